What follows belongs to an exercise in optimizing a design on an open flow for small area; a production flow would make more cautious choices. At most, simulation tests tie the RTL to the original design; equivalence was not proved. Runs are listed by start time; runs that overlapped did not see each other's results, and the first one shown may already differ from the original design. Not every run is shown, and edits may drop behaviour that the tests do not exercise. For runs 2 to 4, 11, 14 and 22, only the layout was checked, not whether the RTL still works. The clock port is modelled as an ideal driver; clocking choices that lean on that would not hold on a real chip. Power and IR drop assume default switching activity.

### design/flow/config.mk
export PLATFORM = sky130hd
export DESIGN_NAME = gain
export DESIGN_NICKNAME = gain
export VERILOG_FILES = /design/flow/design.v
export SDC_FILE = /design/flow/constraint.sdc
export NUM_CORES = 4
export LEC_CHECK = 0
export CAP_MARGIN = 20
export CORE_MARGIN = 2
export CORE_UTILIZATION = 40
export SETUP_SLACK_MARGIN = 0.15
export SLEW_MARGIN = 20
### design/flow/constraint.sdc
create_clock -name core_clock -period 6.4 [get_ports {clk}]
set_input_delay 1.2800 -clock core_clock [delete_from_list [all_inputs] [get_ports {clk}]]
set_output_delay 1.2800 -clock core_clock [all_outputs]
set_load 0.01 [all_outputs]
### design/flow/design.v
module gainAvs   
  #( parameter int COEF_WDT = 16 )   
   ( input  logic                      clk,
     input  logic                      reset,     
     input  logic                      avsWr,
     input  logic           [ 31 : 0 ] avsWrData,
     output logic           [ 31 : 0 ] avsRdData,
     output logic [ COEF_WDT - 1 : 0 ] coef );    
   always_ff @( posedge clk, posedge reset )
   if ( reset ) begin
      avsRdData <= '0;
      coef      <= ( COEF_WDT )'( 2 ** ( COEF_WDT / 2 ) );  
   end else begin
      if ( avsWr ) begin
         if ( COEF_WDT == 32 ) begin
            coef <= avsWrData;
         end else begin  
            if ( |avsWrData[ 31 : COEF_WDT ] )  
               coef <= '1;
            else
               coef <= avsWrData[ COEF_WDT - 1 : 0 ];
         end
      end
      avsRdData <= { { 32 - COEF_WDT { 1'b0 } }, coef };
   end
endmodule
module gainMult  
  #( parameter int A_WDT    = 16,
                   COEF_WDT = 16 )   
   ( input  logic                          clk,
     input  logic                          reset,  
     input  logic                          st,     
     input  logic signed [ A_WDT - 1 : 0 ] a,      
     input  logic     [ COEF_WDT - 1 : 0 ] coef,   
     output logic                          rdy,   
     output logic signed [ A_WDT - 1 : 0 ] y );    
   logic                    [ 1 : 0 ] rdyReg;
   logic signed      [ COEF_WDT : 0 ] coefCnv;  
   localparam MULT_WDT = A_WDT + COEF_WDT + 1;
   logic signed  [ MULT_WDT - 1 : 0 ] mult;     
   always @( posedge clk, posedge reset )
   if ( reset ) begin
      y      <= '0;
      rdyReg <= '0;
      mult   <= '0;
   end else begin
      rdyReg <= { rdyReg[ 0 ], st };
      mult <= a * coefCnv;
      if ( ~mult[ MULT_WDT - 1 ] & |mult[ MULT_WDT - 2 : MULT_WDT - COEF_WDT / 2 - 2 ] )       
         y <= { 1'b0, { A_WDT - 1 { 1'b1 } } };     
      else if ( mult[ MULT_WDT - 1 ] & ~&mult[ MULT_WDT - 2 : MULT_WDT - COEF_WDT / 2 - 2 ] )  
         y <= { 1'b1, { A_WDT - 1 { 1'b0 } } };     
      else
         y <= { mult[ MULT_WDT - 1 ], mult[ MULT_WDT - 3 - COEF_WDT / 2 : COEF_WDT / 2 ] };
   end   
   assign coefCnv = { 1'b0, coef };  
   assign rdy = rdyReg[ 1 ];
endmodule
module gain  
  #( parameter int A_WDT    = 16,
                   COEF_WDT = 16 )   
   ( input  logic                          clk,
     input  logic                          reset,  
     input  logic                          avsWr,
     input  logic               [ 31 : 0 ] avsWrData,
     output logic               [ 31 : 0 ] avsRdData,
     input  logic                          st,     
     input  logic signed [ A_WDT - 1 : 0 ] a,     
     output logic                          rdy,
     output logic signed [ A_WDT - 1 : 0 ] y );   
   logic                    [ 1 : 0 ] rdyReg;
   logic signed      [ COEF_WDT : 0 ] coefCnv;  
   localparam MULT_WDT = A_WDT + COEF_WDT + 1;
   logic signed  [ MULT_WDT - 1 : 0 ] mult;     
   initial begin
      if ( ( COEF_WDT > 32 ) || ( COEF_WDT % 2 ) != 0 ) begin  
         $error( "Not correct parameter, COEF_WDT" );
         $stop;
      end
   end
   logic [ COEF_WDT - 1 : 0 ] coef;  
   gainAvs
     #( .COEF_WDT ( COEF_WDT ) )
   gainAvsInst
      ( .clk       ( clk       ),
        .reset     ( reset     ),
        .avsWr     ( avsWr     ),
        .avsWrData ( avsWrData ),
        .avsRdData ( avsRdData ),    
        .coef      ( coef      ) );
   gainMult
     #( .A_WDT    ( A_WDT    ),
        .COEF_WDT ( COEF_WDT ) )
   gainMultInst
      ( .clk   ( clk   ),
        .reset ( reset ),
        .st    ( st    ),
        .a     ( a     ),
        .coef  ( coef  ),      
        .rdy   ( rdy   ),
        .y     ( y     ) );
endmodule
### design/flow/run.sh
#!/bin/bash
# synth_recipe.tcl (not shown) runs the flow's synth.tcl, then flattens the netlist and writes it again
# the make line also repeats each setting of config.mk as NAME=value (left out here)
make -C /OpenROAD-flow-scripts/flow DESIGN_CONFIG=/design/flow/config.mk WORK_HOME=/design/flow/orfs CLKGATE_MAP_FILE= SYNTH_SCRIPT=/design/flow/synth_recipe.tcl finish
==> results.txt, run 1 <==
- Status: timing/DRC/antenna clean
- Die area: 0.0297 mm2
- Fin crit period: 6.25 ns
- Area grow syn2layout: 28.7%
- Syn_area_per_cell: 9.30 um2
- Top-area cell type share of the netlist area: 34.1%
- GRT Overall Usage: 22.1%
- Largest net degree at the start of global routing: 73
- DR WL/cell: 16.8 um
- CTS root buf: clkbuf_16
- Max Clk Rate: 0.160 GHz
- RePlAce Congestion: 0.857
- Final antenna diode count: 0
- Unrepaired setup endpoints after global routing: true
- Clk latency of the worst-skew pair: 0.36 ns
- Post-Route Skew: 0.0167 ns
- Slew Viols, Final: 0
- Overflow left after global routing: 0
- FFs w/ async S/R, synth: 100%
- Final number of setup-violating endpoints: 0
- First-pass GRT wire length: 50000 um
- Final worst path period share: 97.6%
- Post-synthesis cell area: 0.0113 mm2
- Die span in y: 172 um
- Critical Path AT: 6.47 ns
- Final Hold Fails: 0
- Hold Buf Count CTS: 0
- Worst slew pin tran: 0.975 ns
- Area contributors post-synth: fa_1, dfrtp_1, ha_1, inv_1, and2_1
- DP HPWL: 24300 um
- Routed wire length: 30700 um
- Clock Tree Buf Depth: 2
- Vias in the first global route: 9684
- Final Net Count: 1810
- I/O Pins: 101
- Sequential share of the synthesized area: 16.6%
- Hold/Removal Path Class: reg -> reg
- Largest area contributor in the netlist: fa_1
- Antenna viol nets, final: 0
- Floorplan Core Area: 0.0279 mm2
- Drc violations: 0
- TNS Setup: 0 ns
- Die span in x: 172 um
- Initial Util: 40.7%
- Max transition margin: 35.0%
- Drt pass-1 iters: 5
- Antenna violations before repair: 0
- CTS buffer count: 9
- Synthesized instance count: 1219
- Worst-path clk slew: 0.07 ns
- Yosys reg bits: 75
- Row cnt: 61
- IO buf count: 84
- Detailed Route Iter0 Violations: 375
- Startpoint Class: primary input
- Clock tree sinks: 75
- Synth cell types: 50
- Req. time, crit path: 6.62 ns
- Via/cell ratio: 4.90
- Worst-path fanout max: 7
- CTS tree: yes
- Synth warn: 3
- Post-synth top flop: dfrtp_1
- Post-synth EDFFs: 0
- Setup Crit Path Kind: in -> reg
- Ratio of cells with drive above 1 in the final layout: 21.7%
- CTS H-tree lvls: 3
- Max cap viols: 0
- Type of destination of the critical path: flop
- Via Count: 8954
placed cells by master, fill, tap and decap left out, types with 4 or more instances in the layout:
master             n
dfrtp_1           74
and2_4             8
a21oi_1           21
xor2_1             9
nor2_1            24
a21oi_2           11
ha_4              11
o22a_1            16
nand4_1            9
fa_1             181
nor4_1             5
nand2_2            4
nor2_4             5
conb_1            16
nand2b_1           9
buf_4            162
buf_6             17
a31oi_1            4
nand2_1          150
clkbuf_16          9
nor2_2             4
inv_1            248
fa_2              12
a21o_1             4
nor3_1             6
ha_1             105
o21bai_1           4
and2_1           106
xnor2_1           16
clkdlybuf4s50_1   69
o21ai_1            7
o21ai_0           13
o21a_1            16
o21ai_2            7
inv_2             13
nand3_1            4
buf_2              8
timing repair:
item                       CTS  global route
pin swaps                   52            52
buffers inserted            20             4
cloned                       6             0
setup endpoints to repair   20            16
gates resized for setup    130            72
layout make-up:
cell class,instances,area [um2]
fill,2581,13300
multi-input combinational,834,8690
timing repair buffer,263,2230
sequential,75,1880
inverter,263,990
tap,378,473
clock buffer,9,225
clock inverter,7,100
metrics by stage:
step / area (um2) / cells / hold WS (ns) / util (%) / setup slack, ns
2_1_floorplan: 11500 / 1234 / 0.331 / - / 0.0659
6_report: 14600 / 1829 / 0.352 / 52.4 / 0.154
3_3_place_gp: 13600 / 1783 / 0.333 / 48.8 / -0.634
3_5_place_dp: 13600 / 1783 / 0.343 / 48.8 / -0.669
5_1_grt: 14600 / 1829 / 0.375 / 52.4 / -0.0237
4_1_cts: 14300 / 1825 / 0.356 / 51.4 / 0.128
per-layer routing:
| layer | part of all wire (%) | GRT usage, % |
|---|---|---|
| met1 | 42 | 27.5 |
| met2 | 51 | 39.2 |
| met3 | 4.6 | 3.85 |
| met4 | 2.5 | 6.54 |
| met5 | 0 | 0 |
final timing paths:
check	from	endpoint	slack (ns)	depth (start not counted)
worst max register to register	gainAvsInst.coef[7]$_DFFE_PP0P_	gainMultInst.mult[32]$_DFF_PP0_	0.41	19
worst min register to register	gainMultInst.rdyReg[0]$_DFF_PP0_	gainMultInst.rdyReg[1]$_DFF_PP0_	0.35	0
min in group asynchronous	reset	gainMultInst.y[15]$_DFF_PP0_	1.11	2
worst max-delay path	a[6]	gainMultInst.mult[32]$_DFF_PP0_	0.15	18
max in group asynchronous	reset	gainAvsInst.avsRdData[7]$_DFF_PP0_	4.17	3
worst min-delay path	gainMultInst.rdyReg[0]$_DFF_PP0_	gainMultInst.rdyReg[1]$_DFF_PP0_	0.35	0
worst max-delay path: stages:
cell	delay [ns]
clkbuf_4	0.16
buf_4	0.16
and2_1	0.16
fa_1	0.47
inv_1	0.06
fa_2	0.54
fa_2	0.44
fa_1	0.55
inv_1	0.05
fa_1	0.50
fa_1	0.43
ha_1	0.31
nand4_1	0.18
nor2_4	0.18
a41oi_2	0.17
a31oi_2	0.28
nor2_1	0.06
or4_1	0.49
synth_stat cells (2+ instances only):
cell	n
nand3_1	6
inv_1	261
fa_1	193
a31oi_1	5
ha_1	119
buf_4	16
buf_2	4
o21a_1	16
nor4_1	6
a211oi_1	6
and3_1	4
a21o_1	4
a21oi_2	2
o21ai_0	26
o22a_1	16
dfrtp_1	74
nand2b_1	9
o31ai_1	2
nand2_1	155
nand4_1	9
nor3_1	9
nor2_1	33
xnor2_1	18
and2_1	114
xor2_1	9
a21oi_1	32
o21bai_1	4
clkbuf_1	42
o211ai_1	3
a41oi_1	2
sequential cells by signal, summed over array words and instances, names as in the netlist:
register	cells
gainMultInst.mult	25
gainMultInst.y	16
gainMultInst.rdyReg	2
gainAvsInst.avsRdData	16
gainAvsInst.coef	16
logic make-up after synthesis:
logic type	synth area share, %
AOI/OAI and AO/OA	7.67
xor gates and xnor gates	2.09
adders and majority gates	47.2
buffers and inverters	11.3
DFF	16.6
other	0.0331
and+or+nand+nor	15.1
Power of run 1 is not shown: default switching activity piles up to over one toggle a cycle in this logic, so the estimate is an artifact.
==> inputs of run 2 (changes only) <==
==> design/flow/design.v (replaced) <==
module gainAvs   
  #( parameter int COEF_WDT = 16 )   
   ( input  logic                      clk,
     input  logic                      reset,     
     input  logic                      avsWr,
     input  logic           [ 31 : 0 ] avsWrData,
     output logic           [ 31 : 0 ] avsRdData,
     output logic [ COEF_WDT - 1 : 0 ] coef );    
   always_ff @( posedge clk, posedge reset )
   if ( reset ) begin
      avsRdData <= '0;
      coef      <= ( COEF_WDT )'( 2 ** ( COEF_WDT / 2 ) );  
   end else begin
      if ( avsWr ) begin
         if ( COEF_WDT == 32 ) begin
            coef <= avsWrData;
         end else begin  
            if ( |avsWrData[ 31 : COEF_WDT ] )  
               coef <= '1;
            else
               coef <= avsWrData[ COEF_WDT - 1 : 0 ];
         end
      end
      avsRdData <= { { 32 - COEF_WDT { 1'b0 } }, coef };
   end
endmodule
module gainMult
   ( input  logic                   clk,
     input  logic                   reset,
     input  logic                   st,
     input  logic signed [ 15 : 0 ] a,
     input  logic        [ 15 : 0 ] coef,
     output logic                   rdy,
     output logic signed [ 15 : 0 ] y );
   logic          [ 1 : 0 ] rdyReg;
   logic         [ 15 : 0 ] aReg;
   logic         [ 23 : 0 ] nP;       
   logic         [ 23 : 0 ] P;
   logic         [ 14 : 0 ] aMag;     
   logic         [ 15 : 0 ] cSuf;     
   logic                    big, neg, ovf;
   logic pp1, pp2, pp3, pp4, pp5, pp6, pp7, pp8, pp9, pp10, pp11, pp12, pp13, pp14, pp15, pp16;
   logic pp17, pp18, pp19, pp20, pp21, pp22, pp23, pp24, pp25, pp26, pp27, pp28, pp29, pp30, pp31, pp32;
   logic pp33, pp34, pp35, pp36, pp37, pp38, pp39, pp40, pp41, pp42, pp43, pp44, pp45, pp46, pp47, pp48;
   logic pp49, pp50, pp51, pp52, pp53, pp54, pp55, pp56, pp57, pp58, pp59, pp60, pp61, pp62, pp63, pp64;
   logic pp65, pp66, pp67, pp68, pp69, pp70, pp71, pp72, pp73, pp74, pp75, pp76, pp77, pp78, pp79, pp80;
   logic pp81, pp82, pp83, pp84, pp85, pp86, pp87, pp88, pp89, pp90, pp91, pp92, pp93, pp94, pp95, pp96;
   logic pp97, pp98, pp99, pp100, pp101, pp102, pp103, pp104, pp105, pp106, pp107, pp108, pp109, pp110, pp111, pp112;
   logic pp113, pp114, pp115, pp116, pp117, pp118, pp119, pp120, pp121, pp122, pp123, pp124, pp125, pp126, pp127, pp128;
   logic pp129, pp130, pp131, pp132, pp133, pp134, pp135, pp136, pp137, pp138, pp139, pp140, pp141, pp142, pp143, pp144;
   logic pp145, pp146, pp147, pp148, pp149, pp150, pp151, pp152, pp153, pp154, pp155, pp156, pp157, pp158, pp159, pp160;
   logic pp161, pp162, pp163, pp164, pp165, pp166, pp167, pp168, pp169, pp170, pp171, pp172, pp173, pp174, pp175, pp176;
   logic pp177, pp178, pp179, pp180, pp181, pp182, pp183, pp184, pp185, pp186, pp187, pp188, pp189, pp190, pp191, pp192;
   logic pp193, pp194, pp195, pp196, pp197, pp198, pp199, pp200, pp201, pp202, pp203, pp204, pp205, pp206, pp207, pp208;
   logic pp209, pp210, pp211, pp212, pp213, pp214, pp215, pp216, pp217, pp218, pp219, pp220, pp221, pp222, pp223, pp224;
   logic pp225, pp226, pp227, pp228, s229, c230, s231, c232, s233, c234, s235, c236, s237, c238, s239, c240;
   logic s241, c242, s243, c244, s245, c246, s247, c248, s249, c250, s251, c252, s253, c254, s255, c256;
   logic s257, c258, s259, c260, s261, c262, s263, c264, s265, c266, s267, c268, s269, c270, s271, c272;
   logic s273, c274, s275, c276, s277, c278, s279, c280, s281, c282, s283, c284, s285, c286, s287, c288;
   logic s289, c290, s291, c292, s293, c294, s295, c296, s297, c298, s299, c300, s301, c302, s303, c304;
   logic s305, c306, s307, c308, s309, c310, s311, c312, s313, c314, s315, c316, s317, c318, s319, c320;
   logic s321, c322, s323, c324, s325, c326, s327, c328, s329, c330, s331, c332, s333, c334, s335, c336;
   logic s337, c338, s339, c340, s341, c342, s343, c344, s345, c346, s347, c348, s349, c350, s351, c352;
   logic s353, c354, s355, c356, s357, c358, s359, c360, s361, c362, s363, c364, s365, c366, s367, c368;
   logic s369, c370, s371, c372, s373, c374, s375, c376, s377, c378, s379, c380, s381, c382, s383, c384;
   logic s385, c386, s387, c388, s389, c390, s391, c392, s393, c394, s395, c396, s397, c398, s399, c400;
   logic s401, c402, s403, c404, s405, c406, s407, c408, s409, c410, s411, c412, s413, c414, s415, c416;
   logic s417, c418, s419, c420, s421, c422, s423, c424, s425, c426, s427, c428, s429, c430, s431, c432;
   logic s433, c434, s435, c436, s437, c438, s439, c440, s441, c442, s443, c444, s445, c446, s447, c448;
   logic s449, c450, s451, c452, s453, c454, s455, c456, s457, c458, s459, c460, s461, c462, s463, c464;
   logic s465, c466, s467, c468, s469, c470, s471, c472, s473, c474, s475, c476, s477, c478, s479, c480;
   logic s481, c482, s483, c484, s485, c486, s487, c488, s489, c490, s491, c492, s493, c494, s495, c496;
   logic s497, c498, s499, c500, s501, c502, s503, c504, s505, c506, s507, c508, s509, c510, s511, c512;
   logic s513, c514, s515, c516, s517, c518, s519, c520, s521, c522, s523, c524, s525, c526, s527, c528;
   logic s529, c530, s531, c532, s533, c534, s535, c536, s537, c538, s539, c540, s541, c542, s543, c544;
   logic s545, c546, s547, c548, s549, c550, s551, c552, s553, c554, s555, c556, s557, c558, s559, c560;
   logic s561, c562, s563, c564, s565, c566, s567, c568, s569, c570, s571, c572, s573, c574, s575, c576;
   logic s577, c578, s579, c580, s581, c582, s583, c584, s585, c586, s587, c588, s589, c590, s591, c592;
   logic s593, c594, s595, c596, s597, c598, s599, c600, s601, c602, s603, c604, s605, c606, s607, c608;
   logic s609, c610, s611, c612, s613, c614, s615, c616, s617, c618, s619, c620, s621, c622, s623, c624;
   logic s625, c626, s627, c628, s629, c630, s631, c632, s633, c634, s635, c636, s637, c638, s639, c640;
   logic s641, c642, s643, c644, s645, c646, s647, c648, s649, c650, s651, c652;
   always_ff @( posedge clk )
      aReg <= a;
   assign pp1 = ~( aReg[ 0 ] & coef[ 0 ] );
   assign pp2 = ~( aReg[ 0 ] & coef[ 1 ] );
   assign pp3 = ~( aReg[ 0 ] & coef[ 2 ] );
   assign pp4 = ~( aReg[ 0 ] & coef[ 3 ] );
   assign pp5 = ~( aReg[ 0 ] & coef[ 4 ] );
   assign pp6 = ~( aReg[ 0 ] & coef[ 5 ] );
   assign pp7 = ~( aReg[ 0 ] & coef[ 6 ] );
   assign pp8 = ~( aReg[ 0 ] & coef[ 7 ] );
   assign pp9 = ~( aReg[ 0 ] & coef[ 8 ] );
   assign pp10 = ~( aReg[ 0 ] & coef[ 9 ] );
   assign pp11 = ~( aReg[ 0 ] & coef[ 10 ] );
   assign pp12 = ~( aReg[ 0 ] & coef[ 11 ] );
   assign pp13 = ~( aReg[ 0 ] & coef[ 12 ] );
   assign pp14 = ~( aReg[ 0 ] & coef[ 13 ] );
   assign pp15 = ~( aReg[ 0 ] & coef[ 14 ] );
   assign pp16 = ~( aReg[ 0 ] & coef[ 15 ] );
   assign pp17 = ~( aReg[ 1 ] & coef[ 0 ] );
   assign pp18 = ~( aReg[ 1 ] & coef[ 1 ] );
   assign pp19 = ~( aReg[ 1 ] & coef[ 2 ] );
   assign pp20 = ~( aReg[ 1 ] & coef[ 3 ] );
   assign pp21 = ~( aReg[ 1 ] & coef[ 4 ] );
   assign pp22 = ~( aReg[ 1 ] & coef[ 5 ] );
   assign pp23 = ~( aReg[ 1 ] & coef[ 6 ] );
   assign pp24 = ~( aReg[ 1 ] & coef[ 7 ] );
   assign pp25 = ~( aReg[ 1 ] & coef[ 8 ] );
   assign pp26 = ~( aReg[ 1 ] & coef[ 9 ] );
   assign pp27 = ~( aReg[ 1 ] & coef[ 10 ] );
   assign pp28 = ~( aReg[ 1 ] & coef[ 11 ] );
   assign pp29 = ~( aReg[ 1 ] & coef[ 12 ] );
   assign pp30 = ~( aReg[ 1 ] & coef[ 13 ] );
   assign pp31 = ~( aReg[ 1 ] & coef[ 14 ] );
   assign pp32 = ~( aReg[ 1 ] & coef[ 15 ] );
   assign pp33 = ~( aReg[ 2 ] & coef[ 0 ] );
   assign pp34 = ~( aReg[ 2 ] & coef[ 1 ] );
   assign pp35 = ~( aReg[ 2 ] & coef[ 2 ] );
   assign pp36 = ~( aReg[ 2 ] & coef[ 3 ] );
   assign pp37 = ~( aReg[ 2 ] & coef[ 4 ] );
   assign pp38 = ~( aReg[ 2 ] & coef[ 5 ] );
   assign pp39 = ~( aReg[ 2 ] & coef[ 6 ] );
   assign pp40 = ~( aReg[ 2 ] & coef[ 7 ] );
   assign pp41 = ~( aReg[ 2 ] & coef[ 8 ] );
   assign pp42 = ~( aReg[ 2 ] & coef[ 9 ] );
   assign pp43 = ~( aReg[ 2 ] & coef[ 10 ] );
   assign pp44 = ~( aReg[ 2 ] & coef[ 11 ] );
   assign pp45 = ~( aReg[ 2 ] & coef[ 12 ] );
   assign pp46 = ~( aReg[ 2 ] & coef[ 13 ] );
   assign pp47 = ~( aReg[ 2 ] & coef[ 14 ] );
   assign pp48 = ~( aReg[ 2 ] & coef[ 15 ] );
   assign pp49 = ~( aReg[ 3 ] & coef[ 0 ] );
   assign pp50 = ~( aReg[ 3 ] & coef[ 1 ] );
   assign pp51 = ~( aReg[ 3 ] & coef[ 2 ] );
   assign pp52 = ~( aReg[ 3 ] & coef[ 3 ] );
   assign pp53 = ~( aReg[ 3 ] & coef[ 4 ] );
   assign pp54 = ~( aReg[ 3 ] & coef[ 5 ] );
   assign pp55 = ~( aReg[ 3 ] & coef[ 6 ] );
   assign pp56 = ~( aReg[ 3 ] & coef[ 7 ] );
   assign pp57 = ~( aReg[ 3 ] & coef[ 8 ] );
   assign pp58 = ~( aReg[ 3 ] & coef[ 9 ] );
   assign pp59 = ~( aReg[ 3 ] & coef[ 10 ] );
   assign pp60 = ~( aReg[ 3 ] & coef[ 11 ] );
   assign pp61 = ~( aReg[ 3 ] & coef[ 12 ] );
   assign pp62 = ~( aReg[ 3 ] & coef[ 13 ] );
   assign pp63 = ~( aReg[ 3 ] & coef[ 14 ] );
   assign pp64 = ~( aReg[ 3 ] & coef[ 15 ] );
   assign pp65 = ~( aReg[ 4 ] & coef[ 0 ] );
   assign pp66 = ~( aReg[ 4 ] & coef[ 1 ] );
   assign pp67 = ~( aReg[ 4 ] & coef[ 2 ] );
   assign pp68 = ~( aReg[ 4 ] & coef[ 3 ] );
   assign pp69 = ~( aReg[ 4 ] & coef[ 4 ] );
   assign pp70 = ~( aReg[ 4 ] & coef[ 5 ] );
   assign pp71 = ~( aReg[ 4 ] & coef[ 6 ] );
   assign pp72 = ~( aReg[ 4 ] & coef[ 7 ] );
   assign pp73 = ~( aReg[ 4 ] & coef[ 8 ] );
   assign pp74 = ~( aReg[ 4 ] & coef[ 9 ] );
   assign pp75 = ~( aReg[ 4 ] & coef[ 10 ] );
   assign pp76 = ~( aReg[ 4 ] & coef[ 11 ] );
   assign pp77 = ~( aReg[ 4 ] & coef[ 12 ] );
   assign pp78 = ~( aReg[ 4 ] & coef[ 13 ] );
   assign pp79 = ~( aReg[ 4 ] & coef[ 14 ] );
   assign pp80 = ~( aReg[ 4 ] & coef[ 15 ] );
   assign pp81 = ~( aReg[ 5 ] & coef[ 0 ] );
   assign pp82 = ~( aReg[ 5 ] & coef[ 1 ] );
   assign pp83 = ~( aReg[ 5 ] & coef[ 2 ] );
   assign pp84 = ~( aReg[ 5 ] & coef[ 3 ] );
   assign pp85 = ~( aReg[ 5 ] & coef[ 4 ] );
   assign pp86 = ~( aReg[ 5 ] & coef[ 5 ] );
   assign pp87 = ~( aReg[ 5 ] & coef[ 6 ] );
   assign pp88 = ~( aReg[ 5 ] & coef[ 7 ] );
   assign pp89 = ~( aReg[ 5 ] & coef[ 8 ] );
   assign pp90 = ~( aReg[ 5 ] & coef[ 9 ] );
   assign pp91 = ~( aReg[ 5 ] & coef[ 10 ] );
   assign pp92 = ~( aReg[ 5 ] & coef[ 11 ] );
   assign pp93 = ~( aReg[ 5 ] & coef[ 12 ] );
   assign pp94 = ~( aReg[ 5 ] & coef[ 13 ] );
   assign pp95 = ~( aReg[ 5 ] & coef[ 14 ] );
   assign pp96 = ~( aReg[ 5 ] & coef[ 15 ] );
   assign pp97 = ~( aReg[ 6 ] & coef[ 0 ] );
   assign pp98 = ~( aReg[ 6 ] & coef[ 1 ] );
   assign pp99 = ~( aReg[ 6 ] & coef[ 2 ] );
   assign pp100 = ~( aReg[ 6 ] & coef[ 3 ] );
   assign pp101 = ~( aReg[ 6 ] & coef[ 4 ] );
   assign pp102 = ~( aReg[ 6 ] & coef[ 5 ] );
   assign pp103 = ~( aReg[ 6 ] & coef[ 6 ] );
   assign pp104 = ~( aReg[ 6 ] & coef[ 7 ] );
   assign pp105 = ~( aReg[ 6 ] & coef[ 8 ] );
   assign pp106 = ~( aReg[ 6 ] & coef[ 9 ] );
   assign pp107 = ~( aReg[ 6 ] & coef[ 10 ] );
   assign pp108 = ~( aReg[ 6 ] & coef[ 11 ] );
   assign pp109 = ~( aReg[ 6 ] & coef[ 12 ] );
   assign pp110 = ~( aReg[ 6 ] & coef[ 13 ] );
   assign pp111 = ~( aReg[ 6 ] & coef[ 14 ] );
   assign pp112 = ~( aReg[ 6 ] & coef[ 15 ] );
   assign pp113 = ~( aReg[ 7 ] & coef[ 0 ] );
   assign pp114 = ~( aReg[ 7 ] & coef[ 1 ] );
   assign pp115 = ~( aReg[ 7 ] & coef[ 2 ] );
   assign pp116 = ~( aReg[ 7 ] & coef[ 3 ] );
   assign pp117 = ~( aReg[ 7 ] & coef[ 4 ] );
   assign pp118 = ~( aReg[ 7 ] & coef[ 5 ] );
   assign pp119 = ~( aReg[ 7 ] & coef[ 6 ] );
   assign pp120 = ~( aReg[ 7 ] & coef[ 7 ] );
   assign pp121 = ~( aReg[ 7 ] & coef[ 8 ] );
   assign pp122 = ~( aReg[ 7 ] & coef[ 9 ] );
   assign pp123 = ~( aReg[ 7 ] & coef[ 10 ] );
   assign pp124 = ~( aReg[ 7 ] & coef[ 11 ] );
   assign pp125 = ~( aReg[ 7 ] & coef[ 12 ] );
   assign pp126 = ~( aReg[ 7 ] & coef[ 13 ] );
   assign pp127 = ~( aReg[ 7 ] & coef[ 14 ] );
   assign pp128 = ~( aReg[ 7 ] & coef[ 15 ] );
   assign pp129 = ~( aReg[ 8 ] & coef[ 0 ] );
   assign pp130 = ~( aReg[ 8 ] & coef[ 1 ] );
   assign pp131 = ~( aReg[ 8 ] & coef[ 2 ] );
   assign pp132 = ~( aReg[ 8 ] & coef[ 3 ] );
   assign pp133 = ~( aReg[ 8 ] & coef[ 4 ] );
   assign pp134 = ~( aReg[ 8 ] & coef[ 5 ] );
   assign pp135 = ~( aReg[ 8 ] & coef[ 6 ] );
   assign pp136 = ~( aReg[ 8 ] & coef[ 7 ] );
   assign pp137 = ~( aReg[ 8 ] & coef[ 8 ] );
   assign pp138 = ~( aReg[ 8 ] & coef[ 9 ] );
   assign pp139 = ~( aReg[ 8 ] & coef[ 10 ] );
   assign pp140 = ~( aReg[ 8 ] & coef[ 11 ] );
   assign pp141 = ~( aReg[ 8 ] & coef[ 12 ] );
   assign pp142 = ~( aReg[ 8 ] & coef[ 13 ] );
   assign pp143 = ~( aReg[ 8 ] & coef[ 14 ] );
   assign pp144 = ~( aReg[ 8 ] & coef[ 15 ] );
   assign pp145 = ~( aReg[ 9 ] & coef[ 0 ] );
   assign pp146 = ~( aReg[ 9 ] & coef[ 1 ] );
   assign pp147 = ~( aReg[ 9 ] & coef[ 2 ] );
   assign pp148 = ~( aReg[ 9 ] & coef[ 3 ] );
   assign pp149 = ~( aReg[ 9 ] & coef[ 4 ] );
   assign pp150 = ~( aReg[ 9 ] & coef[ 5 ] );
   assign pp151 = ~( aReg[ 9 ] & coef[ 6 ] );
   assign pp152 = ~( aReg[ 9 ] & coef[ 7 ] );
   assign pp153 = ~( aReg[ 9 ] & coef[ 8 ] );
   assign pp154 = ~( aReg[ 9 ] & coef[ 9 ] );
   assign pp155 = ~( aReg[ 9 ] & coef[ 10 ] );
   assign pp156 = ~( aReg[ 9 ] & coef[ 11 ] );
   assign pp157 = ~( aReg[ 9 ] & coef[ 12 ] );
   assign pp158 = ~( aReg[ 9 ] & coef[ 13 ] );
   assign pp159 = ~( aReg[ 9 ] & coef[ 14 ] );
   assign pp160 = ~( aReg[ 10 ] & coef[ 0 ] );
   assign pp161 = ~( aReg[ 10 ] & coef[ 1 ] );
   assign pp162 = ~( aReg[ 10 ] & coef[ 2 ] );
   assign pp163 = ~( aReg[ 10 ] & coef[ 3 ] );
   assign pp164 = ~( aReg[ 10 ] & coef[ 4 ] );
   assign pp165 = ~( aReg[ 10 ] & coef[ 5 ] );
   assign pp166 = ~( aReg[ 10 ] & coef[ 6 ] );
   assign pp167 = ~( aReg[ 10 ] & coef[ 7 ] );
   assign pp168 = ~( aReg[ 10 ] & coef[ 8 ] );
   assign pp169 = ~( aReg[ 10 ] & coef[ 9 ] );
   assign pp170 = ~( aReg[ 10 ] & coef[ 10 ] );
   assign pp171 = ~( aReg[ 10 ] & coef[ 11 ] );
   assign pp172 = ~( aReg[ 10 ] & coef[ 12 ] );
   assign pp173 = ~( aReg[ 10 ] & coef[ 13 ] );
   assign pp174 = ~( aReg[ 11 ] & coef[ 0 ] );
   assign pp175 = ~( aReg[ 11 ] & coef[ 1 ] );
   assign pp176 = ~( aReg[ 11 ] & coef[ 2 ] );
   assign pp177 = ~( aReg[ 11 ] & coef[ 3 ] );
   assign pp178 = ~( aReg[ 11 ] & coef[ 4 ] );
   assign pp179 = ~( aReg[ 11 ] & coef[ 5 ] );
   assign pp180 = ~( aReg[ 11 ] & coef[ 6 ] );
   assign pp181 = ~( aReg[ 11 ] & coef[ 7 ] );
   assign pp182 = ~( aReg[ 11 ] & coef[ 8 ] );
   assign pp183 = ~( aReg[ 11 ] & coef[ 9 ] );
   assign pp184 = ~( aReg[ 11 ] & coef[ 10 ] );
   assign pp185 = ~( aReg[ 11 ] & coef[ 11 ] );
   assign pp186 = ~( aReg[ 11 ] & coef[ 12 ] );
   assign pp187 = ~( aReg[ 12 ] & coef[ 0 ] );
   assign pp188 = ~( aReg[ 12 ] & coef[ 1 ] );
   assign pp189 = ~( aReg[ 12 ] & coef[ 2 ] );
   assign pp190 = ~( aReg[ 12 ] & coef[ 3 ] );
   assign pp191 = ~( aReg[ 12 ] & coef[ 4 ] );
   assign pp192 = ~( aReg[ 12 ] & coef[ 5 ] );
   assign pp193 = ~( aReg[ 12 ] & coef[ 6 ] );
   assign pp194 = ~( aReg[ 12 ] & coef[ 7 ] );
   assign pp195 = ~( aReg[ 12 ] & coef[ 8 ] );
   assign pp196 = ~( aReg[ 12 ] & coef[ 9 ] );
   assign pp197 = ~( aReg[ 12 ] & coef[ 10 ] );
   assign pp198 = ~( aReg[ 12 ] & coef[ 11 ] );
   assign pp199 = ~( aReg[ 13 ] & coef[ 0 ] );
   assign pp200 = ~( aReg[ 13 ] & coef[ 1 ] );
   assign pp201 = ~( aReg[ 13 ] & coef[ 2 ] );
   assign pp202 = ~( aReg[ 13 ] & coef[ 3 ] );
   assign pp203 = ~( aReg[ 13 ] & coef[ 4 ] );
   assign pp204 = ~( aReg[ 13 ] & coef[ 5 ] );
   assign pp205 = ~( aReg[ 13 ] & coef[ 6 ] );
   assign pp206 = ~( aReg[ 13 ] & coef[ 7 ] );
   assign pp207 = ~( aReg[ 13 ] & coef[ 8 ] );
   assign pp208 = ~( aReg[ 13 ] & coef[ 9 ] );
   assign pp209 = ~( aReg[ 13 ] & coef[ 10 ] );
   assign pp210 = ~( aReg[ 14 ] & coef[ 0 ] );
   assign pp211 = ~( aReg[ 14 ] & coef[ 1 ] );
   assign pp212 = ~( aReg[ 14 ] & coef[ 2 ] );
   assign pp213 = ~( aReg[ 14 ] & coef[ 3 ] );
   assign pp214 = ~( aReg[ 14 ] & coef[ 4 ] );
   assign pp215 = ~( aReg[ 14 ] & coef[ 5 ] );
   assign pp216 = ~( aReg[ 14 ] & coef[ 6 ] );
   assign pp217 = ~( aReg[ 14 ] & coef[ 7 ] );
   assign pp218 = ~( aReg[ 14 ] & coef[ 8 ] );
   assign pp219 = ~( aReg[ 14 ] & coef[ 9 ] );
   assign pp220 = aReg[ 15 ] & coef[ 0 ];
   assign pp221 = aReg[ 15 ] & coef[ 1 ];
   assign pp222 = aReg[ 15 ] & coef[ 2 ];
   assign pp223 = aReg[ 15 ] & coef[ 3 ];
   assign pp224 = aReg[ 15 ] & coef[ 4 ];
   assign pp225 = aReg[ 15 ] & coef[ 5 ];
   assign pp226 = aReg[ 15 ] & coef[ 6 ];
   assign pp227 = aReg[ 15 ] & coef[ 7 ];
   assign pp228 = aReg[ 15 ] & coef[ 8 ];
   assign s229 = 1'b1 ^ pp2 ^ pp17;
   assign c230 = ( 1'b1 & pp2 ) | ( 1'b1 & pp17 ) | ( pp2 & pp17 );
   assign s231 = 1'b1 ^ pp3 ^ pp18;
   assign c232 = ( 1'b1 & pp3 ) | ( 1'b1 & pp18 ) | ( pp3 & pp18 );
   assign s233 = pp33 ^ c230 ^ s231;
   assign c234 = ( pp33 & c230 ) | ( pp33 & s231 ) | ( c230 & s231 );
   assign s235 = 1'b1 ^ pp4 ^ pp19;
   assign c236 = ( 1'b1 & pp4 ) | ( 1'b1 & pp19 ) | ( pp4 & pp19 );
   assign s237 = pp34 ^ pp49 ^ c232;
   assign c238 = ( pp34 & pp49 ) | ( pp34 & c232 ) | ( pp49 & c232 );
   assign s239 = s235 ^ s237 ^ c234;
   assign c240 = ( s235 & s237 ) | ( s235 & c234 ) | ( s237 & c234 );
   assign s241 = 1'b1 ^ pp5 ^ pp20;
   assign c242 = ( 1'b1 & pp5 ) | ( 1'b1 & pp20 ) | ( pp5 & pp20 );
   assign s243 = pp35 ^ pp50 ^ pp65;
   assign c244 = ( pp35 & pp50 ) | ( pp35 & pp65 ) | ( pp50 & pp65 );
   assign s245 = c236 ^ s241 ^ s243;
   assign c246 = ( c236 & s241 ) | ( c236 & s243 ) | ( s241 & s243 );
   assign s247 = c238 ^ s245 ^ c240;
   assign c248 = ( c238 & s245 ) | ( c238 & c240 ) | ( s245 & c240 );
   assign s249 = 1'b1 ^ pp6 ^ pp21;
   assign c250 = ( 1'b1 & pp6 ) | ( 1'b1 & pp21 ) | ( pp6 & pp21 );
   assign s251 = pp36 ^ pp51 ^ pp66;
   assign c252 = ( pp36 & pp51 ) | ( pp36 & pp66 ) | ( pp51 & pp66 );
   assign s253 = pp81 ^ c242 ^ c244;
   assign c254 = ( pp81 & c242 ) | ( pp81 & c244 ) | ( c242 & c244 );
   assign s255 = s249 ^ s251 ^ s253;
   assign c256 = ( s249 & s251 ) | ( s249 & s253 ) | ( s251 & s253 );
   assign s257 = c246 ^ s255 ^ c248;
   assign c258 = ( c246 & s255 ) | ( c246 & c248 ) | ( s255 & c248 );
   assign s259 = 1'b1 ^ pp7 ^ pp22;
   assign c260 = ( 1'b1 & pp7 ) | ( 1'b1 & pp22 ) | ( pp7 & pp22 );
   assign s261 = pp37 ^ pp52 ^ pp67;
   assign c262 = ( pp37 & pp52 ) | ( pp37 & pp67 ) | ( pp52 & pp67 );
   assign s263 = pp82 ^ pp97 ^ c250;
   assign c264 = ( pp82 & pp97 ) | ( pp82 & c250 ) | ( pp97 & c250 );
   assign s265 = c252 ^ s259 ^ s261;
   assign c266 = ( c252 & s259 ) | ( c252 & s261 ) | ( s259 & s261 );
   assign s267 = c254 ^ s263 ^ s265;
   assign c268 = ( c254 & s263 ) | ( c254 & s265 ) | ( s263 & s265 );
   assign s269 = c256 ^ s267 ^ c258;
   assign c270 = ( c256 & s267 ) | ( c256 & c258 ) | ( s267 & c258 );
   assign s271 = 1'b1 ^ pp8 ^ pp23;
   assign c272 = ( 1'b1 & pp8 ) | ( 1'b1 & pp23 ) | ( pp8 & pp23 );
   assign s273 = pp38 ^ pp53 ^ pp68;
   assign c274 = ( pp38 & pp53 ) | ( pp38 & pp68 ) | ( pp53 & pp68 );
   assign s275 = pp83 ^ pp98 ^ pp113;
   assign c276 = ( pp83 & pp98 ) | ( pp83 & pp113 ) | ( pp98 & pp113 );
   assign s277 = c260 ^ c262 ^ s271;
   assign c278 = ( c260 & c262 ) | ( c260 & s271 ) | ( c262 & s271 );
   assign s279 = s273 ^ s275 ^ c264;
   assign c280 = ( s273 & s275 ) | ( s273 & c264 ) | ( s275 & c264 );
   assign s281 = c266 ^ s277 ^ s279;
   assign c282 = ( c266 & s277 ) | ( c266 & s279 ) | ( s277 & s279 );
   assign s283 = c268 ^ s281 ^ c270;
   assign c284 = ( c268 & s281 ) | ( c268 & c270 ) | ( s281 & c270 );
   assign s285 = 1'b1 ^ pp9 ^ pp24;
   assign c286 = ( 1'b1 & pp9 ) | ( 1'b1 & pp24 ) | ( pp9 & pp24 );
   assign s287 = pp39 ^ pp54 ^ pp69;
   assign c288 = ( pp39 & pp54 ) | ( pp39 & pp69 ) | ( pp54 & pp69 );
   assign s289 = pp84 ^ pp99 ^ pp114;
   assign c290 = ( pp84 & pp99 ) | ( pp84 & pp114 ) | ( pp99 & pp114 );
   assign s291 = pp129 ^ c272 ^ c274;
   assign c292 = ( pp129 & c272 ) | ( pp129 & c274 ) | ( c272 & c274 );
   assign s293 = c276 ^ s285 ^ s287;
   assign c294 = ( c276 & s285 ) | ( c276 & s287 ) | ( s285 & s287 );
   assign s295 = s289 ^ s291 ^ c278;
   assign c296 = ( s289 & s291 ) | ( s289 & c278 ) | ( s291 & c278 );
   assign s297 = s293 ^ c280 ^ s295;
   assign c298 = ( s293 & c280 ) | ( s293 & s295 ) | ( c280 & s295 );
   assign s299 = c282 ^ s297 ^ c284;
   assign c300 = ( c282 & s297 ) | ( c282 & c284 ) | ( s297 & c284 );
   assign s301 = 1'b1 ^ pp10 ^ pp25;
   assign c302 = ( 1'b1 & pp10 ) | ( 1'b1 & pp25 ) | ( pp10 & pp25 );
   assign s303 = pp40 ^ pp55 ^ pp70;
   assign c304 = ( pp40 & pp55 ) | ( pp40 & pp70 ) | ( pp55 & pp70 );
   assign s305 = pp85 ^ pp100 ^ pp115;
   assign c306 = ( pp85 & pp100 ) | ( pp85 & pp115 ) | ( pp100 & pp115 );
   assign s307 = pp130 ^ pp145 ^ c286;
   assign c308 = ( pp130 & pp145 ) | ( pp130 & c286 ) | ( pp145 & c286 );
   assign s309 = c288 ^ c290 ^ s301;
   assign c310 = ( c288 & c290 ) | ( c288 & s301 ) | ( c290 & s301 );
   assign s311 = s303 ^ s305 ^ c292;
   assign c312 = ( s303 & s305 ) | ( s303 & c292 ) | ( s305 & c292 );
   assign s313 = s307 ^ c294 ^ s309;
   assign c314 = ( s307 & c294 ) | ( s307 & s309 ) | ( c294 & s309 );
   assign s315 = c296 ^ s311 ^ s313;
   assign c316 = ( c296 & s311 ) | ( c296 & s313 ) | ( s311 & s313 );
   assign s317 = c298 ^ s315 ^ c300;
   assign c318 = ( c298 & s315 ) | ( c298 & c300 ) | ( s315 & c300 );
   assign s319 = 1'b1 ^ pp11 ^ pp26;
   assign c320 = ( 1'b1 & pp11 ) | ( 1'b1 & pp26 ) | ( pp11 & pp26 );
   assign s321 = pp41 ^ pp56 ^ pp71;
   assign c322 = ( pp41 & pp56 ) | ( pp41 & pp71 ) | ( pp56 & pp71 );
   assign s323 = pp86 ^ pp101 ^ pp116;
   assign c324 = ( pp86 & pp101 ) | ( pp86 & pp116 ) | ( pp101 & pp116 );
   assign s325 = pp131 ^ pp146 ^ pp160;
   assign c326 = ( pp131 & pp146 ) | ( pp131 & pp160 ) | ( pp146 & pp160 );
   assign s327 = c302 ^ c304 ^ c306;
   assign c328 = ( c302 & c304 ) | ( c302 & c306 ) | ( c304 & c306 );
   assign s329 = s319 ^ s321 ^ s323;
   assign c330 = ( s319 & s321 ) | ( s319 & s323 ) | ( s321 & s323 );
   assign s331 = s325 ^ c308 ^ s327;
   assign c332 = ( s325 & c308 ) | ( s325 & s327 ) | ( c308 & s327 );
   assign s333 = c310 ^ s329 ^ c312;
   assign c334 = ( c310 & s329 ) | ( c310 & c312 ) | ( s329 & c312 );
   assign s335 = c314 ^ s331 ^ s333;
   assign c336 = ( c314 & s331 ) | ( c314 & s333 ) | ( s331 & s333 );
   assign s337 = c316 ^ s335 ^ c318;
   assign c338 = ( c316 & s335 ) | ( c316 & c318 ) | ( s335 & c318 );
   assign s339 = 1'b1 ^ pp12 ^ pp27;
   assign c340 = ( 1'b1 & pp12 ) | ( 1'b1 & pp27 ) | ( pp12 & pp27 );
   assign s341 = pp42 ^ pp57 ^ pp72;
   assign c342 = ( pp42 & pp57 ) | ( pp42 & pp72 ) | ( pp57 & pp72 );
   assign s343 = pp87 ^ pp102 ^ pp117;
   assign c344 = ( pp87 & pp102 ) | ( pp87 & pp117 ) | ( pp102 & pp117 );
   assign s345 = pp132 ^ pp147 ^ pp161;
   assign c346 = ( pp132 & pp147 ) | ( pp132 & pp161 ) | ( pp147 & pp161 );
   assign s347 = pp174 ^ c320 ^ c322;
   assign c348 = ( pp174 & c320 ) | ( pp174 & c322 ) | ( c320 & c322 );
   assign s349 = c324 ^ c326 ^ s339;
   assign c350 = ( c324 & c326 ) | ( c324 & s339 ) | ( c326 & s339 );
   assign s351 = s341 ^ s343 ^ s345;
   assign c352 = ( s341 & s343 ) | ( s341 & s345 ) | ( s343 & s345 );
   assign s353 = c328 ^ s347 ^ c330;
   assign c354 = ( c328 & s347 ) | ( c328 & c330 ) | ( s347 & c330 );
   assign s355 = s349 ^ s351 ^ c332;
   assign c356 = ( s349 & s351 ) | ( s349 & c332 ) | ( s351 & c332 );
   assign s357 = s353 ^ c334 ^ s355;
   assign c358 = ( s353 & c334 ) | ( s353 & s355 ) | ( c334 & s355 );
   assign s359 = c336 ^ s357 ^ c338;
   assign c360 = ( c336 & s357 ) | ( c336 & c338 ) | ( s357 & c338 );
   assign s361 = 1'b1 ^ pp13 ^ pp28;
   assign c362 = ( 1'b1 & pp13 ) | ( 1'b1 & pp28 ) | ( pp13 & pp28 );
   assign s363 = pp43 ^ pp58 ^ pp73;
   assign c364 = ( pp43 & pp58 ) | ( pp43 & pp73 ) | ( pp58 & pp73 );
   assign s365 = pp88 ^ pp103 ^ pp118;
   assign c366 = ( pp88 & pp103 ) | ( pp88 & pp118 ) | ( pp103 & pp118 );
   assign s367 = pp133 ^ pp148 ^ pp162;
   assign c368 = ( pp133 & pp148 ) | ( pp133 & pp162 ) | ( pp148 & pp162 );
   assign s369 = pp175 ^ pp187 ^ c340;
   assign c370 = ( pp175 & pp187 ) | ( pp175 & c340 ) | ( pp187 & c340 );
   assign s371 = c342 ^ c344 ^ c346;
   assign c372 = ( c342 & c344 ) | ( c342 & c346 ) | ( c344 & c346 );
   assign s373 = s361 ^ s363 ^ s365;
   assign c374 = ( s361 & s363 ) | ( s361 & s365 ) | ( s363 & s365 );
   assign s375 = s367 ^ c348 ^ s369;
   assign c376 = ( s367 & c348 ) | ( s367 & s369 ) | ( c348 & s369 );
   assign s377 = s371 ^ c350 ^ c352;
   assign c378 = ( s371 & c350 ) | ( s371 & c352 ) | ( c350 & c352 );
   assign s379 = s373 ^ c354 ^ s375;
   assign c380 = ( s373 & c354 ) | ( s373 & s375 ) | ( c354 & s375 );
   assign s381 = s377 ^ c356 ^ s379;
   assign c382 = ( s377 & c356 ) | ( s377 & s379 ) | ( c356 & s379 );
   assign s383 = c358 ^ s381 ^ c360;
   assign c384 = ( c358 & s381 ) | ( c358 & c360 ) | ( s381 & c360 );
   assign s385 = 1'b1 ^ pp14 ^ pp29;
   assign c386 = ( 1'b1 & pp14 ) | ( 1'b1 & pp29 ) | ( pp14 & pp29 );
   assign s387 = pp44 ^ pp59 ^ pp74;
   assign c388 = ( pp44 & pp59 ) | ( pp44 & pp74 ) | ( pp59 & pp74 );
   assign s389 = pp89 ^ pp104 ^ pp119;
   assign c390 = ( pp89 & pp104 ) | ( pp89 & pp119 ) | ( pp104 & pp119 );
   assign s391 = pp134 ^ pp149 ^ pp163;
   assign c392 = ( pp134 & pp149 ) | ( pp134 & pp163 ) | ( pp149 & pp163 );
   assign s393 = pp176 ^ pp188 ^ pp199;
   assign c394 = ( pp176 & pp188 ) | ( pp176 & pp199 ) | ( pp188 & pp199 );
   assign s395 = c362 ^ c364 ^ c366;
   assign c396 = ( c362 & c364 ) | ( c362 & c366 ) | ( c364 & c366 );
   assign s397 = c368 ^ s385 ^ s387;
   assign c398 = ( c368 & s385 ) | ( c368 & s387 ) | ( s385 & s387 );
   assign s399 = s389 ^ s391 ^ s393;
   assign c400 = ( s389 & s391 ) | ( s389 & s393 ) | ( s391 & s393 );
   assign s401 = c370 ^ c372 ^ s395;
   assign c402 = ( c370 & c372 ) | ( c370 & s395 ) | ( c372 & s395 );
   assign s403 = c374 ^ s397 ^ s399;
   assign c404 = ( c374 & s397 ) | ( c374 & s399 ) | ( s397 & s399 );
   assign s405 = c376 ^ c378 ^ s401;
   assign c406 = ( c376 & c378 ) | ( c376 & s401 ) | ( c378 & s401 );
   assign s407 = s403 ^ c380 ^ s405;
   assign c408 = ( s403 & c380 ) | ( s403 & s405 ) | ( c380 & s405 );
   assign s409 = c382 ^ s407 ^ c384;
   assign c410 = ( c382 & s407 ) | ( c382 & c384 ) | ( s407 & c384 );
   assign s411 = 1'b1 ^ pp15 ^ pp30;
   assign c412 = ( 1'b1 & pp15 ) | ( 1'b1 & pp30 ) | ( pp15 & pp30 );
   assign s413 = pp45 ^ pp60 ^ pp75;
   assign c414 = ( pp45 & pp60 ) | ( pp45 & pp75 ) | ( pp60 & pp75 );
   assign s415 = pp90 ^ pp105 ^ pp120;
   assign c416 = ( pp90 & pp105 ) | ( pp90 & pp120 ) | ( pp105 & pp120 );
   assign s417 = pp135 ^ pp150 ^ pp164;
   assign c418 = ( pp135 & pp150 ) | ( pp135 & pp164 ) | ( pp150 & pp164 );
   assign s419 = pp177 ^ pp189 ^ pp200;
   assign c420 = ( pp177 & pp189 ) | ( pp177 & pp200 ) | ( pp189 & pp200 );
   assign s421 = pp210 ^ c386 ^ c388;
   assign c422 = ( pp210 & c386 ) | ( pp210 & c388 ) | ( c386 & c388 );
   assign s423 = c390 ^ c392 ^ c394;
   assign c424 = ( c390 & c392 ) | ( c390 & c394 ) | ( c392 & c394 );
   assign s425 = s411 ^ s413 ^ s415;
   assign c426 = ( s411 & s413 ) | ( s411 & s415 ) | ( s413 & s415 );
   assign s427 = s417 ^ s419 ^ c396;
   assign c428 = ( s417 & s419 ) | ( s417 & c396 ) | ( s419 & c396 );
   assign s429 = s421 ^ s423 ^ c398;
   assign c430 = ( s421 & s423 ) | ( s421 & c398 ) | ( s423 & c398 );
   assign s431 = c400 ^ s425 ^ c402;
   assign c432 = ( c400 & s425 ) | ( c400 & c402 ) | ( s425 & c402 );
   assign s433 = s427 ^ c404 ^ s429;
   assign c434 = ( s427 & c404 ) | ( s427 & s429 ) | ( c404 & s429 );
   assign s435 = c406 ^ s431 ^ s433;
   assign c436 = ( c406 & s431 ) | ( c406 & s433 ) | ( s431 & s433 );
   assign s437 = c408 ^ s435 ^ c410;
   assign c438 = ( c408 & s435 ) | ( c408 & c410 ) | ( s435 & c410 );
   assign s439 = pp16 ^ pp31 ^ pp46;
   assign c440 = ( pp16 & pp31 ) | ( pp16 & pp46 ) | ( pp31 & pp46 );
   assign s441 = pp61 ^ pp76 ^ pp91;
   assign c442 = ( pp61 & pp76 ) | ( pp61 & pp91 ) | ( pp76 & pp91 );
   assign s443 = pp106 ^ pp121 ^ pp136;
   assign c444 = ( pp106 & pp121 ) | ( pp106 & pp136 ) | ( pp121 & pp136 );
   assign s445 = pp151 ^ pp165 ^ pp178;
   assign c446 = ( pp151 & pp165 ) | ( pp151 & pp178 ) | ( pp165 & pp178 );
   assign s447 = pp190 ^ pp201 ^ pp211;
   assign c448 = ( pp190 & pp201 ) | ( pp190 & pp211 ) | ( pp201 & pp211 );
   assign s449 = pp220 ^ c412 ^ c414;
   assign c450 = ( pp220 & c412 ) | ( pp220 & c414 ) | ( c412 & c414 );
   assign s451 = c416 ^ c418 ^ c420;
   assign c452 = ( c416 & c418 ) | ( c416 & c420 ) | ( c418 & c420 );
   assign s453 = s439 ^ s441 ^ s443;
   assign c454 = ( s439 & s441 ) | ( s439 & s443 ) | ( s441 & s443 );
   assign s455 = s445 ^ s447 ^ c422;
   assign c456 = ( s445 & s447 ) | ( s445 & c422 ) | ( s447 & c422 );
   assign s457 = c424 ^ s449 ^ s451;
   assign c458 = ( c424 & s449 ) | ( c424 & s451 ) | ( s449 & s451 );
   assign s459 = c426 ^ s453 ^ c428;
   assign c460 = ( c426 & s453 ) | ( c426 & c428 ) | ( s453 & c428 );
   assign s461 = c430 ^ s455 ^ s457;
   assign c462 = ( c430 & s455 ) | ( c430 & s457 ) | ( s455 & s457 );
   assign s463 = c432 ^ s459 ^ c434;
   assign c464 = ( c432 & s459 ) | ( c432 & c434 ) | ( s459 & c434 );
   assign s465 = s461 ^ c436 ^ s463;
   assign c466 = ( s461 & c436 ) | ( s461 & s463 ) | ( c436 & s463 );
   assign s467 = s465 ^ c438;
   assign c468 = s465 & c438;
   assign s469 = 1'b1 ^ pp32 ^ pp47;
   assign c470 = ( 1'b1 & pp32 ) | ( 1'b1 & pp47 ) | ( pp32 & pp47 );
   assign s471 = pp62 ^ pp77 ^ pp92;
   assign c472 = ( pp62 & pp77 ) | ( pp62 & pp92 ) | ( pp77 & pp92 );
   assign s473 = pp107 ^ pp122 ^ pp137;
   assign c474 = ( pp107 & pp122 ) | ( pp107 & pp137 ) | ( pp122 & pp137 );
   assign s475 = pp152 ^ pp166 ^ pp179;
   assign c476 = ( pp152 & pp166 ) | ( pp152 & pp179 ) | ( pp166 & pp179 );
   assign s477 = pp191 ^ pp202 ^ pp212;
   assign c478 = ( pp191 & pp202 ) | ( pp191 & pp212 ) | ( pp202 & pp212 );
   assign s479 = pp221 ^ c440 ^ c442;
   assign c480 = ( pp221 & c440 ) | ( pp221 & c442 ) | ( c440 & c442 );
   assign s481 = c444 ^ c446 ^ c448;
   assign c482 = ( c444 & c446 ) | ( c444 & c448 ) | ( c446 & c448 );
   assign s483 = s469 ^ s471 ^ s473;
   assign c484 = ( s469 & s471 ) | ( s469 & s473 ) | ( s471 & s473 );
   assign s485 = s475 ^ s477 ^ c450;
   assign c486 = ( s475 & s477 ) | ( s475 & c450 ) | ( s477 & c450 );
   assign s487 = c452 ^ s479 ^ s481;
   assign c488 = ( c452 & s479 ) | ( c452 & s481 ) | ( s479 & s481 );
   assign s489 = c454 ^ s483 ^ c456;
   assign c490 = ( c454 & s483 ) | ( c454 & c456 ) | ( s483 & c456 );
   assign s491 = c458 ^ s485 ^ s487;
   assign c492 = ( c458 & s485 ) | ( c458 & s487 ) | ( s485 & s487 );
   assign s493 = c460 ^ s489 ^ c462;
   assign c494 = ( c460 & s489 ) | ( c460 & c462 ) | ( s489 & c462 );
   assign s495 = s491 ^ c464 ^ s493;
   assign c496 = ( s491 & c464 ) | ( s491 & s493 ) | ( c464 & s493 );
   assign s497 = c466 ^ s495 ^ c468;
   assign c498 = ( c466 & s495 ) | ( c466 & c468 ) | ( s495 & c468 );
   assign s499 = pp48 ^ pp63 ^ pp78;
   assign c500 = ( pp48 & pp63 ) | ( pp48 & pp78 ) | ( pp63 & pp78 );
   assign s501 = pp93 ^ pp108 ^ pp123;
   assign c502 = ( pp93 & pp108 ) | ( pp93 & pp123 ) | ( pp108 & pp123 );
   assign s503 = pp138 ^ pp153 ^ pp167;
   assign c504 = ( pp138 & pp153 ) | ( pp138 & pp167 ) | ( pp153 & pp167 );
   assign s505 = pp180 ^ pp192 ^ pp203;
   assign c506 = ( pp180 & pp192 ) | ( pp180 & pp203 ) | ( pp192 & pp203 );
   assign s507 = pp213 ^ pp222 ^ c470;
   assign c508 = ( pp213 & pp222 ) | ( pp213 & c470 ) | ( pp222 & c470 );
   assign s509 = c472 ^ c474 ^ c476;
   assign c510 = ( c472 & c474 ) | ( c472 & c476 ) | ( c474 & c476 );
   assign s511 = c478 ^ s499 ^ s501;
   assign c512 = ( c478 & s499 ) | ( c478 & s501 ) | ( s499 & s501 );
   assign s513 = s503 ^ s505 ^ c480;
   assign c514 = ( s503 & s505 ) | ( s503 & c480 ) | ( s505 & c480 );
   assign s515 = c482 ^ s507 ^ s509;
   assign c516 = ( c482 & s507 ) | ( c482 & s509 ) | ( s507 & s509 );
   assign s517 = c484 ^ s511 ^ c486;
   assign c518 = ( c484 & s511 ) | ( c484 & c486 ) | ( s511 & c486 );
   assign s519 = c488 ^ s513 ^ s515;
   assign c520 = ( c488 & s513 ) | ( c488 & s515 ) | ( s513 & s515 );
   assign s521 = c490 ^ s517 ^ c492;
   assign c522 = ( c490 & s517 ) | ( c490 & c492 ) | ( s517 & c492 );
   assign s523 = s519 ^ c494 ^ s521;
   assign c524 = ( s519 & c494 ) | ( s519 & s521 ) | ( c494 & s521 );
   assign s525 = c496 ^ s523 ^ c498;
   assign c526 = ( c496 & s523 ) | ( c496 & c498 ) | ( s523 & c498 );
   assign s527 = pp64 ^ pp79 ^ pp94;
   assign c528 = ( pp64 & pp79 ) | ( pp64 & pp94 ) | ( pp79 & pp94 );
   assign s529 = pp109 ^ pp124 ^ pp139;
   assign c530 = ( pp109 & pp124 ) | ( pp109 & pp139 ) | ( pp124 & pp139 );
   assign s531 = pp154 ^ pp168 ^ pp181;
   assign c532 = ( pp154 & pp168 ) | ( pp154 & pp181 ) | ( pp168 & pp181 );
   assign s533 = pp193 ^ pp204 ^ pp214;
   assign c534 = ( pp193 & pp204 ) | ( pp193 & pp214 ) | ( pp204 & pp214 );
   assign s535 = pp223 ^ c500 ^ c502;
   assign c536 = ( pp223 & c500 ) | ( pp223 & c502 ) | ( c500 & c502 );
   assign s537 = c504 ^ c506 ^ s527;
   assign c538 = ( c504 & c506 ) | ( c504 & s527 ) | ( c506 & s527 );
   assign s539 = s529 ^ s531 ^ s533;
   assign c540 = ( s529 & s531 ) | ( s529 & s533 ) | ( s531 & s533 );
   assign s541 = c508 ^ c510 ^ s535;
   assign c542 = ( c508 & c510 ) | ( c508 & s535 ) | ( c510 & s535 );
   assign s543 = c512 ^ s537 ^ s539;
   assign c544 = ( c512 & s537 ) | ( c512 & s539 ) | ( s537 & s539 );
   assign s545 = c514 ^ c516 ^ s541;
   assign c546 = ( c514 & c516 ) | ( c514 & s541 ) | ( c516 & s541 );
   assign s547 = s543 ^ c518 ^ c520;
   assign c548 = ( s543 & c518 ) | ( s543 & c520 ) | ( c518 & c520 );
   assign s549 = s545 ^ c522 ^ s547;
   assign c550 = ( s545 & c522 ) | ( s545 & s547 ) | ( c522 & s547 );
   assign s551 = c524 ^ s549 ^ c526;
   assign c552 = ( c524 & s549 ) | ( c524 & c526 ) | ( s549 & c526 );
   assign s553 = pp80 ^ pp95 ^ pp110;
   assign c554 = ( pp80 & pp95 ) | ( pp80 & pp110 ) | ( pp95 & pp110 );
   assign s555 = pp125 ^ pp140 ^ pp155;
   assign c556 = ( pp125 & pp140 ) | ( pp125 & pp155 ) | ( pp140 & pp155 );
   assign s557 = pp169 ^ pp182 ^ pp194;
   assign c558 = ( pp169 & pp182 ) | ( pp169 & pp194 ) | ( pp182 & pp194 );
   assign s559 = pp205 ^ pp215 ^ pp224;
   assign c560 = ( pp205 & pp215 ) | ( pp205 & pp224 ) | ( pp215 & pp224 );
   assign s561 = c528 ^ c530 ^ c532;
   assign c562 = ( c528 & c530 ) | ( c528 & c532 ) | ( c530 & c532 );
   assign s563 = c534 ^ s553 ^ s555;
   assign c564 = ( c534 & s553 ) | ( c534 & s555 ) | ( s553 & s555 );
   assign s565 = s557 ^ s559 ^ c536;
   assign c566 = ( s557 & s559 ) | ( s557 & c536 ) | ( s559 & c536 );
   assign s567 = s561 ^ c538 ^ c540;
   assign c568 = ( s561 & c538 ) | ( s561 & c540 ) | ( c538 & c540 );
   assign s569 = s563 ^ c542 ^ s565;
   assign c570 = ( s563 & c542 ) | ( s563 & s565 ) | ( c542 & s565 );
   assign s571 = c544 ^ s567 ^ c546;
   assign c572 = ( c544 & s567 ) | ( c544 & c546 ) | ( s567 & c546 );
   assign s573 = s569 ^ c548 ^ s571;
   assign c574 = ( s569 & c548 ) | ( s569 & s571 ) | ( c548 & s571 );
   assign s575 = c550 ^ s573 ^ c552;
   assign c576 = ( c550 & s573 ) | ( c550 & c552 ) | ( s573 & c552 );
   assign s577 = pp96 ^ pp111 ^ pp126;
   assign c578 = ( pp96 & pp111 ) | ( pp96 & pp126 ) | ( pp111 & pp126 );
   assign s579 = pp141 ^ pp156 ^ pp170;
   assign c580 = ( pp141 & pp156 ) | ( pp141 & pp170 ) | ( pp156 & pp170 );
   assign s581 = pp183 ^ pp195 ^ pp206;
   assign c582 = ( pp183 & pp195 ) | ( pp183 & pp206 ) | ( pp195 & pp206 );
   assign s583 = pp216 ^ pp225 ^ c554;
   assign c584 = ( pp216 & pp225 ) | ( pp216 & c554 ) | ( pp225 & c554 );
   assign s585 = c556 ^ c558 ^ c560;
   assign c586 = ( c556 & c558 ) | ( c556 & c560 ) | ( c558 & c560 );
   assign s587 = s577 ^ s579 ^ s581;
   assign c588 = ( s577 & s579 ) | ( s577 & s581 ) | ( s579 & s581 );
   assign s589 = c562 ^ s583 ^ s585;
   assign c590 = ( c562 & s583 ) | ( c562 & s585 ) | ( s583 & s585 );
   assign s591 = c564 ^ s587 ^ c566;
   assign c592 = ( c564 & s587 ) | ( c564 & c566 ) | ( s587 & c566 );
   assign s593 = c568 ^ s589 ^ c570;
   assign c594 = ( c568 & s589 ) | ( c568 & c570 ) | ( s589 & c570 );
   assign s595 = s591 ^ c572 ^ s593;
   assign c596 = ( s591 & c572 ) | ( s591 & s593 ) | ( c572 & s593 );
   assign s597 = c574 ^ s595 ^ c576;
   assign c598 = ( c574 & s595 ) | ( c574 & c576 ) | ( s595 & c576 );
   assign s599 = pp112 ^ pp127 ^ pp142;
   assign c600 = ( pp112 & pp127 ) | ( pp112 & pp142 ) | ( pp127 & pp142 );
   assign s601 = pp157 ^ pp171 ^ pp184;
   assign c602 = ( pp157 & pp171 ) | ( pp157 & pp184 ) | ( pp171 & pp184 );
   assign s603 = pp196 ^ pp207 ^ pp217;
   assign c604 = ( pp196 & pp207 ) | ( pp196 & pp217 ) | ( pp207 & pp217 );
   assign s605 = pp226 ^ c578 ^ c580;
   assign c606 = ( pp226 & c578 ) | ( pp226 & c580 ) | ( c578 & c580 );
   assign s607 = c582 ^ s599 ^ s601;
   assign c608 = ( c582 & s599 ) | ( c582 & s601 ) | ( s599 & s601 );
   assign s609 = s603 ^ c584 ^ c586;
   assign c610 = ( s603 & c584 ) | ( s603 & c586 ) | ( c584 & c586 );
   assign s611 = s605 ^ c588 ^ s607;
   assign c612 = ( s605 & c588 ) | ( s605 & s607 ) | ( c588 & s607 );
   assign s613 = c590 ^ s609 ^ s611;
   assign c614 = ( c590 & s609 ) | ( c590 & s611 ) | ( s609 & s611 );
   assign s615 = c592 ^ s613 ^ c594;
   assign c616 = ( c592 & s613 ) | ( c592 & c594 ) | ( s613 & c594 );
   assign s617 = c596 ^ s615 ^ c598;
   assign c618 = ( c596 & s615 ) | ( c596 & c598 ) | ( s615 & c598 );
   assign s619 = pp128 ^ pp143 ^ pp158;
   assign c620 = ( pp128 & pp143 ) | ( pp128 & pp158 ) | ( pp143 & pp158 );
   assign s621 = pp172 ^ pp185 ^ pp197;
   assign c622 = ( pp172 & pp185 ) | ( pp172 & pp197 ) | ( pp185 & pp197 );
   assign s623 = pp208 ^ pp218 ^ pp227;
   assign c624 = ( pp208 & pp218 ) | ( pp208 & pp227 ) | ( pp218 & pp227 );
   assign s625 = c600 ^ c602 ^ c604;
   assign c626 = ( c600 & c602 ) | ( c600 & c604 ) | ( c602 & c604 );
   assign s627 = s619 ^ s621 ^ s623;
   assign c628 = ( s619 & s621 ) | ( s619 & s623 ) | ( s621 & s623 );
   assign s629 = c606 ^ s625 ^ c608;
   assign c630 = ( c606 & s625 ) | ( c606 & c608 ) | ( s625 & c608 );
   assign s631 = s627 ^ c610 ^ c612;
   assign c632 = ( s627 & c610 ) | ( s627 & c612 ) | ( c610 & c612 );
   assign s633 = s629 ^ s631 ^ c614;
   assign c634 = ( s629 & s631 ) | ( s629 & c614 ) | ( s631 & c614 );
   assign s635 = s633 ^ c616 ^ c618;
   assign c636 = ( s633 & c616 ) | ( s633 & c618 ) | ( c616 & c618 );
   assign s637 = pp144 ^ pp159 ^ pp173;
   assign c638 = ( pp144 & pp159 ) | ( pp144 & pp173 ) | ( pp159 & pp173 );
   assign s639 = pp186 ^ pp198 ^ pp209;
   assign c640 = ( pp186 & pp198 ) | ( pp186 & pp209 ) | ( pp198 & pp209 );
   assign s641 = pp219 ^ pp228 ^ c620;
   assign c642 = ( pp219 & pp228 ) | ( pp219 & c620 ) | ( pp228 & c620 );
   assign s643 = c622 ^ c624 ^ s637;
   assign c644 = ( c622 & c624 ) | ( c622 & s637 ) | ( c624 & s637 );
   assign s645 = s639 ^ c626 ^ s641;
   assign c646 = ( s639 & c626 ) | ( s639 & s641 ) | ( c626 & s641 );
   assign s647 = c628 ^ s643 ^ c630;
   assign c648 = ( c628 & s643 ) | ( c628 & c630 ) | ( s643 & c630 );
   assign s649 = s645 ^ c632 ^ s647;
   assign c650 = ( s645 & c632 ) | ( s645 & s647 ) | ( c632 & s647 );
   assign s651 = c634 ^ s649 ^ c636;
   assign c652 = ( c634 & s649 ) | ( c634 & c636 ) | ( s649 & c636 );
   assign nP = { s651, s635, s617, s597, s575, s551, s525, s497, s467, s437, s409, s383, s359, s337, s317, s299, s283, s269, s257, s247, s239, s233, s229, pp1 };
   assign P = ~nP;
   assign aMag = aReg[ 14 : 0 ] ^ { 15{ aReg[ 15 ] } };
   always_comb begin
      cSuf[ 15 ] = coef[ 15 ];
      for ( int k = 14; k >= 0; k-- )
         cSuf[ k ] = cSuf[ k + 1 ] | coef[ k ];
   end
   always_comb begin
      big = 1'b0;
      for ( int i = 8; i <= 14; i++ )
         big = big | ( aMag[ i ] & cSuf[ 23 - i ] );
   end
   assign neg = aReg[ 15 ] & cSuf[ 0 ];
   assign ovf = big | ( P[ 23 ] ^ neg );
   always_ff @( posedge clk, posedge reset )
   if ( reset ) begin
      y      <= '0;
      rdyReg <= '0;
   end else begin
      rdyReg <= { rdyReg[ 0 ], st };
      if ( ovf )
         y <= { neg, { 15{ ~neg } } };
      else
         y <= P[ 23 : 8 ];
   end
   assign rdy = rdyReg[ 1 ];
endmodule
module gain
   ( input  logic                 clk,
     input  logic                 reset,
     input  logic                 avsWr,
     input  logic        [ 31 : 0 ] avsWrData,
     output logic        [ 31 : 0 ] avsRdData,
     input  logic                 st,
     input  logic signed [ 15 : 0 ] a,
     output logic                 rdy,
     output logic signed [ 15 : 0 ] y );
   logic [ 15 : 0 ] coef;
   gainAvs #( .COEF_WDT ( 16 ) ) gainAvsInst
      ( .clk       ( clk       ),
        .reset     ( reset     ),
        .avsWr     ( avsWr     ),
        .avsWrData ( avsWrData ),
        .avsRdData ( avsRdData ),
        .coef      ( coef      ) );
   gainMult gainMultInst
      ( .clk   ( clk                ),
        .reset ( reset              ),
        .st    ( st                 ),
        .a     ( a                  ),
        .coef  ( avsRdData[ 15 : 0 ] ),
        .rdy   ( rdy                ),
        .y     ( y                  ) );
endmodule
==> results.txt, run 2 <==
- Clock tree sinks: 66 (-12%)
- Fin crit period: 8.66 ns (+2.42 ns)
- Min Hold Slack: 0.351 ns (-0.000316 ns)
- Commonest cells after routing, fill and taps aside: and2_1, fa_1, inv_1
- Final antenna diode count: 0 (unchanged)
- Slew Viols, Final: 0 (unchanged)
- Commonest non-fill, non-tap cell in the layout: and2_1
- Hold Buf Count CTS: 0 (unchanged)
- First-pass GRT wire length: 34100 um (-32%)
- CTS H-tree lvls: 3 (unchanged)
- Req. time, crit path: 6.62 ns (about the same)
- Synthesized instance count: 797 (-35%)
- Hold/Removal Path Class: reg -> reg
- Most frequent cell on the critical path: fa_2
- Drt pass-1 iters: 4 (-1)
- Startpoint Class: flop
- CP max-delay cell: fa_1
- I/O Pins: 101 (unchanged)
- Final Hold Fails: 0 (unchanged)
- CP max stage delay: 0.54 ns (about the same)
- Post-synth EDFFs: 0 (unchanged)
- Post-synth top cells: and2_1, fa_1, inv_1, dfrtp_1, nand2_1
- Sequential share of the synthesized area: 18.9% (+2.3 points)
- Setup Crit Path Kind: reg -> reg
- CTS root buf: clkbuf_16
- Via Count: 5536 (-38%)
- Final worst path period share: 135% (+38 points)
- Overflow left after global routing: 0 (unchanged)
- Adder-cell area share of the yosys netlist: 46.1% (-1.2 points)
- Antenna viol nets, final: 0 (unchanged)
- Final worst slack: -2.26 ns (-2.42 ns)
- Unrepaired setup endpoints after global routing: true
- Via/cell ratio: 4.64 (-5.2%)
- Die area: 0.0220 mm2 (-26%)
- Simple-gate share of the synthesized area: 17.2% (+2.1 points)
- Leak: 4.58 nW
- Top-area cell type share of the netlist area: 43.8% (+9.7 points)
- CTS tree: yes
- Routed wire length: 20800 um (-32%)
- Post-synth top flop: dfrtp_1
- Clk latency of the worst-skew pair: 0.34 ns (-0.02 ns)
- Dpl ws: -2.31 ns (-1.65 ns)
- Final number of setup-violating endpoints: 15 (+15)
- Main combinational cell family by area after synthesis: adder cells
- Post-Route Skew: 0.0118 ns (-0.00496 ns)
- CTS buffer count: 9 (unchanged)
- Mux cell area share after synthesis: 0% (unchanged)
- Die span in x: 148 um (-14%)
- Most common cell in the netlist: and2_1
- Max transition margin: 39.4% (+4.4 points)
- Max cap viols: 0 (unchanged)
- Yosys reg bits: 66 (-12%)
- Synth cell types: 45 (-10%)
- Syn_area_per_cell: 10.4 um2 (+12%)
- Clock Tree Buf Depth: 2 (unchanged)
- Status: failed layout checks
- DR WL/cell: 17.4 um (+3.9%)
- Worst slew pin tran: 0.905 ns (-0.0691 ns)
- Worst-path fanout max: 15 (+8)
- Largest area contributor in the netlist: fa_1
- Vias in the first global route: 6168 (-36%)
- GRT Overall Usage: 20.4% (-1.6 points)
- Drc violations: 0 (unchanged)
- Area grow syn2layout: 22.6%
- Cell Pwr Density: 397 mW/mm2
- Area contributors post-synth: fa_1, dfrtp_1, and2_1, inv_1, dfxtp_1
- Critical Path AT: 8.88 ns (+2.41 ns)
- Synth Area in XOR/XNOR: 1.86% (-0.22 points)
- Synth warn: 2 (-1)
- IO buf count: 84 (unchanged)
- Final Power: 4.05 mW
- Die span in y: 148 um (-14%)
- Type of destination of the critical path: flop
- FFs w/ async S/R, synth: 75.8% (-24 points)
- Detailed Route Iter0 Violations: 364 (-2.9%)
- TNS Setup: -33.86 ns (-33.86 ns)
- Initial Util: 41.0% (+0.30 points)
- Floorplan Core Area: 0.0203 mm2 (-27%)
- Ratio of cells with drive above 1 in the final layout: 12.9% (-8.8 points)
- Worst-path clk slew: 0.06 ns (about the same)
- DP HPWL: 17000 um (-30%)
- Post-synthesis cell area: 0.00832 mm2 (-27%)
- Final Net Count: 1167 (-36%)
- Row cnt: 52 (-15%)
- Maximum vdd drop: 0.308 mV
- Largest net degree at the start of global routing: 51 (-30%)
- RePlAce Congestion: 0.868 (+1.4%)
- Layout Check Failures: negative setup slack
- Antenna violations before repair: 0 (unchanged)
- Max Clk Rate: 0.115 GHz (-28%)
- Compound-Gate Fraction of Synth Area: 4.96% (-2.7 points)
-- run 2: cell types whose count changed in the layout (fill, tap and decap cells not counted), sizes merged, moves of 16 or more --
cell | previous run | this run
nand2 | 155 | 41
nor2 | 33 | 4
ha | 119 | 15
dfxtp | 0 | 16
inv | 262 | 172
dfrtp | 74 | 49
and2 | 114 | 184
buf | 191 | 65
o21ai | 27 | 2
-- run 2: worst max-delay path, delay by kind of cell, from the launching register on --
kind | cells | cell delay, ns
AOI/OAI and AO/OA | 2 | 0.23
xor gates and xnor gates | 4 | 0.78
adders and majority gates | 19 | 6.57
buffers and inverters | 5 | 0.37
DFF | 1 | 0.43
and+or+nand+nor | 1 | 0.17
-- run 2: repair_timing --
action	CTS	global route
endpoints found under the setup margin	15	15
pin swaps	1	1
setup buffers	1	0
gates resized for setup	2	5
-- run 2: report_power, final --
group	leakage [nW]	internal, mW	switching, mW
sequential	0.635	0.484	0.0215
combinational	3.78	1.43	1.55
clock	0.164	0.350	0.209
-- run 2: logic make-up after synthesis --
kind of cell,after synthesis
buffers and inverters,222
AO/OA/AOI/OAI,53
other,1
AND/OR/NAND/NOR,245
flip-flops,66
adder cells (fa/ha/maj),197
XOR/XNOR,13
-- run 2: final timing paths --
check	start	to	cells past startpoint	slack, ns
max	gainAvsInst.avsRdData[4]$_DFF_PP0_	gainMultInst.y[3]$_DFF_PP0_	31	-2.26
min	gainMultInst.rdyReg[0]$_DFF_PP0_	gainMultInst.rdyReg[1]$_DFF_PP0_	0	0.35
max reg2reg	gainAvsInst.avsRdData[4]$_DFF_PP0_	gainMultInst.y[3]$_DFF_PP0_	31	-2.26
min reg2reg	gainMultInst.rdyReg[0]$_DFF_PP0_	gainMultInst.rdyReg[1]$_DFF_PP0_	0	0.35
max in group asynchronous	reset	gainAvsInst.avsRdData[4]$_DFF_PP0_	3	4.50
min in group asynchronous	reset	gainAvsInst.coef[4]$_DFFE_PP0P_	3	1.43
-- run 2: per-layer routing --
metal	part of all wire (%)	GRT usage, %	wire length [um]
met4	1.1	4.10	236
met2	43	30.6	9000
met1	47	30.5	9840
met5	0	0	0
met3	8.2	4.97	1700
-- run 2: cell type report --
type                    count  area (um2)
fillers                  1912       10100
multi-input cells         524        5970
flip-flops and latches     66        1580
repair buffers            149        1350
inverters                 168         631
well taps                 270         338
clock buffers               9         225
clock inverters             7         109
-- run 2: through the flow --
stage	instance area [um2]	utilization, %	cells
6_report	10200	50.3	1193
5_1_grt	10200	50.3	1193
4_1_cts	10200	50.1	1193
3_5_place_dp	9830	48.4	1176
3_3_place_gp	9830	48.4	1176
2_1_floorplan	8460	-	812
==> inputs of run 3 (changes only) <==
==> design/flow/design.v (replaced) <==
module gainAvs   
  #( parameter int COEF_WDT = 16 )   
   ( input  logic                      clk,
     input  logic                      reset,     
     input  logic                      avsWr,
     input  logic           [ 31 : 0 ] avsWrData,
     output logic           [ 31 : 0 ] avsRdData,
     output logic [ COEF_WDT - 1 : 0 ] coef );    
   always_ff @( posedge clk, posedge reset )
   if ( reset ) begin
      avsRdData <= '0;
      coef      <= ( COEF_WDT )'( 2 ** ( COEF_WDT / 2 ) );  
   end else begin
      if ( avsWr ) begin
         if ( COEF_WDT == 32 ) begin
            coef <= avsWrData;
         end else begin  
            if ( |avsWrData[ 31 : COEF_WDT ] )  
               coef <= '1;
            else
               coef <= avsWrData[ COEF_WDT - 1 : 0 ];
         end
      end
      avsRdData <= { { 32 - COEF_WDT { 1'b0 } }, coef };
   end
endmodule
module gainMult
   ( input  logic                   clk,
     input  logic                   reset,
     input  logic                   st,
     input  logic signed [ 15 : 0 ] a,
     input  logic        [ 15 : 0 ] coef,
     output logic                   rdy,
     output logic signed [ 15 : 0 ] y );
   logic          [ 1 : 0 ] rdyReg;
   logic         [ 15 : 0 ] aReg;
   logic         [ 23 : 0 ] nP;       
   logic         [ 23 : 0 ] P;
   logic         [ 14 : 0 ] aMag;     
   logic         [ 15 : 0 ] cSuf;     
   logic                    big, neg, ovf;
   logic pp1, pp2, pp3, pp4, pp5, pp6, pp7, pp8, pp9, pp10, pp11, pp12, pp13, pp14, pp15, pp16;
   logic pp17, pp18, pp19, pp20, pp21, pp22, pp23, pp24, pp25, pp26, pp27, pp28, pp29, pp30, pp31, pp32;
   logic pp33, pp34, pp35, pp36, pp37, pp38, pp39, pp40, pp41, pp42, pp43, pp44, pp45, pp46, pp47, pp48;
   logic pp49, pp50, pp51, pp52, pp53, pp54, pp55, pp56, pp57, pp58, pp59, pp60, pp61, pp62, pp63, pp64;
   logic pp65, pp66, pp67, pp68, pp69, pp70, pp71, pp72, pp73, pp74, pp75, pp76, pp77, pp78, pp79, pp80;
   logic pp81, pp82, pp83, pp84, pp85, pp86, pp87, pp88, pp89, pp90, pp91, pp92, pp93, pp94, pp95, pp96;
   logic pp97, pp98, pp99, pp100, pp101, pp102, pp103, pp104, pp105, pp106, pp107, pp108, pp109, pp110, pp111, pp112;
   logic pp113, pp114, pp115, pp116, pp117, pp118, pp119, pp120, pp121, pp122, pp123, pp124, pp125, pp126, pp127, pp128;
   logic pp129, pp130, pp131, pp132, pp133, pp134, pp135, pp136, pp137, pp138, pp139, pp140, pp141, pp142, pp143, pp144;
   logic pp145, pp146, pp147, pp148, pp149, pp150, pp151, pp152, pp153, pp154, pp155, pp156, pp157, pp158, pp159, pp160;
   logic pp161, pp162, pp163, pp164, pp165, pp166, pp167, pp168, pp169, pp170, pp171, pp172, pp173, pp174, pp175, pp176;
   logic pp177, pp178, pp179, pp180, pp181, pp182, pp183, pp184, pp185, pp186, pp187, pp188, pp189, pp190, pp191, pp192;
   logic pp193, pp194, pp195, pp196, pp197, pp198, pp199, pp200, pp201, pp202, pp203, pp204, pp205, pp206, pp207, pp208;
   logic pp209, pp210, pp211, pp212, pp213, pp214, pp215, pp216, pp217, pp218, pp219, pp220, pp221, pp222, pp223, pp224;
   logic pp225, pp226, pp227, pp228, s229, c230, s231, c232, s233, c234, s235, c236, s237, c238, s239, c240;
   logic s241, c242, s243, c244, s245, c246, s247, c248, s249, c250, s251, c252, s253, c254, s255, c256;
   logic s257, c258, s259, c260, s261, c262, s263, c264, s265, c266, s267, c268, s269, c270, s271, c272;
   logic s273, c274, s275, c276, s277, c278, s279, c280, s281, c282, s283, c284, s285, c286, s287, c288;
   logic s289, c290, s291, c292, s293, c294, s295, c296, s297, c298, s299, c300, s301, c302, s303, c304;
   logic s305, c306, s307, c308, s309, c310, s311, c312, s313, c314, s315, c316, s317, c318, s319, c320;
   logic s321, c322, s323, c324, s325, c326, s327, c328, s329, c330, s331, c332, s333, c334, s335, c336;
   logic s337, c338, s339, c340, s341, c342, s343, c344, s345, c346, s347, c348, s349, c350, s351, c352;
   logic s353, c354, s355, c356, s357, c358, s359, c360, s361, c362, s363, c364, s365, c366, s367, c368;
   logic s369, c370, s371, c372, s373, c374, s375, c376, s377, c378, s379, c380, s381, c382, s383, c384;
   logic s385, c386, s387, c388, s389, c390, s391, c392, s393, c394, s395, c396, s397, c398, s399, c400;
   logic s401, c402, s403, c404, s405, c406, s407, c408, s409, c410, s411, c412, s413, c414, s415, c416;
   logic s417, c418, s419, c420, s421, c422, s423, c424, s425, c426, s427, c428, s429, c430, s431, c432;
   logic s433, c434, s435, c436, s437, c438, s439, c440, s441, c442, s443, c444, s445, c446, s447, c448;
   logic s449, c450, s451, c452, s453, c454, s455, c456, s457, c458, s459, c460, s461, c462, s463, c464;
   logic s465, c466, s467, c468, s469, c470, s471, c472, s473, c474, s475, c476, s477, c478, s479, c480;
   logic s481, c482, s483, c484, s485, c486, s487, c488, s489, c490, s491, c492, s493, c494, s495, c496;
   logic s497, c498, s499, c500, s501, c502, s503, c504, s505, c506, s507, c508, s509, c510, s511, c512;
   logic s513, c514, s515, c516, s517, c518, s519, c520, s521, c522, s523, c524, s525, c526, s527, c528;
   logic s529, c530, s531, c532, s533, c534, s535, c536, s537, c538, s539, c540, s541, c542, s543, c544;
   logic s545, c546, s547, c548, s549, c550, s551, c552, s553, c554, s555, c556, s557, c558, s559, c560;
   logic s561, c562, s563, c564, s565, c566, s567, c568, s569, c570, s571, c572, s573, c574, s575, c576;
   logic s577, c578, s579, c580, s581, c582, s583, c584, s585, c586, s587, c588, s589, c590, s591, c592;
   logic s593, c594, s595, c596, s597, c598, s599, c600, s601, c602, s603, c604, s605, c606, s607, c608;
   logic s609, c610, s611, c612, s613, c614, s615, c616, s617, c618, s619, c620, s621, c622, s623, c624;
   logic s625, c626, s627, c628, s629, c630, s631, c632, s633, c634, s635, c636, s637, c638, s639, c640;
   logic s641, c642, s643, c644, s645, c646, s647, c648, s649, c650, s651, c652;
   always_ff @( posedge clk )
      aReg <= a;
   assign pp1 = ~( aReg[ 0 ] & coef[ 0 ] );
   assign pp2 = ~( aReg[ 0 ] & coef[ 1 ] );
   assign pp3 = ~( aReg[ 0 ] & coef[ 2 ] );
   assign pp4 = ~( aReg[ 0 ] & coef[ 3 ] );
   assign pp5 = ~( aReg[ 0 ] & coef[ 4 ] );
   assign pp6 = ~( aReg[ 0 ] & coef[ 5 ] );
   assign pp7 = ~( aReg[ 0 ] & coef[ 6 ] );
   assign pp8 = ~( aReg[ 0 ] & coef[ 7 ] );
   assign pp9 = ~( aReg[ 0 ] & coef[ 8 ] );
   assign pp10 = ~( aReg[ 0 ] & coef[ 9 ] );
   assign pp11 = ~( aReg[ 0 ] & coef[ 10 ] );
   assign pp12 = ~( aReg[ 0 ] & coef[ 11 ] );
   assign pp13 = ~( aReg[ 0 ] & coef[ 12 ] );
   assign pp14 = ~( aReg[ 0 ] & coef[ 13 ] );
   assign pp15 = ~( aReg[ 0 ] & coef[ 14 ] );
   assign pp16 = ~( aReg[ 0 ] & coef[ 15 ] );
   assign pp17 = ~( aReg[ 1 ] & coef[ 0 ] );
   assign pp18 = ~( aReg[ 1 ] & coef[ 1 ] );
   assign pp19 = ~( aReg[ 1 ] & coef[ 2 ] );
   assign pp20 = ~( aReg[ 1 ] & coef[ 3 ] );
   assign pp21 = ~( aReg[ 1 ] & coef[ 4 ] );
   assign pp22 = ~( aReg[ 1 ] & coef[ 5 ] );
   assign pp23 = ~( aReg[ 1 ] & coef[ 6 ] );
   assign pp24 = ~( aReg[ 1 ] & coef[ 7 ] );
   assign pp25 = ~( aReg[ 1 ] & coef[ 8 ] );
   assign pp26 = ~( aReg[ 1 ] & coef[ 9 ] );
   assign pp27 = ~( aReg[ 1 ] & coef[ 10 ] );
   assign pp28 = ~( aReg[ 1 ] & coef[ 11 ] );
   assign pp29 = ~( aReg[ 1 ] & coef[ 12 ] );
   assign pp30 = ~( aReg[ 1 ] & coef[ 13 ] );
   assign pp31 = ~( aReg[ 1 ] & coef[ 14 ] );
   assign pp32 = ~( aReg[ 1 ] & coef[ 15 ] );
   assign pp33 = ~( aReg[ 2 ] & coef[ 0 ] );
   assign pp34 = ~( aReg[ 2 ] & coef[ 1 ] );
   assign pp35 = ~( aReg[ 2 ] & coef[ 2 ] );
   assign pp36 = ~( aReg[ 2 ] & coef[ 3 ] );
   assign pp37 = ~( aReg[ 2 ] & coef[ 4 ] );
   assign pp38 = ~( aReg[ 2 ] & coef[ 5 ] );
   assign pp39 = ~( aReg[ 2 ] & coef[ 6 ] );
   assign pp40 = ~( aReg[ 2 ] & coef[ 7 ] );
   assign pp41 = ~( aReg[ 2 ] & coef[ 8 ] );
   assign pp42 = ~( aReg[ 2 ] & coef[ 9 ] );
   assign pp43 = ~( aReg[ 2 ] & coef[ 10 ] );
   assign pp44 = ~( aReg[ 2 ] & coef[ 11 ] );
   assign pp45 = ~( aReg[ 2 ] & coef[ 12 ] );
   assign pp46 = ~( aReg[ 2 ] & coef[ 13 ] );
   assign pp47 = ~( aReg[ 2 ] & coef[ 14 ] );
   assign pp48 = ~( aReg[ 2 ] & coef[ 15 ] );
   assign pp49 = ~( aReg[ 3 ] & coef[ 0 ] );
   assign pp50 = ~( aReg[ 3 ] & coef[ 1 ] );
   assign pp51 = ~( aReg[ 3 ] & coef[ 2 ] );
   assign pp52 = ~( aReg[ 3 ] & coef[ 3 ] );
   assign pp53 = ~( aReg[ 3 ] & coef[ 4 ] );
   assign pp54 = ~( aReg[ 3 ] & coef[ 5 ] );
   assign pp55 = ~( aReg[ 3 ] & coef[ 6 ] );
   assign pp56 = ~( aReg[ 3 ] & coef[ 7 ] );
   assign pp57 = ~( aReg[ 3 ] & coef[ 8 ] );
   assign pp58 = ~( aReg[ 3 ] & coef[ 9 ] );
   assign pp59 = ~( aReg[ 3 ] & coef[ 10 ] );
   assign pp60 = ~( aReg[ 3 ] & coef[ 11 ] );
   assign pp61 = ~( aReg[ 3 ] & coef[ 12 ] );
   assign pp62 = ~( aReg[ 3 ] & coef[ 13 ] );
   assign pp63 = ~( aReg[ 3 ] & coef[ 14 ] );
   assign pp64 = ~( aReg[ 3 ] & coef[ 15 ] );
   assign pp65 = ~( aReg[ 4 ] & coef[ 0 ] );
   assign pp66 = ~( aReg[ 4 ] & coef[ 1 ] );
   assign pp67 = ~( aReg[ 4 ] & coef[ 2 ] );
   assign pp68 = ~( aReg[ 4 ] & coef[ 3 ] );
   assign pp69 = ~( aReg[ 4 ] & coef[ 4 ] );
   assign pp70 = ~( aReg[ 4 ] & coef[ 5 ] );
   assign pp71 = ~( aReg[ 4 ] & coef[ 6 ] );
   assign pp72 = ~( aReg[ 4 ] & coef[ 7 ] );
   assign pp73 = ~( aReg[ 4 ] & coef[ 8 ] );
   assign pp74 = ~( aReg[ 4 ] & coef[ 9 ] );
   assign pp75 = ~( aReg[ 4 ] & coef[ 10 ] );
   assign pp76 = ~( aReg[ 4 ] & coef[ 11 ] );
   assign pp77 = ~( aReg[ 4 ] & coef[ 12 ] );
   assign pp78 = ~( aReg[ 4 ] & coef[ 13 ] );
   assign pp79 = ~( aReg[ 4 ] & coef[ 14 ] );
   assign pp80 = ~( aReg[ 4 ] & coef[ 15 ] );
   assign pp81 = ~( aReg[ 5 ] & coef[ 0 ] );
   assign pp82 = ~( aReg[ 5 ] & coef[ 1 ] );
   assign pp83 = ~( aReg[ 5 ] & coef[ 2 ] );
   assign pp84 = ~( aReg[ 5 ] & coef[ 3 ] );
   assign pp85 = ~( aReg[ 5 ] & coef[ 4 ] );
   assign pp86 = ~( aReg[ 5 ] & coef[ 5 ] );
   assign pp87 = ~( aReg[ 5 ] & coef[ 6 ] );
   assign pp88 = ~( aReg[ 5 ] & coef[ 7 ] );
   assign pp89 = ~( aReg[ 5 ] & coef[ 8 ] );
   assign pp90 = ~( aReg[ 5 ] & coef[ 9 ] );
   assign pp91 = ~( aReg[ 5 ] & coef[ 10 ] );
   assign pp92 = ~( aReg[ 5 ] & coef[ 11 ] );
   assign pp93 = ~( aReg[ 5 ] & coef[ 12 ] );
   assign pp94 = ~( aReg[ 5 ] & coef[ 13 ] );
   assign pp95 = ~( aReg[ 5 ] & coef[ 14 ] );
   assign pp96 = ~( aReg[ 5 ] & coef[ 15 ] );
   assign pp97 = ~( aReg[ 6 ] & coef[ 0 ] );
   assign pp98 = ~( aReg[ 6 ] & coef[ 1 ] );
   assign pp99 = ~( aReg[ 6 ] & coef[ 2 ] );
   assign pp100 = ~( aReg[ 6 ] & coef[ 3 ] );
   assign pp101 = ~( aReg[ 6 ] & coef[ 4 ] );
   assign pp102 = ~( aReg[ 6 ] & coef[ 5 ] );
   assign pp103 = ~( aReg[ 6 ] & coef[ 6 ] );
   assign pp104 = ~( aReg[ 6 ] & coef[ 7 ] );
   assign pp105 = ~( aReg[ 6 ] & coef[ 8 ] );
   assign pp106 = ~( aReg[ 6 ] & coef[ 9 ] );
   assign pp107 = ~( aReg[ 6 ] & coef[ 10 ] );
   assign pp108 = ~( aReg[ 6 ] & coef[ 11 ] );
   assign pp109 = ~( aReg[ 6 ] & coef[ 12 ] );
   assign pp110 = ~( aReg[ 6 ] & coef[ 13 ] );
   assign pp111 = ~( aReg[ 6 ] & coef[ 14 ] );
   assign pp112 = ~( aReg[ 6 ] & coef[ 15 ] );
   assign pp113 = ~( aReg[ 7 ] & coef[ 0 ] );
   assign pp114 = ~( aReg[ 7 ] & coef[ 1 ] );
   assign pp115 = ~( aReg[ 7 ] & coef[ 2 ] );
   assign pp116 = ~( aReg[ 7 ] & coef[ 3 ] );
   assign pp117 = ~( aReg[ 7 ] & coef[ 4 ] );
   assign pp118 = ~( aReg[ 7 ] & coef[ 5 ] );
   assign pp119 = ~( aReg[ 7 ] & coef[ 6 ] );
   assign pp120 = ~( aReg[ 7 ] & coef[ 7 ] );
   assign pp121 = ~( aReg[ 7 ] & coef[ 8 ] );
   assign pp122 = ~( aReg[ 7 ] & coef[ 9 ] );
   assign pp123 = ~( aReg[ 7 ] & coef[ 10 ] );
   assign pp124 = ~( aReg[ 7 ] & coef[ 11 ] );
   assign pp125 = ~( aReg[ 7 ] & coef[ 12 ] );
   assign pp126 = ~( aReg[ 7 ] & coef[ 13 ] );
   assign pp127 = ~( aReg[ 7 ] & coef[ 14 ] );
   assign pp128 = ~( aReg[ 7 ] & coef[ 15 ] );
   assign pp129 = ~( aReg[ 8 ] & coef[ 0 ] );
   assign pp130 = ~( aReg[ 8 ] & coef[ 1 ] );
   assign pp131 = ~( aReg[ 8 ] & coef[ 2 ] );
   assign pp132 = ~( aReg[ 8 ] & coef[ 3 ] );
   assign pp133 = ~( aReg[ 8 ] & coef[ 4 ] );
   assign pp134 = ~( aReg[ 8 ] & coef[ 5 ] );
   assign pp135 = ~( aReg[ 8 ] & coef[ 6 ] );
   assign pp136 = ~( aReg[ 8 ] & coef[ 7 ] );
   assign pp137 = ~( aReg[ 8 ] & coef[ 8 ] );
   assign pp138 = ~( aReg[ 8 ] & coef[ 9 ] );
   assign pp139 = ~( aReg[ 8 ] & coef[ 10 ] );
   assign pp140 = ~( aReg[ 8 ] & coef[ 11 ] );
   assign pp141 = ~( aReg[ 8 ] & coef[ 12 ] );
   assign pp142 = ~( aReg[ 8 ] & coef[ 13 ] );
   assign pp143 = ~( aReg[ 8 ] & coef[ 14 ] );
   assign pp144 = ~( aReg[ 8 ] & coef[ 15 ] );
   assign pp145 = ~( aReg[ 9 ] & coef[ 0 ] );
   assign pp146 = ~( aReg[ 9 ] & coef[ 1 ] );
   assign pp147 = ~( aReg[ 9 ] & coef[ 2 ] );
   assign pp148 = ~( aReg[ 9 ] & coef[ 3 ] );
   assign pp149 = ~( aReg[ 9 ] & coef[ 4 ] );
   assign pp150 = ~( aReg[ 9 ] & coef[ 5 ] );
   assign pp151 = ~( aReg[ 9 ] & coef[ 6 ] );
   assign pp152 = ~( aReg[ 9 ] & coef[ 7 ] );
   assign pp153 = ~( aReg[ 9 ] & coef[ 8 ] );
   assign pp154 = ~( aReg[ 9 ] & coef[ 9 ] );
   assign pp155 = ~( aReg[ 9 ] & coef[ 10 ] );
   assign pp156 = ~( aReg[ 9 ] & coef[ 11 ] );
   assign pp157 = ~( aReg[ 9 ] & coef[ 12 ] );
   assign pp158 = ~( aReg[ 9 ] & coef[ 13 ] );
   assign pp159 = ~( aReg[ 9 ] & coef[ 14 ] );
   assign pp160 = ~( aReg[ 10 ] & coef[ 0 ] );
   assign pp161 = ~( aReg[ 10 ] & coef[ 1 ] );
   assign pp162 = ~( aReg[ 10 ] & coef[ 2 ] );
   assign pp163 = ~( aReg[ 10 ] & coef[ 3 ] );
   assign pp164 = ~( aReg[ 10 ] & coef[ 4 ] );
   assign pp165 = ~( aReg[ 10 ] & coef[ 5 ] );
   assign pp166 = ~( aReg[ 10 ] & coef[ 6 ] );
   assign pp167 = ~( aReg[ 10 ] & coef[ 7 ] );
   assign pp168 = ~( aReg[ 10 ] & coef[ 8 ] );
   assign pp169 = ~( aReg[ 10 ] & coef[ 9 ] );
   assign pp170 = ~( aReg[ 10 ] & coef[ 10 ] );
   assign pp171 = ~( aReg[ 10 ] & coef[ 11 ] );
   assign pp172 = ~( aReg[ 10 ] & coef[ 12 ] );
   assign pp173 = ~( aReg[ 10 ] & coef[ 13 ] );
   assign pp174 = ~( aReg[ 11 ] & coef[ 0 ] );
   assign pp175 = ~( aReg[ 11 ] & coef[ 1 ] );
   assign pp176 = ~( aReg[ 11 ] & coef[ 2 ] );
   assign pp177 = ~( aReg[ 11 ] & coef[ 3 ] );
   assign pp178 = ~( aReg[ 11 ] & coef[ 4 ] );
   assign pp179 = ~( aReg[ 11 ] & coef[ 5 ] );
   assign pp180 = ~( aReg[ 11 ] & coef[ 6 ] );
   assign pp181 = ~( aReg[ 11 ] & coef[ 7 ] );
   assign pp182 = ~( aReg[ 11 ] & coef[ 8 ] );
   assign pp183 = ~( aReg[ 11 ] & coef[ 9 ] );
   assign pp184 = ~( aReg[ 11 ] & coef[ 10 ] );
   assign pp185 = ~( aReg[ 11 ] & coef[ 11 ] );
   assign pp186 = ~( aReg[ 11 ] & coef[ 12 ] );
   assign pp187 = ~( aReg[ 12 ] & coef[ 0 ] );
   assign pp188 = ~( aReg[ 12 ] & coef[ 1 ] );
   assign pp189 = ~( aReg[ 12 ] & coef[ 2 ] );
   assign pp190 = ~( aReg[ 12 ] & coef[ 3 ] );
   assign pp191 = ~( aReg[ 12 ] & coef[ 4 ] );
   assign pp192 = ~( aReg[ 12 ] & coef[ 5 ] );
   assign pp193 = ~( aReg[ 12 ] & coef[ 6 ] );
   assign pp194 = ~( aReg[ 12 ] & coef[ 7 ] );
   assign pp195 = ~( aReg[ 12 ] & coef[ 8 ] );
   assign pp196 = ~( aReg[ 12 ] & coef[ 9 ] );
   assign pp197 = ~( aReg[ 12 ] & coef[ 10 ] );
   assign pp198 = ~( aReg[ 12 ] & coef[ 11 ] );
   assign pp199 = ~( aReg[ 13 ] & coef[ 0 ] );
   assign pp200 = ~( aReg[ 13 ] & coef[ 1 ] );
   assign pp201 = ~( aReg[ 13 ] & coef[ 2 ] );
   assign pp202 = ~( aReg[ 13 ] & coef[ 3 ] );
   assign pp203 = ~( aReg[ 13 ] & coef[ 4 ] );
   assign pp204 = ~( aReg[ 13 ] & coef[ 5 ] );
   assign pp205 = ~( aReg[ 13 ] & coef[ 6 ] );
   assign pp206 = ~( aReg[ 13 ] & coef[ 7 ] );
   assign pp207 = ~( aReg[ 13 ] & coef[ 8 ] );
   assign pp208 = ~( aReg[ 13 ] & coef[ 9 ] );
   assign pp209 = ~( aReg[ 13 ] & coef[ 10 ] );
   assign pp210 = ~( aReg[ 14 ] & coef[ 0 ] );
   assign pp211 = ~( aReg[ 14 ] & coef[ 1 ] );
   assign pp212 = ~( aReg[ 14 ] & coef[ 2 ] );
   assign pp213 = ~( aReg[ 14 ] & coef[ 3 ] );
   assign pp214 = ~( aReg[ 14 ] & coef[ 4 ] );
   assign pp215 = ~( aReg[ 14 ] & coef[ 5 ] );
   assign pp216 = ~( aReg[ 14 ] & coef[ 6 ] );
   assign pp217 = ~( aReg[ 14 ] & coef[ 7 ] );
   assign pp218 = ~( aReg[ 14 ] & coef[ 8 ] );
   assign pp219 = ~( aReg[ 14 ] & coef[ 9 ] );
   assign pp220 = aReg[ 15 ] & coef[ 0 ];
   assign pp221 = aReg[ 15 ] & coef[ 1 ];
   assign pp222 = aReg[ 15 ] & coef[ 2 ];
   assign pp223 = aReg[ 15 ] & coef[ 3 ];
   assign pp224 = aReg[ 15 ] & coef[ 4 ];
   assign pp225 = aReg[ 15 ] & coef[ 5 ];
   assign pp226 = aReg[ 15 ] & coef[ 6 ];
   assign pp227 = aReg[ 15 ] & coef[ 7 ];
   assign pp228 = aReg[ 15 ] & coef[ 8 ];
   gainFa fa230 ( 1'b1, pp2, pp17, s229, c230 );
   gainFa fa232 ( 1'b1, pp3, pp18, s231, c232 );
   gainFa fa234 ( pp33, c230, s231, s233, c234 );
   gainFa fa236 ( 1'b1, pp4, pp19, s235, c236 );
   gainFa fa238 ( pp34, pp49, c232, s237, c238 );
   gainFa fa240 ( s235, s237, c234, s239, c240 );
   gainFa fa242 ( 1'b1, pp5, pp20, s241, c242 );
   gainFa fa244 ( pp35, pp50, pp65, s243, c244 );
   gainFa fa246 ( c236, s241, s243, s245, c246 );
   gainFa fa248 ( c238, s245, c240, s247, c248 );
   gainFa fa250 ( 1'b1, pp6, pp21, s249, c250 );
   gainFa fa252 ( pp36, pp51, pp66, s251, c252 );
   gainFa fa254 ( pp81, c242, c244, s253, c254 );
   gainFa fa256 ( s249, s251, s253, s255, c256 );
   gainFa fa258 ( c246, s255, c248, s257, c258 );
   gainFa fa260 ( 1'b1, pp7, pp22, s259, c260 );
   gainFa fa262 ( pp37, pp52, pp67, s261, c262 );
   gainFa fa264 ( pp82, pp97, c250, s263, c264 );
   gainFa fa266 ( c252, s259, s261, s265, c266 );
   gainFa fa268 ( c254, s263, s265, s267, c268 );
   gainFa fa270 ( c256, s267, c258, s269, c270 );
   gainFa fa272 ( 1'b1, pp8, pp23, s271, c272 );
   gainFa fa274 ( pp38, pp53, pp68, s273, c274 );
   gainFa fa276 ( pp83, pp98, pp113, s275, c276 );
   gainFa fa278 ( c260, c262, s271, s277, c278 );
   gainFa fa280 ( s273, s275, c264, s279, c280 );
   gainFa fa282 ( c266, s277, s279, s281, c282 );
   gainFa fa284 ( c268, s281, c270, s283, c284 );
   gainFa fa286 ( 1'b1, pp9, pp24, s285, c286 );
   gainFa fa288 ( pp39, pp54, pp69, s287, c288 );
   gainFa fa290 ( pp84, pp99, pp114, s289, c290 );
   gainFa fa292 ( pp129, c272, c274, s291, c292 );
   gainFa fa294 ( c276, s285, s287, s293, c294 );
   gainFa fa296 ( s289, s291, c278, s295, c296 );
   gainFa fa298 ( s293, c280, s295, s297, c298 );
   gainFa fa300 ( c282, s297, c284, s299, c300 );
   gainFa fa302 ( 1'b1, pp10, pp25, s301, c302 );
   gainFa fa304 ( pp40, pp55, pp70, s303, c304 );
   gainFa fa306 ( pp85, pp100, pp115, s305, c306 );
   gainFa fa308 ( pp130, pp145, c286, s307, c308 );
   gainFa fa310 ( c288, c290, s301, s309, c310 );
   gainFa fa312 ( s303, s305, c292, s311, c312 );
   gainFa fa314 ( s307, c294, s309, s313, c314 );
   gainFa fa316 ( c296, s311, s313, s315, c316 );
   gainFa fa318 ( c298, s315, c300, s317, c318 );
   gainFa fa320 ( 1'b1, pp11, pp26, s319, c320 );
   gainFa fa322 ( pp41, pp56, pp71, s321, c322 );
   gainFa fa324 ( pp86, pp101, pp116, s323, c324 );
   gainFa fa326 ( pp131, pp146, pp160, s325, c326 );
   gainFa fa328 ( c302, c304, c306, s327, c328 );
   gainFa fa330 ( s319, s321, s323, s329, c330 );
   gainFa fa332 ( s325, c308, s327, s331, c332 );
   gainFa fa334 ( c310, s329, c312, s333, c334 );
   gainFa fa336 ( c314, s331, s333, s335, c336 );
   gainFa fa338 ( c316, s335, c318, s337, c338 );
   gainFa fa340 ( 1'b1, pp12, pp27, s339, c340 );
   gainFa fa342 ( pp42, pp57, pp72, s341, c342 );
   gainFa fa344 ( pp87, pp102, pp117, s343, c344 );
   gainFa fa346 ( pp132, pp147, pp161, s345, c346 );
   gainFa fa348 ( pp174, c320, c322, s347, c348 );
   gainFa fa350 ( c324, c326, s339, s349, c350 );
   gainFa fa352 ( s341, s343, s345, s351, c352 );
   gainFa fa354 ( c328, s347, c330, s353, c354 );
   gainFa fa356 ( s349, s351, c332, s355, c356 );
   gainFa fa358 ( s353, c334, s355, s357, c358 );
   gainFa fa360 ( c336, s357, c338, s359, c360 );
   gainFa fa362 ( 1'b1, pp13, pp28, s361, c362 );
   gainFa fa364 ( pp43, pp58, pp73, s363, c364 );
   gainFa fa366 ( pp88, pp103, pp118, s365, c366 );
   gainFa fa368 ( pp133, pp148, pp162, s367, c368 );
   gainFa fa370 ( pp175, pp187, c340, s369, c370 );
   gainFa fa372 ( c342, c344, c346, s371, c372 );
   gainFa fa374 ( s361, s363, s365, s373, c374 );
   gainFa fa376 ( s367, c348, s369, s375, c376 );
   gainFa fa378 ( s371, c350, c352, s377, c378 );
   gainFa fa380 ( s373, c354, s375, s379, c380 );
   gainFa fa382 ( s377, c356, s379, s381, c382 );
   gainFa fa384 ( c358, s381, c360, s383, c384 );
   gainFa fa386 ( 1'b1, pp14, pp29, s385, c386 );
   gainFa fa388 ( pp44, pp59, pp74, s387, c388 );
   gainFa fa390 ( pp89, pp104, pp119, s389, c390 );
   gainFa fa392 ( pp134, pp149, pp163, s391, c392 );
   gainFa fa394 ( pp176, pp188, pp199, s393, c394 );
   gainFa fa396 ( c362, c364, c366, s395, c396 );
   gainFa fa398 ( c368, s385, s387, s397, c398 );
   gainFa fa400 ( s389, s391, s393, s399, c400 );
   gainFa fa402 ( c370, c372, s395, s401, c402 );
   gainFa fa404 ( c374, s397, s399, s403, c404 );
   gainFa fa406 ( c376, c378, s401, s405, c406 );
   gainFa fa408 ( s403, c380, s405, s407, c408 );
   gainFa fa410 ( c382, s407, c384, s409, c410 );
   gainFa fa412 ( 1'b1, pp15, pp30, s411, c412 );
   gainFa fa414 ( pp45, pp60, pp75, s413, c414 );
   gainFa fa416 ( pp90, pp105, pp120, s415, c416 );
   gainFa fa418 ( pp135, pp150, pp164, s417, c418 );
   gainFa fa420 ( pp177, pp189, pp200, s419, c420 );
   gainFa fa422 ( pp210, c386, c388, s421, c422 );
   gainFa fa424 ( c390, c392, c394, s423, c424 );
   gainFa fa426 ( s411, s413, s415, s425, c426 );
   gainFa fa428 ( s417, s419, c396, s427, c428 );
   gainFa fa430 ( s421, s423, c398, s429, c430 );
   gainFa fa432 ( c400, s425, c402, s431, c432 );
   gainFa fa434 ( s427, c404, s429, s433, c434 );
   gainFa fa436 ( c406, s431, s433, s435, c436 );
   gainFa fa438 ( c408, s435, c410, s437, c438 );
   gainFa fa440 ( pp16, pp31, pp46, s439, c440 );
   gainFa fa442 ( pp61, pp76, pp91, s441, c442 );
   gainFa fa444 ( pp106, pp121, pp136, s443, c444 );
   gainFa fa446 ( pp151, pp165, pp178, s445, c446 );
   gainFa fa448 ( pp190, pp201, pp211, s447, c448 );
   gainFa fa450 ( pp220, c412, c414, s449, c450 );
   gainFa fa452 ( c416, c418, c420, s451, c452 );
   gainFa fa454 ( s439, s441, s443, s453, c454 );
   gainFa fa456 ( s445, s447, c422, s455, c456 );
   gainFa fa458 ( c424, s449, s451, s457, c458 );
   gainFa fa460 ( c426, s453, c428, s459, c460 );
   gainFa fa462 ( c430, s455, s457, s461, c462 );
   gainFa fa464 ( c432, s459, c434, s463, c464 );
   gainFa fa466 ( s461, c436, s463, s465, c466 );
   gainHa ha468 ( s465, c438, s467, c468 );
   gainFa fa470 ( 1'b1, pp32, pp47, s469, c470 );
   gainFa fa472 ( pp62, pp77, pp92, s471, c472 );
   gainFa fa474 ( pp107, pp122, pp137, s473, c474 );
   gainFa fa476 ( pp152, pp166, pp179, s475, c476 );
   gainFa fa478 ( pp191, pp202, pp212, s477, c478 );
   gainFa fa480 ( pp221, c440, c442, s479, c480 );
   gainFa fa482 ( c444, c446, c448, s481, c482 );
   gainFa fa484 ( s469, s471, s473, s483, c484 );
   gainFa fa486 ( s475, s477, c450, s485, c486 );
   gainFa fa488 ( c452, s479, s481, s487, c488 );
   gainFa fa490 ( c454, s483, c456, s489, c490 );
   gainFa fa492 ( c458, s485, s487, s491, c492 );
   gainFa fa494 ( c460, s489, c462, s493, c494 );
   gainFa fa496 ( s491, c464, s493, s495, c496 );
   gainFa fa498 ( c466, s495, c468, s497, c498 );
   gainFa fa500 ( pp48, pp63, pp78, s499, c500 );
   gainFa fa502 ( pp93, pp108, pp123, s501, c502 );
   gainFa fa504 ( pp138, pp153, pp167, s503, c504 );
   gainFa fa506 ( pp180, pp192, pp203, s505, c506 );
   gainFa fa508 ( pp213, pp222, c470, s507, c508 );
   gainFa fa510 ( c472, c474, c476, s509, c510 );
   gainFa fa512 ( c478, s499, s501, s511, c512 );
   gainFa fa514 ( s503, s505, c480, s513, c514 );
   gainFa fa516 ( c482, s507, s509, s515, c516 );
   gainFa fa518 ( c484, s511, c486, s517, c518 );
   gainFa fa520 ( c488, s513, s515, s519, c520 );
   gainFa fa522 ( c490, s517, c492, s521, c522 );
   gainFa fa524 ( s519, c494, s521, s523, c524 );
   gainFa fa526 ( c496, s523, c498, s525, c526 );
   gainFa fa528 ( pp64, pp79, pp94, s527, c528 );
   gainFa fa530 ( pp109, pp124, pp139, s529, c530 );
   gainFa fa532 ( pp154, pp168, pp181, s531, c532 );
   gainFa fa534 ( pp193, pp204, pp214, s533, c534 );
   gainFa fa536 ( pp223, c500, c502, s535, c536 );
   gainFa fa538 ( c504, c506, s527, s537, c538 );
   gainFa fa540 ( s529, s531, s533, s539, c540 );
   gainFa fa542 ( c508, c510, s535, s541, c542 );
   gainFa fa544 ( c512, s537, s539, s543, c544 );
   gainFa fa546 ( c514, c516, s541, s545, c546 );
   gainFa fa548 ( s543, c518, c520, s547, c548 );
   gainFa fa550 ( s545, c522, s547, s549, c550 );
   gainFa fa552 ( c524, s549, c526, s551, c552 );
   gainFa fa554 ( pp80, pp95, pp110, s553, c554 );
   gainFa fa556 ( pp125, pp140, pp155, s555, c556 );
   gainFa fa558 ( pp169, pp182, pp194, s557, c558 );
   gainFa fa560 ( pp205, pp215, pp224, s559, c560 );
   gainFa fa562 ( c528, c530, c532, s561, c562 );
   gainFa fa564 ( c534, s553, s555, s563, c564 );
   gainFa fa566 ( s557, s559, c536, s565, c566 );
   gainFa fa568 ( s561, c538, c540, s567, c568 );
   gainFa fa570 ( s563, c542, s565, s569, c570 );
   gainFa fa572 ( c544, s567, c546, s571, c572 );
   gainFa fa574 ( s569, c548, s571, s573, c574 );
   gainFa fa576 ( c550, s573, c552, s575, c576 );
   gainFa fa578 ( pp96, pp111, pp126, s577, c578 );
   gainFa fa580 ( pp141, pp156, pp170, s579, c580 );
   gainFa fa582 ( pp183, pp195, pp206, s581, c582 );
   gainFa fa584 ( pp216, pp225, c554, s583, c584 );
   gainFa fa586 ( c556, c558, c560, s585, c586 );
   gainFa fa588 ( s577, s579, s581, s587, c588 );
   gainFa fa590 ( c562, s583, s585, s589, c590 );
   gainFa fa592 ( c564, s587, c566, s591, c592 );
   gainFa fa594 ( c568, s589, c570, s593, c594 );
   gainFa fa596 ( s591, c572, s593, s595, c596 );
   gainFa fa598 ( c574, s595, c576, s597, c598 );
   gainFa fa600 ( pp112, pp127, pp142, s599, c600 );
   gainFa fa602 ( pp157, pp171, pp184, s601, c602 );
   gainFa fa604 ( pp196, pp207, pp217, s603, c604 );
   gainFa fa606 ( pp226, c578, c580, s605, c606 );
   gainFa fa608 ( c582, s599, s601, s607, c608 );
   gainFa fa610 ( s603, c584, c586, s609, c610 );
   gainFa fa612 ( s605, c588, s607, s611, c612 );
   gainFa fa614 ( c590, s609, s611, s613, c614 );
   gainFa fa616 ( c592, s613, c594, s615, c616 );
   gainFa fa618 ( c596, s615, c598, s617, c618 );
   gainFa fa620 ( pp128, pp143, pp158, s619, c620 );
   gainFa fa622 ( pp172, pp185, pp197, s621, c622 );
   gainFa fa624 ( pp208, pp218, pp227, s623, c624 );
   gainFa fa626 ( c600, c602, c604, s625, c626 );
   gainFa fa628 ( s619, s621, s623, s627, c628 );
   gainFa fa630 ( c606, s625, c608, s629, c630 );
   gainFa fa632 ( s627, c610, c612, s631, c632 );
   gainFa fa634 ( s629, s631, c614, s633, c634 );
   gainFa fa636 ( s633, c616, c618, s635, c636 );
   gainFa fa638 ( pp144, pp159, pp173, s637, c638 );
   gainFa fa640 ( pp186, pp198, pp209, s639, c640 );
   gainFa fa642 ( pp219, pp228, c620, s641, c642 );
   gainFa fa644 ( c622, c624, s637, s643, c644 );
   gainFa fa646 ( s639, c626, s641, s645, c646 );
   gainFa fa648 ( c628, s643, c630, s647, c648 );
   gainFa fa650 ( s645, c632, s647, s649, c650 );
   gainFa fa652 ( c634, s649, c636, s651, c652 );
   assign nP = { s651, s635, s617, s597, s575, s551, s525, s497, s467, s437, s409, s383, s359, s337, s317, s299, s283, s269, s257, s247, s239, s233, s229, pp1 };
   assign P = ~nP;
   assign aMag = aReg[ 14 : 0 ] ^ { 15{ aReg[ 15 ] } };
   always_comb begin
      cSuf[ 15 ] = coef[ 15 ];
      for ( int k = 14; k >= 0; k-- )
         cSuf[ k ] = cSuf[ k + 1 ] | coef[ k ];
   end
   always_comb begin
      big = 1'b0;
      for ( int i = 8; i <= 14; i++ )
         big = big | ( aMag[ i ] & cSuf[ 23 - i ] );
   end
   assign neg = aReg[ 15 ] & cSuf[ 0 ];
   assign ovf = big | ( P[ 23 ] ^ neg );
   always_ff @( posedge clk, posedge reset )
   if ( reset ) begin
      y      <= '0;
      rdyReg <= '0;
   end else begin
      rdyReg <= { rdyReg[ 0 ], st };
      if ( ovf )
         y <= { neg, { 15{ ~neg } } };
      else
         y <= P[ 23 : 8 ];
   end
   assign rdy = rdyReg[ 1 ];
endmodule
module gainFa
   ( input  logic a, b, ci,
     output logic s, co );
   assign s  = a ^ b ^ ci;
   assign co = ( a & b ) | ( a & ci ) | ( b & ci );
endmodule
module gainHa
   ( input  logic a, b,
     output logic s, co );
   assign s  = a ^ b;
   assign co = a & b;
endmodule
module gain
   ( input  logic                 clk,
     input  logic                 reset,
     input  logic                 avsWr,
     input  logic        [ 31 : 0 ] avsWrData,
     output logic        [ 31 : 0 ] avsRdData,
     input  logic                 st,
     input  logic signed [ 15 : 0 ] a,
     output logic                 rdy,
     output logic signed [ 15 : 0 ] y );
   logic [ 15 : 0 ] coef;
   gainAvs #( .COEF_WDT ( 16 ) ) gainAvsInst
      ( .clk       ( clk       ),
        .reset     ( reset     ),
        .avsWr     ( avsWr     ),
        .avsWrData ( avsWrData ),
        .avsRdData ( avsRdData ),
        .coef      ( coef      ) );
   gainMult gainMultInst
      ( .clk   ( clk                ),
        .reset ( reset              ),
        .st    ( st                 ),
        .a     ( a                  ),
        .coef  ( avsRdData[ 15 : 0 ] ),
        .rdy   ( rdy                ),
        .y     ( y                  ) );
endmodule
--- a/design/flow/config.mk
+++ b/design/flow/config.mk
@@ -12 +12,3 @@
 export SLEW_MARGIN = 20
+export SYNTH_HIERARCHICAL = 1
+export SYNTH_MINIMUM_KEEP_SIZE = 0
==> results.txt, run 3 <==
- Status: failed layout checks
- Layout Check Failures: negative setup slack
- Worst slew pin tran: 0.959 ns (+0.0540 ns)
- Antenna viol nets, final: 0 (unchanged)
- Cell Pwr Density: 543 mW/mm2 (+37%)
- Floorplan Core Area: 0.0193 mm2 (-5.1%)
- CP startpoint: gainAvsInst.avsRdData[1]$_DFF_PP0_
- Drt pass-1 iters: 7 (+3)
- Worst-path clk slew: 0.05 ns (about the same)
- Synth warn: 8 (+6)
- CTS root buf: clkbuf_16
- I/O Pins: 101 (unchanged)
- Initial Util: 40.4% (-0.57 points)
- Leak: 4.25 nW (-7.2%)
- Util after Layout: 50.0% (-0.26 points)
- Area contributors post-synth: fa_1, dfrtp_1, nand2_1, dfxtp_1, clkbuf_1
- Sequential share of the synthesized area: 20.2% (+1.3 points)
- First-pass GRT wire length: 34700 um (+1.5%)
- Post-DP Area: 0.00933 mm2 (-5.1%)
- IO buf count: 84 (unchanged)
- Hold/Removal Path Class: reg -> reg
- Final Net Count: 1063 (-8.9%)
- Slew Viols, Final: 0 (unchanged)
- Maximum vdd drop: 0.728 mV (+140%)
- CTS H-tree lvls: 3 (unchanged)
- Final antenna diode count: 0 (unchanged)
- Worst-path fanout max: 30 (+15)
- Yosys reg bits: 66 (unchanged)
- Critical Path AT: 9.51 ns (+0.63 ns)
- Most common cell in the netlist: nand2_1
- Antenna violations before repair: 0 (unchanged)
- Synth cell types: 36 (-20%)
- Max Clk Rate: 0.108 GHz (-6.7%)
- Row cnt: 51 (-1.9%)
- Die span in x: 144 um (-3.2%)
- Unrepaired setup endpoints after global routing: true
- CTS buffer count: 9 (unchanged)
- Clock tree sinks: 66 (unchanged)
- Post-Route Skew: 0.0160 ns (+0.00424 ns)
- Largest area contributor in the netlist: fa_1
- Max transition margin: 35.6% (-3.8 points)
- Post-synth top cells: nand2_1, fa_1, clkbuf_1, dfrtp_1, buf_4
- Ratio of cells with drive above 1 in the final layout: 14.3% (+1.4 points)
- Die area: 0.0206 mm2 (-6.2%)
- Final worst slack: -2.88 ns (-0.620 ns)
- Area grow syn2layout: 23.7%
- Max cap viols: 0 (unchanged)
- Type of destination of the critical path: flop
- Post-synth EDFFs: 0 (unchanged)
- CTS tree: yes
- RePlAce Congestion: 0.968 (+11%)
- GRT Overall Usage: 22.9% (+2.5 points)
- Crit Reg-Reg Startpoint: gainAvsInst.avsRdData[1]$_DFF_PP0_
- Fin crit period: 9.28 ns (+0.620 ns)
- Clock Tree Buf Depth: 2 (unchanged)
- HP Start: gainMultInst.rdyReg[0]$_DFF_PP0_
- Via/cell ratio: 5.20 (+12%)
- Vias in the first global route: 6262 (+1.5%)
- Top-area cell type share of the netlist area: 54.2% (+10 points)
- Post-synthesis cell area: 0.00779 mm2 (-6.4%)
- TNS Setup: -42.87 ns (-9.01 ns)
- Clk latency of the worst-skew pair: 0.36 ns (+0.02 ns)
- Setup Crit Path Kind: reg -> reg
- Commonest cells after routing, fill and taps aside: nand2_1, fa_1, clkdlybuf4s50_1
- Via Count: 5562 (+0.47%)
- Detailed Route Iter0 Violations: 501 (+38%)
- Drc violations: 0 (unchanged)
- Startpoint Class: flop
- Fillers: 1747 (-8.6%)
- Final number of setup-violating endpoints: 15 (unchanged)
- Synthesized instance count: 685 (-14%)
- Req. time, crit path: 6.63 ns (about the same)
- Post-synth top flop: dfrtp_1
- Largest net degree at the start of global routing: 33 (-35%)
- DR WL/cell: 20.9 um (+20%)
- Min Hold Slack: 0.348 ns (-0.00356 ns)
- Post-route cell area: 0.00964 mm2 (-5.6%)
- Commonest non-fill, non-tap cell in the layout: nand2_1
- Overflow left after global routing: 0 (unchanged)
- Dpl ws: -2.93 ns (-0.615 ns)
- Routed wire length: 22300 um (+7.5%)
- DP HPWL: 17500 um (+2.7%)
- Die span in y: 144 um (-3.2%)
- Final Hold Fails: 0 (unchanged)
- Final worst path period share: 145% (+9.7 points)
- Syn_area_per_cell: 11.4 um2 (+8.9%)
- FFs w/ async S/R, synth: 75.8% (unchanged)
-- run 3: cell count changes in the layout (fill, tap and decap cells not counted), moves of 14 or more --
cell / before / now
nand2_1: 41 / 235
and2_1: 182 / 10
inv_1: 165 / 2
fa_1: 167 / 189
a21oi_1: 18 / 2
o22a_1: 16 / 0
o32a_1: 0 / 16
conb_1: 16 / 31
o211a_1: 0 / 15
ha_1: 14 / 0
-- run 3: path summary, 6_finish.rpt --
kind                                                     to  slack (ns)  depth (start not counted)
hold / removal             gainMultInst.rdyReg[1]$_DFF_PP0_        0.35                          0
min in group asynchronous       gainMultInst.y[7]$_DFF_PP0_        1.34                          2
setup / recovery                gainMultInst.y[0]$_DFF_PP0_       -2.88                         27
hold reg to reg            gainMultInst.rdyReg[1]$_DFF_PP0_        0.35                          0
max in group asynchronous      gainMultInst.y[14]$_DFF_PP0_        4.62                          2
setup reg to reg                gainMultInst.y[0]$_DFF_PP0_       -2.88                         27
-- run 3: repair_timing --
item | CTS | global route
setup buffers | 1 | 0
gates resized for setup | 2 | 3
pin swaps | 1 | 0
cloned | 0 | 0
hold endpoints to repair | 0 | 0
hold buffers | 0 | 0
endpoints found under the setup margin | 15 | 15
-- run 3: logic make-up (layout without fill, tap and decap cells) --
logic type | count (synthesis) | in the layout | share of synthesized area [%]
xor gates and xnor gates | 2 | 2 | 0.225
AOI/OAI and AO/OA | 56 | 56 | 5.82
DFF | 66 | 66 | 20.2
adders and majority gates | 212 | 212 | 54.4
buffers and inverters | 82 | 172 | 5.16
and+or+nand+nor | 265 | 265 | 14.1
other | 2 | 31 | 0.0964
-- run 3: cell type report --
type	count	area (um2)	area share, %
Clock buffer	12	246	2.56
Clock inverter	4	51.3	0.532
Inverter	2	7.51	0.0779
Multi-Input combinational cell	566	5980	62.1
Sequential cell	66	1570	16.3
Tap cell	265	332	3.44
Timing Repair Buffer	154	1440	15.0
-- run 3: through the flow --
stage,power (mW),cells
after floorplan,3.74,714
after global placement,4.59,1052
after detailed placement,4.72,1052
after CTS,5.24,1069
after global routing,5.85,1069
final,5.23,1069
-- run 3: per-module statistics from Yosys (local to each module, per instance), a selection --
| module | cells | cell area [um2] | copies in the design | flip-flops and latches |
|---|---|---|---|---|
| gainFa | 1 | 20.0 | 211 | 0 |
| gainHa | 1 | 12.5 | 1 | 0 |
| gainMult | 396 | 2350 | 1 | 34 |
-- run 3: layer usage --
metal	vias to the layer above	part of all wire, %	GRT usage, %
li1	2291	-	-
met1	2869	41	31.1
met2	350	45	34.6
met3	52	11	8.10
met4	0	3.1	7.43
met5	-	0	0
-- run 3: critical path, cell delays in order (launching register included) --
cell	delay, ns
dfrtp_1	0.41
nand2_2	0.08
fa_2	0.44
fa_2	0.38
fa_2	0.40
fa_2	0.35
fa_2	0.35
fa_2	0.35
fa_2	0.35
fa_2	0.34
fa_2	0.34
fa_2	0.35
fa_2	0.35
fa_2	0.35
fa_2	0.35
fa_2	0.34
ha_2	0.18
fa_2	0.33
fa_2	0.34
fa_2	0.34
fa_2	0.35
fa_2	0.35
fa_2	0.34
fa_2	0.35
fa_2	0.57
buf_12	0.16
o21ai_0	0.10
o211a_1	0.18
-- run 3: power by group --
group / switching (mW) / internal, mW
Combinational: 2.20 / 2.02
Sequential: 0.0176 / 0.481
Clock: 0.197 / 0.312
Total: 2.41 / 2.82
==> inputs of run 4 (changes only) <==
--- a/design/flow/design.v
+++ b/design/flow/design.v
@@ -41,2 +41,3 @@
    logic                    big, neg, ovf;
+   logic [ 20 : 0 ] ra, rb, rs;
    logic pp1, pp2, pp3, pp4, pp5, pp6, pp7, pp8, pp9, pp10, pp11, pp12, pp13, pp14, pp15, pp16;
@@ -80,4 +81,3 @@
    logic s609, c610, s611, c612, s613, c614, s615, c616, s617, c618, s619, c620, s621, c622, s623, c624;
-   logic s625, c626, s627, c628, s629, c630, s631, c632, s633, c634, s635, c636, s637, c638, s639, c640;
-   logic s641, c642, s643, c644, s645, c646, s647, c648, s649, c650, s651, c652;
+   logic s625, c626, s627, c628, s629, c630, s631, c632, s633, c634, c635, s636, c637, s638, c639;
    always_ff @( posedge clk )
@@ -312,8 +312,8 @@
    assign pp228 = aReg[ 15 ] & coef[ 8 ];
-   gainFa fa230 ( 1'b1, pp2, pp17, s229, c230 );
+   gainHa ha230 ( 1'b1, pp2, s229, c230 );
    gainFa fa232 ( 1'b1, pp3, pp18, s231, c232 );
-   gainFa fa234 ( pp33, c230, s231, s233, c234 );
+   gainHa ha234 ( pp33, c230, s233, c234 );
    gainFa fa236 ( 1'b1, pp4, pp19, s235, c236 );
    gainFa fa238 ( pp34, pp49, c232, s237, c238 );
-   gainFa fa240 ( s235, s237, c234, s239, c240 );
+   gainHa ha240 ( s235, c234, s239, c240 );
    gainFa fa242 ( 1'b1, pp5, pp20, s241, c242 );
@@ -321,3 +321,3 @@
    gainFa fa246 ( c236, s241, s243, s245, c246 );
-   gainFa fa248 ( c238, s245, c240, s247, c248 );
+   gainHa ha248 ( c240, c238, s247, c248 );
    gainFa fa250 ( 1'b1, pp6, pp21, s249, c250 );
@@ -326,3 +326,3 @@
    gainFa fa256 ( s249, s251, s253, s255, c256 );
-   gainFa fa258 ( c246, s255, c248, s257, c258 );
+   gainHa ha258 ( c246, c248, s257, c258 );
    gainFa fa260 ( 1'b1, pp7, pp22, s259, c260 );
@@ -332,3 +332,3 @@
    gainFa fa268 ( c254, s263, s265, s267, c268 );
-   gainFa fa270 ( c256, s267, c258, s269, c270 );
+   gainHa ha270 ( c256, c258, s269, c270 );
    gainFa fa272 ( 1'b1, pp8, pp23, s271, c272 );
@@ -339,3 +339,3 @@
    gainFa fa282 ( c266, s277, s279, s281, c282 );
-   gainFa fa284 ( c268, s281, c270, s283, c284 );
+   gainHa ha284 ( c268, c270, s283, c284 );
    gainFa fa286 ( 1'b1, pp9, pp24, s285, c286 );
@@ -347,3 +347,3 @@
    gainFa fa298 ( s293, c280, s295, s297, c298 );
-   gainFa fa300 ( c282, s297, c284, s299, c300 );
+   gainHa ha300 ( c282, s297, s299, c300 );
    gainFa fa302 ( 1'b1, pp10, pp25, s301, c302 );
@@ -356,3 +356,3 @@
    gainFa fa316 ( c296, s311, s313, s315, c316 );
-   gainFa fa318 ( c298, s315, c300, s317, c318 );
+   gainHa ha318 ( c298, s315, s317, c318 );
    gainFa fa320 ( 1'b1, pp11, pp26, s319, c320 );
@@ -366,3 +366,3 @@
    gainFa fa336 ( c314, s331, s333, s335, c336 );
-   gainFa fa338 ( c316, s335, c318, s337, c338 );
+   gainHa ha338 ( c316, c318, s337, c338 );
    gainFa fa340 ( 1'b1, pp12, pp27, s339, c340 );
@@ -377,3 +377,3 @@
    gainFa fa358 ( s353, c334, s355, s357, c358 );
-   gainFa fa360 ( c336, s357, c338, s359, c360 );
+   gainHa ha360 ( c336, s357, s359, c360 );
    gainFa fa362 ( 1'b1, pp13, pp28, s361, c362 );
@@ -389,3 +389,3 @@
    gainFa fa382 ( s377, c356, s379, s381, c382 );
-   gainFa fa384 ( c358, s381, c360, s383, c384 );
+   gainHa ha384 ( c358, s381, s383, c384 );
    gainFa fa386 ( 1'b1, pp14, pp29, s385, c386 );
@@ -402,3 +402,3 @@
    gainFa fa408 ( s403, c380, s405, s407, c408 );
-   gainFa fa410 ( c382, s407, c384, s409, c410 );
+   gainHa ha410 ( c382, s407, s409, c410 );
    gainFa fa412 ( 1'b1, pp15, pp30, s411, c412 );
@@ -416,3 +416,3 @@
    gainFa fa436 ( c406, s431, s433, s435, c436 );
-   gainFa fa438 ( c408, s435, c410, s437, c438 );
+   gainHa ha438 ( c408, s435, s437, c438 );
    gainFa fa440 ( pp16, pp31, pp46, s439, c440 );
@@ -431,108 +431,100 @@
    gainFa fa466 ( s461, c436, s463, s465, c466 );
-   gainHa ha468 ( s465, c438, s467, c468 );
-   gainFa fa470 ( 1'b1, pp32, pp47, s469, c470 );
-   gainFa fa472 ( pp62, pp77, pp92, s471, c472 );
-   gainFa fa474 ( pp107, pp122, pp137, s473, c474 );
-   gainFa fa476 ( pp152, pp166, pp179, s475, c476 );
-   gainFa fa478 ( pp191, pp202, pp212, s477, c478 );
-   gainFa fa480 ( pp221, c440, c442, s479, c480 );
-   gainFa fa482 ( c444, c446, c448, s481, c482 );
-   gainFa fa484 ( s469, s471, s473, s483, c484 );
-   gainFa fa486 ( s475, s477, c450, s485, c486 );
-   gainFa fa488 ( c452, s479, s481, s487, c488 );
-   gainFa fa490 ( c454, s483, c456, s489, c490 );
-   gainFa fa492 ( c458, s485, s487, s491, c492 );
-   gainFa fa494 ( c460, s489, c462, s493, c494 );
-   gainFa fa496 ( s491, c464, s493, s495, c496 );
-   gainFa fa498 ( c466, s495, c468, s497, c498 );
-   gainFa fa500 ( pp48, pp63, pp78, s499, c500 );
-   gainFa fa502 ( pp93, pp108, pp123, s501, c502 );
-   gainFa fa504 ( pp138, pp153, pp167, s503, c504 );
-   gainFa fa506 ( pp180, pp192, pp203, s505, c506 );
-   gainFa fa508 ( pp213, pp222, c470, s507, c508 );
-   gainFa fa510 ( c472, c474, c476, s509, c510 );
-   gainFa fa512 ( c478, s499, s501, s511, c512 );
-   gainFa fa514 ( s503, s505, c480, s513, c514 );
-   gainFa fa516 ( c482, s507, s509, s515, c516 );
-   gainFa fa518 ( c484, s511, c486, s517, c518 );
-   gainFa fa520 ( c488, s513, s515, s519, c520 );
-   gainFa fa522 ( c490, s517, c492, s521, c522 );
-   gainFa fa524 ( s519, c494, s521, s523, c524 );
-   gainFa fa526 ( c496, s523, c498, s525, c526 );
-   gainFa fa528 ( pp64, pp79, pp94, s527, c528 );
-   gainFa fa530 ( pp109, pp124, pp139, s529, c530 );
-   gainFa fa532 ( pp154, pp168, pp181, s531, c532 );
-   gainFa fa534 ( pp193, pp204, pp214, s533, c534 );
-   gainFa fa536 ( pp223, c500, c502, s535, c536 );
-   gainFa fa538 ( c504, c506, s527, s537, c538 );
-   gainFa fa540 ( s529, s531, s533, s539, c540 );
-   gainFa fa542 ( c508, c510, s535, s541, c542 );
-   gainFa fa544 ( c512, s537, s539, s543, c544 );
-   gainFa fa546 ( c514, c516, s541, s545, c546 );
-   gainFa fa548 ( s543, c518, c520, s547, c548 );
-   gainFa fa550 ( s545, c522, s547, s549, c550 );
-   gainFa fa552 ( c524, s549, c526, s551, c552 );
-   gainFa fa554 ( pp80, pp95, pp110, s553, c554 );
-   gainFa fa556 ( pp125, pp140, pp155, s555, c556 );
-   gainFa fa558 ( pp169, pp182, pp194, s557, c558 );
-   gainFa fa560 ( pp205, pp215, pp224, s559, c560 );
-   gainFa fa562 ( c528, c530, c532, s561, c562 );
-   gainFa fa564 ( c534, s553, s555, s563, c564 );
-   gainFa fa566 ( s557, s559, c536, s565, c566 );
-   gainFa fa568 ( s561, c538, c540, s567, c568 );
-   gainFa fa570 ( s563, c542, s565, s569, c570 );
-   gainFa fa572 ( c544, s567, c546, s571, c572 );
-   gainFa fa574 ( s569, c548, s571, s573, c574 );
-   gainFa fa576 ( c550, s573, c552, s575, c576 );
-   gainFa fa578 ( pp96, pp111, pp126, s577, c578 );
-   gainFa fa580 ( pp141, pp156, pp170, s579, c580 );
-   gainFa fa582 ( pp183, pp195, pp206, s581, c582 );
-   gainFa fa584 ( pp216, pp225, c554, s583, c584 );
-   gainFa fa586 ( c556, c558, c560, s585, c586 );
-   gainFa fa588 ( s577, s579, s581, s587, c588 );
-   gainFa fa590 ( c562, s583, s585, s589, c590 );
-   gainFa fa592 ( c564, s587, c566, s591, c592 );
-   gainFa fa594 ( c568, s589, c570, s593, c594 );
-   gainFa fa596 ( s591, c572, s593, s595, c596 );
-   gainFa fa598 ( c574, s595, c576, s597, c598 );
-   gainFa fa600 ( pp112, pp127, pp142, s599, c600 );
-   gainFa fa602 ( pp157, pp171, pp184, s601, c602 );
-   gainFa fa604 ( pp196, pp207, pp217, s603, c604 );
-   gainFa fa606 ( pp226, c578, c580, s605, c606 );
-   gainFa fa608 ( c582, s599, s601, s607, c608 );
-   gainFa fa610 ( s603, c584, c586, s609, c610 );
-   gainFa fa612 ( s605, c588, s607, s611, c612 );
-   gainFa fa614 ( c590, s609, s611, s613, c614 );
-   gainFa fa616 ( c592, s613, c594, s615, c616 );
-   gainFa fa618 ( c596, s615, c598, s617, c618 );
-   gainFa fa620 ( pp128, pp143, pp158, s619, c620 );
-   gainFa fa622 ( pp172, pp185, pp197, s621, c622 );
-   gainFa fa624 ( pp208, pp218, pp227, s623, c624 );
-   gainFa fa626 ( c600, c602, c604, s625, c626 );
-   gainFa fa628 ( s619, s621, s623, s627, c628 );
-   gainFa fa630 ( c606, s625, c608, s629, c630 );
-   gainFa fa632 ( s627, c610, c612, s631, c632 );
-   gainFa fa634 ( s629, s631, c614, s633, c634 );
-   gainFa fa636 ( s633, c616, c618, s635, c636 );
-   gainFa fa638 ( pp144, pp159, pp173, s637, c638 );
-   gainFa fa640 ( pp186, pp198, pp209, s639, c640 );
-   gainFa fa642 ( pp219, pp228, c620, s641, c642 );
-   gainFa fa644 ( c622, c624, s637, s643, c644 );
-   gainFa fa646 ( s639, c626, s641, s645, c646 );
-   gainFa fa648 ( c628, s643, c630, s647, c648 );
-   gainFa fa650 ( s645, c632, s647, s649, c650 );
-   gainFa fa652 ( c634, s649, c636, s651, c652 );
-   assign nP = { s651, s635, s617, s597, s575, s551, s525, s497, s467, s437, s409, s383, s359, s337, s317, s299, s283, s269, s257, s247, s239, s233, s229, pp1 };
+   gainFa fa468 ( 1'b1, pp32, pp47, s467, c468 );
+   gainFa fa470 ( pp62, pp77, pp92, s469, c470 );
+   gainFa fa472 ( pp107, pp122, pp137, s471, c472 );
+   gainFa fa474 ( pp152, pp166, pp179, s473, c474 );
+   gainFa fa476 ( pp191, pp202, pp212, s475, c476 );
+   gainFa fa478 ( pp221, c440, c442, s477, c478 );
+   gainFa fa480 ( c444, c446, c448, s479, c480 );
+   gainFa fa482 ( s467, s469, s471, s481, c482 );
+   gainFa fa484 ( s473, s475, c450, s483, c484 );
+   gainFa fa486 ( c452, s477, s479, s485, c486 );
+   gainFa fa488 ( c454, s481, c456, s487, c488 );
+   gainFa fa490 ( c458, s483, s485, s489, c490 );
+   gainFa fa492 ( c460, s487, c462, s491, c492 );
+   gainFa fa494 ( s489, c464, s491, s493, c494 );
+   gainFa fa496 ( pp48, pp63, pp78, s495, c496 );
+   gainFa fa498 ( pp93, pp108, pp123, s497, c498 );
+   gainFa fa500 ( pp138, pp153, pp167, s499, c500 );
+   gainFa fa502 ( pp180, pp192, pp203, s501, c502 );
+   gainFa fa504 ( pp213, pp222, c468, s503, c504 );
+   gainFa fa506 ( c470, c472, c474, s505, c506 );
+   gainFa fa508 ( c476, s495, s497, s507, c508 );
+   gainFa fa510 ( s499, s501, c478, s509, c510 );
+   gainFa fa512 ( c480, s503, s505, s511, c512 );
+   gainFa fa514 ( c482, s507, c484, s513, c514 );
+   gainFa fa516 ( c486, s509, s511, s515, c516 );
+   gainFa fa518 ( c488, s513, c490, s517, c518 );
+   gainFa fa520 ( s515, c492, s517, s519, c520 );
+   gainFa fa522 ( pp64, pp79, pp94, s521, c522 );
+   gainFa fa524 ( pp109, pp124, pp139, s523, c524 );
+   gainFa fa526 ( pp154, pp168, pp181, s525, c526 );
+   gainFa fa528 ( pp193, pp204, pp214, s527, c528 );
+   gainFa fa530 ( pp223, c496, c498, s529, c530 );
+   gainFa fa532 ( c500, c502, s521, s531, c532 );
+   gainFa fa534 ( s523, s525, s527, s533, c534 );
+   gainFa fa536 ( c504, c506, s529, s535, c536 );
+   gainFa fa538 ( c508, s531, s533, s537, c538 );
+   gainFa fa540 ( c510, c512, s535, s539, c540 );
+   gainFa fa542 ( s537, c514, c516, s541, c542 );
+   gainFa fa544 ( s539, c518, s541, s543, c544 );
+   gainFa fa546 ( pp80, pp95, pp110, s545, c546 );
+   gainFa fa548 ( pp125, pp140, pp155, s547, c548 );
+   gainFa fa550 ( pp169, pp182, pp194, s549, c550 );
+   gainFa fa552 ( pp205, pp215, pp224, s551, c552 );
+   gainFa fa554 ( c522, c524, c526, s553, c554 );
+   gainFa fa556 ( c528, s545, s547, s555, c556 );
+   gainFa fa558 ( s549, s551, c530, s557, c558 );
+   gainFa fa560 ( s553, c532, c534, s559, c560 );
+   gainFa fa562 ( s555, c536, s557, s561, c562 );
+   gainFa fa564 ( c538, s559, c540, s563, c564 );
+   gainFa fa566 ( s561, c542, s563, s565, c566 );
+   gainFa fa568 ( pp96, pp111, pp126, s567, c568 );
+   gainFa fa570 ( pp141, pp156, pp170, s569, c570 );
+   gainFa fa572 ( pp183, pp195, pp206, s571, c572 );
+   gainFa fa574 ( pp216, pp225, c546, s573, c574 );
+   gainFa fa576 ( c548, c550, c552, s575, c576 );
+   gainFa fa578 ( s567, s569, s571, s577, c578 );
+   gainFa fa580 ( c554, s573, s575, s579, c580 );
+   gainFa fa582 ( c556, s577, c558, s581, c582 );
+   gainFa fa584 ( c560, s579, c562, s583, c584 );
+   gainFa fa586 ( s581, c564, s583, s585, c586 );
+   gainFa fa588 ( pp112, pp127, pp142, s587, c588 );
+   gainFa fa590 ( pp157, pp171, pp184, s589, c590 );
+   gainFa fa592 ( pp196, pp207, pp217, s591, c592 );
+   gainFa fa594 ( pp226, c568, c570, s593, c594 );
+   gainFa fa596 ( c572, s587, s589, s595, c596 );
+   gainFa fa598 ( s591, c574, c576, s597, c598 );
+   gainFa fa600 ( s593, c578, s595, s599, c600 );
+   gainFa fa602 ( c580, s597, s599, s601, c602 );
+   gainFa fa604 ( c582, s601, c584, s603, c604 );
+   gainFa fa606 ( pp128, pp143, pp158, s605, c606 );
+   gainFa fa608 ( pp172, pp185, pp197, s607, c608 );
+   gainFa fa610 ( pp208, pp218, pp227, s609, c610 );
+   gainFa fa612 ( c588, c590, c592, s611, c612 );
+   gainFa fa614 ( s605, s607, s609, s613, c614 );
+   gainFa fa616 ( c594, s611, c596, s615, c616 );
+   gainFa fa618 ( s613, c598, c600, s617, c618 );
+   gainFa fa620 ( s615, s617, c602, s619, c620 );
+   gainFa fa622 ( pp144, pp159, pp173, s621, c622 );
+   gainFa fa624 ( pp186, pp198, pp209, s623, c624 );
+   gainFa fa626 ( pp219, pp228, c606, s625, c626 );
+   gainFa fa628 ( c608, c610, s621, s627, c628 );
+   gainFa fa630 ( s623, c612, s625, s629, c630 );
+   gainFa fa632 ( c614, s627, c616, s631, c632 );
+   gainFa fa634 ( s629, c618, s631, s633, c634 );
+   assign c635 = pp17 & s229;
+   gainFa fa637 ( s231, s233, c635, s636, c637 );
+   gainFa fa639 ( s237, s239, c637, s638, c639 );
+   assign ra = { c620, c604, c586, c566, c544, c520, c494, c466, c438, c410, c384, c360, c338, s335, c300, c284, s281, s267, s255, s245, 1'b1 };
+   assign rb = { s633, s619, s603, s585, s565, s543, s519, s493, s465, s437, s409, s383, s359, s337, s317, s299, s283, s269, s257, s247, c639 };
+   assign rs = ra + rb;
+   assign nP[ 23 : 4 ] = rs[ 20 : 1 ];
    assign P = ~nP;
    assign aMag = aReg[ 14 : 0 ] ^ { 15{ aReg[ 15 ] } };
-   always_comb begin
-      cSuf[ 15 ] = coef[ 15 ];
-      for ( int k = 14; k >= 0; k-- )
-         cSuf[ k ] = cSuf[ k + 1 ] | coef[ k ];
-   end
-   always_comb begin
-      big = 1'b0;
-      for ( int i = 8; i <= 14; i++ )
-         big = big | ( aMag[ i ] & cSuf[ 23 - i ] );
+   assign cSuf[ 15 ] = coef[ 15 ];
+   for ( genvar k = 14; k >= 0; k-- ) begin : gSuf
+      assign cSuf[ k ] = cSuf[ k + 1 ] | coef[ k ];
    end
+   assign big = |( aMag[ 14 : 8 ] & { cSuf[ 9 ], cSuf[ 10 ], cSuf[ 11 ], cSuf[ 12 ], cSuf[ 13 ], cSuf[ 14 ], cSuf[ 15 ] } );
    assign neg = aReg[ 15 ] & cSuf[ 0 ];
--- a/design/flow/config.mk
+++ b/design/flow/config.mk
@@ -10,3 +10,3 @@
 export CORE_UTILIZATION = 40
-export SETUP_SLACK_MARGIN = 0.15
+export SETUP_SLACK_MARGIN = 0.05
 export SLEW_MARGIN = 20
==> results.txt, run 4 <==
- Startpoint Class: flop
- Routed wire length: 20700 um (-7.5%)
- CP startpoint: gainAvsInst.avsRdData[8]$_DFF_PP0_
- Final number of setup-violating endpoints: 0 (-15)
- Critical Path AT: 6.11 ns (-3.40 ns)
- Post-route cell area: 0.00957 mm2 (-0.71%)
- R2r endpoint: gainMultInst.y[14]$_DFF_PP0_
- RePlAce Congestion: 0.881 (-9.0%)
- Detailed Route Iter0 Violations: 396 (-21%)
- CTS tree: yes
- Overflow left after global routing: 0 (unchanged)
- Antenna violations before repair: 0 (unchanged)
- Die area: 0.0215 mm2 (+4.3%)
- Drc violations: 0 (unchanged)
- Worst-path fanout max: 18 (-40%)
- Hold/Removal Path Class: reg -> reg
- Final antenna diode count: 0 (unchanged)
- I/O Pins: 101 (unchanged)
- Final worst path period share: 91.6% (-53 points)
- Top Family by Delay on Critical Path: adder cells
- Floorplan Core Area: 0.0201 mm2 (+4.3%)
- Post-CTS Setup Repair Bufs: 0 (-1)
- CP endpoint: gainMultInst.y[14]$_DFF_PP0_
- Flop-to-flop setup slack: 0.54 ns (+3.42 ns)
- CP max-delay cell: dfrtp_1
- Hold Buf Count CTS: 0 (unchanged)
- Clock Tree Buf Depth: 2 (unchanged)
- Type of destination of the critical path: flop
- Top-area cell type share of the netlist area: 47.0% (-7.2 points)
- Unrepaired setup endpoints after global routing: false
- CTS root buf: clkbuf_16
- Max transition margin: 50.2% (+15 points)
- TNS Setup: 0 ns (+42.87 ns)
- Post-synth top cells: nand2_1, fa_1, clkbuf_1, dfrtp_1, ha_1
- Antenna viol nets, final: 0 (unchanged)
- Area grow syn2layout: 17.7%
- DP HPWL: 16600 um (-5.2%)
- Min Hold Slack: 0.355 ns (+0.00755 ns)
- Via/cell ratio: 5.13 (-1.4%)
- Vias in the first global route: 6194 (-1.1%)
- Mux cell area share after synthesis: 1.85% (+1.8 points)
- Most common cell in the netlist: nand2_1
- Max Clk Rate: 0.171 GHz (+58%)
- IO buf count: 84 (unchanged)
- Req. time, crit path: 6.65 ns (+0.02 ns)
- Die span in y: 147 um (+2.1%)
- Synth Area in XOR/XNOR: 1.71% (+1.5 points)
- Drt pass-1 iters: 5 (-2)
- Commonest non-fill, non-tap cell in the layout: nand2_1
- Most frequent cell on the critical path: fa_1
- Crit Reg-Reg Startpoint: gainAvsInst.avsRdData[8]$_DFF_PP0_
- Post-synthesis cell area: 0.00813 mm2 (+4.4%)
- Worst path cell trace: nand2_1 > fa_1 > fa_1 > fa_1 > fa_1 > fa_1 > fa_1 > ha_1 > a21o_1 > a221o_1 > a31oi_1 > o2111ai_1 > a211oi_1 > o32ai_1 > mux2i_1
- Ratio of cells with drive above 1 in the final layout: 6.79% (-7.5 points)
- Final Net Count: 1096 (+3.1%)
- Worst-path clk slew: 0.06 ns (about the same)
- Fillers: 1877 (+7.4%)
- Placed cells: 1079 (+2.6%)
- Commonest cells after routing, fill and taps aside: nand2_1, fa_1, clkdlybuf4s50_1
- Max cap viols: 0 (unchanged)
- Synthesized instance count: 737 (+7.6%)
- Initial Util: 40.4% (about the same)
- Post-synth EDFFs: 0 (unchanged)
- Simple-gate share of the synthesized area: 14.6% (+0.47 points)
- Main combinational cell family by area after synthesis: adder cells
- Via Count: 5619 (+1.0%)
- Largest net degree at the start of global routing: 33 (unchanged)
- First-pass GRT wire length: 33600 um (-3.2%)
- Final Hold Fails: 0 (unchanged)
- DR WL/cell: 18.9 um (-9.7%)
- Synth warn: 16 (+8)
- Area contributors post-synth: fa_1, dfrtp_1, nand2_1, ha_1, dfxtp_1
- Synth cell types: 52 (+44%)
- Adder-cell area share of the yosys netlist: 52.1% (-2.3 points)
- Cell Count, Final, Fillers Out: 1095 (+2.4%)
- Compound-Gate Fraction of Synth Area: 5.45% (-0.37 points)
- CP max stage delay: 0.78 ns (+0.21 ns)
- Syn_area_per_cell: 11.0 um2 (-3.0%)
- Largest area contributor in the netlist: fa_1
- Reg2Reg Depth: 15 (-44%)
- Row cnt: 52 (+2.0%)
- Setup Crit Path Kind: reg -> reg
- Slew Viols, Final: 0 (unchanged)
- Clock tree sinks: 66 (unchanged)
- Total stage count of the critical path: 15 (-44%)
- Post-Route Skew: 0.0158 ns (-0.000161 ns)
- Buf+Inv Stages, Crit Path: 0 (-1)
- GRT Overall Usage: 20.3% (-2.6 points)
- Yosys reg bits: 66 (unchanged)
- Sequential share of the synthesized area: 19.3% (-0.85 points)
- FFs w/ async S/R, synth: 75.8% (unchanged)
- Status: timing/DRC/antenna clean
- Multi-input logic area: 0.00627 mm2 (+4.8%)
- FF+latch area: 0.00157 mm2 (about the same)
- CTS buffer count: 9 (unchanged)
- Post-synth top flop: dfrtp_1
- Die span in x: 147 um (+2.1%)
- CTS H-tree lvls: 3 (unchanged)
- Worst slew pin tran: 0.747 ns (-0.213 ns)
- Clk latency of the worst-skew pair: 0.35 ns (about the same)
- Post-CTS Resized: 0 (-2)
- Post-DP Area: 0.00929 mm2 (-0.40%)
- Fin crit period: 5.86 ns (-3.42 ns)
## run 4: kinds of logic after synthesis
group,count (synthesis)
compound gates,58
xor+xnor,15
fa+ha+maj,224
buf+inv,80
flops,66
mux,15
other cells,2
simple gates,277
## run 4: cell type report
type	count	share of cell area [%]
multi-input cells	620	65.5
flip-flops and latches	66	16.4
repair buffers	116	11.3
well taps	270	3.53
clock buffers	11	2.54
clock inverters	5	0.392
inverters	7	0.275
## run 4: worst min path at each step
stage / startpoint / to / slack [ns] / cells past startpoint
after CTS: gainMultInst.rdyReg[0]$_DFF_PP0_ / gainMultInst.rdyReg[1]$_DFF_PP0_ / 0.36 / 0
final: gainMultInst.rdyReg[0]$_DFF_PP0_ / gainMultInst.rdyReg[1]$_DFF_PP0_ / 0.36 / 0
after global placement: gainMultInst.rdyReg[0]$_DFF_PP0_ / gainMultInst.rdyReg[1]$_DFF_PP0_ / 0.34 / 0
after detailed placement: gainMultInst.rdyReg[0]$_DFF_PP0_ / gainMultInst.rdyReg[1]$_DFF_PP0_ / 0.34 / 0
after floorplan: gainMultInst.rdyReg[0]$_DFF_PP0_ / gainMultInst.rdyReg[1]$_DFF_PP0_ / 0.33 / 0
after global routing: gainMultInst.rdyReg[0]$_DFF_PP0_ / gainMultInst.rdyReg[1]$_DFF_PP0_ / 0.36 / 0
## run 4: routing by layer
| metal | track usage [%] | share of wire, % | routed length, um | vias to the layer above |
|---|---|---|---|---|
| met5 | 0 | 0 | 0 | - |
| met4 | 4.51 | 1.4 | 289 | 0 |
| met3 | 4.97 | 9.0 | 1850 | 29 |
| met2 | 32.5 | 48 | 9840 | 268 |
| met1 | 28.4 | 42 | 8700 | 2861 |
| li1 | - | - | - | 2461 |
## run 4: metrics by stage
stage | setup WS [ns] | util (%)
finish | 0.540 | 47.6
CTS | 0.579 | 47.6
floorplan | 0.798 | -
global placement | 0.669 | 46.2
global route | 0.257 | 47.6
detailed placement | 0.591 | 46.2
## run 4: per-module statistics from Yosys, one instance, submodules excluded, excerpt
| module | cell area [um2] | cells inside | copies in the design | flops+latches |
|---|---|---|---|---|
| gainMult | 2930 | 455 | 1 | 34 |
| gainFa | 20.0 | 1 | 191 | 0 |
| gainHa | 12.5 | 1 | 14 | 0 |
Power of run 4 is not shown: the default activity estimate is doubtful for this run.
==> inputs of run 5 (changes only) <==
--- a/design/flow/design.v
+++ b/design/flow/design.v
@@ -36,4 +36,4 @@
    logic         [ 15 : 0 ] aReg;
-   logic         [ 23 : 0 ] nP;       
-   logic         [ 23 : 0 ] P;
+   logic         [ 23 : 8 ] nP;       
+   logic         [ 23 : 8 ] P;
    logic         [ 14 : 0 ] aMag;     
@@ -521,3 +521,3 @@
    assign rs = ra + rb;
-   assign nP[ 23 : 4 ] = rs[ 20 : 1 ];
+   assign nP[ 23 : 8 ] = rs[ 20 : 5 ];
    assign P = ~nP;
==> results.txt, run 5 <==
- Fillers: 1877 (unchanged)
- Synthesized instance count: 737 (unchanged)
- Post-synth top flop: dfrtp_1
- Top-area cell type share of the netlist area: 47.0% (unchanged)
- Syn_area_per_cell: 11.0 um2 (unchanged)
- Post-CTS Resized: 0 (unchanged)
- DR WL/cell: 18.9 um (unchanged)
- CTS H-tree lvls: 3 (unchanged)
- Overflow left after global routing: 0 (unchanged)
- Critical Path AT: 6.11 ns (about the same)
- Post-synthesis cell area: 0.00813 mm2 (unchanged)
- Max Clk Rate: 0.171 GHz (unchanged)
- Synth cell types: 52 (unchanged)
- Post-CTS Setup Repair Bufs: 0 (unchanged)
- TNS Setup: 0 ns (unchanged)
- Status: timing/DRC/antenna clean
- Placed cells: 1079 (unchanged)
- Initial Util: 40.4% (unchanged)
- CP max-delay cell: dfrtp_1
- Most frequent cell on the critical path: fa_1
- Ratio of cells with drive above 1 in the final layout: 6.79% (unchanged)
- Final worst path period share: 91.6% (unchanged)
- Largest area contributor in the netlist: fa_1
- Max cap viols: 0 (unchanged)
- Startpoint Class: flop
- GRT Overall Usage: 20.3% (unchanged)
- Final antenna diode count: 0 (unchanged)
- Via Count: 5619 (unchanged)
- IO buf count: 84 (unchanged)
- Worst-path fanout max: 18 (unchanged)
- Via/cell ratio: 5.13 (unchanged)
- Final Hold Fails: 0 (unchanged)
- Unrepaired setup endpoints after global routing: false
- Setup Crit Path Kind: reg -> reg
- Post-Route Skew: 0.0158 ns (unchanged)
- Vias in the first global route: 6194 (unchanged)
- Final Net Count: 1096 (unchanged)
- I/O Pins: 101 (unchanged)
- Antenna violations before repair: 0 (unchanged)
- CP max stage delay: 0.78 ns (about the same)
- Max transition margin: 50.2% (unchanged)
- Worst path cell trace: nand2_1 > fa_1 > fa_1 > fa_1 > fa_1 > fa_1 > fa_1 > ha_1 > a21o_1 > a221o_1 > a31oi_1 > o2111ai_1 > a211oi_1 > o32ai_1 > mux2i_1
- RePlAce Congestion: 0.881 (unchanged)
- Clk latency of the worst-skew pair: 0.35 ns (about the same)
- Worst slew pin tran: 0.747 ns (unchanged)
- Commonest cells after routing, fill and taps aside: nand2_1, fa_1, clkdlybuf4s50_1
- Post-synth top cells: nand2_1, fa_1, clkbuf_1, dfrtp_1, ha_1
- Commonest non-fill, non-tap cell in the layout: nand2_1
- Req. time, crit path: 6.65 ns (about the same)
- Yosys reg bits: 66 (unchanged)
- Die span in x: 147 um (unchanged)
- FFs w/ async S/R, synth: 75.8% (unchanged)
- Drc violations: 0 (unchanged)
- Clock Tree Buf Depth: 2 (unchanged)
- Largest net degree at the start of global routing: 33 (unchanged)
- Post-synth EDFFs: 0 (unchanged)
- CTS buffer count: 9 (unchanged)
- First-pass GRT wire length: 33600 um (unchanged)
- Row cnt: 52 (unchanged)
- Fin crit period: 5.86 ns (unchanged)
- Dpl ws: 0.591 ns (unchanged)
- Most common cell in the netlist: nand2_1
- Floorplan Core Area: 0.0201 mm2 (unchanged)
- DP HPWL: 16600 um (unchanged)
- Detailed Route Iter0 Violations: 396 (unchanged)
- Die span in y: 147 um (unchanged)
- Clock tree sinks: 66 (unchanged)
- Type of destination of the critical path: flop
- Final number of setup-violating endpoints: 0 (unchanged)
- Die area: 0.0215 mm2 (unchanged)
- Final worst slack: 0.540 ns (unchanged)
- Post-route cell area: 0.00957 mm2 (unchanged)
- Drt pass-1 iters: 5 (unchanged)
- Worst-path clk slew: 0.06 ns (about the same)
- CTS tree: yes
- Area grow syn2layout: 17.7% (unchanged)
- Antenna viol nets, final: 0 (unchanged)
- Hold/Removal Path Class: reg -> reg
- Synth warn: 8 (-8)
- CTS root buf: clkbuf_16
- Slew Viols, Final: 0 (unchanged)
- Routed wire length: 20700 um (unchanged)
- Cell Count, Final, Fillers Out: 1095 (unchanged)
- Area contributors post-synth: fa_1, dfrtp_1, nand2_1, ha_1, dfxtp_1
- Hold Buf Count CTS: 0 (unchanged)
- Post-DP Area: 0.00929 mm2 (unchanged)
- Sequential share of the synthesized area: 19.3% (unchanged)
-- run 5: cell counts in the layout (fill, tap and decap cells not counted) --
Identical to the previous run, type by type.
-- run 5: kinds of logic (layout without fill, tap and decap cells) --
family | count (synthesis) | after routing | synth area share [%]
AOI/OAI and AO/OA | 58 | 58 | 5.45
xor gates and xnor gates | 15 | 15 | 1.71
adders and majority gates | 224 | 224 | 52.1
buffers and inverters | 80 | 139 | 4.88
DFF | 66 | 66 | 19.3
muxes | 15 | 15 | 1.85
other | 2 | 31 | 0.0924
and+or+nand+nor | 277 | 277 | 14.6
-- run 5: area by class of cell --
type	instances	area, um2	area share (%)
Clock buffer	11	243	2.54
Tap cell	270	338	3.53
Inverter	7	26.3	0.275
Clock inverter	5	37.5	0.392
Multi-Input combinational cell	620	6270	65.5
Timing Repair Buffer	116	1080	11.3
Sequential cell	66	1570	16.4
-- run 5: per-module statistics from Yosys, one instance, submodules excluded, excerpt --
module / times used / cells inside / flip-flops and latches
gainMult: 1 / 455 / 34
gainFa: 191 / 1 / 0
gainHa: 14 / 1 / 0
-- run 5: final timing paths --
| kind | to | slack, ns | from | cells past startpoint |
|---|---|---|---|---|
| setup / recovery | gainMultInst.y[14]$_DFF_PP0_ | 0.54 | gainAvsInst.avsRdData[8]$_DFF_PP0_ | 15 |
| hold / removal | gainMultInst.rdyReg[1]$_DFF_PP0_ | 0.36 | gainMultInst.rdyReg[0]$_DFF_PP0_ | 0 |
| setup reg to reg | gainMultInst.y[14]$_DFF_PP0_ | 0.54 | gainAvsInst.avsRdData[8]$_DFF_PP0_ | 15 |
| hold reg to reg | gainMultInst.rdyReg[1]$_DFF_PP0_ | 0.36 | gainMultInst.rdyReg[0]$_DFF_PP0_ | 0 |
| max in group asynchronous | gainMultInst.y[6]$_DFF_PP0_ | 4.46 | reset | 2 |
| min in group asynchronous | gainAvsInst.coef[1]$_DFFE_PP0P_ | 1.48 | reset | 3 |
-- run 5: worst max-delay path: cells and delay by family, from the launching register on --
family	cells	cell delay, ns
adders and majority gates	7	3.16
AOI/OAI and AO/OA	6	1.52
DFF	1	0.78
and+or+nand+nor	1	0.17
muxes	1	0.13
-- run 5: metrics by stage --
| stage | hold WS (ns) | utilization [%] |
|---|---|---|
| finish | 0.355 | 47.6 |
| global route | 0.359 | 47.6 |
| CTS | 0.359 | 47.6 |
| detailed placement | 0.341 | 46.2 |
| global placement | 0.340 | 46.2 |
| floorplan | 0.331 | - |
-- run 5: metal layers --
metal  part of all wire, %  vias up  global-route usage, %
met3                   9.0       29                   4.97
met1                    42     2861                   28.4
met5                     0        -                      0
met2                    48      268                   32.5
li1                      -     2461                      -
met4                   1.4        0                   4.51
Power of run 5 is not shown: the default activity estimate is doubtful for this run.
==> inputs of run 6 (changes only) <==
==> design/flow/design.v (replaced) <==
module gainAvs   
  #( parameter int COEF_WDT = 16 )   
   ( input  logic                      clk,
     input  logic                      reset,     
     input  logic                      avsWr,
     input  logic           [ 31 : 0 ] avsWrData,
     output logic           [ 31 : 0 ] avsRdData,
     output logic [ COEF_WDT - 1 : 0 ] coef );    
   always_ff @( posedge clk, posedge reset )
   if ( reset ) begin
      avsRdData <= '0;
      coef      <= ( COEF_WDT )'( 2 ** ( COEF_WDT / 2 ) );  
   end else begin
      if ( avsWr ) begin
         if ( COEF_WDT == 32 ) begin
            coef <= avsWrData;
         end else begin  
            if ( |avsWrData[ 31 : COEF_WDT ] )  
               coef <= '1;
            else
               coef <= avsWrData[ COEF_WDT - 1 : 0 ];
         end
      end
      avsRdData <= { { 32 - COEF_WDT { 1'b0 } }, coef };
   end
endmodule
module gainMult
   ( input  logic                   clk,
     input  logic                   reset,
     input  logic                   st,
     input  logic signed [ 15 : 0 ] a,
     input  logic        [ 15 : 0 ] coef,
     output logic                   rdy,
     output logic signed [ 15 : 0 ] y );
   logic          [ 1 : 0 ] rdyReg;
   logic         [ 15 : 0 ] aReg;
   logic         [ 23 : 8 ] nP;       
   logic         [ 23 : 8 ] P;
   logic         [ 14 : 0 ] aMag;     
   logic         [ 15 : 0 ] cSuf;     
   logic                    big, neg, ovf;
   logic          [ 7 : 0 ] bOne, bTwo, bNeg;   
   logic [ 16 : 0 ] ra, rb, rs;
   logic [ 16 : 0 ] pg, pp_;
   logic pp1, pp2, pp3, pp4, pp5, pp6, pp7, pp8, pp9, pp10, pp11, pp12, pp13, pp14, pp15, pp16;
   logic pp17, pp18, pp19, pp20, pp21, pp22, pp23, pp24, pp25, pp26, pp27, pp28, pp29, pp30, pp31, pp32;
   logic pp33, pp34, pp35, pp36, pp37, pp38, pp39, pp40, pp41, pp42, pp43, pp44, pp45, pp46, pp47, pp48;
   logic pp49, pp50, pp51, pp52, pp53, pp54, pp55, pp56, pp57, pp58, pp59, pp60, pp61, pp62, pp63, pp64;
   logic pp65, pp66, pp67, pp68, pp69, pp70, pp71, pp72, pp73, pp74, pp75, pp76, pp77, pp78, pp79, pp80;
   logic pp81, pp82, pp83, pp84, pp85, pp86, pp87, pp88, pp89, pp90, pp91, pp92, pp93, pp94, pp95, pp96;
   logic pp97, pp98, pp99, pp100, pp101, pp102, pp103, pp104, pp105, pp106, pp107, pp108, pp109, pp110, pp111, pp112;
   logic pp113, pp114, pp115, pp116, pp117, pp118, pp119, pp120, pp121, pp122, pp123, pp124, s125, c126, s127, c128;
   logic s129, c130, s131, c132, s133, c134, s135, c136, s137, c138, s139, c140, s141, c142, s143, c144;
   logic s145, c146, s147, c148, s149, c150, s151, c152, s153, c154, s155, c156, s157, c158, s159, c160;
   logic s161, c162, s163, c164, s165, c166, s167, c168, s169, c170, s171, c172, s173, c174, s175, c176;
   logic s177, c178, s179, c180, s181, c182, s183, c184, s185, c186, s187, c188, s189, c190, s191, c192;
   logic s193, c194, s195, c196, s197, c198, s199, c200, s201, c202, s203, c204, s205, c206, s207, c208;
   logic s209, c210, s211, c212, s213, c214, s215, c216, s217, c218, s219, c220, s221, c222, s223, c224;
   logic s225, c226, s227, c228, s229, c230, s231, c232, s233, c234, s235, c236, s237, c238, s239, c240;
   logic s241, c242, s243, c244, s245, c246, s247, c248, s249, c250, s251, c252, s253, c254, s255, c256;
   logic s257, c258, s259, c260, s261, c262, s263, c264, s265, c266, s267, c268, s269, c270, s271, c272;
   logic s273, c274, s275, c276, s277, c278, s279, c280, s281, c282, s283, c284, s285, c286, s287, c288;
   logic s289, c290, s291, c292, s293, c294, s295, c296, s297, c298, s299, c300, s301, c302, s303, c304;
   logic s305, c306, s307, c308, s309, c310, s311, c312, s313, c314, s315, c316, s317, c318, s319, c320;
   logic s321, c322, s323, c324, s325, c326, s327, c328, s329, c330, c331, c332, s333, c334, s335, c336;
   logic s337, c338, s339, c340, s341, c342, s343, c344, pG345, pP346, pG347, pP348, pG349, pP350, pG351, pP352;
   logic pG353, pP354, pG355, pP356, pG357, pP358, pG359, pP360, pG361, pP362, pG363, pP364, pG365, pP366, pG367, pP368;
   logic pG369, pP370, pG371, pP372, pG373, pP374, pG375, pP376, pG377, pP378, pG379, pP380, pG381, pP382, pG383, pP384;
   logic pG385, pP386, pG387, pP388, pG389, pP390, pG391, pP392, pG393, pP394, pG395, pP396, pG397, pP398;
   always_ff @( posedge clk )
      aReg <= a;
   assign bOne[ 0 ] = aReg[ 0 ] ^ 1'b0;
   assign bTwo[ 0 ] = ( aReg[ 1 ] & ~aReg[ 0 ] & ~1'b0 ) | ( ~aReg[ 1 ] & aReg[ 0 ] & 1'b0 );
   assign bNeg[ 0 ] = aReg[ 1 ];
   assign pp1 = ( ( bOne[ 0 ] & coef[ 0 ] ) ) ^ bNeg[ 0 ];
   assign pp2 = ( ( bOne[ 0 ] & coef[ 1 ] ) | ( bTwo[ 0 ] & coef[ 0 ] ) ) ^ bNeg[ 0 ];
   assign pp3 = ( ( bOne[ 0 ] & coef[ 2 ] ) | ( bTwo[ 0 ] & coef[ 1 ] ) ) ^ bNeg[ 0 ];
   assign pp4 = ( ( bOne[ 0 ] & coef[ 3 ] ) | ( bTwo[ 0 ] & coef[ 2 ] ) ) ^ bNeg[ 0 ];
   assign pp5 = ( ( bOne[ 0 ] & coef[ 4 ] ) | ( bTwo[ 0 ] & coef[ 3 ] ) ) ^ bNeg[ 0 ];
   assign pp6 = ( ( bOne[ 0 ] & coef[ 5 ] ) | ( bTwo[ 0 ] & coef[ 4 ] ) ) ^ bNeg[ 0 ];
   assign pp7 = ( ( bOne[ 0 ] & coef[ 6 ] ) | ( bTwo[ 0 ] & coef[ 5 ] ) ) ^ bNeg[ 0 ];
   assign pp8 = ( ( bOne[ 0 ] & coef[ 7 ] ) | ( bTwo[ 0 ] & coef[ 6 ] ) ) ^ bNeg[ 0 ];
   assign pp9 = ( ( bOne[ 0 ] & coef[ 8 ] ) | ( bTwo[ 0 ] & coef[ 7 ] ) ) ^ bNeg[ 0 ];
   assign pp10 = ( ( bOne[ 0 ] & coef[ 9 ] ) | ( bTwo[ 0 ] & coef[ 8 ] ) ) ^ bNeg[ 0 ];
   assign pp11 = ( ( bOne[ 0 ] & coef[ 10 ] ) | ( bTwo[ 0 ] & coef[ 9 ] ) ) ^ bNeg[ 0 ];
   assign pp12 = ( ( bOne[ 0 ] & coef[ 11 ] ) | ( bTwo[ 0 ] & coef[ 10 ] ) ) ^ bNeg[ 0 ];
   assign pp13 = ( ( bOne[ 0 ] & coef[ 12 ] ) | ( bTwo[ 0 ] & coef[ 11 ] ) ) ^ bNeg[ 0 ];
   assign pp14 = ( ( bOne[ 0 ] & coef[ 13 ] ) | ( bTwo[ 0 ] & coef[ 12 ] ) ) ^ bNeg[ 0 ];
   assign pp15 = ( ( bOne[ 0 ] & coef[ 14 ] ) | ( bTwo[ 0 ] & coef[ 13 ] ) ) ^ bNeg[ 0 ];
   assign pp16 = ( ( bOne[ 0 ] & coef[ 15 ] ) | ( bTwo[ 0 ] & coef[ 14 ] ) ) ^ bNeg[ 0 ];
   assign pp17 = ( ( bTwo[ 0 ] & coef[ 15 ] ) ) ^ bNeg[ 0 ];
   assign pp18 = ~bNeg[ 0 ];
   assign bOne[ 1 ] = aReg[ 2 ] ^ aReg[ 1 ];
   assign bTwo[ 1 ] = ( aReg[ 3 ] & ~aReg[ 2 ] & ~aReg[ 1 ] ) | ( ~aReg[ 3 ] & aReg[ 2 ] & aReg[ 1 ] );
   assign bNeg[ 1 ] = aReg[ 3 ];
   assign pp19 = ( ( bOne[ 1 ] & coef[ 0 ] ) ) ^ bNeg[ 1 ];
   assign pp20 = ( ( bOne[ 1 ] & coef[ 1 ] ) | ( bTwo[ 1 ] & coef[ 0 ] ) ) ^ bNeg[ 1 ];
   assign pp21 = ( ( bOne[ 1 ] & coef[ 2 ] ) | ( bTwo[ 1 ] & coef[ 1 ] ) ) ^ bNeg[ 1 ];
   assign pp22 = ( ( bOne[ 1 ] & coef[ 3 ] ) | ( bTwo[ 1 ] & coef[ 2 ] ) ) ^ bNeg[ 1 ];
   assign pp23 = ( ( bOne[ 1 ] & coef[ 4 ] ) | ( bTwo[ 1 ] & coef[ 3 ] ) ) ^ bNeg[ 1 ];
   assign pp24 = ( ( bOne[ 1 ] & coef[ 5 ] ) | ( bTwo[ 1 ] & coef[ 4 ] ) ) ^ bNeg[ 1 ];
   assign pp25 = ( ( bOne[ 1 ] & coef[ 6 ] ) | ( bTwo[ 1 ] & coef[ 5 ] ) ) ^ bNeg[ 1 ];
   assign pp26 = ( ( bOne[ 1 ] & coef[ 7 ] ) | ( bTwo[ 1 ] & coef[ 6 ] ) ) ^ bNeg[ 1 ];
   assign pp27 = ( ( bOne[ 1 ] & coef[ 8 ] ) | ( bTwo[ 1 ] & coef[ 7 ] ) ) ^ bNeg[ 1 ];
   assign pp28 = ( ( bOne[ 1 ] & coef[ 9 ] ) | ( bTwo[ 1 ] & coef[ 8 ] ) ) ^ bNeg[ 1 ];
   assign pp29 = ( ( bOne[ 1 ] & coef[ 10 ] ) | ( bTwo[ 1 ] & coef[ 9 ] ) ) ^ bNeg[ 1 ];
   assign pp30 = ( ( bOne[ 1 ] & coef[ 11 ] ) | ( bTwo[ 1 ] & coef[ 10 ] ) ) ^ bNeg[ 1 ];
   assign pp31 = ( ( bOne[ 1 ] & coef[ 12 ] ) | ( bTwo[ 1 ] & coef[ 11 ] ) ) ^ bNeg[ 1 ];
   assign pp32 = ( ( bOne[ 1 ] & coef[ 13 ] ) | ( bTwo[ 1 ] & coef[ 12 ] ) ) ^ bNeg[ 1 ];
   assign pp33 = ( ( bOne[ 1 ] & coef[ 14 ] ) | ( bTwo[ 1 ] & coef[ 13 ] ) ) ^ bNeg[ 1 ];
   assign pp34 = ( ( bOne[ 1 ] & coef[ 15 ] ) | ( bTwo[ 1 ] & coef[ 14 ] ) ) ^ bNeg[ 1 ];
   assign pp35 = ( ( bTwo[ 1 ] & coef[ 15 ] ) ) ^ bNeg[ 1 ];
   assign pp36 = ~bNeg[ 1 ];
   assign bOne[ 2 ] = aReg[ 4 ] ^ aReg[ 3 ];
   assign bTwo[ 2 ] = ( aReg[ 5 ] & ~aReg[ 4 ] & ~aReg[ 3 ] ) | ( ~aReg[ 5 ] & aReg[ 4 ] & aReg[ 3 ] );
   assign bNeg[ 2 ] = aReg[ 5 ];
   assign pp37 = ( ( bOne[ 2 ] & coef[ 0 ] ) ) ^ bNeg[ 2 ];
   assign pp38 = ( ( bOne[ 2 ] & coef[ 1 ] ) | ( bTwo[ 2 ] & coef[ 0 ] ) ) ^ bNeg[ 2 ];
   assign pp39 = ( ( bOne[ 2 ] & coef[ 2 ] ) | ( bTwo[ 2 ] & coef[ 1 ] ) ) ^ bNeg[ 2 ];
   assign pp40 = ( ( bOne[ 2 ] & coef[ 3 ] ) | ( bTwo[ 2 ] & coef[ 2 ] ) ) ^ bNeg[ 2 ];
   assign pp41 = ( ( bOne[ 2 ] & coef[ 4 ] ) | ( bTwo[ 2 ] & coef[ 3 ] ) ) ^ bNeg[ 2 ];
   assign pp42 = ( ( bOne[ 2 ] & coef[ 5 ] ) | ( bTwo[ 2 ] & coef[ 4 ] ) ) ^ bNeg[ 2 ];
   assign pp43 = ( ( bOne[ 2 ] & coef[ 6 ] ) | ( bTwo[ 2 ] & coef[ 5 ] ) ) ^ bNeg[ 2 ];
   assign pp44 = ( ( bOne[ 2 ] & coef[ 7 ] ) | ( bTwo[ 2 ] & coef[ 6 ] ) ) ^ bNeg[ 2 ];
   assign pp45 = ( ( bOne[ 2 ] & coef[ 8 ] ) | ( bTwo[ 2 ] & coef[ 7 ] ) ) ^ bNeg[ 2 ];
   assign pp46 = ( ( bOne[ 2 ] & coef[ 9 ] ) | ( bTwo[ 2 ] & coef[ 8 ] ) ) ^ bNeg[ 2 ];
   assign pp47 = ( ( bOne[ 2 ] & coef[ 10 ] ) | ( bTwo[ 2 ] & coef[ 9 ] ) ) ^ bNeg[ 2 ];
   assign pp48 = ( ( bOne[ 2 ] & coef[ 11 ] ) | ( bTwo[ 2 ] & coef[ 10 ] ) ) ^ bNeg[ 2 ];
   assign pp49 = ( ( bOne[ 2 ] & coef[ 12 ] ) | ( bTwo[ 2 ] & coef[ 11 ] ) ) ^ bNeg[ 2 ];
   assign pp50 = ( ( bOne[ 2 ] & coef[ 13 ] ) | ( bTwo[ 2 ] & coef[ 12 ] ) ) ^ bNeg[ 2 ];
   assign pp51 = ( ( bOne[ 2 ] & coef[ 14 ] ) | ( bTwo[ 2 ] & coef[ 13 ] ) ) ^ bNeg[ 2 ];
   assign pp52 = ( ( bOne[ 2 ] & coef[ 15 ] ) | ( bTwo[ 2 ] & coef[ 14 ] ) ) ^ bNeg[ 2 ];
   assign pp53 = ( ( bTwo[ 2 ] & coef[ 15 ] ) ) ^ bNeg[ 2 ];
   assign pp54 = ~bNeg[ 2 ];
   assign bOne[ 3 ] = aReg[ 6 ] ^ aReg[ 5 ];
   assign bTwo[ 3 ] = ( aReg[ 7 ] & ~aReg[ 6 ] & ~aReg[ 5 ] ) | ( ~aReg[ 7 ] & aReg[ 6 ] & aReg[ 5 ] );
   assign bNeg[ 3 ] = aReg[ 7 ];
   assign pp55 = ( ( bOne[ 3 ] & coef[ 0 ] ) ) ^ bNeg[ 3 ];
   assign pp56 = ( ( bOne[ 3 ] & coef[ 1 ] ) | ( bTwo[ 3 ] & coef[ 0 ] ) ) ^ bNeg[ 3 ];
   assign pp57 = ( ( bOne[ 3 ] & coef[ 2 ] ) | ( bTwo[ 3 ] & coef[ 1 ] ) ) ^ bNeg[ 3 ];
   assign pp58 = ( ( bOne[ 3 ] & coef[ 3 ] ) | ( bTwo[ 3 ] & coef[ 2 ] ) ) ^ bNeg[ 3 ];
   assign pp59 = ( ( bOne[ 3 ] & coef[ 4 ] ) | ( bTwo[ 3 ] & coef[ 3 ] ) ) ^ bNeg[ 3 ];
   assign pp60 = ( ( bOne[ 3 ] & coef[ 5 ] ) | ( bTwo[ 3 ] & coef[ 4 ] ) ) ^ bNeg[ 3 ];
   assign pp61 = ( ( bOne[ 3 ] & coef[ 6 ] ) | ( bTwo[ 3 ] & coef[ 5 ] ) ) ^ bNeg[ 3 ];
   assign pp62 = ( ( bOne[ 3 ] & coef[ 7 ] ) | ( bTwo[ 3 ] & coef[ 6 ] ) ) ^ bNeg[ 3 ];
   assign pp63 = ( ( bOne[ 3 ] & coef[ 8 ] ) | ( bTwo[ 3 ] & coef[ 7 ] ) ) ^ bNeg[ 3 ];
   assign pp64 = ( ( bOne[ 3 ] & coef[ 9 ] ) | ( bTwo[ 3 ] & coef[ 8 ] ) ) ^ bNeg[ 3 ];
   assign pp65 = ( ( bOne[ 3 ] & coef[ 10 ] ) | ( bTwo[ 3 ] & coef[ 9 ] ) ) ^ bNeg[ 3 ];
   assign pp66 = ( ( bOne[ 3 ] & coef[ 11 ] ) | ( bTwo[ 3 ] & coef[ 10 ] ) ) ^ bNeg[ 3 ];
   assign pp67 = ( ( bOne[ 3 ] & coef[ 12 ] ) | ( bTwo[ 3 ] & coef[ 11 ] ) ) ^ bNeg[ 3 ];
   assign pp68 = ( ( bOne[ 3 ] & coef[ 13 ] ) | ( bTwo[ 3 ] & coef[ 12 ] ) ) ^ bNeg[ 3 ];
   assign pp69 = ( ( bOne[ 3 ] & coef[ 14 ] ) | ( bTwo[ 3 ] & coef[ 13 ] ) ) ^ bNeg[ 3 ];
   assign pp70 = ( ( bOne[ 3 ] & coef[ 15 ] ) | ( bTwo[ 3 ] & coef[ 14 ] ) ) ^ bNeg[ 3 ];
   assign pp71 = ( ( bTwo[ 3 ] & coef[ 15 ] ) ) ^ bNeg[ 3 ];
   assign pp72 = ~bNeg[ 3 ];
   assign bOne[ 4 ] = aReg[ 8 ] ^ aReg[ 7 ];
   assign bTwo[ 4 ] = ( aReg[ 9 ] & ~aReg[ 8 ] & ~aReg[ 7 ] ) | ( ~aReg[ 9 ] & aReg[ 8 ] & aReg[ 7 ] );
   assign bNeg[ 4 ] = aReg[ 9 ];
   assign pp73 = ( ( bOne[ 4 ] & coef[ 0 ] ) ) ^ bNeg[ 4 ];
   assign pp74 = ( ( bOne[ 4 ] & coef[ 1 ] ) | ( bTwo[ 4 ] & coef[ 0 ] ) ) ^ bNeg[ 4 ];
   assign pp75 = ( ( bOne[ 4 ] & coef[ 2 ] ) | ( bTwo[ 4 ] & coef[ 1 ] ) ) ^ bNeg[ 4 ];
   assign pp76 = ( ( bOne[ 4 ] & coef[ 3 ] ) | ( bTwo[ 4 ] & coef[ 2 ] ) ) ^ bNeg[ 4 ];
   assign pp77 = ( ( bOne[ 4 ] & coef[ 4 ] ) | ( bTwo[ 4 ] & coef[ 3 ] ) ) ^ bNeg[ 4 ];
   assign pp78 = ( ( bOne[ 4 ] & coef[ 5 ] ) | ( bTwo[ 4 ] & coef[ 4 ] ) ) ^ bNeg[ 4 ];
   assign pp79 = ( ( bOne[ 4 ] & coef[ 6 ] ) | ( bTwo[ 4 ] & coef[ 5 ] ) ) ^ bNeg[ 4 ];
   assign pp80 = ( ( bOne[ 4 ] & coef[ 7 ] ) | ( bTwo[ 4 ] & coef[ 6 ] ) ) ^ bNeg[ 4 ];
   assign pp81 = ( ( bOne[ 4 ] & coef[ 8 ] ) | ( bTwo[ 4 ] & coef[ 7 ] ) ) ^ bNeg[ 4 ];
   assign pp82 = ( ( bOne[ 4 ] & coef[ 9 ] ) | ( bTwo[ 4 ] & coef[ 8 ] ) ) ^ bNeg[ 4 ];
   assign pp83 = ( ( bOne[ 4 ] & coef[ 10 ] ) | ( bTwo[ 4 ] & coef[ 9 ] ) ) ^ bNeg[ 4 ];
   assign pp84 = ( ( bOne[ 4 ] & coef[ 11 ] ) | ( bTwo[ 4 ] & coef[ 10 ] ) ) ^ bNeg[ 4 ];
   assign pp85 = ( ( bOne[ 4 ] & coef[ 12 ] ) | ( bTwo[ 4 ] & coef[ 11 ] ) ) ^ bNeg[ 4 ];
   assign pp86 = ( ( bOne[ 4 ] & coef[ 13 ] ) | ( bTwo[ 4 ] & coef[ 12 ] ) ) ^ bNeg[ 4 ];
   assign pp87 = ( ( bOne[ 4 ] & coef[ 14 ] ) | ( bTwo[ 4 ] & coef[ 13 ] ) ) ^ bNeg[ 4 ];
   assign pp88 = ( ( bOne[ 4 ] & coef[ 15 ] ) | ( bTwo[ 4 ] & coef[ 14 ] ) ) ^ bNeg[ 4 ];
   assign bOne[ 5 ] = aReg[ 10 ] ^ aReg[ 9 ];
   assign bTwo[ 5 ] = ( aReg[ 11 ] & ~aReg[ 10 ] & ~aReg[ 9 ] ) | ( ~aReg[ 11 ] & aReg[ 10 ] & aReg[ 9 ] );
   assign bNeg[ 5 ] = aReg[ 11 ];
   assign pp89 = ( ( bOne[ 5 ] & coef[ 0 ] ) ) ^ bNeg[ 5 ];
   assign pp90 = ( ( bOne[ 5 ] & coef[ 1 ] ) | ( bTwo[ 5 ] & coef[ 0 ] ) ) ^ bNeg[ 5 ];
   assign pp91 = ( ( bOne[ 5 ] & coef[ 2 ] ) | ( bTwo[ 5 ] & coef[ 1 ] ) ) ^ bNeg[ 5 ];
   assign pp92 = ( ( bOne[ 5 ] & coef[ 3 ] ) | ( bTwo[ 5 ] & coef[ 2 ] ) ) ^ bNeg[ 5 ];
   assign pp93 = ( ( bOne[ 5 ] & coef[ 4 ] ) | ( bTwo[ 5 ] & coef[ 3 ] ) ) ^ bNeg[ 5 ];
   assign pp94 = ( ( bOne[ 5 ] & coef[ 5 ] ) | ( bTwo[ 5 ] & coef[ 4 ] ) ) ^ bNeg[ 5 ];
   assign pp95 = ( ( bOne[ 5 ] & coef[ 6 ] ) | ( bTwo[ 5 ] & coef[ 5 ] ) ) ^ bNeg[ 5 ];
   assign pp96 = ( ( bOne[ 5 ] & coef[ 7 ] ) | ( bTwo[ 5 ] & coef[ 6 ] ) ) ^ bNeg[ 5 ];
   assign pp97 = ( ( bOne[ 5 ] & coef[ 8 ] ) | ( bTwo[ 5 ] & coef[ 7 ] ) ) ^ bNeg[ 5 ];
   assign pp98 = ( ( bOne[ 5 ] & coef[ 9 ] ) | ( bTwo[ 5 ] & coef[ 8 ] ) ) ^ bNeg[ 5 ];
   assign pp99 = ( ( bOne[ 5 ] & coef[ 10 ] ) | ( bTwo[ 5 ] & coef[ 9 ] ) ) ^ bNeg[ 5 ];
   assign pp100 = ( ( bOne[ 5 ] & coef[ 11 ] ) | ( bTwo[ 5 ] & coef[ 10 ] ) ) ^ bNeg[ 5 ];
   assign pp101 = ( ( bOne[ 5 ] & coef[ 12 ] ) | ( bTwo[ 5 ] & coef[ 11 ] ) ) ^ bNeg[ 5 ];
   assign pp102 = ( ( bOne[ 5 ] & coef[ 13 ] ) | ( bTwo[ 5 ] & coef[ 12 ] ) ) ^ bNeg[ 5 ];
   assign bOne[ 6 ] = aReg[ 12 ] ^ aReg[ 11 ];
   assign bTwo[ 6 ] = ( aReg[ 13 ] & ~aReg[ 12 ] & ~aReg[ 11 ] ) | ( ~aReg[ 13 ] & aReg[ 12 ] & aReg[ 11 ] );
   assign bNeg[ 6 ] = aReg[ 13 ];
   assign pp103 = ( ( bOne[ 6 ] & coef[ 0 ] ) ) ^ bNeg[ 6 ];
   assign pp104 = ( ( bOne[ 6 ] & coef[ 1 ] ) | ( bTwo[ 6 ] & coef[ 0 ] ) ) ^ bNeg[ 6 ];
   assign pp105 = ( ( bOne[ 6 ] & coef[ 2 ] ) | ( bTwo[ 6 ] & coef[ 1 ] ) ) ^ bNeg[ 6 ];
   assign pp106 = ( ( bOne[ 6 ] & coef[ 3 ] ) | ( bTwo[ 6 ] & coef[ 2 ] ) ) ^ bNeg[ 6 ];
   assign pp107 = ( ( bOne[ 6 ] & coef[ 4 ] ) | ( bTwo[ 6 ] & coef[ 3 ] ) ) ^ bNeg[ 6 ];
   assign pp108 = ( ( bOne[ 6 ] & coef[ 5 ] ) | ( bTwo[ 6 ] & coef[ 4 ] ) ) ^ bNeg[ 6 ];
   assign pp109 = ( ( bOne[ 6 ] & coef[ 6 ] ) | ( bTwo[ 6 ] & coef[ 5 ] ) ) ^ bNeg[ 6 ];
   assign pp110 = ( ( bOne[ 6 ] & coef[ 7 ] ) | ( bTwo[ 6 ] & coef[ 6 ] ) ) ^ bNeg[ 6 ];
   assign pp111 = ( ( bOne[ 6 ] & coef[ 8 ] ) | ( bTwo[ 6 ] & coef[ 7 ] ) ) ^ bNeg[ 6 ];
   assign pp112 = ( ( bOne[ 6 ] & coef[ 9 ] ) | ( bTwo[ 6 ] & coef[ 8 ] ) ) ^ bNeg[ 6 ];
   assign pp113 = ( ( bOne[ 6 ] & coef[ 10 ] ) | ( bTwo[ 6 ] & coef[ 9 ] ) ) ^ bNeg[ 6 ];
   assign pp114 = ( ( bOne[ 6 ] & coef[ 11 ] ) | ( bTwo[ 6 ] & coef[ 10 ] ) ) ^ bNeg[ 6 ];
   assign bOne[ 7 ] = aReg[ 14 ] ^ aReg[ 13 ];
   assign bTwo[ 7 ] = ( aReg[ 15 ] & ~aReg[ 14 ] & ~aReg[ 13 ] ) | ( ~aReg[ 15 ] & aReg[ 14 ] & aReg[ 13 ] );
   assign bNeg[ 7 ] = aReg[ 15 ];
   assign pp115 = ( ( bOne[ 7 ] & coef[ 0 ] ) ) ^ bNeg[ 7 ];
   assign pp116 = ( ( bOne[ 7 ] & coef[ 1 ] ) | ( bTwo[ 7 ] & coef[ 0 ] ) ) ^ bNeg[ 7 ];
   assign pp117 = ( ( bOne[ 7 ] & coef[ 2 ] ) | ( bTwo[ 7 ] & coef[ 1 ] ) ) ^ bNeg[ 7 ];
   assign pp118 = ( ( bOne[ 7 ] & coef[ 3 ] ) | ( bTwo[ 7 ] & coef[ 2 ] ) ) ^ bNeg[ 7 ];
   assign pp119 = ( ( bOne[ 7 ] & coef[ 4 ] ) | ( bTwo[ 7 ] & coef[ 3 ] ) ) ^ bNeg[ 7 ];
   assign pp120 = ( ( bOne[ 7 ] & coef[ 5 ] ) | ( bTwo[ 7 ] & coef[ 4 ] ) ) ^ bNeg[ 7 ];
   assign pp121 = ( ( bOne[ 7 ] & coef[ 6 ] ) | ( bTwo[ 7 ] & coef[ 5 ] ) ) ^ bNeg[ 7 ];
   assign pp122 = ( ( bOne[ 7 ] & coef[ 7 ] ) | ( bTwo[ 7 ] & coef[ 6 ] ) ) ^ bNeg[ 7 ];
   assign pp123 = ( ( bOne[ 7 ] & coef[ 8 ] ) | ( bTwo[ 7 ] & coef[ 7 ] ) ) ^ bNeg[ 7 ];
   assign pp124 = ( ( bOne[ 7 ] & coef[ 9 ] ) | ( bTwo[ 7 ] & coef[ 8 ] ) ) ^ bNeg[ 7 ];
   gainHa ha126 ( bNeg[ 5 ], pp11, s125, c126 );
   gainHa ha128 ( pp12, pp28, s127, c128 );
   gainFa fa130 ( bNeg[ 6 ], pp13, pp29, s129, c130 );
   gainHa ha132 ( pp45, pp61, s131, c132 );
   gainFa fa134 ( pp14, pp30, pp46, s133, c134 );
   gainHa ha136 ( pp62, pp78, s135, c136 );
   gainFa fa138 ( bNeg[ 7 ], pp15, pp31, s137, c138 );
   gainFa fa140 ( pp47, pp63, pp79, s139, c140 );
   gainHa ha142 ( pp93, pp105, s141, c142 );
   gainFa fa144 ( pp16, pp32, pp48, s143, c144 );
   gainFa fa146 ( pp64, pp80, pp94, s145, c146 );
   gainHa ha148 ( pp106, pp116, s147, c148 );
   gainFa fa150 ( pp17, pp33, pp49, s149, c150 );
   gainFa fa152 ( pp65, pp81, pp95, s151, c152 );
   gainHa ha154 ( pp107, pp117, s153, c154 );
   gainFa fa156 ( 1'b1, pp18, pp34, s155, c156 );
   gainFa fa158 ( pp50, pp66, pp82, s157, c158 );
   gainFa fa160 ( pp96, pp108, pp118, s159, c160 );
   gainFa fa162 ( 1'b1, pp35, pp51, s161, c162 );
   gainFa fa164 ( pp67, pp83, pp97, s163, c164 );
   gainHa ha166 ( pp109, pp119, s165, c166 );
   gainFa fa168 ( pp36, pp52, pp68, s167, c168 );
   gainFa fa170 ( pp84, pp98, pp110, s169, c170 );
   gainFa fa172 ( 1'b1, pp53, pp69, s171, c172 );
   gainHa ha174 ( pp85, pp99, s173, c174 );
   gainFa fa176 ( pp54, pp70, pp86, s175, c176 );
   gainHa ha178 ( 1'b1, pp71, s177, c178 );
   gainHa ha180 ( bNeg[ 3 ], pp7, s179, c180 );
   gainHa ha182 ( pp8, pp24, s181, c182 );
   gainFa fa184 ( bNeg[ 4 ], pp9, pp25, s183, c184 );
   gainHa ha186 ( pp41, pp57, s185, c186 );
   gainFa fa188 ( pp10, pp26, pp42, s187, c188 );
   gainHa ha190 ( pp58, pp74, s189, c190 );
   gainFa fa192 ( pp27, pp43, pp59, s191, c192 );
   gainFa fa194 ( pp75, pp89, s125, s193, c194 );
   gainFa fa196 ( pp44, pp60, pp76, s195, c196 );
   gainFa fa198 ( pp90, s127, c126, s197, c198 );
   gainFa fa200 ( pp77, pp91, pp103, s199, c200 );
   gainFa fa202 ( s131, c128, s129, s201, c202 );
   gainFa fa204 ( pp92, pp104, s135, s203, c204 );
   gainFa fa206 ( c132, c130, s133, s205, c206 );
   gainFa fa208 ( pp115, s141, c136, s207, c208 );
   gainFa fa210 ( c134, s137, s139, s209, c210 );
   gainFa fa212 ( s147, c142, c138, s211, c212 );
   gainFa fa214 ( c140, s143, s145, s213, c214 );
   gainFa fa216 ( s153, c148, c144, s215, c216 );
   gainFa fa218 ( c146, s149, s151, s217, c218 );
   gainFa fa220 ( c154, c150, c152, s219, c220 );
   gainFa fa222 ( s155, s157, s159, s221, c222 );
   gainFa fa224 ( s165, c156, c158, s223, c224 );
   gainFa fa226 ( c160, s161, s163, s225, c226 );
   gainFa fa228 ( pp120, c166, c162, s227, c228 );
   gainFa fa230 ( c164, s167, s169, s229, c230 );
   gainFa fa232 ( pp111, pp121, s173, s231, c232 );
   gainFa fa234 ( c168, c170, s171, s233, c234 );
   gainFa fa236 ( pp100, pp112, pp122, s235, c236 );
   gainFa fa238 ( c174, c172, s175, s237, c238 );
   gainFa fa240 ( pp87, pp101, pp113, s239, c240 );
   gainFa fa242 ( pp123, s177, c176, s241, c242 );
   gainFa fa244 ( pp72, pp88, pp102, s243, c244 );
   gainFa fa246 ( pp114, pp124, c178, s245, c246 );
   gainHa ha248 ( bNeg[ 2 ], pp5, s247, c248 );
   gainHa ha250 ( pp6, pp22, s249, c250 );
   gainFa fa252 ( pp23, pp39, pp55, s251, c252 );
   gainFa fa254 ( pp40, pp56, s181, s253, c254 );
   gainFa fa256 ( pp73, s185, c182, s255, c256 );
   gainFa fa258 ( s189, c186, c184, s257, c258 );
   gainFa fa260 ( c190, c188, s191, s259, c260 );
   gainFa fa262 ( c192, s195, c194, s261, c262 );
   gainFa fa264 ( c196, s199, c198, s263, c264 );
   gainFa fa266 ( c200, s203, c202, s265, c266 );
   gainFa fa268 ( c204, s207, c206, s267, c268 );
   gainFa fa270 ( c208, s211, c210, s269, c270 );
   gainFa fa272 ( c212, s215, c214, s271, c272 );
   gainFa fa274 ( c216, s219, c218, s273, c274 );
   gainFa fa276 ( c220, s223, c222, s275, c276 );
   gainFa fa278 ( c224, s227, c226, s277, c278 );
   gainFa fa280 ( s231, c228, c230, s279, c280 );
   gainFa fa282 ( s235, c232, c234, s281, c282 );
   gainFa fa284 ( c236, s239, s241, s283, c284 );
   gainFa fa286 ( c240, s243, s245, s285, c286 );
   gainHa ha288 ( bNeg[ 1 ], pp3, s287, c288 );
   gainHa ha290 ( pp4, pp20, s289, c290 );
   gainFa fa292 ( pp21, pp37, s247, s291, c292 );
   gainFa fa294 ( pp38, s249, c248, s293, c294 );
   gainFa fa296 ( s179, c250, s251, s295, c296 );
   gainFa fa298 ( c180, c252, s253, s297, c298 );
   gainFa fa300 ( s183, c254, s255, s299, c300 );
   gainFa fa302 ( s187, c256, s257, s301, c302 );
   gainFa fa304 ( s193, c258, s259, s303, c304 );
   gainFa fa306 ( s197, c260, s261, s305, c306 );
   gainFa fa308 ( s201, c262, s263, s307, c308 );
   gainFa fa310 ( s205, c264, s265, s309, c310 );
   gainFa fa312 ( s209, c266, s267, s311, c312 );
   gainFa fa314 ( s213, c268, s269, s313, c314 );
   gainFa fa316 ( s217, c270, s271, s315, c316 );
   gainFa fa318 ( s221, c272, s273, s317, c318 );
   gainFa fa320 ( s225, c274, s275, s319, c320 );
   gainFa fa322 ( s229, c276, s277, s321, c322 );
   gainFa fa324 ( s233, c278, s279, s323, c324 );
   gainFa fa326 ( s237, c280, s281, s325, c326 );
   gainFa fa328 ( c238, c282, s283, s327, c328 );
   gainFa fa330 ( c242, s285, c284, s329, c330 );
   assign c331 = bNeg[ 0 ] & pp1;
   assign c332 = pp2 & c331;
   gainFa fa334 ( pp19, s287, c332, s333, c334 );
   gainFa fa336 ( s289, c288, c334, s335, c336 );
   gainFa fa338 ( s291, c290, c336, s337, c338 );
   gainFa fa340 ( s293, c292, c338, s339, c340 );
   gainFa fa342 ( s295, c294, c340, s341, c342 );
   gainFa fa344 ( s297, c296, c342, s343, c344 );
   assign ra = { s329, s327, s325, s323, s321, s319, s317, s315, s313, s311, s309, s307, s305, s303, s301, s299, 1'b1 };
   assign rb = { c328, c326, c324, c322, c320, c318, c316, c314, c312, c310, c308, c306, c304, c302, c300, c298, c344 };
   assign pg[ 0 ] = ra[ 0 ] & rb[ 0 ];
   assign pp_[ 0 ] = ra[ 0 ] ^ rb[ 0 ];
   assign pg[ 1 ] = ra[ 1 ] & rb[ 1 ];
   assign pp_[ 1 ] = ra[ 1 ] ^ rb[ 1 ];
   assign pg[ 2 ] = ra[ 2 ] & rb[ 2 ];
   assign pp_[ 2 ] = ra[ 2 ] ^ rb[ 2 ];
   assign pg[ 3 ] = ra[ 3 ] & rb[ 3 ];
   assign pp_[ 3 ] = ra[ 3 ] ^ rb[ 3 ];
   assign pg[ 4 ] = ra[ 4 ] & rb[ 4 ];
   assign pp_[ 4 ] = ra[ 4 ] ^ rb[ 4 ];
   assign pg[ 5 ] = ra[ 5 ] & rb[ 5 ];
   assign pp_[ 5 ] = ra[ 5 ] ^ rb[ 5 ];
   assign pg[ 6 ] = ra[ 6 ] & rb[ 6 ];
   assign pp_[ 6 ] = ra[ 6 ] ^ rb[ 6 ];
   assign pg[ 7 ] = ra[ 7 ] & rb[ 7 ];
   assign pp_[ 7 ] = ra[ 7 ] ^ rb[ 7 ];
   assign pg[ 8 ] = ra[ 8 ] & rb[ 8 ];
   assign pp_[ 8 ] = ra[ 8 ] ^ rb[ 8 ];
   assign pg[ 9 ] = ra[ 9 ] & rb[ 9 ];
   assign pp_[ 9 ] = ra[ 9 ] ^ rb[ 9 ];
   assign pg[ 10 ] = ra[ 10 ] & rb[ 10 ];
   assign pp_[ 10 ] = ra[ 10 ] ^ rb[ 10 ];
   assign pg[ 11 ] = ra[ 11 ] & rb[ 11 ];
   assign pp_[ 11 ] = ra[ 11 ] ^ rb[ 11 ];
   assign pg[ 12 ] = ra[ 12 ] & rb[ 12 ];
   assign pp_[ 12 ] = ra[ 12 ] ^ rb[ 12 ];
   assign pg[ 13 ] = ra[ 13 ] & rb[ 13 ];
   assign pp_[ 13 ] = ra[ 13 ] ^ rb[ 13 ];
   assign pg[ 14 ] = ra[ 14 ] & rb[ 14 ];
   assign pp_[ 14 ] = ra[ 14 ] ^ rb[ 14 ];
   assign pg[ 15 ] = ra[ 15 ] & rb[ 15 ];
   assign pp_[ 15 ] = ra[ 15 ] ^ rb[ 15 ];
   assign pg[ 16 ] = ra[ 16 ] & rb[ 16 ];
   assign pp_[ 16 ] = ra[ 16 ] ^ rb[ 16 ];
   assign pG345 = pg[ 1 ] | ( pp_[ 1 ] & pg[ 0 ] );
   assign pP346 = pp_[ 1 ] & pp_[ 0 ];
   assign pG347 = pg[ 3 ] | ( pp_[ 3 ] & pg[ 2 ] );
   assign pP348 = pp_[ 3 ] & pp_[ 2 ];
   assign pG349 = pg[ 5 ] | ( pp_[ 5 ] & pg[ 4 ] );
   assign pP350 = pp_[ 5 ] & pp_[ 4 ];
   assign pG351 = pg[ 7 ] | ( pp_[ 7 ] & pg[ 6 ] );
   assign pP352 = pp_[ 7 ] & pp_[ 6 ];
   assign pG353 = pg[ 9 ] | ( pp_[ 9 ] & pg[ 8 ] );
   assign pP354 = pp_[ 9 ] & pp_[ 8 ];
   assign pG355 = pg[ 11 ] | ( pp_[ 11 ] & pg[ 10 ] );
   assign pP356 = pp_[ 11 ] & pp_[ 10 ];
   assign pG357 = pg[ 13 ] | ( pp_[ 13 ] & pg[ 12 ] );
   assign pP358 = pp_[ 13 ] & pp_[ 12 ];
   assign pG359 = pg[ 15 ] | ( pp_[ 15 ] & pg[ 14 ] );
   assign pP360 = pp_[ 15 ] & pp_[ 14 ];
   assign pG361 = pG347 | ( pP348 & pG345 );
   assign pP362 = pP348 & pP346;
   assign pG363 = pG351 | ( pP352 & pG349 );
   assign pP364 = pP352 & pP350;
   assign pG365 = pG355 | ( pP356 & pG353 );
   assign pP366 = pP356 & pP354;
   assign pG367 = pG359 | ( pP360 & pG357 );
   assign pP368 = pP360 & pP358;
   assign pG369 = pG363 | ( pP364 & pG361 );
   assign pP370 = pP364 & pP362;
   assign pG371 = pG367 | ( pP368 & pG365 );
   assign pP372 = pP368 & pP366;
   assign pG373 = pG371 | ( pP372 & pG369 );
   assign pP374 = pP372 & pP370;
   assign pG375 = pG365 | ( pP366 & pG369 );
   assign pP376 = pP366 & pP370;
   assign pG377 = pG349 | ( pP350 & pG361 );
   assign pP378 = pP350 & pP362;
   assign pG379 = pG353 | ( pP354 & pG369 );
   assign pP380 = pP354 & pP370;
   assign pG381 = pG357 | ( pP358 & pG375 );
   assign pP382 = pP358 & pP376;
   assign pG383 = pg[ 2 ] | ( pp_[ 2 ] & pG345 );
   assign pP384 = pp_[ 2 ] & pP346;
   assign pG385 = pg[ 4 ] | ( pp_[ 4 ] & pG361 );
   assign pP386 = pp_[ 4 ] & pP362;
   assign pG387 = pg[ 6 ] | ( pp_[ 6 ] & pG377 );
   assign pP388 = pp_[ 6 ] & pP378;
   assign pG389 = pg[ 8 ] | ( pp_[ 8 ] & pG369 );
   assign pP390 = pp_[ 8 ] & pP370;
   assign pG391 = pg[ 10 ] | ( pp_[ 10 ] & pG379 );
   assign pP392 = pp_[ 10 ] & pP380;
   assign pG393 = pg[ 12 ] | ( pp_[ 12 ] & pG375 );
   assign pP394 = pp_[ 12 ] & pP376;
   assign pG395 = pg[ 14 ] | ( pp_[ 14 ] & pG381 );
   assign pP396 = pp_[ 14 ] & pP382;
   assign pG397 = pg[ 16 ] | ( pp_[ 16 ] & pG373 );
   assign pP398 = pp_[ 16 ] & pP374;
   assign rs[ 0 ] = 1'b0;
   assign rs[ 1 ] = pp_[ 1 ] ^ pg[ 0 ];
   assign rs[ 2 ] = pp_[ 2 ] ^ pG345;
   assign rs[ 3 ] = pp_[ 3 ] ^ pG383;
   assign rs[ 4 ] = pp_[ 4 ] ^ pG361;
   assign rs[ 5 ] = pp_[ 5 ] ^ pG385;
   assign rs[ 6 ] = pp_[ 6 ] ^ pG377;
   assign rs[ 7 ] = pp_[ 7 ] ^ pG387;
   assign rs[ 8 ] = pp_[ 8 ] ^ pG369;
   assign rs[ 9 ] = pp_[ 9 ] ^ pG389;
   assign rs[ 10 ] = pp_[ 10 ] ^ pG379;
   assign rs[ 11 ] = pp_[ 11 ] ^ pG391;
   assign rs[ 12 ] = pp_[ 12 ] ^ pG375;
   assign rs[ 13 ] = pp_[ 13 ] ^ pG393;
   assign rs[ 14 ] = pp_[ 14 ] ^ pG381;
   assign rs[ 15 ] = pp_[ 15 ] ^ pG395;
   assign rs[ 16 ] = pp_[ 16 ] ^ pG373;
   assign nP[ 23 : 8 ] = rs[ 16 : 1 ];
   assign P = nP;
   assign aMag = aReg[ 14 : 0 ] ^ { 15{ aReg[ 15 ] } };
   assign cSuf[ 15 ] = coef[ 15 ];
   for ( genvar k = 14; k >= 0; k-- ) begin : gSuf
      assign cSuf[ k ] = cSuf[ k + 1 ] | coef[ k ];
   end
   assign big = |( aMag[ 14 : 8 ] & { cSuf[ 9 ], cSuf[ 10 ], cSuf[ 11 ], cSuf[ 12 ], cSuf[ 13 ], cSuf[ 14 ], cSuf[ 15 ] } );
   assign neg = aReg[ 15 ] & cSuf[ 0 ];
   assign ovf = big | ( P[ 23 ] ^ neg );
   always_ff @( posedge clk, posedge reset )
   if ( reset ) begin
      y      <= '0;
      rdyReg <= '0;
   end else begin
      rdyReg <= { rdyReg[ 0 ], st };
      if ( ovf )
         y <= { neg, { 15{ ~neg } } };
      else
         y <= P[ 23 : 8 ];
   end
   assign rdy = rdyReg[ 1 ];
endmodule
module gainFa
   ( input  logic a, b, ci,
     output logic s, co );
   assign s  = a ^ b ^ ci;
   assign co = ( a & b ) | ( a & ci ) | ( b & ci );
endmodule
module gainHa
   ( input  logic a, b,
     output logic s, co );
   assign s  = a ^ b;
   assign co = a & b;
endmodule
module gain
   ( input  logic                 clk,
     input  logic                 reset,
     input  logic                 avsWr,
     input  logic        [ 31 : 0 ] avsWrData,
     output logic        [ 31 : 0 ] avsRdData,
     input  logic                 st,
     input  logic signed [ 15 : 0 ] a,
     output logic                 rdy,
     output logic signed [ 15 : 0 ] y );
   logic [ 15 : 0 ] coef;
   gainAvs #( .COEF_WDT ( 16 ) ) gainAvsInst
      ( .clk       ( clk       ),
        .reset     ( reset     ),
        .avsWr     ( avsWr     ),
        .avsWrData ( avsWrData ),
        .avsRdData ( avsRdData ),
        .coef      ( coef      ) );
   gainMult gainMultInst
      ( .clk   ( clk                ),
        .reset ( reset              ),
        .st    ( st                 ),
        .a     ( a                  ),
        .coef  ( avsRdData[ 15 : 0 ] ),
        .rdy   ( rdy                ),
        .y     ( y                  ) );
endmodule
--- a/design/flow/config.mk
+++ b/design/flow/config.mk
@@ -7,5 +7,7 @@
 export LEC_CHECK = 0
+export ABC_AREA = 1
 export CAP_MARGIN = 20
 export CORE_MARGIN = 2
-export CORE_UTILIZATION = 40
+export CORE_UTILIZATION = 65
+export CTS_BUF_LIST = sky130_fd_sc_hd__clkbuf_4
 export SETUP_SLACK_MARGIN = 0.05
==> results.txt, run 6 <==
- Floorplan Core Area: 0.0114 mm2 (-43%)
- Sw frac: 51.5%
- Clk latency of the worst-skew pair: 0.46 ns (+0.11 ns)
- Syn_area_per_cell: 9.31 um2 (-16%)
- Via/cell ratio: 5.83 (+14%)
- Largest net degree at the start of global routing: 33 (unchanged)
- Most frequent cell on the critical path: fa_1
- Synthesized instance count: 807 (+9.5%)
- Maximum vdd drop: 0.596 mV
- NetSw: 2.01 mW
- Post-synthesis cell area: 0.00751 mm2 (-7.6%)
- Commonest cells after routing, fill and taps aside: xor2_1, o22ai_1, fa_1
- CP max stage delay: 0.41 ns (-0.37 ns)
- Initial Util: 66.1% (+26 points)
- CTS buffer count: 9 (unchanged)
- Util after Layout: 75.1% (+27 points)
- Most common cell in the netlist: xor2_1
- Final antenna diode count: 0 (unchanged)
- M2 GR Usage: 52.4% (+20 points)
- Post-synth EDFFs: 0 (unchanged)
- Pint: 1.90 mW
- GR Util met3: 5.77% (+0.80 points)
- Reg2Reg Depth: 24 (+9)
- Final worst path period share: 89.6% (-2.0 points)
- R2r endpoint: gainMultInst.y[14]$_DFF_PP0_
- Die span in y: 111 um (-24%)
- Critical Path AT: 6.09 ns (-0.02 ns)
- Reg power frac: 11.2%
- GRT Overall Usage: 30.6% (+10 points)
- Worst-path fanout max: 16 (-2)
- Min Hold Slack: 0.363 ns (+0.00743 ns)
- Final number of setup-violating endpoints: 0 (unchanged)
- Power share of the combinational group: 82.4%
- Cell Pwr Density: 459 mW/mm2
- Hold/Removal Path Class: reg -> reg
- Post-Route Skew: 0.0143 ns (-0.00156 ns)
- Adder-cell area share of the yosys netlist: 32.1% (-20 points)
- Worst path cell trace: buf_4 > nand2_1 > o22ai_1 > xor2_1 > ha_1 > fa_1 > fa_1 > fa_1 > fa_1 > fa_1 > fa_1 > inv_1 > fa_1 > inv_1 > nand3_1 > nand2_1 > nand2_1 > a21oi_1 > or2_2 > a31o_2 > fa_1 > xor2_1 > nand3_1 > nand2_1
- Drc violations: 0 (unchanged)
- First-pass GRT wire length: 30100 um (-10%)
- IO buf count: 84 (unchanged)
- Clock tree sinks: 66 (unchanged)
- Slew Viols, Final: 0 (unchanged)
- Antenna viol nets, final: 0 (unchanged)
- Total stage count of the critical path: 24 (+9)
- Hold Buf Count CTS: 0 (unchanged)
- Routed wire length: 17900 um (-13%)
- Area grow syn2layout: 13.7%
- Worst slew pin tran: 0.712 ns (-0.0343 ns)
- Antenna violations before repair: 0 (unchanged)
- Max Clk Rate: 0.174 GHz (+2.2%)
- TNS Setup: 0 ns (unchanged)
- DR WL/cell: 17.4 um (-7.7%)
- Compound-Gate Fraction of Synth Area: 11.0% (+5.6 points)
- Final Hold Fails: 0 (unchanged)
- CP max-delay cell: fa_1
- Drt pass-1 iters: 5 (unchanged)
- CP startpoint: gainMultInst.aReg[1]$_DFF_P_
- Type of destination of the critical path: flop
- Overflow left after global routing: 0 (unchanged)
- RePlAce Congestion: 0.899 (+2.0%)
- Post-synth top flop: dfrtp_1
- GRT Max-Usage Layer: met2
- Via Count: 5989 (+6.6%)
- Synth cell types: 36 (-31%)
- Die area: 0.0124 mm2 (-42%)
- Req. time, crit path: 6.75 ns (+0.10 ns)
- Final Net Count: 1064 (-2.9%)
- Ratio of cells with drive above 1 in the final layout: 7.92% (+1.1 points)
- Buf+Inv Stages, Crit Path: 3 (+3)
- Row cnt: 39 (-25%)
- Crit Reg-Reg Startpoint: gainMultInst.aReg[1]$_DFF_P_
- DP HPWL: 14000 um (-16%)
- Die span in x: 111 um (-24%)
- Detailed Route Iter0 Violations: 407 (+2.8%)
- CP endpoint: gainMultInst.y[14]$_DFF_PP0_
- Max transition margin: 52.5% (+2.2 points)
- FFs w/ async S/R, synth: 75.8% (unchanged)
- Top Family by Delay on Critical Path: adder cells
- Post-CTS Setup Repair Bufs: 0 (unchanged)
- Post-synth top cells: xor2_1, o22ai_1, fa_1, nand2_1, inv_1
- Simple-gate share of the synthesized area: 12.6% (-2.0 points)
- Leak: 3.71 nW
- Sequential share of the synthesized area: 20.9% (+1.6 points)
- Clock Power Share: 6.4%
- Yosys reg bits: 66 (unchanged)
- Clock Tree Buf Depth: 2 (unchanged)
- Top-area cell type share of the netlist area: 26.4% (-21 points)
- CTS root buf: clkbuf_4
- Grt met1 use: 37.5% (+9.2 points)
- CTS H-tree lvls: 3 (unchanged)
- Startpoint Class: flop
- Max cap viols: 0 (unchanged)
- Dpl ws: 0.723 ns (+0.132 ns)
- CTS tree: yes
- Post-CTS Resized: 0 (unchanged)
- Flop-to-flop setup slack: 0.67 ns (+0.13 ns)
- Final worst slack: 0.668 ns (+0.128 ns)
- Setup Crit Path Kind: reg -> reg
- Synth warn: 8 (unchanged)
- Mux cell area share after synthesis: 0.133% (-1.7 points)
- Fin crit period: 5.73 ns (-0.128 ns)
- Unrepaired setup endpoints after global routing: false
- Commonest non-fill, non-tap cell in the layout: xor2_1
- Synth Area in XOR/XNOR: 14.6% (+13 points)
- Vias in the first global route: 6239 (+0.73%)
- Largest area contributor in the netlist: fa_1
- I/O Pins: 101 (unchanged)
- Area contributors post-synth: fa_1, dfrtp_1, xor2_1, o22ai_1, ha_1
- Status: timing/DRC/antenna clean
- Main combinational cell family by area after synthesis: adder cells
- Worst-path clk slew: 0.12 ns (+0.06 ns)
## run 6: cell count changes in the layout (fill, tap and decap cells not counted), moves of 10 or more
cell,previous run,this run
nor2_1,12,51
nand3_1,5,43
xor2_1,6,123
nand2_1,227,87
o32a_1,16,0
clkbuf_4,0,10
fa_1,191,99
inv_1,7,63
and2_1,10,0
or2_1,0,10
o22ai_1,1,107
mux2i_1,15,1
conb_1,31,20
## run 6: cells by family after synthesis
logic type / count (synthesis)
flip-flops: 66
other: 2
AND/OR/NAND/NOR: 209
AO/OA/AOI/OAI: 133
multiplexers: 1
adder cells (fa/ha/maj): 133
buffers and inverters: 138
XOR/XNOR: 125
## run 6: cell type report
class | instances | area [um2]
clock buffer | 10 | 75.1
clock inverter | 6 | 43.8
fill | 858 | 2830
inverter | 71 | 267
multi-input combinational | 621 | 5360
sequential | 66 | 1570
tap | 143 | 179
timing repair buffer | 110 | 1040
## run 6: metrics by stage
stage | instance area (um2) | cells | power [mW]
finish | 8540 | 1027 | 3.92
global route | 8540 | 1027 | 4.43
CTS | 8540 | 1027 | 3.96
detailed placement | 8420 | 1011 | 3.69
global placement | 8420 | 1011 | 3.55
floorplan | 7580 | 825 | 3.01
## run 6: power by group through the flow
stage                     Clock [mW]  Sequential, mW  Combinational [mW]
after floorplan                    0           0.448                2.56
after global placement             0           0.446                3.10
after detailed placement           0           0.447                3.24
after CTS                      0.257           0.438                3.27
after global routing           0.273           0.440                3.72
final                          0.250           0.438                3.23
## run 6: worst min path at each step
stage	to	start	cells past startpoint
floorplan	gainMultInst.rdyReg[1]$_DFF_PP0_	gainMultInst.rdyReg[0]$_DFF_PP0_	0
global placement	gainMultInst.rdyReg[1]$_DFF_PP0_	gainMultInst.rdyReg[0]$_DFF_PP0_	0
detailed placement	gainMultInst.rdyReg[1]$_DFF_PP0_	gainMultInst.rdyReg[0]$_DFF_PP0_	0
CTS	gainMultInst.rdyReg[1]$_DFF_PP0_	gainMultInst.rdyReg[0]$_DFF_PP0_	0
global route	gainMultInst.rdyReg[1]$_DFF_PP0_	gainMultInst.rdyReg[0]$_DFF_PP0_	0
finish	gainMultInst.rdyReg[1]$_DFF_PP0_	gainMultInst.rdyReg[0]$_DFF_PP0_	0
## run 6: layer usage
| metal | wire, um | up-vias |
|---|---|---|
| li1 | - | 2750 |
| met1 | 7070 | 2950 |
| met2 | 9070 | 237 |
| met3 | 1040 | 52 |
| met4 | 708 | 0 |
| met5 | 0 | - |
## run 6: Yosys stat by module, one instance, submodules excluded, a selection
| module | cells inside | area (um2) | copies in the design |
|---|---|---|---|
| gainFa | 1 | 20.0 | 91 |
| gainHa | 1 | 12.5 | 18 |
| gainMult | 549 | 4070 | 1 |
==> inputs of run 7 (changes only) <==
--- a/design/flow/config.mk
+++ b/design/flow/config.mk
@@ -10,4 +10,3 @@
 export CORE_MARGIN = 2
-export CORE_UTILIZATION = 65
-export CTS_BUF_LIST = sky130_fd_sc_hd__clkbuf_4
+export CORE_UTILIZATION = 40
 export SETUP_SLACK_MARGIN = 0.05
==> results.txt, run 7 <==
- Overflow left after global routing: 0 (unchanged)
- Synthesized instance count: 807 (unchanged)
- Antenna violations before repair: 0 (unchanged)
- Final Net Count: 1067 (+0.28%)
- Top Family by Delay on Critical Path: adder cells
- Largest area contributor in the netlist: fa_1
- HP Start: gainMultInst.rdyReg[0]$_DFF_PP0_
- Post-Route Skew: 0.0106 ns (-0.00370 ns)
- Initial Util: 40.4% (-26 points)
- Clock tree sinks: 66 (unchanged)
- Floorplan Core Area: 0.0186 mm2 (+63%)
- Setup Crit Path Kind: reg -> reg
- Antenna viol nets, final: 0 (unchanged)
- R2r endpoint: gainMultInst.y[14]$_DFF_PP0_
- Post-CTS Resized: 0 (unchanged)
- CP max-delay cell: fa_1
- Yosys reg bits: 66 (unchanged)
- Largest net degree at the start of global routing: 33 (unchanged)
- Cell Pwr Density: 468 mW/mm2 (+2.0%)
- I/O Pins: 101 (unchanged)
- Area contributors post-synth: fa_1, dfrtp_1, xor2_1, o22ai_1, ha_1
- RePlAce Congestion: 0.898 (-0.13%)
- Die span in x: 141 um (+26%)
- Hold Buf Count CTS: 0 (unchanged)
- Worst path cell trace: inv_1 > nand2_1 > o22ai_1 > xor2_1 > ha_1 > fa_1 > fa_1 > fa_1 > fa_1 > fa_1 > fa_1 > inv_1 > fa_1 > inv_1 > nand3_1 > nand2_1 > nand2_1 > a21oi_1 > or2_2 > a31o_2 > fa_1 > xor2_1 > nand3_1 > nand2_1
- Leak: 3.81 nW (+2.7%)
- Fin crit period: 5.77 ns (+0.0367 ns)
- Startpoint Class: flop
- CP max stage delay: 0.42 ns (about the same)
- Area grow syn2layout: 17.9%
- Post-synthesis cell area: 0.00751 mm2 (unchanged)
- Worst-path clk slew: 0.06 ns (-0.06 ns)
- Post-CTS Setup Repair Bufs: 0 (unchanged)
- CTS buffer count: 9 (unchanged)
- FFs w/ async S/R, synth: 75.8% (unchanged)
- Max cap viols: 0 (unchanged)
- Routed wire length: 18700 um (+4.6%)
- Final Hold Fails: 0 (unchanged)
- Drc violations: 0 (unchanged)
- Final number of setup-violating endpoints: 0 (unchanged)
- Flop-to-flop setup slack: 0.63 ns (-0.04 ns)
- Post-synth top flop: dfrtp_1
- Clock Tree Buf Depth: 2 (unchanged)
- Die span in y: 141 um (+26%)
- Clk latency of the worst-skew pair: 0.34 ns (-0.12 ns)
- Via/cell ratio: 5.13 (-12%)
- Reg2Reg Depth: 24 (unchanged)
- Dpl ws: 0.716 ns (-0.00659 ns)
- Type of destination of the critical path: flop
- Fillers: 1764 (+110%)
- Slew Viols, Final: 0 (unchanged)
- Worst slew pin tran: 0.929 ns (+0.216 ns)
- Buf+Inv Stages, Crit Path: 3 (unchanged)
- Synth warn: 8 (unchanged)
- Commonest non-fill, non-tap cell in the layout: xor2_1
- Max transition margin: 38.1% (-14 points)
- CTS root buf: clkbuf_16
- Max Clk Rate: 0.173 GHz (-0.64%)
- Ratio of cells with drive above 1 in the final layout: 8.23% (+0.31 points)
- Most frequent cell on the critical path: fa_1
- Final antenna diode count: 0 (unchanged)
- IO buf count: 84 (unchanged)
- Status: timing/DRC/antenna clean
- Util after Layout: 47.7% (-27 points)
- Commonest cells after routing, fill and taps aside: xor2_1, o22ai_1, fa_1
- Worst-path fanout max: 16 (unchanged)
- Post-synth top cells: xor2_1, o22ai_1, fa_1, nand2_1, inv_1
- Row cnt: 50 (+28%)
- Die area: 0.0199 mm2 (+60%)
- TNS Setup: 0 ns (unchanged)
- Synth cell types: 36 (unchanged)
- Sequential share of the synthesized area: 20.9% (unchanged)
- GRT Overall Usage: 19.7% (-11 points)
- Final worst path period share: 90.1% (+0.57 points)
- Top-area cell type share of the netlist area: 26.4% (unchanged)
- WHS Path Cells: 0 (unchanged)
- Post-synth EDFFs: 0 (unchanged)
- Critical Path AT: 5.99 ns (-0.10 ns)
- Unrepaired setup endpoints after global routing: false
- Drt pass-1 iters: 5 (unchanged)
- Via Count: 5753 (-3.9%)
- Syn_area_per_cell: 9.31 um2 (unchanged)
- CTS H-tree lvls: 3 (unchanged)
- DR WL/cell: 16.7 um (-4.2%)
- Hold/Removal Path Class: reg -> reg
- Crit Reg-Reg Startpoint: gainMultInst.aReg[0]$_DFF_P_
- First-pass GRT wire length: 30500 um (+1.3%)
- WHS Endpoint: gainMultInst.rdyReg[1]$_DFF_PP0_
- Most common cell in the netlist: xor2_1
- Final worst slack: 0.631 ns (-0.0367 ns)
- Vias in the first global route: 5813 (-6.8%)
- Req. time, crit path: 6.62 ns (-0.13 ns)
- Detailed Route Iter0 Violations: 398 (-2.2%)
- CTS tree: yes
- DP HPWL: 14500 um (+3.5%)
- Maximum vdd drop: 0.323 mV (-46%)
==> run 7: how the worst max path moves through the flow <==
stage | end | cells past startpoint | slack (ns) | from
2_1_floorplan | gainMultInst.y[14]$_DFF_PP0_ | 24 | 0.90 | gainAvsInst.avsRdData[1]$_DFF_PP0_
3_3_place_gp | gainMultInst.y[14]$_DFF_PP0_ | 24 | 0.73 | gainMultInst.aReg[0]$_DFF_P_
3_5_place_dp | gainMultInst.y[14]$_DFF_PP0_ | 24 | 0.72 | gainMultInst.aReg[0]$_DFF_P_
4_1_cts | gainMultInst.y[14]$_DFF_PP0_ | 24 | 0.65 | gainMultInst.aReg[0]$_DFF_P_
5_1_grt | gainMultInst.y[14]$_DFF_PP0_ | 24 | 0.34 | gainMultInst.aReg[0]$_DFF_P_
6_report | gainMultInst.y[14]$_DFF_PP0_ | 24 | 0.63 | gainMultInst.aReg[0]$_DFF_P_
==> run 7: routing by layer <==
metal / share of wire (%) / track usage [%] / wire [um] / up-vias
li1: - / - / - / 2750
met1: 43 / 25.6 / 8060 / 2732
met2: 47 / 32.5 / 8750 / 235
met3: 7.1 / 4.08 / 1320 / 36
met4: 3.1 / 7.58 / 580 / 0
met5: 0 / 0 / 0 / -
==> run 7: metrics by stage <==
stage                     power [mW]  instances  area (um2)  hold WS, ns
after global routing            4.67       1121        8860        0.358
after floorplan                 3.01        825        7580        0.331
after detailed placement        3.66       1105        8550        0.339
after global placement          3.59       1105        8550        0.336
after CTS                       4.21       1121        8860        0.351
final                           4.14       1121        8860        0.349
==> run 7: power breakdown <==
part | switching (mW) | total, mW | internal (mW)
combinational | 1.81 | 3.19 | 1.39
clock | 0.198 | 0.510 | 0.313
sequential | 0.00999 | 0.440 | 0.430
total | 2.01 | 4.14 | 2.13
==> run 7: cell type report <==
| class | instances | area, um2 | share of cell area [%] |
|---|---|---|---|
| multi-input combinational | 621 | 5360 | 60.5 |
| clock buffer | 10 | 239 | 2.70 |
| timing repair buffer | 113 | 1060 | 12.0 |
| sequential | 66 | 1570 | 17.8 |
| tap | 234 | 293 | 3.31 |
| clock inverter | 6 | 65.1 | 0.735 |
| inverter | 71 | 267 | 3.01 |
==> run 7: Yosys stat by module, one instance, submodules excluded, a selection <==
module | area (um2) | cells | copies in the design
gainMult | 4070 | 549 | 1
gainFa | 20.0 | 1 | 91
gainHa | 12.5 | 1 | 18
==> run 7: cells by family after synthesis <==
group                    after synthesis  share of synthesized area (%)
AND/OR/NAND/NOR                      209                           12.6
buffers and inverters                138                           8.55
adder cells (fa/ha/maj)              133                           32.1
AO/OA/AOI/OAI                        133                           11.0
XOR/XNOR                             125                           14.6
flip-flops                            66                           20.9
other                                  2                          0.100
multiplexers                           1                          0.133
==> inputs of run 8 (changes only) <==
--- a/design/flow/config.mk
+++ b/design/flow/config.mk
@@ -10,3 +10,5 @@
 export CORE_MARGIN = 2
-export CORE_UTILIZATION = 40
+export CORE_UTILIZATION = 65
+export CTS_BUF_LIST = sky130_fd_sc_hd__clkbuf_4
+export CTS_CLUSTER_SIZE = 8
 export SETUP_SLACK_MARGIN = 0.05
==> results.txt, run 8 <==
- Status: timing/DRC/antenna clean
- Final Hold Fails: 0 (unchanged)
- WHS Path Cells: 0 (unchanged)
- Slew Viols, Final: 0 (unchanged)
- Die span in x: 111 um (-21%)
- Final Net Count: 1064 (-0.28%)
- Area grow syn2layout: 13.7%
- IO buf count: 84 (unchanged)
- Drt pass-1 iters: 5 (unchanged)
- Unrepaired setup endpoints after global routing: false
- Post-DP Area: 0.00842 mm2 (-1.6%)
- Detailed Route Iter0 Violations: 407 (+2.3%)
- Max cap viols: 0 (unchanged)
- Vias in the first global route: 6239 (+7.3%)
- Commonest cells after routing, fill and taps aside: xor2_1, o22ai_1, fa_1
- Final worst path period share: 89.6% (-0.57 points)
- Hold Buf Count CTS: 0 (unchanged)
- Post-route cell area: 0.00854 mm2 (-3.6%)
- Compound-Gate Fraction of Synth Area: 11.0% (unchanged)
- CTS tree: yes
- Antenna viol nets, final: 0 (unchanged)
- CP max-delay cell: fa_1
- Via Count: 5989 (+4.1%)
- GRT Overall Usage: 30.6% (+11 points)
- Setup Crit Path Kind: reg -> reg
- Post-synth top cells: xor2_1, o22ai_1, fa_1, nand2_1, inv_1
- Largest net degree at the start of global routing: 33 (unchanged)
- Post-Route Skew: 0.0143 ns (+0.00370 ns)
- Critical Path AT: 6.09 ns (+0.10 ns)
- CP max stage delay: 0.41 ns (about the same)
- Type of destination of the critical path: flop
- Die area: 0.0124 mm2 (-38%)
- Main combinational cell family by area after synthesis: adder cells
- Cell Count, Final, Fillers Out: 1027 (-8.4%)
- Final number of setup-violating endpoints: 0 (unchanged)
- Row cnt: 39 (-22%)
- Adder-cell area share of the yosys netlist: 32.1% (unchanged)
- Final worst slack: 0.668 ns (+0.0367 ns)
- Maximum vdd drop: 0.596 mV (+85%)
- Post-CTS Resized: 0 (unchanged)
- Worst-path clk slew: 0.12 ns (+0.06 ns)
- Final antenna diode count: 0 (unchanged)
- Clock Tree Buf Depth: 2 (unchanged)
- RePlAce Congestion: 0.899 (+0.13%)
- Leak: 3.71 nW (-2.6%)
- Via/cell ratio: 5.83 (+14%)
- Antenna violations before repair: 0 (unchanged)
- FFs w/ async S/R, synth: 75.8% (unchanged)
- Top-area cell type share of the netlist area: 26.4% (unchanged)
- Mux cell area share after synthesis: 0.133% (unchanged)
- Clk latency of the worst-skew pair: 0.46 ns (+0.12 ns)
- Pint: 1.90 mW (-11%)
- Ratio of cells with drive above 1 in the final layout: 7.92% (-0.31 points)
- Sequential share of the synthesized area: 20.9% (unchanged)
- Dpl ws: 0.723 ns (+0.00659 ns)
- Hold/Removal Path Class: reg -> reg
- Sw frac: 51.5% (+2.9 points)
- NetSw: 2.01 mW (about the same)
- Drc violations: 0 (unchanged)
- First-pass GRT wire length: 30100 um (-1.3%)
- Cell Pwr Density: 459 mW/mm2 (-1.9%)
- CTS H-tree lvls: 3 (unchanged)
- Reg power frac: 11.2% (+0.6 points)
- Max transition margin: 52.5% (+14 points)
- Power share of the combinational group: 82.4% (+5.3 points)
- Largest area contributor in the netlist: fa_1
- Synth cell types: 36 (unchanged)
- Most common cell in the netlist: xor2_1
- DP HPWL: 14000 um (-3.4%)
- Worst-path fanout max: 16 (unchanged)
- Clock Power Share: 6.4% (-5.9 points)
- Worst path cell trace: buf_4 > nand2_1 > o22ai_1 > xor2_1 > ha_1 > fa_1 > fa_1 > fa_1 > fa_1 > fa_1 > fa_1 > inv_1 > fa_1 > inv_1 > nand3_1 > nand2_1 > nand2_1 > a21oi_1 > or2_2 > a31o_2 > fa_1 > xor2_1 > nand3_1 > nand2_1
- Overflow left after global routing: 0 (unchanged)
- TNS Setup: 0 ns (unchanged)
- Reg2Reg Depth: 24 (unchanged)
- Syn_area_per_cell: 9.31 um2 (unchanged)
- CTS buffer count: 9 (unchanged)
- Yosys reg bits: 66 (unchanged)
- Initial Util: 66.1% (+26 points)
- Clock tree sinks: 66 (unchanged)
- Die span in y: 111 um (-21%)
- Simple-gate share of the synthesized area: 12.6% (unchanged)
- Post-synth top flop: dfrtp_1
- Synth warn: 8 (unchanged)
- Floorplan Core Area: 0.0114 mm2 (-39%)
- Req. time, crit path: 6.75 ns (+0.13 ns)
- Util after Layout: 75.1% (+27 points)
- Fin crit period: 5.73 ns (-0.0367 ns)
- CTS root buf: clkbuf_4
- Post-CTS Setup Repair Bufs: 0 (unchanged)
- Worst slew pin tran: 0.712 ns (-0.216 ns)
- Routed wire length: 17900 um (-4.4%)
- Max Clk Rate: 0.174 GHz (+0.64%)
- DR WL/cell: 17.4 um (+4.4%)
- Most frequent cell on the critical path: fa_1
- Final Power: 3.92 mW (-5.5%)
- Synth Area in XOR/XNOR: 14.6% (unchanged)
- Area contributors post-synth: fa_1, dfrtp_1, xor2_1, o22ai_1, ha_1
- Synthesized instance count: 807 (unchanged)
- Fillers: 858 (-51%)
- Commonest non-fill, non-tap cell in the layout: xor2_1
- Flop-to-flop setup slack: 0.67 ns (+0.04 ns)
- Placed cells: 1011 (-8.5%)
- I/O Pins: 101 (unchanged)
- Startpoint Class: flop
- Min Hold Slack: 0.363 ns (+0.0140 ns)
- Post-synth EDFFs: 0 (unchanged)
- Post-synthesis cell area: 0.00751 mm2 (unchanged)
==> run 8: Yosys stat by module, one instance, submodules excluded, a selection <==
module / flip-flops and latches / times used
gainHa: 0 / 18
gainFa: 0 / 91
gainMult: 34 / 1
==> run 8: cell families (layout without fill, tap and decap cells) <==
family / count (synthesis) / after routing
other cells: 2 / 20
compound gates: 133 / 133
mux: 1 / 1
simple gates: 209 / 209
fa+ha+maj: 133 / 133
flops: 66 / 66
xor+xnor: 125 / 125
buf+inv: 138 / 197
==> run 8: layout make-up <==
type,count,area [um2],share of cell area (%)
Multi-Input combinational cell,621,5360,62.8
Sequential cell,66,1570,18.4
Timing Repair Buffer,110,1040,12.1
Inverter,71,267,3.12
Tap cell,143,179,2.10
Clock buffer,10,75.1,0.880
Clock inverter,6,43.8,0.513
==> run 8: final timing paths <==
check                                                 start                          endpoint
max in group asynchronous                             reset      gainMultInst.y[10]$_DFF_PP0_
min in group asynchronous                             reset   gainAvsInst.coef[9]$_DFFE_PP0P_
min                        gainMultInst.rdyReg[0]$_DFF_PP0_  gainMultInst.rdyReg[1]$_DFF_PP0_
min reg2reg                gainMultInst.rdyReg[0]$_DFF_PP0_  gainMultInst.rdyReg[1]$_DFF_PP0_
max reg2reg                    gainMultInst.aReg[1]$_DFF_P_      gainMultInst.y[14]$_DFF_PP0_
max                            gainMultInst.aReg[1]$_DFF_P_      gainMultInst.y[14]$_DFF_PP0_
==> run 8: layer usage <==
metal | global-route usage (%) | wire length [um]
met5 | 0 | 0
met2 | 52.4 | 9070
met3 | 5.77 | 1040
met1 | 37.5 | 7070
met4 | 14.4 | 708
==> run 8: worst max-delay path, delay by kind of cell, from the launching register on <==
family / cells / cell delay [ns]
AO/OA/AOI/OAI: 3 / 0.45
XOR/XNOR: 2 / 0.33
adder cells (fa/ha/maj): 9 / 3.19
buffers and inverters: 3 / 0.40
flip-flops: 1 / 0.37
AND/OR/NAND/NOR: 7 / 0.86
==> run 8: power by group through the flow <==
stage / clock (mW) / sequential [mW] / combinational (mW)
2_1_floorplan: 0 / 0.448 / 2.56
3_3_place_gp: 0 / 0.446 / 3.10
3_5_place_dp: 0 / 0.447 / 3.24
4_1_cts: 0.257 / 0.438 / 3.27
5_1_grt: 0.273 / 0.440 / 3.72
6_report: 0.250 / 0.438 / 3.23
==> inputs of run 9 (changes only) <==
==> design/flow/flow/run.sh (new file) <==
#!/bin/bash
# Standard layout (standard.sh: standard synthesis and ORFS steps), with the
# input and output ports buffered by the smallest buffer cell instead of the one
# buffer_ports picks by default. Each ORFS step keeps its own log under orfs/logs/.
set -euo pipefail
bash standard.sh 'BUFFER_PORTS_ARGS=-buffer_cell sky130_fd_sc_hd__buf_1' finish > standard_flow.log 2>&1
==> design/flow/standard.sh (new file) <==
#!/bin/bash
# synth_recipe.tcl (not shown) runs the flow's synth.tcl, then flattens the netlist and writes it again
# the make line also repeats each setting of config.mk as NAME=value (left out here)
make -C /OpenROAD-flow-scripts/flow DESIGN_CONFIG=/design/flow/config.mk WORK_HOME=/design/flow/orfs CLKGATE_MAP_FILE= SYNTH_SCRIPT=/design/flow/synth_recipe.tcl "${@:-finish}"
--- a/design/flow/config.mk
+++ b/design/flow/config.mk
@@ -12,3 +12,2 @@
 export CTS_BUF_LIST = sky130_fd_sc_hd__clkbuf_4
-export CTS_CLUSTER_SIZE = 8
 export SETUP_SLACK_MARGIN = 0.05
removed: design/flow/run.sh
==> results.txt, run 9 <==
- Status: timing/DRC/antenna clean
- Startpoint Class: flop
- Critical Path AT: 6.21 ns (+0.12 ns)
- Multi-input logic area: 0.00536 mm2 (unchanged)
- Fillers: 934 (+8.9%)
- Worst slew pin tran: 0.704 ns (-0.00803 ns)
- Final Hold Fails: 0 (unchanged)
- Floorplan Core Area: 0.0114 mm2 (unchanged)
- Simple-gate share of the synthesized area: 12.6% (unchanged)
- Crit Reg-Reg Startpoint: gainMultInst.aReg[0]$_DFF_P_
- Synth warn: 8 (unchanged)
- Routed wire length: 18300 um (+2.4%)
- Clock tree sinks: 66 (unchanged)
- Max Clk Rate: 0.170 GHz (-2.3%)
- Clock Tree Buf Depth: 2 (unchanged)
- Worst-path fanout max: 16 (unchanged)
- Clk latency of the worst-skew pair: 0.45 ns (about the same)
- R2r endpoint: gainMultInst.y[14]$_DFF_PP0_
- Leak: 3.49 nW (-6.0%)
- Drc violations: 0 (unchanged)
- FFs w/ async S/R, synth: 75.8% (unchanged)
- Area grow syn2layout: 7.33%
- Max transition margin: 52.7% (+0.27 points)
- Yosys reg bits: 66 (unchanged)
- DR WL/cell: 17.8 um (+2.4%)
- Die area: 0.0124 mm2 (unchanged)
- Antenna viol nets, final: 0 (unchanged)
- Sequential share of the synthesized area: 20.9% (unchanged)
- Detailed Route Iter0 Violations: 466 (+14%)
- Largest net degree at the start of global routing: 33 (unchanged)
- Final number of setup-violating endpoints: 0 (unchanged)
- Largest area contributor in the netlist: fa_1
- Cell Pwr Density: 499 mW/mm2 (+8.7%)
- WHS Path Cells: 0 (unchanged)
- First-pass GRT wire length: 30600 um (+1.8%)
- Via/cell ratio: 5.83 (about the same)
- I/O Pins: 101 (unchanged)
- Row cnt: 39 (unchanged)
- Initial Util: 66.1% (unchanged)
- WHS Endpoint: gainMultInst.rdyReg[1]$_DFF_PP0_
- IO buf count: 84 (unchanged)
- Worst-path clk slew: 0.12 ns (about the same)
- CTS tree: yes
- Type of destination of the critical path: flop
- CTS root buf: clkbuf_4
- Via Count: 5990 (+0.017%)
- Slew Viols, Final: 0 (unchanged)
- Hold Buf Count CTS: 0 (unchanged)
- Fin crit period: 5.87 ns (+0.136 ns)
- Compound-Gate Fraction of Synth Area: 11.0% (unchanged)
- Synth Area in XOR/XNOR: 14.6% (unchanged)
- Post-synth EDFFs: 0 (unchanged)
- Post-synth top cells: xor2_1, o22ai_1, fa_1, nand2_1, inv_1
- Mux cell area share after synthesis: 0.133% (unchanged)
- Area contributors post-synth: fa_1, dfrtp_1, xor2_1, o22ai_1, ha_1
- Drt pass-1 iters: 5 (unchanged)
- Most common cell in the netlist: xor2_1
- Synth cell types: 36 (unchanged)
- Vias in the first global route: 6263 (+0.38%)
- Setup Crit Path Kind: reg -> reg
- Die span in x: 111 um (unchanged)
- Flop-to-flop setup slack: 0.53 ns (-0.14 ns)
- Post-Route Skew: 0.0142 ns (-0.0000591 ns)
- Final antenna diode count: 0 (unchanged)
- Commonest cells after routing, fill and taps aside: xor2_1, o22ai_1, fa_1
- TNS Setup: 0 ns (unchanged)
- Ratio of cells with drive above 1 in the final layout: 7.92% (unchanged)
- RePlAce Congestion: 0.940 (+4.6%)
- CTS buffer count: 9 (unchanged)
- Commonest non-fill, non-tap cell in the layout: xor2_1
- Req. time, crit path: 6.75 ns (about the same)
- GRT Overall Usage: 31.2% (+0.63 points)
- Synthesized instance count: 807 (unchanged)
- Die span in y: 111 um (unchanged)
- Top-area cell type share of the netlist area: 26.4% (unchanged)
- Dpl ws: 0.599 ns (-0.124 ns)
- Final Power: 4.02 mW (+2.7%)
- Overflow left after global routing: 0 (unchanged)
- Maximum vdd drop: 0.588 mV (-1.4%)
- HP Start: gainMultInst.rdyReg[0]$_DFF_PP0_
- Unrepaired setup endpoints after global routing: false
- Hold/Removal Path Class: reg -> reg
- Reg2Reg Depth: 24 (unchanged)
- CTS H-tree lvls: 3 (unchanged)
- Post-synthesis cell area: 0.00751 mm2 (unchanged)
- Final worst path period share: 91.7% (+2.1 points)
- Post-CTS Resized: 0 (unchanged)
- Final worst slack: 0.532 ns (-0.136 ns)
- Antenna violations before repair: 0 (unchanged)
- Max cap viols: 0 (unchanged)
- Main combinational cell family by area after synthesis: adder cells
- FF+latch area: 0.00157 mm2 (unchanged)
- Post-synth top flop: dfrtp_1
- Post-CTS Setup Repair Bufs: 0 (unchanged)
- Final Net Count: 1064 (unchanged)
- Min Hold Slack: 0.362 ns (-0.00122 ns)
- DP HPWL: 14200 um (+1.2%)
- Syn_area_per_cell: 9.31 um2 (unchanged)
- Adder-cell area share of the yosys netlist: 32.1% (unchanged)
## run 9: cell counts after synthesis
No cell type changed its count.
## run 9: per-module statistics from Yosys, one instance, submodules excluded, a selection
module	times used	area [um2]	cells	flip-flops and latches
gainMult	1	4070	549	34
gainFa	91	20.0	1	0
gainHa	18	12.5	1	0
## run 9: worst max path at each step
stage,to,from,cells after the start
4_1_cts,gainMultInst.y[14]$_DFF_PP0_,gainMultInst.aReg[0]$_DFF_P_,24
2_1_floorplan,gainMultInst.y[14]$_DFF_PP0_,gainAvsInst.avsRdData[1]$_DFF_PP0_,24
3_3_place_gp,gainMultInst.y[14]$_DFF_PP0_,gainMultInst.aReg[0]$_DFF_P_,24
3_5_place_dp,gainMultInst.y[14]$_DFF_PP0_,gainMultInst.aReg[0]$_DFF_P_,24
5_1_grt,gainMultInst.y[14]$_DFF_PP0_,gainMultInst.aReg[0]$_DFF_P_,24
6_report,gainMultInst.y[14]$_DFF_PP0_,gainMultInst.aReg[0]$_DFF_P_,24
## run 9: report_power, final
group | leakage, nW | switching [mW] | internal [mW] | total (mW)
registers | 0.627 | 0.00975 | 0.429 | 0.439
logic | 2.78 | 1.87 | 1.38 | 3.25
clock network | 0.0831 | 0.171 | 0.161 | 0.332
total | 3.49 | 2.05 | 1.97 | 4.02
## run 9: per-layer routing
layer | GRT usage (%) | vias to the layer above | share of wire, %
met4 | 12.6 | 0 | 3.8
met3 | 7.08 | 52 | 7.3
met1 | 39.0 | 2927 | 40
li1 | - | 2744 | -
met5 | 0 | - | 0
met2 | 52.9 | 267 | 49
## run 9: final cells by class
type / instances / share of cell area, %
multi-input combinational: 621 / 66.5
sequential: 66 / 19.5
timing repair buffer: 110 / 6.33
inverter: 71 / 3.31
tap: 143 / 2.22
clock inverter: 7 / 1.26
clock buffer: 9 / 0.838
## run 9: kinds of logic (layout without fill, tap and decap cells)
kind of cell / after synthesis / in the layout
buf+inv: 138 / 197
xor+xnor: 125 / 125
flops: 66 / 66
fa+ha+maj: 133 / 133
mux: 1 / 1
compound gates: 133 / 133
simple gates: 209 / 209
other cells: 2 / 20
## run 9: stage by stage
step | instances | utilization, % | area, um2
2_1_floorplan | 825 | - | 7580
3_3_place_gp | 1011 | 69.4 | 7890
3_5_place_dp | 1011 | 69.4 | 7890
4_1_cts | 1027 | 70.9 | 8060
5_1_grt | 1027 | 70.9 | 8060
6_report | 1027 | 70.9 | 8060
## run 9: worst max-delay path, stage by stage (launching register included)
cell and delay, ns:
dfxtp_1 0.33, inv_1 0.34, nand2_1 0.14, o22ai_1 0.19, xor2_1 0.19, ha_1 0.27, fa_1 0.42, fa_1 0.41
fa_1 0.43, fa_1 0.40, fa_1 0.39, fa_1 0.36, inv_1 0.08, fa_1 0.16, inv_1 0.06, nand3_1 0.07
nand2_1 0.14, nand2_1 0.12, a21oi_1 0.09, or2_2 0.31, a31o_2 0.21, fa_1 0.37, xor2_1 0.17, nand3_1 0.08
nand2_1 0.05
==> inputs of run 10 (changes only) <==
==> design/flow/run.sh (new file) <==
#!/bin/bash
# synth_recipe.tcl (not shown) runs the flow's synth.tcl, then flattens the netlist and writes it again
# the make line also repeats each setting of config.mk as NAME=value (left out here)
make -C /OpenROAD-flow-scripts/flow DESIGN_CONFIG=/design/flow/config.mk WORK_HOME=/design/flow/orfs CLKGATE_MAP_FILE= SYNTH_SCRIPT=/design/flow/synth_recipe.tcl finish
--- a/design/flow/config.mk
+++ b/design/flow/config.mk
@@ -11,3 +11,3 @@
 export CORE_UTILIZATION = 65
-export CTS_BUF_LIST = sky130_fd_sc_hd__clkbuf_4
+export CTS_BUF_LIST = sky130_fd_sc_hd__clkbuf_8
 export SETUP_SLACK_MARGIN = 0.05
removed: design/flow/flow/run.sh
removed: design/flow/standard.sh
==> results.txt, run 10 <==
- Initial Util: 66.1% (unchanged)
- Final Hold Fails: 0 (unchanged)
- IO buf count: 84 (unchanged)
- I/O Pins: 101 (unchanged)
- Post-route cell area: 0.00859 mm2 (+6.6%)
- Compound-Gate Fraction of Synth Area: 11.0% (unchanged)
- Hold/Removal Path Class: reg -> reg
- Routed wire length: 17900 um (-2.4%)
- CTS H-tree lvls: 3 (unchanged)
- Syn_area_per_cell: 9.31 um2 (unchanged)
- Synth warn: 8 (unchanged)
- Post-synthesis cell area: 0.00751 mm2 (unchanged)
- Worst-path clk slew: 0.08 ns (-0.04 ns)
- Drc violations: 0 (unchanged)
- Final number of setup-violating endpoints: 0 (unchanged)
- Row cnt: 39 (unchanged)
- Post-synth top cells: xor2_1, o22ai_1, fa_1, nand2_1, inv_1
- First-pass GRT wire length: 30100 um (-1.6%)
- Sw frac: 50.8% (-0.32 points)
- Top-area cell type share of the netlist area: 26.4% (unchanged)
- Drt pass-1 iters: 5 (unchanged)
- Req. time, crit path: 6.65 ns (-0.10 ns)
- Clock Power Share: 7.8% (-0.5 points)
- Synthesized instance count: 807 (unchanged)
- Synth cell types: 36 (unchanged)
- Detailed Route Iter0 Violations: 406 (-13%)
- CTS tree: yes
- Startpoint Class: flop
- Multi-input logic area: 0.00536 mm2 (unchanged)
- Fillers: 854 (-8.6%)
- Power share of the combinational group: 81.2% (+0.4 points)
- Die span in x: 111 um (unchanged)
- DP HPWL: 14000 um (-1.2%)
- Post-DP Area: 0.00842 mm2 (+6.7%)
- Type of destination of the critical path: flop
- CTS buffer count: 9 (unchanged)
- Critical Path AT: 5.98 ns (-0.23 ns)
- NetSw: 2.02 mW (-1.8%)
- Util after Layout: 75.5% (+4.6 points)
- FFs w/ async S/R, synth: 75.8% (unchanged)
- Most common cell in the netlist: xor2_1
- Synth Area in XOR/XNOR: 14.6% (unchanged)
- Mux cell area share after synthesis: 0.133% (unchanged)
- Adder-cell area share of the yosys netlist: 32.1% (unchanged)
- Max cap viols: 0 (unchanged)
- Post-synth top flop: dfrtp_1
- CTS root buf: clkbuf_8
- Via Count: 5956 (-0.57%)
- Simple-gate share of the synthesized area: 12.6% (unchanged)
- Final worst slack: 0.666 ns (+0.135 ns)
- Area contributors post-synth: fa_1, dfrtp_1, xor2_1, o22ai_1, ha_1
- Floorplan Core Area: 0.0114 mm2 (unchanged)
- Max Clk Rate: 0.174 GHz (+2.3%)
- Die area: 0.0124 mm2 (unchanged)
- Post-Route Skew: 0.00896 ns (-0.00526 ns)
- Final Net Count: 1064 (unchanged)
- Main combinational cell family by area after synthesis: adder cells
- Final Power: 3.97 mW (-1.1%)
- Sequential share of the synthesized area: 20.9% (unchanged)
- Ratio of cells with drive above 1 in the final layout: 7.81% (-0.11 points)
- GRT Overall Usage: 30.6% (-0.59 points)
- Via/cell ratio: 5.80 (-0.57%)
- Max transition margin: 53.4% (+0.62 points)
- Area grow syn2layout: 14.4%
- DR WL/cell: 17.4 um (-2.4%)
- Clock Tree Buf Depth: 2 (unchanged)
- Post-CTS Resized: 0 (unchanged)
- Setup Crit Path Kind: reg -> reg
- FF+latch area: 0.00157 mm2 (unchanged)
- Vias in the first global route: 6245 (-0.29%)
- Largest net degree at the start of global routing: 33 (unchanged)
- Commonest non-fill, non-tap cell in the layout: xor2_1
- Post-synth EDFFs: 0 (unchanged)
- Maximum vdd drop: 0.608 mV (+3.5%)
- Overflow left after global routing: 0 (unchanged)
- RePlAce Congestion: 0.899 (-4.4%)
- Pint: 1.96 mW (-0.50%)
- Largest area contributor in the netlist: fa_1
- Final worst path period share: 89.6% (-2.1 points)
- Dpl ws: 0.723 ns (+0.124 ns)
- Worst slew pin tran: 0.699 ns (-0.00539 ns)
- Die span in y: 111 um (unchanged)
- TNS Setup: 0 ns (unchanged)
- Hold Buf Count CTS: 0 (unchanged)
- Reg power frac: 11.0% (about the same)
- Post-CTS Setup Repair Bufs: 0 (unchanged)
- Yosys reg bits: 66 (unchanged)
- Clock tree sinks: 66 (unchanged)
- Unrepaired setup endpoints after global routing: false
- Status: timing/DRC/antenna clean
- Fin crit period: 5.73 ns (-0.135 ns)
- Leak: 3.73 nW (+7.0%)
- Flop-to-flop setup slack: 0.67 ns (+0.13 ns)
- Cell Pwr Density: 463 mW/mm2 (-7.2%)
- Antenna viol nets, final: 0 (unchanged)
- Clk latency of the worst-skew pair: 0.36 ns (-0.09 ns)
- Commonest cells after routing, fill and taps aside: xor2_1, o22ai_1, fa_1
- Worst-path fanout max: 16 (unchanged)
- Antenna violations before repair: 0 (unchanged)
- Slew Viols, Final: 0 (unchanged)
- Final antenna diode count: 0 (unchanged)
[run 10: cell counts after synthesis]
No cell type changed its count.
[run 10: critical path: stages (launching register included)]
cell and delay (ns):
dfxtp_1 0.35, buf_4 0.27, nand2_1 0.11, o22ai_1 0.15
xor2_1 0.16, ha_1 0.26, fa_1 0.41, fa_1 0.41
fa_1 0.41, fa_1 0.40, fa_1 0.39, fa_1 0.37
inv_1 0.07, fa_1 0.18, inv_1 0.06, nand3_1 0.06
nand2_1 0.13, nand2_1 0.12, a21oi_1 0.08, or2_2 0.31
a31o_2 0.22, fa_1 0.37, xor2_1 0.17, nand3_1 0.08
nand2_1 0.05
[run 10: per-stage QoR]
stage | cells | hold WS [ns]
floorplan | 825 | 0.331
global placement | 1011 | 0.333
detailed placement | 1011 | 0.336
CTS | 1027 | 0.352
global route | 1027 | 0.354
finish | 1027 | 0.353
[run 10: kinds of logic after synthesis]
logic type / Yosys count
compound gates: 133
xor+xnor: 125
fa+ha+maj: 133
buf+inv: 138
flops: 66
mux: 1
other cells: 2
simple gates: 209
[run 10: worst paths after layout]
kind	cells after the start	startpoint	end
max	24	gainMultInst.aReg[1]$_DFF_P_	gainMultInst.y[14]$_DFF_PP0_
min	0	gainMultInst.rdyReg[0]$_DFF_PP0_	gainMultInst.rdyReg[1]$_DFF_PP0_
max reg2reg	24	gainMultInst.aReg[1]$_DFF_P_	gainMultInst.y[14]$_DFF_PP0_
min reg2reg	0	gainMultInst.rdyReg[0]$_DFF_PP0_	gainMultInst.rdyReg[1]$_DFF_PP0_
max in group asynchronous	2	reset	gainMultInst.y[1]$_DFF_PP0_
min in group asynchronous	3	reset	gainAvsInst.coef[9]$_DFFE_PP0P_
[run 10: modules after synthesis, one instance, submodules excluded, excerpt]
module | area [um2] | flip-flops and latches
gainFa | 20.0 | 0
gainHa | 12.5 | 0
gainMult | 4070 | 34
[run 10: cell type report]
| class | instances | share of cell area [%] |
|---|---|---|
| Sequential cell | 66 | 18.3 |
| Timing Repair Buffer | 110 | 12.1 |
| Inverter | 71 | 3.10 |
| Tap cell | 143 | 2.08 |
| Clock buffer | 9 | 1.44 |
| Multi-Input combinational cell | 621 | 62.4 |
| Clock inverter | 7 | 0.554 |
[run 10: routing by layer]
layer	vias up	wire, um	GRT usage, %
met4	0	642	13.7
met1	2903	6960	37.4
met2	250	9150	53.4
li1	2748	-	-
met5	-	0	0
met3	55	1120	5.28
[run 10: power by group through the flow]
stage          registers [mW]  logic [mW]  clock network [mW]
5_1_grt                 0.440        3.71               0.336
2_1_floorplan           0.448        2.56                   0
4_1_cts                 0.438        3.26               0.317
6_report                0.438        3.23               0.310
3_3_place_gp            0.446        3.10                   0
3_5_place_dp            0.447        3.24                   0
==> inputs of run 11 (changes only) <==
==> design/flow/design.v (replaced) <==
module gainAvs
   ( input  logic              clk,
     input  logic              reset,     
     input  logic              avsWr,
     input  logic   [ 31 : 0 ] avsWrData,
     output logic   [ 31 : 0 ] avsRdData,
     output logic   [ 15 : 0 ] coef );    
   logic            wrSat, hold;
   logic [ 15 : 0 ] coefNext;
   assign wrSat = avsWr & ( |avsWrData[ 31 : 16 ] );
   assign hold  = ~avsWr;
   for ( genvar i = 0; i < 16; i++ ) begin : gBit
      gainCoefBit coefBitInst
         ( .wr   ( avsWr          ),
           .hold ( hold           ),
           .sat  ( wrSat          ),
           .d    ( avsWrData[ i ] ),
           .q    ( coef[ i ]      ),
           .n    ( coefNext[ i ]  ) );
   end
   always_ff @( posedge clk, posedge reset )
   if ( reset ) begin
      avsRdData <= '0;
      coef      <= 16'd256;    
   end else begin
      coef      <= coefNext;
      avsRdData <= { 16'b0, coef };
   end
endmodule
module gainCoefBit
   ( input  logic wr, hold, sat, d, q,
     output logic n );
   assign n = ( wr & d ) | ( hold & q ) | sat;
endmodule
module gainMult
   ( input  logic                   clk,
     input  logic                   reset,
     input  logic                   st,
     input  logic signed [ 15 : 0 ] a,
     input  logic        [ 15 : 0 ] coef,
     output logic                   rdy,
     output logic signed [ 15 : 0 ] y );
   logic          [ 1 : 0 ] rdyReg;
   logic         [ 15 : 0 ] aReg;
   logic         [ 15 : 0 ] nCoef;
   logic          [ 7 : 0 ] bNOne, bNTwo, bNeg;    
   logic         [ 23 : 8 ] nP;                    
   logic         [ 14 : 0 ] aMag;                  
   logic         [ 15 : 0 ] cSuf;                  
   logic                    big, neg, ovf, nSet0, nSet1;
   logic         [ 15 : 0 ] yNext;
   logic         [ 16 : 0 ] ag, ap;
   logic pp1, pp2, pp3, pp4, pp5, pp6, pp7, pp8, pp9, pp10, pp11, pp12;
   logic pp13, pp14, pp15, pp16, pp17, pp18, pp19, pp20, pp21, pp22, pp23, pp24;
   logic pp25, pp26, pp27, pp28, pp29, pp30, pp31, pp32, pp33, pp34, pp35, pp36;
   logic pp37, pp38, pp39, pp40, pp41, pp42, pp43, pp44, pp45, pp46, pp47, pp48;
   logic pp49, pp50, pp51, pp52, pp53, pp54, pp55, pp56, pp57, pp58, pp59, pp60;
   logic pp61, pp62, pp63, pp64, pp65, pp66, pp67, pp68, pp69, pp70, pp71, pp72;
   logic pp73, pp74, pp75, pp76, pp77, pp78, pp79, pp80, pp81, pp82, pp83, pp84;
   logic pp85, pp86, pp87, pp88, pp89, pp90, pp91, pp92, pp93, pp94, pp95, pp96;
   logic pp97, pp98, pp99, pp100, pp101, pp102, pp103, pp104, pp105, pp106, pp107, pp108;
   logic pp109, pp110, pp111, pp112, pp113, pp114, pp115, pp116, pp117, pp118, pp119, pp120;
   logic pp121, pp122, pp123, pp124, s125, c126, s127, c128, s129, c130, s131, c132;
   logic s133, c134, s135, c136, s137, c138, s139, c140, s141, c142, s143, c144;
   logic s145, c146, s147, c148, s149, c150, s151, c152, s153, c154, s155, c156;
   logic s157, c158, s159, c160, s161, c162, s163, c164, s165, c166, s167, c168;
   logic s169, c170, s171, c172, s173, c174, s175, c176, s177, c178, s179, c180;
   logic s181, c182, s183, c184, s185, c186, s187, c188, s189, c190, s191, c192;
   logic s193, c194, s195, c196, s197, c198, s199, c200, s201, c202, s203, c204;
   logic s205, c206, s207, c208, s209, c210, s211, c212, s213, c214, s215, c216;
   logic s217, c218, s219, c220, s221, c222, s223, c224, s225, c226, s227, c228;
   logic s229, c230, s231, c232, s233, c234, s235, c236, s237, c238, s239, c240;
   logic s241, c242, s243, c244, s245, c246, s247, c248, s249, c250, s251, c252;
   logic s253, c254, s255, c256, s257, c258, s259, c260, s261, c262, s263, c264;
   logic s265, c266, s267, c268, s269, c270, s271, c272, s273, c274, s275, c276;
   logic s277, c278, s279, c280, s281, c282, s283, c284, s285, c286, s287, c288;
   logic s289, c290, s291, c292, s293, c294, s295, c296, s297, c298, s299, c300;
   logic s301, c302, s303, c304, s305, c306, s307, c308, s309, c310, s311, c312;
   logic s313, c314, s315, c316, s317, c318, s319, c320, s321, c322, s323, c324;
   logic s325, c326, s327, c328, s329, c330, c331, c332, c333, c334, c335, c336;
   logic c337, c338, pG339, pP340, pG341, pP342, pG343, pP344, pG345, pP346, pG347, pP348;
   logic pG349, pP350, pG351, pP352, pG353, pP354, pG355, pP356, pG357, pP358, pG359, pP360;
   logic pG361, pP362, pG363, pP364, pG365, pP366, pG367, pP368, pG369, pP370, pG371, pP372;
   logic pG373, pP374, pG375, pP376, pG377, pP378, pG379, pP380, pG381, pP382, pG383, pP384;
   logic pG385, pP386, pG387, pP388, pG389, pP390, pG391, pP392;
   always_ff @( posedge clk )
      aReg <= a;
   assign nCoef = ~coef;
   for ( genvar k = 0; k < 8; k++ ) begin : gEnc
      logic b2, b1, b0;
      assign b2 = aReg[ 2 * k + 1 ];
      assign b1 = aReg[ 2 * k ];
      if ( k == 0 ) begin : gLow
         assign b0 = 1'b0;
      end else begin : gHigh
         assign b0 = aReg[ 2 * k - 1 ];
      end
      assign bNOne[ k ] = ~( b1 ^ b0 );
      assign bNTwo[ k ] = ~( ( b2 & ~b1 & ~b0 ) | ( ~b2 & b1 & b0 ) );
      assign bNeg[ k ]  = b2;
   end
   gainBsel bsel1 ( bNOne[ 0 ], bNTwo[ 0 ], bNeg[ 0 ], nCoef[ 0 ], 1'b1, pp1 );
   gainBsel bsel2 ( bNOne[ 0 ], bNTwo[ 0 ], bNeg[ 0 ], nCoef[ 1 ], nCoef[ 0 ], pp2 );
   gainBsel bsel3 ( bNOne[ 0 ], bNTwo[ 0 ], bNeg[ 0 ], nCoef[ 2 ], nCoef[ 1 ], pp3 );
   gainBsel bsel4 ( bNOne[ 0 ], bNTwo[ 0 ], bNeg[ 0 ], nCoef[ 3 ], nCoef[ 2 ], pp4 );
   gainBsel bsel5 ( bNOne[ 0 ], bNTwo[ 0 ], bNeg[ 0 ], nCoef[ 4 ], nCoef[ 3 ], pp5 );
   gainBsel bsel6 ( bNOne[ 0 ], bNTwo[ 0 ], bNeg[ 0 ], nCoef[ 5 ], nCoef[ 4 ], pp6 );
   gainBsel bsel7 ( bNOne[ 0 ], bNTwo[ 0 ], bNeg[ 0 ], nCoef[ 6 ], nCoef[ 5 ], pp7 );
   gainBsel bsel8 ( bNOne[ 0 ], bNTwo[ 0 ], bNeg[ 0 ], nCoef[ 7 ], nCoef[ 6 ], pp8 );
   gainBsel bsel9 ( bNOne[ 0 ], bNTwo[ 0 ], bNeg[ 0 ], nCoef[ 8 ], nCoef[ 7 ], pp9 );
   gainBsel bsel10 ( bNOne[ 0 ], bNTwo[ 0 ], bNeg[ 0 ], nCoef[ 9 ], nCoef[ 8 ], pp10 );
   gainBsel bsel11 ( bNOne[ 0 ], bNTwo[ 0 ], bNeg[ 0 ], nCoef[ 10 ], nCoef[ 9 ], pp11 );
   gainBsel bsel12 ( bNOne[ 0 ], bNTwo[ 0 ], bNeg[ 0 ], nCoef[ 11 ], nCoef[ 10 ], pp12 );
   gainBsel bsel13 ( bNOne[ 0 ], bNTwo[ 0 ], bNeg[ 0 ], nCoef[ 12 ], nCoef[ 11 ], pp13 );
   gainBsel bsel14 ( bNOne[ 0 ], bNTwo[ 0 ], bNeg[ 0 ], nCoef[ 13 ], nCoef[ 12 ], pp14 );
   gainBsel bsel15 ( bNOne[ 0 ], bNTwo[ 0 ], bNeg[ 0 ], nCoef[ 14 ], nCoef[ 13 ], pp15 );
   gainBsel bsel16 ( bNOne[ 0 ], bNTwo[ 0 ], bNeg[ 0 ], nCoef[ 15 ], nCoef[ 14 ], pp16 );
   gainBsel bsel17 ( bNOne[ 0 ], bNTwo[ 0 ], bNeg[ 0 ], 1'b1, nCoef[ 15 ], pp17 );
   assign pp18 = ~bNeg[ 0 ];
   gainBsel bsel19 ( bNOne[ 1 ], bNTwo[ 1 ], bNeg[ 1 ], nCoef[ 0 ], 1'b1, pp19 );
   gainBsel bsel20 ( bNOne[ 1 ], bNTwo[ 1 ], bNeg[ 1 ], nCoef[ 1 ], nCoef[ 0 ], pp20 );
   gainBsel bsel21 ( bNOne[ 1 ], bNTwo[ 1 ], bNeg[ 1 ], nCoef[ 2 ], nCoef[ 1 ], pp21 );
   gainBsel bsel22 ( bNOne[ 1 ], bNTwo[ 1 ], bNeg[ 1 ], nCoef[ 3 ], nCoef[ 2 ], pp22 );
   gainBsel bsel23 ( bNOne[ 1 ], bNTwo[ 1 ], bNeg[ 1 ], nCoef[ 4 ], nCoef[ 3 ], pp23 );
   gainBsel bsel24 ( bNOne[ 1 ], bNTwo[ 1 ], bNeg[ 1 ], nCoef[ 5 ], nCoef[ 4 ], pp24 );
   gainBsel bsel25 ( bNOne[ 1 ], bNTwo[ 1 ], bNeg[ 1 ], nCoef[ 6 ], nCoef[ 5 ], pp25 );
   gainBsel bsel26 ( bNOne[ 1 ], bNTwo[ 1 ], bNeg[ 1 ], nCoef[ 7 ], nCoef[ 6 ], pp26 );
   gainBsel bsel27 ( bNOne[ 1 ], bNTwo[ 1 ], bNeg[ 1 ], nCoef[ 8 ], nCoef[ 7 ], pp27 );
   gainBsel bsel28 ( bNOne[ 1 ], bNTwo[ 1 ], bNeg[ 1 ], nCoef[ 9 ], nCoef[ 8 ], pp28 );
   gainBsel bsel29 ( bNOne[ 1 ], bNTwo[ 1 ], bNeg[ 1 ], nCoef[ 10 ], nCoef[ 9 ], pp29 );
   gainBsel bsel30 ( bNOne[ 1 ], bNTwo[ 1 ], bNeg[ 1 ], nCoef[ 11 ], nCoef[ 10 ], pp30 );
   gainBsel bsel31 ( bNOne[ 1 ], bNTwo[ 1 ], bNeg[ 1 ], nCoef[ 12 ], nCoef[ 11 ], pp31 );
   gainBsel bsel32 ( bNOne[ 1 ], bNTwo[ 1 ], bNeg[ 1 ], nCoef[ 13 ], nCoef[ 12 ], pp32 );
   gainBsel bsel33 ( bNOne[ 1 ], bNTwo[ 1 ], bNeg[ 1 ], nCoef[ 14 ], nCoef[ 13 ], pp33 );
   gainBsel bsel34 ( bNOne[ 1 ], bNTwo[ 1 ], bNeg[ 1 ], nCoef[ 15 ], nCoef[ 14 ], pp34 );
   gainBsel bsel35 ( bNOne[ 1 ], bNTwo[ 1 ], bNeg[ 1 ], 1'b1, nCoef[ 15 ], pp35 );
   assign pp36 = ~bNeg[ 1 ];
   gainBsel bsel37 ( bNOne[ 2 ], bNTwo[ 2 ], bNeg[ 2 ], nCoef[ 0 ], 1'b1, pp37 );
   gainBsel bsel38 ( bNOne[ 2 ], bNTwo[ 2 ], bNeg[ 2 ], nCoef[ 1 ], nCoef[ 0 ], pp38 );
   gainBsel bsel39 ( bNOne[ 2 ], bNTwo[ 2 ], bNeg[ 2 ], nCoef[ 2 ], nCoef[ 1 ], pp39 );
   gainBsel bsel40 ( bNOne[ 2 ], bNTwo[ 2 ], bNeg[ 2 ], nCoef[ 3 ], nCoef[ 2 ], pp40 );
   gainBsel bsel41 ( bNOne[ 2 ], bNTwo[ 2 ], bNeg[ 2 ], nCoef[ 4 ], nCoef[ 3 ], pp41 );
   gainBsel bsel42 ( bNOne[ 2 ], bNTwo[ 2 ], bNeg[ 2 ], nCoef[ 5 ], nCoef[ 4 ], pp42 );
   gainBsel bsel43 ( bNOne[ 2 ], bNTwo[ 2 ], bNeg[ 2 ], nCoef[ 6 ], nCoef[ 5 ], pp43 );
   gainBsel bsel44 ( bNOne[ 2 ], bNTwo[ 2 ], bNeg[ 2 ], nCoef[ 7 ], nCoef[ 6 ], pp44 );
   gainBsel bsel45 ( bNOne[ 2 ], bNTwo[ 2 ], bNeg[ 2 ], nCoef[ 8 ], nCoef[ 7 ], pp45 );
   gainBsel bsel46 ( bNOne[ 2 ], bNTwo[ 2 ], bNeg[ 2 ], nCoef[ 9 ], nCoef[ 8 ], pp46 );
   gainBsel bsel47 ( bNOne[ 2 ], bNTwo[ 2 ], bNeg[ 2 ], nCoef[ 10 ], nCoef[ 9 ], pp47 );
   gainBsel bsel48 ( bNOne[ 2 ], bNTwo[ 2 ], bNeg[ 2 ], nCoef[ 11 ], nCoef[ 10 ], pp48 );
   gainBsel bsel49 ( bNOne[ 2 ], bNTwo[ 2 ], bNeg[ 2 ], nCoef[ 12 ], nCoef[ 11 ], pp49 );
   gainBsel bsel50 ( bNOne[ 2 ], bNTwo[ 2 ], bNeg[ 2 ], nCoef[ 13 ], nCoef[ 12 ], pp50 );
   gainBsel bsel51 ( bNOne[ 2 ], bNTwo[ 2 ], bNeg[ 2 ], nCoef[ 14 ], nCoef[ 13 ], pp51 );
   gainBsel bsel52 ( bNOne[ 2 ], bNTwo[ 2 ], bNeg[ 2 ], nCoef[ 15 ], nCoef[ 14 ], pp52 );
   gainBsel bsel53 ( bNOne[ 2 ], bNTwo[ 2 ], bNeg[ 2 ], 1'b1, nCoef[ 15 ], pp53 );
   assign pp54 = ~bNeg[ 2 ];
   gainBsel bsel55 ( bNOne[ 3 ], bNTwo[ 3 ], bNeg[ 3 ], nCoef[ 0 ], 1'b1, pp55 );
   gainBsel bsel56 ( bNOne[ 3 ], bNTwo[ 3 ], bNeg[ 3 ], nCoef[ 1 ], nCoef[ 0 ], pp56 );
   gainBsel bsel57 ( bNOne[ 3 ], bNTwo[ 3 ], bNeg[ 3 ], nCoef[ 2 ], nCoef[ 1 ], pp57 );
   gainBsel bsel58 ( bNOne[ 3 ], bNTwo[ 3 ], bNeg[ 3 ], nCoef[ 3 ], nCoef[ 2 ], pp58 );
   gainBsel bsel59 ( bNOne[ 3 ], bNTwo[ 3 ], bNeg[ 3 ], nCoef[ 4 ], nCoef[ 3 ], pp59 );
   gainBsel bsel60 ( bNOne[ 3 ], bNTwo[ 3 ], bNeg[ 3 ], nCoef[ 5 ], nCoef[ 4 ], pp60 );
   gainBsel bsel61 ( bNOne[ 3 ], bNTwo[ 3 ], bNeg[ 3 ], nCoef[ 6 ], nCoef[ 5 ], pp61 );
   gainBsel bsel62 ( bNOne[ 3 ], bNTwo[ 3 ], bNeg[ 3 ], nCoef[ 7 ], nCoef[ 6 ], pp62 );
   gainBsel bsel63 ( bNOne[ 3 ], bNTwo[ 3 ], bNeg[ 3 ], nCoef[ 8 ], nCoef[ 7 ], pp63 );
   gainBsel bsel64 ( bNOne[ 3 ], bNTwo[ 3 ], bNeg[ 3 ], nCoef[ 9 ], nCoef[ 8 ], pp64 );
   gainBsel bsel65 ( bNOne[ 3 ], bNTwo[ 3 ], bNeg[ 3 ], nCoef[ 10 ], nCoef[ 9 ], pp65 );
   gainBsel bsel66 ( bNOne[ 3 ], bNTwo[ 3 ], bNeg[ 3 ], nCoef[ 11 ], nCoef[ 10 ], pp66 );
   gainBsel bsel67 ( bNOne[ 3 ], bNTwo[ 3 ], bNeg[ 3 ], nCoef[ 12 ], nCoef[ 11 ], pp67 );
   gainBsel bsel68 ( bNOne[ 3 ], bNTwo[ 3 ], bNeg[ 3 ], nCoef[ 13 ], nCoef[ 12 ], pp68 );
   gainBsel bsel69 ( bNOne[ 3 ], bNTwo[ 3 ], bNeg[ 3 ], nCoef[ 14 ], nCoef[ 13 ], pp69 );
   gainBsel bsel70 ( bNOne[ 3 ], bNTwo[ 3 ], bNeg[ 3 ], nCoef[ 15 ], nCoef[ 14 ], pp70 );
   gainBsel bsel71 ( bNOne[ 3 ], bNTwo[ 3 ], bNeg[ 3 ], 1'b1, nCoef[ 15 ], pp71 );
   assign pp72 = ~bNeg[ 3 ];
   gainBsel bsel73 ( bNOne[ 4 ], bNTwo[ 4 ], bNeg[ 4 ], nCoef[ 0 ], 1'b1, pp73 );
   gainBsel bsel74 ( bNOne[ 4 ], bNTwo[ 4 ], bNeg[ 4 ], nCoef[ 1 ], nCoef[ 0 ], pp74 );
   gainBsel bsel75 ( bNOne[ 4 ], bNTwo[ 4 ], bNeg[ 4 ], nCoef[ 2 ], nCoef[ 1 ], pp75 );
   gainBsel bsel76 ( bNOne[ 4 ], bNTwo[ 4 ], bNeg[ 4 ], nCoef[ 3 ], nCoef[ 2 ], pp76 );
   gainBsel bsel77 ( bNOne[ 4 ], bNTwo[ 4 ], bNeg[ 4 ], nCoef[ 4 ], nCoef[ 3 ], pp77 );
   gainBsel bsel78 ( bNOne[ 4 ], bNTwo[ 4 ], bNeg[ 4 ], nCoef[ 5 ], nCoef[ 4 ], pp78 );
   gainBsel bsel79 ( bNOne[ 4 ], bNTwo[ 4 ], bNeg[ 4 ], nCoef[ 6 ], nCoef[ 5 ], pp79 );
   gainBsel bsel80 ( bNOne[ 4 ], bNTwo[ 4 ], bNeg[ 4 ], nCoef[ 7 ], nCoef[ 6 ], pp80 );
   gainBsel bsel81 ( bNOne[ 4 ], bNTwo[ 4 ], bNeg[ 4 ], nCoef[ 8 ], nCoef[ 7 ], pp81 );
   gainBsel bsel82 ( bNOne[ 4 ], bNTwo[ 4 ], bNeg[ 4 ], nCoef[ 9 ], nCoef[ 8 ], pp82 );
   gainBsel bsel83 ( bNOne[ 4 ], bNTwo[ 4 ], bNeg[ 4 ], nCoef[ 10 ], nCoef[ 9 ], pp83 );
   gainBsel bsel84 ( bNOne[ 4 ], bNTwo[ 4 ], bNeg[ 4 ], nCoef[ 11 ], nCoef[ 10 ], pp84 );
   gainBsel bsel85 ( bNOne[ 4 ], bNTwo[ 4 ], bNeg[ 4 ], nCoef[ 12 ], nCoef[ 11 ], pp85 );
   gainBsel bsel86 ( bNOne[ 4 ], bNTwo[ 4 ], bNeg[ 4 ], nCoef[ 13 ], nCoef[ 12 ], pp86 );
   gainBsel bsel87 ( bNOne[ 4 ], bNTwo[ 4 ], bNeg[ 4 ], nCoef[ 14 ], nCoef[ 13 ], pp87 );
   gainBsel bsel88 ( bNOne[ 4 ], bNTwo[ 4 ], bNeg[ 4 ], nCoef[ 15 ], nCoef[ 14 ], pp88 );
   gainBsel bsel89 ( bNOne[ 5 ], bNTwo[ 5 ], bNeg[ 5 ], nCoef[ 0 ], 1'b1, pp89 );
   gainBsel bsel90 ( bNOne[ 5 ], bNTwo[ 5 ], bNeg[ 5 ], nCoef[ 1 ], nCoef[ 0 ], pp90 );
   gainBsel bsel91 ( bNOne[ 5 ], bNTwo[ 5 ], bNeg[ 5 ], nCoef[ 2 ], nCoef[ 1 ], pp91 );
   gainBsel bsel92 ( bNOne[ 5 ], bNTwo[ 5 ], bNeg[ 5 ], nCoef[ 3 ], nCoef[ 2 ], pp92 );
   gainBsel bsel93 ( bNOne[ 5 ], bNTwo[ 5 ], bNeg[ 5 ], nCoef[ 4 ], nCoef[ 3 ], pp93 );
   gainBsel bsel94 ( bNOne[ 5 ], bNTwo[ 5 ], bNeg[ 5 ], nCoef[ 5 ], nCoef[ 4 ], pp94 );
   gainBsel bsel95 ( bNOne[ 5 ], bNTwo[ 5 ], bNeg[ 5 ], nCoef[ 6 ], nCoef[ 5 ], pp95 );
   gainBsel bsel96 ( bNOne[ 5 ], bNTwo[ 5 ], bNeg[ 5 ], nCoef[ 7 ], nCoef[ 6 ], pp96 );
   gainBsel bsel97 ( bNOne[ 5 ], bNTwo[ 5 ], bNeg[ 5 ], nCoef[ 8 ], nCoef[ 7 ], pp97 );
   gainBsel bsel98 ( bNOne[ 5 ], bNTwo[ 5 ], bNeg[ 5 ], nCoef[ 9 ], nCoef[ 8 ], pp98 );
   gainBsel bsel99 ( bNOne[ 5 ], bNTwo[ 5 ], bNeg[ 5 ], nCoef[ 10 ], nCoef[ 9 ], pp99 );
   gainBsel bsel100 ( bNOne[ 5 ], bNTwo[ 5 ], bNeg[ 5 ], nCoef[ 11 ], nCoef[ 10 ], pp100 );
   gainBsel bsel101 ( bNOne[ 5 ], bNTwo[ 5 ], bNeg[ 5 ], nCoef[ 12 ], nCoef[ 11 ], pp101 );
   gainBsel bsel102 ( bNOne[ 5 ], bNTwo[ 5 ], bNeg[ 5 ], nCoef[ 13 ], nCoef[ 12 ], pp102 );
   gainBsel bsel103 ( bNOne[ 6 ], bNTwo[ 6 ], bNeg[ 6 ], nCoef[ 0 ], 1'b1, pp103 );
   gainBsel bsel104 ( bNOne[ 6 ], bNTwo[ 6 ], bNeg[ 6 ], nCoef[ 1 ], nCoef[ 0 ], pp104 );
   gainBsel bsel105 ( bNOne[ 6 ], bNTwo[ 6 ], bNeg[ 6 ], nCoef[ 2 ], nCoef[ 1 ], pp105 );
   gainBsel bsel106 ( bNOne[ 6 ], bNTwo[ 6 ], bNeg[ 6 ], nCoef[ 3 ], nCoef[ 2 ], pp106 );
   gainBsel bsel107 ( bNOne[ 6 ], bNTwo[ 6 ], bNeg[ 6 ], nCoef[ 4 ], nCoef[ 3 ], pp107 );
   gainBsel bsel108 ( bNOne[ 6 ], bNTwo[ 6 ], bNeg[ 6 ], nCoef[ 5 ], nCoef[ 4 ], pp108 );
   gainBsel bsel109 ( bNOne[ 6 ], bNTwo[ 6 ], bNeg[ 6 ], nCoef[ 6 ], nCoef[ 5 ], pp109 );
   gainBsel bsel110 ( bNOne[ 6 ], bNTwo[ 6 ], bNeg[ 6 ], nCoef[ 7 ], nCoef[ 6 ], pp110 );
   gainBsel bsel111 ( bNOne[ 6 ], bNTwo[ 6 ], bNeg[ 6 ], nCoef[ 8 ], nCoef[ 7 ], pp111 );
   gainBsel bsel112 ( bNOne[ 6 ], bNTwo[ 6 ], bNeg[ 6 ], nCoef[ 9 ], nCoef[ 8 ], pp112 );
   gainBsel bsel113 ( bNOne[ 6 ], bNTwo[ 6 ], bNeg[ 6 ], nCoef[ 10 ], nCoef[ 9 ], pp113 );
   gainBsel bsel114 ( bNOne[ 6 ], bNTwo[ 6 ], bNeg[ 6 ], nCoef[ 11 ], nCoef[ 10 ], pp114 );
   gainBsel bsel115 ( bNOne[ 7 ], bNTwo[ 7 ], bNeg[ 7 ], nCoef[ 0 ], 1'b1, pp115 );
   gainBsel bsel116 ( bNOne[ 7 ], bNTwo[ 7 ], bNeg[ 7 ], nCoef[ 1 ], nCoef[ 0 ], pp116 );
   gainBsel bsel117 ( bNOne[ 7 ], bNTwo[ 7 ], bNeg[ 7 ], nCoef[ 2 ], nCoef[ 1 ], pp117 );
   gainBsel bsel118 ( bNOne[ 7 ], bNTwo[ 7 ], bNeg[ 7 ], nCoef[ 3 ], nCoef[ 2 ], pp118 );
   gainBsel bsel119 ( bNOne[ 7 ], bNTwo[ 7 ], bNeg[ 7 ], nCoef[ 4 ], nCoef[ 3 ], pp119 );
   gainBsel bsel120 ( bNOne[ 7 ], bNTwo[ 7 ], bNeg[ 7 ], nCoef[ 5 ], nCoef[ 4 ], pp120 );
   gainBsel bsel121 ( bNOne[ 7 ], bNTwo[ 7 ], bNeg[ 7 ], nCoef[ 6 ], nCoef[ 5 ], pp121 );
   gainBsel bsel122 ( bNOne[ 7 ], bNTwo[ 7 ], bNeg[ 7 ], nCoef[ 7 ], nCoef[ 6 ], pp122 );
   gainBsel bsel123 ( bNOne[ 7 ], bNTwo[ 7 ], bNeg[ 7 ], nCoef[ 8 ], nCoef[ 7 ], pp123 );
   gainBsel bsel124 ( bNOne[ 7 ], bNTwo[ 7 ], bNeg[ 7 ], nCoef[ 9 ], nCoef[ 8 ], pp124 );
   gainHa ha126 ( bNeg[ 5 ], pp11, s125, c126 );
   gainHa ha128 ( pp12, pp28, s127, c128 );
   gainFa fa130 ( bNeg[ 6 ], pp13, pp29, s129, c130 );
   gainHa ha132 ( pp45, pp61, s131, c132 );
   gainFa fa134 ( pp14, pp30, pp46, s133, c134 );
   gainHa ha136 ( pp62, pp78, s135, c136 );
   gainFa fa138 ( bNeg[ 7 ], pp15, pp31, s137, c138 );
   gainFa fa140 ( pp47, pp63, pp79, s139, c140 );
   gainHa ha142 ( pp93, pp105, s141, c142 );
   gainFa fa144 ( pp16, pp32, pp48, s143, c144 );
   gainFa fa146 ( pp64, pp80, pp94, s145, c146 );
   gainHa ha148 ( pp106, pp116, s147, c148 );
   gainFa fa150 ( pp17, pp33, pp49, s149, c150 );
   gainFa fa152 ( pp65, pp81, pp95, s151, c152 );
   gainHa ha154 ( pp107, pp117, s153, c154 );
   gainFa1 fa156 ( pp18, pp34, s155, c156 );
   gainFa fa158 ( pp50, pp66, pp82, s157, c158 );
   gainFa fa160 ( pp96, pp108, pp118, s159, c160 );
   gainFa1 fa162 ( pp35, pp51, s161, c162 );
   gainFa fa164 ( pp67, pp83, pp97, s163, c164 );
   gainHa ha166 ( pp109, pp119, s165, c166 );
   gainFa fa168 ( pp36, pp52, pp68, s167, c168 );
   gainFa fa170 ( pp84, pp98, pp110, s169, c170 );
   gainFa1 fa172 ( pp53, pp69, s171, c172 );
   gainHa ha174 ( pp85, pp99, s173, c174 );
   gainFa fa176 ( pp54, pp70, pp86, s175, c176 );
   assign s177 = ~pp71;
   assign c178 = pp71;
   gainHa ha180 ( bNeg[ 3 ], pp7, s179, c180 );
   gainHa ha182 ( pp8, pp24, s181, c182 );
   gainFa fa184 ( bNeg[ 4 ], pp9, pp25, s183, c184 );
   gainHa ha186 ( pp41, pp57, s185, c186 );
   gainFa fa188 ( pp10, pp26, pp42, s187, c188 );
   gainHa ha190 ( pp58, pp74, s189, c190 );
   gainFa fa192 ( pp27, pp43, pp59, s191, c192 );
   gainFa fa194 ( pp75, pp89, s125, s193, c194 );
   gainFa fa196 ( pp44, pp60, pp76, s195, c196 );
   gainFa fa198 ( pp90, s127, c126, s197, c198 );
   gainFa fa200 ( pp77, pp91, pp103, s199, c200 );
   gainFa fa202 ( s131, c128, s129, s201, c202 );
   gainFa fa204 ( pp92, pp104, s135, s203, c204 );
   gainFa fa206 ( c132, c130, s133, s205, c206 );
   gainFa fa208 ( pp115, s141, c136, s207, c208 );
   gainFa fa210 ( c134, s137, s139, s209, c210 );
   gainFa fa212 ( s147, c142, c138, s211, c212 );
   gainFa fa214 ( c140, s143, s145, s213, c214 );
   gainFa fa216 ( s153, c148, c144, s215, c216 );
   gainFa fa218 ( c146, s149, s151, s217, c218 );
   gainFa fa220 ( c154, c150, c152, s219, c220 );
   gainFa fa222 ( s155, s157, s159, s221, c222 );
   gainFa fa224 ( s165, c156, c158, s223, c224 );
   gainFa fa226 ( c160, s161, s163, s225, c226 );
   gainFa fa228 ( pp120, c166, c162, s227, c228 );
   gainFa fa230 ( c164, s167, s169, s229, c230 );
   gainFa fa232 ( pp111, pp121, s173, s231, c232 );
   gainFa fa234 ( c168, c170, s171, s233, c234 );
   gainFa fa236 ( pp100, pp112, pp122, s235, c236 );
   gainFa fa238 ( c174, c172, s175, s237, c238 );
   gainFa fa240 ( pp87, pp101, pp113, s239, c240 );
   gainFa fa242 ( pp123, s177, c176, s241, c242 );
   gainFa fa244 ( pp72, pp88, pp102, s243, c244 );
   gainFa fa246 ( pp114, pp124, c178, s245, c246 );
   gainHa ha248 ( bNeg[ 2 ], pp5, s247, c248 );
   gainHa ha250 ( pp6, pp22, s249, c250 );
   gainFa fa252 ( pp23, pp39, pp55, s251, c252 );
   gainFa fa254 ( pp40, pp56, s181, s253, c254 );
   gainFa fa256 ( pp73, s185, c182, s255, c256 );
   gainFa fa258 ( s189, c186, c184, s257, c258 );
   gainFa fa260 ( c190, c188, s191, s259, c260 );
   gainFa fa262 ( c192, s195, c194, s261, c262 );
   gainFa fa264 ( c196, s199, c198, s263, c264 );
   gainFa fa266 ( c200, s203, c202, s265, c266 );
   gainFa fa268 ( c204, s207, c206, s267, c268 );
   gainFa fa270 ( c208, s211, c210, s269, c270 );
   gainFa fa272 ( c212, s215, c214, s271, c272 );
   gainFa fa274 ( c216, s219, c218, s273, c274 );
   gainFa fa276 ( c220, s223, c222, s275, c276 );
   gainFa fa278 ( c224, s227, c226, s277, c278 );
   gainFa fa280 ( s231, c228, c230, s279, c280 );
   gainFa fa282 ( s235, c232, c234, s281, c282 );
   gainFa fa284 ( c236, s239, s241, s283, c284 );
   gainFa fa286 ( c240, s243, s245, s285, c286 );
   gainHa ha288 ( bNeg[ 1 ], pp3, s287, c288 );
   gainHa ha290 ( pp4, pp20, s289, c290 );
   gainFa fa292 ( pp21, pp37, s247, s291, c292 );
   gainFa fa294 ( pp38, s249, c248, s293, c294 );
   gainFa fa296 ( s179, c250, s251, s295, c296 );
   gainFa fa298 ( c180, c252, s253, s297, c298 );
   gainFa fa300 ( s183, c254, s255, s299, c300 );
   gainFa fa302 ( s187, c256, s257, s301, c302 );
   gainFa fa304 ( s193, c258, s259, s303, c304 );
   gainFa fa306 ( s197, c260, s261, s305, c306 );
   gainFa fa308 ( s201, c262, s263, s307, c308 );
   gainFa fa310 ( s205, c264, s265, s309, c310 );
   gainFa fa312 ( s209, c266, s267, s311, c312 );
   gainFa fa314 ( s213, c268, s269, s313, c314 );
   gainFa fa316 ( s217, c270, s271, s315, c316 );
   gainFa fa318 ( s221, c272, s273, s317, c318 );
   gainFa fa320 ( s225, c274, s275, s319, c320 );
   gainFa fa322 ( s229, c276, s277, s321, c322 );
   gainFa fa324 ( s233, c278, s279, s323, c324 );
   gainFa fa326 ( s237, c280, s281, s325, c326 );
   gainFa fa328 ( c238, c282, s283, s327, c328 );
   gainFa fa330 ( c242, s285, c284, s329, c330 );
   assign c331 = bNeg[ 0 ] & pp1;
   assign c332 = pp2 & c331;
   gainMaj maj333 ( pp19, s287, c332, c333 );
   gainMaj maj334 ( s289, c288, c333, c334 );
   gainMaj maj335 ( s291, c290, c334, c335 );
   gainMaj maj336 ( s293, c292, c335, c336 );
   gainMaj maj337 ( s295, c294, c336, c337 );
   gainMaj maj338 ( s297, c296, c337, c338 );
   assign ag[ 0 ] = 1'b1 & c338;
   assign ap[ 0 ] = 1'b1 ^ c338;
   assign ag[ 1 ] = s299 & c298;
   assign ap[ 1 ] = s299 ^ c298;
   assign ag[ 2 ] = s301 & c300;
   assign ap[ 2 ] = s301 ^ c300;
   assign ag[ 3 ] = s303 & c302;
   assign ap[ 3 ] = s303 ^ c302;
   assign ag[ 4 ] = s305 & c304;
   assign ap[ 4 ] = s305 ^ c304;
   assign ag[ 5 ] = s307 & c306;
   assign ap[ 5 ] = s307 ^ c306;
   assign ag[ 6 ] = s309 & c308;
   assign ap[ 6 ] = s309 ^ c308;
   assign ag[ 7 ] = s311 & c310;
   assign ap[ 7 ] = s311 ^ c310;
   assign ag[ 8 ] = s313 & c312;
   assign ap[ 8 ] = s313 ^ c312;
   assign ag[ 9 ] = s315 & c314;
   assign ap[ 9 ] = s315 ^ c314;
   assign ag[ 10 ] = s317 & c316;
   assign ap[ 10 ] = s317 ^ c316;
   assign ag[ 11 ] = s319 & c318;
   assign ap[ 11 ] = s319 ^ c318;
   assign ag[ 12 ] = s321 & c320;
   assign ap[ 12 ] = s321 ^ c320;
   assign ag[ 13 ] = s323 & c322;
   assign ap[ 13 ] = s323 ^ c322;
   assign ag[ 14 ] = s325 & c324;
   assign ap[ 14 ] = s325 ^ c324;
   assign ag[ 15 ] = s327 & c326;
   assign ap[ 15 ] = s327 ^ c326;
   assign ag[ 16 ] = s329 & c328;
   assign ap[ 16 ] = s329 ^ c328;
   assign pG339 = ag[ 1 ] | ( ap[ 1 ] & ag[ 0 ] );
   assign pP340 = ap[ 1 ] & ap[ 0 ];
   assign pG341 = ag[ 3 ] | ( ap[ 3 ] & ag[ 2 ] );
   assign pP342 = ap[ 3 ] & ap[ 2 ];
   assign pG343 = ag[ 5 ] | ( ap[ 5 ] & ag[ 4 ] );
   assign pP344 = ap[ 5 ] & ap[ 4 ];
   assign pG345 = ag[ 7 ] | ( ap[ 7 ] & ag[ 6 ] );
   assign pP346 = ap[ 7 ] & ap[ 6 ];
   assign pG347 = ag[ 9 ] | ( ap[ 9 ] & ag[ 8 ] );
   assign pP348 = ap[ 9 ] & ap[ 8 ];
   assign pG349 = ag[ 11 ] | ( ap[ 11 ] & ag[ 10 ] );
   assign pP350 = ap[ 11 ] & ap[ 10 ];
   assign pG351 = ag[ 13 ] | ( ap[ 13 ] & ag[ 12 ] );
   assign pP352 = ap[ 13 ] & ap[ 12 ];
   assign pG353 = ag[ 15 ] | ( ap[ 15 ] & ag[ 14 ] );
   assign pP354 = ap[ 15 ] & ap[ 14 ];
   assign pG355 = pG341 | ( pP342 & pG339 );
   assign pP356 = pP342 & pP340;
   assign pG357 = pG345 | ( pP346 & pG343 );
   assign pP358 = pP346 & pP344;
   assign pG359 = pG349 | ( pP350 & pG347 );
   assign pP360 = pP350 & pP348;
   assign pG361 = pG353 | ( pP354 & pG351 );
   assign pP362 = pP354 & pP352;
   assign pG363 = pG357 | ( pP358 & pG355 );
   assign pP364 = pP358 & pP356;
   assign pG365 = pG361 | ( pP362 & pG359 );
   assign pP366 = pP362 & pP360;
   assign pG367 = pG365 | ( pP366 & pG363 );
   assign pP368 = pP366 & pP364;
   assign pG369 = pG359 | ( pP360 & pG363 );
   assign pP370 = pP360 & pP364;
   assign pG371 = pG343 | ( pP344 & pG355 );
   assign pP372 = pP344 & pP356;
   assign pG373 = pG347 | ( pP348 & pG363 );
   assign pP374 = pP348 & pP364;
   assign pG375 = pG351 | ( pP352 & pG369 );
   assign pP376 = pP352 & pP370;
   assign pG377 = ag[ 2 ] | ( ap[ 2 ] & pG339 );
   assign pP378 = ap[ 2 ] & pP340;
   assign pG379 = ag[ 4 ] | ( ap[ 4 ] & pG355 );
   assign pP380 = ap[ 4 ] & pP356;
   assign pG381 = ag[ 6 ] | ( ap[ 6 ] & pG371 );
   assign pP382 = ap[ 6 ] & pP372;
   assign pG383 = ag[ 8 ] | ( ap[ 8 ] & pG363 );
   assign pP384 = ap[ 8 ] & pP364;
   assign pG385 = ag[ 10 ] | ( ap[ 10 ] & pG373 );
   assign pP386 = ap[ 10 ] & pP374;
   assign pG387 = ag[ 12 ] | ( ap[ 12 ] & pG369 );
   assign pP388 = ap[ 12 ] & pP370;
   assign pG389 = ag[ 14 ] | ( ap[ 14 ] & pG375 );
   assign pP390 = ap[ 14 ] & pP376;
   assign pG391 = ag[ 16 ] | ( ap[ 16 ] & pG367 );
   assign pP392 = ap[ 16 ] & pP368;
   assign nP[ 8 ] = ~( ap[ 1 ] ^ ag[ 0 ] );
   assign nP[ 9 ] = ~( ap[ 2 ] ^ pG339 );
   assign nP[ 10 ] = ~( ap[ 3 ] ^ pG377 );
   assign nP[ 11 ] = ~( ap[ 4 ] ^ pG355 );
   assign nP[ 12 ] = ~( ap[ 5 ] ^ pG379 );
   assign nP[ 13 ] = ~( ap[ 6 ] ^ pG371 );
   assign nP[ 14 ] = ~( ap[ 7 ] ^ pG381 );
   assign nP[ 15 ] = ~( ap[ 8 ] ^ pG363 );
   assign nP[ 16 ] = ~( ap[ 9 ] ^ pG383 );
   assign nP[ 17 ] = ~( ap[ 10 ] ^ pG373 );
   assign nP[ 18 ] = ~( ap[ 11 ] ^ pG385 );
   assign nP[ 19 ] = ~( ap[ 12 ] ^ pG369 );
   assign nP[ 20 ] = ~( ap[ 13 ] ^ pG387 );
   assign nP[ 21 ] = ~( ap[ 14 ] ^ pG375 );
   assign nP[ 22 ] = ~( ap[ 15 ] ^ pG389 );
   assign nP[ 23 ] = ~( ap[ 16 ] ^ pG367 );
   assign aMag = aReg[ 14 : 0 ] ^ { 15{ aReg[ 15 ] } };
   assign cSuf[ 15 ] = coef[ 15 ];
   for ( genvar k = 14; k >= 0; k-- ) begin : gSuf
      assign cSuf[ k ] = cSuf[ k + 1 ] | coef[ k ];
   end
   assign big = |( aMag[ 14 : 8 ] & { cSuf[ 9 ], cSuf[ 10 ], cSuf[ 11 ], cSuf[ 12 ], cSuf[ 13 ], cSuf[ 14 ], cSuf[ 15 ] } );
   assign neg = aReg[ 15 ] & cSuf[ 0 ];
   assign ovf = big | ~( nP[ 23 ] ^ neg );
   assign nSet0 = ~( ovf & ~neg );
   for ( genvar k = 0; k < 15; k++ ) begin : gSat
      gainSat satInst ( ovf, nP[ k + 8 ], nSet0, yNext[ k ] );
   end
   assign yNext[ 15 ] = neg;
   always_ff @( posedge clk, posedge reset )
   if ( reset ) begin
      y      <= '0;
      rdyReg <= '0;
   end else begin
      rdyReg <= { rdyReg[ 0 ], st };
      y      <= yNext;
   end
   assign rdy = rdyReg[ 1 ];
endmodule
module gainBsel
   ( input  logic nOne, nTwo, neg, nc0, nc1,
     output logic x );
   assign x = ~( ( nOne | nc0 ) & ( nTwo | nc1 ) ) ^ neg;
endmodule
module gainFa
   ( input  logic a, b, ci,
     output logic s, co );
   assign s  = a ^ b ^ ci;
   assign co = ( a & b ) | ( a & ci ) | ( b & ci );
endmodule
module gainFa1
   ( input  logic a, b,
     output logic s, co );
   assign s  = ~( a ^ b );
   assign co = a | b;
endmodule
module gainHa
   ( input  logic a, b,
     output logic s, co );
   assign s  = a ^ b;
   assign co = a & b;
endmodule
module gainMaj
   ( input  logic a, b, ci,
     output logic co );
   assign co = ( a & b ) | ( a & ci ) | ( b & ci );
endmodule
module gainSat
   ( input  logic ovf, nP, nSet,
     output logic y );
   assign y = ~( ( ovf | nP ) & nSet );
endmodule
module gain
   ( input  logic                 clk,
     input  logic                 reset,
     input  logic                 avsWr,
     input  logic        [ 31 : 0 ] avsWrData,
     output logic        [ 31 : 0 ] avsRdData,
     input  logic                 st,
     input  logic signed [ 15 : 0 ] a,
     output logic                 rdy,
     output logic signed [ 15 : 0 ] y );
   logic [ 15 : 0 ] coef;
   gainAvs gainAvsInst
      ( .clk       ( clk       ),
        .reset     ( reset     ),
        .avsWr     ( avsWr     ),
        .avsWrData ( avsWrData ),
        .avsRdData ( avsRdData ),
        .coef      ( coef      ) );
   gainMult gainMultInst
      ( .clk   ( clk                ),
        .reset ( reset              ),
        .st    ( st                 ),
        .a     ( a                  ),
        .coef  ( avsRdData[ 15 : 0 ] ),
        .rdy   ( rdy                ),
        .y     ( y                  ) );
endmodule
==> design/flow/flow/run.sh (new file) <==
#!/bin/bash
# Standard layout (standard.sh: standard synthesis and ORFS steps) with two
# changes: every combinational cell is set to its smallest drive strength after
# floorplan (flow/downsize.tcl; later repair steps size up what they need), and the
# ports are buffered with the smallest buffer cell. Each ORFS step keeps its own log
# under orfs/logs/; make's output goes to standard_flow.log.
set -euo pipefail
here=$(pwd)
bash standard.sh "POST_FLOORPLAN_TCL=$here/flow/downsize.tcl" \
  'BUFFER_PORTS_ARGS=-buffer_cell sky130_fd_sc_hd__buf_1' finish > standard_flow.log 2>&1
==> design/flow/flow/downsize.tcl (new file) <==
# Sourced after floorplan (POST_FLOORPLAN_TCL): give every combinational cell
# the smallest drive strength of its function; the later repair steps size up
# what timing, slew and capacitance need.
set skip {^(df|dl|sdf|edf|conb|tap|fill|decap|diode|clk|lpflow|probe|macro)}
set dont_use [split [string trim $::env(DONT_USE_CELLS)]]
set n_swapped 0
foreach inst [get_cells *] {
  set m [get_property $inst ref_name]
  if { ![regexp {^sky130_fd_sc_hd__(.+)_([0-9]+)$} $m -> base drv] } { continue }
  if { [regexp $skip $base] } { continue }
  set best ""
  set best_area 1e9
  foreach lc [get_lib_cells sky130_fd_sc_hd__${base}_*] {
    set name [get_property $lc name]
    if { ![regexp "^sky130_fd_sc_hd__${base}_\[0-9\]+\$" $name] } { continue }
    if { [lsearch -exact $dont_use $name] >= 0 } { continue }
    set a [get_property $lc area]
    if { $a < $best_area } {
      set best_area $a
      set best $name
    }
  }
  if { $best ne "" && $best ne $m } {
    set cur_area [get_property [lindex [get_lib_cells $m] 0] area]
    if { $best_area < $cur_area } {
      replace_cell [get_property $inst full_name] $best
      incr n_swapped
    }
  }
}
puts "downsize: $n_swapped cells downsized"
==> design/flow/standard.sh (new file) <==
#!/bin/bash
# synth_recipe.tcl (not shown) runs the flow's synth.tcl, then flattens the netlist and writes it again
# the make line also repeats each setting of config.mk as NAME=value (left out here)
make -C /OpenROAD-flow-scripts/flow DESIGN_CONFIG=/design/flow/config.mk WORK_HOME=/design/flow/orfs CLKGATE_MAP_FILE= SYNTH_SCRIPT=/design/flow/synth_recipe.tcl "${@:-finish}"
--- a/design/flow/config.mk
+++ b/design/flow/config.mk
@@ -7,3 +7,2 @@
 export LEC_CHECK = 0
-export ABC_AREA = 1
 export CAP_MARGIN = 20
removed: design/flow/run.sh
==> results.txt, run 11 <==
- Reg2Reg Depth: 18 (-25%)
- CP max-delay cell: fa_1
- Vias in the first global route: 5840 (-6.5%)
- CTS root buf: clkbuf_8
- Max Clk Rate: 0.170 GHz (-2.8%)
- CP max stage delay: 0.45 ns (+0.04 ns)
- Post-Route Skew: 0.0161 ns (+0.00714 ns)
- Drt pass-1 iters: 18 (+13)
- Post-CTS Setup Repair Bufs: 0 (unchanged)
- GRT Overall Usage: 31.2% (+0.61 points)
- Synth warn: 8 (unchanged)
- Max cap viols: 0 (unchanged)
- Slew Viols, Final: 0 (unchanged)
- CTS buffer count: 9 (unchanged)
- Synthesized instance count: 652 (-19%)
- Req. time, crit path: 6.63 ns (-0.02 ns)
- Hold/Removal Path Class: reg -> reg
- Area contributors post-synth: fa_1, o22ai_2, dfrtp_1, xor2_1, ha_1
- TNS Setup: 0 ns (unchanged)
- Post-synth top cells: xor2_1, o22ai_2, fa_1, inv_1, dfrtp_1
- Antenna viol nets, final: 0 (unchanged)
- Area grow syn2layout: 1.71%
- Drc violations: 0 (unchanged)
- Most frequent cell on the critical path: maj3_1
- Setup Crit Path Kind: reg -> reg
- Sequential share of the synthesized area: 20.3% (-0.63 points)
- Unrepaired setup endpoints after global routing: false
- CTS tree: yes
- Floorplan Core Area: 0.0115 mm2 (+1.3%)
- Final antenna diode count: 0 (unchanged)
- Buf+Inv Stages, Crit Path: 1 (-2)
- Commonest non-fill, non-tap cell in the layout: xor2_1
- Post-synth top flop: dfrtp_1
- FFs w/ async S/R, synth: 75.8% (unchanged)
- Max transition margin: 34.1% (-19 points)
- Final number of setup-violating endpoints: 0 (unchanged)
- Post-synth EDFFs: 0 (unchanged)
- Status: timing/DRC/antenna clean
- DP HPWL: 14400 um (+3.0%)
- RePlAce Congestion: 0.975 (+8.4%)
- WHS Endpoint: gainAvsInst.avsRdData[1]$_DFF_PP0_
- Top Family by Delay on Critical Path: adder cells
- Min Hold Slack: 0.371 ns (+0.0186 ns)
- Post-CTS Resized: 0 (unchanged)
- Die span in y: 113 um (+1.5%)
- Row cnt: 39 (unchanged)
- Worst slew pin tran: 0.982 ns (+0.283 ns)
- DR WL/cell: 20.3 um (+17%)
- Via Count: 5812 (-2.4%)
- I/O Pins: 101 (unchanged)
- Worst path cell trace: inv_1 > o22ai_1 > xor2_1 > ha_1 > maj3_1 > maj3_1 > maj3_1 > maj3_1 > maj3_1 > maj3_1 > fa_1 > a211o_1 > a21oi_1 > a2111oi_1 > a211o_1 > a21oi_1 > or2_1 > o21ai_1
- Synth cell types: 45 (+25%)
- Die area: 0.0128 mm2 (+3.0%)
- Type of destination of the critical path: flop
- Final Net Count: 964 (-9.4%)
- Largest area contributor in the netlist: fa_1
- Initial Util: 67.2% (+1.2 points)
- Dpl ws: 0.285 ns (-0.438 ns)
- Final worst slack: 0.504 ns (-0.162 ns)
- Syn_area_per_cell: 11.9 um2 (+28%)
- Critical Path AT: 6.13 ns (+0.15 ns)
- HP Start: gainAvsInst.coef[1]$_DFF_PP0_
- Fin crit period: 5.90 ns (+0.162 ns)
- Detailed Route Iter0 Violations: 489 (+20%)
- Commonest cells after routing, fill and taps aside: xor2_1, o22ai_1, fa_1
- Final worst path period share: 92.1% (+2.5 points)
- First-pass GRT wire length: 30800 um (+2.1%)
- Top-area cell type share of the netlist area: 23.3% (-3.1 points)
- Yosys reg bits: 66 (unchanged)
- Worst-path fanout max: 15 (-1)
- CTS H-tree lvls: 3 (unchanged)
- Most common cell in the netlist: xor2_1
- IO buf count: 84 (unchanged)
- Clock tree sinks: 66 (unchanged)
- Antenna violations before repair: 0 (unchanged)
- Clock Tree Buf Depth: 2 (unchanged)
- Final Hold Fails: 0 (unchanged)
- Post-DP Area: 0.00766 mm2 (-9.0%)
- Ratio of cells with drive above 1 in the final layout: 6.95% (-0.85 points)
- Hold Buf Count CTS: 0 (unchanged)
- Startpoint Class: flop
- Clk latency of the worst-skew pair: 0.37 ns (about the same)
- Largest net degree at the start of global routing: 33 (unchanged)
- Flop-to-flop setup slack: 0.50 ns (-0.16 ns)
- Crit Reg-Reg Startpoint: gainAvsInst.avsRdData[1]$_DFF_PP0_
- Post-synthesis cell area: 0.00774 mm2 (+3.1%)
- Die span in x: 113 um (+1.5%)
- R2r endpoint: gainMultInst.y[8]$_DFF_PP0_
- WHS Path Cells: 0 (unchanged)
- Via/cell ratio: 6.22 (+7.3%)
- Routed wire length: 19000 um (+6.0%)
- Overflow left after global routing: 0 (unchanged)
- Worst-path clk slew: 0.09 ns (about the same)
- Post-route cell area: 0.00788 mm2 (-8.3%)
-- run 11: cell type report --
class	count	area, um2
clock buffers	10	138
clock inverters	6	72.6
fillers	901	3640
inverters	55	206
multi-input cells	538	5150
flip-flops and latches	66	1570
well taps	143	179
repair buffers	116	556
-- run 11: per-layer routing --
metal / part of all wire (%) / global-route usage (%) / vias to the layer above
met3: 8.2 / 4.71 / 53
li1: - / - / 2577
met1: 41 / 41.6 / 2848
met5: 0 / 0 / -
met4: 3.0 / 10.7 / 0
met2: 48 / 52.5 / 334
-- run 11: how the worst max path moves through the flow --
stage,startpoint,end,slack (ns),depth (start not counted)
finish,gainAvsInst.avsRdData[1]$_DFF_PP0_,gainMultInst.y[8]$_DFF_PP0_,0.50,18
global route,gainMultInst.aReg[1]$_DFF_P_,gainMultInst.y[5]$_DFF_PP0_,0.20,17
CTS,gainMultInst.aReg[6]$_DFF_P_,gainMultInst.y[14]$_DFF_PP0_,0.26,15
detailed placement,gainMultInst.aReg[6]$_DFF_P_,gainMultInst.y[14]$_DFF_PP0_,0.28,15
global placement,gainMultInst.aReg[6]$_DFF_P_,gainMultInst.y[7]$_DFF_PP0_,0.53,16
floorplan,gainMultInst.aReg[3]$_DFF_P_,gainMultInst.y[0]$_DFF_PP0_,0.06,16
-- run 11: through the flow --
step,instances,utilization (%)
finish,934,68.4
global placement,918,66.4
floorplan,678,-
global route,934,68.4
CTS,934,68.3
detailed placement,918,66.5
-- run 11: Yosys stat by module, one instance, submodules excluded, excerpt --
module / copies in the design / flip-flops and latches / cells / area (um2)
gainAvs: 1 / 32 / 56 / 967
gainBsel: 120 / 0 / 2 / 21.3
gainCoefBit: 16 / 0 / 1 / 10.0
gainFa: 82 / 0 / 1 / 20.0
gainFa1: 3 / 0 / 5 / 27.5
gainHa: 17 / 0 / 1 / 12.5
gainMaj: 6 / 0 / 1 / 11.3
gainMult: 1 / 34 / 205 / 1980
gainSat: 15 / 0 / 1 / 5.00
-- run 11: cell families (layout without fill, tap and decap cells) --
logic type	count (synthesis)	count (layout)	share of synthesized area, %
compound gates	193	193	26.5
buf+inv	74	187	4.46
fa+ha+maj	132	132	30.0
mux	2	2	0.259
xor+xnor	137	137	15.5
simple gates	46	46	2.97
other cells	2	28	0.0970
flops	66	66	20.3
-- run 11: worst register-to-register path: stages (launching register included) --
cell       delay (ns)
dfrtp_1          0.42
inv_1            0.21
o22ai_1          0.14
xor2_1           0.16
ha_1             0.29
maj3_1           0.37
maj3_1           0.37
maj3_1           0.36
maj3_1           0.36
maj3_1           0.37
maj3_1           0.40
fa_1             0.45
a211o_1          0.29
a21oi_1          0.33
a2111oi_1        0.24
a211o_1          0.32
a21oi_1          0.13
or2_1            0.40
o21ai_1          0.15
Power of run 11 is not shown: the default activity estimate is doubtful for this run.
==> inputs of run 12 (changes only) <==
--- a/design/flow/design.v
+++ b/design/flow/design.v
@@ -101,3 +101,3 @@
    end
-   gainBsel bsel1 ( bNOne[ 0 ], bNTwo[ 0 ], bNeg[ 0 ], nCoef[ 0 ], 1'b1, pp1 );
+   gainBsel1 bsel1 ( bNOne[ 0 ], bNeg[ 0 ], nCoef[ 0 ], pp1 );
    gainBsel bsel2 ( bNOne[ 0 ], bNTwo[ 0 ], bNeg[ 0 ], nCoef[ 1 ], nCoef[ 0 ], pp2 );
@@ -117,5 +117,5 @@
    gainBsel bsel16 ( bNOne[ 0 ], bNTwo[ 0 ], bNeg[ 0 ], nCoef[ 15 ], nCoef[ 14 ], pp16 );
-   gainBsel bsel17 ( bNOne[ 0 ], bNTwo[ 0 ], bNeg[ 0 ], 1'b1, nCoef[ 15 ], pp17 );
+   gainBsel1 bsel17 ( bNTwo[ 0 ], bNeg[ 0 ], nCoef[ 15 ], pp17 );
    assign pp18 = ~bNeg[ 0 ];
-   gainBsel bsel19 ( bNOne[ 1 ], bNTwo[ 1 ], bNeg[ 1 ], nCoef[ 0 ], 1'b1, pp19 );
+   gainBsel1 bsel19 ( bNOne[ 1 ], bNeg[ 1 ], nCoef[ 0 ], pp19 );
    gainBsel bsel20 ( bNOne[ 1 ], bNTwo[ 1 ], bNeg[ 1 ], nCoef[ 1 ], nCoef[ 0 ], pp20 );
@@ -135,5 +135,5 @@
    gainBsel bsel34 ( bNOne[ 1 ], bNTwo[ 1 ], bNeg[ 1 ], nCoef[ 15 ], nCoef[ 14 ], pp34 );
-   gainBsel bsel35 ( bNOne[ 1 ], bNTwo[ 1 ], bNeg[ 1 ], 1'b1, nCoef[ 15 ], pp35 );
+   gainBsel1 bsel35 ( bNTwo[ 1 ], bNeg[ 1 ], nCoef[ 15 ], pp35 );
    assign pp36 = ~bNeg[ 1 ];
-   gainBsel bsel37 ( bNOne[ 2 ], bNTwo[ 2 ], bNeg[ 2 ], nCoef[ 0 ], 1'b1, pp37 );
+   gainBsel1 bsel37 ( bNOne[ 2 ], bNeg[ 2 ], nCoef[ 0 ], pp37 );
    gainBsel bsel38 ( bNOne[ 2 ], bNTwo[ 2 ], bNeg[ 2 ], nCoef[ 1 ], nCoef[ 0 ], pp38 );
@@ -153,5 +153,5 @@
    gainBsel bsel52 ( bNOne[ 2 ], bNTwo[ 2 ], bNeg[ 2 ], nCoef[ 15 ], nCoef[ 14 ], pp52 );
-   gainBsel bsel53 ( bNOne[ 2 ], bNTwo[ 2 ], bNeg[ 2 ], 1'b1, nCoef[ 15 ], pp53 );
+   gainBsel1 bsel53 ( bNTwo[ 2 ], bNeg[ 2 ], nCoef[ 15 ], pp53 );
    assign pp54 = ~bNeg[ 2 ];
-   gainBsel bsel55 ( bNOne[ 3 ], bNTwo[ 3 ], bNeg[ 3 ], nCoef[ 0 ], 1'b1, pp55 );
+   gainBsel1 bsel55 ( bNOne[ 3 ], bNeg[ 3 ], nCoef[ 0 ], pp55 );
    gainBsel bsel56 ( bNOne[ 3 ], bNTwo[ 3 ], bNeg[ 3 ], nCoef[ 1 ], nCoef[ 0 ], pp56 );
@@ -171,5 +171,5 @@
    gainBsel bsel70 ( bNOne[ 3 ], bNTwo[ 3 ], bNeg[ 3 ], nCoef[ 15 ], nCoef[ 14 ], pp70 );
-   gainBsel bsel71 ( bNOne[ 3 ], bNTwo[ 3 ], bNeg[ 3 ], 1'b1, nCoef[ 15 ], pp71 );
+   gainBsel1 bsel71 ( bNTwo[ 3 ], bNeg[ 3 ], nCoef[ 15 ], pp71 );
    assign pp72 = ~bNeg[ 3 ];
-   gainBsel bsel73 ( bNOne[ 4 ], bNTwo[ 4 ], bNeg[ 4 ], nCoef[ 0 ], 1'b1, pp73 );
+   gainBsel1 bsel73 ( bNOne[ 4 ], bNeg[ 4 ], nCoef[ 0 ], pp73 );
    gainBsel bsel74 ( bNOne[ 4 ], bNTwo[ 4 ], bNeg[ 4 ], nCoef[ 1 ], nCoef[ 0 ], pp74 );
@@ -189,3 +189,3 @@
    gainBsel bsel88 ( bNOne[ 4 ], bNTwo[ 4 ], bNeg[ 4 ], nCoef[ 15 ], nCoef[ 14 ], pp88 );
-   gainBsel bsel89 ( bNOne[ 5 ], bNTwo[ 5 ], bNeg[ 5 ], nCoef[ 0 ], 1'b1, pp89 );
+   gainBsel1 bsel89 ( bNOne[ 5 ], bNeg[ 5 ], nCoef[ 0 ], pp89 );
    gainBsel bsel90 ( bNOne[ 5 ], bNTwo[ 5 ], bNeg[ 5 ], nCoef[ 1 ], nCoef[ 0 ], pp90 );
@@ -203,3 +203,3 @@
    gainBsel bsel102 ( bNOne[ 5 ], bNTwo[ 5 ], bNeg[ 5 ], nCoef[ 13 ], nCoef[ 12 ], pp102 );
-   gainBsel bsel103 ( bNOne[ 6 ], bNTwo[ 6 ], bNeg[ 6 ], nCoef[ 0 ], 1'b1, pp103 );
+   gainBsel1 bsel103 ( bNOne[ 6 ], bNeg[ 6 ], nCoef[ 0 ], pp103 );
    gainBsel bsel104 ( bNOne[ 6 ], bNTwo[ 6 ], bNeg[ 6 ], nCoef[ 1 ], nCoef[ 0 ], pp104 );
@@ -215,3 +215,3 @@
    gainBsel bsel114 ( bNOne[ 6 ], bNTwo[ 6 ], bNeg[ 6 ], nCoef[ 11 ], nCoef[ 10 ], pp114 );
-   gainBsel bsel115 ( bNOne[ 7 ], bNTwo[ 7 ], bNeg[ 7 ], nCoef[ 0 ], 1'b1, pp115 );
+   gainBsel1 bsel115 ( bNOne[ 7 ], bNeg[ 7 ], nCoef[ 0 ], pp115 );
    gainBsel bsel116 ( bNOne[ 7 ], bNTwo[ 7 ], bNeg[ 7 ], nCoef[ 1 ], nCoef[ 0 ], pp116 );
@@ -469,2 +469,7 @@
 endmodule
+module gainBsel1
+   ( input  logic nSel, neg, nc,
+     output logic x );
+   assign x = ~( nSel | nc ) ^ neg;
+endmodule
 module gainFa
==> design/flow/flow/run.sh (replaced) <==
#!/bin/bash
# Standard layout (standard.sh: standard synthesis and ORFS steps) with these
# changes: every combinational cell is set to its smallest drive strength after
# floorplan (flow/downsize.tcl; later repair steps size up what they need), the ports
# are buffered with the smallest buffer cell, clock tree synthesis adds no dummy
# loads, and the repairs after floorplan use only buf_1 and buf_2 (flow/smallbuf.tcl).
# Each ORFS step keeps its own log under orfs/logs/; make's output goes to
# standard_flow.log.
set -euo pipefail
here=$(pwd)
sb=$here/flow/smallbuf.tcl
bash standard.sh "POST_FLOORPLAN_TCL=$here/flow/downsize.tcl" \
  'BUFFER_PORTS_ARGS=-buffer_cell sky130_fd_sc_hd__buf_1' \
  'CTS_ARGS=-sink_clustering_enable -repair_clock_nets -buf_list sky130_fd_sc_hd__clkbuf_8 -dont_use_dummy_load' \
  "PRE_GLOBAL_PLACE_TCL=$sb" "PRE_RESIZE_TCL=$sb" "PRE_REPAIR_TIMING_POST_PLACE_TCL=$sb" \
  "PRE_CTS_TCL=$sb" "PRE_GLOBAL_ROUTE_TCL=$sb" \
  finish > standard_flow.log 2>&1
==> design/flow/flow/smallbuf.tcl (new file) <==
# Sourced before the steps that repair the design: leave only the two smallest
# buffers to the repairs.
set_dont_use {sky130_fd_sc_hd__buf_4 sky130_fd_sc_hd__buf_6 sky130_fd_sc_hd__buf_8 sky130_fd_sc_hd__buf_12 sky130_fd_sc_hd__buf_16}
--- a/design/flow/config.mk
+++ b/design/flow/config.mk
@@ -9,3 +9,3 @@
 export CORE_MARGIN = 2
-export CORE_UTILIZATION = 65
+export CORE_UTILIZATION = 75
 export CTS_BUF_LIST = sky130_fd_sc_hd__clkbuf_8
==> results.txt, run 12 <==
- Status: timing/DRC/antenna clean
- Max cap viols: 0 (unchanged)
- CTS tree: yes
- Post-synth EDFFs: 0 (unchanged)
- Worst slew pin tran: 1.06 ns (+0.0792 ns)
- Ratio of cells with drive above 1 in the final layout: 1.96% (-5.0 points)
- Critical Path AT: 6.29 ns (+0.16 ns)
- Synth Area in XOR/XNOR: 16.0% (+0.53 points)
- Type of destination of the critical path: flop
- Adder-cell area share of the yosys netlist: 30.5% (+0.59 points)
- Final antenna diode count: 0 (unchanged)
- Syn_area_per_cell: 11.8 um2 (-1.0%)
- Startpoint Class: flop
- Yosys reg bits: 66 (unchanged)
- Drt pass-1 iters: 4 (-14)
- WHS Path Cells: 0 (unchanged)
- Initial Util: 77.3% (+10 points)
- FFs w/ async S/R, synth: 75.8% (unchanged)
- Commonest non-fill, non-tap cell in the layout: xor2_1
- Post-route cell area: 0.00771 mm2 (-2.1%)
- Most common cell in the netlist: xor2_1
- First-pass GRT wire length: 28600 um (-7.2%)
- IO buf count: 84 (unchanged)
- Area grow syn2layout: 1.50%
- Row cnt: 36 (-7.7%)
- R2r endpoint: gainMultInst.y[8]$_DFF_PP0_
- Mux cell area share after synthesis: 0.132% (-0.13 points)
- Synth warn: 8 (unchanged)
- Compound-Gate Fraction of Synth Area: 24.6% (-1.8 points)
- Worst-path fanout max: 15 (unchanged)
- Worst-path clk slew: 0.08 ns (about the same)
- RePlAce Congestion: 0.917 (-6.0%)
- Overflow left after global routing: 0 (unchanged)
- Final Net Count: 947 (-1.8%)
- Floorplan Core Area: 0.00982 mm2 (-15%)
- Die area: 0.0109 mm2 (-14%)
- Area contributors post-synth: fa_1, o22ai_2, dfrtp_1, xor2_1, ha_1
- Final worst path period share: 94.1% (+2.0 points)
- Req. time, crit path: 6.67 ns (+0.04 ns)
- Slew Viols, Final: 0 (unchanged)
- Largest net degree at the start of global routing: 33 (unchanged)
- Hold/Removal Path Class: reg -> reg
- DR WL/cell: 19.1 um (-6.2%)
- Simple-gate share of the synthesized area: 3.49% (+0.52 points)
- Fin crit period: 6.02 ns (+0.125 ns)
- Post-synth top cells: xor2_1, o22ai_2, fa_1, inv_1, dfrtp_1
- Final number of setup-violating endpoints: 0 (unchanged)
- TNS Setup: 0 ns (unchanged)
- Synth cell types: 45 (unchanged)
- GRT Overall Usage: 33.6% (+2.4 points)
- Via/cell ratio: 6.25 (+0.49%)
- Final worst slack: 0.379 ns (-0.125 ns)
- Dpl ws: 0.391 ns (+0.106 ns)
- Post-Route Skew: 0.0210 ns (+0.00493 ns)
- Crit Reg-Reg Startpoint: gainMultInst.aReg[1]$_DFF_P_
- Largest area contributor in the netlist: fa_1
- Routed wire length: 17100 um (-9.6%)
- Unrepaired setup endpoints after global routing: false
- Sequential share of the synthesized area: 20.7% (+0.40 points)
- Hold Buf Count CTS: 0 (unchanged)
- I/O Pins: 101 (unchanged)
- Flop-to-flop setup slack: 0.38 ns (-0.12 ns)
- Setup Crit Path Kind: reg -> reg
- Die span in y: 105 um (-7.5%)
- Max transition margin: 29.3% (-4.8 points)
- Cell Count, Final, Fillers Out: 900 (-3.6%)
- Final Hold Fails: 0 (unchanged)
- Clk latency of the worst-skew pair: 0.36 ns (about the same)
- DP HPWL: 13200 um (-8.6%)
- Post-synthesis cell area: 0.00759 mm2 (-1.9%)
- Post-CTS Setup Repair Bufs: 0 (unchanged)
- Commonest cells after routing, fill and taps aside: xor2_1, o22ai_1, fa_1
- WHS Endpoint: gainMultInst.rdyReg[1]$_DFF_PP0_
- CTS buffer count: 9 (unchanged)
- Synthesized instance count: 646 (-0.92%)
- Post-CTS Resized: 0 (unchanged)
- Placed cells: 891 (-2.9%)
- Antenna violations before repair: 0 (unchanged)
- Drc violations: 0 (unchanged)
- Die span in x: 105 um (-7.5%)
- Reg2Reg Depth: 16 (-2)
- Post-synth top flop: dfrtp_1
- Top-area cell type share of the netlist area: 23.7% (+0.46 points)
- Via Count: 5628 (-3.2%)
- HP Start: gainMultInst.rdyReg[0]$_DFF_PP0_
- Clock tree sinks: 66 (unchanged)
- Antenna viol nets, final: 0 (unchanged)
- Max Clk Rate: 0.166 GHz (-2.1%)
- Vias in the first global route: 5735 (-1.8%)
- Post-DP Area: 0.00758 mm2 (-0.95%)
- Main combinational cell family by area after synthesis: adder cells
- Detailed Route Iter0 Violations: 425 (-13%)
## run 12: cell types whose count changed after synthesis, sizes merged, moves of 3 or more
| cell | before | now |
|---|---|---|
| o22ai | 120 | 109 |
| and2 | 3 | 0 |
| clkbuf | 1 | 4 |
| or2 | 4 | 0 |
| nor2 | 10 | 20 |
## run 12: layer usage
layer / wire (um) / vias up / global-route usage, %
met5: 0 / - / 0
met4: 704 / 0 / 16.1
met3: 1190 / 55 / 5.18
met2: 8630 / 269 / 56.0
met1: 6620 / 2789 / 43.3
li1: - / 2515 / -
## run 12: how the worst max path moves through the flow
stage                            startpoint                     endpoint
2_1_floorplan  gainMultInst.aReg[1]$_DFF_P_  gainMultInst.y[0]$_DFF_PP0_
3_3_place_gp   gainMultInst.aReg[1]$_DFF_P_  gainMultInst.y[5]$_DFF_PP0_
3_5_place_dp   gainMultInst.aReg[1]$_DFF_P_  gainMultInst.y[0]$_DFF_PP0_
4_1_cts        gainMultInst.aReg[1]$_DFF_P_  gainMultInst.y[2]$_DFF_PP0_
5_1_grt        gainMultInst.aReg[1]$_DFF_P_  gainMultInst.y[0]$_DFF_PP0_
6_report       gainMultInst.aReg[1]$_DFF_P_  gainMultInst.y[8]$_DFF_PP0_
## run 12: per-module statistics from Yosys, one instance, submodules excluded, excerpt
module | cells | flip-flops and latches | times used | cell area, um2
gainMult | 199 | 34 | 1 | 1940
gainBsel1 | 2 | 0 | 12 | 12.5
gainFa1 | 5 | 0 | 3 | 27.5
gainAvs | 56 | 32 | 1 | 967
gainMaj | 1 | 0 | 6 | 11.3
gainCoefBit | 1 | 0 | 16 | 10.0
gainBsel | 2 | 0 | 108 | 21.3
## run 12: worst max-delay path, stage by stage, from the launching register on
cell           delay [ns]
dfxtp_1              0.55
dlygate4sd1_1        0.76
xor2_1               0.16
ha_1                 0.32
maj3_1               0.34
maj3_1               0.36
maj3_1               0.36
maj3_1               0.36
maj3_1               0.39
fa_1                 0.44
a211o_1              0.28
a21oi_1              0.25
a211o_1              0.28
a211o_1              0.18
a21oi_1              0.06
or3b_1               0.62
o21ai_1              0.22
## run 12: layout make-up
type,instances,area (um2)
inverter,53,199
clock buffer,9,124
tap,133,166
fill,703,2110
multi-input combinational,522,5040
sequential,66,1570
timing repair buffer,117,608
## run 12: stage by stage
step	util (%)	hold slack, ns
4_1_cts	78.5	0.372
3_3_place_gp	77.2	0.334
2_1_floorplan	-	0.331
5_1_grt	78.5	0.389
3_5_place_dp	77.2	0.364
6_report	78.5	0.355
## run 12: kinds of logic after synthesis
group	Yosys count
flip-flops	66
AO/OA/AOI/OAI	181
AND/OR/NAND/NOR	53
adder cells (fa/ha/maj)	132
multiplexers	1
buffers and inverters	73
other	1
XOR/XNOR	139
Power of run 12 is not shown: the default activity estimate is doubtful for this run.
==> inputs of run 13 (changes only) <==
==> design/flow/flow/run.sh (replaced) <==
#!/bin/bash
# Standard layout (standard.sh: standard synthesis and ORFS steps) with these
# changes: every combinational cell is set to its smallest drive strength after
# floorplan (flow/downsize.tcl; later repair steps size up what they need), the ports
# are buffered with the smallest buffer cell, and clock tree synthesis adds no dummy
# loads. Each ORFS step keeps its own log under orfs/logs/; make's output goes to
# standard_flow.log.
set -euo pipefail
here=$(pwd)
bash standard.sh "POST_FLOORPLAN_TCL=$here/flow/downsize.tcl" \
  'BUFFER_PORTS_ARGS=-buffer_cell sky130_fd_sc_hd__buf_1' \
  'CTS_ARGS=-sink_clustering_enable -repair_clock_nets -buf_list sky130_fd_sc_hd__clkbuf_8 -dont_use_dummy_load' \
  finish > standard_flow.log 2>&1
removed: design/flow/flow/smallbuf.tcl
==> results.txt, run 13 <==
- Max Clk Rate: 0.167 GHz (+0.45%)
- Via Count: 5624 (-0.071%)
- Die span in x: 105 um (unchanged)
- Final worst path period share: 93.7% (-0.42 points)
- Routed wire length: 17300 um (+0.98%)
- Clock tree sinks: 66 (unchanged)
- Slew Viols, Final: 0 (unchanged)
- Floorplan Core Area: 0.00982 mm2 (unchanged)
- Drt pass-1 iters: 5 (+1)
- Hold/Removal Path Class: reg -> reg
- Critical Path AT: 6.25 ns (-0.04 ns)
- CP max stage delay: 0.62 ns (-0.14 ns)
- Multi-input logic area: 0.00504 mm2 (unchanged)
- Largest net degree at the start of global routing: 23 (-30%)
- Post-synth top flop: dfrtp_1
- Area grow syn2layout: 1.12%
- Max transition margin: 24.1% (-5.2 points)
- Setup Crit Path Kind: reg -> reg
- IO buf count: 84 (unchanged)
- Final Net Count: 948 (+0.11%)
- Cell Count, Final, Fillers Out: 901 (+0.11%)
- Most common cell in the netlist: xor2_1
- Synth cell types: 45 (unchanged)
- Post-synth top cells: xor2_1, o22ai_2, fa_1, inv_1, dfrtp_1
- Detailed Route Iter0 Violations: 397 (-6.6%)
- FF+latch area: 0.00157 mm2 (about the same)
- Syn_area_per_cell: 11.8 um2 (unchanged)
- CTS root buf: clkbuf_8
- Worst-path clk slew: 0.06 ns (-0.02 ns)
- Fillers: 700 (-0.43%)
- Ratio of cells with drive above 1 in the final layout: 5.99% (+4.0 points)
- Commonest cells after routing, fill and taps aside: xor2_1, o22ai_1, fa_1
- Clk latency of the worst-skew pair: 0.35 ns (about the same)
- Via/cell ratio: 6.24 (-0.18%)
- DR WL/cell: 19.2 um (+0.87%)
- Most frequent cell on the critical path: maj3_1
- Die span in y: 105 um (unchanged)
- Yosys reg bits: 66 (unchanged)
- Initial Util: 77.3% (unchanged)
- Worst path cell trace: inv_1 > nand2_1 > o22ai_1 > xor2_1 > ha_1 > maj3_1 > maj3_1 > maj3_1 > maj3_1 > maj3_1 > maj3_1 > fa_1 > a211o_1 > a21oi_1 > a211o_1 > a211o_1 > a21oi_1 > or3b_1 > o21ai_1
- Die area: 0.0109 mm2 (unchanged)
- Placed cells: 892 (+0.11%)
- FFs w/ async S/R, synth: 75.8% (unchanged)
- Top-area cell type share of the netlist area: 23.7% (unchanged)
- Worst slew pin tran: 1.13 ns (+0.0694 ns)
- CTS H-tree lvls: 3
- Synthesized instance count: 646 (unchanged)
- Largest area contributor in the netlist: fa_1
- DP HPWL: 13400 um (+1.9%)
- Antenna viol nets, final: 0 (unchanged)
- Fin crit period: 5.99 ns (-0.0272 ns)
- Final number of setup-violating endpoints: 0 (unchanged)
- Commonest non-fill, non-tap cell in the layout: xor2_1
- Antenna violations before repair: 1 (+1)
- Final worst slack: 0.406 ns (+0.0272 ns)
- GRT Overall Usage: 34.0% (+0.35 points)
- Final Hold Fails: 0 (unchanged)
- Vias in the first global route: 5818 (+1.4%)
- Type of destination of the critical path: flop
- I/O Pins: 101 (unchanged)
- Post-synthesis cell area: 0.00759 mm2 (unchanged)
- Min Hold Slack: 0.351 ns (-0.00393 ns)
- Startpoint Class: flop
- Hold Buf Count CTS: 0 (unchanged)
- CTS buffer count: 9 (unchanged)
- CP max-delay cell: or3b_1
- Clock Tree Buf Depth: 2
- RePlAce Congestion: 0.903 (-1.5%)
- Req. time, crit path: 6.66 ns (about the same)
- Drc violations: 0 (unchanged)
- Synth warn: 8 (unchanged)
- Post-CTS Setup Repair Bufs: 0 (unchanged)
- Post-synth EDFFs: 0 (unchanged)
- Area contributors post-synth: fa_1, o22ai_2, dfrtp_1, xor2_1, ha_1
- Max cap viols: 0 (unchanged)
- Row cnt: 36 (unchanged)
- Status: timing/DRC/antenna clean
- Dpl ws: 0.295 ns (-0.0961 ns)
- Final antenna diode count: 0 (unchanged)
- Overflow left after global routing: 0 (unchanged)
- First-pass GRT wire length: 29200 um (+2.1%)
- Post-Route Skew: 0.0185 ns (-0.00258 ns)
- Worst-path fanout max: 16 (+1)
- TNS Setup: 0 ns (unchanged)
- Post-CTS Resized: 0 (unchanged)
- Unrepaired setup endpoints after global routing: false
- Sequential share of the synthesized area: 20.7% (unchanged)
- CTS tree: yes
run 13: cells by family after synthesis:
| logic type | share of synthesized area, % |
|---|---|
| AOI/OAI and AO/OA | 24.6 |
| xor gates and xnor gates | 16.0 |
| adders and majority gates | 30.5 |
| buffers and inverters | 4.40 |
| DFF | 20.7 |
| muxes | 0.132 |
| other | 0.0494 |
| and+or+nand+nor | 3.49 |
run 13: Yosys stat by module (local to each module, per instance), excerpt:
module / cell area [um2] / copies in the design / cells inside
gainHa: 12.5 / 17 / 1
gainFa: 20.0 / 82 / 1
gainMaj: 11.3 / 6 / 1
gainSat: 5.00 / 15 / 1
gainBsel: 21.3 / 108 / 2
gainCoefBit: 10.0 / 16 / 1
gainAvs: 967 / 1 / 56
gainMult: 1940 / 1 / 199
gainFa1: 27.5 / 3 / 5
gainBsel1: 12.5 / 12 / 2
run 13: worst paths after layout:
kind	from	end	slack [ns]	cells after the start
min in group asynchronous	reset	gainAvsInst.avsRdData[4]$_DFF_PP0_	1.00	2
min	gainMultInst.rdyReg[0]$_DFF_PP0_	gainMultInst.rdyReg[1]$_DFF_PP0_	0.35	0
max reg2reg	gainMultInst.aReg[0]$_DFF_P_	gainMultInst.y[1]$_DFF_PP0_	0.41	19
max	gainMultInst.aReg[0]$_DFF_P_	gainMultInst.y[1]$_DFF_PP0_	0.41	19
max in group asynchronous	reset	gainMultInst.y[4]$_DFF_PP0_	4.83	2
min reg2reg	gainMultInst.rdyReg[0]$_DFF_PP0_	gainMultInst.rdyReg[1]$_DFF_PP0_	0.35	0
run 13: cell type report:
type	instances	share of cell area [%]
clock buffers	9	1.61
inverters	53	2.59
multi-input cells	522	65.6
flip-flops and latches	66	20.5
well taps	133	2.17
repair buffers	118	7.53
run 13: critical path: cells and delay by family (launching register included):
family                   cells  cell delay [ns]
buffers and inverters        1             0.06
AND/OR/NAND/NOR              2             0.93
flip-flops                   1             0.29
adder cells (fa/ha/maj)      8             2.88
XOR/XNOR                     1             0.18
AO/OA/AOI/OAI                7             1.57
run 13: metrics by stage:
stage	instance area, um2	util (%)
after floorplan	7650	-
after global placement	7540	76.8
after detailed placement	7550	76.9
after CTS	7680	78.2
after global routing	7680	78.2
final	7680	78.2
run 13: metal layers:
metal	track usage, %	wire length (um)
met4	16.0	745
met2	57.6	8840
met1	42.9	6620
met5	0	0
met3	5.24	1100
Power of run 13 is not shown: the default activity estimate is doubtful for this run.
==> inputs of run 14 (changes only) <==
--- a/design/flow/design.v
+++ b/design/flow/design.v
@@ -51,3 +51,3 @@
    logic         [ 15 : 0 ] yNext;
-   logic         [ 16 : 0 ] ag, ap;
+   logic         [ 14 : 0 ] ag, ap;
    logic pp1, pp2, pp3, pp4, pp5, pp6, pp7, pp8, pp9, pp10, pp11, pp12;
@@ -80,3 +80,3 @@
    logic s325, c326, s327, c328, s329, c330, c331, c332, c333, c334, c335, c336;
-   logic c337, c338, pG339, pP340, pG341, pP342, pG343, pP344, pG345, pP346, pG347, pP348;
+   logic c337, c338, c339, s340, c341, s342, pG343, pP344, pG345, pP346, pG347, pP348;
    logic pG349, pP350, pG351, pP352, pG353, pP354, pG355, pP356, pG357, pP358, pG359, pP360;
@@ -84,3 +84,3 @@
    logic pG373, pP374, pG375, pP376, pG377, pP378, pG379, pP380, pG381, pP382, pG383, pP384;
-   logic pG385, pP386, pG387, pP388, pG389, pP390, pG391, pP392;
+   logic pG385, pP386;
    always_ff @( posedge clk )
@@ -337,54 +337,50 @@
    gainMaj maj338 ( s297, c296, c337, c338 );
-   assign ag[ 0 ] = 1'b1 & c338;
-   assign ap[ 0 ] = 1'b1 ^ c338;
-   assign ag[ 1 ] = s299 & c298;
-   assign ap[ 1 ] = s299 ^ c298;
-   assign ag[ 2 ] = s301 & c300;
-   assign ap[ 2 ] = s301 ^ c300;
-   assign ag[ 3 ] = s303 & c302;
-   assign ap[ 3 ] = s303 ^ c302;
-   assign ag[ 4 ] = s305 & c304;
-   assign ap[ 4 ] = s305 ^ c304;
-   assign ag[ 5 ] = s307 & c306;
-   assign ap[ 5 ] = s307 ^ c306;
-   assign ag[ 6 ] = s309 & c308;
-   assign ap[ 6 ] = s309 ^ c308;
-   assign ag[ 7 ] = s311 & c310;
-   assign ap[ 7 ] = s311 ^ c310;
-   assign ag[ 8 ] = s313 & c312;
-   assign ap[ 8 ] = s313 ^ c312;
-   assign ag[ 9 ] = s315 & c314;
-   assign ap[ 9 ] = s315 ^ c314;
-   assign ag[ 10 ] = s317 & c316;
-   assign ap[ 10 ] = s317 ^ c316;
-   assign ag[ 11 ] = s319 & c318;
-   assign ap[ 11 ] = s319 ^ c318;
-   assign ag[ 12 ] = s321 & c320;
-   assign ap[ 12 ] = s321 ^ c320;
-   assign ag[ 13 ] = s323 & c322;
-   assign ap[ 13 ] = s323 ^ c322;
-   assign ag[ 14 ] = s325 & c324;
-   assign ap[ 14 ] = s325 ^ c324;
-   assign ag[ 15 ] = s327 & c326;
-   assign ap[ 15 ] = s327 ^ c326;
-   assign ag[ 16 ] = s329 & c328;
-   assign ap[ 16 ] = s329 ^ c328;
-   assign pG339 = ag[ 1 ] | ( ap[ 1 ] & ag[ 0 ] );
-   assign pP340 = ap[ 1 ] & ap[ 0 ];
-   assign pG341 = ag[ 3 ] | ( ap[ 3 ] & ag[ 2 ] );
-   assign pP342 = ap[ 3 ] & ap[ 2 ];
-   assign pG343 = ag[ 5 ] | ( ap[ 5 ] & ag[ 4 ] );
-   assign pP344 = ap[ 5 ] & ap[ 4 ];
-   assign pG345 = ag[ 7 ] | ( ap[ 7 ] & ag[ 6 ] );
-   assign pP346 = ap[ 7 ] & ap[ 6 ];
-   assign pG347 = ag[ 9 ] | ( ap[ 9 ] & ag[ 8 ] );
-   assign pP348 = ap[ 9 ] & ap[ 8 ];
-   assign pG349 = ag[ 11 ] | ( ap[ 11 ] & ag[ 10 ] );
-   assign pP350 = ap[ 11 ] & ap[ 10 ];
-   assign pG351 = ag[ 13 ] | ( ap[ 13 ] & ag[ 12 ] );
-   assign pP352 = ap[ 13 ] & ap[ 12 ];
-   assign pG353 = ag[ 15 ] | ( ap[ 15 ] & ag[ 14 ] );
-   assign pP354 = ap[ 15 ] & ap[ 14 ];
-   assign pG355 = pG341 | ( pP342 & pG339 );
-   assign pP356 = pP342 & pP340;
+   gainFa fa340 ( s299, c298, c338, s340, c339 );
+   gainFa fa342 ( s301, c300, c339, s342, c341 );
+   assign nP[ 8 ] = ~s340;
+   assign nP[ 9 ] = ~s342;
+   assign ag[ 0 ] = 1'b1 & c341;
+   assign ap[ 0 ] = 1'b1 ^ c341;
+   assign ag[ 1 ] = s303 & c302;
+   assign ap[ 1 ] = s303 ^ c302;
+   assign ag[ 2 ] = s305 & c304;
+   assign ap[ 2 ] = s305 ^ c304;
+   assign ag[ 3 ] = s307 & c306;
+   assign ap[ 3 ] = s307 ^ c306;
+   assign ag[ 4 ] = s309 & c308;
+   assign ap[ 4 ] = s309 ^ c308;
+   assign ag[ 5 ] = s311 & c310;
+   assign ap[ 5 ] = s311 ^ c310;
+   assign ag[ 6 ] = s313 & c312;
+   assign ap[ 6 ] = s313 ^ c312;
+   assign ag[ 7 ] = s315 & c314;
+   assign ap[ 7 ] = s315 ^ c314;
+   assign ag[ 8 ] = s317 & c316;
+   assign ap[ 8 ] = s317 ^ c316;
+   assign ag[ 9 ] = s319 & c318;
+   assign ap[ 9 ] = s319 ^ c318;
+   assign ag[ 10 ] = s321 & c320;
+   assign ap[ 10 ] = s321 ^ c320;
+   assign ag[ 11 ] = s323 & c322;
+   assign ap[ 11 ] = s323 ^ c322;
+   assign ag[ 12 ] = s325 & c324;
+   assign ap[ 12 ] = s325 ^ c324;
+   assign ag[ 13 ] = s327 & c326;
+   assign ap[ 13 ] = s327 ^ c326;
+   assign ag[ 14 ] = s329 & c328;
+   assign ap[ 14 ] = s329 ^ c328;
+   assign pG343 = ag[ 1 ] | ( ap[ 1 ] & ag[ 0 ] );
+   assign pP344 = ap[ 1 ] & ap[ 0 ];
+   assign pG345 = ag[ 3 ] | ( ap[ 3 ] & ag[ 2 ] );
+   assign pP346 = ap[ 3 ] & ap[ 2 ];
+   assign pG347 = ag[ 5 ] | ( ap[ 5 ] & ag[ 4 ] );
+   assign pP348 = ap[ 5 ] & ap[ 4 ];
+   assign pG349 = ag[ 7 ] | ( ap[ 7 ] & ag[ 6 ] );
+   assign pP350 = ap[ 7 ] & ap[ 6 ];
+   assign pG351 = ag[ 9 ] | ( ap[ 9 ] & ag[ 8 ] );
+   assign pP352 = ap[ 9 ] & ap[ 8 ];
+   assign pG353 = ag[ 11 ] | ( ap[ 11 ] & ag[ 10 ] );
+   assign pP354 = ap[ 11 ] & ap[ 10 ];
+   assign pG355 = ag[ 13 ] | ( ap[ 13 ] & ag[ 12 ] );
+   assign pP356 = ap[ 13 ] & ap[ 12 ];
    assign pG357 = pG345 | ( pP346 & pG343 );
@@ -395,48 +391,40 @@
    assign pP362 = pP354 & pP352;
-   assign pG363 = pG357 | ( pP358 & pG355 );
-   assign pP364 = pP358 & pP356;
-   assign pG365 = pG361 | ( pP362 & pG359 );
-   assign pP366 = pP362 & pP360;
-   assign pG367 = pG365 | ( pP366 & pG363 );
-   assign pP368 = pP366 & pP364;
-   assign pG369 = pG359 | ( pP360 & pG363 );
-   assign pP370 = pP360 & pP364;
-   assign pG371 = pG343 | ( pP344 & pG355 );
-   assign pP372 = pP344 & pP356;
-   assign pG373 = pG347 | ( pP348 & pG363 );
-   assign pP374 = pP348 & pP364;
-   assign pG375 = pG351 | ( pP352 & pG369 );
-   assign pP376 = pP352 & pP370;
-   assign pG377 = ag[ 2 ] | ( ap[ 2 ] & pG339 );
-   assign pP378 = ap[ 2 ] & pP340;
-   assign pG379 = ag[ 4 ] | ( ap[ 4 ] & pG355 );
-   assign pP380 = ap[ 4 ] & pP356;
-   assign pG381 = ag[ 6 ] | ( ap[ 6 ] & pG371 );
-   assign pP382 = ap[ 6 ] & pP372;
-   assign pG383 = ag[ 8 ] | ( ap[ 8 ] & pG363 );
-   assign pP384 = ap[ 8 ] & pP364;
-   assign pG385 = ag[ 10 ] | ( ap[ 10 ] & pG373 );
-   assign pP386 = ap[ 10 ] & pP374;
-   assign pG387 = ag[ 12 ] | ( ap[ 12 ] & pG369 );
-   assign pP388 = ap[ 12 ] & pP370;
-   assign pG389 = ag[ 14 ] | ( ap[ 14 ] & pG375 );
-   assign pP390 = ap[ 14 ] & pP376;
-   assign pG391 = ag[ 16 ] | ( ap[ 16 ] & pG367 );
-   assign pP392 = ap[ 16 ] & pP368;
-   assign nP[ 8 ] = ~( ap[ 1 ] ^ ag[ 0 ] );
-   assign nP[ 9 ] = ~( ap[ 2 ] ^ pG339 );
-   assign nP[ 10 ] = ~( ap[ 3 ] ^ pG377 );
-   assign nP[ 11 ] = ~( ap[ 4 ] ^ pG355 );
-   assign nP[ 12 ] = ~( ap[ 5 ] ^ pG379 );
-   assign nP[ 13 ] = ~( ap[ 6 ] ^ pG371 );
-   assign nP[ 14 ] = ~( ap[ 7 ] ^ pG381 );
-   assign nP[ 15 ] = ~( ap[ 8 ] ^ pG363 );
-   assign nP[ 16 ] = ~( ap[ 9 ] ^ pG383 );
-   assign nP[ 17 ] = ~( ap[ 10 ] ^ pG373 );
-   assign nP[ 18 ] = ~( ap[ 11 ] ^ pG385 );
-   assign nP[ 19 ] = ~( ap[ 12 ] ^ pG369 );
-   assign nP[ 20 ] = ~( ap[ 13 ] ^ pG387 );
-   assign nP[ 21 ] = ~( ap[ 14 ] ^ pG375 );
-   assign nP[ 22 ] = ~( ap[ 15 ] ^ pG389 );
-   assign nP[ 23 ] = ~( ap[ 16 ] ^ pG367 );
+   assign pG363 = pG359 | ( pP360 & pG357 );
+   assign pP364 = pP360 & pP358;
+   assign pG365 = pG361 | ( pP362 & pG363 );
+   assign pP366 = pP362 & pP364;
+   assign pG367 = pG347 | ( pP348 & pG357 );
+   assign pP368 = pP348 & pP358;
+   assign pG369 = pG351 | ( pP352 & pG363 );
+   assign pP370 = pP352 & pP364;
+   assign pG371 = pG355 | ( pP356 & pG365 );
+   assign pP372 = pP356 & pP366;
+   assign pG373 = ag[ 2 ] | ( ap[ 2 ] & pG343 );
+   assign pP374 = ap[ 2 ] & pP344;
+   assign pG375 = ag[ 4 ] | ( ap[ 4 ] & pG357 );
+   assign pP376 = ap[ 4 ] & pP358;
+   assign pG377 = ag[ 6 ] | ( ap[ 6 ] & pG367 );
+   assign pP378 = ap[ 6 ] & pP368;
+   assign pG379 = ag[ 8 ] | ( ap[ 8 ] & pG363 );
+   assign pP380 = ap[ 8 ] & pP364;
+   assign pG381 = ag[ 10 ] | ( ap[ 10 ] & pG369 );
+   assign pP382 = ap[ 10 ] & pP370;
+   assign pG383 = ag[ 12 ] | ( ap[ 12 ] & pG365 );
+   assign pP384 = ap[ 12 ] & pP366;
+   assign pG385 = ag[ 14 ] | ( ap[ 14 ] & pG371 );
+   assign pP386 = ap[ 14 ] & pP372;
+   assign nP[ 10 ] = ~( ap[ 1 ] ^ ag[ 0 ] );
+   assign nP[ 11 ] = ~( ap[ 2 ] ^ pG343 );
+   assign nP[ 12 ] = ~( ap[ 3 ] ^ pG373 );
+   assign nP[ 13 ] = ~( ap[ 4 ] ^ pG357 );
+   assign nP[ 14 ] = ~( ap[ 5 ] ^ pG375 );
+   assign nP[ 15 ] = ~( ap[ 6 ] ^ pG367 );
+   assign nP[ 16 ] = ~( ap[ 7 ] ^ pG377 );
+   assign nP[ 17 ] = ~( ap[ 8 ] ^ pG363 );
+   assign nP[ 18 ] = ~( ap[ 9 ] ^ pG379 );
+   assign nP[ 19 ] = ~( ap[ 10 ] ^ pG369 );
+   assign nP[ 20 ] = ~( ap[ 11 ] ^ pG381 );
+   assign nP[ 21 ] = ~( ap[ 12 ] ^ pG365 );
+   assign nP[ 22 ] = ~( ap[ 13 ] ^ pG383 );
+   assign nP[ 23 ] = ~( ap[ 14 ] ^ pG371 );
    assign aMag = aReg[ 14 : 0 ] ^ { 15{ aReg[ 15 ] } };
--- a/design/flow/flow/run.sh
+++ b/design/flow/flow/run.sh
@@ -5,3 +5,3 @@
 # are buffered with the smallest buffer cell, and clock tree synthesis adds no dummy
-# loads. Each ORFS step keeps its own log under orfs/logs/; make's output goes to
+# loads, and the constant outputs share one tie cell. Each ORFS step keeps its own log under orfs/logs/; make's output goes to
 # standard_flow.log.
@@ -12,2 +12,2 @@
   'CTS_ARGS=-sink_clustering_enable -repair_clock_nets -buf_list sky130_fd_sc_hd__clkbuf_8 -dont_use_dummy_load' \
-  finish > standard_flow.log 2>&1
+  'SKIP_REPAIR_TIE_FANOUT=1' finish > standard_flow.log 2>&1
--- a/design/flow/config.mk
+++ b/design/flow/config.mk
@@ -9,3 +9,3 @@
 export CORE_MARGIN = 2
-export CORE_UTILIZATION = 75
+export CORE_UTILIZATION = 85
 export CTS_BUF_LIST = sky130_fd_sc_hd__clkbuf_8
==> results.txt, run 14 <==
- Final Net Count: 938 (-1.1%)
- Row cnt: 34 (-5.6%)
- Critical Path AT: 6.35 ns (+0.10 ns)
- I/O Pins: 101 (unchanged)
- Largest net degree at the start of global routing: 33 (+43%)
- Post-synth EDFFs: 0 (unchanged)
- Initial Util: 87.5% (+10 points)
- Overflow left after global routing: 0 (unchanged)
- Max transition margin: 51.8% (+28 points)
- Startpoint Class: flop
- Die span in x: 98.5 um (-5.8%)
- Largest area contributor in the netlist: fa_1
- Syn_area_per_cell: 11.8 um2 (+0.29%)
- Fin crit period: 6.14 ns (+0.144 ns)
- Post-Route Skew: 0.0150 ns (-0.00348 ns)
- Post-synth top cells: xor2_1, o22ai_2, fa_1, inv_1, dfrtp_1
- DP HPWL: 14300 um (+6.2%)
- Worst-path clk slew: 0.07 ns (about the same)
- Worst slew pin tran: 0.723 ns (-0.408 ns)
- Die area: 0.00971 mm2 (-11%)
- CTS root buf: clkbuf_8
- Synth warn: 8 (unchanged)
- Req. time, crit path: 6.61 ns (-0.05 ns)
- Vias in the first global route: 6194 (+6.5%)
- Worst-path fanout max: 8 (-8)
- Routed wire length: 20000 um (+15%)
- GRT Overall Usage: 41.6% (+7.7 points)
- Type of destination of the critical path: flop
- Status: timing/DRC/antenna clean
- Crit Reg-Reg Startpoint: gainMultInst.aReg[0]$_DFF_P_
- GRT Max-Usage Layer: met2
- Synthesized instance count: 644 (-0.31%)
- Commonest cells after routing, fill and taps aside: xor2_1, o22ai_1, fa_1
- Grt met1 use: 51.1% (+8.2 points)
- Final antenna diode count: 0 (unchanged)
- Via/cell ratio: 7.03 (+13%)
- M2 GR Usage: 69.8% (+12 points)
- Max Clk Rate: 0.163 GHz (-2.3%)
- Yosys reg bits: 66 (unchanged)
- Antenna violations before repair: 0 (-1)
- GR Util met3: 9.08% (+3.8 points)
- Floorplan Core Area: 0.00868 mm2 (-12%)
- Clock Tree Buf Depth: 2 (unchanged)
- R2r endpoint: gainMultInst.y[3]$_DFF_PP0_
- RePlAce Congestion: 1.02 (+13%)
- Most common cell in the netlist: xor2_1
- Post-synthesis cell area: 0.00759 mm2 (about the same)
- FFs w/ async S/R, synth: 75.8% (unchanged)
- Reg2Reg Depth: 21 (+2)
- Via Count: 6099 (+8.4%)
- CTS H-tree lvls: 3 (unchanged)
- Ratio of cells with drive above 1 in the final layout: 9.22% (+3.2 points)
- Dpl ws: -0.0664 ns (-0.361 ns)
- Area contributors post-synth: fa_1, o22ai_2, dfrtp_1, xor2_1, ha_1
- Final worst slack: 0.262 ns (-0.144 ns)
- First-pass GRT wire length: 31200 um (+7.1%)
- TNS Setup: 0 ns (unchanged)
- Sequential share of the synthesized area: 20.7% (about the same)
- Die span in y: 98.5 um (-5.8%)
- Clock tree sinks: 66 (unchanged)
- CTS tree: yes
- Antenna viol nets, final: 0 (unchanged)
- Clk latency of the worst-skew pair: 0.34 ns (about the same)
- Area grow syn2layout: 1.37%
- Drt pass-1 iters: 6 (+1)
- CP endpoint: gainMultInst.y[3]$_DFF_PP0_
- Setup Crit Path Kind: reg -> reg
- CTS buffer count: 9 (unchanged)
- Slew Viols, Final: 0 (unchanged)
- Post-synth top flop: dfrtp_1
- Drc violations: 0 (unchanged)
- Detailed Route Iter0 Violations: 694 (+75%)
- Final number of setup-violating endpoints: 0 (unchanged)
- Synth cell types: 45 (unchanged)
- Final Hold Fails: 0 (unchanged)
- Commonest non-fill, non-tap cell in the layout: xor2_1
- IO buf count: 84 (unchanged)
- Final worst path period share: 95.9% (+2.3 points)
- DR WL/cell: 23.1 um (+20%)
- Flop-to-flop setup slack: 0.26 ns (-0.14 ns)
- Top-area cell type share of the netlist area: 24.0% (+0.27 points)
- Max cap viols: 0 (unchanged)
- Hold/Removal Path Class: reg -> reg
- Min Hold Slack: 0.354 ns (+0.00279 ns)
- WHS Path Cells: 0 (unchanged)
- CP startpoint: gainMultInst.aReg[0]$_DFF_P_
run 14: changes by cell type in the layout (fill, tap and decap cells not counted), moves of 5 or more:
cell | previous run | this run
nand2_1 | 11 | 4
buf_4 | 33 | 39
xnor2_1 | 15 | 10
conb_1 | 16 | 1
nor3_1 | 4 | 9
run 14: cell type report:
type,instances,area (um2)
Clock buffer,9,124
Fill cell,418,981
Inverter,55,210
Multi-Input combinational cell,504,5020
Sequential cell,66,1580
Tap cell,108,135
Timing Repair Buffer,125,631
run 14: stage by stage:
| stage | utilization (%) | instances | instance area [um2] |
|---|---|---|---|
| after floorplan | - | 644 | 7660 |
| final | 88.7 | 867 | 7700 |
| after CTS | 87.7 | 862 | 7610 |
| after global routing | 88.7 | 867 | 7700 |
| after detailed placement | 86.1 | 853 | 7470 |
| after global placement | 86.1 | 853 | 7470 |
run 14: worst min path at each step:
stage	from	endpoint	slack [ns]
floorplan	gainMultInst.rdyReg[0]$_DFF_PP0_	gainMultInst.rdyReg[1]$_DFF_PP0_	0.33
global placement	gainMultInst.rdyReg[0]$_DFF_PP0_	gainMultInst.rdyReg[1]$_DFF_PP0_	0.34
detailed placement	gainMultInst.rdyReg[0]$_DFF_PP0_	gainMultInst.rdyReg[1]$_DFF_PP0_	0.35
CTS	gainMultInst.rdyReg[0]$_DFF_PP0_	gainMultInst.rdyReg[1]$_DFF_PP0_	0.36
global route	gainMultInst.rdyReg[0]$_DFF_PP0_	gainMultInst.rdyReg[1]$_DFF_PP0_	0.37
finish	gainMultInst.rdyReg[0]$_DFF_PP0_	gainMultInst.rdyReg[1]$_DFF_PP0_	0.35
run 14: metal layers:
layer  share of wire [%]  wire (um)
met1                  34       6730
met2                  48       9510
met3                  12       2330
met4                 7.1       1420
met5                   0          0
run 14: cell families (layout without fill, tap and decap cells):
logic type	count (synthesis)	in the layout	synth area share [%]
other	1	1	0.0494
DFF	66	66	20.7
AOI/OAI and AO/OA	182	182	24.6
and+or+nand+nor	53	53	3.63
adders and majority gates	131	131	30.5
muxes	2	2	0.264
xor gates and xnor gates	135	135	15.6
buffers and inverters	74	189	4.68
run 14: modules after synthesis, one instance, submodules excluded, a selection:
module,times used,area (um2),cells,flip-flops and latches
gainMaj,6,11.3,1,0
gainCoefBit,16,10.0,1,0
gainMult,1,1900,195,34
gainFa1,3,27.5,5,0
gainSat,15,5.00,1,0
gainBsel,108,21.3,2,0
gainFa,84,20.0,1,0
gainAvs,1,967,56,32
gainHa,17,12.5,1,0
gainBsel1,12,12.5,2,0
run 14: critical path: stages, from the launching register on:
cell	delay [ns]
dfxtp_2	0.34
clkinvlp_4	0.13
nand2_4	0.11
o22ai_2	0.07
xor2_1	0.17
ha_1	0.27
maj3_1	0.36
maj3_2	0.32
maj3_2	0.32
maj3_1	0.36
maj3_1	0.36
maj3_2	0.32
fa_2	0.38
fa_2	0.40
fa_2	0.41
a211oi_2	0.28
o211ai_1	0.19
a22o_1	0.27
a221oi_2	0.36
mux2i_1	0.31
buf_4	0.21
o21ai_1	0.07
run 14: timing repair:
action / in CTS / in global routing
setup buffers: 0 / 4
pin swaps: 0 / 10
gates cloned: 0 / 1
hold buffers: 0 / 0
gates resized for setup: 3 / 17
setup endpoints to repair: 15 / 15
Power of run 14 is not shown: the default activity estimate is doubtful for this run.
==> inputs of run 15 (changes only) <==
==> design/flow/design.v: back to that of run 12 <==
==> design/flow/flow/run.sh (replaced) <==
#!/bin/bash
# Standard layout (standard.sh: standard synthesis and ORFS steps) with these
# changes: every combinational cell is set to its smallest drive strength after
# floorplan (flow/downsize.tcl; later repair steps size up what they need), the ports
# are buffered with the smallest buffer cell, and clock tree synthesis uses large sink clusters and adds no dummy
# loads, and the constant outputs share one tie cell. Each ORFS step keeps its own log under orfs/logs/; make's output goes to
# standard_flow.log.
set -euo pipefail
here=$(pwd)
bash standard.sh "POST_FLOORPLAN_TCL=$here/flow/downsize.tcl" \
  'BUFFER_PORTS_ARGS=-buffer_cell sky130_fd_sc_hd__buf_1' \
  'CTS_ARGS=-sink_clustering_enable -sink_clustering_size 34 -sink_clustering_max_diameter 300 -repair_clock_nets -buf_list sky130_fd_sc_hd__clkbuf_8 -dont_use_dummy_load' \
  'SKIP_REPAIR_TIE_FANOUT=1' finish > standard_flow.log 2>&1
==> results.txt, run 15 <==
- RePlAce Congestion: 0.920 (-9.7%)
- Synth cell types: 45 (unchanged)
- CP startpoint: gainMultInst.aReg[0]$_DFF_P_
- Unrepaired setup endpoints after global routing: false
- Buf+Inv Stages, Crit Path: 1 (-1)
- CTS H-tree lvls: 3 (unchanged)
- Area grow syn2layout: -0.115%
- Hold/Removal Path Class: reg -> reg
- Post-synth top flop: dfrtp_1
- Die span in y: 98.5 um (about the same)
- R2r endpoint: gainMultInst.y[13]$_DFF_PP0_
- GRT Overall Usage: 40.5% (-1.1 points)
- CP max stage delay: 0.54 ns (+0.13 ns)
- Die area: 0.00971 mm2 (about the same)
- Post-CTS Setup Repair Bufs: 0 (unchanged)
- Fin crit period: 5.95 ns (-0.184 ns)
- CTS root buf: clkbuf_8
- Post-synth EDFFs: 0 (unchanged)
- Area contributors post-synth: fa_1, o22ai_2, dfrtp_1, xor2_1, ha_1
- Max cap viols: 0 (unchanged)
- Sequential share of the synthesized area: 20.7% (about the same)
- Clk latency of the worst-skew pair: 0.35 ns (about the same)
- Slew Viols, Final: 0 (unchanged)
- Setup Crit Path Kind: reg -> reg
- Simple-gate share of the synthesized area: 3.49% (-0.13 points)
- Post-synthesis cell area: 0.00759 mm2 (about the same)
- Routed wire length: 18600 um (-7.0%)
- Yosys reg bits: 66 (unchanged)
- Flop-to-flop setup slack: 0.45 ns (+0.18 ns)
- Mux cell area share after synthesis: 0.132% (-0.13 points)
- Req. time, crit path: 6.65 ns (+0.04 ns)
- Final worst path period share: 93.0% (-2.9 points)
- I/O Pins: 101 (unchanged)
- DP HPWL: 13500 um (-5.1%)
- Largest net degree at the start of global routing: 33 (unchanged)
- Max transition margin: 42.4% (-9.5 points)
- Critical Path AT: 6.20 ns (-0.15 ns)
- Row cnt: 34 (unchanged)
- Ratio of cells with drive above 1 in the final layout: 6.39% (-2.8 points)
- First-pass GRT wire length: 30800 um (-1.5%)
- Initial Util: 87.5% (about the same)
- Fillers: 484 (+16%)
- Antenna violations before repair: 0 (unchanged)
- Final Net Count: 931 (-0.75%)
- Die span in x: 98.5 um (about the same)
- Worst path cell trace: clkinvlp_4 > nand2_1 > o22ai_1 > xor2_1 > ha_1 > maj3_1 > maj3_1 > maj3_1 > maj3_1 > maj3_1 > maj3_1 > fa_1 > a211o_1 > a21oi_2 > a211o_1 > a211o_1 > a21oi_1 > or3b_4 > o21ai_1
- Floorplan Core Area: 0.00868 mm2 (unchanged)
- Via Count: 5937 (-2.7%)
- Clock tree sinks: 66 (unchanged)
- DR WL/cell: 21.6 um (-6.2%)
- Detailed Route Iter0 Violations: 578 (-17%)
- Adder-cell area share of the yosys netlist: 30.5% (+0.061 points)
- Top-area cell type share of the netlist area: 23.7% (-0.27 points)
- TNS Setup: 0 ns (unchanged)
- Startpoint Class: flop
- Compound-Gate Fraction of Synth Area: 24.6% (+0.029 points)
- Most frequent cell on the critical path: maj3_1
- Status: timing/DRC/antenna clean
- Post-synth top cells: xor2_1, o22ai_2, fa_1, inv_1, dfrtp_1
- Synthesized instance count: 646 (+0.31%)
- CTS tree: yes
- CTS buffer count: 9 (unchanged)
- WHS Path Cells: 0 (unchanged)
- Type of destination of the critical path: flop
- Largest area contributor in the netlist: fa_1
- Worst-path clk slew: 0.07 ns (about the same)
- Final antenna diode count: 0 (unchanged)
- Post-Route Skew: 0.0236 ns (+0.00858 ns)
- Vias in the first global route: 6234 (+0.65%)
- Overflow left after global routing: 0 (unchanged)
- WHS Endpoint: gainMultInst.rdyReg[1]$_DFF_PP0_
- Reg2Reg Depth: 19 (-9.5%)
- Antenna viol nets, final: 0 (unchanged)
- Commonest non-fill, non-tap cell in the layout: xor2_1
- Main combinational cell family by area after synthesis: adder cells
- Drc violations: 0 (unchanged)
- Max Clk Rate: 0.168 GHz (+3.1%)
- CP max-delay cell: or3b_4
- Final Hold Fails: 0 (unchanged)
- Syn_area_per_cell: 11.8 um2 (-0.29%)
- FFs w/ async S/R, synth: 75.8% (unchanged)
- Via/cell ratio: 6.91 (-1.7%)
- Worst slew pin tran: 0.863 ns (+0.141 ns)
- Commonest cells after routing, fill and taps aside: xor2_1, o22ai_1, fa_1
- Worst-path fanout max: 17 (+9)
- Top Family by Delay on Critical Path: adder cells
- Clock Tree Buf Depth: 2 (unchanged)
- HP Start: gainMultInst.rdyReg[0]$_DFF_PP0_
- IO buf count: 84 (unchanged)
- Final number of setup-violating endpoints: 0 (unchanged)
- Synth Area in XOR/XNOR: 16.0% (+0.46 points)
- Synth warn: 8 (unchanged)
- Crit Reg-Reg Startpoint: gainMultInst.aReg[0]$_DFF_P_
- Drt pass-1 iters: 7 (+1)
- Most common cell in the netlist: xor2_1
==> run 15: cell types whose count changed after synthesis, moves of 3 or more <==
cell      previous run  this run
nand2_1              5        11
clkbuf_1             1         4
a21o_1               8         3
xnor2_1             10        15
nor3_1               9         4
==> run 15: how the worst max path moves through the flow <==
stage	endpoint	cells after the start
CTS	gainMultInst.y[3]$_DFF_PP0_	19
finish	gainMultInst.y[13]$_DFF_PP0_	19
global route	gainMultInst.y[3]$_DFF_PP0_	19
detailed placement	gainMultInst.y[3]$_DFF_PP0_	19
global placement	gainMultInst.y[8]$_DFF_PP0_	19
floorplan	gainMultInst.y[0]$_DFF_PP0_	18
==> run 15: per-module statistics from Yosys, one instance, submodules excluded, excerpt <==
module	cell area (um2)	copies in the design	flip-flops and latches
gainMult	1940	1	34
gainAvs	967	1	32
gainFa1	27.5	3	0
gainBsel	21.3	108	0
gainFa	20.0	82	0
gainBsel1	12.5	12	0
gainHa	12.5	17	0
gainMaj	11.3	6	0
gainCoefBit	10.0	16	0
gainSat	5.00	15	0
==> run 15: layout make-up <==
| class | count | area (um2) | area share (%) |
|---|---|---|---|
| Clock buffer | 9 | 124 | 1.63 |
| Inverter | 53 | 203 | 2.67 |
| Multi-Input combinational cell | 507 | 5000 | 65.9 |
| Sequential cell | 66 | 1570 | 20.7 |
| Tap cell | 108 | 135 | 1.78 |
| Timing Repair Buffer | 116 | 556 | 7.32 |
==> run 15: repair_timing <==
item,in CTS,in global routing
resized for setup,0,4
setup endpoints to repair,0,15
hold buffers,0,0
==> run 15: metrics by stage <==
step,util [%],area (um2),setup WS [ns],std cells,hold slack (ns)
CTS,87.3,7580,0.179,859,0.338
finish,87.4,7590,0.446,859,0.334
detailed placement,85.9,7450,0.205,850,0.335
floorplan,-,7590,0.135,646,0.331
global placement,85.8,7440,0.496,850,0.337
global route,87.4,7590,0.223,859,0.350
==> run 15: cell families after synthesis <==
logic type	count (synthesis)
AOI/OAI and AO/OA	181
buffers and inverters	73
other	1
muxes	1
xor gates and xnor gates	139
adders and majority gates	132
and+or+nand+nor	53
DFF	66
==> run 15: per-layer routing <==
metal  wire [um]  up-vias  global-route usage, %
li1            -     2505                      -
met1        6490     2873                   49.1
met2        9260      430                   69.6
met3        1650      129                   7.09
met4        1180        0                   21.3
met5           0        -                      0
Power of run 15 is not shown: the default activity estimate is doubtful for this run.
==> inputs of run 16 (changes only) <==
==> design/flow/flow/run.sh (replaced) <==
#!/bin/bash
# Standard layout (standard.sh: standard synthesis and ORFS steps) with these
# changes: every combinational cell is set to its smallest drive strength after
# floorplan (flow/downsize.tcl; later repair steps size up what they need), the ports
# are buffered with the smallest buffer cell, and clock tree synthesis adds no dummy
# loads, and the constant outputs share one tie cell. Each ORFS step keeps its own log under orfs/logs/; make's output goes to
# standard_flow.log.
set -euo pipefail
here=$(pwd)
bash standard.sh "POST_FLOORPLAN_TCL=$here/flow/downsize.tcl" \
  'BUFFER_PORTS_ARGS=-buffer_cell sky130_fd_sc_hd__buf_1' \
  'CTS_ARGS=-sink_clustering_enable -repair_clock_nets -buf_list sky130_fd_sc_hd__clkbuf_8 -dont_use_dummy_load' \
  'SKIP_REPAIR_TIE_FANOUT=1' finish > standard_flow.log 2>&1
--- a/design/flow/config.mk
+++ b/design/flow/config.mk
@@ -7,3 +7,3 @@
 export LEC_CHECK = 0
-export CAP_MARGIN = 20
+export CAP_MARGIN = 5
 export CORE_MARGIN = 2
@@ -12,3 +12,3 @@
 export SETUP_SLACK_MARGIN = 0.05
-export SLEW_MARGIN = 20
+export SLEW_MARGIN = 5
 export SYNTH_HIERARCHICAL = 1
==> results.txt, run 16 <==
- Status: timing/DRC/antenna clean
- Post-synth top cells: xor2_1, o22ai_2, fa_1, inv_1, dfrtp_1
- Drc violations: 0 (unchanged)
- I/O Pins: 101 (unchanged)
- TNS Setup: 0 ns (unchanged)
- CTS H-tree lvls: 3 (unchanged)
- Post-synth top flop: dfrtp_1
- Die span in y: 98.5 um (unchanged)
- Row cnt: 34 (unchanged)
- Antenna violations before repair: 0 (unchanged)
- CTS tree: yes
- Area contributors post-synth: fa_1, o22ai_2, dfrtp_1, xor2_1, ha_1
- Max cap viols: 0 (unchanged)
- Routed wire length: 18200 um (-1.8%)
- Via Count: 5878 (-0.99%)
- Final number of setup-violating endpoints: 0 (unchanged)
- Commonest non-fill, non-tap cell in the layout: xor2_1
- Area grow syn2layout: 0.198%
- Top Layer Used: met4
- Post-DP Area: 0.00744 mm2 (-0.10%)
- Final antenna diode count: 0 (unchanged)
- Die span in x: 98.5 um (unchanged)
- Synth warn: 8 (unchanged)
- Post-synth EDFFs: 0 (unchanged)
- Syn_area_per_cell: 11.8 um2 (unchanged)
- DP HPWL: 13600 um (+0.25%)
- Max transition margin: 43.4% (+0.98 points)
- First-pass GRT wire length: 30200 um (-1.7%)
- Most common cell in the netlist: xor2_1
- Ratio of cells with drive above 1 in the final layout: 6.24% (-0.15 points)
- Util after Layout: 87.7% (+0.27 points)
- Post-route cell area: 0.00761 mm2 (+0.31%)
- Final worst path period share: 94.0% (+0.95 points)
- Overflow left after global routing: 0 (unchanged)
- Via/cell ratio: 6.83 (-1.2%)
- Initial Util: 87.5% (unchanged)
- Hold Buf Count CTS: 0 (unchanged)
- Post-CTS Setup Repair Bufs: 0 (unchanged)
- Post-Route Skew: 0.0223 ns (-0.00127 ns)
- Detailed Route Iter0 Violations: 518 (-10%)
- Largest net degree at the start of global routing: 33 (unchanged)
- Floorplan Core Area: 0.00868 mm2 (unchanged)
- Metal2 WL: 9250 um (-0.15%)
- Post-synthesis cell area: 0.00759 mm2 (unchanged)
- Max Clk Rate: 0.166 GHz (-1.0%)
- Fin crit period: 6.02 ns (+0.0609 ns)
- RePlAce Congestion: 0.920 (unchanged)
- CTS buffer count: 9 (unchanged)
- Met3 wire length: 1640 um (-0.49%)
- M1 WL: 6440 um (-0.83%)
- Post-CTS Resized: 0 (unchanged)
- Final Net Count: 933 (+0.21%)
- Synth cell types: 45 (unchanged)
- Type of destination of the critical path: flop
- Worst-path fanout max: 17 (unchanged)
- Clk latency of the worst-skew pair: 0.35 ns (about the same)
- DR WL/cell: 21.2 um (-2.1%)
- Antenna viol nets, final: 0 (unchanged)
- Synthesized instance count: 646 (unchanged)
- Setup Crit Path Kind: reg -> reg
- Final Hold Fails: 0 (unchanged)
- Req. time, crit path: 6.65 ns (about the same)
- Largest area contributor in the netlist: fa_1
- Yosys reg bits: 66 (unchanged)
- Drt pass-1 iters: 6 (-1)
- Slew Viols, Final: 0 (unchanged)
- Clock tree sinks: 66 (unchanged)
- Startpoint Class: flop
- Vias in the first global route: 6222 (-0.19%)
- IO buf count: 84 (unchanged)
- Worst-path clk slew: 0.06 ns (about the same)
- Commonest cells after routing, fill and taps aside: xor2_1, o22ai_1, fa_1
- Hold/Removal Path Class: reg -> reg
- Die area: 0.00971 mm2 (unchanged)
- Clock Tree Buf Depth: 2 (unchanged)
- FFs w/ async S/R, synth: 75.8% (unchanged)
- GRT Overall Usage: 39.8% (-0.72 points)
- CTS root buf: clkbuf_8
- Unrepaired setup endpoints after global routing: false
- Top-area cell type share of the netlist area: 23.7% (unchanged)
- Critical Path AT: 6.27 ns (+0.07 ns)
- Worst slew pin tran: 0.849 ns (-0.0146 ns)
- Sequential share of the synthesized area: 20.7% (unchanged)
## run 16: final timing paths
path | startpoint | to | slack [ns] | cells after the start
max | gainMultInst.aReg[0]$_DFF_P_ | gainMultInst.y[3]$_DFF_PP0_ | 0.38 | 19
min | gainMultInst.rdyReg[0]$_DFF_PP0_ | gainMultInst.rdyReg[1]$_DFF_PP0_ | 0.34 | 0
max reg2reg | gainMultInst.aReg[0]$_DFF_P_ | gainMultInst.y[3]$_DFF_PP0_ | 0.38 | 19
min reg2reg | gainMultInst.rdyReg[0]$_DFF_PP0_ | gainMultInst.rdyReg[1]$_DFF_PP0_ | 0.34 | 0
max in group asynchronous | reset | gainMultInst.y[9]$_DFF_PP0_ | 4.75 | 2
min in group asynchronous | reset | gainAvsInst.coef[9]$_DFF_PP0_ | 0.94 | 2
## run 16: stage by stage
stage,std cells,hold slack (ns),setup WS [ns]
3_5_place_dp,850,0.335,0.192
5_1_grt,861,0.354,0.154
4_1_cts,859,0.343,0.178
3_3_place_gp,850,0.337,0.496
6_report,861,0.342,0.385
2_1_floorplan,646,0.331,0.135
## run 16: modules after synthesis, one instance, submodules excluded, a selection
module	area (um2)	cells
gainFa	20.0	1
gainMult	1940	199
gainCoefBit	10.0	1
gainBsel1	12.5	2
gainFa1	27.5	5
gainBsel	21.3	2
gainHa	12.5	1
gainAvs	967	56
gainSat	5.00	1
gainMaj	11.3	1
## run 16: worst max-delay path, stage by stage (launching register included)
cell and delay (ns):
dfxtp_1 0.35, clkinvlp_4 0.25, nand2_1 0.20, o22ai_1 0.10, xor2_1 0.17, ha_1 0.30, maj3_1 0.35, maj3_1 0.36
maj3_1 0.37, maj3_1 0.36, maj3_1 0.36, maj3_1 0.40, fa_1 0.42, a211o_1 0.29, a21oi_1 0.33, a211o_1 0.30
a211o_1 0.20, a21oi_1 0.09, or3b_4 0.54, o21ai_1 0.19
## run 16: cells by family (layout without fill, tap and decap cells)
group | after synthesis | count (layout) | share of synthesized area, %
mux | 1 | 1 | 0.132
buf+inv | 73 | 180 | 4.40
simple gates | 53 | 53 | 3.49
other cells | 1 | 1 | 0.0494
xor+xnor | 139 | 139 | 16.0
compound gates | 181 | 181 | 24.6
fa+ha+maj | 132 | 132 | 30.5
flops | 66 | 66 | 20.7
## run 16: final cells by class
cell class,instances,area (um2)
multi-input cells,507,4980
flip-flops and latches,66,1570
fillers,470,1070
repair buffers,118,591
inverters,53,203
well taps,108,135
clock buffers,9,124
## run 16: routing by layer
layer	vias to the layer above	GRT usage, %
met5	-	0
met4	0	21.1
met3	93	6.17
met2	418	68.2
met1	2866	48.7
li1	2501	-
Power of run 16 is not shown: the default activity estimate is doubtful for this run.
==> inputs of run 17 (changes only) <==
--- a/design/flow/config.mk
+++ b/design/flow/config.mk
@@ -7,3 +7,3 @@
 export LEC_CHECK = 0
-export CAP_MARGIN = 5
+export CAP_MARGIN = 20
 export CORE_MARGIN = 2
@@ -12,3 +12,3 @@
 export SETUP_SLACK_MARGIN = 0.05
-export SLEW_MARGIN = 5
+export SLEW_MARGIN = 20
 export SYNTH_HIERARCHICAL = 1
==> results.txt, run 17 <==
- Status: timing/DRC/antenna clean
- Fillers: 484 (+3.0%)
- DR WL/cell: 21.6 um (+2.1%)
- Synth warn: 8 (unchanged)
- Die span in y: 98.5 um (unchanged)
- First-pass GRT wire length: 30800 um (+1.8%)
- Row cnt: 34 (unchanged)
- Reg2Reg Depth: 19 (unchanged)
- Final antenna diode count: 0 (unchanged)
- Clock Tree Buf Depth: 2 (unchanged)
- Synth cell types: 45 (unchanged)
- FFs w/ async S/R, synth: 75.8% (unchanged)
- WHS Path Cells: 0 (unchanged)
- Final worst path period share: 93.0% (-0.95 points)
- Worst-path fanout max: 17 (unchanged)
- Hold/Removal Path Class: reg -> reg
- Via Count: 5937 (+1.0%)
- CTS tree: yes
- Req. time, crit path: 6.65 ns (about the same)
- Max cap viols: 0 (unchanged)
- Grt met1 use: 49.1% (+0.33 points)
- Synth Area in XOR/XNOR: 16.0% (unchanged)
- Simple-gate share of the synthesized area: 3.49% (unchanged)
- Area contributors post-synth: fa_1, o22ai_2, dfrtp_1, xor2_1, ha_1
- Worst-path clk slew: 0.07 ns (about the same)
- Main combinational cell family by area after synthesis: adder cells
- Clk latency of the worst-skew pair: 0.35 ns (about the same)
- Critical Path AT: 6.20 ns (-0.07 ns)
- TNS Setup: 0 ns (unchanged)
- Initial Util: 87.5% (unchanged)
- Yosys reg bits: 66 (unchanged)
- R2r endpoint: gainMultInst.y[13]$_DFF_PP0_
- Largest area contributor in the netlist: fa_1
- Max transition margin: 42.4% (-0.98 points)
- Slew Viols, Final: 0 (unchanged)
- DP HPWL: 13500 um (-0.25%)
- Commonest cells after routing, fill and taps aside: xor2_1, o22ai_1, fa_1
- Largest net degree at the start of global routing: 33 (unchanged)
- Post-Route Skew: 0.0236 ns (+0.00127 ns)
- Top-area cell type share of the netlist area: 23.7% (unchanged)
- Post-synthesis cell area: 0.00759 mm2 (unchanged)
- CP max-delay cell: or3b_4
- GRT Max-Usage Layer: met2
- Mux cell area share after synthesis: 0.132% (unchanged)
- Antenna viol nets, final: 0 (unchanged)
- Flop-to-flop setup slack: 0.45 ns (+0.06 ns)
- Startpoint Class: flop
- Setup Crit Path Kind: reg -> reg
- Compound-Gate Fraction of Synth Area: 24.6% (unchanged)
- Die area: 0.00971 mm2 (unchanged)
- Fin crit period: 5.95 ns (-0.0609 ns)
- CTS root buf: clkbuf_8
- Clock tree sinks: 66 (unchanged)
- Drt pass-1 iters: 7 (+1)
- Final Hold Fails: 0 (unchanged)
- Worst path cell trace: clkinvlp_4 > nand2_1 > o22ai_1 > xor2_1 > ha_1 > maj3_1 > maj3_1 > maj3_1 > maj3_1 > maj3_1 > maj3_1 > fa_1 > a211o_1 > a21oi_2 > a211o_1 > a211o_1 > a21oi_1 > or3b_4 > o21ai_1
- Most frequent cell on the critical path: maj3_1
- Ratio of cells with drive above 1 in the final layout: 6.39% (+0.15 points)
- Syn_area_per_cell: 11.8 um2 (unchanged)
- I/O Pins: 101 (unchanged)
- CTS buffer count: 9 (unchanged)
- WHS Endpoint: gainMultInst.rdyReg[1]$_DFF_PP0_
- Routed wire length: 18600 um (+1.9%)
- Unrepaired setup endpoints after global routing: false
- Most common cell in the netlist: xor2_1
- Detailed Route Iter0 Violations: 578 (+12%)
- Vias in the first global route: 6234 (+0.19%)
- HP Start: gainMultInst.rdyReg[0]$_DFF_PP0_
- RePlAce Congestion: 0.920 (unchanged)
- Top Family by Delay on Critical Path: adder cells
- Sequential share of the synthesized area: 20.7% (unchanged)
- CTS H-tree lvls: 3 (unchanged)
- Buf+Inv Stages, Crit Path: 1 (unchanged)
- Max Clk Rate: 0.168 GHz (+1.0%)
- Die span in x: 98.5 um (unchanged)
- Synthesized instance count: 646 (unchanged)
- Commonest non-fill, non-tap cell in the layout: xor2_1
- Final Net Count: 931 (-0.21%)
- Post-synth top cells: xor2_1, o22ai_2, fa_1, inv_1, dfrtp_1
- Post-synth EDFFs: 0 (unchanged)
- Area grow syn2layout: -0.115%
- Drc violations: 0 (unchanged)
- Via/cell ratio: 6.91 (+1.2%)
- Hold Buf Count CTS: 0 (unchanged)
- Final number of setup-violating endpoints: 0 (unchanged)
- GR Util met3: 7.09% (+0.92 points)
- GRT Overall Usage: 40.5% (+0.72 points)
- Post-CTS Resized: 0 (unchanged)
- Post-CTS Setup Repair Bufs: 0 (unchanged)
- Overflow left after global routing: 0 (unchanged)
- Post-synth top flop: dfrtp_1
- M2 GR Usage: 69.6% (+1.4 points)
- Worst slew pin tran: 0.863 ns (+0.0146 ns)
- Floorplan Core Area: 0.00868 mm2 (unchanged)
- Type of destination of the critical path: flop
- CP max stage delay: 0.54 ns (about the same)
- Crit Reg-Reg Startpoint: gainMultInst.aReg[0]$_DFF_P_
- Antenna violations before repair: 0 (unchanged)
- Min Hold Slack: 0.334 ns (-0.00823 ns)
- CP startpoint: gainMultInst.aReg[0]$_DFF_P_
- Adder-cell area share of the yosys netlist: 30.5% (unchanged)
- IO buf count: 84 (unchanged)
-- run 17: layer usage --
layer	wire length, um	part of all wire, %	vias up
met5	0	0	-
li1	-	-	2505
met4	1180	6.4	0
met2	9260	50	430
met3	1650	8.9	129
met1	6490	35	2873
-- run 17: cell families after synthesis --
family,Yosys count
flops,66
mux,1
compound gates,181
xor+xnor,139
buf+inv,73
fa+ha+maj,132
simple gates,53
other cells,1
-- run 17: worst max-delay path by stage --
| stage | depth (start not counted) | end | slack (ns) |
|---|---|---|---|
| after floorplan | 18 | gainMultInst.y[0]$_DFF_PP0_ | 0.13 |
| after global placement | 19 | gainMultInst.y[8]$_DFF_PP0_ | 0.50 |
| after detailed placement | 19 | gainMultInst.y[3]$_DFF_PP0_ | 0.21 |
| after CTS | 19 | gainMultInst.y[3]$_DFF_PP0_ | 0.18 |
| after global routing | 19 | gainMultInst.y[3]$_DFF_PP0_ | 0.22 |
| final | 19 | gainMultInst.y[13]$_DFF_PP0_ | 0.45 |
-- run 17: through the flow --
stage	util, %	std cells	cell area, um2	setup WS (ns)
2_1_floorplan	-	646	7590	0.135
3_3_place_gp	85.8	850	7440	0.496
3_5_place_dp	85.9	850	7450	0.205
4_1_cts	87.3	859	7580	0.179
5_1_grt	87.4	859	7590	0.223
6_report	87.4	859	7590	0.446
-- run 17: per-module statistics from Yosys, one instance, submodules excluded, a selection --
module | copies in the design | cells inside | flops+latches | area [um2]
gainBsel | 108 | 2 | 0 | 21.3
gainFa | 82 | 1 | 0 | 20.0
gainAvs | 1 | 56 | 32 | 967
gainCoefBit | 16 | 1 | 0 | 10.0
gainBsel1 | 12 | 2 | 0 | 12.5
gainFa1 | 3 | 5 | 0 | 27.5
gainMaj | 6 | 1 | 0 | 11.3
gainHa | 17 | 1 | 0 | 12.5
gainMult | 1 | 199 | 34 | 1940
-- run 17: cell type report --
cell class                      count  area, um2  area share [%]
Multi-Input combinational cell    507       5000            65.9
Tap cell                          108        135            1.78
Inverter                           53        203            2.67
Clock buffer                        9        124            1.63
Timing Repair Buffer              116        556            7.32
Sequential cell                    66       1570            20.7
Power of run 17 is not shown: the default activity estimate is doubtful for this run.
==> inputs of run 18 (changes only) <==
--- a/design/flow/config.mk
+++ b/design/flow/config.mk
@@ -11,2 +11,3 @@
 export CTS_BUF_LIST = sky130_fd_sc_hd__clkbuf_8
+export GPL_TIMING_DRIVEN = 0
 export SETUP_SLACK_MARGIN = 0.05
==> results.txt, run 18 <==
- Status: timing/DRC/antenna clean
- Startpoint Class: flop
- Critical Path AT: 6.46 ns (+0.26 ns)
- Worst-path clk slew: 0.07 ns (about the same)
- I/O Pins: 101 (unchanged)
- Most common cell in the netlist: xor2_1
- Setup Crit Path Kind: reg -> reg
- Area grow syn2layout: 0.297%
- Post-synthesis cell area: 0.00759 mm2 (unchanged)
- Post-DP Area: 0.00733 mm2 (-1.6%)
- CP max-delay cell: or3b_4
- HP Start: gainMultInst.rdyReg[0]$_DFF_PP0_
- Buf+Inv Stages, Crit Path: 1 (unchanged)
- Clock tree sinks: 66 (unchanged)
- Post-synth EDFFs: 0 (unchanged)
- Yosys reg bits: 66 (unchanged)
- Compound-Gate Fraction of Synth Area: 24.6% (unchanged)
- Area contributors post-synth: fa_1, o22ai_2, dfrtp_1, xor2_1, ha_1
- Antenna viol nets, final: 0 (unchanged)
- Post-route cell area: 0.00762 mm2 (+0.41%)
- Top Layer Used: met4
- Post-synth top cells: xor2_1, o22ai_2, fa_1, inv_1, dfrtp_1
- Sequential share of the synthesized area: 20.7% (unchanged)
- WHS Path Cells: 0 (unchanged)
- Crit Reg-Reg Startpoint: gainAvsInst.avsRdData[1]$_DFF_PP0_
- CP max stage delay: 0.53 ns (about the same)
- Type of destination of the critical path: flop
- Synthesized instance count: 646 (unchanged)
- Flop-to-flop setup slack: 0.19 ns (-0.26 ns)
- GRT Overall Usage: 39.0% (-1.5 points)
- Top-area cell type share of the netlist area: 23.7% (unchanged)
- Max transition margin: 16.4% (-26 points)
- DP HPWL: 12700 um (-6.4%)
- Routed wire length: 18600 um (+0.33%)
- Largest area contributor in the netlist: fa_1
- Via Count: 5974 (+0.62%)
- Ratio of cells with drive above 1 in the final layout: 6.55% (+0.16 points)
- CTS H-tree lvls: 3 (unchanged)
- Top Family by Delay on Critical Path: adder cells
- FFs w/ async S/R, synth: 75.8% (unchanged)
- Placed cells: 838 (-1.4%)
- Fin crit period: 6.21 ns (+0.257 ns)
- Max cap viols: 0 (unchanged)
- DR WL/cell: 21.8 um (+0.69%)
- Final worst path period share: 97.0% (+4.0 points)
- Synth cell types: 45 (unchanged)
- Simple-gate share of the synthesized area: 3.49% (unchanged)
- Commonest non-fill, non-tap cell in the layout: xor2_1
- Drt pass-1 iters: 8 (+1)
- Cell Count, Final, Fillers Out: 856 (-0.35%)
- Floorplan Core Area: 0.00868 mm2 (unchanged)
- Die span in y: 98.5 um (unchanged)
- CTS tree: yes
- R2r endpoint: gainMultInst.y[8]$_DFF_PP0_
- Main combinational cell family by area after synthesis: adder cells
- Worst slew pin tran: 1.25 ns (+0.382 ns)
- CTS root buf: clkbuf_8
- Clock Tree Buf Depth: 2 (unchanged)
- Reg2Reg Depth: 18 (-1)
- Hold Buf Count CTS: 0 (unchanged)
- Vias in the first global route: 5992 (-3.9%)
- Min Hold Slack: 0.347 ns (+0.0131 ns)
- Final number of setup-violating endpoints: 0 (unchanged)
- CTS buffer count: 9 (unchanged)
- Antenna violations before repair: 0 (unchanged)
- Adder-cell area share of the yosys netlist: 30.5% (unchanged)
- Overflow left after global routing: 0 (unchanged)
- Via/cell ratio: 6.98 (+0.98%)
- Drc violations: 0 (unchanged)
- TNS Setup: 0 ns (unchanged)
- Hold/Removal Path Class: reg -> reg
- Final Net Count: 928 (-0.32%)
- Max Clk Rate: 0.161 GHz (-4.1%)
- Slew Viols, Final: 0 (unchanged)
- Unrepaired setup endpoints after global routing: false
- Largest net degree at the start of global routing: 33 (unchanged)
- Commonest cells after routing, fill and taps aside: xor2_1, o22ai_1, buf_1
- Worst path cell trace: clkinvlp_4 > o22ai_1 > xor2_1 > ha_1 > maj3_1 > maj3_1 > maj3_1 > maj3_1 > maj3_1 > maj3_1 > fa_1 > a211o_1 > a21oi_2 > a211o_1 > a211o_1 > a21oi_1 > or3b_4 > o21ai_1
- Synth Area in XOR/XNOR: 16.0% (unchanged)
- Detailed Route Iter0 Violations: 653 (+13%)
- Metal2 WL: 9120 um (-1.6%)
- IO buf count: 84 (unchanged)
- Initial Util: 87.5% (unchanged)
- Clk latency of the worst-skew pair: 0.35 ns (about the same)
- Post-synth top flop: dfrtp_1
- Row cnt: 34 (unchanged)
- Syn_area_per_cell: 11.8 um2 (unchanged)
- Most frequent cell on the critical path: maj3_1
- First-pass GRT wire length: 29700 um (-3.6%)
- Die area: 0.00971 mm2 (unchanged)
- Post-Route Skew: 0.0241 ns (+0.000564 ns)
- Synth warn: 8 (unchanged)
- WHS Endpoint: gainMultInst.rdyReg[1]$_DFF_PP0_
- Die span in x: 98.5 um (unchanged)
- Worst-path fanout max: 17 (unchanged)
- Mux cell area share after synthesis: 0.132% (unchanged)
- Final antenna diode count: 0 (unchanged)
- M1 WL: 6740 um (+3.9%)
- Met3 wire length: 1780 um (+7.8%)
- RePlAce Congestion: 0.909 (-1.1%)
- Final Hold Fails: 0 (unchanged)
- Req. time, crit path: 6.65 ns (about the same)
run 18: cell counts after synthesis:
Identical to the previous run, type by type.
run 18: cells by family (layout without fill, tap and decap cells):
kind of cell | after synthesis | in the layout
compound gates | 181 | 181
xor+xnor | 139 | 139
simple gates | 53 | 53
other cells | 1 | 1
mux | 1 | 1
fa+ha+maj | 132 | 132
buf+inv | 73 | 175
flops | 66 | 66
run 18: cell type report:
| cell class | instances | area (um2) |
|---|---|---|
| sequential | 66 | 1590 |
| multi-input combinational | 507 | 5100 |
| tap | 108 | 135 |
| clock buffer | 9 | 124 |
| inverter | 53 | 210 |
| fill | 436 | 1060 |
| buffer | 20 | 75.1 |
| timing repair buffer | 93 | 387 |
run 18: worst register-to-register path, stage by stage, from the launching register on:
cell        delay [ns]
dfrtp_1           0.42
clkinvlp_4        0.37
o22ai_1           0.30
xor2_1            0.19
ha_1              0.25
maj3_1            0.35
maj3_1            0.38
maj3_1            0.36
maj3_1            0.40
maj3_1            0.38
maj3_1            0.38
fa_1              0.44
a211o_1           0.30
a21oi_2           0.27
a211o_1           0.29
a211o_1           0.21
a21oi_1           0.08
or3b_4            0.53
o21ai_1           0.22
run 18: per-module statistics from Yosys (local to each module, per instance), a selection:
module       cells  copies in the design  flip-flops and latches  cell area, um2
gainAvs         56                     1                      32             967
gainBsel         2                   108                       0            21.3
gainBsel1        2                    12                       0            12.5
gainCoefBit      1                    16                       0            10.0
gainFa           1                    82                       0            20.0
gainFa1          5                     3                       0            27.5
gainHa           1                    17                       0            12.5
gainMaj          1                     6                       0            11.3
gainMult       199                     1                      34            1940
gainSat          1                    15                       0            5.00
run 18: routing by layer:
layer	track usage (%)	up-vias
met5	0	-
met3	8.09	121
li1	-	2486
met4	21.1	0
met2	64.0	459
met1	49.1	2908
run 18: worst max-delay path by stage:
stage,end,depth (start not counted),start
6_report,gainMultInst.y[8]$_DFF_PP0_,18,gainAvsInst.avsRdData[1]$_DFF_PP0_
5_1_grt,gainMultInst.y[1]$_DFF_PP0_,18,gainAvsInst.avsRdData[1]$_DFF_PP0_
4_1_cts,gainMultInst.y[8]$_DFF_PP0_,19,gainMultInst.aReg[0]$_DFF_P_
3_5_place_dp,gainMultInst.y[8]$_DFF_PP0_,18,gainMultInst.aReg[3]$_DFF_P_
3_3_place_gp,gainMultInst.y[1]$_DFF_PP0_,18,gainMultInst.aReg[3]$_DFF_P_
2_1_floorplan,gainMultInst.y[0]$_DFF_PP0_,18,gainMultInst.aReg[1]$_DFF_P_
run 18: what timing repair did:
item,in CTS,in global routing
resized for setup,14,11
endpoints found under the setup margin,15,15
setup buffers,0,9
cloned,0,0
run 18: metrics by stage:
stage	setup WS [ns]	util [%]
after floorplan	0.135	-
after global placement	-0.731	83.9
after detailed placement	-0.967	84.5
after CTS	0.154	86.4
after global routing	0.0115	87.8
final	0.189	87.8
Power of run 18 is not shown: the default activity estimate is doubtful for this run.
==> inputs of run 19 (changes only) <==
--- a/design/flow/config.mk
+++ b/design/flow/config.mk
@@ -9,5 +9,4 @@
 export CORE_MARGIN = 2
-export CORE_UTILIZATION = 85
+export CORE_UTILIZATION = 90
 export CTS_BUF_LIST = sky130_fd_sc_hd__clkbuf_8
-export GPL_TIMING_DRIVEN = 0
 export SETUP_SLACK_MARGIN = 0.05
==> results.txt, run 19 <==
- Status: timing/DRC/antenna clean
- CP endpoint: gainMultInst.y[10]$_DFF_PP0_
- Top-area cell type share of the netlist area: 23.7% (unchanged)
- Ratio of cells with drive above 1 in the final layout: 6.02% (-0.53 points)
- Area contributors post-synth: fa_1, o22ai_2, dfrtp_1, xor2_1, ha_1
- Req. time, crit path: 6.59 ns (-0.06 ns)
- Overflow left after global routing: 0 (unchanged)
- Clock Tree Buf Depth: 2 (unchanged)
- Floorplan Core Area: 0.00822 mm2 (-5.3%)
- Clk latency of the worst-skew pair: 0.36 ns (about the same)
- Max Clk Rate: 0.165 GHz (+2.4%)
- Row cnt: 33 (-2.9%)
- Worst path cell trace: inv_1 > buf_4 > nand2_1 > o22ai_1 > xor2_1 > ha_1 > maj3_1 > maj3_1 > maj3_1 > maj3_1 > maj3_1 > maj3_1 > fa_1 > a211o_1 > a21oi_2 > a21oi_1 > a21o_1 > a21o_1 > fa_1 > xnor2_1 > o21ai_1
- Max cap viols: 0 (unchanged)
- Initial Util: 92.4% (+4.9 points)
- First-pass GRT wire length: 32100 um (+8.3%)
- Drt pass-1 iters: 8 (unchanged)
- R2r endpoint: gainMultInst.y[10]$_DFF_PP0_
- Routed wire length: 20200 um (+8.5%)
- Die span in x: 95.9 um (-2.7%)
- Via Count: 6149 (+2.9%)
- Reg2Reg Depth: 21 (+3)
- CTS root buf: clkbuf_8
- Synthesized instance count: 646 (unchanged)
- Most frequent cell on the critical path: maj3_1
- Commonest non-fill, non-tap cell in the layout: xor2_1
- I/O Pins: 101 (unchanged)
- Post-synth top cells: xor2_1, o22ai_2, fa_1, inv_1, dfrtp_1
- Startpoint Class: flop
- Post-synth top flop: dfrtp_1
- Die span in y: 95.9 um (-2.7%)
- Simple-gate share of the synthesized area: 3.49% (unchanged)
- CP max stage delay: 0.42 ns (-0.11 ns)
- CTS buffer count: 9 (unchanged)
- Unrepaired setup endpoints after global routing: false
- DP HPWL: 14300 um (+13%)
- CP startpoint: gainMultInst.aReg[0]$_DFF_P_
- Detailed Route Iter0 Violations: 884 (+35%)
- Type of destination of the critical path: flop
- Area grow syn2layout: -0.313%
- Final antenna diode count: 0 (unchanged)
- Post-synthesis cell area: 0.00759 mm2 (unchanged)
- FFs w/ async S/R, synth: 75.8% (unchanged)
- CP max-delay cell: fa_1
- Final worst path period share: 94.8% (-2.3 points)
- Clock tree sinks: 66 (unchanged)
- Largest area contributor in the netlist: fa_1
- Antenna viol nets, final: 0 (unchanged)
- WHS Path Cells: 0 (unchanged)
- Drc violations: 0 (unchanged)
- Post-synth EDFFs: 0 (unchanged)
- Final Net Count: 928 (unchanged)
- Worst slew pin tran: 0.877 ns (-0.369 ns)
- Commonest cells after routing, fill and taps aside: xor2_1, o22ai_1, fa_1
- DR WL/cell: 23.7 um (+8.9%)
- Most common cell in the netlist: xor2_1
- TNS Setup: 0 ns (unchanged)
- Fin crit period: 6.07 ns (-0.145 ns)
- Critical Path AT: 6.25 ns (-0.21 ns)
- Post-CTS Setup Repair Bufs: 0 (unchanged)
- Final number of setup-violating endpoints: 0 (unchanged)
- Via/cell ratio: 7.21 (+3.3%)
- Die area: 0.00919 mm2 (-5.3%)
- Synth warn: 8 (unchanged)
- Crit Reg-Reg Startpoint: gainMultInst.aReg[0]$_DFF_P_
- RePlAce Congestion: 0.916 (+0.68%)
- Worst-path fanout max: 17 (unchanged)
- Mux cell area share after synthesis: 0.132% (unchanged)
- CTS tree: yes
- Hold Buf Count CTS: 0 (unchanged)
- Setup Crit Path Kind: reg -> reg
- Main combinational cell family by area after synthesis: adder cells
- Vias in the first global route: 6704 (+12%)
- Sequential share of the synthesized area: 20.7% (unchanged)
- Slew Viols, Final: 0 (unchanged)
- Min Hold Slack: 0.370 ns (+0.0226 ns)
- Flop-to-flop setup slack: 0.33 ns (+0.15 ns)
- Antenna violations before repair: 0 (unchanged)
- Adder-cell area share of the yosys netlist: 30.5% (unchanged)
- Syn_area_per_cell: 11.8 um2 (unchanged)
- Synth Area in XOR/XNOR: 16.0% (unchanged)
- Final Hold Fails: 0 (unchanged)
- Hold/Removal Path Class: reg -> reg
- Post-Route Skew: 0.0270 ns (+0.00286 ns)
- Max transition margin: 41.1% (+25 points)
- Worst-path clk slew: 0.09 ns (+0.02 ns)
- Compound-Gate Fraction of Synth Area: 24.6% (unchanged)
- Largest net degree at the start of global routing: 33 (unchanged)
- IO buf count: 84 (unchanged)
- Yosys reg bits: 66 (unchanged)
- GRT Overall Usage: 47.1% (+8.1 points)
- Synth cell types: 45 (unchanged)
- CTS H-tree lvls: 3 (unchanged)
[run 19: cell counts after synthesis]
No cell type changed its count.
[run 19: area by class of cell]
cell class / count / area [um2]
timing repair buffer: 113 / 541
tap: 105 / 131
inverter: 53 / 199
sequential: 66 / 1570
clock buffer: 9 / 124
multi-input combinational: 507 / 5000
fill: 313 / 646
[run 19: worst max-delay path: cells and delay by family, from the launching register on]
kind                     cells  cell delay, ns
adder cells (fa/ha/maj)      9            3.25
AND/OR/NAND/NOR              1            0.11
buffers and inverters        2            0.29
XOR/XNOR                     2            0.43
AO/OA/AOI/OAI                7            1.54
flip-flops                   1            0.30
[run 19: stage by stage]
step	setup WS (ns)	util (%)	instance area, um2	instances
finish	0.334	92.1	7570	853
global route	0.125	92.1	7570	853
CTS	0.205	91.8	7540	852
detailed placement	0.231	90.3	7420	843
global placement	0.639	90.2	7410	843
floorplan	0.135	-	7590	646
[run 19: worst min path at each step]
stage / end / startpoint
finish: gainAvsInst.avsRdData[2]$_DFF_PP0_ / gainAvsInst.coef[2]$_DFF_PP0_
detailed placement: gainMultInst.rdyReg[1]$_DFF_PP0_ / gainMultInst.rdyReg[0]$_DFF_PP0_
CTS: gainAvsInst.avsRdData[2]$_DFF_PP0_ / gainAvsInst.coef[2]$_DFF_PP0_
global placement: gainMultInst.rdyReg[1]$_DFF_PP0_ / gainMultInst.rdyReg[0]$_DFF_PP0_
floorplan: gainMultInst.rdyReg[1]$_DFF_PP0_ / gainMultInst.rdyReg[0]$_DFF_PP0_
global route: gainAvsInst.avsRdData[2]$_DFF_PP0_ / gainAvsInst.coef[2]$_DFF_PP0_
[run 19: kinds of logic after synthesis]
| family | after synthesis |
|---|---|
| and+or+nand+nor | 53 |
| xor gates and xnor gates | 139 |
| AOI/OAI and AO/OA | 181 |
| other | 1 |
| DFF | 66 |
| adders and majority gates | 132 |
| buffers and inverters | 73 |
| muxes | 1 |
[run 19: repair_timing]
action | CTS | global route
endpoints found under the setup margin | 0 | 15
resized for setup | 0 | 3
hold endpoints to repair | 0 | 0
[run 19: layer usage]
layer / track usage [%] / vias up / wire length [um]
met5: 0 / - / 0
met4: 32.1 / 0 / 1350
met3: 16.8 / 178 / 2360
met2: 75.3 / 546 / 9960
met1: 52.9 / 2932 / 6560
li1: - / 2493 / -
[run 19: per-module statistics from Yosys, one instance, submodules excluded, excerpt]
module | cells | flops+latches | times used
gainHa | 1 | 0 | 17
gainBsel1 | 2 | 0 | 12
gainMaj | 1 | 0 | 6
gainMult | 199 | 34 | 1
gainSat | 1 | 0 | 15
gainFa | 1 | 0 | 82
gainAvs | 56 | 32 | 1
gainFa1 | 5 | 0 | 3
gainBsel | 2 | 0 | 108
gainCoefBit | 1 | 0 | 16
Power of run 19 is not shown: the default activity estimate is doubtful for this run.
==> inputs of run 20 (changes only) <==
--- a/design/flow/design.v
+++ b/design/flow/design.v
@@ -240,6 +240,8 @@
    gainHa ha154 ( pp107, pp117, s153, c154 );
-   gainFa1 fa156 ( pp18, pp34, s155, c156 );
+   gainXnor xn156 ( pp18, pp34, s155 );
+   gainOr or156 ( pp18, pp34, c156 );
    gainFa fa158 ( pp50, pp66, pp82, s157, c158 );
    gainFa fa160 ( pp96, pp108, pp118, s159, c160 );
-   gainFa1 fa162 ( pp35, pp51, s161, c162 );
+   gainXnor xn162 ( pp35, pp51, s161 );
+   gainOr or162 ( pp35, pp51, c162 );
    gainFa fa164 ( pp67, pp83, pp97, s163, c164 );
@@ -248,3 +250,4 @@
    gainFa fa170 ( pp84, pp98, pp110, s169, c170 );
-   gainFa1 fa172 ( pp53, pp69, s171, c172 );
+   gainXnor xn172 ( pp53, pp69, s171 );
+   gainOr or172 ( pp53, pp69, c172 );
    gainHa ha174 ( pp85, pp99, s173, c174 );
@@ -480,6 +483,10 @@
 endmodule
-module gainFa1
+module gainXnor
    ( input  logic a, b,
-     output logic s, co );
-   assign s  = ~( a ^ b );
+     output logic s );
+   assign s = ~( a ^ b );
+endmodule
+module gainOr
+   ( input  logic a, b,
+     output logic co );
    assign co = a | b;
==> results.txt, run 20 <==
- Via Count: 6051 (-1.6%)
- Floorplan Core Area: 0.00818 mm2 (-0.50%)
- Crit Reg-Reg Startpoint: gainMultInst.aReg[0]$_DFF_P_
- Post-synth EDFFs: 0 (unchanged)
- Max Clk Rate: 0.167 GHz (+1.0%)
- Worst slew pin tran: 0.970 ns (+0.0938 ns)
- R2r endpoint: gainMultInst.y[8]$_DFF_PP0_
- Clk latency of the worst-skew pair: 0.36 ns (about the same)
- Antenna violations before repair: 0 (unchanged)
- RePlAce Congestion: 0.951 (+3.9%)
- Syn_area_per_cell: 11.9 um2 (+0.91%)
- FFs w/ async S/R, synth: 75.8% (unchanged)
- CP startpoint: gainMultInst.aReg[0]$_DFF_P_
- Antenna viol nets, final: 0 (unchanged)
- Max cap viols: 0 (unchanged)
- First-pass GRT wire length: 31500 um (-1.8%)
- Critical Path AT: 6.25 ns (about the same)
- Routed wire length: 19600 um (-3.3%)
- CTS buffer count: 9 (unchanged)
- GRT Overall Usage: 46.4% (-0.71 points)
- Type of destination of the critical path: flop
- Area grow syn2layout: -0.199%
- Die span in x: 95.6 um (-0.23%)
- Fin crit period: 6.00 ns (-0.0617 ns)
- Final worst path period share: 93.8% (-0.96 points)
- Post-DP Area: 0.00740 mm2 (-0.30%)
- Clock tree sinks: 66 (unchanged)
- Post-route cell area: 0.00754 mm2 (-0.38%)
- Ratio of cells with drive above 1 in the final layout: 6.48% (+0.46 points)
- Unrepaired setup endpoints after global routing: false
- Top-area cell type share of the netlist area: 23.8% (+0.12 points)
- Most common cell in the netlist: xor2_1
- Fillers: 308 (-1.6%)
- I/O Pins: 101 (unchanged)
- Setup Crit Path Kind: reg -> reg
- Overflow left after global routing: 0 (unchanged)
- Post-synth top cells: xor2_1, o22ai_2, fa_1, dfrtp_1, inv_1
- Max transition margin: 34.8% (-6.3 points)
- Post-synth top flop: dfrtp_1
- Hold/Removal Path Class: reg -> reg
- Area contributors post-synth: fa_1, o22ai_2, dfrtp_1, xor2_1, ha_1
- Clock Tree Buf Depth: 2 (unchanged)
- Synthesized instance count: 637 (-1.4%)
- CTS H-tree lvls: 3 (unchanged)
- CP endpoint: gainMultInst.y[8]$_DFF_PP0_
- Via/cell ratio: 7.15 (-0.78%)
- Final antenna diode count: 0 (unchanged)
- Commonest non-fill, non-tap cell in the layout: xor2_1
- Row cnt: 33 (unchanged)
- Req. time, crit path: 6.65 ns (+0.06 ns)
- Drt pass-1 iters: 9 (+1)
- Final Hold Fails: 0 (unchanged)
- HP Start: gainMultInst.rdyReg[0]$_DFF_PP0_
- Worst-path clk slew: 0.08 ns (about the same)
- Final number of setup-violating endpoints: 0 (unchanged)
- Detailed Route Iter0 Violations: 906 (+2.5%)
- Post-synthesis cell area: 0.00756 mm2 (-0.49%)
- Die area: 0.00915 mm2 (-0.47%)
- IO buf count: 84 (unchanged)
- Synth warn: 8 (unchanged)
- DR WL/cell: 23.1 um (-2.5%)
- Yosys reg bits: 66 (unchanged)
- CTS root buf: clkbuf_8
- CTS tree: yes
- Startpoint Class: flop
- Largest area contributor in the netlist: fa_1
- Largest net degree at the start of global routing: 33 (unchanged)
- Final Net Count: 918 (-1.1%)
- Synth cell types: 46 (+2.2%)
- Flop-to-flop setup slack: 0.40 ns (+0.06 ns)
- Worst-path fanout max: 15 (-2)
- Vias in the first global route: 6263 (-6.6%)
- Initial Util: 92.4% (about the same)
- Post-Route Skew: 0.0171 ns (-0.00991 ns)
- Drc violations: 0 (unchanged)
- Status: timing/DRC/antenna clean
- TNS Setup: 0 ns (unchanged)
- DP HPWL: 14000 um (-2.2%)
- FF+latch area: 0.00157 mm2 (unchanged)
- Multi-input logic area: 0.00501 mm2 (+0.18%)
- Sequential share of the synthesized area: 20.8% (+0.10 points)
- Commonest cells after routing, fill and taps aside: xor2_1, o22ai_1, fa_1
- Hold Buf Count CTS: 0 (unchanged)
- Slew Viols, Final: 0 (unchanged)
- Post-CTS Setup Repair Bufs: 0 (unchanged)
- Reg2Reg Depth: 19 (-9.5%)
- Die span in y: 95.6 um (-0.23%)
## run 20: per-stage QoR
stage / setup WS (ns) / util, % / std cells / hold slack [ns]
after floorplan: 0.135 / - / 637 / 0.331
after global placement: 0.662 / 90.4 / 836 / 0.336
after detailed placement: 0.378 / 90.5 / 836 / 0.343
after CTS: 0.290 / 92.0 / 845 / 0.347
after global routing: 0.140 / 92.3 / 846 / 0.351
final: 0.396 / 92.3 / 846 / 0.348
## run 20: cell type report
| cell class | instances | share of cell area (%) |
|---|---|---|
| clock buffer | 9 | 1.64 |
| timing repair buffer | 115 | 7.27 |
| tap | 105 | 1.74 |
| multi-input combinational | 510 | 66.5 |
| sequential | 66 | 20.9 |
| inverter | 41 | 2.04 |
## run 20: worst max-delay path, cell delays in order (launching register included)
cell and delay, ns:
dfxtp_1 0.30, inv_1 0.25, nand2_1 0.15, o22ai_1 0.16, xor2_1 0.17, ha_1 0.25
maj3_1 0.35, maj3_1 0.37, maj3_1 0.37, maj3_1 0.36, maj3_1 0.36, maj3_1 0.37
fa_1 0.43, a211o_1 0.32, a21oi_2 0.24, a211o_1 0.26, a211o_1 0.19, a21oi_1 0.07
or3b_2 0.67, o21ai_1 0.24
## run 20: cell families after synthesis
group	after synthesis	synth area share [%]
compound gates	181	24.8
buf+inv	61	3.82
other cells	1	0.0496
flops	66	20.8
fa+ha+maj	129	30.2
simple gates	56	3.76
mux	1	0.132
xor+xnor	142	16.5
## run 20: worst min path at each step
| stage | to | slack, ns | cells after the start |
|---|---|---|---|
| finish | gainMultInst.rdyReg[1]$_DFF_PP0_ | 0.35 | 0 |
| global route | gainMultInst.rdyReg[1]$_DFF_PP0_ | 0.35 | 0 |
| CTS | gainMultInst.rdyReg[1]$_DFF_PP0_ | 0.35 | 0 |
| detailed placement | gainMultInst.rdyReg[1]$_DFF_PP0_ | 0.34 | 0 |
| global placement | gainMultInst.rdyReg[1]$_DFF_PP0_ | 0.34 | 0 |
| floorplan | gainMultInst.rdyReg[1]$_DFF_PP0_ | 0.33 | 0 |
## run 20: metal layers
metal	global-route usage, %	routed length, um	vias to the layer above	part of all wire (%)
met5	2.38	0	-	0
met4	28.0	1400	0	7.2
met3	14.9	2100	159	11
met2	75.1	9420	499	48
met1	53.6	6630	2907	34
li1	-	-	2486	-
## run 20: repair_timing
item,4_1_cts,5_1_grt
resized for setup,0,3
endpoints found under the hold margin,0,0
setup endpoints to repair,0,15
## run 20: Yosys stat by module (local to each module, per instance), a selection
module,cells inside,cell area (um2),times used
gainBsel,2,21.3,108
gainOr,1,6.26,3
gainAvs,56,967,1
gainFa,1,20.0,82
gainHa,1,12.5,17
gainMult,199,1940,1
gainXnor,1,8.76,3
gainCoefBit,1,10.0,16
gainBsel1,2,12.5,12
gainSat,1,5.00,15
gainMaj,1,11.3,6
Power of run 20 is not shown: the default activity estimate is doubtful for this run.
==> inputs of run 21 (changes only) <==
==> design/flow/design.v (replaced) <==
module gainAvs
   ( input  logic              clk,
     input  logic              reset,     
     input  logic              avsWr,
     input  logic   [ 31 : 0 ] avsWrData,
     output logic   [ 31 : 0 ] avsRdData,
     output logic   [ 15 : 0 ] coef );    
   logic            wrSat, hold;
   logic [ 15 : 0 ] coefNext;
   assign wrSat = avsWr & ( |avsWrData[ 31 : 16 ] );
   assign hold  = ~avsWr;
   for ( genvar i = 0; i < 16; i++ ) begin : gBit
      gainCoefBit coefBitInst
         ( .wr   ( avsWr          ),
           .hold ( hold           ),
           .sat  ( wrSat          ),
           .d    ( avsWrData[ i ] ),
           .q    ( coef[ i ]      ),
           .n    ( coefNext[ i ]  ) );
   end
   always_ff @( posedge clk, posedge reset )
   if ( reset ) begin
      avsRdData <= '0;
      coef      <= 16'd256;    
   end else begin
      coef      <= coefNext;
      avsRdData <= { 16'b0, coef };
   end
endmodule
module gainCoefBit
   ( input  logic wr, hold, sat, d, q,
     output logic n );
   assign n = ( wr & d ) | ( hold & q ) | sat;
endmodule
module gainMult
   ( input  logic                   clk,
     input  logic                   reset,
     input  logic                   st,
     input  logic signed [ 15 : 0 ] a,
     input  logic        [ 15 : 0 ] coef,
     output logic                   rdy,
     output logic signed [ 15 : 0 ] y );
   logic          [ 1 : 0 ] rdyReg;
   logic         [ 15 : 0 ] aReg;
   logic         [ 15 : 0 ] nCoef;
   logic          [ 7 : 0 ] bNOne, bNTwo, bNeg;    
   logic         [ 23 : 8 ] nP;                    
   logic         [ 14 : 0 ] aMag;                  
   logic         [ 15 : 0 ] cSuf;                  
   logic                    big, neg, ovf, nSet0, nSet1;
   logic         [ 15 : 0 ] yNext;
   logic         [ 16 : 0 ] ag, ap;
   logic pp1, pw2, pp3, pp4, pp5, pp6, pp7, pp8, pp9, pp10, pp11, pp12;
   logic pp13, pp14, pp15, pp16, pp17, pp18, pp19, pp20, pw21, pp22, pp23, pp24;
   logic pp25, pp26, pp27, pp28, pp29, pp30, pp31, pp32, pp33, pp34, pp35, pp36;
   logic pp37, pp38, pp39, pw40, pp41, pp42, pp43, pp44, pp45, pp46, pp47, pp48;
   logic pp49, pp50, pp51, pp52, pp53, pp54, pp55, pp56, pp57, pp58, pw59, pp60;
   logic pp61, pp62, pp63, pp64, pp65, pp66, pp67, pp68, pp69, pp70, pp71, pp72;
   logic pp73, pp74, pp75, pp76, pp77, pw78, pp79, pp80, pp81, pp82, pp83, pp84;
   logic pp85, pp86, pp87, pp88, pp89, pp90, pp91, pp92, pp93, pp94, pw95, pp96;
   logic pp97, pp98, pp99, pp100, pp101, pp102, pp103, pp104, pp105, pp106, pp107, pp108;
   logic pp109, pw110, pp111, pp112, pp113, pp114, pp115, pp116, pp117, pp118, pp119, pp120;
   logic pp121, pp122, pw123, pp124, pp125, pp126, pp127, pp128, pp129, pp130, pp131, pp132;
   logic s133, c134, s135, c136, s137, c138, s139, c140, s141, c142, s143, c144;
   logic s145, c146, s147, c148, s149, c150, s151, c152, s153, c154, s155, c156;
   logic s157, c158, s159, c160, s161, c162, s163, c164, s165, c166, s167, c168;
   logic s169, c170, s171, c172, s173, c174, s175, c176, s177, c178, s179, c180;
   logic s181, c182, s183, c184, s185, c186, s187, c188, s189, c190, s191, c192;
   logic s193, c194, s195, c196, s197, c198, s199, c200, s201, c202, s203, c204;
   logic s205, c206, s207, c208, s209, c210, s211, c212, s213, c214, s215, c216;
   logic s217, c218, s219, c220, s221, c222, s223, c224, s225, c226, s227, c228;
   logic s229, c230, s231, c232, s233, c234, s235, c236, s237, c238, s239, c240;
   logic s241, c242, s243, c244, s245, c246, s247, c248, s249, c250, s251, c252;
   logic s253, c254, s255, c256, s257, c258, s259, c260, s261, c262, s263, c264;
   logic s265, c266, s267, c268, s269, c270, s271, c272, s273, c274, s275, c276;
   logic s277, c278, s279, c280, s281, c282, s283, c284, s285, c286, s287, c288;
   logic s289, c290, s291, c292, s293, c294, s295, c296, s297, c298, s299, c300;
   logic s301, c302, s303, c304, s305, c306, s307, c308, s309, c310, s311, c312;
   logic s313, c314, s315, c316, s317, c318, s319, c320, s321, c322, s323, c324;
   logic c325, c326, c327, c328, c329, c330, c331, pG332, pP333, pG334, pP335, pG336;
   logic pP337, pG338, pP339, pG340, pP341, pG342, pP343, pG344, pP345, pG346, pP347, pG348;
   logic pP349, pG350, pP351, pG352, pP353, pG354, pP355, pG356, pP357, pG358, pP359, pG360;
   logic pP361, pG362, pP363, pG364, pP365, pG366, pP367, pG368, pP369, pG370, pP371, pG372;
   logic pP373, pG374, pP375, pG376, pP377, pG378, pP379, pG380, pP381, pG382, pP383, pG384;
   logic pP385;
   always_ff @( posedge clk )
      aReg <= a;
   assign nCoef = ~coef;
   for ( genvar k = 0; k < 8; k++ ) begin : gEnc
      logic b2, b1, b0;
      assign b2 = aReg[ 2 * k + 1 ];
      assign b1 = aReg[ 2 * k ];
      if ( k == 0 ) begin : gLow
         assign b0 = 1'b0;
      end else begin : gHigh
         assign b0 = aReg[ 2 * k - 1 ];
      end
      assign bNOne[ k ] = ~( b1 ^ b0 );
      assign bNTwo[ k ] = ~( ( b2 & ~b1 & ~b0 ) | ( ~b2 & b1 & b0 ) );
      assign bNeg[ k ]  = b2;
   end
   gainLsb lsb2 ( bNOne[ 0 ], bNeg[ 0 ], nCoef[ 0 ], pp1, pw2 );
   gainBsel bsel3 ( bNOne[ 0 ], bNTwo[ 0 ], bNeg[ 0 ], nCoef[ 1 ], nCoef[ 0 ], pp3 );
   gainBsel bsel4 ( bNOne[ 0 ], bNTwo[ 0 ], bNeg[ 0 ], nCoef[ 2 ], nCoef[ 1 ], pp4 );
   gainBsel bsel5 ( bNOne[ 0 ], bNTwo[ 0 ], bNeg[ 0 ], nCoef[ 3 ], nCoef[ 2 ], pp5 );
   gainBsel bsel6 ( bNOne[ 0 ], bNTwo[ 0 ], bNeg[ 0 ], nCoef[ 4 ], nCoef[ 3 ], pp6 );
   gainBsel bsel7 ( bNOne[ 0 ], bNTwo[ 0 ], bNeg[ 0 ], nCoef[ 5 ], nCoef[ 4 ], pp7 );
   gainBsel bsel8 ( bNOne[ 0 ], bNTwo[ 0 ], bNeg[ 0 ], nCoef[ 6 ], nCoef[ 5 ], pp8 );
   gainBsel bsel9 ( bNOne[ 0 ], bNTwo[ 0 ], bNeg[ 0 ], nCoef[ 7 ], nCoef[ 6 ], pp9 );
   gainBsel bsel10 ( bNOne[ 0 ], bNTwo[ 0 ], bNeg[ 0 ], nCoef[ 8 ], nCoef[ 7 ], pp10 );
   gainBsel bsel11 ( bNOne[ 0 ], bNTwo[ 0 ], bNeg[ 0 ], nCoef[ 9 ], nCoef[ 8 ], pp11 );
   gainBsel bsel12 ( bNOne[ 0 ], bNTwo[ 0 ], bNeg[ 0 ], nCoef[ 10 ], nCoef[ 9 ], pp12 );
   gainBsel bsel13 ( bNOne[ 0 ], bNTwo[ 0 ], bNeg[ 0 ], nCoef[ 11 ], nCoef[ 10 ], pp13 );
   gainBsel bsel14 ( bNOne[ 0 ], bNTwo[ 0 ], bNeg[ 0 ], nCoef[ 12 ], nCoef[ 11 ], pp14 );
   gainBsel bsel15 ( bNOne[ 0 ], bNTwo[ 0 ], bNeg[ 0 ], nCoef[ 13 ], nCoef[ 12 ], pp15 );
   gainBsel bsel16 ( bNOne[ 0 ], bNTwo[ 0 ], bNeg[ 0 ], nCoef[ 14 ], nCoef[ 13 ], pp16 );
   gainBsel bsel17 ( bNOne[ 0 ], bNTwo[ 0 ], bNeg[ 0 ], nCoef[ 15 ], nCoef[ 14 ], pp17 );
   gainBsel1 bsel18 ( bNTwo[ 0 ], bNeg[ 0 ], nCoef[ 15 ], pp18 );
   assign pp19 = ~bNeg[ 0 ];
   gainLsb lsb21 ( bNOne[ 1 ], bNeg[ 1 ], nCoef[ 0 ], pp20, pw21 );
   gainBsel bsel22 ( bNOne[ 1 ], bNTwo[ 1 ], bNeg[ 1 ], nCoef[ 1 ], nCoef[ 0 ], pp22 );
   gainBsel bsel23 ( bNOne[ 1 ], bNTwo[ 1 ], bNeg[ 1 ], nCoef[ 2 ], nCoef[ 1 ], pp23 );
   gainBsel bsel24 ( bNOne[ 1 ], bNTwo[ 1 ], bNeg[ 1 ], nCoef[ 3 ], nCoef[ 2 ], pp24 );
   gainBsel bsel25 ( bNOne[ 1 ], bNTwo[ 1 ], bNeg[ 1 ], nCoef[ 4 ], nCoef[ 3 ], pp25 );
   gainBsel bsel26 ( bNOne[ 1 ], bNTwo[ 1 ], bNeg[ 1 ], nCoef[ 5 ], nCoef[ 4 ], pp26 );
   gainBsel bsel27 ( bNOne[ 1 ], bNTwo[ 1 ], bNeg[ 1 ], nCoef[ 6 ], nCoef[ 5 ], pp27 );
   gainBsel bsel28 ( bNOne[ 1 ], bNTwo[ 1 ], bNeg[ 1 ], nCoef[ 7 ], nCoef[ 6 ], pp28 );
   gainBsel bsel29 ( bNOne[ 1 ], bNTwo[ 1 ], bNeg[ 1 ], nCoef[ 8 ], nCoef[ 7 ], pp29 );
   gainBsel bsel30 ( bNOne[ 1 ], bNTwo[ 1 ], bNeg[ 1 ], nCoef[ 9 ], nCoef[ 8 ], pp30 );
   gainBsel bsel31 ( bNOne[ 1 ], bNTwo[ 1 ], bNeg[ 1 ], nCoef[ 10 ], nCoef[ 9 ], pp31 );
   gainBsel bsel32 ( bNOne[ 1 ], bNTwo[ 1 ], bNeg[ 1 ], nCoef[ 11 ], nCoef[ 10 ], pp32 );
   gainBsel bsel33 ( bNOne[ 1 ], bNTwo[ 1 ], bNeg[ 1 ], nCoef[ 12 ], nCoef[ 11 ], pp33 );
   gainBsel bsel34 ( bNOne[ 1 ], bNTwo[ 1 ], bNeg[ 1 ], nCoef[ 13 ], nCoef[ 12 ], pp34 );
   gainBsel bsel35 ( bNOne[ 1 ], bNTwo[ 1 ], bNeg[ 1 ], nCoef[ 14 ], nCoef[ 13 ], pp35 );
   gainBsel bsel36 ( bNOne[ 1 ], bNTwo[ 1 ], bNeg[ 1 ], nCoef[ 15 ], nCoef[ 14 ], pp36 );
   gainBsel1 bsel37 ( bNTwo[ 1 ], bNeg[ 1 ], nCoef[ 15 ], pp37 );
   assign pp38 = ~bNeg[ 1 ];
   gainLsb lsb40 ( bNOne[ 2 ], bNeg[ 2 ], nCoef[ 0 ], pp39, pw40 );
   gainBsel bsel41 ( bNOne[ 2 ], bNTwo[ 2 ], bNeg[ 2 ], nCoef[ 1 ], nCoef[ 0 ], pp41 );
   gainBsel bsel42 ( bNOne[ 2 ], bNTwo[ 2 ], bNeg[ 2 ], nCoef[ 2 ], nCoef[ 1 ], pp42 );
   gainBsel bsel43 ( bNOne[ 2 ], bNTwo[ 2 ], bNeg[ 2 ], nCoef[ 3 ], nCoef[ 2 ], pp43 );
   gainBsel bsel44 ( bNOne[ 2 ], bNTwo[ 2 ], bNeg[ 2 ], nCoef[ 4 ], nCoef[ 3 ], pp44 );
   gainBsel bsel45 ( bNOne[ 2 ], bNTwo[ 2 ], bNeg[ 2 ], nCoef[ 5 ], nCoef[ 4 ], pp45 );
   gainBsel bsel46 ( bNOne[ 2 ], bNTwo[ 2 ], bNeg[ 2 ], nCoef[ 6 ], nCoef[ 5 ], pp46 );
   gainBsel bsel47 ( bNOne[ 2 ], bNTwo[ 2 ], bNeg[ 2 ], nCoef[ 7 ], nCoef[ 6 ], pp47 );
   gainBsel bsel48 ( bNOne[ 2 ], bNTwo[ 2 ], bNeg[ 2 ], nCoef[ 8 ], nCoef[ 7 ], pp48 );
   gainBsel bsel49 ( bNOne[ 2 ], bNTwo[ 2 ], bNeg[ 2 ], nCoef[ 9 ], nCoef[ 8 ], pp49 );
   gainBsel bsel50 ( bNOne[ 2 ], bNTwo[ 2 ], bNeg[ 2 ], nCoef[ 10 ], nCoef[ 9 ], pp50 );
   gainBsel bsel51 ( bNOne[ 2 ], bNTwo[ 2 ], bNeg[ 2 ], nCoef[ 11 ], nCoef[ 10 ], pp51 );
   gainBsel bsel52 ( bNOne[ 2 ], bNTwo[ 2 ], bNeg[ 2 ], nCoef[ 12 ], nCoef[ 11 ], pp52 );
   gainBsel bsel53 ( bNOne[ 2 ], bNTwo[ 2 ], bNeg[ 2 ], nCoef[ 13 ], nCoef[ 12 ], pp53 );
   gainBsel bsel54 ( bNOne[ 2 ], bNTwo[ 2 ], bNeg[ 2 ], nCoef[ 14 ], nCoef[ 13 ], pp54 );
   gainBsel bsel55 ( bNOne[ 2 ], bNTwo[ 2 ], bNeg[ 2 ], nCoef[ 15 ], nCoef[ 14 ], pp55 );
   gainBsel1 bsel56 ( bNTwo[ 2 ], bNeg[ 2 ], nCoef[ 15 ], pp56 );
   assign pp57 = ~bNeg[ 2 ];
   gainLsb lsb59 ( bNOne[ 3 ], bNeg[ 3 ], nCoef[ 0 ], pp58, pw59 );
   gainBsel bsel60 ( bNOne[ 3 ], bNTwo[ 3 ], bNeg[ 3 ], nCoef[ 1 ], nCoef[ 0 ], pp60 );
   gainBsel bsel61 ( bNOne[ 3 ], bNTwo[ 3 ], bNeg[ 3 ], nCoef[ 2 ], nCoef[ 1 ], pp61 );
   gainBsel bsel62 ( bNOne[ 3 ], bNTwo[ 3 ], bNeg[ 3 ], nCoef[ 3 ], nCoef[ 2 ], pp62 );
   gainBsel bsel63 ( bNOne[ 3 ], bNTwo[ 3 ], bNeg[ 3 ], nCoef[ 4 ], nCoef[ 3 ], pp63 );
   gainBsel bsel64 ( bNOne[ 3 ], bNTwo[ 3 ], bNeg[ 3 ], nCoef[ 5 ], nCoef[ 4 ], pp64 );
   gainBsel bsel65 ( bNOne[ 3 ], bNTwo[ 3 ], bNeg[ 3 ], nCoef[ 6 ], nCoef[ 5 ], pp65 );
   gainBsel bsel66 ( bNOne[ 3 ], bNTwo[ 3 ], bNeg[ 3 ], nCoef[ 7 ], nCoef[ 6 ], pp66 );
   gainBsel bsel67 ( bNOne[ 3 ], bNTwo[ 3 ], bNeg[ 3 ], nCoef[ 8 ], nCoef[ 7 ], pp67 );
   gainBsel bsel68 ( bNOne[ 3 ], bNTwo[ 3 ], bNeg[ 3 ], nCoef[ 9 ], nCoef[ 8 ], pp68 );
   gainBsel bsel69 ( bNOne[ 3 ], bNTwo[ 3 ], bNeg[ 3 ], nCoef[ 10 ], nCoef[ 9 ], pp69 );
   gainBsel bsel70 ( bNOne[ 3 ], bNTwo[ 3 ], bNeg[ 3 ], nCoef[ 11 ], nCoef[ 10 ], pp70 );
   gainBsel bsel71 ( bNOne[ 3 ], bNTwo[ 3 ], bNeg[ 3 ], nCoef[ 12 ], nCoef[ 11 ], pp71 );
   gainBsel bsel72 ( bNOne[ 3 ], bNTwo[ 3 ], bNeg[ 3 ], nCoef[ 13 ], nCoef[ 12 ], pp72 );
   gainBsel bsel73 ( bNOne[ 3 ], bNTwo[ 3 ], bNeg[ 3 ], nCoef[ 14 ], nCoef[ 13 ], pp73 );
   gainBsel bsel74 ( bNOne[ 3 ], bNTwo[ 3 ], bNeg[ 3 ], nCoef[ 15 ], nCoef[ 14 ], pp74 );
   gainBsel1 bsel75 ( bNTwo[ 3 ], bNeg[ 3 ], nCoef[ 15 ], pp75 );
   assign pp76 = ~bNeg[ 3 ];
   gainLsb lsb78 ( bNOne[ 4 ], bNeg[ 4 ], nCoef[ 0 ], pp77, pw78 );
   gainBsel bsel79 ( bNOne[ 4 ], bNTwo[ 4 ], bNeg[ 4 ], nCoef[ 1 ], nCoef[ 0 ], pp79 );
   gainBsel bsel80 ( bNOne[ 4 ], bNTwo[ 4 ], bNeg[ 4 ], nCoef[ 2 ], nCoef[ 1 ], pp80 );
   gainBsel bsel81 ( bNOne[ 4 ], bNTwo[ 4 ], bNeg[ 4 ], nCoef[ 3 ], nCoef[ 2 ], pp81 );
   gainBsel bsel82 ( bNOne[ 4 ], bNTwo[ 4 ], bNeg[ 4 ], nCoef[ 4 ], nCoef[ 3 ], pp82 );
   gainBsel bsel83 ( bNOne[ 4 ], bNTwo[ 4 ], bNeg[ 4 ], nCoef[ 5 ], nCoef[ 4 ], pp83 );
   gainBsel bsel84 ( bNOne[ 4 ], bNTwo[ 4 ], bNeg[ 4 ], nCoef[ 6 ], nCoef[ 5 ], pp84 );
   gainBsel bsel85 ( bNOne[ 4 ], bNTwo[ 4 ], bNeg[ 4 ], nCoef[ 7 ], nCoef[ 6 ], pp85 );
   gainBsel bsel86 ( bNOne[ 4 ], bNTwo[ 4 ], bNeg[ 4 ], nCoef[ 8 ], nCoef[ 7 ], pp86 );
   gainBsel bsel87 ( bNOne[ 4 ], bNTwo[ 4 ], bNeg[ 4 ], nCoef[ 9 ], nCoef[ 8 ], pp87 );
   gainBsel bsel88 ( bNOne[ 4 ], bNTwo[ 4 ], bNeg[ 4 ], nCoef[ 10 ], nCoef[ 9 ], pp88 );
   gainBsel bsel89 ( bNOne[ 4 ], bNTwo[ 4 ], bNeg[ 4 ], nCoef[ 11 ], nCoef[ 10 ], pp89 );
   gainBsel bsel90 ( bNOne[ 4 ], bNTwo[ 4 ], bNeg[ 4 ], nCoef[ 12 ], nCoef[ 11 ], pp90 );
   gainBsel bsel91 ( bNOne[ 4 ], bNTwo[ 4 ], bNeg[ 4 ], nCoef[ 13 ], nCoef[ 12 ], pp91 );
   gainBsel bsel92 ( bNOne[ 4 ], bNTwo[ 4 ], bNeg[ 4 ], nCoef[ 14 ], nCoef[ 13 ], pp92 );
   gainBsel bsel93 ( bNOne[ 4 ], bNTwo[ 4 ], bNeg[ 4 ], nCoef[ 15 ], nCoef[ 14 ], pp93 );
   gainLsb lsb95 ( bNOne[ 5 ], bNeg[ 5 ], nCoef[ 0 ], pp94, pw95 );
   gainBsel bsel96 ( bNOne[ 5 ], bNTwo[ 5 ], bNeg[ 5 ], nCoef[ 1 ], nCoef[ 0 ], pp96 );
   gainBsel bsel97 ( bNOne[ 5 ], bNTwo[ 5 ], bNeg[ 5 ], nCoef[ 2 ], nCoef[ 1 ], pp97 );
   gainBsel bsel98 ( bNOne[ 5 ], bNTwo[ 5 ], bNeg[ 5 ], nCoef[ 3 ], nCoef[ 2 ], pp98 );
   gainBsel bsel99 ( bNOne[ 5 ], bNTwo[ 5 ], bNeg[ 5 ], nCoef[ 4 ], nCoef[ 3 ], pp99 );
   gainBsel bsel100 ( bNOne[ 5 ], bNTwo[ 5 ], bNeg[ 5 ], nCoef[ 5 ], nCoef[ 4 ], pp100 );
   gainBsel bsel101 ( bNOne[ 5 ], bNTwo[ 5 ], bNeg[ 5 ], nCoef[ 6 ], nCoef[ 5 ], pp101 );
   gainBsel bsel102 ( bNOne[ 5 ], bNTwo[ 5 ], bNeg[ 5 ], nCoef[ 7 ], nCoef[ 6 ], pp102 );
   gainBsel bsel103 ( bNOne[ 5 ], bNTwo[ 5 ], bNeg[ 5 ], nCoef[ 8 ], nCoef[ 7 ], pp103 );
   gainBsel bsel104 ( bNOne[ 5 ], bNTwo[ 5 ], bNeg[ 5 ], nCoef[ 9 ], nCoef[ 8 ], pp104 );
   gainBsel bsel105 ( bNOne[ 5 ], bNTwo[ 5 ], bNeg[ 5 ], nCoef[ 10 ], nCoef[ 9 ], pp105 );
   gainBsel bsel106 ( bNOne[ 5 ], bNTwo[ 5 ], bNeg[ 5 ], nCoef[ 11 ], nCoef[ 10 ], pp106 );
   gainBsel bsel107 ( bNOne[ 5 ], bNTwo[ 5 ], bNeg[ 5 ], nCoef[ 12 ], nCoef[ 11 ], pp107 );
   gainBsel bsel108 ( bNOne[ 5 ], bNTwo[ 5 ], bNeg[ 5 ], nCoef[ 13 ], nCoef[ 12 ], pp108 );
   gainLsb lsb110 ( bNOne[ 6 ], bNeg[ 6 ], nCoef[ 0 ], pp109, pw110 );
   gainBsel bsel111 ( bNOne[ 6 ], bNTwo[ 6 ], bNeg[ 6 ], nCoef[ 1 ], nCoef[ 0 ], pp111 );
   gainBsel bsel112 ( bNOne[ 6 ], bNTwo[ 6 ], bNeg[ 6 ], nCoef[ 2 ], nCoef[ 1 ], pp112 );
   gainBsel bsel113 ( bNOne[ 6 ], bNTwo[ 6 ], bNeg[ 6 ], nCoef[ 3 ], nCoef[ 2 ], pp113 );
   gainBsel bsel114 ( bNOne[ 6 ], bNTwo[ 6 ], bNeg[ 6 ], nCoef[ 4 ], nCoef[ 3 ], pp114 );
   gainBsel bsel115 ( bNOne[ 6 ], bNTwo[ 6 ], bNeg[ 6 ], nCoef[ 5 ], nCoef[ 4 ], pp115 );
   gainBsel bsel116 ( bNOne[ 6 ], bNTwo[ 6 ], bNeg[ 6 ], nCoef[ 6 ], nCoef[ 5 ], pp116 );
   gainBsel bsel117 ( bNOne[ 6 ], bNTwo[ 6 ], bNeg[ 6 ], nCoef[ 7 ], nCoef[ 6 ], pp117 );
   gainBsel bsel118 ( bNOne[ 6 ], bNTwo[ 6 ], bNeg[ 6 ], nCoef[ 8 ], nCoef[ 7 ], pp118 );
   gainBsel bsel119 ( bNOne[ 6 ], bNTwo[ 6 ], bNeg[ 6 ], nCoef[ 9 ], nCoef[ 8 ], pp119 );
   gainBsel bsel120 ( bNOne[ 6 ], bNTwo[ 6 ], bNeg[ 6 ], nCoef[ 10 ], nCoef[ 9 ], pp120 );
   gainBsel bsel121 ( bNOne[ 6 ], bNTwo[ 6 ], bNeg[ 6 ], nCoef[ 11 ], nCoef[ 10 ], pp121 );
   gainLsb lsb123 ( bNOne[ 7 ], bNeg[ 7 ], nCoef[ 0 ], pp122, pw123 );
   gainBsel bsel124 ( bNOne[ 7 ], bNTwo[ 7 ], bNeg[ 7 ], nCoef[ 1 ], nCoef[ 0 ], pp124 );
   gainBsel bsel125 ( bNOne[ 7 ], bNTwo[ 7 ], bNeg[ 7 ], nCoef[ 2 ], nCoef[ 1 ], pp125 );
   gainBsel bsel126 ( bNOne[ 7 ], bNTwo[ 7 ], bNeg[ 7 ], nCoef[ 3 ], nCoef[ 2 ], pp126 );
   gainBsel bsel127 ( bNOne[ 7 ], bNTwo[ 7 ], bNeg[ 7 ], nCoef[ 4 ], nCoef[ 3 ], pp127 );
   gainBsel bsel128 ( bNOne[ 7 ], bNTwo[ 7 ], bNeg[ 7 ], nCoef[ 5 ], nCoef[ 4 ], pp128 );
   gainBsel bsel129 ( bNOne[ 7 ], bNTwo[ 7 ], bNeg[ 7 ], nCoef[ 6 ], nCoef[ 5 ], pp129 );
   gainBsel bsel130 ( bNOne[ 7 ], bNTwo[ 7 ], bNeg[ 7 ], nCoef[ 7 ], nCoef[ 6 ], pp130 );
   gainBsel bsel131 ( bNOne[ 7 ], bNTwo[ 7 ], bNeg[ 7 ], nCoef[ 8 ], nCoef[ 7 ], pp131 );
   gainBsel bsel132 ( bNOne[ 7 ], bNTwo[ 7 ], bNeg[ 7 ], nCoef[ 9 ], nCoef[ 8 ], pp132 );
   gainHa ha134 ( pp13, pp30, s133, c134 );
   gainFa fa136 ( pp14, pp31, pp48, s135, c136 );
   gainFa fa138 ( pp15, pp32, pp49, s137, c138 );
   gainHa ha140 ( pp66, pp83, s139, c140 );
   gainFa fa142 ( pp16, pp33, pp50, s141, c142 );
   gainFa fa144 ( pp67, pp84, pp99, s143, c144 );
   gainFa fa146 ( pp17, pp34, pp51, s145, c146 );
   gainFa fa148 ( pp68, pp85, pp100, s147, c148 );
   gainHa ha150 ( pp113, pw123, s149, c150 );
   gainFa fa152 ( pp18, pp35, pp52, s151, c152 );
   gainFa fa154 ( pp69, pp86, pp101, s153, c154 );
   gainHa ha156 ( pp114, pp125, s155, c156 );
   gainXnor xn158 ( pp19, pp36, s157 );
   gainOr or158 ( pp19, pp36, c158 );
   gainFa fa160 ( pp53, pp70, pp87, s159, c160 );
   gainFa fa162 ( pp102, pp115, pp126, s161, c162 );
   gainXnor xn164 ( pp37, pp54, s163 );
   gainOr or164 ( pp37, pp54, c164 );
   gainFa fa166 ( pp71, pp88, pp103, s165, c166 );
   gainHa ha168 ( pp116, pp127, s167, c168 );
   gainFa fa170 ( pp38, pp55, pp72, s169, c170 );
   gainFa fa172 ( pp89, pp104, pp117, s171, c172 );
   gainXnor xn174 ( pp56, pp73, s173 );
   gainOr or174 ( pp56, pp73, c174 );
   gainHa ha176 ( pp90, pp105, s175, c176 );
   gainFa fa178 ( pp57, pp74, pp91, s177, c178 );
   assign s179 = ~pp75;
   assign c180 = pp75;
   gainHa ha182 ( pp9, pp26, s181, c182 );
   gainFa fa184 ( pp10, pp27, pp44, s183, c184 );
   gainFa fa186 ( pp11, pp28, pp45, s185, c186 );
   gainHa ha188 ( pp62, pw78, s187, c188 );
   gainFa fa190 ( pp12, pp29, pp46, s189, c190 );
   gainFa fa192 ( pp63, pp80, pp94, s191, c192 );
   gainFa fa194 ( pp47, pp64, pp81, s193, c194 );
   gainFa fa196 ( pw95, pp96, s133, s195, c196 );
   gainFa fa198 ( pp65, pp82, pp97, s197, c198 );
   gainFa fa200 ( pp109, c134, s135, s199, c200 );
   gainFa fa202 ( pp98, pw110, pp111, s201, c202 );
   gainFa fa204 ( s139, c136, s137, s203, c204 );
   gainFa fa206 ( pp112, pp122, c140, s205, c206 );
   gainFa fa208 ( c138, s141, s143, s207, c208 );
   gainFa fa210 ( pp124, s149, c142, s209, c210 );
   gainFa fa212 ( c144, s145, s147, s211, c212 );
   gainFa fa214 ( s155, c150, c146, s213, c214 );
   gainFa fa216 ( c148, s151, s153, s215, c216 );
   gainFa fa218 ( c156, c152, c154, s217, c218 );
   gainFa fa220 ( s157, s159, s161, s219, c220 );
   gainFa fa222 ( s167, c158, c160, s221, c222 );
   gainFa fa224 ( c162, s163, s165, s223, c224 );
   gainFa fa226 ( pp128, c168, c164, s225, c226 );
   gainFa fa228 ( c166, s169, s171, s227, c228 );
   gainFa fa230 ( pp118, pp129, s175, s229, c230 );
   gainFa fa232 ( c170, c172, s173, s231, c232 );
   gainFa fa234 ( pp106, pp119, pp130, s233, c234 );
   gainFa fa236 ( c176, c174, s177, s235, c236 );
   gainFa fa238 ( pp92, pp107, pp120, s237, c238 );
   gainFa fa240 ( pp131, s179, c178, s239, c240 );
   gainFa fa242 ( pp76, pp93, pp108, s241, c242 );
   gainFa fa244 ( pp121, pp132, c180, s243, c244 );
   gainHa ha246 ( pp7, pp24, s245, c246 );
   gainFa fa248 ( pp8, pp25, pp42, s247, c248 );
   gainFa fa250 ( pp43, pw59, pp60, s249, c250 );
   gainFa fa252 ( pp61, pp77, c182, s251, c252 );
   gainFa fa254 ( pp79, s187, c184, s253, c254 );
   gainFa fa256 ( c188, c186, s189, s255, c256 );
   gainFa fa258 ( c190, c192, s193, s257, c258 );
   gainFa fa260 ( c194, s197, c196, s259, c260 );
   gainFa fa262 ( c198, s201, c200, s261, c262 );
   gainFa fa264 ( c202, s205, c204, s263, c264 );
   gainFa fa266 ( c206, s209, c208, s265, c266 );
   gainFa fa268 ( c210, s213, c212, s267, c268 );
   gainFa fa270 ( c214, s217, c216, s269, c270 );
   gainFa fa272 ( c218, s221, c220, s271, c272 );
   gainFa fa274 ( c222, s225, c224, s273, c274 );
   gainFa fa276 ( s229, c226, c228, s275, c276 );
   gainFa fa278 ( s233, c230, c232, s277, c278 );
   gainFa fa280 ( c234, s237, s239, s279, c280 );
   gainFa fa282 ( c238, s241, s243, s281, c282 );
   gainHa ha284 ( pp5, pw21, s283, c284 );
   gainFa fa286 ( pp6, pp23, pp39, s285, c286 );
   gainFa fa288 ( pw40, pp41, s245, s287, c288 );
   gainFa fa290 ( pp58, c246, s247, s289, c290 );
   gainFa fa292 ( s181, c248, s249, s291, c292 );
   gainFa fa294 ( c250, s183, s251, s293, c294 );
   gainFa fa296 ( s185, c252, s253, s295, c296 );
   gainFa fa298 ( s191, c254, s255, s297, c298 );
   gainFa fa300 ( s195, c256, s257, s299, c300 );
   gainFa fa302 ( c258, s199, s259, s301, c302 );
   gainFa fa304 ( s203, c260, s261, s303, c304 );
   gainFa fa306 ( s207, c262, s263, s305, c306 );
   gainFa fa308 ( s211, c264, s265, s307, c308 );
   gainFa fa310 ( s215, c266, s267, s309, c310 );
   gainFa fa312 ( s219, c268, s269, s311, c312 );
   gainFa fa314 ( s223, c270, s271, s313, c314 );
   gainFa fa316 ( s227, c272, s273, s315, c316 );
   gainFa fa318 ( s231, c274, s275, s317, c318 );
   gainFa fa320 ( s235, c276, s277, s319, c320 );
   gainFa fa322 ( c236, c278, s279, s321, c322 );
   gainFa fa324 ( c240, s281, c280, s323, c324 );
   assign c325 = pw2 & pp3;
   gainMaj maj326 ( pp4, pp20, c325, c326 );
   gainMaj maj327 ( pp22, s283, c326, c327 );
   gainMaj maj328 ( s285, c284, c327, c328 );
   gainMaj maj329 ( s287, c286, c328, c329 );
   gainMaj maj330 ( s289, c288, c329, c330 );
   gainMaj maj331 ( s291, c290, c330, c331 );
   assign ag[ 0 ] = 1'b1 & c331;
   assign ap[ 0 ] = 1'b1 ^ c331;
   assign ag[ 1 ] = s293 & c292;
   assign ap[ 1 ] = s293 ^ c292;
   assign ag[ 2 ] = s295 & c294;
   assign ap[ 2 ] = s295 ^ c294;
   assign ag[ 3 ] = s297 & c296;
   assign ap[ 3 ] = s297 ^ c296;
   assign ag[ 4 ] = s299 & c298;
   assign ap[ 4 ] = s299 ^ c298;
   assign ag[ 5 ] = s301 & c300;
   assign ap[ 5 ] = s301 ^ c300;
   assign ag[ 6 ] = s303 & c302;
   assign ap[ 6 ] = s303 ^ c302;
   assign ag[ 7 ] = s305 & c304;
   assign ap[ 7 ] = s305 ^ c304;
   assign ag[ 8 ] = s307 & c306;
   assign ap[ 8 ] = s307 ^ c306;
   assign ag[ 9 ] = s309 & c308;
   assign ap[ 9 ] = s309 ^ c308;
   assign ag[ 10 ] = s311 & c310;
   assign ap[ 10 ] = s311 ^ c310;
   assign ag[ 11 ] = s313 & c312;
   assign ap[ 11 ] = s313 ^ c312;
   assign ag[ 12 ] = s315 & c314;
   assign ap[ 12 ] = s315 ^ c314;
   assign ag[ 13 ] = s317 & c316;
   assign ap[ 13 ] = s317 ^ c316;
   assign ag[ 14 ] = s319 & c318;
   assign ap[ 14 ] = s319 ^ c318;
   assign ag[ 15 ] = s321 & c320;
   assign ap[ 15 ] = s321 ^ c320;
   assign ag[ 16 ] = s323 & c322;
   assign ap[ 16 ] = s323 ^ c322;
   assign pG332 = ag[ 1 ] | ( ap[ 1 ] & ag[ 0 ] );
   assign pP333 = ap[ 1 ] & ap[ 0 ];
   assign pG334 = ag[ 3 ] | ( ap[ 3 ] & ag[ 2 ] );
   assign pP335 = ap[ 3 ] & ap[ 2 ];
   assign pG336 = ag[ 5 ] | ( ap[ 5 ] & ag[ 4 ] );
   assign pP337 = ap[ 5 ] & ap[ 4 ];
   assign pG338 = ag[ 7 ] | ( ap[ 7 ] & ag[ 6 ] );
   assign pP339 = ap[ 7 ] & ap[ 6 ];
   assign pG340 = ag[ 9 ] | ( ap[ 9 ] & ag[ 8 ] );
   assign pP341 = ap[ 9 ] & ap[ 8 ];
   assign pG342 = ag[ 11 ] | ( ap[ 11 ] & ag[ 10 ] );
   assign pP343 = ap[ 11 ] & ap[ 10 ];
   assign pG344 = ag[ 13 ] | ( ap[ 13 ] & ag[ 12 ] );
   assign pP345 = ap[ 13 ] & ap[ 12 ];
   assign pG346 = ag[ 15 ] | ( ap[ 15 ] & ag[ 14 ] );
   assign pP347 = ap[ 15 ] & ap[ 14 ];
   assign pG348 = pG334 | ( pP335 & pG332 );
   assign pP349 = pP335 & pP333;
   assign pG350 = pG338 | ( pP339 & pG336 );
   assign pP351 = pP339 & pP337;
   assign pG352 = pG342 | ( pP343 & pG340 );
   assign pP353 = pP343 & pP341;
   assign pG354 = pG346 | ( pP347 & pG344 );
   assign pP355 = pP347 & pP345;
   assign pG356 = pG350 | ( pP351 & pG348 );
   assign pP357 = pP351 & pP349;
   assign pG358 = pG354 | ( pP355 & pG352 );
   assign pP359 = pP355 & pP353;
   assign pG360 = pG358 | ( pP359 & pG356 );
   assign pP361 = pP359 & pP357;
   assign pG362 = pG352 | ( pP353 & pG356 );
   assign pP363 = pP353 & pP357;
   assign pG364 = pG336 | ( pP337 & pG348 );
   assign pP365 = pP337 & pP349;
   assign pG366 = pG340 | ( pP341 & pG356 );
   assign pP367 = pP341 & pP357;
   assign pG368 = pG344 | ( pP345 & pG362 );
   assign pP369 = pP345 & pP363;
   assign pG370 = ag[ 2 ] | ( ap[ 2 ] & pG332 );
   assign pP371 = ap[ 2 ] & pP333;
   assign pG372 = ag[ 4 ] | ( ap[ 4 ] & pG348 );
   assign pP373 = ap[ 4 ] & pP349;
   assign pG374 = ag[ 6 ] | ( ap[ 6 ] & pG364 );
   assign pP375 = ap[ 6 ] & pP365;
   assign pG376 = ag[ 8 ] | ( ap[ 8 ] & pG356 );
   assign pP377 = ap[ 8 ] & pP357;
   assign pG378 = ag[ 10 ] | ( ap[ 10 ] & pG366 );
   assign pP379 = ap[ 10 ] & pP367;
   assign pG380 = ag[ 12 ] | ( ap[ 12 ] & pG362 );
   assign pP381 = ap[ 12 ] & pP363;
   assign pG382 = ag[ 14 ] | ( ap[ 14 ] & pG368 );
   assign pP383 = ap[ 14 ] & pP369;
   assign pG384 = ag[ 16 ] | ( ap[ 16 ] & pG360 );
   assign pP385 = ap[ 16 ] & pP361;
   assign nP[ 8 ] = ~( ap[ 1 ] ^ ag[ 0 ] );
   assign nP[ 9 ] = ~( ap[ 2 ] ^ pG332 );
   assign nP[ 10 ] = ~( ap[ 3 ] ^ pG370 );
   assign nP[ 11 ] = ~( ap[ 4 ] ^ pG348 );
   assign nP[ 12 ] = ~( ap[ 5 ] ^ pG372 );
   assign nP[ 13 ] = ~( ap[ 6 ] ^ pG364 );
   assign nP[ 14 ] = ~( ap[ 7 ] ^ pG374 );
   assign nP[ 15 ] = ~( ap[ 8 ] ^ pG356 );
   assign nP[ 16 ] = ~( ap[ 9 ] ^ pG376 );
   assign nP[ 17 ] = ~( ap[ 10 ] ^ pG366 );
   assign nP[ 18 ] = ~( ap[ 11 ] ^ pG378 );
   assign nP[ 19 ] = ~( ap[ 12 ] ^ pG362 );
   assign nP[ 20 ] = ~( ap[ 13 ] ^ pG380 );
   assign nP[ 21 ] = ~( ap[ 14 ] ^ pG368 );
   assign nP[ 22 ] = ~( ap[ 15 ] ^ pG382 );
   assign nP[ 23 ] = ~( ap[ 16 ] ^ pG360 );
   assign aMag = aReg[ 14 : 0 ] ^ { 15{ aReg[ 15 ] } };
   assign cSuf[ 15 ] = coef[ 15 ];
   for ( genvar k = 14; k >= 0; k-- ) begin : gSuf
      assign cSuf[ k ] = cSuf[ k + 1 ] | coef[ k ];
   end
   assign big = |( aMag[ 14 : 8 ] & { cSuf[ 9 ], cSuf[ 10 ], cSuf[ 11 ], cSuf[ 12 ], cSuf[ 13 ], cSuf[ 14 ], cSuf[ 15 ] } );
   assign neg = aReg[ 15 ] & cSuf[ 0 ];
   assign ovf = big | ~( nP[ 23 ] ^ neg );
   assign nSet0 = ~( ovf & ~neg );
   for ( genvar k = 0; k < 15; k++ ) begin : gSat
      gainSat satInst ( ovf, nP[ k + 8 ], nSet0, yNext[ k ] );
   end
   assign yNext[ 15 ] = neg;
   always_ff @( posedge clk, posedge reset )
   if ( reset ) begin
      y      <= '0;
      rdyReg <= '0;
   end else begin
      rdyReg <= { rdyReg[ 0 ], st };
      y      <= yNext;
   end
   assign rdy = rdyReg[ 1 ];
endmodule
module gainBsel
   ( input  logic nOne, nTwo, neg, nc0, nc1,
     output logic x );
   assign x = ~( ( nOne | nc0 ) & ( nTwo | nc1 ) ) ^ neg;
endmodule
module gainBsel1
   ( input  logic nSel, neg, nc,
     output logic x );
   assign x = ~( nSel | nc ) ^ neg;
endmodule
module gainLsb
   ( input  logic nSel, neg, nc,
     output logic u, w );
   assign u = ~( nSel | nc );
   assign w = neg & ( nSel | nc );
endmodule
module gainFa
   ( input  logic a, b, ci,
     output logic s, co );
   assign s  = a ^ b ^ ci;
   assign co = ( a & b ) | ( a & ci ) | ( b & ci );
endmodule
module gainXnor
   ( input  logic a, b,
     output logic s );
   assign s = ~( a ^ b );
endmodule
module gainOr
   ( input  logic a, b,
     output logic co );
   assign co = a | b;
endmodule
module gainHa
   ( input  logic a, b,
     output logic s, co );
   assign s  = a ^ b;
   assign co = a & b;
endmodule
module gainMaj
   ( input  logic a, b, ci,
     output logic co );
   assign co = ( a & b ) | ( a & ci ) | ( b & ci );
endmodule
module gainSat
   ( input  logic ovf, nP, nSet,
     output logic y );
   assign y = ~( ( ovf | nP ) & nSet );
endmodule
module gain
   ( input  logic                 clk,
     input  logic                 reset,
     input  logic                 avsWr,
     input  logic        [ 31 : 0 ] avsWrData,
     output logic        [ 31 : 0 ] avsRdData,
     input  logic                 st,
     input  logic signed [ 15 : 0 ] a,
     output logic                 rdy,
     output logic signed [ 15 : 0 ] y );
   logic [ 15 : 0 ] coef;
   gainAvs gainAvsInst
      ( .clk       ( clk       ),
        .reset     ( reset     ),
        .avsWr     ( avsWr     ),
        .avsWrData ( avsWrData ),
        .avsRdData ( avsRdData ),
        .coef      ( coef      ) );
   gainMult gainMultInst
      ( .clk   ( clk                ),
        .reset ( reset              ),
        .st    ( st                 ),
        .a     ( a                  ),
        .coef  ( avsRdData[ 15 : 0 ] ),
        .rdy   ( rdy                ),
        .y     ( y                  ) );
endmodule
==> results.txt, run 21 <==
- Fin crit period: 6.03 ns (+0.0299 ns)
- Row cnt: 33 (unchanged)
- Routed wire length: 19900 um (+1.6%)
- Clock Tree Buf Depth: 2 (unchanged)
- CTS buffer count: 9 (unchanged)
- Post-Route Skew: 0.0221 ns (+0.00503 ns)
- Clock tree sinks: 66 (unchanged)
- DP HPWL: 13400 um (-4.3%)
- Min Hold Slack: 0.370 ns (+0.0223 ns)
- Die span in y: 95.2 um (-0.49%)
- Via/cell ratio: 7.18 (+0.33%)
- Final worst slack: 0.366 ns (-0.0299 ns)
- CP max stage delay: 0.70 ns (+0.03 ns)
- RePlAce Congestion: 0.978 (+2.8%)
- Critical Path AT: 6.21 ns (-0.04 ns)
- Final Net Count: 907 (-1.2%)
- Slew Viols, Final: 0 (unchanged)
- First-pass GRT wire length: 30900 um (-2.1%)
- Unrepaired setup endpoints after global routing: false
- Setup Crit Path Kind: reg -> reg
- Final number of setup-violating endpoints: 0 (unchanged)
- Synth warn: 8 (unchanged)
- Worst path cell trace: inv_1 > nor3_1 > a21oi_1 > buf_4 > o22ai_1 > xor2_1 > fa_1 > fa_1 > fa_1 > fa_1 > ha_1 > nand4_1 > a211o_1 > a211o_1 > nand2_1 > a21o_1 > o21ai_1
- Multi-input logic area: 0.00491 mm2 (-2.1%)
- GRT Overall Usage: 45.2% (-1.2 points)
- Startpoint Class: flop
- Final antenna diode count: 0 (unchanged)
- Post-CTS Setup Repair Bufs: 0 (unchanged)
- CTS root buf: clkbuf_8
- Commonest cells after routing, fill and taps aside: xor2_1, o22ai_1, fa_1
- Max Clk Rate: 0.166 GHz (-0.49%)
- Worst-path clk slew: 0.08 ns (about the same)
- Util after Layout: 91.7% (-0.55 points)
- Type of destination of the critical path: flop
- Detailed Route Iter0 Violations: 806 (-11%)
- Most frequent cell on the critical path: fa_1
- Syn_area_per_cell: 11.9 um2 (+0.39%)
- DR WL/cell: 23.6 um (+2.1%)
- Final worst path period share: 94.3% (+0.47 points)
- Hold/Removal Path Class: reg -> reg
- Antenna viol nets, final: 0 (unchanged)
- Overflow left after global routing: 0 (unchanged)
- CTS tree: yes
- WHS Endpoint: gainMultInst.rdyReg[1]$_DFF_PP0_
- Flop-to-flop setup slack: 0.37 ns (-0.03 ns)
- WHS Path Cells: 0 (unchanged)
- Initial Util: 92.0% (-0.48 points)
- Commonest non-fill, non-tap cell in the layout: xor2_1
- Ratio of cells with drive above 1 in the final layout: 6.38% (-0.10 points)
- CP startpoint: gainMultInst.aReg[5]$_DFF_P_
- Req. time, crit path: 6.58 ns (-0.07 ns)
- CTS H-tree lvls: 3 (unchanged)
- FF+latch area: 0.00157 mm2 (unchanged)
- R2r endpoint: gainMultInst.y[2]$_DFF_PP0_
- Drc violations: 0 (unchanged)
- Fillers: 312 (+1.3%)
- Synthesized instance count: 628 (-1.4%)
- Final Hold Fails: 0 (unchanged)
- I/O Pins: 101 (unchanged)
- Reg2Reg Depth: 17 (-2)
- Die span in x: 95.2 um (-0.49%)
- TNS Setup: 0 ns (unchanged)
- Via Count: 6042 (-0.15%)
- Crit Reg-Reg Startpoint: gainMultInst.aReg[5]$_DFF_P_
- Max cap viols: 0 (unchanged)
- Status: timing/DRC/antenna clean
- Post-CTS Resized: 0 (unchanged)
- Hold Buf Count CTS: 0 (unchanged)
- Vias in the first global route: 6125 (-2.2%)
- Max transition margin: 39.2% (+4.3 points)
- Floorplan Core Area: 0.00813 mm2 (-0.51%)
- Post-synthesis cell area: 0.00748 mm2 (-1.0%)
- Area grow syn2layout: -0.268% (about the same)
- HP Start: gainMultInst.rdyReg[0]$_DFF_PP0_
- Drt pass-1 iters: 8 (-1)
- Worst-path fanout max: 15 (unchanged)
- Clk latency of the worst-skew pair: 0.36 ns (about the same)
- Antenna violations before repair: 0 (unchanged)
- Dpl ws: 0.600 ns (+0.223 ns)
- Worst slew pin tran: 0.889 ns (-0.0809 ns)
- Die area: 0.00906 mm2 (-0.98%)
- CP max-delay cell: dfxtp_1
- IO buf count: 84 (unchanged)
- Largest net degree at the start of global routing: 33 (unchanged)
[run 21: worst max-delay path, delay by kind of cell (launching register included)]
family | cells | cell delay [ns]
AOI/OAI and AO/OA | 6 | 1.74
xor gates and xnor gates | 1 | 0.22
buffers and inverters | 2 | 0.43
adders and majority gates | 5 | 2.28
and+or+nand+nor | 3 | 0.46
DFF | 1 | 0.70
[run 21: worst max-delay path by stage]
| stage | to | slack (ns) | depth (start not counted) |
|---|---|---|---|
| 2_1_floorplan | gainMultInst.y[10]$_DFF_PP0_ | 0.27 | 18 |
| 3_3_place_gp | gainMultInst.y[10]$_DFF_PP0_ | 0.88 | 21 |
| 3_5_place_dp | gainMultInst.y[9]$_DFF_PP0_ | 0.60 | 16 |
| 4_1_cts | gainMultInst.y[9]$_DFF_PP0_ | 0.55 | 17 |
| 5_1_grt | gainMultInst.y[9]$_DFF_PP0_ | 0.05 | 18 |
| 6_report | gainMultInst.y[2]$_DFF_PP0_ | 0.37 | 17 |
[run 21: metrics by stage]
step | instances | instance area [um2]
2_1_floorplan | 628 | 7480
3_5_place_dp | 833 | 7330
6_report | 842 | 7460
4_1_cts | 842 | 7450
5_1_grt | 842 | 7460
3_3_place_gp | 833 | 7320
[run 21: cell type report]
class	count	share of cell area, %
clock buffers	9	1.66
inverters	41	2.06
multi-input cells	503	65.8
flip-flops and latches	66	21.1
well taps	105	1.76
repair buffers	118	7.65
[run 21: per-layer routing]
| layer | track usage, % | vias to the layer above | share of wire, % |
|---|---|---|---|
| met4 | 27.7 | 0 | 7.9 |
| met3 | 11.9 | 173 | 12 |
| met1 | 54.8 | 2837 | 33 |
| li1 | - | 2460 | - |
| met5 | 0 | - | 0 |
| met2 | 72.4 | 572 | 47 |
Power of run 21 is not shown: the default activity estimate is doubtful for this run.
==> inputs of run 22 (changes only) <==
--- a/design/flow/design.v
+++ b/design/flow/design.v
@@ -51,3 +51,3 @@
    logic         [ 15 : 0 ] yNext;
-   logic         [ 16 : 0 ] ag, ap;
+   logic         [ 15 : 0 ] ag, ap;
    logic pp1, pw2, pp3, pp4, pp5, pp6, pp7, pp8, pp9, pp10, pp11, pp12;
@@ -79,3 +79,3 @@
    logic s313, c314, s315, c316, s317, c318, s319, c320, s321, c322, s323, c324;
-   logic c325, c326, c327, c328, c329, c330, c331, pG332, pP333, pG334, pP335, pG336;
+   logic c325, c326, c327, c328, c329, c330, c331, c332, s333, pG334, pP335, pG336;
    logic pP337, pG338, pP339, pG340, pP341, pG342, pP343, pG344, pP345, pG346, pP347, pG348;
@@ -332,106 +332,103 @@
    gainMaj maj331 ( s291, c290, c330, c331 );
-   assign ag[ 0 ] = 1'b1 & c331;
-   assign ap[ 0 ] = 1'b1 ^ c331;
-   assign ag[ 1 ] = s293 & c292;
-   assign ap[ 1 ] = s293 ^ c292;
-   assign ag[ 2 ] = s295 & c294;
-   assign ap[ 2 ] = s295 ^ c294;
-   assign ag[ 3 ] = s297 & c296;
-   assign ap[ 3 ] = s297 ^ c296;
-   assign ag[ 4 ] = s299 & c298;
-   assign ap[ 4 ] = s299 ^ c298;
-   assign ag[ 5 ] = s301 & c300;
-   assign ap[ 5 ] = s301 ^ c300;
-   assign ag[ 6 ] = s303 & c302;
-   assign ap[ 6 ] = s303 ^ c302;
-   assign ag[ 7 ] = s305 & c304;
-   assign ap[ 7 ] = s305 ^ c304;
-   assign ag[ 8 ] = s307 & c306;
-   assign ap[ 8 ] = s307 ^ c306;
-   assign ag[ 9 ] = s309 & c308;
-   assign ap[ 9 ] = s309 ^ c308;
-   assign ag[ 10 ] = s311 & c310;
-   assign ap[ 10 ] = s311 ^ c310;
-   assign ag[ 11 ] = s313 & c312;
-   assign ap[ 11 ] = s313 ^ c312;
-   assign ag[ 12 ] = s315 & c314;
-   assign ap[ 12 ] = s315 ^ c314;
-   assign ag[ 13 ] = s317 & c316;
-   assign ap[ 13 ] = s317 ^ c316;
-   assign ag[ 14 ] = s319 & c318;
-   assign ap[ 14 ] = s319 ^ c318;
-   assign ag[ 15 ] = s321 & c320;
-   assign ap[ 15 ] = s321 ^ c320;
-   assign ag[ 16 ] = s323 & c322;
-   assign ap[ 16 ] = s323 ^ c322;
-   assign pG332 = ag[ 1 ] | ( ap[ 1 ] & ag[ 0 ] );
-   assign pP333 = ap[ 1 ] & ap[ 0 ];
-   assign pG334 = ag[ 3 ] | ( ap[ 3 ] & ag[ 2 ] );
-   assign pP335 = ap[ 3 ] & ap[ 2 ];
-   assign pG336 = ag[ 5 ] | ( ap[ 5 ] & ag[ 4 ] );
-   assign pP337 = ap[ 5 ] & ap[ 4 ];
-   assign pG338 = ag[ 7 ] | ( ap[ 7 ] & ag[ 6 ] );
-   assign pP339 = ap[ 7 ] & ap[ 6 ];
-   assign pG340 = ag[ 9 ] | ( ap[ 9 ] & ag[ 8 ] );
-   assign pP341 = ap[ 9 ] & ap[ 8 ];
-   assign pG342 = ag[ 11 ] | ( ap[ 11 ] & ag[ 10 ] );
-   assign pP343 = ap[ 11 ] & ap[ 10 ];
-   assign pG344 = ag[ 13 ] | ( ap[ 13 ] & ag[ 12 ] );
-   assign pP345 = ap[ 13 ] & ap[ 12 ];
-   assign pG346 = ag[ 15 ] | ( ap[ 15 ] & ag[ 14 ] );
-   assign pP347 = ap[ 15 ] & ap[ 14 ];
-   assign pG348 = pG334 | ( pP335 & pG332 );
-   assign pP349 = pP335 & pP333;
-   assign pG350 = pG338 | ( pP339 & pG336 );
-   assign pP351 = pP339 & pP337;
-   assign pG352 = pG342 | ( pP343 & pG340 );
-   assign pP353 = pP343 & pP341;
-   assign pG354 = pG346 | ( pP347 & pG344 );
-   assign pP355 = pP347 & pP345;
-   assign pG356 = pG350 | ( pP351 & pG348 );
-   assign pP357 = pP351 & pP349;
-   assign pG358 = pG354 | ( pP355 & pG352 );
-   assign pP359 = pP355 & pP353;
-   assign pG360 = pG358 | ( pP359 & pG356 );
-   assign pP361 = pP359 & pP357;
-   assign pG362 = pG352 | ( pP353 & pG356 );
-   assign pP363 = pP353 & pP357;
-   assign pG364 = pG336 | ( pP337 & pG348 );
-   assign pP365 = pP337 & pP349;
-   assign pG366 = pG340 | ( pP341 & pG356 );
-   assign pP367 = pP341 & pP357;
-   assign pG368 = pG344 | ( pP345 & pG362 );
-   assign pP369 = pP345 & pP363;
-   assign pG370 = ag[ 2 ] | ( ap[ 2 ] & pG332 );
-   assign pP371 = ap[ 2 ] & pP333;
-   assign pG372 = ag[ 4 ] | ( ap[ 4 ] & pG348 );
-   assign pP373 = ap[ 4 ] & pP349;
-   assign pG374 = ag[ 6 ] | ( ap[ 6 ] & pG364 );
-   assign pP375 = ap[ 6 ] & pP365;
-   assign pG376 = ag[ 8 ] | ( ap[ 8 ] & pG356 );
-   assign pP377 = ap[ 8 ] & pP357;
-   assign pG378 = ag[ 10 ] | ( ap[ 10 ] & pG366 );
-   assign pP379 = ap[ 10 ] & pP367;
-   assign pG380 = ag[ 12 ] | ( ap[ 12 ] & pG362 );
-   assign pP381 = ap[ 12 ] & pP363;
-   assign pG382 = ag[ 14 ] | ( ap[ 14 ] & pG368 );
-   assign pP383 = ap[ 14 ] & pP369;
-   assign pG384 = ag[ 16 ] | ( ap[ 16 ] & pG360 );
-   assign pP385 = ap[ 16 ] & pP361;
-   assign nP[ 8 ] = ~( ap[ 1 ] ^ ag[ 0 ] );
-   assign nP[ 9 ] = ~( ap[ 2 ] ^ pG332 );
-   assign nP[ 10 ] = ~( ap[ 3 ] ^ pG370 );
-   assign nP[ 11 ] = ~( ap[ 4 ] ^ pG348 );
-   assign nP[ 12 ] = ~( ap[ 5 ] ^ pG372 );
-   assign nP[ 13 ] = ~( ap[ 6 ] ^ pG364 );
-   assign nP[ 14 ] = ~( ap[ 7 ] ^ pG374 );
-   assign nP[ 15 ] = ~( ap[ 8 ] ^ pG356 );
-   assign nP[ 16 ] = ~( ap[ 9 ] ^ pG376 );
-   assign nP[ 17 ] = ~( ap[ 10 ] ^ pG366 );
-   assign nP[ 18 ] = ~( ap[ 11 ] ^ pG378 );
-   assign nP[ 19 ] = ~( ap[ 12 ] ^ pG362 );
-   assign nP[ 20 ] = ~( ap[ 13 ] ^ pG380 );
-   assign nP[ 21 ] = ~( ap[ 14 ] ^ pG368 );
-   assign nP[ 22 ] = ~( ap[ 15 ] ^ pG382 );
-   assign nP[ 23 ] = ~( ap[ 16 ] ^ pG360 );
+   gainFa fa333 ( s293, c292, c331, s333, c332 );
+   assign nP[ 8 ] = ~s333;
+   assign ag[ 0 ] = 1'b1 & c332;
+   assign ap[ 0 ] = 1'b1 ^ c332;
+   assign ag[ 1 ] = s295 & c294;
+   assign ap[ 1 ] = s295 ^ c294;
+   assign ag[ 2 ] = s297 & c296;
+   assign ap[ 2 ] = s297 ^ c296;
+   assign ag[ 3 ] = s299 & c298;
+   assign ap[ 3 ] = s299 ^ c298;
+   assign ag[ 4 ] = s301 & c300;
+   assign ap[ 4 ] = s301 ^ c300;
+   assign ag[ 5 ] = s303 & c302;
+   assign ap[ 5 ] = s303 ^ c302;
+   assign ag[ 6 ] = s305 & c304;
+   assign ap[ 6 ] = s305 ^ c304;
+   assign ag[ 7 ] = s307 & c306;
+   assign ap[ 7 ] = s307 ^ c306;
+   assign ag[ 8 ] = s309 & c308;
+   assign ap[ 8 ] = s309 ^ c308;
+   assign ag[ 9 ] = s311 & c310;
+   assign ap[ 9 ] = s311 ^ c310;
+   assign ag[ 10 ] = s313 & c312;
+   assign ap[ 10 ] = s313 ^ c312;
+   assign ag[ 11 ] = s315 & c314;
+   assign ap[ 11 ] = s315 ^ c314;
+   assign ag[ 12 ] = s317 & c316;
+   assign ap[ 12 ] = s317 ^ c316;
+   assign ag[ 13 ] = s319 & c318;
+   assign ap[ 13 ] = s319 ^ c318;
+   assign ag[ 14 ] = s321 & c320;
+   assign ap[ 14 ] = s321 ^ c320;
+   assign ag[ 15 ] = s323 & c322;
+   assign ap[ 15 ] = s323 ^ c322;
+   assign pG334 = ag[ 1 ] | ( ap[ 1 ] & ag[ 0 ] );
+   assign pP335 = ap[ 1 ] & ap[ 0 ];
+   assign pG336 = ag[ 3 ] | ( ap[ 3 ] & ag[ 2 ] );
+   assign pP337 = ap[ 3 ] & ap[ 2 ];
+   assign pG338 = ag[ 5 ] | ( ap[ 5 ] & ag[ 4 ] );
+   assign pP339 = ap[ 5 ] & ap[ 4 ];
+   assign pG340 = ag[ 7 ] | ( ap[ 7 ] & ag[ 6 ] );
+   assign pP341 = ap[ 7 ] & ap[ 6 ];
+   assign pG342 = ag[ 9 ] | ( ap[ 9 ] & ag[ 8 ] );
+   assign pP343 = ap[ 9 ] & ap[ 8 ];
+   assign pG344 = ag[ 11 ] | ( ap[ 11 ] & ag[ 10 ] );
+   assign pP345 = ap[ 11 ] & ap[ 10 ];
+   assign pG346 = ag[ 13 ] | ( ap[ 13 ] & ag[ 12 ] );
+   assign pP347 = ap[ 13 ] & ap[ 12 ];
+   assign pG348 = ag[ 15 ] | ( ap[ 15 ] & ag[ 14 ] );
+   assign pP349 = ap[ 15 ] & ap[ 14 ];
+   assign pG350 = pG336 | ( pP337 & pG334 );
+   assign pP351 = pP337 & pP335;
+   assign pG352 = pG340 | ( pP341 & pG338 );
+   assign pP353 = pP341 & pP339;
+   assign pG354 = pG344 | ( pP345 & pG342 );
+   assign pP355 = pP345 & pP343;
+   assign pG356 = pG348 | ( pP349 & pG346 );
+   assign pP357 = pP349 & pP347;
+   assign pG358 = pG352 | ( pP353 & pG350 );
+   assign pP359 = pP353 & pP351;
+   assign pG360 = pG356 | ( pP357 & pG354 );
+   assign pP361 = pP357 & pP355;
+   assign pG362 = pG360 | ( pP361 & pG358 );
+   assign pP363 = pP361 & pP359;
+   assign pG364 = pG354 | ( pP355 & pG358 );
+   assign pP365 = pP355 & pP359;
+   assign pG366 = pG338 | ( pP339 & pG350 );
+   assign pP367 = pP339 & pP351;
+   assign pG368 = pG342 | ( pP343 & pG358 );
+   assign pP369 = pP343 & pP359;
+   assign pG370 = pG346 | ( pP347 & pG364 );
+   assign pP371 = pP347 & pP365;
+   assign pG372 = ag[ 2 ] | ( ap[ 2 ] & pG334 );
+   assign pP373 = ap[ 2 ] & pP335;
+   assign pG374 = ag[ 4 ] | ( ap[ 4 ] & pG350 );
+   assign pP375 = ap[ 4 ] & pP351;
+   assign pG376 = ag[ 6 ] | ( ap[ 6 ] & pG366 );
+   assign pP377 = ap[ 6 ] & pP367;
+   assign pG378 = ag[ 8 ] | ( ap[ 8 ] & pG358 );
+   assign pP379 = ap[ 8 ] & pP359;
+   assign pG380 = ag[ 10 ] | ( ap[ 10 ] & pG368 );
+   assign pP381 = ap[ 10 ] & pP369;
+   assign pG382 = ag[ 12 ] | ( ap[ 12 ] & pG364 );
+   assign pP383 = ap[ 12 ] & pP365;
+   assign pG384 = ag[ 14 ] | ( ap[ 14 ] & pG370 );
+   assign pP385 = ap[ 14 ] & pP371;
+   assign nP[ 9 ] = ~( ap[ 1 ] ^ ag[ 0 ] );
+   assign nP[ 10 ] = ~( ap[ 2 ] ^ pG334 );
+   assign nP[ 11 ] = ~( ap[ 3 ] ^ pG372 );
+   assign nP[ 12 ] = ~( ap[ 4 ] ^ pG350 );
+   assign nP[ 13 ] = ~( ap[ 5 ] ^ pG374 );
+   assign nP[ 14 ] = ~( ap[ 6 ] ^ pG366 );
+   assign nP[ 15 ] = ~( ap[ 7 ] ^ pG376 );
+   assign nP[ 16 ] = ~( ap[ 8 ] ^ pG358 );
+   assign nP[ 17 ] = ~( ap[ 9 ] ^ pG378 );
+   assign nP[ 18 ] = ~( ap[ 10 ] ^ pG368 );
+   assign nP[ 19 ] = ~( ap[ 11 ] ^ pG380 );
+   assign nP[ 20 ] = ~( ap[ 12 ] ^ pG364 );
+   assign nP[ 21 ] = ~( ap[ 13 ] ^ pG382 );
+   assign nP[ 22 ] = ~( ap[ 14 ] ^ pG370 );
+   assign nP[ 23 ] = ~( ap[ 15 ] ^ pG384 );
    assign aMag = aReg[ 14 : 0 ] ^ { 15{ aReg[ 15 ] } };
==> results.txt, run 22 <==
- Clock tree sinks: 66 (unchanged)
- Worst path cell trace: inv_1 > nor3_1 > a21oi_2 > buf_4 > o22ai_1 > xor2_1 > fa_1 > fa_1 > fa_1 > fa_1 > ha_1 > o21ai_0 > a21oi_1 > nand4_1 > o21ai_1 > a21oi_2 > fa_2 > xor2_2 > xnor2_2 > xor2_1 > buf_4 > nand2b_4 > o21ai_2
- First-pass GRT wire length: 34300 um (+11%)
- Area grow syn2layout: 4.09%
- Layout Check Failures: negative setup slack
- Drt pass-1 iters: 22 (+14)
- Die span in x: 94.5 um (-0.66%)
- Hold Buf Count CTS: 0 (unchanged)
- Synthesized instance count: 620 (-1.3%)
- Post-Route Skew: 0.0206 ns (-0.00145 ns)
- Final worst slack: -0.316 ns (-0.682 ns)
- Type of destination of the critical path: flop
- Die span in y: 94.5 um (-0.66%)
- Clk latency of the worst-skew pair: 0.37 ns (about the same)
- Setup Crit Path Kind: reg -> reg
- Final antenna diode count: 0 (unchanged)
- Max Clk Rate: 0.149 GHz (-10%)
- Clock Tree Buf Depth: 2 (unchanged)
- Startpoint Class: flop
- CTS buffer count: 9 (unchanged)
- CTS H-tree lvls: 3 (unchanged)
- Initial Util: 91.2% (-0.80 points)
- Worst-path fanout max: 15 (unchanged)
- IO buf count: 84 (unchanged)
- Syn_area_per_cell: 11.9 um2 (about the same)
- Max transition margin: 39.6% (+0.45 points)
- Slew Viols, Final: 0 (unchanged)
- Worst-path clk slew: 0.08 ns (about the same)
- CTS root buf: clkbuf_8
- Commonest non-fill, non-tap cell in the layout: xor2_1
- Antenna violations before repair: 0 (unchanged)
- Hold/Removal Path Class: reg -> reg
- Final Net Count: 911 (+0.44%)
- Util after Layout: 94.9% (+3.2 points)
- Worst slew pin tran: 0.901 ns (+0.0118 ns)
- GRT Overall Usage: 52.8% (+7.6 points)
- CP max-delay cell: fa_1
- Dpl ws: -0.478 ns (-1.08 ns)
- Post-synthesis cell area: 0.00738 mm2 (-1.4%)
- Via/cell ratio: 8.10 (+13%)
- Fin crit period: 6.72 ns (+0.682 ns)
- DR WL/cell: 31.3 um (+33%)
- Cell Count, Final, Fillers Out: 847 (+0.59%)
- Vias in the first global route: 6446 (+5.2%)
- CP max stage delay: 0.62 ns (-0.08 ns)
- Final number of setup-violating endpoints: 15 (+15)
- Post-route cell area: 0.00768 mm2 (+2.9%)
- CTS tree: yes
- Critical Path AT: 7.00 ns (+0.79 ns)
- Die area: 0.00894 mm2 (-1.3%)
- Drc violations: 0 (unchanged)
- Commonest cells after routing, fill and taps aside: xor2_1, o22ai_1, fa_1
- RePlAce Congestion: 0.988 (+1.1%)
- Req. time, crit path: 6.68 ns (+0.10 ns)
- Placed cells: 830 (-0.36%)
- Post-DP Area: 0.00731 mm2 (-0.31%)
- Max cap viols: 0 (unchanged)
- Detailed Route Iter0 Violations: 1604 (+99%)
- Row cnt: 33 (unchanged)
- I/O Pins: 101 (unchanged)
- Final worst path period share: 105% (+11 points)
- Final Hold Fails: 0 (unchanged)
- Overflow left after global routing: 0 (unchanged)
- Via Count: 6859 (+14%)
- Floorplan Core Area: 0.00809 mm2 (-0.51%)
- DP HPWL: 15000 um (+12%)
- Antenna viol nets, final: 0 (unchanged)
- Ratio of cells with drive above 1 in the final layout: 13.2% (+6.8 points)
- Routed wire length: 26500 um (+33%)
- Most frequent cell on the critical path: fa_1
- Status: failed layout checks
- Largest net degree at the start of global routing: 33 (unchanged)
- Synth warn: 8 (unchanged)
-- run 22: stage by stage --
step / TNS (ns) / hold WS (ns)
2_1_floorplan: 0 / 0.331
3_3_place_gp: 0 / 0.336
3_5_place_dp: -6.34 / 0.348
4_1_cts: 0 / 0.352
5_1_grt: -5.22 / 0.372
6_report: -4.01 / 0.367
-- run 22: worst max-delay path, delay by kind of cell, from the launching register on --
family / cells / cell delay, ns
AOI/OAI and AO/OA: 7 / 1.23
xor gates and xnor gates: 4 / 0.82
adders and majority gates: 6 / 2.77
buffers and inverters: 3 / 0.64
DFF: 1 / 0.47
and+or+nand+nor: 3 / 0.69
-- run 22: final timing paths --
| kind | startpoint | endpoint | slack [ns] | cells after the start |
|---|---|---|---|---|
| max in group asynchronous | reset | gainMultInst.y[13]$_DFF_PP0_ | 4.81 | 2 |
| hold reg to reg | gainAvsInst.coef[15]$_DFF_PP0_ | gainAvsInst.avsRdData[15]$_DFF_PP0_ | 0.37 | 0 |
| setup reg to reg | gainMultInst.aReg[7]$_DFF_P_ | gainMultInst.y[14]$_DFF_PP0_ | -0.32 | 23 |
| min in group asynchronous | reset | gainAvsInst.avsRdData[6]$_DFF_PP0_ | 1.02 | 2 |
| setup / recovery | gainMultInst.aReg[7]$_DFF_P_ | gainMultInst.y[14]$_DFF_PP0_ | -0.32 | 23 |
| hold / removal | gainAvsInst.coef[15]$_DFF_PP0_ | gainAvsInst.avsRdData[15]$_DFF_PP0_ | 0.37 | 0 |
-- run 22: area by class of cell --
cell class	instances	area, um2
Multi-Input combinational cell	490	4990
Timing Repair Buffer	131	683
Fill cell	222	414
Inverter	46	173
Tap cell	105	131
Sequential cell	66	1580
Clock buffer	9	124
-- run 22: metal layers --
layer	up-vias	GRT usage, %	part of all wire, %
met3	416	25.5	17
met5	-	1.19	0.19
met4	2	36.1	13
met2	893	78.3	41
li1	2450	-	-
met1	3098	60.5	29
-- run 22: what timing repair did --
action	CTS	global route
buffers inserted	2	4
setup endpoints to repair	15	15
resized for setup	5	43
pin swaps	3	15
gates cloned	1	1
hold endpoints to repair	0	0
Power of run 22 is not shown: the default activity estimate is doubtful for this run.

## port drivers added, routing unchanged
No port has a modelled driver above. Below, the same layouts with a new extraction and two added sets of constraints. Step 1 (the two cells are an assumption about what drives the block):
set clk [get_ports {clk}]
set_driving_cell -lib_cell sky130_fd_sc_hd__clkbuf_16 $clk
set_driving_cell -lib_cell sky130_fd_sc_hd__buf_2 [delete_from_list [all_inputs] $clk]
Step 2 times the ports against the registers' clock, not the clock port: input delays grow and output delays shrink by t, the midpoint of the rising clock arrivals with the driver on. a / b / c = ideal / step 1 / step 2; a / b = the first two.
run	shift t [ns]	setup WS [ns]	worst setup path at the end
run 1	0.390	0.154 / 0.169 / -0.221	input to register
run 2	0.382	-2.262 / -2.262 / -2.262	register to register
run 3	0.385	-2.881 / -2.881 / -2.881	register to register
run 4	0.381	0.540 / 0.540 / 0.540	register to register
run 5	0.381	0.540 / 0.540 / 0.540	register to register
run 6	0.487	0.668 / 0.668 / 0.668	register to register
run 7	0.384	0.631 / 0.631 / 0.631	register to register
run 8	0.487	0.668 / 0.668 / 0.668	register to register
run 9	0.470	0.532 / 0.532 / 0.532	register to register
run 10	0.390	0.666 / 0.666 / 0.666	register to register
run 11	0.400	0.504 / 0.504 / 0.504	register to register
run 12	0.384	0.379 / 0.379 / 0.379	register to register
run 13	0.374	0.406 / 0.406 / 0.406	register to register
run 14	0.363	0.262 / 0.262 / 0.262	register to register
run 15	0.373	0.446 / 0.446 / 0.446	register to register
run 16	0.376	0.385 / 0.385 / 0.385	register to register
run 17	0.373	0.446 / 0.446 / 0.446	register to register
run 18	0.373	0.189 / 0.189 / 0.189	register to register
run 19	0.377	0.334 / 0.334 / 0.334	register to register
run 20	0.379	0.396 / 0.396 / 0.396	register to register
run 21	0.379	0.366 / 0.366 / 0.366	register to register
run 22	0.395	-0.316 / -0.316 / -0.316	register to register
Met with ideal ports but missed after step 2: setup timing in run 1. The setup slack of run 1, which loses most, moves by +0.015 ns with the drivers and by -0.375 ns with both steps.
